Context: an optimization exercise on an open-source flow, tuned for a short achievable clock period and few clock cycles. The choices shown serve that exercise and are no tape-out recipe. Only simulation tests tie the RTL to the original design; equivalence was not proved. Runs are listed by start time; runs that overlapped did not see each other's results, and the first one shown may already differ from the original design. Some runs may be left out. An edit can pass the tests and still lose a function that they never use. Power figures rest on the tool's default switching activity, not on a simulated workload.

$ cat design.v
module nr_mcu(clk, enable, code_addr, code_din, emif_addr, emif_wr_n, emif_rd_n, emif_din, emif_dout);
   parameter        INTER_NUM = 32;
   parameter        INTER_NUM_2 = 5;
   input            clk;
   input            enable;
   output [15:0]    code_addr;
   input [39:0]     code_din;
   output [31:0]    emif_addr;
   reg [31:0]       emif_addr;
   output           emif_wr_n;
   reg              emif_wr_n;
   output           emif_rd_n;
   reg              emif_rd_n;
   output [31:0]    emif_din;
   reg [31:0]       emif_din;
   input [31:0]     emif_dout;
   localparam [7:0]  EMIF_RD_CODE = 8'h01;
   localparam [7:0]  EMIF_WR_CODE = 8'h02;
   localparam [7:0]  JUMP_GO_CODE = 8'h11;
   localparam [7:0]  JUMP_EQ_CODE = 8'h12;
   localparam [7:0]  JUMP_NQ_CODE = 8'h13;
   localparam [7:0]  INTER_RD_CODE = 8'h21;
   localparam [7:0]  INTER_WR_CODE = 8'h22;
   localparam [7:0]  SET_R0_CODE = 8'h23;
   localparam [7:0]  ADD_R0_CODE = 8'h31;
   localparam [7:0]  AND_R0_CODE = 8'h32;
   localparam [7:0]  OR_R0_CODE = 8'h33;
   localparam [7:0]  XOR_R0_CODE = 8'h34;
   localparam [7:0]  SHL_R0_CODE = 8'h35;
   localparam [7:0]  SHR_R0_CODE = 8'h36;
   localparam [7:0]  SHL4_R0_CODE = 8'h37;
   localparam [7:0]  SHR4_R0_CODE = 8'h38;
   localparam [7:0]  DELAY_CODE = 8'h41;
   localparam [7:0]  CALLON_CODE = 8'h51;
   localparam [7:0]  CALLBK_CODE = 8'h52;
   localparam [4:0]  c_idle = 0,
                    c_code = 1,
                    c_read = 2,
                    c_write = 3,
                    c_jump = 4,
                    c_jumpe = 5,
                    c_jumpn = 6,
                    c_callon = 7,
                    c_callbk = 8,
                    c_iread = 9,
                    c_iwrite = 10,
                    c_setR0 = 11,
                    c_addR0 = 12,
                    c_andR0 = 13,
                    c_orR0 = 14,
                    c_xorR0 = 15,
                    c_shl = 16,
                    c_shr = 17,
                    c_shl4 = 18,
                    c_shr4 = 19,
                    c_delay = 20,
                    c_opt1 = 21,
                    c_err = 22;
   reg [4:0]        c_state;
   reg [1:0]        code_cnt;
   reg [7:0]        code_opt;
   reg [31:0]       code_data;
   reg [31:0]       inter_reg[INTER_NUM-1:0];
   reg [31:0]       inter_R0;
   reg [3:0]        emif_read_cnt;
   reg [3:0]        emif_wr_cnt;
   reg [15:0]       code_addr_i;
   reg [15:0]       code_addr_bk1;
   reg [15:0]       code_addr_bk2;
   reg [15:0]       code_addr_bk3;
   reg [15:0]       code_addr_bk4;
   reg [31:0]       delay_cnt;
   always @(posedge clk)
      begin
         if (enable == 1'b0)
            c_state <= c_idle;
         else
            case (c_state)
               (c_idle) :
                  c_state <= c_code;
               (c_code) :
                  if (code_cnt == 2'b11)
                  begin
                     if (code_opt == EMIF_RD_CODE)
                        c_state <= c_read;
                     else if (code_opt == EMIF_WR_CODE)
                        c_state <= c_write;
                     else if (code_opt == JUMP_GO_CODE)
                        c_state <= c_jump;
                     else if (code_opt == JUMP_EQ_CODE)
                        c_state <= c_jumpe;
                     else if (code_opt == JUMP_NQ_CODE)
                        c_state <= c_jumpn;
                     else if (code_opt == CALLON_CODE)
                        c_state <= c_callon;
                     else if (code_opt == CALLBK_CODE)
                        c_state <= c_callbk;
                     else if (code_opt == INTER_RD_CODE)
                        c_state <= c_iread;
                     else if (code_opt == INTER_WR_CODE)
                        c_state <= c_iwrite;
                     else if (code_opt == SET_R0_CODE)
                        c_state <= c_setR0;
                     else if (code_opt == ADD_R0_CODE)
                        c_state <= c_addR0;
                     else if (code_opt == AND_R0_CODE)
                        c_state <= c_andR0;
                     else if (code_opt == OR_R0_CODE)
                        c_state <= c_orR0;
                     else if (code_opt == XOR_R0_CODE)
                        c_state <= c_xorR0;
                     else if (code_opt == SHL_R0_CODE)
                        c_state <= c_shl;
                     else if (code_opt == SHR_R0_CODE)
                        c_state <= c_shr;
                     else if (code_opt == SHL4_R0_CODE)
                        c_state <= c_shl4;
                     else if (code_opt == SHR4_R0_CODE)
                        c_state <= c_shr4;
                     else if (code_opt == DELAY_CODE)
                        c_state <= c_delay;
                     else
                        c_state <= c_err;
                  end
               (c_read) :
                  if (emif_read_cnt == 4'h9)
                     c_state <= c_opt1;
               (c_write) :
                  if (emif_wr_cnt == 4'h5)
                     c_state <= c_opt1;
               (c_jump) :
                  c_state <= c_idle;
               (c_jumpe) :
                  c_state <= c_idle;
               (c_jumpn) :
                  c_state <= c_idle;
               (c_callon) :
                  c_state <= c_idle;
               (c_callbk) :
                  c_state <= c_idle;
               (c_iread) :
                  c_state <= c_opt1;
               (c_iwrite) :
                  c_state <= c_opt1;
               (c_setR0) :
                  c_state <= c_opt1;
               (c_addR0) :
                  c_state <= c_opt1;
               (c_andR0) :
                  c_state <= c_opt1;
               (c_orR0) :
                  c_state <= c_opt1;
               (c_xorR0) :
                  c_state <= c_opt1;
               (c_shl) :
                  c_state <= c_opt1;
               (c_shr) :
                  c_state <= c_opt1;
               (c_shl4) :
                  c_state <= c_opt1;
               (c_shr4) :
                  c_state <= c_opt1;
               (c_delay) :
                  if (delay_cnt == code_data)
                     c_state <= c_opt1;
               (c_opt1) :
                  c_state <= c_idle;
               (c_err) :
                  c_state <= c_err;
               default :
                  c_state <= c_idle;
            endcase
      end
   always @(posedge clk)
      begin
         if (c_state == c_code)
            code_cnt <= code_cnt + 1'b1;
         else
            code_cnt <= {2{1'b0}};
         if (c_state == c_read)
            emif_read_cnt <= emif_read_cnt + 1'b1;
         else
            emif_read_cnt <= {4{1'b0}};
         if (c_state == c_write)
            emif_wr_cnt <= emif_wr_cnt + 1'b1;
         else
            emif_wr_cnt <= {4{1'b0}};
         if (c_state == c_delay)
            delay_cnt <= delay_cnt + 1'b1;
         else
            delay_cnt <= {32{1'b0}};
      end
   always @(posedge clk)
      begin
         if ((c_state == c_code) & (code_cnt == 2'b10))
         begin
            code_opt <= code_din[39:32];
            code_data <= code_din[31:0];
         end
      end
   always @(posedge clk)
      begin
         if (c_state == c_read)
         begin
            if (emif_read_cnt == 4'h0)
            begin
               emif_addr <= code_data;
               emif_wr_n <= 1'b1;
               emif_rd_n <= 1'b1;
               emif_din <= {32{1'b0}};
            end
            else if (emif_read_cnt == 4'h1)
               emif_rd_n <= 1'b0;
            else if (emif_read_cnt == 4'h9)
               emif_rd_n <= 1'b1;
         end
         else if (c_state == c_write)
         begin
            if (emif_wr_cnt == 4'h0)
            begin
               emif_addr <= code_data;
               emif_wr_n <= 1'b1;
               emif_rd_n <= 1'b1;
               emif_din <= inter_R0;
            end
            else if (emif_wr_cnt == 4'h4)
               emif_wr_n <= 1'b0;
            else if (emif_wr_cnt == 4'h5)
               emif_wr_n <= 1'b1;
         end
         else
         begin
            emif_addr <= {32{1'b0}};
            emif_wr_n <= 1'b1;
            emif_rd_n <= 1'b1;
            emif_din <= {32{1'b0}};
         end
      end
   always @(posedge clk)
      begin
         if ((c_state == c_read) & (emif_read_cnt == 4'h9))
            inter_R0 <= emif_dout;
         else if (c_state == c_iread)
            inter_R0 <= inter_reg[(code_data[INTER_NUM_2 - 1:0])];
         else if (c_state == c_setR0)
            inter_R0 <= code_data;
         else if (c_state == c_addR0)
            inter_R0 <= inter_reg[(code_data[INTER_NUM_2 - 1:0])] + inter_R0;
         else if (c_state == c_andR0)
            inter_R0 <= {32{inter_reg[(code_data[INTER_NUM_2 - 1:0])]}} & inter_R0;
         else if (c_state == c_orR0)
            inter_R0 <= {32{inter_reg[(code_data[INTER_NUM_2 - 1:0])]}} | inter_R0;
         else if (c_state == c_xorR0)
            inter_R0 <= {32{inter_reg[(code_data[INTER_NUM_2 - 1:0])]}} ^ inter_R0;
         else if (c_state == c_shl)
            inter_R0 <= {inter_R0[30:0], 1'b0};
         else if (c_state == c_shr)
            inter_R0 <= {1'b0, inter_R0[31:1]};
         else if (c_state == c_shl4)
            inter_R0 <= {inter_R0[27:0], 4'b0000};
         else if (c_state == c_shr4)
            inter_R0 <= {4'b0000, inter_R0[31:4]};
      end
   always @(posedge clk)
      begin
         if (c_state == c_iwrite)
            inter_reg[(code_data[INTER_NUM_2 - 1:0])] <= inter_R0;
      end
   always @(posedge clk)
      begin
         if (enable == 1'b0)
            code_addr_i <= {16{1'b0}};
         else if (c_state == c_opt1)
            code_addr_i <= code_addr_i + 1'b1;
         else if (c_state == c_jump)
            code_addr_i <= code_data[15:0];
         else if (c_state == c_jumpe)
         begin
            if (inter_R0 == 32'h00000000)
               code_addr_i <= code_data[15:0];
            else
               code_addr_i <= code_addr_i + 1'b1;
         end
         else if (c_state == c_jumpn)
         begin
            if (inter_R0 != 32'h00000000)
               code_addr_i <= code_data[15:0];
            else
               code_addr_i <= code_addr_i + 1'b1;
         end
         else if (c_state == c_callon)
         begin
            code_addr_i <= code_data[15:0];
            code_addr_bk1 <= code_addr_i + 1'b1;
            code_addr_bk2 <= code_addr_bk1;
            code_addr_bk3 <= code_addr_bk2;
            code_addr_bk4 <= code_addr_bk3;
         end
         else if (c_state == c_callbk)
         begin
            code_addr_i <= code_addr_bk1;
            code_addr_bk1 <= code_addr_bk2;
            code_addr_bk2 <= code_addr_bk3;
            code_addr_bk3 <= code_addr_bk4;
         end
      end
   assign code_addr = code_addr_i;
endmodule
$ cat run.sh
#!/bin/bash
# synth_recipe.tcl (not shown) runs the flow's synth.tcl, then flattens the netlist and writes it again
# the make line also repeats each setting of config.mk as NAME=value (left out here)
make -C /OpenROAD-flow-scripts/flow DESIGN_CONFIG=/design/flow/config.mk WORK_HOME=/design/flow/orfs CLKGATE_MAP_FILE= SYNTH_SCRIPT=/design/flow/synth_recipe.tcl finish
$ cat config.mk
export PLATFORM = sky130hd
export DESIGN_NAME = nr_mcu
export DESIGN_NICKNAME = nr_mcu
export VERILOG_FILES = /design/flow/design.v
export SDC_FILE = /design/flow/constraint.sdc
export NUM_CORES = 4
export LEC_CHECK = 0
export CAP_MARGIN = 20
export CORE_MARGIN = 2
export CORE_UTILIZATION = 40
export SLEW_MARGIN = 20
$ cat constraint.sdc
create_clock -name core_clock -period 7.0 [get_ports {clk}]
set_input_delay 1.4000 -clock core_clock [delete_from_list [all_inputs] [get_ports {clk}]]
set_output_delay 1.4000 -clock core_clock [all_outputs]
set_load 0.01 [all_outputs]
==> results of run 1 <==
[metal layers]
layer	global-route usage, %	vias up
met5	0.206	-
met4	8.43	0
met3	4.80	273
met2	35.1	1609
met1	32.9	16900
li1	-	13500
[cell families after synthesis]
family / Yosys count / share of synthesized area (%)
flip-flops: 1294 / 69.2
AND/OR/NAND/NOR: 646 / 5.38
AO/OA/AOI/OAI: 489 / 5.64
multiplexers: 391 / 14.4
buffers and inverters: 278 / 2.10
XOR/XNOR: 98 / 1.56
adder cells (fa/ha/maj): 75 / 1.71
[critical path: stages (launching register included)]
cell                       delay [ns]
sky130_fd_sc_hd__dfxtp_4         0.63
sky130_fd_sc_hd__buf_4           0.57
sky130_fd_sc_hd__mux4_2          0.58
sky130_fd_sc_hd__mux4_2          0.48
sky130_fd_sc_hd__mux2_2          0.32
sky130_fd_sc_hd__inv_1           0.11
sky130_fd_sc_hd__ha_1            0.26
sky130_fd_sc_hd__a211oi_1        0.33
sky130_fd_sc_hd__o21bai_1        0.21
sky130_fd_sc_hd__o21ai_0         0.38
sky130_fd_sc_hd__a21boi_1        0.12
sky130_fd_sc_hd__buf_4           0.18
sky130_fd_sc_hd__a211o_1         0.28
sky130_fd_sc_hd__and2_1          0.21
sky130_fd_sc_hd__or3b_1          0.35
sky130_fd_sc_hd__a31oi_1         0.18
sky130_fd_sc_hd__a211oi_1        0.07
[final timing paths]
path               startpoint                to  slack, ns  cells past startpoint
max reg2reg              flop      inter_R0[29]       1.46                     16
min          code_addr_bk3[4]  code_addr_bk4[4]       0.45                      0
max                      flop      inter_R0[29]       1.46                     16
min reg2reg  code_addr_bk3[4]  code_addr_bk4[4]       0.45                      0
[stage by stage]
step                setup slack [ns]  util, %  std cells
finish                          1.46     46.5       5401
global route                    1.10     46.5       5399
CTS                             1.47     46.5       5397
detailed placement              1.49     43.4       5154
global placement                1.51     43.3       5151
floorplan                       1.42        -       3271
[synth_stat cells (56+ instances only)]
library cell and count:
sky130_fd_sc_hd__dfxtp_1 68, sky130_fd_sc_hd__mux2i_1 56, sky130_fd_sc_hd__nand2_1 198, sky130_fd_sc_hd__inv_1 89, sky130_fd_sc_hd__nor2_1 223, sky130_fd_sc_hd__o21ai_0 138
sky130_fd_sc_hd__clkbuf_1 129, sky130_fd_sc_hd__a21oi_1 126, sky130_fd_sc_hd__edfxtp_1 1226, sky130_fd_sc_hd__xor2_1 71, sky130_fd_sc_hd__mux4_2 320, sky130_fd_sc_hd__ha_1 74
[power breakdown]
| group | switching, uW | internal (uW) | leakage (uW) |
|---|---|---|---|
| combinational | 1920 | 1070 | 0.00709 |
| clock | 3030 | 4000 | 0.00207 |
| sequential | 153 | 9040 | 0.0118 |
[cell type report]
class                      count  share of cell area [%]
sequential                  1294                    59.9
antenna                        3                  0.0118
inverter                      90                   0.529
clock buffer                 184                    5.68
multi-input combinational   1699                    25.3
clock inverter                59                    1.04
timing repair buffer         278                    4.07
tap                         1794                    3.52
==> run summary, run 1 <==
Worst setup path:
- The arrival time reported for the critical path endpoint is 6.05 ns.
- The data required time at the worst endpoint is 7.51 ns.
- The endpoint kind of the worst setup timing path is a flop.
- Of all nets on the critical path, the largest fanout is 29.
- The category of the critical setup timing path is flop to flop.
- STA classifies the critical path startpoint as a flop.

Yosys:
- Sorting the synthesized cells by area gives the leading types as sky130_fd_sc_hd__edfxtp_1 67%, sky130_fd_sc_hd__mux4_2 13%, sky130_fd_sc_hd__dfxtp_1 2.5%.
- The synthesized netlist net count is 3420.
- Counting flops with a built-in enable in the synthesized netlist gives 1226.
- The total of flip-flops plus latches after synthesis is 1294.
- In the synthesized netlist, the number of instances is ~3300.
- After synthesis, flip-flops and latches occupy just under 70% of the total area.
- The synthesized netlist occupies a cell area of ~55000 um2.
- The netlist uses between 70 and 80 different library cells.
- The count of yosys warnings during synthesis is 1.
- The average size of a mapped cell is 16.9 um2.
- The synthesized design devotes to its leading area cell type 66.7% of total area.
- The biggest area contributor in the post-synthesis netlist is sky130_fd_sc_hd__edfxtp_1.
- After synthesis, the share of flip-flops with an asynchronous set or reset is 0%.
- For this run, the leading register cell type out of synthesis is sky130_fd_sc_hd__edfxtp_1.

Timing:
- The number of setup violations in the final report is 0.
- The final total negative setup slack is 0 ns.
- The final number of hold-violating endpoints was 0.
- Across all hold checks on the routed design, the worst slack comes to 0.454 ns.
- Timing would allow up to 180 MHz.
- The worst-margin pin slew is 1.17 ns.
- The worst clock skew is 0.0275 ns.
- Setup repair after global routing left no endpoint under its margin.
- In this run the tightest slew margin relative to its limit is between 20 and 25%.
- The total count of max-transition violations in the final report is 0.
- The clock period minus final worst setup slack is 5.54 ns.
- Of the available clock period, the critical path in the final layout requires 79.2%.

Detailed routing:
- The number of routed nets with antenna violations is 0.
- The post-detailed-route via-to-cell ratio is 5.98.
- The total detailed-routing wirelength is 163000 um.
- The vias after detailed routing is 32300.
- In the routed design, unresolved DRC markers number 0.
- The number of design-rule violations left by the first detailed-router iteration is 4274.
- After detailed routing, the wire length on met1 is 67900 um.
- The routed design uses 15000 um of met3 wire.
- The highest metal layer used by the detailed router is met4.
- The first detailed-routing pass ran for 6 iterations.
- Dividing the detail-routed wire length by the instance count gives 30.3 um.
- The detailed-routed wire length on met2 is 74800 um.

Clock tree:
- The quantity of hold-fixing buffers added after cts is 0.
- CTS placed an instance of sky130_fd_sc_hd__clkbuf_16 at the clock tree root.
- The number of buffers created by CTS is 134.
- The H-tree was split into 4 levels.
- For the worst-skew pair, the clock arrives at the later sink with an insertion delay of 0.78 ns.
- The buffer count from post-CTS setup fixing is 0.
- The clock-pin slew on the worst setup and hold paths is about 0.06 ns.
- The maximum count of clock buffers along a single path is 3.
- The TritonCTS clock tree is yes.
- The post-cts repair resize count is 0.
- The CTS sink count is ~1300.

Final layout:
- The multi-input combinational cells in the finished layout cover a total of 16100 um2.
- In the layout the commonest cells are 1226 x sky130_fd_sc_hd__edfxtp_1, 320 x sky130_fd_sc_hd__mux4_2, 196 x sky130_fd_sc_hd__nand2_1, 187 x sky130_fd_sc_hd__nor2_1, 155 x sky130_fd_sc_hd__clkdlybuf4s50_1.
- The fill cell instance count of the final layout is 11700.
- Across the whole layout, storage elements account for 38200 um2.
- After routing the design area is 63800 um2.
- The library cell used most frequently in the layout, excluding fill and tap cells, is sky130_fd_sc_hd__edfxtp_1.
- For this run, the post-layout net count is 3646.
- The area growth from synthesis to layout is 15.7%.
- The fraction of layout cells with a size suffix above 1 is 19.6%.
- The number of flip-flops under the largest register name is roughly 1000.

Place:
- Once detailed placement completed, the half-perimeter wirelength came to 98800 um.
- Input and output buffers added on the ports amount to 155.
- Once placement finished, the instance area stood at 59500 um2.
- The routability congestion estimate from global placement is 0.947.

GRT:
- Entering global routing, the biggest net connects 72 pins.
- The first global-routing pass estimated between 200000 and 250000 um of wire.
- The number of global-route vias before repair came to 31300.
- The total overflow reported by the global router is 0.
- The combined global-route utilization of all metal layers is 23.1%.
- The number of antenna violations at the first check in global routing is 7.

Die:
- Once the floorplan was initialized, standard cells occupied about two fifths of the core.
- In this run the vertical extent of the chip is ~380 um.
- Pin placement for this block handled 156 I/O pins.
- The floorplan has 136 rows.
- The floorplan step defined a die boundary enclosing 141000 um2.
- The floorplan step set the die width to approximately 380 um.
- The core region is 137000 um2.

Worst hold path:
- In this run the worst hold path is classified as flop to flop.

Run status:
- The run finished with no timing, DRC or antenna violations.

Pwr:
- The power consumption is 19200 uW.
- The static leakage is 0.0209 uW.
- Dividing total power by cell area gives a power density of 301 nW/um2.
- The maximum resistive drop on vdd is 0.265 mV.

Flow run:
- Max-cap violations in this run came to 0.
Testbench counts, summed over its fixed seeds: cycles 302,893.
==> inputs of run 2 (changes only) <==
==> design.v (replaced) <==
module nr_mcu(clk, enable, code_addr, code_din, emif_addr, emif_wr_n, emif_rd_n, emif_din, emif_dout);
   input            clk;
   input            enable;
   output [15:0]    code_addr;
   input [39:0]     code_din;
   output [31:0]    emif_addr;
   reg [31:0]       emif_addr;
   output           emif_wr_n;
   reg              emif_wr_n;
   output           emif_rd_n;
   reg              emif_rd_n;
   output [31:0]    emif_din;
   reg [31:0]       emif_din;
   input [31:0]     emif_dout;
   localparam K_READ = 0, K_WRITE = 1, K_IREAD = 2, K_IWRITE = 3, K_SET = 4,
              K_ADD = 5, K_AND = 6, K_OR = 7, K_XOR = 8, K_SHL = 9, K_SHR = 10,
              K_SHL4 = 11, K_SHR4 = 12, K_DELAY = 13;
   localparam NK = 14;
   reg [15:0]       pc_f;
   reg              d_v;
   reg [15:0]       d_pc;
   reg              hold;
   reg              hold_jcc;
   reg              halted;
   reg [15:0]       bk1, bk2, bk3, bk4;
   reg              r_v;
   reg [NK-1:0]     r_k;
   reg [31:0]       r_dat;
   reg              e_v;
   reg [NK-1:0]     e_k;
   reg [31:0]       e_dat;
   reg [31:0]       e_opnd;
   reg              e_started;
   reg [31:0]       R0;
   reg [31:0]       regs [0:31];
   reg              b_rd, b_wr;
   reg [3:0]        bc;
   reg [31:0]       dly;
   assign code_addr = pc_f;
   wire [7:0]  op_d = code_din[39:32];
   wire d_jmp  = (op_d == 8'h11);
   wire d_jeq  = (op_d == 8'h12);
   wire d_jne  = (op_d == 8'h13);
   wire d_call = (op_d == 8'h51);
   wire d_ret  = (op_d == 8'h52);
   wire d_jcc  = d_jeq | d_jne;
   wire [NK-1:0] d_k;
   assign d_k[K_READ]   = (op_d == 8'h01);
   assign d_k[K_WRITE]  = (op_d == 8'h02);
   assign d_k[K_IREAD]  = (op_d == 8'h21);
   assign d_k[K_IWRITE] = (op_d == 8'h22);
   assign d_k[K_SET]    = (op_d == 8'h23);
   assign d_k[K_ADD]    = (op_d == 8'h31);
   assign d_k[K_AND]    = (op_d == 8'h32);
   assign d_k[K_OR]     = (op_d == 8'h33);
   assign d_k[K_XOR]    = (op_d == 8'h34);
   assign d_k[K_SHL]    = (op_d == 8'h35);
   assign d_k[K_SHR]    = (op_d == 8'h36);
   assign d_k[K_SHL4]   = (op_d == 8'h37);
   assign d_k[K_SHR4]   = (op_d == 8'h38);
   assign d_k[K_DELAY]  = (op_d == 8'h41);
   wire d_data = |d_k;
   wire d_ctl  = d_jmp | d_jcc | d_call | d_ret;
   wire bus_idle = ~b_rd & ~b_wr;
   wire bus_free = bus_idle | (b_rd & (bc == 4'd9)) | (b_wr & (bc == 4'd5));
   wire dly_ok   = (dly[31:1] == 31'd0);           
   wire dly_zero = dly_ok & ~dly[0];
   wire dly_ok2  = (dly[31:2] == 30'd0) & ~(dly[1] & dly[0]);   
   wire e_acc      = e_k[K_READ] | e_k[K_WRITE];
   wire e_start    = e_v & e_acc & ~e_started & bus_free & dly_ok;
   wire e_rd_done  = e_v & e_k[K_READ] & e_started & b_rd & (bc == 4'd8);
   wire e_dly_go   = e_v & e_k[K_DELAY] & bus_idle & dly_zero;
   wire e_go       = e_v & ((~e_acc & ~e_k[K_DELAY]) |
                            (e_k[K_WRITE] & e_start) |
                            e_rd_done | e_dly_go);
   wire e_free     = ~e_v | e_go;
   wire r_adv      = r_v & e_free;
   wire r_free     = ~r_v | e_free;
   wire gn_e = e_v & ((e_k[K_READ] & e_started & b_rd & (bc == 4'd7)) |
                      (e_acc & ~e_started & dly_ok2 &
                       (bus_free | (b_rd & (bc == 4'd8)) | (b_wr & (bc == 4'd4)))) |
                      (e_k[K_DELAY] & dly_ok &
                       (bus_idle | (b_rd & (bc == 4'd9)) | (b_wr & (bc == 4'd5)))));
   wire r_wr0  = r_k[K_READ] | r_k[K_IREAD] | r_k[K_SET] | r_k[K_ADD] | r_k[K_AND] |
                 r_k[K_OR] | r_k[K_XOR] | r_k[K_SHL] | r_k[K_SHR] | r_k[K_SHL4] | r_k[K_SHR4];
   wire e_wr0  = e_k[K_READ] | e_k[K_IREAD] | e_k[K_SET] | e_k[K_ADD] | e_k[K_AND] |
                 e_k[K_OR] | e_k[K_XOR] | e_k[K_SHL] | e_k[K_SHR] | e_k[K_SHL4] | e_k[K_SHR4];
   wire R0z    = (R0 == 32'd0);
   wire opz    = (e_opnd == 32'd0);
   wire [31:0] a_x = R0 ^ e_opnd;
   wire [31:0] a_o = R0 | e_opnd;
   wire addz   = ~a_x[0] & (a_x[31:1] == a_o[30:0]);
   wire e_z    = (e_k[K_SET]  & (e_dat == 32'd0)) |
                 (e_k[K_IREAD] & opz) |
                 (e_k[K_ADD]  & addz) |
                 (e_k[K_AND]  & ((R0 & e_opnd) == 32'd0)) |
                 (e_k[K_OR]   & R0z & opz) |
                 (e_k[K_XOR]  & (a_x == 32'd0)) |
                 (e_k[K_SHL]  & (R0[30:0] == 31'd0)) |
                 (e_k[K_SHR]  & (R0[31:1] == 31'd0)) |
                 (e_k[K_SHL4] & (R0[27:0] == 28'd0)) |
                 (e_k[K_SHR4] & (R0[31:4] == 28'd0));
   reg zres, zval;
   always @(*) begin
      if (r_v & r_wr0) begin
         zres = r_k[K_SET];
         zval = (r_dat == 32'd0);
      end else if (e_v & e_wr0) begin
         zres = ~e_k[K_READ];
         zval = e_z;
      end else begin
         zres = 1'b1;
         zval = R0z;
      end
   end
   wire d_take  = d_v & (d_jmp | d_call | d_ret | (d_jeq & zres & zval) | (d_jne & zres & ~zval));
   wire d_stall = d_v & ((d_data & ~r_free) | (d_jcc & ~zres));
   wire d_halt  = d_v & ~d_data & ~d_ctl;
   wire d_tor   = d_v & d_data & r_free;       
   wire r_unres = r_k[K_READ] | (r_wr0 & ~r_k[K_SET]);
   wire go_j = r_adv ? ~r_k[K_READ] :
               (~(r_v & r_unres) & ~(e_v & e_k[K_READ] & ~e_go));
   wire go_e = ~r_v | r_adv | gn_e;
   wire go_n = hold_jcc ? go_j : go_e;
   wire [15:0] d_pc1  = d_pc + 16'd1;
   wire [15:0] pc_f1  = pc_f + 16'd1;
   always @(posedge clk) begin
      if (~enable) begin
         pc_f <= 16'd0;
         d_v <= 1'b0;
         hold <= 1'b0;
         hold_jcc <= 1'b0;
         halted <= 1'b0;
      end else if (halted | d_halt) begin
         halted <= 1'b1;
         d_v <= 1'b0;
      end else if (d_take) begin
         pc_f <= d_ret ? bk1 : code_din[15:0];
         d_v <= 1'b0;
         hold <= 1'b0;
      end else if (d_stall) begin
         if (hold) begin
            d_v <= 1'b1;
            d_pc <= pc_f;
            pc_f <= go_n ? pc_f1 : pc_f;
            hold <= ~go_n;
         end else begin
            pc_f <= d_pc;
            d_v <= 1'b0;
            hold <= 1'b1;
            hold_jcc <= d_jcc;
         end
      end else if (d_v) begin
         if (hold) begin
            d_v <= 1'b0;
            pc_f <= d_pc1;
            hold <= 1'b0;
         end else begin
            d_v <= 1'b1;
            d_pc <= pc_f;
            pc_f <= pc_f1;
         end
      end else begin
         d_v <= 1'b1;
         d_pc <= pc_f;
         if (hold) begin
            pc_f <= go_n ? pc_f1 : pc_f;
            hold <= ~go_n;
         end else
            pc_f <= pc_f1;
      end
   end
   always @(posedge clk) begin
      if (enable & ~halted & d_take & d_call) begin
         bk1 <= d_pc1;
         bk2 <= bk1;
         bk3 <= bk2;
         bk4 <= bk3;
      end else if (enable & ~halted & d_take & d_ret) begin
         bk1 <= bk2;
         bk2 <= bk3;
         bk3 <= bk4;
      end
   end
   always @(posedge clk) begin
      if (~enable)
         r_v <= 1'b0;
      else if (r_free)
         r_v <= d_tor & ~halted;
      if (r_free) begin
         r_k <= d_k;
         r_dat <= code_din[31:0];
      end
   end
   wire [4:0]  r_idx = r_dat[4:0];
   wire [31:0] r_opnd = (e_v & e_k[K_IWRITE] & (e_dat[4:0] == r_idx)) ? R0 : regs[r_idx];
   always @(posedge clk) begin
      if (~enable) begin
         e_v <= 1'b0;
         e_started <= 1'b0;
      end else if (e_free) begin
         e_v <= r_v;
         e_started <= 1'b0;
      end else if (e_start)
         e_started <= 1'b1;
      if (e_free) begin
         e_k <= r_k;
         e_dat <= r_dat;
         e_opnd <= r_opnd;
      end
   end
   always @(posedge clk) begin
      if (e_v) begin
         if (e_rd_done)        R0 <= emif_dout;
         else if (e_k[K_SET])  R0 <= e_dat;
         else if (e_k[K_IREAD]) R0 <= e_opnd;
         else if (e_k[K_ADD])  R0 <= R0 + e_opnd;
         else if (e_k[K_AND])  R0 <= R0 & e_opnd;
         else if (e_k[K_OR])   R0 <= R0 | e_opnd;
         else if (e_k[K_XOR])  R0 <= R0 ^ e_opnd;
         else if (e_k[K_SHL])  R0 <= {R0[30:0], 1'b0};
         else if (e_k[K_SHR])  R0 <= {1'b0, R0[31:1]};
         else if (e_k[K_SHL4]) R0 <= {R0[27:0], 4'b0000};
         else if (e_k[K_SHR4]) R0 <= {4'b0000, R0[31:4]};
      end
   end
   always @(posedge clk) begin
      if (e_v & e_k[K_IWRITE])
         regs[e_dat[4:0]] <= R0;
   end
   always @(posedge clk) begin
      if (~enable)
         dly <= 32'd0;
      else if (e_dly_go)
         dly <= e_dat;
      else if (~dly_zero)
         dly <= dly - 32'd1;
   end
   always @(posedge clk) begin
      if (~enable) begin
         b_rd <= 1'b0;
         b_wr <= 1'b0;
         emif_rd_n <= 1'b1;
         emif_wr_n <= 1'b1;
      end else if (e_start) begin
         emif_addr <= e_dat;
         if (e_k[K_WRITE])
            emif_din <= R0;
         b_rd <= e_k[K_READ];
         b_wr <= e_k[K_WRITE];
         bc <= 4'd0;
         emif_rd_n <= 1'b1;
         emif_wr_n <= 1'b1;
      end else if (b_rd) begin
         bc <= bc + 4'd1;
         emif_rd_n <= ~(bc <= 4'd7);
         if (bc == 4'd9)
            b_rd <= 1'b0;
      end else if (b_wr) begin
         bc <= bc + 4'd1;
         emif_wr_n <= ~(bc == 4'd3);
         if (bc == 4'd5)
            b_wr <= 1'b0;
      end
   end
endmodule
==> run 2 against run 1 <==
Count of clock-buffer cells in the layout is 6 lower. Highest routed layer is now met5. Clock skew is 0.0056 ns higher. Worst setup slack better by 0.99 ns. Sequential share of layout area is 0.10 points lower.
==> run summary, run 2 <==
Run status:
- The run finished with no timing, DRC or antenna violations.

Worst setup path:
- STA classifies the critical path endpoint as a flop.
- At the worst endpoint, the arrival time is between 5 and 6 ns.
- STA classifies the critical path startpoint as a flop.
- STA puts the critical path data required time at 7.46 ns.
- Along the worst path, the maximum fanout reaches 41.
- By startpoint and endpoint, the worst setup path is classified as flop to flop.

Yosys:
- For this run, the number of Yosys warnings is 1.
- Summed over its instances, the top area cell type makes up 66.5% of the synthesized netlist area.
- Yosys instantiated no cell more often than sky130_fd_sc_hd__edfxtp_1.
- Dividing the synthesized area by the synthesized cell count gives around 17 um2.
- The count of mapped cells out of synthesis is roughly 3600.
- In this run, synthesis inferred 1328 flip-flops with an integrated enable.
- Summing every instance area after synthesis gives 60000 um2.
- Synthesis inferred 1387 register bits.
- Yosys mapped the design onto 85 distinct sky130hd cell types.
- The synthesized netlist net count is 3765.
- The synthesized design spends more area on one cell type than any other, namely sky130_fd_sc_hd__edfxtp_1.
- By area the synthesized netlist is led by sky130_fd_sc_hd__edfxtp_1 66%, sky130_fd_sc_hd__mux4_2 12%, sky130_fd_sc_hd__mux2i_1 2.1%.
- Sequential cells were found to cover 68.4% of the synthesized design area.
- After synthesis, the most frequently instantiated cells are 1328 x sky130_fd_sc_hd__edfxtp_1, 320 x sky130_fd_sc_hd__mux4_2, 225 x sky130_fd_sc_hd__nor2_1.
- In the synthesized netlist the dominant register cell turns out to be sky130_fd_sc_hd__edfxtp_1.
- For this run, asynchronously set or reset flops after synthesis account for 0%.

Detailed routing:
- The number of design-rule violations left by the first detailed-router iteration is 4543.
- The detail-routed net length per standard cell is between 20 and 30 um.
- The number of routed nets with antenna violations is 0.
- For this run, the detailed router's first-pass iteration total came to 5.
- The total detailed-routing wirelength is 173000 um.
- After detailed routing, the number of vias per cell comes to approximately 5.9.
- The residual DRC count is 0.
- Across all layers, the routed design uses 34900 vias.

Timing:
- The number of setup violations in the final report is 0.
- The worst path uses 65.0% of the clock period.
- The clock period minus final worst setup slack is 4.55 ns.
- The worst clock skew is 0.0330 ns.
- The tightest hold path in the finished design has a slack of 0.422 ns.
- The worst-margin pin slew is about 1.2 ns.
- The relative slew slack is 20.4%.
- The final number of hold-violating endpoints was 0.
- Setup total negative slack on the finished layout was measured at 0 ns.
- The highest clock frequency the design can meet is between 200 and 250 MHz.
- The total count of max-transition violations in the final report is 0.
- Setup repair after global routing left no endpoint under its margin.

Final layout:
- Fill cells in the final layout number 12800.
- Cells fill 46.0% of the core in the end.
- The top cell types in the final layout, fill and taps aside, are 1328 x sky130_fd_sc_hd__edfxtp_1, 320 x sky130_fd_sc_hd__mux4_2, 190 x sky130_fd_sc_hd__nor2_1, 182 x sky130_fd_sc_hd__nand2_1, 164 x sky130_fd_sc_hd__a21oi_1.
- The area growth from synthesis to layout is 14.5%.
- The multi-input combinational cells in the finished layout cover a total of 18100 um2.
- Across the whole layout, storage elements account for ~41000 um2.
- The fraction of layout cells with a size suffix above 1 is 18.7%.
- The register with the most flip-flops in the layout has a little over 1000 of them.
- The finished cells cover 68700 um2.
- The net total in the final layout is 3955.
- The most common cell after layout, fill and taps aside is sky130_fd_sc_hd__edfxtp_1.
- The final non-filler cell total is approximately 5900.

Clock tree:
- The maximum count of clock buffers along a single path is 3.
- The clock net in this run drives a total of 1387 sinks.
- The cell at the root of the clock tree is sky130_fd_sc_hd__clkbuf_16.
- The clock tree synthesis step divided the H-tree into 4 levels.
- For the worst-skew pair, the clock arrives at the later sink with an insertion delay of 0.79 ns.
- The number of setup buffers added after CTS is 0.
- The quantity of hold-fixing buffers added after cts is 0.
- The TritonCTS clock tree is yes.
- Gates resized during post-CTS repair numbered 0.
- Clock-pin slew was measured on the worst setup and hold paths at approximately 0.060 ns.
- Clock tree synthesis inserted a total of 142 buffers.

Pwr:
- The power dissipated by switching net loads is approximately 4300 uW.
- The share of power burned in combinational logic is approximately a tenth.
- The internal cell power is 13900 uW.
- The analysis attributes to cell leakage a power of roughly 0.022 uW.
- In this run switching power makes up a little under a quarter of total power.
- Power spread over the standard cell area amounts to 265 nW/um2.
- The clock network fraction of design power is 39.4%.
- The sequential fraction of design power is 51.3%.
- Across the VDD grid, the largest voltage drop is 0.176 mV.

GRT:
- The wire length of the first global-routing pass is ~250000 um.
- The total overflow reported by the global router is 0.
- The number of global-route vias before repair is 33800.
- The met2 track utilization from global routing is 35.2%.
- The routing usage on met1 is a little under a third.
- Entering global routing, the biggest net connects ~120 pins.
- The combined global-route utilization of all metal layers is 22.4%.
- Global routing consumed, on the met3 layer, 4.02% of the routing resources.
- The most used routing layer in global routing is met2.
- The number of antenna violations at the first check in global routing is 10.

Die:
- The die is 391 um wide.
- The area of the die is 153000 um2.
- For this configuration, the core starts out at a cell density of 40.2%.
- Row generation in the floorplan step produced approximately 140 rows.
- For this design the top-level I/O count stands at 156.
- The total area inside the core boundary comes to around 150000 um2.
- The height of the die is 391 um.

Place:
- Counting tap cells, the placed design contains a total of between 5000 and 6000 instances.
- After detailed placement, the total cell area comes to approximately 64000 um2.
- The sum of net half-perimeters after detailed placement is 103000 um.
- At the end of routability-driven placement, the weighted congestion stood at 0.967.
- The port buffer count is roughly 160.

Flow run:
- The max-capacitance violation count is 0.

Worst hold path:
- The min-delay analysis places its worst path in the category flop to flop.
## run 2: logic make-up after synthesis
kind of cell    after synthesis  synth area share [%]
compound gates              492                  5.20
xor+xnor                    110                  1.61
fa+ha+maj                    72                  1.51
buf+inv                     313                  2.02
flops                      1387                  68.4
mux                         500                  15.1
simple gates                745                  6.12
## run 2: cell type report
class	instances	share of cell area, %
repair buffers	263	3.56
clock buffers	178	5.43
diodes	2	0.00728
clock inverters	67	0.776
multi-input cells	1919	26.3
well taps	2016	3.67
flip-flops and latches	1387	59.8
inverters	96	0.524
## run 2: worst paths after layout
kind	start	endpoint	slack (ns)	cells after the start
hold / removal	r_k[13]	e_k[13]	0.42	0
setup reg to reg	R0[22]	d_pc[10]	2.45	13
setup / recovery	R0[22]	d_pc[10]	2.45	13
hold reg to reg	r_k[13]	e_k[13]	0.42	0
## run 2: per-layer routing
metal	vias to the layer above	share of wire, %
met5	-	0.037
met4	8	3.5
met3	311	7.4
met2	1578	47
met1	18200	42
li1	14800	-
## run 2: worst max-delay path: stages, from the launching register on
cell,delay (ns)
sky130_fd_sc_hd__edfxtp_1,0.32
sky130_fd_sc_hd__buf_4,0.38
sky130_fd_sc_hd__inv_1,0.09
sky130_fd_sc_hd__ha_1,0.53
sky130_fd_sc_hd__nor4_1,0.15
sky130_fd_sc_hd__nand4_1,0.14
sky130_fd_sc_hd__nor4_1,0.10
sky130_fd_sc_hd__or4b_1,0.55
sky130_fd_sc_hd__a2111oi_1,0.60
sky130_fd_sc_hd__buf_4,0.25
sky130_fd_sc_hd__mux2i_1,0.34
sky130_fd_sc_hd__a21oi_4,0.26
sky130_fd_sc_hd__nor3_2,0.22
sky130_fd_sc_hd__buf_4,0.28
## run 2: power groups by stage
stage,sequential (uW),combinational [uW],clock (uW)
floorplan,9410,1240,0
global placement,9490,1670,0
detailed placement,9490,1680,0
CTS,9320,1680,7290
global route,9340,1830,7580
finish,9330,1700,7170
## run 2: stage by stage
step | setup WS [ns] | power (uW)
after global routing | 2.26 | 18700
final | 2.45 | 18200
after detailed placement | 1.75 | 11200
after CTS | 2.55 | 18300
after global placement | 1.79 | 11200
after floorplan | 1.05 | 10600
Testbench counts for the RTL of run 2, summed over its fixed seeds: cycles 65,538.
==> inputs of run 3 (changes only) <==
--- a/design.v
+++ b/design.v
@@ -32,4 +32,6 @@
    reg [31:0]       e_opnd;
    reg              e_started;
+   reg              r_started;
+   reg              r0p;              
    reg [31:0]       R0;
    reg [31:0]       regs [0:31];
@@ -68,14 +70,20 @@
    wire dly_ok2  = (dly[31:2] == 30'd0) & ~(dly[1] & dly[0]);   
    wire e_acc      = e_k[K_READ] | e_k[K_WRITE];
-   wire e_start    = e_v & e_acc & ~e_started & bus_free & dly_ok;
-   wire e_rd_done  = e_v & e_k[K_READ] & e_started & b_rd & (bc == 4'd8);
+   wire e_needr0   = e_k[K_WRITE] | e_k[K_IWRITE] | e_k[K_ADD] | e_k[K_AND] | e_k[K_OR] |
+                     e_k[K_XOR] | e_k[K_SHL] | e_k[K_SHR] | e_k[K_SHL4] | e_k[K_SHR4];
+   wire e_start    = e_v & e_acc & ~e_started & bus_free & dly_ok & ~(e_k[K_WRITE] & r0p);
+   wire rd_data    = b_rd & (bc == 4'd8);         
    wire e_dly_go   = e_v & e_k[K_DELAY] & bus_idle & dly_zero;
-   wire e_go       = e_v & ((~e_acc & ~e_k[K_DELAY]) |
+   wire e_go       = e_v & ((e_k[K_READ] & (e_started | e_start)) |
                             (e_k[K_WRITE] & e_start) |
-                            e_rd_done | e_dly_go);
+                            e_dly_go |
+                            (~e_acc & ~e_k[K_DELAY] & ~(e_needr0 & r0p)));
    wire e_free     = ~e_v | e_go;
    wire r_adv      = r_v & e_free;
    wire r_free     = ~r_v | e_free;
-   wire gn_e = e_v & ((e_k[K_READ] & e_started & b_rd & (bc == 4'd7)) |
+   wire r_start    = r_v & r_k[K_READ] & ~r_started & bus_free & dly_ok &
+                     ~(e_v & ((e_acc & ~e_started) | e_k[K_DELAY]));
+   wire e_kill     = e_v & (e_k[K_SET] | e_k[K_IREAD]);
+   wire gn_e = e_v & ((e_needr0 & r0p & rd_data) |
                       (e_acc & ~e_started & dly_ok2 &
                        (bus_free | (b_rd & (bc == 4'd8)) | (b_wr & (bc == 4'd4)))) |
@@ -107,8 +115,8 @@
          zval = (r_dat == 32'd0);
       end else if (e_v & e_wr0) begin
-         zres = ~e_k[K_READ];
+         zres = e_k[K_SET] | e_k[K_IREAD] | (~e_k[K_READ] & ~r0p);
          zval = e_z;
       end else begin
-         zres = 1'b1;
+         zres = ~r0p;
          zval = R0z;
       end
@@ -119,6 +127,7 @@
    wire d_tor   = d_v & d_data & r_free;       
    wire r_unres = r_k[K_READ] | (r_wr0 & ~r_k[K_SET]);
-   wire go_j = r_adv ? ~r_k[K_READ] :
-               (~(r_v & r_unres) & ~(e_v & e_k[K_READ] & ~e_go));
+   wire r0p_n = (r0p & ~rd_data) | r_start | (e_start & e_k[K_READ]);
+   wire go_j = r_adv ? (r_k[K_SET] | r_k[K_IREAD] | (~r_k[K_READ] & ~r0p_n)) :
+               (~(r_v & r_unres) & ~(e_v & e_k[K_READ] & ~e_go) & ~r0p_n);
    wire go_e = ~r_v | r_adv | gn_e;
    wire go_n = hold_jcc ? go_j : go_e;
@@ -188,4 +197,8 @@
       else if (r_free)
          r_v <= d_tor & ~halted;
+      if (~enable | r_free)
+         r_started <= 1'b0;
+      else if (r_start)
+         r_started <= 1'b1;
       if (r_free) begin
          r_k <= d_k;
@@ -201,5 +214,5 @@
       end else if (e_free) begin
          e_v <= r_v;
-         e_started <= 1'b0;
+         e_started <= r_started | r_start;
       end else if (e_start)
          e_started <= 1'b1;
@@ -211,7 +224,12 @@
    end
    always @(posedge clk) begin
-      if (e_v) begin
-         if (e_rd_done)        R0 <= emif_dout;
-         else if (e_k[K_SET])  R0 <= e_dat;
+      if (~enable)
+         r0p <= 1'b0;
+      else if (r_start | (e_start & e_k[K_READ]))
+         r0p <= 1'b1;
+      else if (rd_data | e_kill)
+         r0p <= 1'b0;
+      if (e_kill | (e_v & e_wr0 & ~e_k[K_READ] & ~r0p)) begin
+         if (e_k[K_SET])  R0 <= e_dat;
          else if (e_k[K_IREAD]) R0 <= e_opnd;
          else if (e_k[K_ADD])  R0 <= R0 + e_opnd;
@@ -223,8 +241,9 @@
          else if (e_k[K_SHL4]) R0 <= {R0[27:0], 4'b0000};
          else if (e_k[K_SHR4]) R0 <= {4'b0000, R0[31:4]};
-      end
-   end
-   always @(posedge clk) begin
-      if (e_v & e_k[K_IWRITE])
+      end else if (r0p & rd_data)
+         R0 <= emif_dout;
+   end
+   always @(posedge clk) begin
+      if (e_v & e_k[K_IWRITE] & ~r0p)
          regs[e_dat[4:0]] <= R0;
    end
@@ -243,10 +262,10 @@
          emif_rd_n <= 1'b1;
          emif_wr_n <= 1'b1;
-      end else if (e_start) begin
-         emif_addr <= e_dat;
-         if (e_k[K_WRITE])
+      end else if (e_start | r_start) begin
+         emif_addr <= e_start ? e_dat : r_dat;
+         if (e_start & e_k[K_WRITE])
             emif_din <= R0;
-         b_rd <= e_k[K_READ];
-         b_wr <= e_k[K_WRITE];
+         b_rd <= ~(e_start & e_k[K_WRITE]);
+         b_wr <= e_start & e_k[K_WRITE];
          bc <= 4'd0;
          emif_rd_n <= 1'b1;
--- a/config.mk
+++ b/config.mk
@@ -6,6 +6,8 @@
 export NUM_CORES = 4
 export LEC_CHECK = 0
+export ABC_CLOCK_PERIOD_IN_PS = 2400
 export CAP_MARGIN = 20
 export CORE_MARGIN = 2
 export CORE_UTILIZATION = 40
+export SETUP_SLACK_MARGIN = 4.6
 export SLEW_MARGIN = 20
==> run 3 against run 2 <==
Sequential share of layout area fell by 8.8 points. Final cell count rose by 12%. Fmax rose by 16%. Die area rose by 1.5%. First-iteration DRC count rose by 23%. Synthesized area rose by 1.6%. Critical endpoint is now bk3[7]. Clock power rose by 11%. Hold slack got worse by 0.0044 ns. Clock skew rose by 0.046 ns. Count of clock-buffer cells in the layout did not move.
==> run summary, run 3 <==
Run status:
- The flow ran to the end and the layout has no timing, DRC or antenna violations.

Die:
- Once the floorplan was initialized, standard cells occupied 40.2% of the core.
- The site row count is approximately 140.
- The number of primary I/O pins is around 160.
- The area of the die is 155000 um2.
- The placeable core area is approximately 150000 um2.
- The floorplan step set the die height to 394 um.
- The floorplan step set the die width to just under 400 um.

Worst hold path:
- The path category of the worst min-delay check is flop to flop.
- The startpoint of the worst hold path is r_k[3].

Pwr:
- Of the total power, the clock network draws 40.2%.
- The share of power burned in combinational logic is 12.3%.
- The power per standard cell area is between 200 and 250 nW/um2.
- The static leakage is approximately 0.028 uW.
- The internal cell power is 14800 uW.
- The maximum resistive drop on vdd is 0.243 mV.
- The analysis attributes to net switching a power of 4950 uW.
- Net switching is 25.1% of the power.
- The sequential fraction of design power is between 40% and 50%.

Place:
- The pre-CTS setup slack is 1.50 ns.
- The sum of net half-perimeters after detailed placement is ~120000 um.
- Once placement completed, the tool counted placed cells totaling 5822.
- The port buffer count is 155.
- Routability-driven placement finished with a final weighted congestion of 0.994.

Detailed routing:
- Dividing the detail-routed via count by the number of cells gives around 6.
- In the routed design, unresolved DRC markers number 0.
- The number of design-rule violations left by the first detailed-router iteration is 5586.
- The routed layout has 41000 vias.
- After detailed routing, the average wire length per cell comes to 33.7 um.
- The total detailed-routing wirelength is 224000 um.
- The number of search-and-repair iterations in the first detailed-routing pass is 5.
- The number of routed nets with antenna violations is 0.

Worst setup path:
- The category of the critical setup timing path is flop to flop.
- Counting cells, the worst reg-to-reg path comes to 11.
- The end of the worst register-to-register path is bk3[7].
- STA puts the critical path data arrival time at 4.49 ns.
- The startpoint type of the worst setup path is a flop.
- The critical path starts at R0[26].
- Along the worst path, the maximum fanout reaches 5.
- The endpoint kind of the worst setup timing path is a flop.
- The last element of the critical path is bk3[7].
- The data required time at the worst endpoint is 7.58 ns.
- The setup check on the worst reg-to-reg path leaves a slack of around 3.1 ns.
- The startpoint identified for the worst register-to-register timing path is R0[26].

Yosys:
- The cell area that synthesis handed to floorplanning was 60900 um2.
- The number of enable-type register cells in the synthesized netlist is roughly 1300.
- The total of flip-flops plus latches after synthesis is 1394.
- Averaged over all synthesized cells, the footprint is ~16 um2.
- Of the post-synthesis cell area, the dominant cell type holds roughly 65%.
- When the netlist entered floorplanning its net count stood at 3892.
- By instance count, the leading cell after synthesis is sky130_fd_sc_hd__edfxtp_1.
- The most used flip-flop cell after synthesis is sky130_fd_sc_hd__edfxtp_1.
- The count of mapped cells out of synthesis is 3746.
- Ranked by total cell area, the synthesized netlist is headed by sky130_fd_sc_hd__edfxtp_1 65%, sky130_fd_sc_hd__mux4_2 12%, sky130_fd_sc_hd__dfxtp_1 2.2%.
- Counting distinct cell types in the post-synthesis netlist gives 92.
- The commonest cells after synthesis are 1328 x sky130_fd_sc_hd__edfxtp_1, 320 x sky130_fd_sc_hd__mux4_2, 249 x sky130_fd_sc_hd__nand2_1.
- For this run, the number of Yosys warnings is 1.
- For this run, asynchronously set or reset flops after synthesis account for 0%.
- Sequential cells were found to cover 67.6% of the synthesized design area.
- The library cell with the largest summed area after synthesis is sky130_fd_sc_hd__edfxtp_1.

Flow run:
- Max-cap violations in this run came to 0.

GRT:
- The number of global-route vias before repair was 38900.
- In the global route stage, overall resource usage came out at 27.9%.
- The number of antenna violations at the first check in global routing is 6.
- Entering global routing, the biggest net connects 72 pins.
- The total overflow reported by the global router is 0.
- The first global-routing pass estimated 305000 um of wire.

Clock tree:
- The clock-pin slew on the worst setup and hold paths is 0.07 ns.
- Clock latency on the worst-skew pair, taken at its later pin, is about 0.84 ns.
- The cell at the root of the clock tree is sky130_fd_sc_hd__clkbuf_16.
- In this run the deepest clock path goes through 3 buffers.
- The quantity of hold-fixing buffers added after cts is 0.
- The TritonCTS clock tree is yes.
- The number of clock buffers added by TritonCTS is 148.
- The CTS sink count is 1394.
- The maximum level of the CTS H-tree is 4.

Timing:
- The final total negative setup slack is 0 ns.
- The final worst-path cycle share is 56.0%.
- After layout, the worst setup slack is 3.08 ns.
- For the final database, setup skew stands at 0.0793 ns.
- The number of setup violations in the final report is 0.
- The total count of max-transition violations in the final report came to 0.
- The clock period minus final worst setup slack is 3.92 ns.
- The relative slew slack is 27.0%.
- The worst hold slack across all endpoints is ~0.42 ns.
- The highest clock frequency the design can meet is 255 MHz.
- The worst-margin pin slew is 1.10 ns.
- The final number of hold-violating endpoints came to 0.
- Setup repair after global routing could not meet its margin everywhere.

Final layout:
- The library cell used most frequently in the layout, excluding fill and tap cells, is sky130_fd_sc_hd__edfxtp_1.
- For this run, the post-layout net count is 4635.
- Compared with the post-synthesis result, the final layout area differs by 32.9%.
- The fraction of layout cells with a size suffix above 1 is 38.9%.
- Excluding fillers, the count of instances in the completed layout stands at 6639.
- The library cells used most frequently in the layout, excluding fill and tap cells, are 1328 x sky130_fd_sc_hd__edfxtp_1, 321 x sky130_fd_sc_hd__buf_4, 320 x sky130_fd_sc_hd__mux4_2, 228 x sky130_fd_sc_hd__nand2_1, 168 x sky130_fd_sc_hd__nor2_1.
- The register with the most flip-flops in the layout has 1024 of them.
==> run 3: cell types whose count changed after synthesis, moves of 18 or more <==
cell	before	now
sky130_fd_sc_hd__nand2_1	184	249
sky130_fd_sc_hd__mux2_2	52	18
sky130_fd_sc_hd__a211oi_1	45	63
sky130_fd_sc_hd__mux2_4	0	47
sky130_fd_sc_hd__xnor2_1	76	42
sky130_fd_sc_hd__mux2i_1	128	108
==> run 3: how the worst min path moves through the flow <==
stage / cells after the start / endpoint / slack, ns
global placement: 0 / e_k[3] / 0.40
finish: 0 / e_k[3] / 0.42
global route: 0 / e_k[3] / 0.43
floorplan: 0 / e_k[13] / 0.40
detailed placement: 0 / e_k[3] / 0.41
CTS: 0 / e_k[3] / 0.42
==> run 3: per-layer routing <==
metal | GRT usage [%] | vias to the layer above | share of wire, %
met1 | 37.9 | 21400 | 39
met2 | 43.6 | 2492 | 46
li1 | - | 16600 | -
met4 | 13.2 | 8 | 5.7
met5 | 0 | - | 0.027
met3 | 5.12 | 541 | 9.4
==> run 3: cells by family after synthesis <==
group | share of synthesized area, %
adders and majority gates | 1.49
DFF | 67.6
AOI/OAI and AO/OA | 5.83
buffers and inverters | 2.04
and+or+nand+nor | 6.61
xor gates and xnor gates | 1.34
muxes | 15.1
==> run 3: final cells by class <==
| type | count | area (um2) |
|---|---|---|
| fill | 11900 | 70600 |
| sequential | 1394 | 41300 |
| multi-input combinational | 2043 | 21700 |
| timing repair buffer | 805 | 10100 |
| clock buffer | 178 | 3830 |
| tap | 2030 | 2540 |
| clock inverter | 91 | 1080 |
| inverter | 97 | 420 |
| antenna | 1 | 2.50 |
==> run 3: what timing repair did <==
item,CTS,global route
pin swaps,142,108
endpoints found under the hold margin,0,0
setup endpoints to repair,1591,1108
setup buffers,331,115
gates resized for setup,1003,251
cloned,81,20
==> run 3: per-stage QoR <==
stage / util (%) / instance area, um2 / total power, uW
floorplan: - / 61900 / 10500
global placement: 43.4 / 65800 / 11000
detailed placement: 43.5 / 65900 / 11000
CTS: 51.7 / 78400 / 19400
global route: 53.4 / 81000 / 20300
finish: 53.4 / 81000 / 19800
==> run 3: power by group through the flow <==
stage | clock network (uW) | registers (uW) | logic (uW)
after floorplan | 0 | 9420 | 1110
after global placement | 0 | 9520 | 1500
after detailed placement | 0 | 9520 | 1500
after CTS | 8020 | 9340 | 2020
after global routing | 8330 | 9390 | 2540
final | 7940 | 9380 | 2430
==> run 3: worst max-delay path, cell delays in order (launching register included) <==
cell and delay (ns):
sky130_fd_sc_hd__edfxtp_1 0.44, sky130_fd_sc_hd__buf_12 0.17, sky130_fd_sc_hd__nor4_4 0.36, sky130_fd_sc_hd__nand4_1 0.28
sky130_fd_sc_hd__o21ai_2 0.30, sky130_fd_sc_hd__a21oi_4 0.14, sky130_fd_sc_hd__or4_4 0.54, sky130_fd_sc_hd__mux2i_4 0.19
sky130_fd_sc_hd__o21ai_4 0.09, sky130_fd_sc_hd__or4_4 0.62, sky130_fd_sc_hd__clkbuf_16 0.22, sky130_fd_sc_hd__mux2_4 0.29
Testbench counts for the RTL of run 3, summed over its fixed seeds: cycles 60,871.
==> inputs of run 4 (changes only) <==
==> design.v (replaced) <==
module nr_mcu(clk, enable, code_addr, code_din, emif_addr, emif_wr_n, emif_rd_n, emif_din, emif_dout);
   input            clk;
   input            enable;
   output [15:0]    code_addr;
   input [39:0]     code_din;
   output [31:0]    emif_addr;
   reg [31:0]       emif_addr;
   output           emif_wr_n;
   reg              emif_wr_n;
   output           emif_rd_n;
   reg              emif_rd_n;
   output [31:0]    emif_din;
   reg [31:0]       emif_din;
   input [31:0]     emif_dout;
   localparam K_READ = 0, K_WRITE = 1, K_IREAD = 2, K_IWRITE = 3, K_SET = 4,
              K_ADD = 5, K_AND = 6, K_OR = 7, K_XOR = 8, K_SHL = 9, K_SHR = 10,
              K_SHL4 = 11, K_SHR4 = 12, K_DELAY = 13;
   localparam NK = 14;
   reg [15:0]       pc_f;
   reg              d_v;
   reg [15:0]       d_pc;
   reg [15:0]       d_pc1;
   reg              hold;
   reg              hold_jcc;
   reg              halted;
   reg [15:0]       bk1, bk2, bk3, bk4;
   reg              push_p, pop_p;
   reg [15:0]       push_v;
   reg              r_v;
   reg [NK-1:0]     r_k;
   reg [31:0]       r_dat;
   reg              r_datz;
   reg [31:0]       r_sel;           
   reg              r_started;
   reg              e_v;
   reg [NK-1:0]     e_k;
   reg [31:0]       e_dat;
   reg              e_datz;
   reg [31:0]       e_sel;
   reg [31:0]       e_opnd;
   reg              e_opz;
   reg              e_started;
   reg [31:0]       R0;
   reg              R0z;              
   reg              r0p;              
   reg [31:0]       regs [0:31];
   reg              b_rd, b_wr;
   reg [3:0]        bc;
   reg              f_idle;           
   reg              f_free;           
   reg              f_rdd;            
   reg              f_free1;          
   reg              f_idle1;          
   reg [31:0]       dly;
   reg              dly0, dly1, dly2, dly3;    
   assign code_addr = pc_f;
   wire [7:0]  op_d = code_din[39:32];
   wire d_jmp  = (op_d == 8'h11);
   wire d_jeq  = (op_d == 8'h12);
   wire d_jne  = (op_d == 8'h13);
   wire d_call = (op_d == 8'h51);
   wire d_ret  = (op_d == 8'h52);
   wire d_jcc  = d_jeq | d_jne;
   wire [NK-1:0] d_k;
   assign d_k[K_READ]   = (op_d == 8'h01);
   assign d_k[K_WRITE]  = (op_d == 8'h02);
   assign d_k[K_IREAD]  = (op_d == 8'h21);
   assign d_k[K_IWRITE] = (op_d == 8'h22);
   assign d_k[K_SET]    = (op_d == 8'h23);
   assign d_k[K_ADD]    = (op_d == 8'h31);
   assign d_k[K_AND]    = (op_d == 8'h32);
   assign d_k[K_OR]     = (op_d == 8'h33);
   assign d_k[K_XOR]    = (op_d == 8'h34);
   assign d_k[K_SHL]    = (op_d == 8'h35);
   assign d_k[K_SHR]    = (op_d == 8'h36);
   assign d_k[K_SHL4]   = (op_d == 8'h37);
   assign d_k[K_SHR4]   = (op_d == 8'h38);
   assign d_k[K_DELAY]  = (op_d == 8'h41);
   wire d_data = |d_k;
   wire d_ctl  = d_jmp | d_jcc | d_call | d_ret;
   wire e_acc      = e_k[K_READ] | e_k[K_WRITE];
   wire e_alu      = e_k[K_ADD] | e_k[K_AND] | e_k[K_OR] | e_k[K_XOR] |
                     e_k[K_SHL] | e_k[K_SHR] | e_k[K_SHL4] | e_k[K_SHR4];
   wire e_needr0   = e_k[K_WRITE] | e_k[K_IWRITE] | e_alu;
   wire e_start    = e_v & e_acc & ~e_started & f_free & dly1 & ~(e_k[K_WRITE] & r0p);
   wire e_dly_go   = e_v & e_k[K_DELAY] & f_idle & dly0;
   wire e_go       = e_v & ((e_k[K_READ] & (e_started | e_start)) |
                            (e_k[K_WRITE] & e_start) |
                            e_dly_go |
                            (~e_acc & ~e_k[K_DELAY] & ~(e_needr0 & r0p)));
   wire e_free     = ~e_v | e_go;
   wire r_adv      = r_v & e_free;
   wire r_free     = ~r_v | e_free;
   wire e_kill     = e_v & (e_k[K_SET] | e_k[K_IREAD]);
   wire e_rdfin    = e_v & e_k[K_READ] & (e_started | e_start);
   wire r_acc      = r_k[K_READ] | r_k[K_WRITE];
   wire e_wait     = e_v & ((e_acc & ~e_started) | e_k[K_DELAY]);
   wire r_start    = r_v & r_k[K_READ] & ~r_started & f_free & dly1 & ~e_wait;
   wire older_wait = (r_v & ((r_acc & ~r_started) | r_k[K_DELAY])) | e_wait;
   wire d_start_ok = f_free & dly1 & ~older_wait & ~halted;
   wire gn_e = e_v & ((e_needr0 & r0p & f_rdd) |
                      (e_acc & ~e_started & dly2 & f_free1) |
                      (e_k[K_DELAY] & dly1 & f_idle1));
   wire r_wr0  = r_k[K_READ] | r_k[K_IREAD] | r_k[K_SET] | r_k[K_ADD] | r_k[K_AND] |
                 r_k[K_OR] | r_k[K_XOR] | r_k[K_SHL] | r_k[K_SHR] | r_k[K_SHL4] | r_k[K_SHR4];
   wire [31:0] a_x = R0 ^ e_opnd;
   wire [31:0] a_o = R0 | e_opnd;
   wire addz   = ~a_x[0] & (a_x[31:1] == a_o[30:0]);
   wire e_z    = (e_k[K_SET]  & e_datz) |
                 (e_k[K_IREAD] & e_opz) |
                 (e_k[K_ADD]  & addz) |
                 (e_k[K_AND]  & ((R0 & e_opnd) == 32'd0)) |
                 (e_k[K_OR]   & R0z & e_opz) |
                 (e_k[K_XOR]  & (a_x == 32'd0)) |
                 (e_k[K_SHL]  & (R0[30:0] == 31'd0)) |
                 (e_k[K_SHR]  & (R0[31:1] == 31'd0)) |
                 (e_k[K_SHL4] & (R0[27:0] == 28'd0)) |
                 (e_k[K_SHR4] & (R0[31:4] == 28'd0));
   wire sel_r  = r_v & r_wr0;
   wire sel_e  = ~sel_r & e_v & (e_k[K_SET] | e_k[K_IREAD] | e_alu | e_k[K_READ]);
   wire sel_n  = ~sel_r & ~sel_e;
   wire zres   = (sel_r & r_k[K_SET]) |
                 (sel_e & (e_k[K_SET] | e_k[K_IREAD] | (e_alu & ~r0p))) |
                 (sel_n & ~r0p);
   wire zval   = (sel_r & r_datz) | (sel_e & e_z) | (sel_n & R0z);
   wire d_take  = d_v & (d_jmp | d_call | d_ret | (d_jeq & zres & zval) | (d_jne & zres & ~zval));
   wire d_stall = d_v & ((d_data & ~r_free) | (d_jcc & ~zres));
   wire d_halt  = d_v & ~d_data & ~d_ctl;
   wire d_tor   = d_v & d_data & r_free;       
   wire d_start = d_tor & d_k[K_READ] & d_start_ok;
   wire r_unres = r_k[K_READ] | (r_wr0 & ~r_k[K_SET]);
   wire r0p_n = (r0p & ~f_rdd) | e_rdfin;
   wire go_j = r_adv ? (r_k[K_SET] | r_k[K_IREAD] | (~r_k[K_READ] & ~r0p_n)) :
               (~(r_v & r_unres) & ~(e_v & e_k[K_READ] & ~e_go) & ~r0p_n);
   wire go_e = ~r_v | r_adv | gn_e;
   wire go_n = hold_jcc ? go_j : go_e;
   wire [15:0] pc_f1  = pc_f + 16'd1;
   always @(posedge clk) begin
      d_pc <= pc_f;
      d_pc1 <= pc_f1;
   end
   always @(posedge clk) begin
      if (~enable) begin
         pc_f <= 16'd0;
         d_v <= 1'b0;
         hold <= 1'b0;
         hold_jcc <= 1'b0;
         halted <= 1'b0;
      end else if (halted | d_halt) begin
         halted <= 1'b1;
         d_v <= 1'b0;
      end else if (d_take) begin
         pc_f <= d_ret ? bk1 : code_din[15:0];
         d_v <= 1'b0;
         hold <= 1'b0;
      end else if (d_stall) begin
         if (hold) begin
            d_v <= 1'b1;
            pc_f <= go_n ? pc_f1 : pc_f;
            hold <= ~go_n;
         end else begin
            pc_f <= d_pc;
            d_v <= 1'b0;
            hold <= 1'b1;
            hold_jcc <= d_jcc;
         end
      end else if (d_v) begin
         if (hold) begin
            d_v <= 1'b0;
            pc_f <= d_pc1;
            hold <= 1'b0;
         end else begin
            d_v <= 1'b1;
            pc_f <= pc_f1;
         end
      end else begin
         d_v <= 1'b1;
         if (hold) begin
            pc_f <= go_n ? pc_f1 : pc_f;
            hold <= ~go_n;
         end else
            pc_f <= pc_f1;
      end
   end
   always @(posedge clk) begin
      push_p <= enable & ~halted & d_take & d_call;
      pop_p  <= enable & ~halted & d_take & d_ret;
      push_v <= d_pc1;
      if (push_p) begin
         bk1 <= push_v;
         bk2 <= bk1;
         bk3 <= bk2;
         bk4 <= bk3;
      end else if (pop_p) begin
         bk1 <= bk2;
         bk2 <= bk3;
         bk3 <= bk4;
      end
   end
   integer i;
   always @(posedge clk) begin
      if (~enable)
         r_v <= 1'b0;
      else if (r_free)
         r_v <= d_tor & ~halted;
      if (~enable)
         r_started <= 1'b0;
      else if (r_free)
         r_started <= d_start;
      else if (r_start)
         r_started <= 1'b1;
      if (r_free) begin
         r_k <= d_k;
         r_dat <= code_din[31:0];
         r_datz <= (code_din[31:0] == 32'd0);
         for (i = 0; i < 32; i = i + 1)
            r_sel[i] <= (code_din[4:0] == i);
      end
   end
   reg [31:0] r_rd;
   always @(*) begin
      r_rd = 32'd0;
      for (i = 0; i < 32; i = i + 1)
         r_rd = r_rd | ({32{r_sel[i]}} & regs[i]);
   end
   wire r_fwd = e_v & e_k[K_IWRITE] & (e_dat[4:0] == r_dat[4:0]);
   wire [31:0] r_opnd = r_fwd ? R0 : r_rd;
   always @(posedge clk) begin
      if (~enable) begin
         e_v <= 1'b0;
         e_started <= 1'b0;
      end else if (e_free) begin
         e_v <= r_v;
         e_started <= r_started | r_start;
      end else if (e_start)
         e_started <= 1'b1;
      if (e_free) begin
         e_k <= r_k;
         e_dat <= r_dat;
         e_datz <= r_datz;
         e_sel <= r_sel;
         e_opnd <= r_opnd;
         e_opz <= (r_opnd == 32'd0);
      end
   end
   wire e_w = e_kill | (e_v & e_alu & ~r0p);
   always @(posedge clk) begin
      if (~enable)
         r0p <= 1'b0;
      else if (e_rdfin)
         r0p <= 1'b1;
      else if (f_rdd | e_kill)
         r0p <= 1'b0;
      if (e_w) begin
         R0z <= e_z;
         if (e_k[K_SET])  R0 <= e_dat;
         else if (e_k[K_IREAD]) R0 <= e_opnd;
         else if (e_k[K_ADD])  R0 <= R0 + e_opnd;
         else if (e_k[K_AND])  R0 <= R0 & e_opnd;
         else if (e_k[K_OR])   R0 <= R0 | e_opnd;
         else if (e_k[K_XOR])  R0 <= R0 ^ e_opnd;
         else if (e_k[K_SHL])  R0 <= {R0[30:0], 1'b0};
         else if (e_k[K_SHR])  R0 <= {1'b0, R0[31:1]};
         else if (e_k[K_SHL4]) R0 <= {R0[27:0], 4'b0000};
         else                  R0 <= {4'b0000, R0[31:4]};
      end else if (r0p & f_rdd) begin
         R0 <= emif_dout;
         R0z <= (emif_dout == 32'd0);
      end
   end
   always @(posedge clk) begin
      for (i = 0; i < 32; i = i + 1)
         if (e_v & e_k[K_IWRITE] & ~r0p & e_sel[i])
            regs[i] <= R0;
   end
   always @(posedge clk) begin
      if (~enable) begin
         dly <= 32'd0;
         dly0 <= 1'b1;
         dly1 <= 1'b1;
         dly2 <= 1'b1;
         dly3 <= 1'b1;
      end else if (e_dly_go) begin
         dly <= e_dat;
         dly0 <= e_datz;
         dly1 <= (e_dat[31:1] == 31'd0);
         dly2 <= (e_dat[31:2] == 30'd0) & ~(e_dat[1] & e_dat[0]);
         dly3 <= (e_dat[31:2] == 30'd0);
      end else if (~dly0) begin
         dly <= dly - 32'd1;
         dly0 <= dly1;
         dly1 <= dly2;
         dly2 <= dly3;
         dly3 <= (dly[31:3] == 29'd0) & ~(dly[2] & (dly[1] | dly[0]));    
      end
   end
   wire b_start = e_start | r_start | d_start;
   always @(posedge clk) begin
      if (~enable) begin
         b_rd <= 1'b0;
         b_wr <= 1'b0;
         emif_rd_n <= 1'b1;
         emif_wr_n <= 1'b1;
         f_idle <= 1'b1;
         f_free <= 1'b1;
         f_rdd <= 1'b0;
         f_free1 <= 1'b1;
         f_idle1 <= 1'b1;
      end else if (b_start) begin
         emif_addr <= e_start ? e_dat : r_start ? r_dat : code_din[31:0];
         if (e_start & e_k[K_WRITE])
            emif_din <= R0;
         b_rd <= ~(e_start & e_k[K_WRITE]);
         b_wr <= e_start & e_k[K_WRITE];
         bc <= 4'd0;
         emif_rd_n <= 1'b1;
         emif_wr_n <= 1'b1;
         f_idle <= 1'b0;
         f_free <= 1'b0;
         f_rdd <= 1'b0;
         f_free1 <= 1'b0;
         f_idle1 <= 1'b0;
      end else if (b_rd) begin
         bc <= bc + 4'd1;
         emif_rd_n <= ~(bc <= 4'd7);
         if (bc == 4'd9)
            b_rd <= 1'b0;
         f_idle <= (bc == 4'd9);
         f_free <= (bc >= 4'd8);
         f_rdd <= (bc == 4'd7);
         f_free1 <= (bc >= 4'd7);
         f_idle1 <= (bc >= 4'd8);
      end else if (b_wr) begin
         bc <= bc + 4'd1;
         emif_wr_n <= ~(bc == 4'd3);
         if (bc == 4'd5)
            b_wr <= 1'b0;
         f_idle <= (bc == 4'd5);
         f_free <= (bc >= 4'd4);
         f_rdd <= 1'b0;
         f_free1 <= (bc >= 4'd3);
         f_idle1 <= (bc >= 4'd4);
      end else begin
         f_idle <= 1'b1;
         f_free <= 1'b1;
         f_rdd <= 1'b0;
         f_free1 <= 1'b1;
         f_idle1 <= 1'b1;
      end
   end
endmodule
==> run 4 against run 3 <==
Utilization decreased by 1.3 points. Sequential cell count increased by 105. Total power decreased by 3.7%. Sequential share of layout area up 4.4 points. Global-route usage increased by 3.3 points. Sequential power grew 4.8%. Design area fell by 2.2%. Combinational power is 44% lower. Fmax increased by 14%. Register-to-register slack better by 0.47 ns. Clock power down 1%. Synthesized cell count increased by 13%. Largest power group unchanged.
==> run summary, run 4 <==
Die:
- The site row count is 143.
- 156 I/O pins were placed.
- The initial core utilization is 40.3%.
- The die covers 156000 um2.
- The placeable core area is 152000 um2.
- The width of the die is 395 um.
- Measured along the y axis, the die boundary spans roughly 400 um.

Clock tree:
- The TritonCTS clock tree is yes.
- For the worst-skew pair, the clock arrives at the later sink with an insertion delay of 0.80 ns.
- The clock-pin slew on the worst setup and hold paths is 0.07 ns.
- The clock net in this run drives a total of 1499 sinks.
- In this run, CTS created clock tree buffers numbering 146.
- The cell sitting at the root of the clock tree is a sky130_fd_sc_hd__clkbuf_16.
- The clock passes through at most 3 buffers.
- The H-tree generated during clock tree synthesis spans 4 levels.

Worst setup path:
- The reg-to-reg critical path startpoint is R0[5].
- The startpoint of the most critical setup path is R0[5].
- The worst register-to-register path has a depth of 12.
- The worst-case register-to-register setup slack is approximately 3.5 ns.
- The worst register-to-register path ends at pc_f[7].
- STA classifies the critical path startpoint as a flop.
- The worst setup path is captured at a flop.
- The category of the critical setup timing path is flop to flop.
- The arrival time reported for the critical path endpoint is roughly 4.2 ns.
- At the worst endpoint, the required time is 7.72 ns.
- The maximum fanout encountered on the critical timing path is 5.
- The last element of the critical path is pc_f[7].

Detailed routing:
- The number of routed nets with antenna violations is 0.
- Before antenna repair, the detailed router went through 8 iterations.
- The post-detailed-route via-to-cell ratio is 6.60.
- Wires add up to 255000 um.
- After the first detailed-routing iteration, the DRC count stood at 8213.
- For this run, design rule violations remaining after detail routing come to 0.
- In the final routed layout, each cell accounts on average for 36.5 um.
- Detailed routing inserted a total of 46200 vias.

Yosys:
- Summing the sequential cell areas from Yosys gives 71.5% of the chip area.
- The average size of a mapped cell is 14.5 um2.
- After synthesis, the largest area contributor takes up 67.6% of total cell area.
- Yosys mapped a number of flops with a built-in enable equal to 1380.
- Summing the areas of all xor and xnor instances in the mapped netlist gives less than 1% of the synthesized area.
- The count of mapped cells out of synthesis is ~4200.
- Of all flip-flops after synthesis, the portion carrying an async set or reset was 0%.
- The count of cell types in the netlist is 89.
- The area share of fa/ha/maj cells after synthesis is between 1 and 1.5%.
- Summing the areas of all and, or, nand and nor instances in the mapped netlist gives ~7.6% of the synthesized area.
- The library cell with the largest summed area after synthesis is sky130_fd_sc_hd__edfxtp_1.
- The post-synthesis compound-gate area fraction is approximately an eighth.
- After synthesis, the cell types taking the most area are sky130_fd_sc_hd__edfxtp_1 68%, sky130_fd_sc_hd__a22oi_1 4.7%, sky130_fd_sc_hd__dfxtp_1 3.9%.
- The count of yosys warnings during synthesis is 2.
- In the synthesized netlist, mux cells make up 3.57% of the area.
- The combinational family with the most area after synthesis is compound AO/OA/AOI/OAI gates.
- The synthesized netlist net count is 4366.
- Among all flip-flop cells after synthesis, the most frequent one is sky130_fd_sc_hd__edfxtp_1.
- By count the netlist is led by 1380 x sky130_fd_sc_hd__edfxtp_1, 384 x sky130_fd_sc_hd__a22oi_1, 213 x sky130_fd_sc_hd__clkbuf_1.
- The synthesized design contains around 1500 register bits.
- The most frequently used cell type in the post-synthesis netlist is sky130_fd_sc_hd__edfxtp_1.
- The synthesized netlist occupies a cell area of 61300 um2.

Run status:
- The run finished with no timing, DRC or antenna violations.

Place:
- Detailed placement finished with a half-perimeter wire length of 120000 um.
- The routability congestion estimate from global placement is 0.953.
- Input and output buffers added on the ports amount to 155.

Final layout:
- The number of flip-flops under the largest register name is 1024.
- In the final design database the tool counted 4989 nets.
- From synthesis to final layout, the design area changed by 29.3%.
- In the layout the commonest cells are 1380 x sky130_fd_sc_hd__edfxtp_1, 381 x sky130_fd_sc_hd__a22oi_1, 286 x sky130_fd_sc_hd__buf_4, 187 x sky130_fd_sc_hd__nand2_1, 185 x sky130_fd_sc_hd__nor2_1.
- The fraction of layout cells with a size suffix above 1 is between 20% and 30%.
- The most common cell after layout, fill and taps aside is sky130_fd_sc_hd__edfxtp_1.

GRT:
- The number of antenna violations at the first check in global routing is 11.
- The combined global-route utilization of all metal layers is approximately 31%.
- The number of global-route vias before repair came to 42600.
- The total overflow reported by the global router is 0.
- Entering global routing, the biggest net connects 66 pins.
- The first global-routing pass estimated 342000 um of wire.

Pwr:
- For this design the static power due to leakage is 0.0271 uW.
- Power spread over the standard cell area amounts to 240 nW/um2.
- IR analysis of the VDD net gives a maximum drop of around 0.26 mV.

Timing:
- The number of setup violations in the final report is 0.
- Hold is met by 0.349 ns.
- In the finished design, the share of the clock period the worst path needs comes to 49.3%.
- The highest clock frequency the design can meet is 290 MHz.
- The total count of max-transition violations in the final report is 0.
- The final number of hold-violating endpoints is 0.
- The worst-margin pin slew is between 1 and 1.5 ns.
- Across the routed clock network, the largest skew measured is 0.0324 ns.
- Adding up every negative setup slack in the final design gives 0 ns.
- The clock period minus final worst setup slack is 3.45 ns.
- Setup repair after global routing could not meet its margin everywhere.
- The relative slew slack is 25.2%.

Worst hold path:
- The worst hold path passes through 0 cells.
- The path category of the worst min-delay check is flop to flop.

Flow run:
- The max-capacitance violation count is 0.
run 4: area by class of cell:
class                      count  area (um2)
timing repair buffer         674        8080
multi-input combinational   2403       19300
clock inverter                78         732
fill                       12400       72900
antenna                        5        12.5
timing repair inverter        15         297
sequential                  1499       43900
tap                         2030        2540
inverter                     105         452
clock buffer                 185        3880
run 4: critical path, cell delays in order, from the launching register on:
cell and delay, ns:
sky130_fd_sc_hd__edfxtp_1 0.43, sky130_fd_sc_hd__buf_12 0.16, sky130_fd_sc_hd__buf_4 0.13, sky130_fd_sc_hd__nor4_1 0.31
sky130_fd_sc_hd__nand4_1 0.29, sky130_fd_sc_hd__a211oi_2 0.41, sky130_fd_sc_hd__a41oi_2 0.12, sky130_fd_sc_hd__nand3_4 0.21
sky130_fd_sc_hd__nor3_2 0.05, sky130_fd_sc_hd__a21o_1 0.19, sky130_fd_sc_hd__o31a_4 0.39, sky130_fd_sc_hd__or4_4 0.56
sky130_fd_sc_hd__o22ai_2 0.12
run 4: metrics by stage:
stage	utilization, %	cells	instance area (um2)	worst slack, ns	power (uW)
after floorplan	-	4221	61700	3.04	10500
after global placement	43.2	6272	65800	1.80	10900
after detailed placement	43.3	6273	65800	1.76	10900
after CTS	50.7	6889	77200	3.72	18800
after global routing	52.1	6989	79200	3.56	19400
final	52.1	6994	79200	3.55	19000
run 4: repair_timing:
item / CTS / global route
cloned: 95 / 18
buffers inserted: 258 / 82
gates resized for setup: 1059 / 244
setup endpoints to repair: 1531 / 601
pin swaps: 196 / 119
hold buffers: 0 / 0
run 4: worst min path at each step:
stage,end,start
3_5_place_dp,push_v[8],d_pc1[8]
2_1_floorplan,push_v[0],d_pc1[0]
6_report,push_v[8],d_pc1[8]
3_3_place_gp,push_v[8],d_pc1[8]
5_1_grt,push_v[5],d_pc1[5]
4_1_cts,push_v[8],d_pc1[8]
run 4: routing by layer:
metal	wire [um]	GRT usage, %	up-vias
met5	59	0	-
met4	17500	16.6	10
met3	36600	8.79	851
met2	110000	46.2	3951
met1	91600	41.5	23200
li1	-	-	18100
run 4: cell families after synthesis:
logic type,count (synthesis)
AO/OA/AOI/OAI,1102
XOR/XNOR,68
adder cells (fa/ha/maj),71
buffers and inverters,362
flip-flops,1499
multiplexers,208
AND/OR/NAND/NOR,911
run 4: report_power, final:
part | switching, uW | internal [uW]
Combinational | 777 | 581
Clock | 3520 | 4320
Sequential | 102 | 9730
Testbench counts for the RTL of run 4, summed over its fixed seeds: cycles 60,100.
==> inputs of run 5 (changes only) <==
--- a/config.mk
+++ b/config.mk
@@ -6,8 +6,8 @@
 export NUM_CORES = 4
 export LEC_CHECK = 0
-export ABC_CLOCK_PERIOD_IN_PS = 2400
+export ABC_CLOCK_PERIOD_IN_PS = 1500
 export CAP_MARGIN = 20
 export CORE_MARGIN = 2
-export CORE_UTILIZATION = 40
-export SETUP_SLACK_MARGIN = 4.6
+export CORE_UTILIZATION = 35
+export SETUP_SLACK_MARGIN = 4.4
 export SLEW_MARGIN = 20
==> run 5 against run 4 <==
Fmax increased by 2.0%. Sequential share of layout area increased by 0.22 points. Global-route usage decreased by 4.0 points. Register-to-register slack improved by 0.07 ns.
==> run summary, run 5 <==
Clock tree:
- Clock-pin slew was measured on the worst setup and hold paths at about 0.060 ns.
- The tree built by TritonCTS fans out to 1499 sinks.
- The maximum level of the CTS H-tree is 4.
- At the later pin of the worst-skew pair, clock insertion delay measures 0.83 ns.
- The TritonCTS clock tree is yes.
- The maximum count of clock buffers along a single path is 3.
- Clock tree synthesis inserted a total of between 100 and 150 buffers.
- The cell sitting at the root of the clock tree is a sky130_fd_sc_hd__clkbuf_16.

Yosys:
- Synthesis handed over a netlist of approximately 4200 instances.
- The average size of a mapped cell is 14.5 um2.
- By count the netlist is led by 1380 x sky130_fd_sc_hd__edfxtp_1, 384 x sky130_fd_sc_hd__a22oi_1, 213 x sky130_fd_sc_hd__clkbuf_1.
- The sequential cell area fraction in the yosys report is 71.5%.
- The post-synthesis instance area is roughly 61000 um2.
- The largest total area in the synthesized netlist belongs to sky130_fd_sc_hd__edfxtp_1.
- For this run, the leading register cell type out of synthesis is sky130_fd_sc_hd__edfxtp_1.
- After synthesis the netlist holds a flip-flop and latch count of about 1500.
- The share of synthesized area in the top cell type comes to 67.6%.
- The number of enable-type register cells in the synthesized netlist is 1380.
- Yosys attributes the largest share of cell area to sky130_fd_sc_hd__edfxtp_1 68%, sky130_fd_sc_hd__a22oi_1 4.7%, sky130_fd_sc_hd__dfxtp_1 3.9%.
- The async set or reset register ratio after synthesis is 0%.
- The count of cell types in the netlist is 89.
- Among all cell types in the netlist, the one instantiated most often is sky130_fd_sc_hd__edfxtp_1.
- The synthesized netlist net count is 4366.
- The count of yosys warnings during synthesis is 2.

Worst setup path:
- At the worst endpoint, the required time is 7.70 ns.
- Of all nets on the critical path, the largest fanout is 7.
- The arrival time reported for the critical path endpoint is 4.08 ns.
- The worst setup path is launched from a flop.
- The category of the critical setup timing path is flop to flop.
- The endpoint kind of the worst setup timing path is a flop.

Place:
- At the end of routability-driven placement, the weighted congestion stood at 0.911.
- Timing analysis after detailed placement gives a worst setup slack of ~1.7 ns.
- The port buffer count is 155.
- The sum of net half-perimeters after detailed placement is 117000 um.

Timing:
- The final number of hold-violating endpoints is 0.
- Once routing completed, OpenROAD measured the worst setup slack at 3.62 ns.
- The final worst-path cycle share is 48.3%.
- The final total negative setup slack is 0 ns.
- The relative slew slack is between 30 and 40%.
- The total count of max-transition violations in the final report is 0.
- The highest clock frequency the design can meet is 296 MHz.
- The worst clock skew is 0.0517 ns.
- Setup violations remaining at the end of the flow were counted as 0.
- Subtracting the final worst setup slack from the clock period gives roughly 3.4 ns.
- Setup repair after global routing could not meet its margin everywhere.
- For the pin with the worst max-slew slack, the measured transition is 0.930 ns.

Pwr:
- Summed over all nets, the switching power comes to between 4000 and 5000 uW.
- Registers are responsible for 51.3% of the overall power.
- Combinational logic is responsible for 7.2% of the overall power.
- In this run the static leakage power is 0.0269 uW.
- The clock network fraction of design power is 41.5%.
- Net switching is between 20% and 30% of the power.
- Cell internal power was estimated by the tool at around 15000 uW.
- The maximum resistive drop on vdd is roughly 0.29 mV.
- The power per standard cell area is ~240 nW/um2.

GRT:
- The number of global-route vias before repair was 41800.
- Entering global routing, the biggest net connects 66 pins.
- The number of antenna violations at the first check in global routing was 20.
- Global routing finished with a remaining overflow of 0.
- Across every metal layer, demand over resource in global routing totals 27.1%.
- The wire length of the first global-routing pass is 340000 um.

Detailed routing:
- The total detailed-routing wirelength is 256000 um.
- Dividing the detail-routed wire length by the instance count gives 35.4 um.
- In the routed design, unresolved DRC markers number 0.
- Summing over every cut layer, the via total after detailed routing is 46100.
- The post-detailed-route via-to-cell ratio is 6.36.
- The detailed router finished its first iteration with 8547 violations.
- The number of search-and-repair iterations in the first detailed-routing pass is 10.
- The number of routed nets with antenna violations is 0.

Die:
- The floorplan step defined a die boundary enclosing 178000 um2.
- The die is 422 um wide.
- The site row count is 153.
- The number of primary I/O pins is 156.
- From bottom edge to top edge, the die measures 422 um.
- The floorplan step defined a core boundary enclosing 174000 um2.
- The initial core utilization is 35.3%.

Worst hold path:
- The path class of the tightest hold or removal check is flop to flop.

Final layout:
- The post-route netlist has between 20% and 30% of its cells at a drive strength greater than 1.
- In the layout the commonest cells are 1380 x sky130_fd_sc_hd__edfxtp_1, 382 x sky130_fd_sc_hd__a22oi_1, 275 x sky130_fd_sc_hd__buf_4, 190 x sky130_fd_sc_hd__nand2_1, 190 x sky130_fd_sc_hd__nor2_1.
- The library cell used most frequently in the layout, excluding fill and tap cells, is sky130_fd_sc_hd__edfxtp_1.
- The final layout contains 4941 nets.
- The utilization after layout is 45.4%.
- The area growth from synthesis to layout is 28.7%.
- The number of flip-flops under the largest register name is 1024.

Run status:
- The run finished with no timing, DRC or antenna violations.

Flow run:
- The max-capacitance violation count is 0.
run 5: critical path, cell delays in order (launching register included):
cell,delay [ns]
sky130_fd_sc_hd__edfxtp_1,0.44
sky130_fd_sc_hd__buf_12,0.17
sky130_fd_sc_hd__inv_4,0.06
sky130_fd_sc_hd__ha_4,0.23
sky130_fd_sc_hd__xnor2_4,0.15
sky130_fd_sc_hd__nor4_4,0.31
sky130_fd_sc_hd__o2111a_1,0.26
sky130_fd_sc_hd__a41oi_2,0.19
sky130_fd_sc_hd__nand3_4,0.18
sky130_fd_sc_hd__nor3_2,0.06
sky130_fd_sc_hd__a21o_1,0.19
sky130_fd_sc_hd__o31a_4,0.38
sky130_fd_sc_hd__or4_1,0.54
sky130_fd_sc_hd__o22ai_1,0.11
run 5: layout make-up:
| class | count | area, um2 |
|---|---|---|
| flip-flops and latches | 1499 | 43900 |
| fillers | 15100 | 94900 |
| diodes | 5 | 12.5 |
| multi-input cells | 2393 | 19000 |
| clock buffers | 182 | 3830 |
| well taps | 2325 | 2910 |
| inverters | 105 | 445 |
| repair inverters | 10 | 238 |
| repair buffers | 642 | 7690 |
| clock inverters | 85 | 867 |
run 5: logic make-up after synthesis:
group                    share of synthesized area [%]
AO/OA/AOI/OAI                                     12.6
buffers and inverters                             2.26
multiplexers                                      3.57
adder cells (fa/ha/maj)                           1.46
flip-flops                                        71.5
XOR/XNOR                                         0.972
AND/OR/NAND/NOR                                   7.60
run 5: worst paths after layout:
kind	start	to	slack, ns	depth (start not counted)
worst max-delay path	R0[4]	pc_f[7]	3.62	13
worst min-delay path	d_pc1[6]	push_v[6]	0.35	0
worst max register to register	R0[4]	pc_f[7]	3.62	13
worst min register to register	d_pc1[6]	push_v[6]	0.35	0
run 5: power groups by stage:
| stage | Clock [uW] | Sequential [uW] | Combinational, uW |
|---|---|---|---|
| 3_3_place_gp | 0 | 10000 | 902 |
| 4_1_cts | 7930 | 9810 | 1210 |
| 6_report | 7940 | 9820 | 1370 |
| 3_5_place_dp | 0 | 10000 | 901 |
| 2_1_floorplan | 0 | 9960 | 543 |
| 5_1_grt | 8270 | 9820 | 1400 |
run 5: repair_timing:
item / CTS / global route
cloned: 81 / 25
pin swaps: 175 / 127
hold buffers: 0 / 0
setup endpoints to repair: 1488 / 1078
buffers inserted: 244 / 65
resized for setup: 989 / 248
hold endpoints to repair: 0 / 0
run 5: per-layer routing:
layer	share of wire (%)	global-route usage, %	vias to the layer above
li1	-	-	18000
met1	36	36.4	23200
met2	43	39.8	4003
met3	15	8.63	852
met4	6.1	13.2	14
met5	0.045	0	-
run 5: through the flow:
step	cells	hold slack (ns)	cell area [um2]	power [uW]
3_3_place_gp	6559	0.341	66000	10900
2_1_floorplan	4221	0.331	61600	10500
6_report	7246	0.349	78900	19100
3_5_place_dp	6559	0.337	66000	10900
4_1_cts	7151	0.346	76900	19000
5_1_grt	7241	0.358	78900	19500
==> inputs of run 6 (changes only) <==
==> design.v (replaced) <==
module nr_mcu(clk, enable, code_addr, code_din, emif_addr, emif_wr_n, emif_rd_n, emif_din, emif_dout);
   input            clk;
   input            enable;
   output [15:0]    code_addr;
   input [39:0]     code_din;
   output [31:0]    emif_addr;
   reg [31:0]       emif_addr;
   output           emif_wr_n;
   reg              emif_wr_n;
   output           emif_rd_n;
   reg              emif_rd_n;
   output [31:0]    emif_din;
   reg [31:0]       emif_din;
   input [31:0]     emif_dout;
   localparam K_READ = 0, K_WRITE = 1, K_IREAD = 2, K_IWRITE = 3, K_SET = 4,
              K_ADD = 5, K_AND = 6, K_OR = 7, K_XOR = 8, K_SHL = 9, K_SHR = 10,
              K_SHL4 = 11, K_SHR4 = 12, K_DELAY = 13;
   localparam NK = 14;
   integer i;
   reg [15:0]       pc_f;
   reg              d_v;
   reg [15:0]       d_pc1;
   reg              sk_v;
   reg [39:0]       sk_w;
   reg [15:0]       sk_pc1;
   reg              halted;
   reg [15:0]       bk1, bk2, bk3, bk4;
   reg              push_p, pop_p;
   reg [15:0]       push_v;
   reg              r_v;
   reg [NK-1:0]     r_k;
   reg [31:0]       r_dat;
   reg              r_datz;
   reg [31:0]       r_sel;           
   reg              r_started;       
   reg              e_v;
   reg [NK-1:0]     e_k;
   reg              e_alu;           
   reg              e_nr0;           
   reg              e_simp;          
   reg              e_acw;           
   reg              e_rds;           
   reg [31:0]       e_dat;
   reg              e_datz;
   reg [31:0]       e_sel;
   reg [31:0]       e_opnd;
   reg [31:0]       R0;
   reg              r0p;              
   reg [31:0]       regs [0:31];
   reg              b_rd, b_wr;
   reg [3:0]        bc;
   reg              f_idle;           
   reg              f_free;           
   reg              f_rdd;            
   reg [31:0]       dly;
   reg              dly0, dly1;       
   assign code_addr = pc_f;
   wire        dv   = d_v | sk_v;
   wire [39:0] dw   = sk_v ? sk_w : code_din;
   wire [15:0] dpc1 = sk_v ? sk_pc1 : d_pc1;
   wire [7:0]  op_d = dw[39:32];
   wire d_jmp  = (op_d == 8'h11);
   wire d_jeq  = (op_d == 8'h12);
   wire d_jne  = (op_d == 8'h13);
   wire d_call = (op_d == 8'h51);
   wire d_ret  = (op_d == 8'h52);
   wire d_jcc  = d_jeq | d_jne;
   wire [NK-1:0] d_k;
   assign d_k[K_READ]   = (op_d == 8'h01);
   assign d_k[K_WRITE]  = (op_d == 8'h02);
   assign d_k[K_IREAD]  = (op_d == 8'h21);
   assign d_k[K_IWRITE] = (op_d == 8'h22);
   assign d_k[K_SET]    = (op_d == 8'h23);
   assign d_k[K_ADD]    = (op_d == 8'h31);
   assign d_k[K_AND]    = (op_d == 8'h32);
   assign d_k[K_OR]     = (op_d == 8'h33);
   assign d_k[K_XOR]    = (op_d == 8'h34);
   assign d_k[K_SHL]    = (op_d == 8'h35);
   assign d_k[K_SHR]    = (op_d == 8'h36);
   assign d_k[K_SHL4]   = (op_d == 8'h37);
   assign d_k[K_SHR4]   = (op_d == 8'h38);
   assign d_k[K_DELAY]  = (op_d == 8'h41);
   wire d_data = |d_k;
   wire d_ctl  = d_jmp | d_jcc | d_call | d_ret;
   wire r_alu   = r_k[K_ADD] | r_k[K_AND] | r_k[K_OR] | r_k[K_XOR] |
                  r_k[K_SHL] | r_k[K_SHR] | r_k[K_SHL4] | r_k[K_SHR4];
   wire r_acc   = r_k[K_READ] | r_k[K_WRITE];
   wire r_wr0   = r_k[K_READ] | r_k[K_IREAD] | r_k[K_SET] | r_alu;
   wire e_start = e_acw & f_free & dly1 & ~(e_k[K_WRITE] & r0p);
   wire e_dlygo = e_k[K_DELAY] & f_idle & dly0;
   wire e_go    = e_start | e_rds | e_dlygo | (e_simp & ~(e_nr0 & r0p));
   wire e_free  = ~e_v | e_go;
   wire r_free  = ~r_v | e_free;
   wire e_kill  = e_k[K_SET] | e_k[K_IREAD];
   wire e_rdfin = e_rds | (e_start & e_k[K_READ]);
   wire e_wait  = e_acw | e_k[K_DELAY];
   wire r_start = r_k[K_READ] & ~r_started & f_free & dly1 & ~e_wait;
   wire r_wait  = (r_acc & ~r_started) | r_k[K_DELAY];
   wire d_start_ok = f_free & dly1 & ~r_wait & ~e_wait & ~halted;
   wire [31:0] a_x = R0 ^ e_opnd;
   wire [31:0] a_o = R0 | e_opnd;
   wire addz    = ~a_x[0] & (a_x[31:1] == a_o[30:0]);    
   wire opz     = (e_opnd == 32'd0);
   wire R0z     = (R0 == 32'd0);
   wire e_any0  = e_k[K_SET] | e_k[K_IREAD] | e_alu | e_k[K_READ];
   wire zres    = r_wr0 ? r_k[K_SET] :
                  e_any0 ? (e_k[K_SET] | e_k[K_IREAD] | (e_k[K_ADD] & ~r0p)) :
                  ~r0p;
   wire use_add = ~r_wr0 & e_k[K_ADD];
   wire z_fast  = r_wr0 ? r_datz :
                  e_k[K_SET] ? e_datz :
                  e_k[K_IREAD] ? opz : R0z;
   wire zval    = use_add ? addz : z_fast;
   wire d_halt  = dv & ~d_data & ~d_ctl;
   wire halt_c  = halted | d_halt;
   wire d_stall = dv & ((d_data & ~r_free) | (d_jcc & ~zres));
   wire d_tor   = dv & d_data & r_free;       
   wire d_start = d_tor & d_k[K_READ] & d_start_ok;
   wire t_unc   = dv & (d_jmp | d_call | d_ret);
   wire t_ok    = dv & zres;
   wire take1   = ~halt_c & (t_unc | (t_ok & d_jeq));   
   wire take0   = ~halt_c & (t_unc | (t_ok & d_jne));   
   wire [15:0] pc_f1  = pc_f + 16'd1;
   wire [15:0] tgt    = d_ret ? bk1 : dw[15:0];
   wire [15:0] pc_o   = (halt_c | d_stall) ? pc_f : pc_f1;
   wire [15:0] pc_n1  = take1 ? tgt : pc_o;
   wire [15:0] pc_n0  = take0 ? tgt : pc_o;
   wire        dv_o   = ~halt_c & ~d_stall;
   wire        dv_n1  = dv_o & ~take1;
   wire        dv_n0  = dv_o & ~take0;
   always @(posedge clk) begin
      d_pc1 <= pc_f1;
      if (~enable) begin
         pc_f <= 16'd0;
         d_v <= 1'b0;
         sk_v <= 1'b0;
         halted <= 1'b0;
      end else begin
         pc_f <= zval ? pc_n1 : pc_n0;
         d_v <= zval ? dv_n1 : dv_n0;
         sk_v <= ~halt_c & d_stall;
         halted <= halt_c;
      end
      if (~sk_v) begin
         sk_w <= code_din;
         sk_pc1 <= d_pc1;
      end
   end
   always @(posedge clk) begin
      push_p <= enable & ~halted & dv & d_call;
      pop_p  <= enable & ~halted & dv & d_ret;
      push_v <= dpc1;
      if (push_p) begin
         bk1 <= push_v;
         bk2 <= bk1;
         bk3 <= bk2;
         bk4 <= bk3;
      end else if (pop_p) begin
         bk1 <= bk2;
         bk2 <= bk3;
         bk3 <= bk4;
      end
   end
   wire d_go_r = d_tor & ~halted;
   always @(posedge clk) begin
      if (~enable) begin
         r_v <= 1'b0;
         r_k <= {NK{1'b0}};
         r_started <= 1'b0;
      end else if (r_free) begin
         r_v <= d_go_r;
         r_k <= d_go_r ? d_k : {NK{1'b0}};
         r_started <= d_start;
      end else if (r_start)
         r_started <= 1'b1;
      if (r_free) begin
         r_dat <= dw[31:0];
         r_datz <= (dw[31:0] == 32'd0);
         for (i = 0; i < 32; i = i + 1)
            r_sel[i] <= (dw[4:0] == i);
      end
   end
   reg [31:0] r_rd;
   always @(*) begin
      r_rd = 32'd0;
      for (i = 0; i < 32; i = i + 1)
         r_rd = r_rd | ({32{r_sel[i]}} & regs[i]);
   end
   wire r_fwd = e_k[K_IWRITE] & (e_dat[4:0] == r_dat[4:0]);
   wire [31:0] r_opnd = r_fwd ? R0 : r_rd;
   wire r_st = r_started | r_start;
   always @(posedge clk) begin
      if (~enable) begin
         e_v <= 1'b0;
         e_k <= {NK{1'b0}};
         e_alu <= 1'b0;
         e_nr0 <= 1'b0;
         e_simp <= 1'b0;
         e_acw <= 1'b0;
         e_rds <= 1'b0;
      end else if (e_free) begin
         e_v <= r_v;
         e_k <= r_k;
         e_alu <= r_alu;
         e_nr0 <= r_alu | r_k[K_WRITE] | r_k[K_IWRITE];
         e_simp <= r_v & ~r_acc & ~r_k[K_DELAY];
         e_acw <= r_acc & ~(r_k[K_READ] & r_st);
         e_rds <= r_k[K_READ] & r_st;
      end
      if (e_free) begin
         e_dat <= r_dat;
         e_datz <= r_datz;
         e_sel <= r_sel;
         e_opnd <= r_opnd;
      end
   end
   wire e_w = e_kill | (e_alu & ~r0p);
   reg [31:0] e_res;
   always @(*) begin
      e_res = ({32{e_k[K_SET]}}   & e_dat) |
              ({32{e_k[K_IREAD]}} & e_opnd) |
              ({32{e_k[K_ADD]}}   & (R0 + e_opnd)) |
              ({32{e_k[K_AND]}}   & (R0 & e_opnd)) |
              ({32{e_k[K_OR]}}    & (R0 | e_opnd)) |
              ({32{e_k[K_XOR]}}   & (R0 ^ e_opnd)) |
              ({32{e_k[K_SHL]}}   & {R0[30:0], 1'b0}) |
              ({32{e_k[K_SHR]}}   & {1'b0, R0[31:1]}) |
              ({32{e_k[K_SHL4]}}  & {R0[27:0], 4'b0000}) |
              ({32{e_k[K_SHR4]}}  & {4'b0000, R0[31:4]});
   end
   always @(posedge clk) begin
      if (~enable)
         r0p <= 1'b0;
      else if (e_rdfin)
         r0p <= 1'b1;
      else if (f_rdd | e_kill)
         r0p <= 1'b0;
      if (e_w)
         R0 <= e_res;
      else if (r0p & f_rdd)
         R0 <= emif_dout;
   end
   always @(posedge clk) begin
      for (i = 0; i < 32; i = i + 1)
         if (e_k[K_IWRITE] & ~r0p & e_sel[i])
            regs[i] <= R0;
   end
   always @(posedge clk) begin
      if (~enable) begin
         dly <= 32'd0;
         dly0 <= 1'b1;
         dly1 <= 1'b1;
      end else if (e_dlygo) begin
         dly <= e_dat;
         dly0 <= e_datz;
         dly1 <= (e_dat[31:1] == 31'd0);
      end else if (~dly0) begin
         dly <= dly - 32'd1;
         dly0 <= dly1;
         dly1 <= (dly[31:2] == 30'd0) & ~(dly[1] & dly[0]);    
      end
   end
   wire b_start = e_start | r_start | d_start;
   always @(posedge clk) begin
      if (~enable) begin
         b_rd <= 1'b0;
         b_wr <= 1'b0;
         emif_rd_n <= 1'b1;
         emif_wr_n <= 1'b1;
         f_idle <= 1'b1;
         f_free <= 1'b1;
         f_rdd <= 1'b0;
      end else if (b_start) begin
         emif_addr <= e_start ? e_dat : r_start ? r_dat : dw[31:0];
         if (e_start & e_k[K_WRITE])
            emif_din <= R0;
         b_rd <= ~(e_start & e_k[K_WRITE]);
         b_wr <= e_start & e_k[K_WRITE];
         bc <= 4'd0;
         emif_rd_n <= 1'b1;
         emif_wr_n <= 1'b1;
         f_idle <= 1'b0;
         f_free <= 1'b0;
         f_rdd <= 1'b0;
      end else if (b_rd) begin
         bc <= bc + 4'd1;
         emif_rd_n <= ~(bc <= 4'd7);
         if (bc == 4'd9)
            b_rd <= 1'b0;
         f_idle <= (bc == 4'd9);
         f_free <= (bc >= 4'd8);
         f_rdd <= (bc == 4'd7);
      end else if (b_wr) begin
         bc <= bc + 4'd1;
         emif_wr_n <= ~(bc == 4'd3);
         if (bc == 4'd5)
            b_wr <= 1'b0;
         f_idle <= (bc == 4'd5);
         f_free <= (bc >= 4'd4);
         f_rdd <= 1'b0;
      end else begin
         f_idle <= 1'b1;
         f_free <= 1'b1;
         f_rdd <= 1'b0;
      end
   end
endmodule
==> run 6 against run 5 <==
Critical path type unchanged. Wire length fell by 11%. Critical endpoint is now pc_f[9]. Largest power group unchanged. Clock skew rose by 0.033 ns. Register-to-register slack improved by 0.18 ns. Count of clock-buffer cells in the layout rose by 2. Sequential share of layout area rose by 4.0 points. Utilization fell by 2.1 points. First-iteration DRC count fell by 16%. Synthesized area fell by 1.9%.
==> run summary, run 6 <==
Die:
- From bottom edge to top edge, the die measures 418 um.
- The initial core utilization is 35.1%.
- The die covers roughly 180000 um2.
- In this run the standard cell core region covers 171000 um2.
- Pin placement for this block handled 156 I/O pins.
- The width of the die is 418 um.
- In this run the core area contains 152 standard-cell rows.

Pwr:
- The share of power burned in combinational logic is about 6%.
- For this design the total switching power over the nets is approximately 4500 uW.
- The sequential fraction of design power is 51.4%.
- For this design the static power due to leakage is 0.0252 uW.
- The worst-case IR drop observed on VDD is 0.285 mV.
- Cell internal power was estimated by the tool at 14900 uW.
- Net switching is 23.1% of the power.
- For this design the ratio of total power to cell area is 262 nW/um2.
- Of the total power, the clock network draws around 43%.
- Summing internal, switching and leakage power gives 19400 uW.

Clock tree:
- The maximum count of clock buffers along a single path is 3.
- The clock reaches the later pin of the worst-skew pair after 0.83 ns.
- The maximum level of the CTS H-tree is 4.
- In this run the clock root is driven by a sky130_fd_sc_hd__clkbuf_16.
- The clock-pin slew on the worst setup and hold paths is 0.06 ns.
- Buffers inserted during clock tree synthesis total 150.
- Hold repair after CTS inserted 0 buffers.
- The TritonCTS clock tree is yes.
- The CTS sink count is between 1500 and 2000.

Run status:
- The run finished with no timing, DRC or antenna violations.

Timing:
- The number of setup violations in the final report is 0.
- Headroom to the max-slew limit came out at 28.6%.
- The final number of hold-violating endpoints is 0.
- The worst-margin pin slew is between 1 and 1.5 ns.
- Setup repair after global routing could not meet its margin everywhere.
- After layout, the worst path uses between 40% and 50% of the clock period.
- The worst clock skew is 0.0842 ns.
- The clock period minus final worst setup slack is 3.20 ns.
- For this run, the top clock speed supported by timing is between 300 and 400 MHz.
- Adding up every negative setup slack in the final design gives 0 ns.
- The total count of max-transition violations in the final report is 0.

Yosys:
- Counting every instance in the synthesized netlist gives 4023.
- After Yosys synthesis, and, or, nand and nor cells account for 6.90% of the synthesized area.
- A synthesized cell averages roughly 15 um2.
- The area share of fa/ha/maj cells after synthesis is 1.49%.
- The synthesized design contains 1366 enable-type register cells.
- The library cell with the largest summed area after synthesis is sky130_fd_sc_hd__edfxtp_1.
- The sequential cell area fraction in the yosys report is between 70% and 80%.
- For this run, the number of Yosys warnings is 2.
- The count of cell types in the netlist is 88.
- The total of flip-flops plus latches after synthesis is 1521.
- Ranked by total cell area, the synthesized netlist is headed by sky130_fd_sc_hd__edfxtp_1 68%, sky130_fd_sc_hd__a22oi_1 5.2%, sky130_fd_sc_hd__dfxtp_1 5.2%.
- The async set or reset register ratio after synthesis is 0%.
- The most frequently used cell type in the post-synthesis netlist is sky130_fd_sc_hd__edfxtp_1.
- The post-synthesis instance area is 60100 um2.
- The synthesized netlist net count is 4168.
- The post-synthesis compound-gate area fraction is between 10 and 15%.
- In the synthesized netlist, the cells that appear most often are 1366 x sky130_fd_sc_hd__edfxtp_1, 418 x sky130_fd_sc_hd__a22oi_1, 238 x sky130_fd_sc_hd__nor2_1.
- By area, the combinational part of the netlist is dominated by compound AO/OA/AOI/OAI gates.
- Of the post-synthesis cell area, the dominant cell type holds about two thirds.
- The share of cell area taken by muxes after synthesis is 1.97%.
- The most used flip-flop cell after synthesis is sky130_fd_sc_hd__edfxtp_1.
- The synthesized netlist devotes under 10% of its cell area to XOR and XNOR gates.

Detailed routing:
- Using the TritonRoute via totals, the vias-per-cell ratio works out to slightly above 6.
- For this block, wires on met1 add up to around 80000 um.
- The count of nets left with antenna violations once routing finished came out at 0.
- The highest metal layer used by the detailed router is met5.
- Detailed routing inserted a total of 41900 vias.
- The number of design-rule violations left by the first detailed-router iteration is a little over 7000.
- After detailed routing, the met3 layer carries ~28000 um of wire.
- For this run, design rule violations remaining after detail routing come to 0.
- The total detailed-routing wirelength is 227000 um.
- The number of search-and-repair iterations in the first detailed-routing pass is 7.
- The detailed-routed wire length on met2 is 104000 um.
- Dividing the detail-routed wire length by the instance count gives between 30 and 40 um.

Worst setup path:
- For the worst flop-to-flop path, the logic depth is 13.
- The endpoint kind of the worst setup timing path is a flop.
- The category of the critical setup timing path is flop to flop.
- The worst setup path is launched from a flop.
- STA puts the critical path data arrival time at 3.92 ns.
- Data on the critical path is required at its endpoint by roughly 7.7 ns.
- In this run the worst path has a maximum fanout of 8.

GRT:
- The number of global-route vias before repair is between 30000 and 40000.
- The total overflow reported by the global router is 0.
- The number of antenna violations at the first check in global routing is 14.
- Entering global routing, the biggest net connects 95 pins.
- The wire length of the first global-routing pass is 311000 um.
- The combined global-route utilization of all metal layers is 25.2%.

Place:
- The port buffer count is 155.
- The number of placed instances, taps included, is 6311.
- The routability congestion estimate from global placement is between 0.9 and 1.
- The sum of net half-perimeters after detailed placement is 118000 um.

Final layout:
- The library cells used most frequently in the layout, excluding fill and tap cells, are 1366 x sky130_fd_sc_hd__edfxtp_1, 418 x sky130_fd_sc_hd__a22oi_1, 225 x sky130_fd_sc_hd__nor2_1, 210 x sky130_fd_sc_hd__buf_4, 160 x sky130_fd_sc_hd__nand2_1.
- The largest registers in the layout are regs x1024, sk_w x40.
- The area growth from synthesis to layout is 23.3%.
- Measured on the finished design, the core utilization comes to 43.3%.
- The final non-filler cell total is between 6000 and 7000.
- The fraction of layout cells with a size suffix above 1 is 22.2%.
- The most common cell after layout, fill and taps aside is sky130_fd_sc_hd__edfxtp_1.
- The register with the most flip-flops in the layout has 1024 of them.
- In the final design database the tool counted between 4000 and 5000 nets.

Worst hold path:
- The tightest min-delay check is of the flop to flop type.
- The number of cells on the worst hold path is 0.

Flow run:
- Max-cap violations in this run came to 0.
-- run 6: cell types whose count changed after synthesis, moves of 25 or more --
cell / delta
sky130_fd_sc_hd__mux2i_1: -85
sky130_fd_sc_hd__o21ai_0: -53
sky130_fd_sc_hd__dfxtp_1: +36
sky130_fd_sc_hd__a22oi_1: +34
sky130_fd_sc_hd__nand2_1: -33
sky130_fd_sc_hd__nor2_1: +31
sky130_fd_sc_hd__clkbuf_1: -30
sky130_fd_sc_hd__a221oi_1: +27
sky130_fd_sc_hd__o22ai_1: -25
-- run 6: routing by layer --
metal | up-vias | track usage, %
met5 | - | 0
met4 | 12 | 12.6
met3 | 640 | 5.79
met2 | 3051 | 39.7
met1 | 21300 | 32.8
li1 | 16900 | -
-- run 6: cell families (layout without fill, tap and decap cells) --
kind of cell / after synthesis / count (layout)
fa+ha+maj: 71 / 71
flops: 1521 / 1521
xor+xnor: 79 / 79
mux: 109 / 109
simple gates: 839 / 843
compound gates: 1068 / 1068
other cells: 0 / 3
buf+inv: 336 / 860
-- run 6: worst max-delay path, cell delays in order, from the launching register on --
cell	delay, ns
sky130_fd_sc_hd__edfxtp_1	0.42
sky130_fd_sc_hd__buf_12	0.16
sky130_fd_sc_hd__clkinv_4	0.04
sky130_fd_sc_hd__ha_4	0.19
sky130_fd_sc_hd__a22o_1	0.21
sky130_fd_sc_hd__or4_1	0.40
sky130_fd_sc_hd__or4_4	0.44
sky130_fd_sc_hd__nor4_4	0.16
sky130_fd_sc_hd__buf_4	0.20
sky130_fd_sc_hd__o31ai_2	0.07
sky130_fd_sc_hd__o21ai_2	0.22
sky130_fd_sc_hd__or2_4	0.30
sky130_fd_sc_hd__nand2_4	0.12
sky130_fd_sc_hd__o22ai_2	0.15
-- run 6: power groups by stage --
stage,logic (uW),registers (uW),clock network [uW]
global placement,866,10200,0
detailed placement,867,10200,0
floorplan,531,10100,0
CTS,1070,9960,8280
global route,1220,9970,8610
finish,1170,9970,8260
-- run 6: through the flow --
stage	setup WS, ns	hold WS, ns	cell area [um2]
finish	3.80	0.392	74100
global route	3.74	0.400	74100
CTS	3.85	0.392	73200
detailed placement	2.61	0.389	64900
global placement	2.64	0.387	64900
floorplan	3.46	0.386	60500
-- run 6: worst paths after layout --
check                 from   endpoint  slack [ns]
setup / recovery    R0[19]    pc_f[9]        3.80
setup reg to reg    R0[19]    pc_f[9]        3.80
hold / removal    d_pc1[5]  sk_pc1[5]        0.39
hold reg to reg   d_pc1[5]  sk_pc1[5]        0.39
-- run 6: layout make-up --
| type | instances | area [um2] |
|---|---|---|
| antenna | 3 | 7.51 |
| clock buffer | 184 | 3910 |
| clock inverter | 90 | 1090 |
| fill | 15100 | 97000 |
| inverter | 111 | 458 |
| multi-input combinational | 2170 | 16500 |
| sequential | 1521 | 44200 |
| tap | 2233 | 2790 |
| timing repair buffer | 474 | 5090 |
| timing repair inverter | 1 | 16.3 |
-- run 6: what timing repair did --
| item | in CTS | in global routing |
|---|---|---|
| setup buffers | 126 | 32 |
| endpoints found under the setup margin | 457 | 263 |
| resized for setup | 691 | 128 |
| pin swaps | 87 | 75 |
| cloned | 38 | 3 |
Testbench counts for the RTL of run 6, summed over its fixed seeds: cycles 59,949.
==> inputs of run 7 (changes only) <==
--- a/config.mk
+++ b/config.mk
@@ -10,4 +10,4 @@
 export CORE_MARGIN = 2
 export CORE_UTILIZATION = 35
-export SETUP_SLACK_MARGIN = 4.4
+export SETUP_SLACK_MARGIN = 3.9
 export SLEW_MARGIN = 20
==> run 7 against run 6 <==
Still clean on timing, DRC and antenna. Clock power shrank 3.6%. Sequential power is essentially flat. Synthesized area is the same. Wire length shrank 3.0%. Design area shrank 3.4%. Clock skew shrank 0.034 ns. Utilization shrank 1.5 points. Final cell count shrank 1.5%. Sequential share of layout area grew 2.0 points. Count of clock-buffer cells in the layout grew 14. Critical path depth shrank 3. First-iteration DRC count shrank 13%. Largest power group unchanged. Highest routed layer unchanged.
==> run summary, run 7 <==
Die:
- The height of the die is 418 um.
- The area of the die is 175000 um2.
- In this run the count of I/O pins placed on the die edge is 156.
- After floorplanning, the core was divided into approximately 150 placement rows.
- The initial core utilization is 35.1%.
- From left edge to right edge, the die measures 418 um.
- The placeable core area is 171000 um2.

Pwr:
- VDD sags by at most 0.162 mV.
- The share of total power dissipated in the clock network is 42.0%.
- Power spread over the standard cell area amounts to 265 nW/um2.
- Cell internal power was estimated by the tool at approximately 15000 uW.
- The share of power burned in combinational logic is 5.5%.
- The static leakage is 0.0241 uW.
- Sequential cells account for 52.6% of the total power.
- The fraction of power spent switching nets is around 22%.
- In this run the power spent charging and discharging nets is 4260 uW.

Detailed routing:
- After detailed routing, the number of remaining DRC violations is 0.
- The detailed router finished its first iteration with roughly 6200 violations.
- After detailed routing, the number of vias per cell comes to 6.06.
- In this run the remaining antenna-violating nets after routing total 0.
- The detail-routed net length per standard cell is between 30 and 40 um.
- The number of search-and-repair iterations in the first detailed-routing pass is 8.
- The routed design has 221000 um of wire.
- The vias after detailed routing is 40500.

Worst hold path:
- The number of cells on the worst hold path is 0.
- The path class of the tightest hold or removal check is flop to flop.

Worst setup path:
- The critical path buffer and inverter count is 1.
- In this run the number of cells on the critical path is 10.
- The arrival time reported for the critical path endpoint is about 3.8 ns.
- The number of cells on the worst reg-to-reg path is 10.
- STA classifies the critical path startpoint as a flop.
- STA classifies the critical path endpoint as a flop.
- Along the worst path, the maximum fanout reaches 8.
- Grouping stages by cell kind, the critical path spends the most delay in simple AND/OR/NAND/NOR gates.
- The category of the critical setup timing path is flop to flop.
- Traced cell by cell, the critical path runs through buf_4 > nor4_1 > nand3_1 > nor3_1 > a311o_1 > o21a_1 > o21ai_4 > or2_4 > a211oi_2 > a211oi_2.
- The worst stage delay on the critical path is 0.60 ns.
- The most common cell type on the critical path is sky130_fd_sc_hd__a211oi_2.
- The data required time at the worst endpoint is 7.64 ns.
- The slowest library cell on the worst path is sky130_fd_sc_hd__nor4_1.

Yosys:
- The commonest cells after synthesis are 1366 x sky130_fd_sc_hd__edfxtp_1, 418 x sky130_fd_sc_hd__a22oi_1, 238 x sky130_fd_sc_hd__nor2_1.
- In this run the cell area of the synthesized design comes to 60100 um2.
- Yosys mapped a number of flops with a built-in enable equal to between 1000 and 1500.
- The count of mapped cells out of synthesis is 4023.
- The total of flip-flops plus latches after synthesis is 1521.
- The library cell with the largest summed area after synthesis is sky130_fd_sc_hd__edfxtp_1.
- The count of cell types in the netlist is 88.
- By area the synthesized netlist is led by sky130_fd_sc_hd__edfxtp_1 68%, sky130_fd_sc_hd__a22oi_1 5.2%, sky130_fd_sc_hd__dfxtp_1 5.2%.
- The synthesized netlist net count is around 4200.
- Of the synthesized area, sequential elements account for 73.4%.
- The count of yosys warnings during synthesis is 2.
- The share of synthesized area in the top cell type comes to about two thirds.
- The most used flip-flop cell after synthesis is sky130_fd_sc_hd__edfxtp_1.
- By instance count, the leading cell after synthesis is sky130_fd_sc_hd__edfxtp_1.
- After synthesis, the share of flip-flops with an asynchronous set or reset is 0%.
- The average size of a mapped cell is about 15 um2.

Timing:
- The relative slew slack is 29.7%.
- The highest clock frequency the design can meet is 314 MHz.
- The total count of max-transition violations in the final report was 0.
- The final number of hold-violating endpoints is 0.
- The worst clock skew is 0.0506 ns.
- Dividing the final minimum period by the clock period gives 45.6%.
- The smallest clock period supported by the final layout is computed as 3.19 ns.
- In the final timing run, aggregate negative setup slack is 0 ns.
- Setup repair after global routing could not meet its margin everywhere.
- Setup violations remaining at the end of the flow were counted as 0.
- The worst-margin pin slew is 1.05 ns.

Clock tree:
- The clock passes through at most 3 buffers.
- The cell sitting at the root of the clock tree is a sky130_fd_sc_hd__clkbuf_16.
- The clock-pin slew on the worst setup and hold paths is 0.06 ns.
- TritonCTS built the clock tree.
- The worst-skew pair later-pin latency is 0.81 ns.
- In this run, CTS created clock tree buffers numbering 152.
- The maximum level of the CTS H-tree is 4.
- The CTS sink count is about 1500.
- In this run, post-CTS hold repair placed 0 buffers.

Final layout:
- Counting the fill cells in the layout gives 15400.
- The most common cell after layout, fill and taps aside is sky130_fd_sc_hd__edfxtp_1.
- Across the whole layout, storage elements account for 44200 um2.
- The multi-input gate area in the final layout is 15600 um2.
- The fraction of layout cells with a size suffix above 1 is 15.8%.
- The final non-filler cell total is about 6700.
- The final instance area is 71600 um2.
- In the layout the commonest cells are 1366 x sky130_fd_sc_hd__edfxtp_1, 418 x sky130_fd_sc_hd__a22oi_1, 231 x sky130_fd_sc_hd__nor2_1, 177 x sky130_fd_sc_hd__buf_4, 166 x sky130_fd_sc_hd__nand2_1.
- The largest registers in the layout are regs x1024, sk_w x40.
- From synthesis to final layout, the design area changed by 19.2%.
- The utilization after layout is 41.8%.
- The net total in the final layout is about 4500.
- The number of flip-flops under the largest register name is 1024.

GRT:
- The number of global-route vias before repair came to 38700.
- Entering global routing, the biggest net connects 74 pins.
- For this run the aggregate overflow at the end of global routing stands at 0.
- The combined global-route utilization of all metal layers is roughly 24%.
- The number of antenna violations at the first check in global routing is 10.
- The first global-routing pass estimated 301000 um of wire.

Place:
- Summing all placed instances gives a cell area of 64600 um2.
- Detailed placement ended at an HPWL of roughly 120000 um.
- Routability-driven placement finished with a final weighted congestion of about 0.87.
- Input and output buffers added on the ports amount to approximately 160.
- Once placement completed, the tool counted placed cells totaling ~6300.

Run status:
- The flow ran to the end and the layout has no timing, DRC or antenna violations.

Flow run:
- The max-capacitance violation count is 0.
==> run 7: power by group through the flow <==
stage	sequential, uW	combinational (uW)	clock [uW]
6_report	9960	1030	7960
5_1_grt	9970	1080	8340
4_1_cts	9970	905	8000
3_5_place_dp	10200	834	0
3_3_place_gp	10200	837	0
2_1_floorplan	10100	498	0
==> run 7: logic make-up after synthesis <==
logic type / synth area share [%]
compound gates: 12.8
flops: 73.4
buf+inv: 2.21
fa+ha+maj: 1.49
simple gates: 6.90
mux: 1.97
xor+xnor: 1.15
==> run 7: worst register-to-register path, stage by stage, from the launching register on <==
cell and delay (ns):
sky130_fd_sc_hd__edfxtp_1 0.51, sky130_fd_sc_hd__buf_4 0.19, sky130_fd_sc_hd__nor4_1 0.60, sky130_fd_sc_hd__nand3_1 0.17, sky130_fd_sc_hd__nor3_1 0.28, sky130_fd_sc_hd__a311o_1 0.38
sky130_fd_sc_hd__o21a_1 0.20, sky130_fd_sc_hd__o21ai_4 0.08, sky130_fd_sc_hd__or2_4 0.35, sky130_fd_sc_hd__a211oi_2 0.21, sky130_fd_sc_hd__a211oi_2 0.06
==> run 7: layout make-up <==
cell class	count	area share (%)
repair inverters	1	0.0157
inverters	111	0.632
repair buffers	379	5.35
flip-flops and latches	1521	61.7
diodes	1	0.00349
multi-input cells	2168	21.8
well taps	2233	3.90
clock inverters	76	0.912
clock buffers	198	5.73
==> run 7: timing repair <==
item	4_1_cts	5_1_grt
setup buffers	38	57
pin swaps	19	26
endpoints found under the setup margin	242	165
resized for setup	215	107
gates cloned	14	7
==> run 7: final timing paths <==
kind | start | endpoint | slack, ns
worst max register to register | e_opnd[0] | pc_f[1] | 3.81
worst max-delay path | e_opnd[0] | pc_f[1] | 3.81
worst min register to register | d_pc1[10] | sk_pc1[10] | 0.40
worst min-delay path | d_pc1[10] | sk_pc1[10] | 0.40
==> run 7: routing by layer <==
layer  GRT usage [%]  routed length, um
met1            32.0              82300
met2            39.0             103000
met3            4.55              23900
met4            11.3              11400
met5               0                 20
==> run 7: metrics by stage <==
| step | hold WS [ns] | worst slack [ns] | power, uW |
|---|---|---|---|
| floorplan | 0.386 | 3.46 | 10600 |
| global placement | 0.388 | 2.45 | 11000 |
| detailed placement | 0.389 | 2.51 | 11000 |
| CTS | 0.402 | 3.88 | 18900 |
| global route | 0.409 | 3.76 | 19400 |
| finish | 0.402 | 3.81 | 19000 |
==> inputs of run 8 (changes only) <==
--- a/design.v
+++ b/design.v
@@ -19,4 +19,14 @@
    integer i;
    reg [15:0]       pc_f;
+   reg [15:0]       pc_o_r;          
+   reg              d_pred;          
+   reg              sk_pred;
+   reg [15:0]       d_pc, sk_pc;
+   localparam NB = 8;
+   reg [NB-1:0]     bt_v;
+   reg [NB-1:0]     bt_ret;
+   reg [15:0]       bt_tag [0:NB-1];
+   reg [15:0]       bt_tgt [0:NB-1];
+   reg [2:0]        bt_ptr;
    reg              d_v;
    reg [15:0]       d_pc1;
@@ -26,6 +36,4 @@
    reg              halted;
    reg [15:0]       bk1, bk2, bk3, bk4;
-   reg              push_p, pop_p;
-   reg [15:0]       push_v;
    reg              r_v;
    reg [NK-1:0]     r_k;
@@ -55,8 +63,10 @@
    reg [31:0]       dly;
    reg              dly0, dly1;       
-   assign code_addr = pc_f;
+   assign code_addr = pc_o_r;
    wire        dv   = d_v | sk_v;
    wire [39:0] dw   = sk_v ? sk_w : code_din;
    wire [15:0] dpc1 = sk_v ? sk_pc1 : d_pc1;
+   wire [15:0] dpc  = sk_v ? sk_pc : d_pc;
+   wire        dpred = sk_v ? sk_pred : (d_v & d_pred);
    wire [7:0]  op_d = dw[39:32];
    wire d_jmp  = (op_d == 8'h11);
@@ -123,19 +133,39 @@
    wire [15:0] pc_f1  = pc_f + 16'd1;
    wire [15:0] tgt    = d_ret ? bk1 : dw[15:0];
-   wire [15:0] pc_o   = (halt_c | d_stall) ? pc_f : pc_f1;
-   wire [15:0] pc_n1  = take1 ? tgt : pc_o;
-   wire [15:0] pc_n0  = take0 ? tgt : pc_o;
-   wire        dv_o   = ~halt_c & ~d_stall;
-   wire        dv_n1  = dv_o & ~take1;
-   wire        dv_n0  = dv_o & ~take0;
+   wire [15:0] bk1_n  = (dv & d_call) ? dpc1 : (dv & d_ret) ? bk2 : bk1;
+   reg         bt_hit;
+   reg [15:0]  bt_t;
+   always @(*) begin
+      bt_hit = 1'b0;
+      bt_t = 16'd0;
+      for (i = 0; i < NB; i = i + 1)
+         if (bt_v[i] & (bt_tag[i] == pc_f)) begin
+            bt_hit = 1'b1;
+            bt_t = bt_t | (bt_ret[i] ? bk1_n : bt_tgt[i]);
+         end
+   end
+   wire [15:0] seqn   = bt_hit ? bt_t : pc_f1;
+   wire        hs     = halt_c | d_stall;
+   wire [15:0] pc_t   = dpred ? seqn : tgt;     
+   wire [15:0] pc_nt  = dpred ? dpc1 : seqn;    
+   wire [15:0] pc_n1  = hs ? pc_f : take1 ? pc_t : pc_nt;
+   wire [15:0] pc_n0  = hs ? pc_f : take0 ? pc_t : pc_nt;
+   wire        dv_n1  = ~hs & (take1 ? dpred : ~dpred);
+   wire        dv_n0  = ~hs & (take0 ? dpred : ~dpred);
+   wire [15:0] pc_n   = zval ? pc_n1 : pc_n0;
+   wire        take   = zval ? take1 : take0;
    always @(posedge clk) begin
       d_pc1 <= pc_f1;
+      d_pc <= pc_f;
+      d_pred <= bt_hit;
       if (~enable) begin
          pc_f <= 16'd0;
+         pc_o_r <= 16'd0;
          d_v <= 1'b0;
          sk_v <= 1'b0;
          halted <= 1'b0;
       end else begin
-         pc_f <= zval ? pc_n1 : pc_n0;
+         pc_f <= pc_n;
+         pc_o_r <= pc_n;
          d_v <= zval ? dv_n1 : dv_n0;
          sk_v <= ~halt_c & d_stall;
@@ -145,16 +175,33 @@
          sk_w <= code_din;
          sk_pc1 <= d_pc1;
+         sk_pc <= d_pc;
+         sk_pred <= d_pred;
+      end
+   end
+   reg         ba_v, ba_ret;
+   reg [15:0]  ba_tag, ba_tgt;
+   always @(posedge clk) begin
+      ba_v <= enable & take & ~dpred;
+      ba_ret <= d_ret;
+      ba_tag <= dpc;
+      ba_tgt <= dw[15:0];
+      if (~enable) begin
+         bt_v <= {NB{1'b0}};
+         bt_ptr <= 3'd0;
+      end else if (ba_v) begin
+         bt_v[bt_ptr] <= 1'b1;
+         bt_ret[bt_ptr] <= ba_ret;
+         bt_tag[bt_ptr] <= ba_tag;
+         bt_tgt[bt_ptr] <= ba_tgt;
+         bt_ptr <= bt_ptr + 3'd1;
       end
    end
    always @(posedge clk) begin
-      push_p <= enable & ~halted & dv & d_call;
-      pop_p  <= enable & ~halted & dv & d_ret;
-      push_v <= dpc1;
-      if (push_p) begin
-         bk1 <= push_v;
+      if (enable & dv & d_call) begin
+         bk1 <= dpc1;
          bk2 <= bk1;
          bk3 <= bk2;
          bk4 <= bk3;
-      end else if (pop_p) begin
+      end else if (enable & dv & d_ret) begin
          bk1 <= bk2;
          bk2 <= bk3;
--- a/config.mk
+++ b/config.mk
@@ -10,4 +10,4 @@
 export CORE_MARGIN = 2
 export CORE_UTILIZATION = 35
-export SETUP_SLACK_MARGIN = 3.9
+export SETUP_SLACK_MARGIN = 4.4
 export SLEW_MARGIN = 20
==> run 8 against run 7 <==
First-iteration DRC count rose by 39%. Largest cell class unchanged. Register-to-register slack lost 0.21 ns. Worst setup slack worse by 0.21 ns.
==> run summary, run 8 <==
Final layout:
- Summing all flip-flop and latch instances after layout gives 53000 um2.
- In the final layout, the multi-input gates occupy ~21000 um2.
- The net total in the final layout is approximately 5700.
- Leaving out fill and tap cells, the most frequent cell in the layout is sky130_fd_sc_hd__edfxtp_1.
- The fraction of layout cells with a size suffix above 1 is 24.0%.
- The largest registers in the layout are regs x1024, bt_tag x128, bt_tgt x128.
- The area growth from synthesis to layout is 24.6%.
- The number of flip-flops under the largest register name is between 1000 and 1500.
- Cells fill 43.9% of the core in the end.
- The fill cell instance count of the final layout is 18300.
- In the layout the commonest cells are 1631 x sky130_fd_sc_hd__edfxtp_1, 433 x sky130_fd_sc_hd__a22oi_1, 332 x sky130_fd_sc_hd__buf_4, 273 x sky130_fd_sc_hd__nor2_1, 210 x sky130_fd_sc_hd__nand2_1.

Detailed routing:
- The number of design-rule violations left by the first detailed-router iteration is 8659.
- The vias after detailed routing is 50700.
- The first TritonRoute pass finished after 8 iterations.
- The total detailed-routing wirelength is approximately 270000 um.
- The number of routed nets with antenna violations is 0.
- The residual DRC count is 0.
- Dividing the detail-routed wire length by the instance count gives about 32 um.
- The post-detailed-route via-to-cell ratio is ~6.0.

Clock tree:
- The TritonCTS clock tree is yes.
- The clock-pin slew on the worst setup and hold paths is 0.06 ns.
- The cell at the root of the clock tree is sky130_fd_sc_hd__clkbuf_16.
- The CTS sink count is 1830.
- The maximum level of the CTS H-tree is 4.
- For this design, the CTS-stage hold fixing added 0 buffers.
- The maximum count of clock buffers along a single path is 3.
- At the later pin of the worst-skew pair, clock insertion delay measures 0.89 ns.
- Counting the buffers created by CTS gives roughly 180.

Yosys:
- Among all cell types in the netlist, the one instantiated most often is sky130_fd_sc_hd__edfxtp_1.
- The number of nets in the synthesized netlist is 5071.
- For this run, the leading register cell type out of synthesis is sky130_fd_sc_hd__edfxtp_1.
- The library cell with the largest summed area after synthesis is sky130_fd_sc_hd__edfxtp_1.
- The total of flip-flops plus latches after synthesis is roughly 1800.
- The average size of a mapped cell is 14.8 um2.
- The count of cell types in the netlist is 96.
- After synthesis, the largest area contributor takes up 67.0% of total cell area.
- After synthesis, the most frequently instantiated cells are 1631 x sky130_fd_sc_hd__edfxtp_1, 437 x sky130_fd_sc_hd__a22oi_1, 297 x sky130_fd_sc_hd__nor2_1.
- Counting every instance in the synthesized netlist gives 4922.
- The count of yosys warnings during synthesis is 2.
- The sequential cell area fraction in the yosys report is 72.5%.
- By area the synthesized netlist is led by sky130_fd_sc_hd__edfxtp_1 67%, sky130_fd_sc_hd__dfxtp_1 5.5%, sky130_fd_sc_hd__a22oi_1 4.5%.
- In this run, synthesis inferred 1631 flip-flops with an integrated enable.
- Counting flops with an async set or reset pin after synthesis yields a share of 0%.
- The post-synthesis instance area is 73100 um2.

Pwr:
- The static leakage is between 0.03 and 0.04 uW.
- The power consumption is 23000 uW.
- The power per standard cell area is 253 nW/um2.
- The maximum resistive drop on vdd is 0.290 mV.

Timing:
- On the final layout, the worst hold slack is 0.400 ns.
- The relative slew slack is 29.7%.
- The clock period minus final worst setup slack is 3.40 ns.
- The final worst-path cycle share is 48.6%.
- The total count of max-transition violations in the final report is 0.
- The highest clock frequency the design can meet is 294 MHz.
- The final total negative setup slack is 0 ns.
- The worst clock skew is 0.113 ns.
- For the pin with the worst max-slew slack, the measured transition is 1.05 ns.
- Setup repair after global routing could not meet its margin everywhere.
- Once routing completed, OpenROAD measured the worst setup slack at 3.60 ns.
- The final number of hold-violating endpoints is 0.
- The number of setup violations in the final report is 0.

Worst setup path:
- The critical path buffer and inverter count is 4.
- The data required time at the worst endpoint is 7.76 ns.
- The critical path is of the input pin to flop type.
- The number of cells on the worst reg-to-reg path is 12.
- Traced cell by cell, the critical path runs through buf_6 > mux2_4 > o21ai_4 > a311oi_2 > buf_4 > buf_6 > a2111oi_4 > nand2b_4 > nor3_4 > a211oi_4 > buf_12 > mux2_4 > a211o_1 > a22o_1.
- STA classifies the critical path endpoint as a flop.
- The startpoint of the most critical setup path is code_din[36].
- The worst register-to-register path begins at e_opnd[0].
- The largest individual stage delay along the critical path comes from the cell sky130_fd_sc_hd__mux2_4.
- The number of cells on the critical path is 14.
- The worst stage delay on the critical path is about 0.37 ns.
- The worst setup path is launched from an input pin.
- Across all register-to-register paths, the minimum setup slack is 3.60 ns.
- The kind of cell with the highest combined delay along the critical path is compound AO/OA/AOI/OAI gates.
- In this run the worst path has a maximum fanout of 6.
- At the worst endpoint, the arrival time is 4.16 ns.

GRT:
- Entering global routing, the biggest net connects between 60 and 70 pins.
- The combined global-route utilization of all metal layers is 24.6%.
- The wire length of the first global-routing pass is 370000 um.
- After global routing the overflow that remains totals 0.
- The number of antenna violations at the first check in global routing came to 20.
- The number of global-route vias before repair is approximately 47000.

Worst hold path:
- The worst hold path begins at d_pc[6].
- The number of cells on the worst hold path is 0.
- The tightest min-delay check is of the flop to flop type.

Die:
- The width of the die is 461 um.
- The placeable core area is 207000 um2.
- The area of the die is between 200000 and 250000 um2.
- Row generation in the floorplan step produced about 170 rows.
- The height of the die is 461 um.
- The initial core utilization is 35.3%.
- The number of primary I/O pins is roughly 160.

Place:
- The routability congestion estimate from global placement is 0.896.
- The port buffer count is 155.
- The pre-CTS setup slack is around 1.6 ns.
- The sum of net half-perimeters after detailed placement is 142000 um.

Flow run:
- The max-capacitance violation count is 0.

Run status:
- The flow ran to the end and the layout has no timing, DRC or antenna violations.
-- run 8: cell count changes after synthesis, moves of 22 or more --
cell,delta
sky130_fd_sc_hd__xnor2_1,+76
sky130_fd_sc_hd__nor2_1,+59
sky130_fd_sc_hd__a22o_1,+23
sky130_fd_sc_hd__nand3_1,+40
sky130_fd_sc_hd__buf_2,+29
sky130_fd_sc_hd__nor4_1,+22
sky130_fd_sc_hd__a21oi_1,+34
sky130_fd_sc_hd__a221oi_1,+31
sky130_fd_sc_hd__edfxtp_1,+265
sky130_fd_sc_hd__mux2i_1,+36
sky130_fd_sc_hd__nand2_1,+53
sky130_fd_sc_hd__dfxtp_1,+44
sky130_fd_sc_hd__xor2_1,+54
-- run 8: final cells by class --
class / instances / area share, %
multi-input cells: 2702 / 23.1
clock buffers: 223 / 5.18
flip-flops and latches: 1830 / 58.2
diodes: 20 / 0.0550
inverters: 120 / 0.550
well taps: 2788 / 3.83
clock inverters: 106 / 1.24
repair buffers: 675 / 7.84
-- run 8: path summary, 6_finish.rpt --
check,endpoint
worst min-delay path,ba_tag[6]
worst max register to register,pc_f[9]
worst min register to register,ba_tag[6]
worst max-delay path,pc_f[9]
-- run 8: worst register-to-register path, delay by kind of cell, from the launching register on --
kind | cells | cell delay (ns)
flops | 1 | 0.49
compound gates | 5 | 1.17
mux | 1 | 0.37
buf+inv | 3 | 0.53
simple gates | 3 | 0.72
-- run 8: kinds of logic (layout without fill, tap and decap cells) --
group | count (synthesis) | count (layout) | share of synthesized area, %
flops | 1830 | 1830 | 72.5
compound gates | 1183 | 1183 | 11.8
simple gates | 1072 | 1074 | 7.38
buf+inv | 392 | 1124 | 2.19
xor+xnor | 209 | 209 | 2.51
mux | 161 | 161 | 2.36
fa+ha+maj | 75 | 75 | 1.29
other cells | 0 | 20 | 0
-- run 8: timing repair --
item	in CTS	in global routing
pin swaps	110	125
gates cloned	36	4
buffers inserted	222	106
setup endpoints to repair	839	452
gates resized for setup	844	271
-- run 8: per-stage QoR --
stage | area (um2) | std cells
after CTS | 88900 | 8334
final | 91000 | 8464
after detailed placement | 78500 | 7747
after global routing | 91000 | 8461
after global placement | 78500 | 7746
after floorplan | 73300 | 4922
-- run 8: where the power goes --
group / switching (uW) / leakage (uW) / internal (uW)
Clock: 4380 / 0.00283 / 5250
Sequential: 117 / 0.0164 / 11900
Combinational: 809 / 0.0112 / 610
-- run 8: metal layers --
layer  track usage, %  vias up  wire length [um]
met3             5.06      696             32300
met1             33.3    25700            102000
li1                 -    20700                 -
met2             38.0     3612            123000
met5                0        -               102
met4             11.6       12             14000
Testbench counts for the RTL of run 8, summed over its fixed seeds: cycles 58,116.
==> inputs of run 9 (changes only) <==
==> design.v: back to that of run 6 <==
--- a/config.mk
+++ b/config.mk
@@ -10,4 +10,5 @@
 export CORE_MARGIN = 2
 export CORE_UTILIZATION = 35
+export PLACE_DENSITY = 0.75
 export SETUP_SLACK_MARGIN = 4.4
 export SLEW_MARGIN = 20
==> run 9 against run 8 <==
Non-clock buffer count decreased by 222. Utilization decreased by 0.94 points. Highest routed layer unchanged. Count of clock-buffer cells in the layout shrank 37. Largest cell class unchanged. Synthesized cell count is 18% lower.
==> run summary, run 9 <==
Clock tree:
- In this run the number of H-tree levels came out at 4.
- Clock-pin slew was measured on the worst setup and hold paths at 0.07 ns.
- TritonCTS built the clock tree.
- The maximum count of clock buffers along a single path is 3.
- The later pin in the worst-skew pair is clocked with a latency of between 0.8 and 0.9 ns.
- The CTS sink count is 1521.
- Hold repair after CTS inserted 0 buffers.
- The tree is rooted in a sky130_fd_sc_hd__clkbuf_16.
- TritonCTS created 147 clock buffers.

Timing:
- Dividing the final minimum period by the clock period gives 45.3%.
- The worst clock skew is 0.0409 ns.
- The total count of max-transition violations in the final report was 0.
- At the pin with the least slew margin, the transition time is 1.00 ns.
- The final total negative setup slack is 0 ns.
- Setup violations remaining at the end of the flow were counted as 0.
- The final number of hold-violating endpoints was 0.
- The relative slew slack is 33.2%.
- On the final layout, the worst hold slack is about 0.40 ns.
- The highest clock frequency the design can meet is 315 MHz.
- Setup repair after global routing could not meet its margin everywhere.
- The clock period could shrink to about 3.2 ns.

Final layout:
- Registers take 44200 um2.
- The most common cell after layout, fill and taps aside is sky130_fd_sc_hd__edfxtp_1.
- Leaving out fill and tap cells, the most frequent cells in the layout are 1366 x sky130_fd_sc_hd__edfxtp_1, 418 x sky130_fd_sc_hd__a22oi_1, 227 x sky130_fd_sc_hd__nor2_1, 206 x sky130_fd_sc_hd__buf_4.
- The final layout contains about 4500 nets.
- The multi-input gate area in the final layout is ~17000 um2.
- Of the cells placed in the final design, the portion with a size suffix greater than 1 is 21.4%.
- The fill cell instance count of the final layout is about 15000.
- The number of flip-flops under the largest register name is about 1000.
- The area growth from synthesis to layout is 22.4%.
- The largest registers in the layout are regs x1024, sk_w x40.

Place:
- The port buffer count is 155.
- The congestion estimate from routability-driven global placement came to between 0.9 and 1.
- The sum of net half-perimeters after detailed placement is 114000 um.

Detailed routing:
- The number of routed nets with antenna violations is 0.
- The number of search-and-repair iterations in the first detailed-routing pass is 9.
- The vias after detailed routing is 42500.
- In this run, the number of DRC markers left after iteration 0 of detailed routing was 8567.
- The post-detailed-route via-to-cell ratio is around 6.3.
- The total detailed-routing wirelength is 218000 um.
- Dividing the detail-routed wire length by the instance count gives 32.3 um.
- After detailed routing, the number of remaining DRC violations is 0.

Yosys:
- The count of yosys warnings during synthesis is 2.
- Synthesis produced a netlist with a net count of 4168.
- Ranked by total cell area, the synthesized netlist is headed by sky130_fd_sc_hd__edfxtp_1 68%, sky130_fd_sc_hd__a22oi_1 5.2%, sky130_fd_sc_hd__dfxtp_1 5.2%.
- Sorting the synthesized cells by how often they occur yields 1366 x sky130_fd_sc_hd__edfxtp_1, 418 x sky130_fd_sc_hd__a22oi_1, 238 x sky130_fd_sc_hd__nor2_1.
- Counting flops and latches in the post-synthesis netlist gives 1521.
- Summing every instance area after synthesis gives roughly 60000 um2.
- The most used flip-flop cell after synthesis is sky130_fd_sc_hd__edfxtp_1.
- The most frequently used cell type in the post-synthesis netlist is sky130_fd_sc_hd__edfxtp_1.
- The library cell with the largest summed area after synthesis is sky130_fd_sc_hd__edfxtp_1.
- The synthesized design contains 1366 enable-type register cells.
- In this run, distinct cell masters in the synthesized netlist total 88.
- Synthesis produced a netlist whose cell count is 4023.
- The sequential cell area fraction in the yosys report is 73.4%.
- Counting flops with an async set or reset pin after synthesis yields a share of 0%.
- The average size of a mapped cell is 14.9 um2.
- The top-area cell type share of the netlist area is approximately two thirds.

Flow run:
- Max-cap violations in this run came to 0.

Worst setup path:
- In this run the worst path has a maximum fanout of 40.
- The worst stage delay on the critical path is 0.44 ns.
- Among cell families on the critical path, the largest total delay comes from compound AO/OA/AOI/OAI gates.
- In this design, the critical path's most frequently occurring cell is sky130_fd_sc_hd__o21ai_2.
- At the worst endpoint, the required time is 7.65 ns.
- STA classifies the critical path startpoint as a flop.
- The signal on the critical path passes through buf_4 > ha_2 > a211oi_1 > o21ai_0 > nand3_1 > nand4_1 > a31oi_4 > o21ai_2 > o21ai_2 > o41ai_1 > a21o_1.
- The category of the critical setup timing path is flop to flop.
- The arrival time reported for the critical path endpoint is around 3.8 ns.
- The endpoint kind of the worst setup timing path is a flop.
- The number of buffers and inverters on the critical path is 1.
- The slowest library cell on the worst path is sky130_fd_sc_hd__buf_4.

Die:
- The initialized floorplan defines between 150 and 200 standard-cell rows.
- Once the floorplan was initialized, standard cells occupied a little over a third of the core.
- The height of the die is 418 um.
- From left edge to right edge, the die measures roughly 420 um.
- The core region is around 170000 um2.
- The area of the die is between 150000 and 200000 um2.
- The number of primary I/O pins is 156.

GRT:
- The combined global-route utilization of all metal layers is 23.8%.
- The number of global-route vias before repair is 39900.
- The number of antenna violations at the first check in global routing is 28.
- The total overflow reported by the global router is 0.
- The first global-routing pass estimated roughly 300000 um of wire.
- The maximum number of pins on one net before global-route repair is 68.

Run status:
- The flow ran to the end and the layout has no timing, DRC or antenna violations.

Pwr:
- The power consumption is ~19000 uW.
- The maximum resistive drop on vdd is between 0.15 and 0.2 mV.
- In this run the power density over the cells is 261 nW/um2.
- The static leakage is about 0.025 uW.

Worst hold path:
- In this run the worst hold path is classified as flop to flop.
## run 9: path summary, 6_finish.rpt
check	from	end	slack (ns)	cells after the start
worst max register to register	R0[8]	R0[30]	3.83	11
worst min register to register	d_pc1[11]	sk_pc1[11]	0.40	0
worst min-delay path	d_pc1[11]	sk_pc1[11]	0.40	0
worst max-delay path	R0[8]	R0[30]	3.83	11
## run 9: power breakdown
part           internal, uW  leakage (uW)  switching [uW]
clock network          4530       0.00237            3560
registers              9860        0.0140             106
logic                   470       0.00843             676
## run 9: logic make-up (layout without fill, tap and decap cells)
group	Yosys count	count (layout)	share of synthesized area (%)
adder cells (fa/ha/maj)	71	71	1.49
AND/OR/NAND/NOR	839	841	6.90
AO/OA/AOI/OAI	1068	1068	12.8
other	0	3	0
multiplexers	109	109	1.97
XOR/XNOR	79	79	1.15
buffers and inverters	336	833	2.21
flip-flops	1521	1521	73.4
## run 9: final cells by class
class                           count  area share, %
Clock buffer                      186           5.37
Inverter                          111          0.616
Tap cell                         2233           3.80
Sequential cell                  1521           60.1
Multi-Input combinational cell   2168           22.4
Antenna cell                        3         0.0102
Clock inverter                     82           1.24
Timing Repair inverter              1         0.0221
Timing Repair Buffer              453           6.43
## run 9: per-layer routing
layer	vias to the layer above	part of all wire [%]	global-route usage (%)	routed length, um
li1	16800	-	-	-
met1	20700	33	29.3	71500
met2	4097	44	36.7	96300
met3	863	16	7.74	35000
met4	16	7.0	13.8	15300
met5	-	0.042	0	92
## run 9: through the flow
stage | instances | cell area [um2] | setup WS (ns) | util (%)
detailed placement | 6304 | 64800 | 2.64 | 37.9
global placement | 6304 | 64800 | 2.59 | 37.9
global route | 6755 | 73600 | 3.67 | 43.0
floorplan | 4023 | 60500 | 3.46 | -
CTS | 6700 | 72200 | 3.83 | 42.2
finish | 6758 | 73600 | 3.83 | 43.0
## run 9: worst register-to-register path: stages (launching register included)
cell	delay [ns]
sky130_fd_sc_hd__edfxtp_1	0.36
sky130_fd_sc_hd__buf_4	0.44
sky130_fd_sc_hd__ha_2	0.40
sky130_fd_sc_hd__a211oi_1	0.10
sky130_fd_sc_hd__o21ai_0	0.28
sky130_fd_sc_hd__nand3_1	0.27
sky130_fd_sc_hd__nand4_1	0.31
sky130_fd_sc_hd__a31oi_4	0.14
sky130_fd_sc_hd__o21ai_2	0.19
sky130_fd_sc_hd__o21ai_2	0.09
sky130_fd_sc_hd__o41ai_1	0.30
sky130_fd_sc_hd__a21o_1	0.14
## run 9: repair_timing
item / 4_1_cts / 5_1_grt
pin swaps: 54 / 78
buffers inserted: 104 / 46
endpoints found under the setup margin: 373 / 294
gates cloned: 24 / 9
resized for setup: 648 / 164
Testbench counts for the RTL of run 9, summed over its fixed seeds: cycles 59,949.
==> inputs of run 10 (changes only) <==
--- a/design.v
+++ b/design.v
@@ -187,6 +187,11 @@
          r_rd = r_rd | ({32{r_sel[i]}} & regs[i]);
    end
-   wire r_fwd = e_k[K_IWRITE] & (e_dat[4:0] == r_dat[4:0]);
-   wire [31:0] r_opnd = r_fwd ? R0 : r_rd;
+   reg         wb_v;
+   reg [4:0]   wb_idx;
+   reg [31:0]  wb_sel;
+   reg [31:0]  wb_dat;
+   wire r_fwd  = e_k[K_IWRITE] & (e_dat[4:0] == r_dat[4:0]);
+   wire r_fwdw = wb_v & (wb_idx == r_dat[4:0]);
+   wire [31:0] r_opnd = r_fwd ? R0 : r_fwdw ? wb_dat : r_rd;
    wire r_st = r_started | r_start;
    always @(posedge clk) begin
@@ -242,7 +247,11 @@
    end
    always @(posedge clk) begin
+      wb_v <= e_k[K_IWRITE] & ~r0p;
+      wb_idx <= e_dat[4:0];
+      wb_sel <= e_sel;
+      wb_dat <= R0;
       for (i = 0; i < 32; i = i + 1)
-         if (e_k[K_IWRITE] & ~r0p & e_sel[i])
-            regs[i] <= R0;
+         if (wb_v & wb_sel[i])
+            regs[i] <= wb_dat;
    end
    always @(posedge clk) begin
--- a/config.mk
+++ b/config.mk
@@ -10,5 +10,4 @@
 export CORE_MARGIN = 2
 export CORE_UTILIZATION = 35
-export PLACE_DENSITY = 0.75
 export SETUP_SLACK_MARGIN = 4.4
 export SLEW_MARGIN = 20
==> run 10 against run 9 <==
Critical path depth fell by 10. Design area rose by 2.0%. Total power rose by 4.6%. Synthesized area rose by 3.1%. Global-route usage fell by 0.095 points. Synthesized cell count rose by 3.9%. Largest power group unchanged.
==> run summary, run 10 <==
GRT:
- The met2 track utilization from global routing is a little over a third.
- The total overflow reported by the global router is 0.
- The number of antenna violations at the first check in global routing came to 7.
- The first global-routing pass estimated 306000 um of wire.
- The most used routing layer in global routing is met2.
- Across every metal layer, demand over resource in global routing totals 23.7%.
- The number of global-route vias before repair is 40700.
- Global routing consumed, on the met1 layer, 32.1% of the routing resources.
- Entering global routing, the biggest net connects 90 pins.
- Global routing consumed, on the met3 layer, under 10% of the routing resources.

Final layout:
- The fraction of layout cells with a size suffix above 1 is 22.0%.
- The net total in the final layout is approximately 4700.
- The register with the most flip-flops in the layout has 1024 of them.
- Leaving out fill and tap cells, the most frequent cells in the layout are 1366 x sky130_fd_sc_hd__edfxtp_1, 475 x sky130_fd_sc_hd__a22oi_1, 258 x sky130_fd_sc_hd__buf_4, 228 x sky130_fd_sc_hd__nor2_1, 187 x sky130_fd_sc_hd__dfxtp_1.
- The largest registers in the layout are regs x1024, sk_w x40.
- The library cell used most frequently in the layout, excluding fill and tap cells, is sky130_fd_sc_hd__edfxtp_1.
- Cells fill 42.6% of the core in the end.
- The fill cell instance count of the final layout is 15800.
- The area growth from synthesis to layout is 21.1%.

Timing:
- Clock skew on the completed layout was measured at roughly 0.075 ns.
- The final number of hold-violating endpoints is 0.
- The clock period minus final worst setup slack is 3.17 ns.
- For this run, the top clock speed supported by timing is 316 MHz.
- At the pin with the least slew margin, the transition time is around 1.2 ns.
- The final worst-path cycle share is between 40% and 50%.
- The final total negative setup slack is 0 ns.
- Setup repair after global routing could not meet its margin everywhere.
- The worst hold slack across all endpoints is 0.268 ns.
- The total count of max-transition violations in the final report is 0.
- Setup violations remaining at the end of the flow were counted as 0.
- The relative slew slack is approximately 22%.

Clock tree:
- The clock passes through at most 3 buffers.
- The worst-skew pair later-pin latency is between 0.8 and 0.9 ns.
- Clock tree synthesis found a total of 1591 sinks.
- The TritonCTS clock tree is yes.
- The clock-pin slew on the worst setup and hold paths is 0.06 ns.
- The tree is rooted in a sky130_fd_sc_hd__clkbuf_16.
- The maximum level of the CTS H-tree is 4.
- The quantity of hold-fixing buffers added after cts is 0.
- The number of buffers created by CTS is between 150 and 200.

Worst setup path:
- The number of cells on the critical path is 1.
- The largest single stage delay on the critical path is 0.74 ns.
- The critical path is of the flop to primary output type.
- The slowest library cell on the worst path is sky130_fd_sc_hd__edfxtp_1.
- Walking the worst path, the cells encountered are buf_2.
- The endpoint kind of the worst setup timing path is a primary output.
- The number of cells on the worst reg-to-reg path is 12.
- For the worst setup path, the data required time is 5.60 ns.
- The arrival time reported for the critical path endpoint is 1.77 ns.
- The maximum fanout encountered on the critical timing path is 8.
- The reg-to-reg critical path startpoint is e_opnd[24].
- The worst setup path is launched from a flop.
- Together, buffers and inverters on the worst path number 1.
- The end of the worst register-to-register path is pc_f[5].
- Broken down by cell family, the worst path's largest delay share belongs to flip-flops.
- For flop-to-flop paths, the worst setup slack is 3.94 ns.

Place:
- During placement, the flow inserted port buffers numbering 155.
- Detailed placement finished with a half-perimeter wire length of 122000 um.
- The routability congestion estimate from global placement is 0.919.

Detailed routing:
- The count of nets left with antenna violations once routing finished came out at 0.
- In the final routed layout, each cell accounts on average for 31.2 um.
- The residual DRC count is 0.
- In the routed layout, each cell is associated on average with a via count of 5.91.
- The number of design-rule violations left by the first detailed-router iteration is 6190.
- The total detailed-routing wirelength is 220000 um.
- Before antenna repair, the detailed router went through 8 iterations.
- The routed layout has between 40000 and 50000 vias.

Pwr:
- The maximum resistive drop on vdd is 0.267 mV.
- The power per standard cell area is 268 nW/um2.
- The analysis attributes to cell leakage a power of 0.0249 uW.

Yosys:
- The total of flip-flops plus latches after synthesis is 1591.
- The most frequently used cell type in the post-synthesis netlist is sky130_fd_sc_hd__edfxtp_1.
- The top-area cell type share of the netlist area is between 60% and 70%.
- After synthesis, flip-flops and latches occupy 73.4% of the total area.
- Yosys mapped a number of flops with a built-in enable equal to 1366.
- The count of yosys warnings during synthesis is 2.
- The synthesized netlist net count is 4323.
- For this run, asynchronously set or reset flops after synthesis account for 0%.
- The mapped netlist covers 62000 um2.
- In the synthesized netlist, the number of instances is 4178.
- The average size of a mapped cell is roughly 15 um2.
- The most used flip-flop cell after synthesis is sky130_fd_sc_hd__edfxtp_1.
- The commonest cells after synthesis are 1366 x sky130_fd_sc_hd__edfxtp_1, 475 x sky130_fd_sc_hd__a22oi_1, 234 x sky130_fd_sc_hd__nor2_1.
- The count of cell types in the netlist is 88.
- By area the synthesized netlist is led by sky130_fd_sc_hd__edfxtp_1 66%, sky130_fd_sc_hd__dfxtp_1 7.3%, sky130_fd_sc_hd__a22oi_1 5.8%.
- The library cell with the largest summed area after synthesis is sky130_fd_sc_hd__edfxtp_1.

Worst hold path:
- The number of cells on the worst hold path is 0.
- The path category of the worst min-delay check is flop to flop.
- The startpoint identified for the worst hold timing path is e_sel[6].
- The worst hold path terminates at wb_sel[6].

Run status:
- The run finished with no timing, DRC or antenna violations.

Die:
- Once the floorplan was initialized, standard cells occupied 35.2% of the core.
- In this run the horizontal extent of the chip is 425 um.
- The region available for standard cell placement spans ~180000 um2.
- The floorplan has roughly 150 rows.
- The area of the die is between 150000 and 200000 um2.
- The height of the die is 425 um.
- The number of primary I/O pins is 156.

Flow run:
- Max-cap violations in this run came to 0.
-- run 10: kinds of logic (layout without fill, tap and decap cells) --
logic type,after synthesis,count (layout),share of synthesized area (%)
XOR/XNOR,93,93,1.33
flip-flops,1591,1591,73.4
other,0,12,0
adder cells (fa/ha/maj),71,71,1.45
AO/OA/AOI/OAI,1081,1083,12.3
multiplexers,130,130,2.32
buffers and inverters,331,863,2.11
AND/OR/NAND/NOR,881,885,7.03
-- run 10: timing repair --
item                       4_1_cts  5_1_grt
resized for setup              699      102
setup buffers                  152       39
setup endpoints to repair      437      255
cloned                          11        0
pin swaps                      109       57
-- run 10: metrics by stage --
step,setup slack (ns),std cells,total power [uW],area (um2)
floorplan,3.52,4178,11100,62200
global placement,2.61,6560,11500,66700
detailed placement,2.59,6560,11500,66700
CTS,3.76,7017,20000,74300
global route,3.79,7067,20600,75100
finish,3.83,7068,20100,75100
-- run 10: routing by layer --
layer  vias to the layer above  part of all wire (%)
met5                         -                 0.015
met4                         4                   5.1
met3                       476                    11
met2                      2639                    45
met1                     21300                    39
li1                      17300                     -
-- run 10: area by class of cell --
| type | instances | area, um2 | share of cell area [%] |
|---|---|---|---|
| tap | 2340 | 2930 | 3.90 |
| inverter | 104 | 423 | 0.563 |
| clock buffer | 230 | 4410 | 5.88 |
| antenna | 12 | 30.0 | 0.0400 |
| timing repair inverter | 1 | 8.76 | 0.0117 |
| timing repair buffer | 464 | 3960 | 5.27 |
| sequential | 1591 | 45600 | 60.8 |
| multi-input combinational | 2262 | 17000 | 22.6 |
| clock inverter | 64 | 721 | 0.960 |
-- run 10: how the worst max path moves through the flow --
stage / startpoint / endpoint
2_1_floorplan: code_din[34] / emif_addr[0]
3_3_place_gp: code_din[33] / pc_f[2]
3_5_place_dp: code_din[35] / pc_f[5]
4_1_cts: emif_din[14] / emif_din[14]
5_1_grt: emif_din[14] / emif_din[14]
6_report: emif_din[14] / emif_din[14]
-- run 10: power by group --
group | internal (uW) | switching (uW) | leakage (uW)
Combinational | 548 | 729 | 0.00805
Sequential | 10300 | 108 | 0.0143
Clock | 4690 | 3740 | 0.00249
Total | 15500 | 4580 | 0.0249
Testbench counts for the RTL of run 10, summed over its fixed seeds: cycles 59,949.
==> inputs of run 11 (changes only) <==
--- a/design.v
+++ b/design.v
@@ -221,9 +221,8 @@
    end
    wire e_w = e_kill | (e_alu & ~r0p);
-   reg [31:0] e_res;
+   reg [31:0] e_res, e_oth;
    always @(*) begin
-      e_res = ({32{e_k[K_SET]}}   & e_dat) |
+      e_oth = ({32{e_k[K_SET]}}   & e_dat) |
               ({32{e_k[K_IREAD]}} & e_opnd) |
-              ({32{e_k[K_ADD]}}   & (R0 + e_opnd)) |
               ({32{e_k[K_AND]}}   & (R0 & e_opnd)) |
               ({32{e_k[K_OR]}}    & (R0 | e_opnd)) |
@@ -233,4 +232,5 @@
               ({32{e_k[K_SHL4]}}  & {R0[27:0], 4'b0000}) |
               ({32{e_k[K_SHR4]}}  & {4'b0000, R0[31:4]});
+      e_res = e_k[K_ADD] ? (R0 + e_opnd) : e_oth;
    end
    always @(posedge clk) begin
==> run 11 against run 10 <==
Total power grew 1.2%. Synthesized area increased by 0.56%. Die area up 0.55%. Clock power rose by 2%. Final cell count grew 0.91%. Sequential power about the same. Clock skew is 0.0034 ns higher. Register-to-register slack better by 0.19 ns.
==> run summary, run 11 <==
Run status:
- The run finished with no timing, DRC or antenna violations.

Timing:
- Derived from the worst setup path, the maximum achievable clock frequency is approximately 330 MHz.
- The clock arrives with between 0.07 and 0.08 ns of skew.
- Setup violations remaining at the end of the flow were counted as 0.
- At the pin with the least slew margin, the transition time is about 1.2 ns.
- The clock period minus final worst setup slack is 2.99 ns.
- After layout, the worst path uses 42.7% of the clock period.
- The final worst slack is 4.01 ns.
- The total count of max-transition violations in the final report is 0.
- Hold is met by 0.296 ns.
- The final number of hold-violating endpoints is 0.
- Setup repair after global routing could not meet its margin everywhere.
- The worst pin sits at a relative slew slack of 21.6%.
- The final total negative setup slack is 0 ns.

Detailed routing:
- In the final routed layout, each cell accounts on average for 31.1 um.
- The number of search-and-repair iterations in the first detailed-routing pass is 8.
- The total detailed-routing wirelength is 222000 um.
- The vias after detailed routing is 42600.
- The number of design-rule violations left by the first detailed-router iteration is 6514.
- In the routed design, unresolved DRC markers number 0.
- The post-detailed-route via-to-cell ratio is 5.98.
- The number of routed nets with antenna violations is 0.

Place:
- Buffers placed on the I/O ports in this run total 155.
- Summed over all nets, the half-perimeter wirelength after detailed placement is 116000 um.
- At the placement stage, the worst setup path has a slack of between 2 and 2.5 ns.
- The routability congestion estimate from global placement is 0.907.
- The area after detailed placement is 66800 um2.

Die:
- The width of the die is 426 um.
- The placeable core area is 176000 um2.
- The die is around 430 um tall.
- The number of primary I/O pins is between 150 and 200.
- The area of the die is approximately 180000 um2.
- The initialized floorplan defines 154 standard-cell rows.
- Once the floorplan was initialized, standard cells occupied 35.3% of the core.

Clock tree:
- The number of buffers created by CTS is 160.
- Clock-pin slew was measured on the worst setup and hold paths at 0.06 ns.
- The TritonCTS clock tree is yes.
- The tree is rooted in a sky130_fd_sc_hd__clkbuf_16.
- The CTS sink count is 1591.
- The maximum count of clock buffers along a single path is 3.
- At the later pin of the worst-skew pair, clock insertion delay measures 0.82 ns.
- The maximum level of the CTS H-tree is 4.

Worst setup path:
- The endpoint kind of the worst setup timing path is a primary output.
- The worst stage delay on the critical path is 0.61 ns.
- At the worst endpoint, the required time is 5.60 ns.
- By startpoint and endpoint, the worst setup path is classified as flop to primary output.
- Walking the worst path, the cells encountered are buf_2.
- The arrival time reported for the critical path endpoint is roughly 1.6 ns.
- In this run the worst path has a maximum fanout of 1.
- The cell family contributing the most delay on the critical path is flip-flops.
- The worst setup path is launched from a flop.
- Counting both buffers and inverters, the worst setup path holds a total of 1.
- The slowest library cell on the worst path is sky130_fd_sc_hd__edfxtp_1.

Yosys:
- Ranked by instance count, the synthesized netlist is headed by 1366 x sky130_fd_sc_hd__edfxtp_1, 478 x sky130_fd_sc_hd__a22oi_1, 249 x sky130_fd_sc_hd__nor2_1.
- The average size of a mapped cell is 14.6 um2.
- Yosys attributes the largest share of cell area to sky130_fd_sc_hd__edfxtp_1 66%, sky130_fd_sc_hd__dfxtp_1 7.2%, sky130_fd_sc_hd__a22oi_1 5.8%.
- The most used flip-flop cell after synthesis is sky130_fd_sc_hd__edfxtp_1.
- For this run, the number of Yosys warnings is 2.
- The synthesized design spends more area on one cell type than any other, namely sky130_fd_sc_hd__edfxtp_1.
- The post-synthesis instance area is 62300 um2.
- The count of mapped cells out of synthesis is 4256.
- Counting distinct cell types in the post-synthesis netlist gives between 90 and 100.
- The number of nets in the synthesized netlist is 4401.
- The top-area cell type share of the netlist area is 65.8%.
- The most frequently used cell type in the post-synthesis netlist is sky130_fd_sc_hd__edfxtp_1.
- The total of flip-flops plus latches after synthesis is ~1600.
- The async set or reset register ratio after synthesis is 0%.
- The number of enable-type register cells in the synthesized netlist is 1366.
- Sequential cells were found to cover 73.0% of the synthesized design area.

GRT:
- The most used routing layer in global routing is met2.
- For met3 alone, demand over resource in global routing was 4.84%.
- The total overflow left after global routing is 0.
- The number of global-route vias before repair is 40600.
- The routing usage on met1 is a little under a third.
- Global routing used 23.5% of the available tracks.
- The number of antenna violations at the first check in global routing is 7.
- For met2 alone, demand over resource in global routing was around 37%.
- Entering global routing, the biggest net connects 85 pins.
- The wire length of the first global-routing pass is between 300000 and 400000 um.

Final layout:
- The area growth from synthesis to layout is 21.8%.
- In the final layout, the registers with the most flip-flops are regs x1024, sk_w x40.
- The register with the most flip-flops in the layout has 1024 of them.
- In the layout the commonest cells are 1366 x sky130_fd_sc_hd__edfxtp_1, 477 x sky130_fd_sc_hd__a22oi_1, 254 x sky130_fd_sc_hd__buf_4, 230 x sky130_fd_sc_hd__nor2_1, 188 x sky130_fd_sc_hd__dfxtp_1.
- At the end of the flow, the number of nets in the layout was about 4800.
- The final instance area is 75900 um2.
- Leaving out fill and tap cells, the most frequent cell in the layout is sky130_fd_sc_hd__edfxtp_1.
- The fraction of layout cells with a size suffix above 1 is between 20% and 30%.

Flow run:
- The tool flagged a number of max-cap violations equal to 0.

Pwr:
- Summed over all cells, the static leakage comes to about 0.025 uW.
- Across the VDD grid, the largest voltage drop is ~0.23 mV.
- The power per standard cell area is 268 nW/um2.

Worst hold path:
- The path category of the worst min-delay check is flop to flop.
-- run 11: changes by cell type in the layout (fill, tap and decap cells not counted), sizes merged, moves of 14 or more --
cell,before,now
a21oi,114,177
xor2,68,24
xnor2,25,61
a21boi,35,6
a22o,39,56
nor2b,24,9
o21ai,199,184
nor4,51,65
-- run 11: final timing paths --
| path | from | end | slack [ns] | cells past startpoint |
|---|---|---|---|---|
| setup reg to reg | R0[0] | pc_f[1] | 4.13 | 13 |
| setup / recovery | emif_din[0] | emif_din[0] | 4.01 | 1 |
| hold reg to reg | e_sel[31] | wb_sel[31] | 0.30 | 0 |
| hold / removal | e_sel[31] | wb_sel[31] | 0.30 | 0 |
-- run 11: where the power goes --
part	switching (uW)	internal, uW	total (uW)
Sequential	121	10300	10400
Combinational	749	575	1320
Clock	3830	4790	8610
-- run 11: layer usage --
layer  vias to the layer above  routed length (um)
li1                      17700                   -
met4                         4               11100
met3                       558               23000
met5                         -                  27
met1                     21700               86400
met2                      2725              101000
-- run 11: repair_timing --
item / CTS / global route
pin swaps: 73 / 108
hold buffers: 0 / 0
hold endpoints to repair: 0 / 0
gates cloned: 11 / 2
setup buffers: 168 / 54
gates resized for setup: 670 / 213
endpoints found under the setup margin: 339 / 274
-- run 11: kinds of logic (layout without fill, tap and decap cells) --
group,Yosys count,count (layout),share of synthesized area (%)
other,0,1,0
AOI/OAI and AO/OA,1140,1141,12.7
adders and majority gates,71,71,1.44
and+or+nand+nor,901,907,7.18
buffers and inverters,338,866,2.15
xor gates and xnor gates,85,85,1.19
muxes,130,130,2.27
DFF,1591,1591,73.0
-- run 11: final cells by class --
cell class / count / area [um2]
Clock inverter: 85 / 951
Antenna cell: 1 / 2.50
Fill cell: 15800 / 101000
Sequential cell: 1591 / 45600
Tap cell: 2340 / 2930
Multi-Input combinational cell: 2334 / 17600
Clock buffer: 215 / 4330
Timing Repair Buffer: 469 / 4090
Inverter: 97 / 377
-- run 11: through the flow --
stage	util, %	total power (uW)	cells
floorplan	-	11100	4256
global placement	37.9	11500	6596
detailed placement	37.9	11500	6596
CTS	42.2	20100	7075
global route	43.0	20800	7132
finish	43.0	20300	7132
Testbench counts for the RTL of run 11, summed over its fixed seeds: cycles 59,949.
==> inputs of run 12 (changes only) <==
--- a/design.v
+++ b/design.v
@@ -281,7 +281,4 @@
          f_rdd <= 1'b0;
       end else if (b_start) begin
-         emif_addr <= e_start ? e_dat : r_start ? r_dat : dw[31:0];
-         if (e_start & e_k[K_WRITE])
-            emif_din <= R0;
          b_rd <= ~(e_start & e_k[K_WRITE]);
          b_wr <= e_start & e_k[K_WRITE];
@@ -295,4 +292,5 @@
          bc <= bc + 4'd1;
          emif_rd_n <= ~(bc <= 4'd7);
+         emif_wr_n <= 1'b1;
          if (bc == 4'd9)
             b_rd <= 1'b0;
@@ -303,4 +301,5 @@
          bc <= bc + 4'd1;
          emif_wr_n <= ~(bc == 4'd3);
+         emif_rd_n <= 1'b1;
          if (bc == 4'd5)
             b_wr <= 1'b0;
@@ -309,4 +308,6 @@
          f_rdd <= 1'b0;
       end else begin
+         emif_rd_n <= 1'b1;
+         emif_wr_n <= 1'b1;
          f_idle <= 1'b1;
          f_free <= 1'b1;
@@ -314,3 +315,13 @@
       end
    end
+   reg [31:0]  a_h, w_h;
+   wire        w_start = e_start & e_k[K_WRITE];
+   wire [31:0] a_n = b_start ? (e_start ? e_dat : r_start ? r_dat : dw[31:0]) : a_h;
+   wire [31:0] w_n = w_start ? R0 : w_h;
+   always @(posedge clk) begin
+      a_h <= a_n;
+      w_h <= w_n;
+      emif_addr <= enable ? a_n : 32'd0;
+      emif_din <= enable ? w_n : 32'd0;
+   end
 endmodule
==> run 12 against run 11 <==
Non-clock buffer count is 3 higher. Final cell count is 4.7% higher. Fmax is 9.9% lower. First-iteration DRC count is 15% higher. Combinational power is 11% higher. Sequential cell count is 64 higher. Via count is 4.9% higher. Sequential share of layout area is 1.6 points lower. Wire length is 1.2% higher. Register-to-register slack worse by 0.44 ns. Highest routed layer unchanged.
==> run summary, run 12 <==
Worst setup path:
- Together, buffers and inverters on the worst path number 4.
- STA classifies the critical path endpoint as a flop.
- Setup slack on the worst reg-to-reg path comes out at 3.69 ns.
- The most common cell type on the critical path is sky130_fd_sc_hd__buf_6.
- The worst stage delay on the critical path is 0.55 ns.
- At the worst endpoint, the arrival time is between 3 and 4 ns.
- The startpoint type of the worst setup path is a flop.
- Walking the worst path, the cells encountered are buf_6 > inv_1 > ha_4 > nor2b_4 > buf_4 > o2111ai_1 > nor3_4 > a31oi_2 > a21oi_2 > a2111oi_4 > buf_6 > or2_4 > o311a_1.
- The reg-to-reg critical path startpoint is e_opnd[0].
- The data required time at the worst endpoint is around 7.7 ns.
- The startpoint of the most critical setup path is e_opnd[0].
- The slowest library cell on the worst path is sky130_fd_sc_hd__edfxtp_1.
- In this run the critical register-to-register path is captured at pc_f[4].
- The largest delay contributor family on the critical path is compound AO/OA/AOI/OAI gates.
- In this run the worst path has a maximum fanout of 8.
- The worst register-to-register path has a depth of 13.
- The worst setup path is of the flop to flop kind.

Final layout:
- The finished cells cover 79100 um2.
- The most common cell after layout, fill and taps aside is sky130_fd_sc_hd__edfxtp_1.
- The fraction of layout cells with a size suffix above 1 is 25.1%.
- For this run, the post-layout net count is 5015.
- The largest registers in the layout are regs x1024, sk_w x40.
- The number of flip-flops under the largest register name is 1024.
- The fill cell instance count of the final layout is 16400.
- Compared with the post-synthesis result, the final layout area differs by 22.7%.
- The top cell types in the final layout, fill and taps aside, are 1302 x sky130_fd_sc_hd__edfxtp_1, 419 x sky130_fd_sc_hd__a22oi_1, 263 x sky130_fd_sc_hd__dfxtp_1, 229 x sky130_fd_sc_hd__buf_4, 226 x sky130_fd_sc_hd__nand2_1.

Detailed routing:
- The vias after detailed routing is 44700.
- The number of design-rule violations left by the first detailed-router iteration is 7505.
- The number of routed nets with antenna violations is 0.
- Dividing the detail-routed wire length by the instance count gives 30.1 um.
- The total detailed-routing wirelength is ~220000 um.
- Dividing the detail-routed via count by the number of cells gives 5.99.
- After detailed routing, the number of remaining DRC violations is 0.
- The first TritonRoute pass finished after 10 iterations.

Die:
- In this run the horizontal extent of the chip is 433 um.
- The initial core utilization is 35.2%.
- After floorplanning, the core was divided into 157 placement rows.
- The floorplan step defined a core boundary enclosing 183000 um2.
- The number of primary I/O pins is 156.
- The die covers 188000 um2.
- Measured along the y axis, the die boundary spans 433 um.

Yosys:
- In this run, synthesis inferred 1302 flip-flops with an integrated enable.
- For this run, the number of Yosys warnings is 2.
- The async set or reset register ratio after synthesis is 0%.
- The synthesized netlist net count is 4650.
- Sorting the synthesized cells by how often they occur yields 1302 x sky130_fd_sc_hd__edfxtp_1, 427 x sky130_fd_sc_hd__a22oi_1, 353 x sky130_fd_sc_hd__dfxtp_1.
- The share of synthesized area in the top cell type comes to between 60% and 70%.
- In this run, synthesis produced a sequential element count of 1655.
- In the post-synthesis netlist, the biggest area contributors are sky130_fd_sc_hd__edfxtp_1 61%, sky130_fd_sc_hd__dfxtp_1 11%, sky130_fd_sc_hd__a22oi_1 5.0%.
- Sequential elements use slightly above 70% of the synthesized area.
- After technology mapping, the gate count stands at 4505.
- The library cell with the largest summed area after synthesis is sky130_fd_sc_hd__edfxtp_1.
- The post-synthesis instance area is roughly 64000 um2.
- The most frequently used cell type in the post-synthesis netlist is sky130_fd_sc_hd__edfxtp_1.
- A synthesized cell averages 14.3 um2.
- Synthesis instantiated 94 different standard cells from the library.
- The most used flip-flop cell after synthesis is sky130_fd_sc_hd__edfxtp_1.

GRT:
- Summed over all layers, the global routing overflow is 0.
- The first global-routing pass estimated 312000 um of wire.
- The maximum number of pins on one net before global-route repair is 101.
- The number of antenna violations at the first check in global routing is 7.
- The number of global-route vias before repair is 42300.
- In the global route stage, overall resource usage came out at 23.1%.

Timing:
- The total count of max-transition violations in the final report came to 0.
- Setup repair after global routing could not meet its margin everywhere.
- In the finished design, the share of the clock period the worst path needs comes to 47.3%.
- Setup violations remaining at the end of the flow were counted as 0.
- The final total negative setup slack is 0 ns.
- For the final database, setup skew stands at 0.0502 ns.
- The final number of hold-violating endpoints was 0.
- The highest clock frequency the design can meet is 302 MHz.
- The worst-margin pin slew is about 1.2 ns.
- The worst pin sits at a relative slew slack of 22.0%.
- The clock period minus final worst setup slack is 3.31 ns.

Place:
- The wire-length estimate of the detail-placed layout is 119000 um.
- After detailed placement, the total cell area comes to 69100 um2.
- At the end of routability-driven placement, the weighted congestion stood at between 0.9 and 1.
- The port buffer count is 155.

Clock tree:
- The maximum level of the CTS H-tree is 4.
- The TritonCTS clock tree is yes.
- CTS saw 1655 sinks.
- Counting the buffers created by CTS gives around 160.
- The number of hold buffers added after CTS was 0.
- The clock-pin slew on the worst setup and hold paths is 0.06 ns.
- The longest clock path from root to sink contains 3 buffers.
- The cell at the root of the clock tree is sky130_fd_sc_hd__clkbuf_16.
- Clock latency on the worst-skew pair, taken at its later pin, is 0.81 ns.

Worst hold path:
- In this run the most critical hold path is launched from e_sel[4].
- The path class of the tightest hold or removal check is flop to flop.
- The path with the worst hold slack has its endpoint at wb_sel[4].
- The number of cells on the worst hold path is 0.

Pwr:
- Summed over all cells, the static leakage comes to 0.0271 uW.
- Dividing total power by cell area gives a power density of 265 nW/um2.
- VDD sags by at most 0.283 mV.

Flow run:
- The tool flagged a number of max-cap violations equal to 0.

Run status:
- The run finished with no timing, DRC or antenna violations.
[run 12: changes by cell type in the layout (fill, tap and decap cells not counted), moves of 32 or more]
cell / change
sky130_fd_sc_hd__dfxtp_1: +75
sky130_fd_sc_hd__buf_6: +35
sky130_fd_sc_hd__a22oi_1: -58
sky130_fd_sc_hd__mux2_4: +33
sky130_fd_sc_hd__dfxtp_2: +55
sky130_fd_sc_hd__nor2_1: -32
sky130_fd_sc_hd__nand2_1: +43
sky130_fd_sc_hd__and2_1: +41
sky130_fd_sc_hd__edfxtp_1: -64
[run 12: layout make-up]
type,count,area (um2),share of cell area [%]
sequential,1655,46300,58.5
multi-input combinational,2459,19400,24.5
clock buffer,223,4610,5.83
inverter,120,483,0.610
antenna,3,7.51,0.00949
clock inverter,74,653,0.825
tap,2464,3080,3.90
timing repair buffer,472,4600,5.82
[run 12: stage by stage]
step / cells / setup slack [ns] / hold slack, ns / total power (uW) / utilization, %
after floorplan: 4505 / 3.48 / 0.323 / 11600 / -
after global placement: 6941 / 1.93 / 0.324 / 12000 / 37.7
after detailed placement: 6943 / 2.13 / 0.327 / 12000 / 37.8
after CTS: 7421 / 3.84 / 0.326 / 20900 / 42.5
after global routing: 7467 / 3.66 / 0.336 / 21500 / 43.2
final: 7470 / 3.69 / 0.308 / 21000 / 43.2
[run 12: worst max path at each step]
stage                          to  slack, ns  cells past startpoint
floorplan           emif_addr[10]       3.48                      9
global placement         pc_f[12]       1.93                      8
detailed placement        pc_f[1]       2.13                     10
CTS                       pc_f[4]       3.84                     11
global route              pc_f[4]       3.66                     13
finish                    pc_f[4]       3.69                     13
[run 12: logic make-up (layout without fill, tap and decap cells)]
logic type      count (synthesis)  in the layout  share of synthesized area, %
compound gates               1152           1155                          12.7
buf+inv                       400            889                          2.45
other cells                     0              3                             0
mux                           171            171                          3.10
flops                        1655           1655                          71.6
simple gates                  985            991                          7.76
fa+ha+maj                      71             71                          1.39
xor+xnor                       71             71                         0.965
[run 12: metal layers]
metal	share of wire (%)	routed length [um]	global-route usage (%)	vias to the layer above
met5	0.0085	19	0	-
met4	3.5	7830	7.57	4
met3	12	26000	4.88	446
met2	45	100000	34.9	2958
met1	40	90500	33.0	22900
li1	-	-	-	18400
[run 12: timing repair]
action                     in CTS  in global routing
pin swaps                     124                117
setup endpoints to repair     461                322
cloned                         11                  1
resized for setup             840                228
buffers inserted              170                 44
[run 12: power by group]
| part | switching [uW] | internal [uW] |
|---|---|---|
| logic | 816 | 658 |
| clock network | 3830 | 4920 |
| registers | 134 | 10600 |
| total | 4780 | 16200 |
Testbench counts for the RTL of run 12, summed over its fixed seeds: cycles 59,949.
==> inputs of run 13 (changes only) <==
--- a/config.mk
+++ b/config.mk
@@ -6,8 +6,8 @@
 export NUM_CORES = 4
 export LEC_CHECK = 0
-export ABC_CLOCK_PERIOD_IN_PS = 1500
+export ABC_CLOCK_PERIOD_IN_PS = 1200
 export CAP_MARGIN = 20
 export CORE_MARGIN = 2
 export CORE_UTILIZATION = 35
-export SETUP_SLACK_MARGIN = 4.4
+export SETUP_SLACK_MARGIN = 4.8
 export SLEW_MARGIN = 20
==> run 13 against run 12 <==
Hold slack improved by 0.00091 ns. Design area rose by 4.7%. Total power up 1.0%. Synthesized area unchanged. Critical path type unchanged. Still clean on timing, DRC and antenna. Combinational power grew 9%. Worst setup slack better by 0.12 ns. Via count rose by 2.5%. Largest power group unchanged. Clock power is 0.8% higher. Sequential share of layout area fell by 2.6 points. Die area is the same. First-iteration DRC count up 7.6%. Sequential power hardly changed.
==> run summary, run 13 <==
Run status:
- The flow ran to the end and the layout has no timing, DRC or antenna violations.

Clock tree:
- TritonCTS built the clock tree.
- The maximum count of clock buffers along a single path is 3.
- CTS built an H-tree with a depth of 4.
- The worst-skew pair later-pin latency is approximately 0.83 ns.
- Clock tree synthesis found a total of 1655 sinks.
- The number of buffers created by CTS is 165.
- The cell sitting at the root of the clock tree is a sky130_fd_sc_hd__clkbuf_16.
- After clock tree synthesis, the clock-pin slew on the worst setup and hold paths is 0.06 ns.

GRT:
- The first global-routing pass estimated approximately 320000 um of wire.
- The number of antenna violations at the first check in global routing is 1.
- For this run the aggregate overflow at the end of global routing stands at 0.
- The maximum number of pins on one net before global-route repair is around 70.
- The number of global-route vias before repair is 42900.
- Global routing consumed, over all layers together, 24.2% of the routing resources.

Timing:
- For the pin with the worst max-slew slack, the measured transition is 1.17 ns.
- The number of setup violations in the final report is 0.
- After layout, the worst path uses 45.6% of the clock period.
- Setup repair after global routing could not meet its margin everywhere.
- The final number of hold-violating endpoints came to 0.
- The worst clock skew is 0.0567 ns.
- Static timing analysis puts the maximum clock frequency at ~310 MHz.
- The total count of max-transition violations in the final report is 0.
- The worst pin sits at a relative slew slack of 21.8%.
- The clock period minus final worst setup slack is 3.19 ns.
- The final total negative setup slack is 0 ns.

Detailed routing:
- Dividing the detail-routed via count by the number of cells gives 5.98.
- The number of design-rule violations left by the first detailed-router iteration is 8079.
- In this run the remaining antenna-violating nets after routing total 0.
- The pre-antenna-repair detailed-routing pass consisted of 7 iterations.
- The total detailed-routing wirelength is 237000 um.
- The vias after detailed routing is roughly 46000.
- After detailed routing, the average wire length per cell comes to approximately 31 um.
- After detailed routing, the number of remaining DRC violations is 0.

Final layout:
- From synthesis to final layout, the design area changed by 28.6%.
- The register with the most flip-flops in the layout has slightly above 1000 of them.
- The fraction of layout cells with a size suffix above 1 is 30.9%.
- The net total in the final layout is 5208.
- The number of antenna diodes is 0.
- The multi-input gate area in the final layout is 20400 um2.
- The library cells used most frequently in the layout, excluding fill and tap cells, are 1302 x sky130_fd_sc_hd__edfxtp_1, 390 x sky130_fd_sc_hd__a22oi_1, 307 x sky130_fd_sc_hd__buf_4, 258 x sky130_fd_sc_hd__dfxtp_1, 218 x sky130_fd_sc_hd__nand2_1.
- The library cell used most frequently in the layout, excluding fill and tap cells, is sky130_fd_sc_hd__edfxtp_1.
- The fill cell instance count of the final layout is approximately 16000.
- The flip-flop and latch area is 46300 um2.
- The largest registers in the layout are regs x1024, sk_w x40.

Pwr:
- The maximum resistive drop on vdd is 0.248 mV.
- The power dissipated by switching net loads is 4950 uW.
- The sequential fraction of design power is 50.8%.
- The clock network fraction of design power is a little over two fifths.
- The internal cell power is around 16000 uW.
- The static leakage is roughly 0.029 uW.
- In this run the power density over the cells is roughly 260 nW/um2.
- The share of power burned in combinational logic is 7.5%.
- The design draws 21200 uW.
- The fraction of power spent switching nets is between 20% and 30%.

Yosys:
- During synthesis, Yosys emitted a total of 2 warnings.
- Synthesis produced 4505 cells.
- The synthesized netlist net count is 4650.
- The average size of a mapped cell is between 10 and 15 um2.
- The most common cell in the synthesized netlist is sky130_fd_sc_hd__edfxtp_1.
- Counting flops with a built-in enable in the synthesized netlist gives ~1300.
- The library cell with the largest summed area after synthesis is sky130_fd_sc_hd__edfxtp_1.
- The sequential cell area fraction in the yosys report is 71.6%.
- The commonest cells after synthesis are 1302 x sky130_fd_sc_hd__edfxtp_1, 427 x sky130_fd_sc_hd__a22oi_1, 353 x sky130_fd_sc_hd__dfxtp_1.
- The mapped netlist covers around 64000 um2.
- After synthesis, the cell types taking the most area are sky130_fd_sc_hd__edfxtp_1 61%, sky130_fd_sc_hd__dfxtp_1 11%, sky130_fd_sc_hd__a22oi_1 5.0%.
- For this run, asynchronously set or reset flops after synthesis account for 0%.
- After synthesis the netlist holds a flip-flop and latch count of between 1500 and 2000.
- The top-area cell type share of the netlist area is 60.6%.
- Yosys mapped the design onto 94 distinct sky130hd cell types.
- The most used flip-flop cell after synthesis is sky130_fd_sc_hd__edfxtp_1.

Die:
- The floorplan has 157 rows.
- The initial core utilization is 35.2%.
- Measured along the x axis, the die boundary spans 433 um.
- The placeable core area is 183000 um2.
- The number of primary I/O pins is roughly 160.
- The die covers 188000 um2.
- The height of the die is ~430 um.

Worst hold path:
- The worst hold path belongs to the class flop to flop.
- The worst hold path was traced through 0 stages.
- The startpoint of the worst hold path is e_sel[17].
- The worst hold endpoint is wb_sel[17].

Worst setup path:
- STA classifies the critical path endpoint as a flop.
- The worst register-to-register path begins at e_opnd[7].
- At the worst endpoint, the required time is 7.69 ns.
- For this design, the slowest cell found on the critical path is sky130_fd_sc_hd__edfxtp_1.
- In this run the critical register-to-register path is captured at pc_f[3].
- The worst stage delay on the critical path is 0.48 ns.
- The maximum fanout encountered on the critical timing path is 8.
- The startpoint type of the worst setup path is a flop.
- The arrival time reported for the critical path endpoint is slightly below 4 ns.
- The number of cells on the worst reg-to-reg path is 10.
- In this run the register-to-register setup slack is 3.81 ns.
- The category of the critical setup timing path is flop to flop.
- The signal on the critical path passes through buf_4 > nor4_4 > nand4_1 > o211ai_1 > o2111ai_4 > a21oi_2 > a2111oi_4 > buf_6 > or2_4 > o311a_1.

Place:
- The sum of net half-perimeters after detailed placement is about 120000 um.
- The routability congestion estimate from global placement is around 0.90.
- The port buffer count is approximately 160.

Flow run:
- Across the run, the number of max-cap violations was 0.
[run 13: area by class of cell]
type	count	area share, %
Timing Repair inverter	1	0.0106
Multi-Input combinational cell	2461	24.6
Clock inverter	87	1.05
Timing Repair Buffer	659	8.71
Sequential cell	1655	55.9
Clock buffer	217	5.43
Tap cell	2464	3.72
Inverter	120	0.611
[run 13: worst max path at each step]
stage / start / end / depth (start not counted)
floorplan: code_din[32] / emif_addr[10] / 9
global placement: code_din[33] / pc_f[1] / 10
detailed placement: code_din[33] / pc_f[1] / 10
CTS: e_opnd[13] / pc_f[3] / 10
global route: e_opnd[7] / pc_f[2] / 13
finish: e_opnd[7] / pc_f[3] / 10
[run 13: repair_timing]
action | in CTS | in global routing
cloned | 30 | 6
pin swaps | 209 | 194
resized for setup | 1118 | 327
hold buffers | 0 | 0
setup endpoints to repair | 594 | 398
buffers inserted | 266 | 116
[run 13: logic make-up after synthesis]
group / count (synthesis) / share of synthesized area, %
AO/OA/AOI/OAI: 1152 / 12.7
XOR/XNOR: 71 / 0.965
adder cells (fa/ha/maj): 71 / 1.39
buffers and inverters: 400 / 2.45
flip-flops: 1655 / 71.6
multiplexers: 171 / 3.10
AND/OR/NAND/NOR: 985 / 7.76
[run 13: metrics by stage]
stage	worst slack (ns)	instance area (um2)	std cells	utilization, %	hold WS (ns)
global placement	2.21	69300	6942	37.8	0.323
finish	3.81	82900	7664	45.3	0.309
floorplan	3.52	65100	4505	-	0.323
detailed placement	2.14	69300	6942	37.9	0.327
CTS	3.92	80500	7542	43.9	0.316
global route	3.75	82900	7664	45.3	0.326
[run 13: worst max-delay path: cells and delay by family (launching register included)]
kind / cells / cell delay, ns
AOI/OAI and AO/OA: 5 / 1.37
buffers and inverters: 2 / 0.37
DFF: 1 / 0.48
and+or+nand+nor: 3 / 0.85
[run 13: power by group through the flow]
stage	logic, uW	registers (uW)	clock network (uW)
after floorplan	650	10900	0
after global placement	1040	11000	0
after detailed placement	1050	11000	0
after CTS	1400	10800	8870
after global routing	1670	10800	9250
final	1600	10800	8830
[run 13: routing by layer]
layer  vias up  wire [um]  GRT usage (%)
met4         0       8780           7.94
met5         -          0              0
met1     23300      92000           34.2
met2      3189     105000           36.5
li1      18800          -              -
met3       493      30800           5.85
==> inputs of run 14 (changes only) <==
--- a/design.v
+++ b/design.v
@@ -44,6 +44,8 @@
    reg              e_datz;
    reg [31:0]       e_sel;
-   reg [31:0]       e_opnd;
+   reg [31:0]       e_opnd;          
+   reg [31:0]       e_opc;           
    reg [31:0]       R0;
+   reg [31:0]       R0c;              
    reg              r0p;              
    reg [31:0]       regs [0:31];
@@ -101,6 +103,6 @@
    wire [31:0] a_o = R0 | e_opnd;
    wire addz    = ~a_x[0] & (a_x[31:1] == a_o[30:0]);    
-   wire opz     = (e_opnd == 32'd0);
-   wire R0z     = (R0 == 32'd0);
+   wire opz     = (e_opc == 32'd0);
+   wire R0z     = (R0c == 32'd0);
    wire e_any0  = e_k[K_SET] | e_k[K_IREAD] | e_alu | e_k[K_READ];
    wire zres    = r_wr0 ? r_k[K_SET] :
@@ -193,5 +195,5 @@
    wire r_fwd  = e_k[K_IWRITE] & (e_dat[4:0] == r_dat[4:0]);
    wire r_fwdw = wb_v & (wb_idx == r_dat[4:0]);
-   wire [31:0] r_opnd = r_fwd ? R0 : r_fwdw ? wb_dat : r_rd;
+   wire [31:0] r_opnd = r_fwd ? R0c : r_fwdw ? wb_dat : r_rd;
    wire r_st = r_started | r_start;
    always @(posedge clk) begin
@@ -217,19 +219,22 @@
          e_datz <= r_datz;
          e_sel <= r_sel;
-         e_opnd <= r_opnd;
       end
+      if (enable & e_free)
+         e_opc <= r_opnd;
    end
+   always @(posedge clk)
+      e_opnd <= e_free ? r_opnd : e_opc;
    wire e_w = e_kill | (e_alu & ~r0p);
    reg [31:0] e_res, e_oth;
    always @(*) begin
       e_oth = ({32{e_k[K_SET]}}   & e_dat) |
-              ({32{e_k[K_IREAD]}} & e_opnd) |
-              ({32{e_k[K_AND]}}   & (R0 & e_opnd)) |
-              ({32{e_k[K_OR]}}    & (R0 | e_opnd)) |
-              ({32{e_k[K_XOR]}}   & (R0 ^ e_opnd)) |
-              ({32{e_k[K_SHL]}}   & {R0[30:0], 1'b0}) |
-              ({32{e_k[K_SHR]}}   & {1'b0, R0[31:1]}) |
-              ({32{e_k[K_SHL4]}}  & {R0[27:0], 4'b0000}) |
-              ({32{e_k[K_SHR4]}}  & {4'b0000, R0[31:4]});
+              ({32{e_k[K_IREAD]}} & e_opc) |
+              ({32{e_k[K_AND]}}   & (R0c & e_opc)) |
+              ({32{e_k[K_OR]}}    & (R0c | e_opc)) |
+              ({32{e_k[K_XOR]}}   & (R0c ^ e_opc)) |
+              ({32{e_k[K_SHL]}}   & {R0c[30:0], 1'b0}) |
+              ({32{e_k[K_SHR]}}   & {1'b0, R0c[31:1]}) |
+              ({32{e_k[K_SHL4]}}  & {R0c[27:0], 4'b0000}) |
+              ({32{e_k[K_SHR4]}}  & {4'b0000, R0c[31:4]});
       e_res = e_k[K_ADD] ? (R0 + e_opnd) : e_oth;
    end
@@ -245,4 +250,10 @@
       else if (r0p & f_rdd)
          R0 <= emif_dout;
+      else
+         R0 <= R0c;
+      if (enable & e_w)
+         R0c <= e_res;
+      else if (enable & r0p & f_rdd)
+         R0c <= emif_dout;
    end
    always @(posedge clk) begin
@@ -250,5 +261,5 @@
       wb_idx <= e_dat[4:0];
       wb_sel <= e_sel;
-      wb_dat <= R0;
+      wb_dat <= R0c;
       for (i = 0; i < 32; i = i + 1)
          if (wb_v & wb_sel[i])
@@ -318,5 +329,5 @@
    wire        w_start = e_start & e_k[K_WRITE];
    wire [31:0] a_n = b_start ? (e_start ? e_dat : r_start ? r_dat : dw[31:0]) : a_h;
-   wire [31:0] w_n = w_start ? R0 : w_h;
+   wire [31:0] w_n = w_start ? R0c : w_h;
    always @(posedge clk) begin
       a_h <= a_n;
--- a/config.mk
+++ b/config.mk
@@ -6,8 +6,8 @@
 export NUM_CORES = 4
 export LEC_CHECK = 0
-export ABC_CLOCK_PERIOD_IN_PS = 1200
+export ABC_CLOCK_PERIOD_IN_PS = 1500
 export CAP_MARGIN = 20
 export CORE_MARGIN = 2
 export CORE_UTILIZATION = 35
-export SETUP_SLACK_MARGIN = 4.8
+export SETUP_SLACK_MARGIN = 4.4
 export SLEW_MARGIN = 20
==> run 14 against run 13 <==
Combinational power down 9%. Via count up 2.4%. Sequential cell count up 64. First-iteration DRC count down 8.0%. Critical path depth down 1. Sequential share of layout area up 1.9 points. Clock power up 6.2%. Wire length up 1.9%. Final cell count up 2.4%. Worst setup slack better by 0.23 ns. Synthesized area up 5.5%. Global-route usage down 0.70 points.
==> run summary, run 14 <==
Run status:
- The flow ran to the end and the layout has no timing, DRC or antenna violations.

GRT:
- In the global route stage, overall resource usage came out at 23.5%.
- The most used routing layer in global routing is met2.
- Entering global routing, the biggest net connects between 80 and 90 pins.
- The number of antenna violations at the first check in global routing is 7.
- After global routing the overflow that remains totals 0.
- The first global-routing pass estimated 334000 um of wire.
- The number of global-route vias before repair came to 44200.
- For met3 alone, demand over resource in global routing was 4.80%.
- For met1 alone, demand over resource in global routing was 33.5%.
- The met2 track utilization from global routing is 35.6%.

Final layout:
- Summing all multi-input logic gate instances after layout gives 21200 um2.
- Fill cells in the final layout number 17100.
- At the end of the flow, the number of nets in the layout was 5375.
- Leaving out fill and tap cells, the most frequent cell in the layout is sky130_fd_sc_hd__edfxtp_1.
- The largest registers in the layout are regs x1024, sk_w x40.
- The area growth from synthesis to layout is 21.1%.
- In the layout the commonest cells are 1302 x sky130_fd_sc_hd__edfxtp_1, 445 x sky130_fd_sc_hd__a22oi_1, 324 x sky130_fd_sc_hd__dfxtp_1, 244 x sky130_fd_sc_hd__nor2_1, 208 x sky130_fd_sc_hd__nand2_1.
- In the final layout, the share of cells above drive strength 1 is 22.7%.
- The flip-flop and latch area is 47600 um2.
- The register with the most flip-flops in the layout has approximately 1000 of them.

Timing:
- Setup repair after global routing could not meet its margin everywhere.
- In the post-route analysis, the smallest setup slack over all paths is 4.03 ns.
- The clock period minus final worst setup slack is between 2 and 3 ns.
- After layout, the worst path uses 42.4% of the clock period.
- Setup violations remaining at the end of the flow were counted as 0.
- The worst clock skew is 0.0860 ns.
- The total count of max-transition violations in the final report is 0.
- Measured against its own limit, the worst slew margin works out to 25.2%.
- The worst-margin pin slew is approximately 1.1 ns.
- The highest clock frequency the design can meet is 337 MHz.
- The final total negative setup slack is 0 ns.
- The final number of hold-violating endpoints was 0.

Yosys:
- After Yosys synthesis, XOR and XNOR cells account for 1.07% of the synthesized area.
- The most frequently used cell type in the post-synthesis netlist is sky130_fd_sc_hd__edfxtp_1.
- The number of enable-type register cells in the synthesized netlist is 1302.
- The total of flip-flops plus latches after synthesis is between 1500 and 2000.
- The post-synthesis instance area is slightly below 70000 um2.
- Summing the areas of all compound-gate instances in the mapped netlist gives about an eighth of the synthesized area.
- Of all flip-flops after synthesis, the portion carrying an async set or reset was 0%.
- After technology mapping, the gate count stands at 4869.
- The average size of a mapped cell is about 14 um2.
- By count the netlist is led by 1302 x sky130_fd_sc_hd__edfxtp_1, 449 x sky130_fd_sc_hd__a22oi_1, 417 x sky130_fd_sc_hd__dfxtp_1.
- The synthesized netlist net count is between 5000 and 6000.
- After synthesis, the cell types taking the most area are sky130_fd_sc_hd__edfxtp_1 57%, sky130_fd_sc_hd__dfxtp_1 12%, sky130_fd_sc_hd__a22oi_1 5.0%.
- Yosys printed 2 warnings.
- The count of cell types in the netlist is 94.
- The share of synthesized area in the top cell type comes to 57.5%.
- After synthesis, the share of cell area in mux cells is under 10%.
- Of the total synthesized cell area, the portion taken by AND, OR, NAND and NOR gates is 7.78%.
- The library cell with the largest summed area after synthesis is sky130_fd_sc_hd__edfxtp_1.
- The combinational family with the most area after synthesis is compound AO/OA/AOI/OAI gates.
- The most used flip-flop cell after synthesis is sky130_fd_sc_hd__edfxtp_1.
- The sequential cell area fraction in the yosys report is 69.7%.
- Summing the areas of all fa, ha and maj instances in the mapped netlist gives about 2.5% of the synthesized area.

Worst setup path:
- The startpoint type of the worst setup path is a flop.
- On the worst path, the slowest cell contributes a delay of 0.40 ns.
- Across all register-to-register paths, the minimum setup slack is just over 4 ns.
- Grouping stages by cell kind, the critical path spends the most delay in compound AO/OA/AOI/OAI gates.
- Along the worst path, the maximum fanout reaches 11.
- At the worst endpoint, the arrival time is 3.68 ns.
- The reg-to-reg critical path startpoint is R0c[15].
- On the critical path, the stage with the largest delay is an instance of sky130_fd_sc_hd__a211o_4.
- Measured in cells, the most critical reg-to-reg path has a length of 9.
- The critical path buffer and inverter count is 1.
- In this run the critical register-to-register path is captured at pc_f[1].
- STA puts the critical path data required time at 7.71 ns.
- STA classifies the critical path endpoint as a flop.
- The critical path is of the flop to flop type.
- Walking the worst path, the cells encountered are buf_4 > nor4_4 > nand4_1 > o21ai_2 > nand3_4 > o211a_4 > a211o_4 > a211o_1 > o31ai_2.

Clock tree:
- The clock-pin slew on the worst setup and hold paths is 0.06 ns.
- The maximum count of clock buffers along a single path is 3.
- The number of buffers created by CTS is 174.
- The maximum level of the CTS H-tree is 4.
- For this design, the sink count on the clock tree is between 1500 and 2000.
- The TritonCTS clock tree is yes.
- The cell at the root of the clock tree is sky130_fd_sc_hd__clkbuf_16.
- Clock latency on the worst-skew pair, taken at its later pin, is 0.85 ns.

Detailed routing:
- The vias after detailed routing is 47000.
- The number of search-and-repair iterations in the first detailed-routing pass is 7.
- For this block, the routed nets add up to about 240000 um of wire.
- The residual DRC count is 0.
- In the final routed layout, each cell accounts on average for 30.7 um.
- After the first detailed-routing iteration, the DRC count stood at 7436.
- Once detail routing completed, the nets flagged for antenna violations numbered 0.
- Dividing the detail-routed via count by the number of cells gives 5.98.

Worst hold path:
- The worst hold path was traced through 0 stages.
- The startpoint of the worst hold path is e_sel[20].
- The worst hold path terminates at wb_sel[20].
- The worst hold path belongs to the class flop to flop.

Die:
- In this run the core area contains 161 standard-cell rows.
- The width of the die is 445 um.
- The initial utilization of the core area, before any placement, comes to 35.3%.
- The die covers 198000 um2.
- The height of the die is about 440 um.
- The number of primary I/O pins is 156.
- The region available for standard cell placement spans 193000 um2.

Pwr:
- The maximum resistive drop on vdd is roughly 0.24 mV.
- After layout, the design draws a total of approximately 22000 uW.
- Summed over all cells, the static leakage comes to between 0.02 and 0.03 uW.
- The power per standard cell area is 267 nW/um2.

Place:
- The pre-CTS setup slack is between 2 and 2.5 ns.
- The sum of net half-perimeters after detailed placement is 131000 um.
- The routability congestion estimate from global placement is 0.938.
- The port buffer count is 155.

Flow run:
- The tool flagged a number of max-cap violations equal to 0.
## run 14: cell type report
cell class,count,share of cell area [%]
clock inverter,73,1.07
multi-input combinational,2690,25.7
sequential,1719,57.8
tap,2526,3.84
clock buffer,249,5.90
timing repair buffer,424,4.93
antenna,8,0.0243
inverter,159,0.755
## run 14: how the worst max path moves through the flow
| stage | from | endpoint | cells past startpoint |
|---|---|---|---|
| global route | R0c[24] | pc_f[1] | 9 |
| global placement | code_din[32] | pc_f[6] | 9 |
| CTS | e_opnd[26] | pc_f[14] | 11 |
| detailed placement | code_din[32] | pc_f[12] | 9 |
| finish | R0c[15] | pc_f[1] | 9 |
| floorplan | code_din[39] | bc[0] | 10 |
## run 14: kinds of logic (layout without fill, tap and decap cells)
logic type | after synthesis | in the layout
simple gates | 1045 | 1056
fa+ha+maj | 133 | 133
mux | 206 | 206
buf+inv | 472 | 905
compound gates | 1211 | 1212
flops | 1719 | 1719
other cells | 0 | 8
xor+xnor | 83 | 83
## run 14: routing by layer
metal  part of all wire [%]  wire (um)  up-vias
met5                 0.0054         13        -
met4                    3.5       8380        2
met3                     12      28300      443
met2                     45     107000     3083
met1                     40      97200    23900
li1                       -          -    19500
## run 14: what timing repair did
action | in CTS | in global routing
endpoints found under the hold margin | 0 | 0
cloned | 11 | 1
resized for setup | 835 | 223
pin swaps | 84 | 81
hold buffers | 0 | 0
setup buffers | 106 | 42
endpoints found under the setup margin | 542 | 337
## run 14: per-stage QoR
step                hold WS [ns]  instance area (um2)  utilization [%]  cells
finish                     0.271                82400             42.7   7848
global route               0.279                82400             42.7   7841
CTS                        0.274                81200             42.1   7797
detailed placement         0.327                72700             37.7   7358
global placement           0.324                72700             37.7   7358
floorplan                  0.323                68300                -   4869
## run 14: report_power, final
part	switching, uW	internal, uW	total (uW)
Combinational	813	648	1460
Sequential	158	11000	11200
Clock	4090	5290	9380
Testbench counts for the RTL of run 14, summed over its fixed seeds: cycles 59,949.
==> inputs of run 15 (changes only) <==
--- a/design.v
+++ b/design.v
@@ -292,4 +292,7 @@
          f_rdd <= 1'b0;
       end else if (b_start) begin
+         emif_addr <= e_start ? e_dat : r_start ? r_dat : dw[31:0];
+         if (e_start & e_k[K_WRITE])
+            emif_din <= R0c;
          b_rd <= ~(e_start & e_k[K_WRITE]);
          b_wr <= e_start & e_k[K_WRITE];
@@ -303,5 +306,4 @@
          bc <= bc + 4'd1;
          emif_rd_n <= ~(bc <= 4'd7);
-         emif_wr_n <= 1'b1;
          if (bc == 4'd9)
             b_rd <= 1'b0;
@@ -312,5 +314,4 @@
          bc <= bc + 4'd1;
          emif_wr_n <= ~(bc == 4'd3);
-         emif_rd_n <= 1'b1;
          if (bc == 4'd5)
             b_wr <= 1'b0;
@@ -319,6 +320,4 @@
          f_rdd <= 1'b0;
       end else begin
-         emif_rd_n <= 1'b1;
-         emif_wr_n <= 1'b1;
          f_idle <= 1'b1;
          f_free <= 1'b1;
@@ -326,13 +325,3 @@
       end
    end
-   reg [31:0]  a_h, w_h;
-   wire        w_start = e_start & e_k[K_WRITE];
-   wire [31:0] a_n = b_start ? (e_start ? e_dat : r_start ? r_dat : dw[31:0]) : a_h;
-   wire [31:0] w_n = w_start ? R0c : w_h;
-   always @(posedge clk) begin
-      a_h <= a_n;
-      w_h <= w_n;
-      emif_addr <= enable ? a_n : 32'd0;
-      emif_din <= enable ? w_n : 32'd0;
-   end
 endmodule
==> run 15 against run 14 <==
Still clean. Die area down 3.6%. Utilization is 0.26 points higher. Register-to-register slack got worse by 0.15 ns. Wire length is 3.6% lower. Total power shrank 4.5%. Clock skew down 0.012 ns. Sequential power is 4% lower. Global-route usage decreased by 0.11 points. Synthesized cell count fell by 5.7%. Combinational power shrank 7%. First-iteration DRC count fell by 5.1%. Sequential share of layout area grew 0.92 points. Critical path type unchanged.
==> run summary, run 15 <==
Yosys:
- The top-area cell type share of the netlist area is 62.6%.
- The number of enable-type register cells in the synthesized netlist is 1366.
- The library cell with the largest summed area after synthesis is sky130_fd_sc_hd__edfxtp_1.
- The async set or reset register ratio after synthesis is 0%.
- The total of flip-flops plus latches after synthesis is 1655.
- The number of nets handed over by synthesis was 4800.
- The average size of a mapped cell is 14.3 um2.
- The post-synthesis instance area is ~66000 um2.
- Synthesis instantiated 89 different standard cells from the library.
- For this run, the leading register cell type out of synthesis is sky130_fd_sc_hd__edfxtp_1.
- Yosys printed 2 warnings.
- Synthesis produced between 4000 and 5000 cells.
- After synthesis, the most frequently instantiated cells are 1366 x sky130_fd_sc_hd__edfxtp_1, 439 x sky130_fd_sc_hd__a22oi_1, 289 x sky130_fd_sc_hd__dfxtp_1.
- Yosys attributes the largest share of cell area to sky130_fd_sc_hd__edfxtp_1 63%, sky130_fd_sc_hd__dfxtp_1 8.8%, sky130_fd_sc_hd__a22oi_1 5.0%.
- The sequential cell area fraction in the yosys report is 71.4%.
- Yosys instantiated no cell more often than sky130_fd_sc_hd__edfxtp_1.

Die:
- The placeable core area is roughly 190000 um2.
- The site row count is 158.
- The initial core utilization is 35.3%.
- The floorplan step defined a die boundary enclosing 191000 um2.
- roughly 160 I/O pins were placed.
- The height of the die is 437 um.
- In this run the horizontal extent of the chip is 437 um.

Clock tree:
- The worst-skew pair later-pin latency is 0.83 ns.
- In this run the deepest clock path goes through 3 buffers.
- The number of buffers created by CTS is 166.
- The H-tree was split into 4 levels.
- The TritonCTS clock tree is yes.
- The CTS sink count is 1655.
- After clock tree synthesis, the clock-pin slew on the worst setup and hold paths is 0.06 ns.
- The cell at the root of the clock tree is sky130_fd_sc_hd__clkbuf_16.

Place:
- At the placement stage, the worst setup path has a slack of 2.30 ns.
- The port buffer count is 155.
- At the end of routability-driven placement, the weighted congestion stood at 0.910.
- The HPWL after detailed placement is between 100000 and 150000 um.

Final layout:
- In the final layout, the registers with the most flip-flops are regs x1024, sk_w x40.
- The fraction of layout cells with a size suffix above 1 is 21.4%.
- The net total in the final layout is 5126.
- The library cell used most frequently in the layout, excluding fill and tap cells, is sky130_fd_sc_hd__edfxtp_1.
- Leaving out fill and tap cells, the most frequent cells in the layout are 1366 x sky130_fd_sc_hd__edfxtp_1, 438 x sky130_fd_sc_hd__a22oi_1, 239 x sky130_fd_sc_hd__dfxtp_1, 239 x sky130_fd_sc_hd__nor2_1.
- The number of flip-flops under the largest register name is between 1000 and 1500.
- Compared with the post-synthesis result, the final layout area differs by 21.9%.
- Cells fill between 40 and 50% of the core in the end.

Timing:
- In the finished design, the share of the clock period the worst path needs comes to around 44%.
- The clock period minus final worst setup slack is 3.11 ns.
- The number of setup violations in the final report is 0.
- At the pin with the least slew margin, the transition time is 1.12 ns.
- Measured against its own limit, the worst slew margin works out to 25.1%.
- The highest clock frequency the design can meet is roughly 320 MHz.
- The worst clock skew is 0.0742 ns.
- The final number of hold-violating endpoints came to 0.
- The total count of max-transition violations in the final report is 0.
- The final total negative setup slack is 0 ns.
- Setup repair after global routing could not meet its margin everywhere.
- Setup slack on the critical path of the routed design comes to 3.89 ns.

Worst setup path:
- The endpoint kind of the worst setup timing path is a flop.
- Traced cell by cell, the critical path runs through inv_1 > ha_4 > xor2_2 > nand4_1 > nor4_2 > nand4_1 > a31oi_4 > nand3b_1 > a21oi_4 > buf_12 > buf_16 > o311a_1.
- The largest individual stage delay along the critical path comes from the cell sky130_fd_sc_hd__a31oi_4.
- The startpoint type of the worst setup path is a flop.
- The category of the critical setup timing path is flop to flop.
- The most common cell type on the critical path is sky130_fd_sc_hd__nand4_1.
- For the worst setup path, the data arrival time is 3.80 ns.
- The worst stage delay on the critical path is slightly below 0.4 ns.
- Of all nets on the critical path, the largest fanout is 6.
- For the worst setup path, the data required time is 7.69 ns.

Detailed routing:
- Once detail routing completed, the nets flagged for antenna violations numbered 0.
- The number of search-and-repair iterations in the first detailed-routing pass is 8.
- For this run, design rule violations remaining after detail routing come to 0.
- Summing over every cut layer, the via total after detailed routing is approximately 45000.
- After the first detailed-routing iteration, the DRC count stood at a little over 7000.
- The detail-routed net length per standard cell is 30.8 um.
- The total detailed-routing wirelength is between 200000 and 250000 um.
- Using the TritonRoute via totals, the vias-per-cell ratio works out to 5.99.

Worst hold path:
- The tightest min-delay check is of the flop to flop type.

GRT:
- The number of antenna violations at the first check in global routing is 5.
- Entering global routing, the biggest net connects 82 pins.
- The combined global-route utilization of all metal layers is 23.4%.
- The first global-routing pass estimated approximately 320000 um of wire.
- The number of global-route vias before repair is 43000.
- The total overflow reported by the global router is 0.

Pwr:
- The static leakage is 0.0275 uW.
- The power per standard cell area is 263 nW/um2.
- The maximum resistive drop on vdd is 0.218 mV.

Flow run:
- The tool flagged a number of max-cap violations equal to 0.

Run status:
- The run finished with no timing, DRC or antenna violations.
run 15: cell types whose count changed in the layout (fill, tap and decap cells not counted), moves of 30 or more:
| cell | before | now |
|---|---|---|
| sky130_fd_sc_hd__mux2_2 | 119 | 73 |
| sky130_fd_sc_hd__a21oi_1 | 141 | 180 |
| sky130_fd_sc_hd__dfxtp_2 | 70 | 32 |
| sky130_fd_sc_hd__and2_1 | 47 | 5 |
| sky130_fd_sc_hd__and2_4 | 52 | 19 |
| sky130_fd_sc_hd__buf_2 | 20 | 50 |
| sky130_fd_sc_hd__buf_6 | 125 | 75 |
| sky130_fd_sc_hd__dfxtp_1 | 324 | 239 |
| sky130_fd_sc_hd__edfxtp_1 | 1302 | 1366 |
run 15: report_power, final:
| part | switching, uW | total [uW] | internal (uW) |
|---|---|---|---|
| Sequential | 134 | 10800 | 10700 |
| Clock | 3910 | 8880 | 4970 |
| Combinational | 777 | 1360 | 583 |
run 15: per-layer routing:
layer,vias up,wire [um],GRT usage [%]
li1,18600,-,-
met1,23000,90500,32.2
met2,3094,104000,36.0
met3,488,28500,5.34
met4,4,9500,8.85
met5,-,23,0
run 15: cell type report:
| cell class | count | area [um2] |
|---|---|---|
| fill | 16600 | 106000 |
| sequential | 1655 | 46900 |
| multi-input combinational | 2488 | 19400 |
| clock buffer | 251 | 4800 |
| timing repair buffer | 429 | 4330 |
| tap | 2480 | 3100 |
| inverter | 178 | 716 |
| clock inverter | 60 | 634 |
| timing repair inverter | 1 | 11.3 |
| antenna | 4 | 10.0 |
run 15: final timing paths:
check              endpoint  cells past startpoint  startpoint  slack, ns
setup / recovery   pc_f[15]                     12  e_opnd[19]       3.89
hold / removal    wb_sel[2]                      0    e_sel[2]       0.32
setup reg to reg   pc_f[15]                     12  e_opnd[19]       3.89
hold reg to reg   wb_sel[2]                      0    e_sel[2]       0.32
run 15: what timing repair did:
action,4_1_cts,5_1_grt
pin swaps,103,127
buffers inserted,108,49
endpoints found under the setup margin,557,363
gates cloned,11,5
resized for setup,741,244
hold buffers,0,0
run 15: logic make-up after synthesis:
| family | after synthesis | share of synthesized area, % |
|---|---|---|
| xor+xnor | 87 | 1.16 |
| compound gates | 1214 | 13.2 |
| buf+inv | 456 | 2.67 |
| flops | 1655 | 71.4 |
| simple gates | 933 | 7.11 |
| mux | 115 | 1.90 |
| fa+ha+maj | 133 | 2.55 |
run 15: worst max-delay path: cells and delay by family (launching register included):
| kind | cells | cell delay [ns] |
|---|---|---|
| compound gates | 3 | 0.84 |
| xor+xnor | 1 | 0.18 |
| fa+ha+maj | 1 | 0.32 |
| buf+inv | 3 | 0.38 |
| flops | 1 | 0.35 |
| simple gates | 4 | 0.93 |
run 15: through the flow:
stage | instance area (um2) | hold WS [ns] | instances | power, uW
after CTS | 78400 | 0.328 | 7488 | 20900
final | 79900 | 0.323 | 7546 | 21000
after global placement | 70200 | 0.324 | 7058 | 11900
after floorplan | 65800 | 0.323 | 4593 | 11500
after detailed placement | 70200 | 0.327 | 7058 | 11900
after global routing | 79900 | 0.339 | 7543 | 21500
Testbench counts for the RTL of run 15, summed over its fixed seeds: cycles 59,949.
==> inputs of run 16 (changes only) <==
--- a/design.v
+++ b/design.v
@@ -19,4 +19,12 @@
    integer i;
    reg [15:0]       pc_f;
+   reg              d_pred;          
+   reg              sk_pred;
+   reg [15:0]       d_pc, sk_pc;
+   localparam NB = 8;
+   reg [NB-1:0]     bt_v;
+   reg [15:0]       bt_tag [0:NB-1];
+   reg [15:0]       bt_tgt [0:NB-1];
+   reg [2:0]        bt_ptr;
    reg              d_v;
    reg [15:0]       d_pc1;
@@ -26,6 +34,4 @@
    reg              halted;
    reg [15:0]       bk1, bk2, bk3, bk4;
-   reg              push_p, pop_p;
-   reg [15:0]       push_v;
    reg              r_v;
    reg [NK-1:0]     r_k;
@@ -61,4 +67,6 @@
    wire [39:0] dw   = sk_v ? sk_w : code_din;
    wire [15:0] dpc1 = sk_v ? sk_pc1 : d_pc1;
+   wire [15:0] dpc  = sk_v ? sk_pc : d_pc;
+   wire        dpred = sk_v ? sk_pred : (d_v & d_pred);
    wire [7:0]  op_d = dw[39:32];
    wire d_jmp  = (op_d == 8'h11);
@@ -125,12 +133,27 @@
    wire [15:0] pc_f1  = pc_f + 16'd1;
    wire [15:0] tgt    = d_ret ? bk1 : dw[15:0];
-   wire [15:0] pc_o   = (halt_c | d_stall) ? pc_f : pc_f1;
-   wire [15:0] pc_n1  = take1 ? tgt : pc_o;
-   wire [15:0] pc_n0  = take0 ? tgt : pc_o;
-   wire        dv_o   = ~halt_c & ~d_stall;
-   wire        dv_n1  = dv_o & ~take1;
-   wire        dv_n0  = dv_o & ~take0;
+   reg         bt_hit;
+   reg [15:0]  bt_t;
+   always @(*) begin
+      bt_hit = 1'b0;
+      bt_t = 16'd0;
+      for (i = 0; i < NB; i = i + 1)
+         if (bt_v[i] & (bt_tag[i] == pc_f)) begin
+            bt_hit = 1'b1;
+            bt_t = bt_t | bt_tgt[i];
+         end
+   end
+   wire [15:0] seqn   = bt_hit ? bt_t : pc_f1;
+   wire        hs     = halt_c | d_stall;
+   wire [15:0] pc_t   = dpred ? seqn : tgt;     
+   wire [15:0] pc_nt  = dpred ? dpc1 : seqn;    
+   wire [15:0] pc_n1  = hs ? pc_f : take1 ? pc_t : pc_nt;
+   wire [15:0] pc_n0  = hs ? pc_f : take0 ? pc_t : pc_nt;
+   wire        dv_n1  = ~hs & (take1 ? dpred : ~dpred);
+   wire        dv_n0  = ~hs & (take0 ? dpred : ~dpred);
    always @(posedge clk) begin
       d_pc1 <= pc_f1;
+      d_pc <= pc_f;
+      d_pred <= bt_hit;
       if (~enable) begin
          pc_f <= 16'd0;
@@ -147,16 +170,33 @@
          sk_w <= code_din;
          sk_pc1 <= d_pc1;
+         sk_pc <= d_pc;
+         sk_pred <= d_pred;
+      end
+   end
+   reg         ba_v1, ba_v0, ba_z;
+   reg [15:0]  ba_tag, ba_tgt;
+   always @(posedge clk) begin
+      ba_v1 <= enable & take1 & ~dpred & ~d_ret;
+      ba_v0 <= enable & take0 & ~dpred & ~d_ret;
+      ba_z <= zval;
+      ba_tag <= dpc;
+      ba_tgt <= dw[15:0];
+      if (~enable) begin
+         bt_v <= {NB{1'b0}};
+         bt_ptr <= 3'd0;
+      end else if (ba_z ? ba_v1 : ba_v0) begin
+         bt_v[bt_ptr] <= 1'b1;
+         bt_tag[bt_ptr] <= ba_tag;
+         bt_tgt[bt_ptr] <= ba_tgt;
+         bt_ptr <= bt_ptr + 3'd1;
       end
    end
    always @(posedge clk) begin
-      push_p <= enable & ~halted & dv & d_call;
-      pop_p  <= enable & ~halted & dv & d_ret;
-      push_v <= dpc1;
-      if (push_p) begin
-         bk1 <= push_v;
+      if (enable & dv & d_call) begin
+         bk1 <= dpc1;
          bk2 <= bk1;
          bk3 <= bk2;
          bk4 <= bk3;
-      end else if (pop_p) begin
+      end else if (enable & dv & d_ret) begin
          bk1 <= bk2;
          bk2 <= bk3;
==> run 16 against run 15 <==
Sequential share of layout area decreased by 0.52 points. Sequential power increased by 19%. Still clean on timing, DRC and antenna. Utilization increased by 0.42 points. Combinational power increased by 32%. Critical path depth increased by 1. Clock power increased by about 20%. Register-to-register slack got worse by 0.21 ns. Worst setup slack got worse by 0.28 ns. Design area increased by 19%. Largest power group unchanged. Non-clock buffer count increased by 162.
==> run summary, run 16 <==
GRT:
- The number of antenna violations at the first check in global routing is 2.
- For met1 alone, demand over resource in global routing was a little under a third.
- For this run, global-route usage on met2 was measured as 36.1%.
- The global routing met3 resource utilization is between 5 and 6%.
- The most used routing layer in global routing is met2.
- Global routing used 23.2% of the available tracks.
- The first global-routing pass estimated 375000 um of wire.
- Summed over all layers, the global routing overflow is 0.
- Entering global routing, the biggest net connects 77 pins.
- The number of global-route vias before repair is 49800.

Timing:
- Setup repair after global routing could not meet its margin everywhere.
- Derived from the worst setup path, the maximum achievable clock frequency is 295 MHz.
- The number of setup violations in the final report is 0.
- The total count of max-transition violations in the final report came to 0.
- In this run the tightest slew margin relative to its limit is 23.3%.
- Across the routed clock network, the largest skew measured is around 0.09 ns.
- Setup total negative slack on the finished layout was measured at 0 ns.
- The worst-margin pin slew is 1.15 ns.
- The final number of hold-violating endpoints is 0.
- The final worst-path cycle share is 48.4%.
- The clock period minus final worst setup slack is 3.39 ns.

Yosys:
- The most frequently used cell type in the post-synthesis netlist is sky130_fd_sc_hd__edfxtp_1.
- Yosys mapped a number of flops with a built-in enable equal to 1623.
- The library cell with the largest summed area after synthesis is sky130_fd_sc_hd__edfxtp_1.
- The synthesized netlist net count is 5619.
- The top-area cell type share of the netlist area is between 60% and 70%.
- The async set or reset register ratio after synthesis is 0%.
- In this run the cell area of the synthesized design comes to ~77000 um2.
- The Yosys step of the flow raised 2 warnings.
- The count of mapped cells out of synthesis is around 5400.
- For this run, the leading register cell type out of synthesis is sky130_fd_sc_hd__edfxtp_1.
- Yosys mapped the design onto 87 distinct sky130hd cell types.
- The sequential cell area fraction in the yosys report is between 70% and 80%.
- Yosys attributes the largest share of cell area to sky130_fd_sc_hd__edfxtp_1 63%, sky130_fd_sc_hd__dfxtp_1 8.6%, sky130_fd_sc_hd__a22oi_1 4.4%.
- The commonest cells after synthesis are 1623 x sky130_fd_sc_hd__edfxtp_1, 452 x sky130_fd_sc_hd__a22oi_1, 334 x sky130_fd_sc_hd__dfxtp_1.
- Synthesis inferred 1957 register bits.
- Dividing the synthesized area by the synthesized cell count gives 14.3 um2.

Worst setup path:
- The endpoint kind of the worst setup timing path is a flop.
- In this run the worst path has a maximum fanout of 6.
- The startpoint type of the worst setup path is an input pin.
- The most common cell type on the critical path is sky130_fd_sc_hd__buf_12.
- For the worst setup path, the data arrival time is a little over 4 ns.
- The largest single stage delay on the critical path is 0.40 ns.
- The reg-to-reg critical path startpoint is sk_v.
- By startpoint and endpoint, the worst setup path is classified as input pin to flop.
- The number of cells on the worst reg-to-reg path is 11.
- The worst-case register-to-register setup slack is approximately 3.7 ns.
- The slowest library cell on the worst path is sky130_fd_sc_hd__or3_4.
- The data required time at the worst endpoint is between 7 and 8 ns.
- The critical path contains buffers and inverters numbering 4 combined.
- Broken down by cell family, the worst path's largest delay share belongs to compound AO/OA/AOI/OAI gates.
- The end of the worst register-to-register path is emif_addr[2].
- Walking the worst path, the cells encountered are buf_4 > mux2i_4 > o211ai_1 > or2_4 > buf_12 > a221o_1 > o21ai_4 > nor3_4 > buf_6 > buf_12 > or3_4 > a211o_1 > a41o_1.

Place:
- Routability-driven placement finished with a final weighted congestion of 0.877.
- The number of placed instances, taps included, is 8344.
- The wire-length estimate of the detail-placed layout is 146000 um.
- Once placement finished, the instance area stood at 82900 um2.
- The port buffer count is 155.

Die:
- The floorplan step set the die width to between 400 and 500 um.
- The height of the die is around 470 um.
- The region available for standard cell placement spans 220000 um2.
- The site row count is between 150 and 200.
- The area of the die is 225000 um2.
- The number of primary I/O pins is 156.
- The initial utilization of the core area, before any placement, comes to 35.2%.

Final layout:
- Once layout is done, the placed cells without fillers occupy 95400 um2.
- The largest registers in the layout are regs x1024, bt_tag x128, bt_tgt x128.
- In the layout the commonest cells are 1623 x sky130_fd_sc_hd__edfxtp_1, 450 x sky130_fd_sc_hd__a22oi_1, 295 x sky130_fd_sc_hd__nand2_1, 287 x sky130_fd_sc_hd__dfxtp_1, 276 x sky130_fd_sc_hd__buf_4.
- The fraction of layout cells with a size suffix above 1 is between 20% and 30%.
- The number of flip-flops under the largest register name is 1024.
- The layout has a little under 20000 filler cells.
- Compared with the post-synthesis result, the final layout area differs by 23.4%.
- The library cell used most frequently in the layout, excluding fill and tap cells, is sky130_fd_sc_hd__edfxtp_1.
- At the end of the flow, the number of nets in the layout was 6083.
- The final non-filler cell total is 9000.

Clock tree:
- Counting the buffers created by CTS gives 190.
- After clock tree synthesis, the clock-pin slew on the worst setup and hold paths is 0.06 ns.
- The clock net in this run drives a total of 1957 sinks.
- The maximum level of the CTS H-tree is 4.
- The worst-skew pair later-pin latency is 0.88 ns.
- TritonCTS built the clock tree.
- The cell at the root of the clock tree is sky130_fd_sc_hd__clkbuf_16.
- The maximum count of clock buffers along a single path is 3.

Flow run:
- Across the run, the number of max-cap violations was 0.

Pwr:
- IR analysis of the VDD net gives a maximum drop of 0.281 mV.
- Dividing total power by cell area gives a power density of 266 nW/um2.
- The power consumption is 25400 uW.
- The static leakage is 0.0330 uW.

Worst hold path:
- The startpoint identified for the worst hold timing path is e_sel[16].
- The worst hold path terminates at wb_sel[16].
- The worst hold path belongs to the class flop to flop.
- Along the worst hold path, the cell count comes to 0.

Detailed routing:
- The number of design-rule violations left by the first detailed-router iteration is 8258.
- The vias after detailed routing is 52900.
- The number of search-and-repair iterations in the first detailed-routing pass is 8.
- After detailed routing, the number of remaining DRC violations is 0.
- The total detailed-routing wirelength is 271000 um.
- The post-detailed-route via-to-cell ratio is ~5.9.
- Dividing the detail-routed wire length by the instance count gives 30.1 um.
- The detail route stage leaves a number of antenna-violating nets equal to 0.

Run status:
- The run finished with no timing, DRC or antenna violations.
## run 16: cell types whose count changed in the layout (fill, tap and decap cells not counted), moves of 24 or more
cell                       change
sky130_fd_sc_hd__nand2_1     +115
sky130_fd_sc_hd__buf_4       +107
sky130_fd_sc_hd__xnor2_1     +114
sky130_fd_sc_hd__nand4_1      +24
sky130_fd_sc_hd__buf_2        +24
sky130_fd_sc_hd__edfxtp_1    +257
sky130_fd_sc_hd__nor2_1       -27
sky130_fd_sc_hd__dfxtp_1      +48
sky130_fd_sc_hd__a21oi_1      -27
## run 16: metrics by stage
step	hold WS [ns]	utilization (%)	worst slack, ns
finish	0.299	43.4	3.61
global route	0.310	43.4	3.56
CTS	0.325	42.6	3.68
detailed placement	0.327	37.7	1.77
global placement	0.324	37.7	1.84
floorplan	0.323	-	2.69
## run 16: cell families (layout without fill, tap and decap cells)
| logic type | count (synthesis) | in the layout | synth area share, % |
|---|---|---|---|
| multiplexers | 115 | 115 | 1.59 |
| XOR/XNOR | 209 | 209 | 2.37 |
| adder cells (fa/ha/maj) | 137 | 137 | 2.23 |
| flip-flops | 1957 | 1957 | 71.7 |
| other | 0 | 3 | 0 |
| AND/OR/NAND/NOR | 1148 | 1155 | 7.30 |
| AO/OA/AOI/OAI | 1330 | 1330 | 12.3 |
| buffers and inverters | 512 | 1136 | 2.57 |
## run 16: where the power goes
part	switching [uW]	internal, uW	total, uW
clock network	4690	6050	10700
logic	1000	786	1790
registers	197	12700	12900
## run 16: layer usage
layer	up-vias	part of all wire [%]
met4	0	4.0
met2	3350	45
met1	27100	39
li1	21900	-
met3	521	11
met5	-	0
## run 16: layout make-up
cell class | count | area, um2 | area share, %
flip-flops and latches | 1957 | 55500 | 58.2
clock buffers | 238 | 5030 | 5.27
well taps | 2958 | 3700 | 3.88
multi-input cells | 2946 | 23000 | 24.1
diodes | 3 | 7.51 | 0.00787
repair inverters | 2 | 16.3 | 0.0170
repair buffers | 591 | 5950 | 6.23
inverters | 184 | 729 | 0.764
clock inverters | 121 | 1500 | 1.57
## run 16: what timing repair did
action	CTS	global route
gates cloned	19	3
hold buffers	0	0
setup buffers	201	71
pin swaps	147	141
setup endpoints to repair	879	389
endpoints found under the hold margin	0	0
resized for setup	904	283
## run 16: how the worst max path moves through the flow
stage,slack (ns),to,from,cells after the start
finish,3.61,pc_f[15],code_din[32],13
global route,3.56,pc_f[15],e_k[5],12
floorplan,2.69,emif_addr[0],code_din[33],10
global placement,1.84,pc_f[0],code_din[32],13
CTS,3.68,emif_addr[29],code_din[34],11
detailed placement,1.77,pc_f[1],code_din[32],13
Testbench counts for the RTL of run 16, summed over its fixed seeds: cycles 58,373.
==> inputs of run 17 (changes only) <==
==> design.v: back to that of run 14 <==
--- a/config.mk
+++ b/config.mk
@@ -9,5 +9,5 @@
 export CAP_MARGIN = 20
 export CORE_MARGIN = 2
-export CORE_UTILIZATION = 35
+export CORE_UTILIZATION = 45
 export SETUP_SLACK_MARGIN = 4.4
 export SLEW_MARGIN = 20
==> run 17 against run 16 <==
Final cell count is 19% lower. Clock skew is 0.030 ns lower. Still clean on timing, DRC and antenna. Utilization is 11 points higher. Global-route usage is 6.8 points higher. Non-clock buffer count is 169 lower. Register-to-register slack better by 0.36 ns. Clock power is 12% lower. Sequential power is 13% lower. Fmax is 15% higher. Die area is 31% lower.
==> run summary, run 17 <==
Pwr:
- In this run the power density over the cells is 270 nW/um2.
- In this run, the clock network consumes 42.7% of the power.
- In this run, the combinational gates consume under 10% of the power.
- VDD sags by at most approximately 0.24 mV.
- For this design the total switching power over the nets is 5060 uW.
- The sequential fraction of design power is 50.5%.
- The internal cell power is 17100 uW.
- The power consumption is 22100 uW.
- For this design the static power due to leakage is 0.0286 uW.
- Of the total power, the share spent switching nets is a little under a quarter.

Yosys:
- The synthesized netlist net count is 5076.
- Yosys attributes the largest share of cell area to sky130_fd_sc_hd__edfxtp_1 57%, sky130_fd_sc_hd__dfxtp_1 12%, sky130_fd_sc_hd__a22oi_1 5.0%.
- By count the netlist is led by 1302 x sky130_fd_sc_hd__edfxtp_1, 449 x sky130_fd_sc_hd__a22oi_1, 417 x sky130_fd_sc_hd__dfxtp_1.
- The count of mapped cells out of synthesis is 4869.
- Synthesis inferred ~1700 register bits.
- The number of enable-type register cells in the synthesized netlist is 1302.
- The synthesized netlist occupies a cell area of 68000 um2.
- For this run, the register share of the synthesized area comes to 69.7%.
- Of the post-synthesis cell area, the dominant cell type holds 57.5%.
- The async set or reset register ratio after synthesis is 0%.
- For this run, the number of Yosys warnings is 2.
- Dividing the synthesized area by the synthesized cell count gives between 10 and 15 um2.
- The most used flip-flop cell after synthesis is sky130_fd_sc_hd__edfxtp_1.
- After synthesis, the netlist uses 94 different library cells.
- The library cell with the largest summed area after synthesis is sky130_fd_sc_hd__edfxtp_1.
- The most frequently used cell type in the post-synthesis netlist is sky130_fd_sc_hd__edfxtp_1.

Timing:
- The final number of hold-violating endpoints is 0.
- Setup total negative slack on the finished layout was measured at 0 ns.
- Setup repair after global routing could not meet its margin everywhere.
- On the final layout, the worst clock skew is 0.0606 ns.
- The highest clock frequency the design can meet is 338 MHz.
- Of the available clock period, the critical path in the final layout requires ~42%.
- The clock period minus final worst setup slack is 2.96 ns.
- For the pin with the worst max-slew slack, the measured transition is 1.17 ns.
- The total count of max-transition violations in the final report is 0.
- Headroom to the max-slew limit came out at ~22%.
- The final worst slack is around 4.0 ns.
- Setup violations remaining at the end of the flow were counted as 0.

Worst setup path:
- The worst setup path is launched from a flop.
- STA puts the critical path data arrival time at 3.66 ns.
- The critical path is of the flop to flop type.
- The data required time at the worst endpoint is 7.69 ns.
- In this run the worst path has a maximum fanout of 6.
- The worst setup path is captured at a flop.

Clock tree:
- The quantity of hold-fixing buffers added after cts is 0.
- The worst-skew pair later-pin latency is slightly above 0.8 ns.
- The clock-pin slew on the worst setup and hold paths is 0.06 ns.
- The number of buffers created by CTS is roughly 170.
- TritonCTS built the clock tree.
- CTS saw roughly 1700 sinks.
- The tree is rooted in a sky130_fd_sc_hd__clkbuf_16.
- The maximum count of clock buffers along a single path is 3.
- The maximum level of the CTS H-tree is 4.

GRT:
- For met3 alone, demand over resource in global routing was under 10%.
- For this run the aggregate overflow at the end of global routing stands at 0.
- The number of antenna violations at the first check in global routing is 6.
- Across every metal layer, demand over resource in global routing totals 30.1%.
- The wire length of the first global-routing pass is 329000 um.
- Entering global routing, the biggest net connects 88 pins.
- After global routing, the most crowded layer is met2.
- The number of global-route vias before repair is 44100.
- The routing usage on met1 is a little over two fifths.
- In the global route stage, met2 resource usage came out at 45.4%.

Flow run:
- The max-capacitance violation count is 0.

Place:
- The routability congestion estimate from global placement is 0.897.
- The sum of net half-perimeters after detailed placement is 128000 um.
- The port buffer count is around 160.
- The area after detailed placement is a little over 70000 um2.
- OpenSTA, run right after detailed placement, puts the worst setup slack at 2.34 ns.

Final layout:
- Summing all multi-input logic gate instances after layout gives 21100 um2.
- The largest registers in the layout are regs x1024, sk_w x40.
- The fill cell instance count of the final layout is 12300.
- In the final layout, flip-flops and latches occupy 47600 um2.
- The net count of the finished layout is approximately 5400.
- Of the cells placed in the final design, the portion with a size suffix greater than 1 is approximately 22%.
- The finished cells cover 81800 um2.
- The register with the most flip-flops in the layout has about 1000 of them.
- The utilization after layout is 54.5%.
- The top cell types in the final layout, fill and taps aside, are 1302 x sky130_fd_sc_hd__edfxtp_1, 446 x sky130_fd_sc_hd__a22oi_1, 334 x sky130_fd_sc_hd__dfxtp_1, 244 x sky130_fd_sc_hd__nor2_1, 207 x sky130_fd_sc_hd__nand2_1.
- Leaving out fill and tap cells, the most frequent cell in the layout is sky130_fd_sc_hd__edfxtp_1.
- The area growth from synthesis to layout is 20.2%.

Worst hold path:
- In this run the worst hold path is classified as flop to flop.

Die:
- The area of the die is ~150000 um2.
- The site row count is 142.
- The width of the die is 393 um.
- The initial core utilization is 45.4%.
- The number of primary I/O pins is 156.
- The die is 393 um tall.
- The placeable core area is 150000 um2.

Detailed routing:
- The number of routed nets with antenna violations is 0.
- The detail-routed net length per standard cell is between 30 and 40 um.
- In this run, the number of DRC markers left after iteration 0 of detailed routing was approximately 7000.
- The final layout contains routed wiring with a total length of 238000 um.
- The number of search-and-repair iterations in the first detailed-routing pass is 9.
- The final route contains 46900 vias.
- The post-detailed-route via-to-cell ratio is 6.39.
- In the routed design, unresolved DRC markers number 0.

Run status:
- The flow ran to the end and the layout has no timing, DRC or antenna violations.
[run 17: power by group through the flow]
stage	registers [uW]	logic [uW]	clock network (uW)
finish	11200	1490	9440
global route	11200	1570	9900
CTS	11200	1340	9490
detailed placement	11400	1120	0
global placement	11400	1110	0
floorplan	11300	683	0
[run 17: cell families after synthesis]
family / synth area share (%)
flops: 69.7
compound gates: 12.8
simple gates: 7.78
buf+inv: 2.71
mux: 3.46
fa+ha+maj: 2.46
xor+xnor: 1.07
[run 17: layer usage]
layer	vias to the layer above	part of all wire, %
li1	19500	-
met1	23900	40
met2	3005	45
met3	495	11
met4	0	4.0
met5	-	0
[run 17: worst paths after layout]
check / depth (start not counted) / from / slack, ns / end
min reg2reg: 0 / e_sel[23] / 0.33 / wb_sel[23]
max reg2reg: 11 / R0[1] / 4.04 / pc_f[6]
max: 11 / R0[1] / 4.04 / pc_f[6]
min: 0 / e_sel[23] / 0.33 / wb_sel[23]
[run 17: what timing repair did]
action,CTS,global route
cloned,9,2
resized for setup,777,255
setup buffers,80,62
pin swaps,70,101
endpoints found under the setup margin,415,334
[run 17: worst max-delay path: stages, from the launching register on]
cell                      delay, ns
sky130_fd_sc_hd__dfxtp_1       0.33
sky130_fd_sc_hd__inv_1         0.10
sky130_fd_sc_hd__ha_4          0.32
sky130_fd_sc_hd__xor2_2        0.21
sky130_fd_sc_hd__nand4_1       0.23
sky130_fd_sc_hd__nor4_2        0.32
sky130_fd_sc_hd__buf_4         0.24
sky130_fd_sc_hd__nand4_1       0.14
sky130_fd_sc_hd__o211a_4       0.19
sky130_fd_sc_hd__a211o_4       0.41
sky130_fd_sc_hd__a211o_1       0.29
sky130_fd_sc_hd__o31ai_1       0.09
[run 17: final cells by class]
cell class / count / area share [%]
well taps: 2016 / 3.08
diodes: 2 / 0.00612
clock inverters: 85 / 1.15
flip-flops and latches: 1719 / 58.2
repair buffers: 422 / 4.91
clock buffers: 244 / 6.02
inverters: 159 / 0.756
multi-input cells: 2688 / 25.9
[run 17: per-stage QoR]
| stage | instances | hold slack (ns) |
|---|---|---|
| 2_1_floorplan | 4869 | 0.323 |
| 3_3_place_gp | 6850 | 0.324 |
| 3_5_place_dp | 6850 | 0.327 |
| 4_1_cts | 7268 | 0.332 |
| 5_1_grt | 7333 | 0.346 |
| 6_report | 7335 | 0.332 |
Testbench counts for the RTL of run 17, summed over its fixed seeds: cycles 59,949.
==> inputs of run 18 (changes only) <==
==> design.v: back to that of run 11 <==
--- a/config.mk
+++ b/config.mk
@@ -9,5 +9,6 @@
 export CAP_MARGIN = 20
 export CORE_MARGIN = 2
-export CORE_UTILIZATION = 45
+export CORE_UTILIZATION = 35
 export SETUP_SLACK_MARGIN = 4.4
 export SLEW_MARGIN = 20
+export TNS_END_PERCENT = 20
==> run 18 against run 17 <==
Synthesized cell count decreased by 13%. First-iteration DRC count decreased by 5.8%. Critical path depth decreased by 10. Synthesized area decreased by 8.4%. Wire length decreased by 7.4%. Clock power decreased by 11%. Sequential cell count decreased by 128. Sequential power decreased by 7%. Critical path type is now flop to primary output.
==> run summary, run 18 <==
Worst hold path:
- The path category of the worst min-delay check is flop to flop.
- The worst hold path was traced through 0 stages.

Timing:
- Setup violations remaining at the end of the flow were counted as 0.
- Once routing completed, OpenROAD measured the worst setup slack at around 4 ns.
- The total count of max-transition violations in the final report is 0.
- The final number of hold-violating endpoints is 0.
- Setup repair after global routing could not meet its margin everywhere.
- On the final layout, the worst clock skew is 0.0966 ns.
- Of the available clock period, the critical path in the final layout requires 42.7%.
- For the pin with the worst max-slew slack, the measured transition is 1.12 ns.
- The clock period minus final worst setup slack is 2.99 ns.
- The highest clock frequency the design can meet is 335 MHz.
- The final total negative setup slack is 0 ns.
- Measured against its own limit, the worst slew margin works out to 25.5%.

Place:
- Before CTS, the worst setup slack after placement is 2.26 ns.
- The area after detailed placement is 66700 um2.
- The number of cells after detailed placement is 6613.
- The port buffer count is 155.
- The sum of net half-perimeters after detailed placement is 118000 um.
- The routability congestion estimate from global placement is 0.908.

Yosys:
- Counting every net in the synthesized netlist gives approximately 4400.
- The biggest area contributor in the post-synthesis netlist is sky130_fd_sc_hd__edfxtp_1.
- Counting flops with a built-in enable in the synthesized netlist gives 1366.
- The top-area cell type share of the netlist area is 65.8%.
- Yosys attributes the largest share of cell area to sky130_fd_sc_hd__edfxtp_1 66%, sky130_fd_sc_hd__dfxtp_1 7.2%, sky130_fd_sc_hd__a22oi_1 5.8%.
- The synthesized design contains 1591 register bits.
- The commonest cells after synthesis are 1366 x sky130_fd_sc_hd__edfxtp_1, 478 x sky130_fd_sc_hd__a22oi_1, 249 x sky130_fd_sc_hd__nor2_1.
- Sequential elements use 73.0% of the synthesized area.
- Counting every instance in the synthesized netlist gives 4256.
- Among all cell types in the netlist, the one instantiated most often is sky130_fd_sc_hd__edfxtp_1.
- The post-synthesis instance area is 62300 um2.
- The average size of a mapped cell is 14.6 um2.
- The count of yosys warnings during synthesis is 2.
- In the synthesized netlist the async set-or-reset flop fraction comes to 0%.
- The most used flip-flop cell after synthesis is sky130_fd_sc_hd__edfxtp_1.
- Synthesis instantiated between 90 and 100 different standard cells from the library.

GRT:
- The first global-routing pass estimated 304000 um of wire.
- The total overflow reported by the global router is 0.
- Entering global routing, the biggest net connects 80 pins.
- The combined global-route utilization of all metal layers is 23.4%.
- The number of global-route vias before repair came to roughly 40000.
- The number of antenna violations at the first check in global routing is 2.

Clock tree:
- TritonCTS built the clock tree.
- Clock latency on the worst-skew pair, taken at its later pin, is about 0.83 ns.
- The clock net in this run drives a total of about 1600 sinks.
- TritonCTS created 161 clock buffers.
- Hold repair after CTS inserted 0 buffers.
- The cell at the root of the clock tree is sky130_fd_sc_hd__clkbuf_16.
- CTS built an H-tree with a depth of 4.
- The maximum count of clock buffers along a single path is 3.
- After clock tree synthesis, the clock-pin slew on the worst setup and hold paths is 0.06 ns.

Die:
- The initial core utilization is 35.3%.
- The die covers around 180000 um2.
- Pin placement for this block handled 156 I/O pins.
- The die is 426 um wide.
- The die is 426 um tall.
- The floorplan has 154 rows.
- The placeable core area is 176000 um2.

Worst setup path:
- The endpoint kind of the worst setup timing path is a primary output.
- The worst stage delay on the critical path is 0.60 ns.
- The number of cells on the worst reg-to-reg path is 12.
- On the critical path the largest part of the delay comes from flip-flops.
- The number of cells on the critical path is 1.
- The critical path buffer and inverter count is 1.
- STA puts the critical path data required time at 5.60 ns.
- The critical path goes through buf_2.
- The critical path in this run is classified as flop to primary output.
- The slowest library cell on the worst path is sky130_fd_sc_hd__edfxtp_1.
- STA classifies the critical path startpoint as a flop.
- At the worst endpoint, the arrival time is 1.59 ns.
- The maximum fanout encountered on the critical timing path is 1.
- Setup slack on the worst reg-to-reg path comes out at 4.12 ns.

Final layout:
- After routing the design area is ~75000 um2.
- The fill cell instance count of the final layout is 16000.
- The area growth from synthesis to layout is 20.2%.
- The net total in the final layout is about 4800.
- The top cell types in the final layout, fill and taps aside, are 1366 x sky130_fd_sc_hd__edfxtp_1, 477 x sky130_fd_sc_hd__a22oi_1, 258 x sky130_fd_sc_hd__buf_4, 242 x sky130_fd_sc_hd__nor2_1, 187 x sky130_fd_sc_hd__dfxtp_1.
- Summing all flip-flop and latch instances after layout gives ~46000 um2.
- In the final layout, the multi-input gates occupy 17000 um2.
- The fraction of layout cells with a size suffix above 1 is 20.3%.
- In the final layout, the registers with the most flip-flops are regs x1024, sk_w x40.
- For this run, the share of the core covered by cells in the final layout is 42.4%.
- The number of flip-flops under the largest register name is 1024.
- Leaving out fill and tap cells, the most frequent cell in the layout is sky130_fd_sc_hd__edfxtp_1.
- The final non-filler cell total is 7109.

Detailed routing:
- The number of search-and-repair iterations in the first detailed-routing pass is 6.
- The detailed router placed 42700 vias in this run.
- The number of routed nets with antenna violations is 0.
- In the routed design, unresolved DRC markers number 0.
- The total detailed-routing wirelength is 220000 um.
- Dividing the detail-routed wire length by the instance count gives 31.0 um.
- Dividing the detail-routed via count by the number of cells gives 6.00.
- In this run, the number of DRC markers left after iteration 0 of detailed routing was 6618.

Run status:
- The flow ran to the end and the layout has no timing, DRC or antenna violations.

Flow run:
- Across the run, the number of max-cap violations was 0.

Pwr:
- The power per standard cell area is between 200 and 300 nW/um2.
- VDD sags by at most between 0.15 and 0.2 mV.
- The static leakage is 0.0246 uW.
## run 18: cell count changes after synthesis, sizes merged, moves of 60 or more
cell / delta
edfxtp: +64
inv: -61
clkbuf: -62
ha: -62
dfxtp: -192
and2: -69
mux2: -60
## run 18: area by class of cell
type,count,share of cell area (%)
clock buffer,212,5.77
timing repair buffer,451,5.08
antenna,1,0.00334
tap,2340,3.91
clock inverter,84,1.10
sequential,1591,60.9
inverter,97,0.496
multi-input combinational,2333,22.8
## run 18: where the power goes
| part | switching (uW) | leakage [uW] | internal, uW | total (uW) |
|---|---|---|---|---|
| Clock | 3780 | 0.00248 | 4590 | 8370 |
| Sequential | 116 | 0.0143 | 10300 | 10400 |
| Combinational | 699 | 0.00777 | 502 | 1200 |
## run 18: final timing paths
check,from,to
worst max-delay path,emif_din[9],emif_din[9]
worst max register to register,e_opnd[28],pc_f[11]
worst min register to register,e_sel[20],wb_sel[20]
worst min-delay path,e_sel[20],wb_sel[20]
## run 18: kinds of logic (layout without fill, tap and decap cells)
group           Yosys count  in the layout  share of synthesized area [%]
xor+xnor                 85             85                           1.19
mux                     130            130                           2.27
flops                  1591           1591                           73.0
buf+inv                 338            844                           2.15
other cells               0              1                              0
fa+ha+maj                71             71                           1.44
compound gates         1140           1141                           12.7
simple gates            901            906                           7.18
## run 18: timing repair
action,in CTS,in global routing
gates resized for setup,388,234
setup buffers,132,56
pin swaps,72,45
setup endpoints to repair,430,347
gates cloned,9,2
## run 18: routing by layer
| metal | global-route usage, % | up-vias | part of all wire [%] |
|---|---|---|---|
| met5 | 0 | - | 0.0055 |
| met4 | 10.2 | 2 | 4.9 |
| met3 | 4.14 | 528 | 10 |
| met2 | 36.2 | 2782 | 45 |
| met1 | 32.2 | 21700 | 40 |
| li1 | - | 17600 | - |
## run 18: through the flow
stage          total power, uW  hold WS [ns]
2_1_floorplan            11100         0.323
3_3_place_gp             11500         0.323
3_5_place_dp             11500         0.327
4_1_cts                  19900         0.308
5_1_grt                  20400         0.310
6_report                 20000         0.304
Testbench counts for the RTL of run 18, summed over its fixed seeds: cycles 59,949.
==> inputs of run 19 (changes only) <==
--- a/config.mk
+++ b/config.mk
@@ -10,5 +10,6 @@
 export CORE_MARGIN = 2
 export CORE_UTILIZATION = 35
+export CTS_CLUSTER_DIAMETER = 60
+export CTS_CLUSTER_SIZE = 20
 export SETUP_SLACK_MARGIN = 4.4
 export SLEW_MARGIN = 20
-export TNS_END_PERCENT = 20
==> run 19 against run 18 <==
Sequential power hardly changed. Global-route usage is 0.099 points lower. Critical endpoint is now emif_din[0]. Combinational power is 6% higher. Still clean on timing, DRC and antenna. Via count fell by 1.2%. Worst setup slack improved by 0.017 ns. Register-to-register slack improved by 0.05 ns. Synthesized cell count stayed put. First-iteration DRC count fell by 2.4%. Wire length rose by 0.19%. Fmax rose by 0.58%. Critical path depth stayed put. Critical path type unchanged. Clock skew is 0.0039 ns higher. Largest cell class unchanged.
==> run summary, run 19 <==
Run status:
- The flow ran to the end and the layout has no timing, DRC or antenna violations.

Detailed routing:
- For this run, design rule violations remaining after detail routing come to 0.
- The detail-routed net length per standard cell is between 30 and 40 um.
- In the routed layout, each cell is associated on average with a via count of approximately 6.
- Summed over all layers, the routed wires come to 221000 um.
- The number of routed nets with antenna violations is 0.
- The vias after detailed routing is 42200.
- The number of search-and-repair iterations in the first detailed-routing pass is 6.
- The number of design-rule violations left by the first detailed-router iteration is 6458.

Timing:
- Setup repair after global routing could not meet its margin everywhere.
- The final number of hold-violating endpoints is 0.
- The worst clock skew is 0.100 ns.
- For the pin with the worst max-slew slack, the measured transition is 1.19 ns.
- The tightest hold path in the finished design has a slack of roughly 0.32 ns.
- The relative slew slack is between 20% and 30%.
- The highest clock frequency the design can meet is 337 MHz.
- The final total negative setup slack is 0 ns.
- The total count of max-transition violations in the final report was 0.
- The final critical path takes up 42.5% of the cycle.
- Setup violations remaining at the end of the flow were counted as 0.
- The clock period minus final worst setup slack is 2.97 ns.

Yosys:
- In this run, synthesis produced a sequential element count of roughly 1600.
- After synthesis, the most frequently instantiated cells are 1366 x sky130_fd_sc_hd__edfxtp_1, 478 x sky130_fd_sc_hd__a22oi_1, 249 x sky130_fd_sc_hd__nor2_1.
- A synthesized cell averages 14.6 um2.
- The count of yosys warnings during synthesis is 2.
- The post-synthesis instance area is 62300 um2.
- After synthesis, the netlist uses 92 different library cells.
- Among all flip-flop cells after synthesis, the most frequent one is sky130_fd_sc_hd__edfxtp_1.
- Ranked by total cell area, the synthesized netlist is headed by sky130_fd_sc_hd__edfxtp_1 66%, sky130_fd_sc_hd__dfxtp_1 7.2%, sky130_fd_sc_hd__a22oi_1 5.8%.
- The number of enable-type register cells in the synthesized netlist is 1366.
- The synthesized netlist net count is 4401.
- Summed over all instances, the cell type with the most area after synthesis is sky130_fd_sc_hd__edfxtp_1.
- The most frequently used cell type in the post-synthesis netlist is sky130_fd_sc_hd__edfxtp_1.
- Summing the sequential cell areas from Yosys gives 73.0% of the chip area.
- The async set or reset register ratio after synthesis is 0%.
- Synthesis produced around 4300 cells.
- Of the post-synthesis cell area, the dominant cell type holds 65.8%.

GRT:
- The first global-routing pass estimated between 300000 and 400000 um of wire.
- Entering global routing, the biggest net connects 85 pins.
- The number of antenna violations at the first check in global routing is 11.
- The number of global-route vias before repair is between 30000 and 40000.
- Global routing consumed, over all layers together, 23.3% of the routing resources.
- The total overflow reported by the global router is 0.

Worst setup path:
- The critical path goes through buf_2.
- STA classifies the critical path endpoint as a primary output.
- The startpoint type of the worst setup path is a flop.
- Among all stages on the critical path, the largest delay is contributed by sky130_fd_sc_hd__edfxtp_1.
- The largest delay contributor family on the critical path is flip-flops.
- The critical path buffer and inverter count is 1.
- The critical path is of the flop to primary output type.
- The maximum fanout encountered on the critical timing path is 1.
- The data required time at the worst endpoint is between 5 and 6 ns.
- The arrival time reported for the critical path endpoint is about 1.6 ns.
- For this run, the slowest stage of the critical path takes slightly above 0.6 ns.

Final layout:
- The final instance area is about 74000 um2.
- The fill cell instance count of the final layout is 16000.
- The fraction of layout cells with a size suffix above 1 is 21.5%.
- The register with the most flip-flops in the layout has around 1000 of them.
- The most common cell after layout, fill and taps aside is sky130_fd_sc_hd__edfxtp_1.
- The library cells used most frequently in the layout, excluding fill and tap cells, are 1366 x sky130_fd_sc_hd__edfxtp_1, 477 x sky130_fd_sc_hd__a22oi_1, 231 x sky130_fd_sc_hd__buf_4, 230 x sky130_fd_sc_hd__nor2_1, 189 x sky130_fd_sc_hd__dfxtp_1.
- The net total in the final layout is between 4000 and 5000.
- The largest registers in the layout are regs x1024, sk_w x40.
- The area growth from synthesis to layout is 18.7%.

Place:
- In this run the cell area measured after placement is 66800 um2.
- The sum of net half-perimeters after detailed placement is 116000 um.
- The port buffer count is roughly 160.
- The congestion estimate from routability-driven global placement came to 0.907.

Clock tree:
- After clock tree synthesis, the flow added hold-fix buffers numbering 0.
- The tree is rooted in a sky130_fd_sc_hd__clkbuf_16.
- The clock drives 1591 sinks.
- After clock tree synthesis, the clock-pin slew on the worst setup and hold paths is 0.08 ns.
- The TritonCTS clock tree is yes.
- The maximum level of the CTS H-tree is 3.
- The number of buffers created by CTS is 109.
- The worst-skew pair later-pin latency is ~0.80 ns.
- In this run the deepest clock path goes through 3 buffers.

Pwr:
- The design draws 18500 uW.
- VDD sags by at most approximately 0.24 mV.
- The power dissipated by switching net loads is 4350 uW.
- Of the total power, the share spent switching nets is 23.5%.
- The sequential fraction of design power is 56.0%.
- Power spread over the standard cell area amounts to 250 nW/um2.
- The clock network fraction of design power is between 30% and 40%.
- The share of total power dissipated in combinational logic is 6.8%.
- The analysis attributes to cell leakage a power of 0.0240 uW.
- The internal cell power is 14200 uW.

Die:
- In this run the horizontal extent of the chip is approximately 430 um.
- The placeable core area is 176000 um2.
- The number of primary I/O pins is 156.
- Once the floorplan was initialized, standard cells occupied 35.3% of the core.
- The area of the die is 181000 um2.
- In this run the vertical extent of the chip is 426 um.
- After floorplanning, the core was divided into ~150 placement rows.

Flow run:
- The max-capacitance violation count is 0.

Worst hold path:
- The min-delay analysis places its worst path in the category flop to flop.
[run 19: changes by cell type in the layout (fill, tap and decap cells not counted), sizes merged]
cell           delta
and2              -1
and3              +3
buf              +60
bufinv            +4
clkbuf          -115
clkdlybuf4s15     -1
clkinv           -44
clkinvlp          +2
dlygate4sd2      -35
inv              +16
[run 19: final timing paths]
check	from	cells past startpoint	to	slack, ns
worst max register to register	R0[0]	13	pc_f[1]	4.17
worst min register to register	e_sel[24]	0	wb_sel[24]	0.32
worst max-delay path	emif_din[0]	1	emif_din[0]	4.03
worst min-delay path	e_sel[24]	0	wb_sel[24]	0.32
[run 19: stage by stage]
step	cells	worst slack, ns	util, %
2_1_floorplan	4256	3.45	-
3_3_place_gp	6596	2.24	37.9
3_5_place_dp	6596	2.26	37.9
4_1_cts	6961	3.97	41.4
5_1_grt	6998	4.01	41.9
6_report	6998	4.03	41.9
[run 19: kinds of logic (layout without fill, tap and decap cells)]
family	count (synthesis)	after routing	share of synthesized area, %
other	0	1	0
AO/OA/AOI/OAI	1140	1141	12.7
multiplexers	130	130	2.27
AND/OR/NAND/NOR	901	908	7.18
flip-flops	1591	1591	73.0
XOR/XNOR	85	85	1.19
adder cells (fa/ha/maj)	71	71	1.44
buffers and inverters	338	731	2.15
[run 19: layer usage]
layer / up-vias / wire (um) / global-route usage (%)
met1: 21400 / 85400 / 31.5
met4: 6 / 11000 / 9.90
met2: 2735 / 100000 / 36.6
met5: - / 34 / 0
li1: 17500 / - / -
met3: 513 / 23600 / 4.56
[run 19: final cells by class]
cell class                      instances  area (um2)  area share, %
Clock buffer                          125        2850           3.85
Clock inverter                         62         878           1.19
Antenna cell                            1        2.50        0.00338
Sequential cell                      1591       45600           61.7
Timing Repair Buffer                  447        3950           5.34
Inverter                               97         379          0.512
Tap cell                             2340        2930           3.96
Multi-Input combinational cell       2335       17400           23.5
[run 19: what timing repair did]
item,in CTS,in global routing
cloned,11,3
pin swaps,82,86
endpoints found under the setup margin,341,286
endpoints found under the hold margin,0,0
gates resized for setup,687,160
setup buffers,167,32
[run 19: power by group through the flow]
| stage | combinational, uW | sequential [uW] | clock (uW) |
|---|---|---|---|
| after floorplan | 566 | 10500 | 0 |
| after global placement | 878 | 10600 | 0 |
| after detailed placement | 880 | 10600 | 0 |
| after CTS | 1120 | 10400 | 6920 |
| after global routing | 1330 | 10400 | 7230 |
| final | 1270 | 10400 | 6870 |
==> inputs of run 20 (changes only) <==
--- a/design.v
+++ b/design.v
@@ -282,6 +282,4 @@
       end else if (b_start) begin
          emif_addr <= e_start ? e_dat : r_start ? r_dat : dw[31:0];
-         if (e_start & e_k[K_WRITE])
-            emif_din <= R0;
          b_rd <= ~(e_start & e_k[K_WRITE]);
          b_wr <= e_start & e_k[K_WRITE];
@@ -314,3 +312,11 @@
       end
    end
+   reg [31:0]  w_h;
+   wire        w_start = e_start & e_k[K_WRITE];
+   wire [31:0] w_n = w_start ? R0 : w_h;
+   wire        wwin_n = enable & (w_start | (b_wr & (bc != 4'd5) & ~b_start));
+   always @(posedge clk) begin
+      w_h <= w_n;
+      emif_din <= wwin_n ? w_n : 32'd0;
+   end
 endmodule
--- a/config.mk
+++ b/config.mk
@@ -10,6 +10,4 @@
 export CORE_MARGIN = 2
 export CORE_UTILIZATION = 35
-export CTS_CLUSTER_DIAMETER = 60
-export CTS_CLUSTER_SIZE = 20
 export SETUP_SLACK_MARGIN = 4.4
 export SLEW_MARGIN = 20
==> run 20 against run 19 <==
Final cell count up 3.7%. Sequential power is essentially flat. Global-route usage decreased by 0.43 points. Die area grew 1.5%. Critical path depth is 8 higher. Worst setup slack worse by 0.22 ns. Clock skew fell by 0.052 ns. Non-clock buffer count is 46 higher. Synthesized cell count increased by 2.3%. Critical path type is now flop to flop.
==> run summary, run 20 <==
Worst setup path:
- The critical path buffer and inverter count is 1.
- The worst setup path is launched from a flop.
- The largest delay contributor family on the critical path is compound AO/OA/AOI/OAI gates.
- The worst setup path is of the flop to flop kind.
- The worst stage delay on the critical path is 0.54 ns.
- At the worst endpoint, the arrival time is 3.84 ns.
- Walking the worst path, the cells encountered are nor4_2 > nand4_1 > nor2_1 > a21oi_2 > o311ai_4 > mux2i_4 > buf_6 > o211a_4 > a221oi_2.
- The largest individual stage delay along the critical path comes from the cell sky130_fd_sc_hd__o311ai_4.
- The maximum fanout encountered on the critical timing path is 8.
- The endpoint kind of the worst setup timing path is a flop.
- STA puts the critical path data required time at 7.65 ns.

Clock tree:
- The CTS sink count is 1623.
- Clock tree synthesis inserted a total of roughly 160 buffers.
- The TritonCTS clock tree is yes.
- Clock-pin slew was measured on the worst setup and hold paths at 0.06 ns.
- The clock passes through at most 3 buffers.
- The quantity of hold-fixing buffers added after cts is 0.
- The tree is rooted in a sky130_fd_sc_hd__clkbuf_16.
- The worst-skew pair later-pin latency is 0.81 ns.
- The maximum level of the CTS H-tree is 4.

Final layout:
- The number of flip-flops under the largest register name is 1024.
- The largest registers in the layout are regs x1024, sk_w x40.
- The multi-input gate area in the final layout is 17800 um2.
- The net total in the final layout is 4891.
- The area growth from synthesis to layout is 21.8%.
- In the layout the commonest cells are 1334 x sky130_fd_sc_hd__edfxtp_1, 420 x sky130_fd_sc_hd__a22oi_1, 244 x sky130_fd_sc_hd__buf_4, 242 x sky130_fd_sc_hd__nand2_1, 231 x sky130_fd_sc_hd__dfxtp_1.
- Fill cells in the final layout number 16100.
- Across the whole layout, storage elements account for 46000 um2.
- The post-route netlist has 23.0% of its cells at a drive strength greater than 1.
- The final non-filler cell total is 7254.
- The most common cell after layout, fill and taps aside is sky130_fd_sc_hd__edfxtp_1.

Yosys:
- Counting instances in the post-synthesis netlist gives the leading cell types as 1334 x sky130_fd_sc_hd__edfxtp_1, 422 x sky130_fd_sc_hd__a22oi_1, 289 x sky130_fd_sc_hd__dfxtp_1.
- The total of flip-flops plus latches after synthesis is 1623.
- In this run the mean area of a mapped cell was 14.5 um2.
- After synthesis, the cell types taking the most area are sky130_fd_sc_hd__edfxtp_1 63%, sky130_fd_sc_hd__dfxtp_1 9.1%, sky130_fd_sc_hd__a22oi_1 5.0%.
- The most used flip-flop cell after synthesis is sky130_fd_sc_hd__edfxtp_1.
- Counting flops with a built-in enable in the synthesized netlist gives 1334.
- The top-area cell type share of the netlist area is 63.3%.
- The post-synthesis instance area is 63200 um2.
- The synthesized netlist net count is 4499.
- The count of yosys warnings during synthesis is 2.
- In the synthesized netlist the async set-or-reset flop fraction comes to 0%.
- The library cell with the largest summed area after synthesis is sky130_fd_sc_hd__edfxtp_1.
- In the post-synthesis netlist, the cell with the most instances is sky130_fd_sc_hd__edfxtp_1.
- The sequential cell area fraction in the yosys report is 72.5%.
- The count of cell types in the netlist is 94.
- After technology mapping, the gate count stands at about 4400.

Die:
- The width of the die is 429 um.
- The floorplan step set the die height to 429 um.
- The placeable core area is 180000 um2.
- The site row count is ~160.
- 156 I/O pins were placed.
- The initial core utilization is 35.1%.
- The die covers 184000 um2.

GRT:
- The total overflow reported by the global router is 0.
- The wire length of the first global-routing pass is 305000 um.
- The number of antenna violations at the first check in global routing is 2.
- The maximum number of pins on one net before global-route repair is 82.
- The number of global-route vias before repair is 41400.
- Global routing consumed, over all layers together, between 20 and 25% of the routing resources.

Pwr:
- The share of power burned in combinational logic is 6.0%.
- The analysis attributes to net switching a power of 4630 uW.
- The static leakage is 0.0259 uW.
- The sequential fraction of design power is 51.9%.
- The fraction of power spent switching nets is 22.7%.
- The power per standard cell area is 264 nW/um2.
- The worst-case IR drop observed on VDD is 0.273 mV.
- Of the total power, the clock network draws between 40 and 50%.
- Cell internal power was estimated by the tool at ~16000 uW.

Detailed routing:
- The residual DRC count is 0.
- The detailed router finished its first iteration with 6415 violations.
- The vias after detailed routing is 43300.
- The routed design has 219000 um of wire.
- The pre-antenna-repair detailed-routing pass consisted of 9 iterations.
- The number of routed nets with antenna violations is 0.
- Using the TritonRoute via totals, the vias-per-cell ratio works out to 5.97.
- Dividing the detail-routed wire length by the instance count gives 30.2 um.

Place:
- Once placement completed, the tool counted placed cells totaling between 6000 and 7000.
- The pre-CTS setup slack is 2.17 ns.
- The sum of net half-perimeters after detailed placement is 114000 um.
- The routability congestion estimate from global placement is between 0.9 and 1.
- The port buffer count is ~160.

Timing:
- Measured against its own limit, the worst slew margin works out to 19.9%.
- Setup total negative slack on the finished layout was measured at 0 ns.
- The clock period minus final worst setup slack is approximately 3.2 ns.
- The worst-margin pin slew is 1.20 ns.
- The final worst slack is 3.80 ns.
- The final number of hold-violating endpoints is 0.
- Timing would allow up to 313 MHz.
- Across the routed clock network, the largest skew measured is ~0.049 ns.
- Final hold analysis gives a worst-case slack of 0.327 ns.
- The final worst-path cycle share is 45.6%.
- Setup violations remaining at the end of the flow were counted as 0.
- The total count of max-transition violations in the final report is 0.
- Setup repair after global routing could not meet its margin everywhere.

Worst hold path:
- The path category of the worst min-delay check is flop to flop.

Run status:
- The flow ran to the end and the layout has no timing, DRC or antenna violations.

Flow run:
- The max-capacitance violation count is 0.
-- run 20: cell types whose count changed after synthesis, moves of 21 or more --
cell / previous run / this run
sky130_fd_sc_hd__nor2b_1: 9 / 47
sky130_fd_sc_hd__nand4_1: 121 / 92
sky130_fd_sc_hd__nor2_1: 249 / 195
sky130_fd_sc_hd__xnor2_1: 61 / 40
sky130_fd_sc_hd__xor2_1: 24 / 49
sky130_fd_sc_hd__a22o_1: 56 / 83
sky130_fd_sc_hd__edfxtp_1: 1366 / 1334
sky130_fd_sc_hd__nand2_1: 187 / 248
sky130_fd_sc_hd__a221oi_1: 79 / 106
sky130_fd_sc_hd__clkbuf_1: 201 / 231
sky130_fd_sc_hd__dfxtp_1: 225 / 289
sky130_fd_sc_hd__a22oi_1: 478 / 422
-- run 20: area by class of cell --
type / count / share of cell area (%)
antenna: 1 / 0.00325
clock buffer: 235 / 5.98
clock inverter: 66 / 0.855
inverter: 107 / 0.551
multi-input combinational: 2359 / 23.1
sequential: 1623 / 59.7
tap: 2370 / 3.85
timing repair buffer: 493 / 5.99
-- run 20: cells by family (layout without fill, tap and decap cells) --
family | count (synthesis) | after routing | share of synthesized area (%)
flops | 1623 | 1623 | 72.5
compound gates | 1128 | 1132 | 12.7
simple gates | 905 | 910 | 7.09
buf+inv | 381 | 901 | 2.35
mux | 157 | 157 | 2.70
xor+xnor | 89 | 89 | 1.23
fa+ha+maj | 71 | 71 | 1.42
other cells | 0 | 1 | 0
-- run 20: through the flow --
step	util [%]	cell area [um2]	power (uW)
floorplan	-	63700	11300
global placement	37.6	67800	11700
detailed placement	37.6	67800	11700
CTS	41.9	75500	20300
global route	42.7	77000	20800
finish	42.7	77000	20400
-- run 20: worst reg2reg max path: stages (launching register included) --
cell                       delay, ns
sky130_fd_sc_hd__edfxtp_1       0.50
sky130_fd_sc_hd__nor4_2         0.43
sky130_fd_sc_hd__nand4_1        0.27
sky130_fd_sc_hd__nor2_1         0.22
sky130_fd_sc_hd__a21oi_2        0.10
sky130_fd_sc_hd__o311ai_4       0.54
sky130_fd_sc_hd__mux2i_4        0.44
sky130_fd_sc_hd__buf_6          0.17
sky130_fd_sc_hd__o211a_4        0.28
sky130_fd_sc_hd__a221oi_2       0.10
-- run 20: power groups by stage --
stage	logic (uW)	clock network (uW)	registers, uW
floorplan	575	0	10700
global placement	891	0	10800
detailed placement	893	0	10800
CTS	1070	8640	10600
global route	1280	9010	10600
finish	1220	8580	10600
-- run 20: per-layer routing --
metal  track usage, %  vias to the layer above  share of wire, %
met4             7.83                        4               3.7
met3             5.21                      477                11
met2             35.2                     2808                45
met5                0                        -             0.016
met1             31.8                    22100                40
li1                 -                    17900                 -
-- run 20: repair_timing --
action                                 in CTS  in global routing
pin swaps                                  90                 72
setup buffers                             183                 56
cloned                                     13                  1
endpoints found under the hold margin       0                  0
gates resized for setup                   665                221
setup endpoints to repair                 486                294
-- run 20: final timing paths --
path | startpoint | end | slack (ns) | cells after the start
setup / recovery | e_opnd[1] | pc_f[11] | 3.80 | 9
hold / removal | e_sel[13] | wb_sel[13] | 0.33 | 0
setup reg to reg | e_opnd[1] | pc_f[11] | 3.80 | 9
hold reg to reg | e_sel[13] | wb_sel[13] | 0.33 | 0
Testbench counts for the RTL of run 20, summed over its fixed seeds: cycles 59,949.
==> inputs of run 21 (changes only) <==
--- a/design.v
+++ b/design.v
@@ -281,5 +281,4 @@
          f_rdd <= 1'b0;
       end else if (b_start) begin
-         emif_addr <= e_start ? e_dat : r_start ? r_dat : dw[31:0];
          b_rd <= ~(e_start & e_k[K_WRITE]);
          b_wr <= e_start & e_k[K_WRITE];
@@ -320,3 +319,10 @@
       emif_din <= wwin_n ? w_n : 32'd0;
    end
+   reg [31:0]  a_h;
+   wire [31:0] a_n = ~b_start ? a_h : e_start ? e_dat : r_start ? r_dat : dw[31:0];
+   wire        awin_n = enable & (b_start | (b_rd & (bc != 4'd9)) | (b_wr & (bc != 4'd5)));
+   always @(posedge clk) begin
+      a_h <= a_n;
+      emif_addr <= awin_n ? a_n : 32'd0;
+   end
 endmodule
==> run 21 against run 20 <==
Non-clock buffer count down 14. Hold slack worse by 0.023 ns. Synthesized cell count up 3.5%. Global-route usage up 0.68 points. Synthesized area up 1.0%. Total power up 2.6%. Wire length up 4.2%. Combinational power up 15%. First-iteration DRC count up 6.1%. Die area up 1.0%. Fmax up 3.6%. Utilization up 0.87 points.
==> run summary, run 21 <==
Run status:
- The flow ran to the end and the layout has no timing, DRC or antenna violations.

GRT:
- Summed over all layers, the global routing overflow is 0.
- The number of antenna violations at the first check in global routing is 8.
- The wire length of the first global-routing pass is 315000 um.
- The number of global-route vias before repair is about 42000.
- The combined global-route utilization of all metal layers is 23.5%.
- The maximum number of pins on one net before global-route repair is 71.

Yosys:
- The synthesized netlist net count is 4653.
- Synthesis instantiated 86 different standard cells from the library.
- The Yosys step of the flow raised 2 warnings.
- Synthesis inferred around 1700 register bits.
- Of the synthesized area, sequential elements account for between 70% and 80%.
- A synthesized cell averages between 10 and 15 um2.
- The cell area that synthesis handed to floorplanning was 63900 um2.
- The most frequently used cell type in the post-synthesis netlist is sky130_fd_sc_hd__edfxtp_1.
- In this run the biggest area consumer among cell types represents 61.2% of the synthesized area.
- Summed over all instances, the cell type with the most area after synthesis is sky130_fd_sc_hd__edfxtp_1.
- Among all flip-flop cells after synthesis, the most frequent one is sky130_fd_sc_hd__edfxtp_1.
- The async set or reset register ratio after synthesis is 0%.
- The number of enable-type register cells in the synthesized netlist is 1302.
- After technology mapping, the gate count stands at ~4500.
- Yosys attributes the largest share of cell area to sky130_fd_sc_hd__edfxtp_1 61%, sky130_fd_sc_hd__dfxtp_1 11%, sky130_fd_sc_hd__a22oi_1 4.9%.
- By count the netlist is led by 1302 x sky130_fd_sc_hd__edfxtp_1, 420 x sky130_fd_sc_hd__a22oi_1, 353 x sky130_fd_sc_hd__dfxtp_1.

Die:
- The height of the die is about 430 um.
- The floorplan has ~160 rows.
- The core region is 181000 um2.
- During I/O placement, the number of pins put on the boundary was between 150 and 200.
- The area of the die is ~190000 um2.
- The initial core utilization is 35.3%.
- From left edge to right edge, the die measures ~430 um.

Worst setup path:
- The data required time at the worst endpoint is approximately 7.7 ns.
- The startpoint type of the worst setup path is an input pin.
- The end of the worst register-to-register path is pc_f[4].
- The worst-case register-to-register setup slack is ~4.0 ns.
- The number of cells on the worst reg-to-reg path is 11.
- The arrival time reported for the critical path endpoint is 3.78 ns.
- The worst setup path is captured at a flop.
- In this run the critical register-to-register path is launched from sk_v.
- In this run the worst path has a maximum fanout of 5.
- The worst setup path is of the input pin to flop kind.

Clock tree:
- The number of buffers created by CTS is 165.
- The clock-pin slew on the worst setup and hold paths is 0.06 ns.
- The worst-skew pair later-pin latency is between 0.8 and 0.9 ns.
- The maximum count of clock buffers along a single path is 3.
- The maximum level of the CTS H-tree is 4.
- Counting every sink on the clock net gives 1655.
- The root buffer cell chosen for the clock tree is sky130_fd_sc_hd__clkbuf_16.
- TritonCTS built the clock tree.

Final layout:
- The most common cell after layout, fill and taps aside is sky130_fd_sc_hd__edfxtp_1.
- The number of flip-flops under the largest register name is 1024.
- The final instance area is between 70000 and 80000 um2.
- In the layout the commonest cells are 1302 x sky130_fd_sc_hd__edfxtp_1, 419 x sky130_fd_sc_hd__a22oi_1, 281 x sky130_fd_sc_hd__nand2_1, 253 x sky130_fd_sc_hd__dfxtp_1, 231 x sky130_fd_sc_hd__buf_4.
- Of the cells placed in the final design, the portion with a size suffix greater than 1 is 24.7%.
- The net total in the final layout is 5039.
- The area growth from synthesis to layout is 23.6%.
- The largest registers in the layout are regs x1024, sk_w x40.

Timing:
- The final number of hold-violating endpoints is 0.
- For the final routed database, the setup TNS stands at 0 ns.
- The relative slew slack is 15.0%.
- Setup repair after global routing could not meet its margin everywhere.
- The highest clock frequency the design can meet is 324 MHz.
- The total count of max-transition violations in the final report is 0.
- The worst clock skew is 0.0953 ns.
- At the pin with the least slew margin, the transition time is between 1 and 1.5 ns.
- For the finished layout, the period the worst path requires is 3.08 ns.
- The final worst-path cycle share is about 44%.
- The number of setup violations in the final report is 0.

Pwr:
- In this run the static leakage power is 0.0264 uW.
- The fraction of power spent switching nets is 23.1%.
- The internal cell power is 16100 uW.
- The clock network is responsible for 41.8% of the overall power.
- The power dissipated by switching net loads is 4820 uW.
- In this run the power density over the cells is 264 nW/um2.
- The sequential fraction of design power is 51.5%.
- The worst-case IR drop observed on VDD is 0.217 mV.
- The share of power burned in combinational logic is 6.7%.

Detailed routing:
- The detail-routed net length per standard cell is between 30 and 40 um.
- After detailed routing, the number of remaining DRC violations is 0.
- For this block, the via count after detailed routing is 44300.
- The total detailed-routing wirelength is between 200000 and 250000 um.
- Using the TritonRoute via totals, the vias-per-cell ratio works out to 5.99.
- The number of design-rule violations left by the first detailed-router iteration is 6808.
- The first detailed-routing pass ran for 6 iterations.
- The number of routed nets with antenna violations is 0.

Flow run:
- The max-capacitance violation count is 0.

Place:
- The area after detailed placement is about 68000 um2.
- The port buffer count is 155.
- The routability congestion estimate from global placement is slightly above 0.9.
- Detailed placement finished with a half-perimeter wire length of 122000 um.

Worst hold path:
- Counting instances, the worst hold path has a depth of 0.
- The path category of the worst min-delay check is flop to flop.
- The worst hold endpoint is wb_sel[22].
- The startpoint identified for the worst hold timing path is e_sel[22].
[run 21: what timing repair did]
action | CTS | global route
gates cloned | 8 | 11
resized for setup | 868 | 329
setup buffers | 152 | 52
hold buffers | 0 | 0
endpoints found under the setup margin | 515 | 306
pin swaps | 82 | 113
[run 21: layout make-up]
cell class                      count  area [um2]
Multi-Input combinational cell   2483       19100
Sequential cell                  1655       46400
Timing Repair Buffer              479        4800
Fill cell                       16100      102000
Inverter                          110         455
Tap cell                         2370        2970
Clock inverter                     71         707
Clock buffer                      233        4620
Antenna cell                        5        12.5
[run 21: worst max path at each step]
stage	startpoint	endpoint	slack [ns]	depth (start not counted)
2_1_floorplan	code_din[39]	bc[0]	3.53	9
3_3_place_gp	code_din[33]	pc_f[11]	2.34	9
3_5_place_dp	code_din[33]	pc_f[11]	2.23	9
4_1_cts	code_din[32]	pc_f[3]	4.13	11
5_1_grt	code_din[32]	pc_f[4]	3.93	11
6_report	code_din[32]	pc_f[4]	3.92	11
[run 21: power groups by stage]
| stage | combinational, uW | clock (uW) | sequential, uW |
|---|---|---|---|
| floorplan | 575 | 0 | 10900 |
| global placement | 929 | 0 | 11000 |
| detailed placement | 933 | 0 | 11000 |
| CTS | 1200 | 8790 | 10700 |
| global route | 1470 | 9190 | 10800 |
| finish | 1400 | 8730 | 10800 |
[run 21: logic make-up after synthesis]
kind of cell               after synthesis  synth area share [%]
buffers and inverters                  374                  2.27
xor gates and xnor gates                86                  1.18
muxes                                   97                  1.66
DFF                                   1655                  72.2
and+or+nand+nor                       1033                  8.10
AOI/OAI and AO/OA                     1192                  13.1
adders and majority gates               71                  1.40
[run 21: per-stage QoR]
step | total power (uW) | setup slack (ns) | std cells | utilization (%) | hold slack (ns)
5_1_grt | 21400 | 3.93 | 7402 | 43.6 | 0.315
3_3_place_gp | 11900 | 2.34 | 6873 | 37.8 | 0.324
4_1_cts | 20700 | 4.13 | 7337 | 42.4 | 0.305
2_1_floorplan | 11500 | 3.53 | 4508 | - | 0.323
3_5_place_dp | 11900 | 2.23 | 6873 | 37.8 | 0.327
6_report | 20900 | 3.92 | 7406 | 43.6 | 0.305
[run 21: critical path, cell delays in order]
cell                       delay (ns)
sky130_fd_sc_hd__buf_6           0.10
sky130_fd_sc_hd__nor3b_4         0.14
sky130_fd_sc_hd__or2_1           0.26
sky130_fd_sc_hd__o2111a_1        0.29
sky130_fd_sc_hd__nor4_4          0.47
sky130_fd_sc_hd__buf_4           0.23
sky130_fd_sc_hd__buf_6           0.12
sky130_fd_sc_hd__o22ai_4         0.10
sky130_fd_sc_hd__nor3_2          0.20
sky130_fd_sc_hd__xnor2_1         0.14
sky130_fd_sc_hd__a221oi_1        0.34
[run 21: layer usage]
metal / share of wire [%] / global-route usage [%]
met1: 40 / 32.8
met2: 45 / 36.1
met3: 11 / 5.16
met4: 3.9 / 8.57
met5: 0.020 / 0
Testbench counts for the RTL of run 21, summed over its fixed seeds: cycles 59,949.
==> inputs of run 22 (changes only) <==
--- a/design.v
+++ b/design.v
@@ -281,4 +281,7 @@
          f_rdd <= 1'b0;
       end else if (b_start) begin
+         emif_addr <= e_start ? e_dat : r_start ? r_dat : dw[31:0];
+         if (e_start & e_k[K_WRITE])
+            emif_din <= R0;
          b_rd <= ~(e_start & e_k[K_WRITE]);
          b_wr <= e_start & e_k[K_WRITE];
@@ -311,18 +314,3 @@
       end
    end
-   reg [31:0]  w_h;
-   wire        w_start = e_start & e_k[K_WRITE];
-   wire [31:0] w_n = w_start ? R0 : w_h;
-   wire        wwin_n = enable & (w_start | (b_wr & (bc != 4'd5) & ~b_start));
-   always @(posedge clk) begin
-      w_h <= w_n;
-      emif_din <= wwin_n ? w_n : 32'd0;
-   end
-   reg [31:0]  a_h;
-   wire [31:0] a_n = ~b_start ? a_h : e_start ? e_dat : r_start ? r_dat : dw[31:0];
-   wire        awin_n = enable & (b_start | (b_rd & (bc != 4'd9)) | (b_wr & (bc != 4'd5)));
-   always @(posedge clk) begin
-      a_h <= a_n;
-      emif_addr <= awin_n ? a_n : 32'd0;
-   end
 endmodule
--- a/config.mk
+++ b/config.mk
@@ -10,4 +10,6 @@
 export CORE_MARGIN = 2
 export CORE_UTILIZATION = 35
-export SETUP_SLACK_MARGIN = 4.4
+export CTS_CLUSTER_DIAMETER = 60
+export CTS_CLUSTER_SIZE = 20
+export SETUP_SLACK_MARGIN = 4.6
 export SLEW_MARGIN = 20
==> run 22 against run 21 <==
Still clean. Clock power decreased by 24%. Utilization is 1.2 points lower. Count of clock-buffer cells in the layout fell by 91. Critical path depth down 10. Via count shrank 3.9%. Sequential share of layout area increased by 2.2 points. Design area is 5.2% lower. Largest cell class unchanged. Largest power group unchanged.
==> run summary, run 22 <==
Yosys:
- The most used flip-flop cell after synthesis is sky130_fd_sc_hd__edfxtp_1.
- The number of enable-type register cells in the synthesized netlist is 1366.
- The simple-gate share of the synthesized area is 7.18%.
- In this run the cell area of the synthesized design comes to 62300 um2.
- The average size of a mapped cell is roughly 15 um2.
- The top cell type by area accounts for 65.8% of the synthesized area.
- After synthesis, the most frequently instantiated cells are 1366 x sky130_fd_sc_hd__edfxtp_1, 478 x sky130_fd_sc_hd__a22oi_1, 249 x sky130_fd_sc_hd__nor2_1.
- The fraction of synthesized cell area in xor and xnor cells is between 1 and 1.5%.
- The share of cell area taken by muxes after synthesis is 2.27%.
- The async set or reset register ratio after synthesis is 0%.
- The Yosys step of the flow raised 2 warnings.
- The count of cell types in the netlist is 92.
- Yosys attributes the largest share of cell area to sky130_fd_sc_hd__edfxtp_1 66%, sky130_fd_sc_hd__dfxtp_1 7.2%, sky130_fd_sc_hd__a22oi_1 5.8%.
- The combinational family with the most area after synthesis is compound AO/OA/AOI/OAI gates.
- The total of flip-flops plus latches after synthesis is 1591.
- The count of mapped cells out of synthesis is approximately 4300.
- Summing the areas of all fa, ha and maj instances in the mapped netlist gives 1.44% of the synthesized area.
- The post-synthesis compound-gate area fraction is 12.7%.
- The synthesized netlist net count is 4401.
- The sequential cell area fraction in the yosys report is 73.0%.
- The most frequently used cell type in the post-synthesis netlist is sky130_fd_sc_hd__edfxtp_1.
- The library cell with the largest summed area after synthesis is sky130_fd_sc_hd__edfxtp_1.

Worst setup path:
- The category of the critical setup timing path is flop to primary output.
- The worst setup path is launched from a flop.
- The largest single stage delay on the critical path is 0.66 ns.
- For this design, the slowest cell found on the critical path is sky130_fd_sc_hd__edfxtp_1.
- In this design, the largest share of critical-path delay is due to flip-flops.
- The arrival time reported for the critical path endpoint is 1.64 ns.
- The signal on the critical path passes through buf_2.
- Counting both buffers and inverters, the worst setup path holds a total of 1.
- The worst setup path is captured at a primary output.
- The maximum fanout encountered on the critical timing path is 1.
- The data required time at the worst endpoint is 5.60 ns.

Timing:
- The total count of max-transition violations in the final report is 0.
- Setup violations remaining at the end of the flow were counted as 0.
- The tightest hold path in the finished design has a slack of 0.323 ns.
- The final number of hold-violating endpoints was 0.
- The worst path needs about 3 ns of the cycle, external delays included.
- Setup repair after global routing could not meet its margin everywhere.
- The final worst-path cycle share is 43.4%.
- The worst-margin pin slew is approximately 1.2 ns.
- The relative slew slack is 21.8%.
- The worst clock skew is 0.118 ns.
- The highest clock frequency the design can meet is 329 MHz.
- The final total negative setup slack is 0 ns.

Die:
- The initial core utilization is a little over a third.
- The height of the die is about 430 um.
- In this run the count of I/O pins placed on the die edge is 156.
- The region available for standard cell placement spans 176000 um2.
- The width of the die is 426 um.
- The area of the die is 181000 um2.
- The site row count is 154.

GRT:
- The combined global-route utilization of all metal layers is 23.6%.
- The number of global-route vias before repair is approximately 40000.
- The number of antenna violations at the first check in global routing is 4.
- The total overflow reported by the global router is 0.
- Entering global routing, the biggest net connects 81 pins.
- The first global-routing pass estimated 306000 um of wire.

Place:
- The port buffer count is ~160.
- The routability congestion estimate from global placement is around 0.88.
- The HPWL after detailed placement is roughly 120000 um.
- The area after detailed placement is 67100 um2.

Clock tree:
- The TritonCTS clock tree is yes.
- The maximum level of the CTS H-tree is 3.
- The clock-pin slew on the worst setup and hold paths is 0.08 ns.
- CTS placed an instance of sky130_fd_sc_hd__clkbuf_16 at the clock tree root.
- The CTS sink count is 1591.
- At the later pin of the worst-skew pair, clock insertion delay measures roughly 0.81 ns.
- The number of buffers created by CTS is 106.
- Counting along the longest clock path gives a buffer depth of 3.

Detailed routing:
- Dividing the detail-routed via count by the number of cells gives 6.04.
- For this run, design rule violations remaining after detail routing come to 0.
- After the first detailed-routing iteration, the DRC count stood at 6583.
- For this block, the routed nets add up to 222000 um of wire.
- After detailed routing, the average wire length per cell comes to 31.5 um.
- The vias after detailed routing is 42600.
- The number of search-and-repair iterations in the first detailed-routing pass is 10.
- Once detail routing completed, the nets flagged for antenna violations numbered 0.

Pwr:
- Across the VDD grid, the largest voltage drop is 0.216 mV.
- Power spread over the standard cell area amounts to roughly 240 nW/um2.
- Overall power consumption after layout is estimated at 18300 uW.
- The static leakage is 0.0244 uW.

Final layout:
- Leaving out fill and tap cells, the most frequent cell in the layout is sky130_fd_sc_hd__edfxtp_1.
- The top cell types in the final layout, fill and taps aside, are 1366 x sky130_fd_sc_hd__edfxtp_1, 477 x sky130_fd_sc_hd__a22oi_1, 232 x sky130_fd_sc_hd__buf_4, 231 x sky130_fd_sc_hd__nor2_1, 188 x sky130_fd_sc_hd__dfxtp_1.
- The flip-flop and latch area is 45600 um2.
- After routing the design area is ~75000 um2.
- The final layout contains 4768 nets.
- The multi-input gate area in the final layout is between 15000 and 20000 um2.
- The area growth from synthesis to layout is 20.2%.
- The largest registers in the layout are regs x1024, sk_w x40.
- The fill cell instance count of the final layout is 16000.
- The register with the most flip-flops in the layout has 1024 of them.
- In the final layout, the share of cells above drive strength 1 is 22.9%.
- At the end of the flow the core is filled with cells to 42.5%.

Worst hold path:
- The tightest min-delay check is of the flop to flop type.

Flow run:
- The max-capacitance violation count is 0.

Run status:
- The run finished with no timing, DRC or antenna violations.
[run 22: cell types whose count changed after synthesis, moves of 39 or more]
cell / before / now
sky130_fd_sc_hd__edfxtp_1: 1302 / 1366
sky130_fd_sc_hd__nand2_1: 290 / 187
sky130_fd_sc_hd__dfxtp_1: 353 / 225
sky130_fd_sc_hd__a21oi_1: 136 / 177
sky130_fd_sc_hd__a22oi_1: 420 / 478
sky130_fd_sc_hd__a221oi_1: 119 / 79
sky130_fd_sc_hd__nor2_1: 201 / 249
sky130_fd_sc_hd__nand4_1: 82 / 121
[run 22: worst paths after layout]
| path | start | to | slack, ns | depth (start not counted) |
|---|---|---|---|---|
| worst max register to register | R0[2] | R0[23] | 4.07 | 12 |
| worst max-delay path | emif_din[11] | emif_din[11] | 3.96 | 1 |
| worst min-delay path | e_sel[22] | wb_sel[22] | 0.32 | 0 |
| worst min register to register | e_sel[22] | wb_sel[22] | 0.32 | 0 |
[run 22: layer usage]
| layer | part of all wire (%) | global-route usage, % | vias to the layer above | wire [um] |
|---|---|---|---|---|
| met5 | 0.015 | 0 | - | 34 |
| met4 | 5.1 | 9.62 | 6 | 11400 |
| met3 | 10 | 3.99 | 512 | 23100 |
| met2 | 45 | 36.4 | 2792 | 99800 |
| met1 | 40 | 33.0 | 21700 | 88100 |
| li1 | - | - | 17600 | - |
[run 22: power by group]
group / total (uW) / internal, uW / switching, uW
clock network: 6620 / 3120 / 3500
registers: 10400 / 10300 / 121
logic: 1330 / 581 / 745
[run 22: final cells by class]
cell class              instances  share of cell area [%]
repair buffers                493                    6.17
clock buffers                 142                    3.82
clock inverters                50                   0.918
multi-input cells            2334                    23.8
inverters                      97                   0.523
diodes                          3                  0.0100
flip-flops and latches       1591                    60.9
well taps                    2340                    3.91
[run 22: cell families (layout without fill, tap and decap cells)]
group	count (synthesis)	after routing
AO/OA/AOI/OAI	1140	1142
XOR/XNOR	85	85
adder cells (fa/ha/maj)	71	71
buffers and inverters	338	782
flip-flops	1591	1591
multiplexers	130	130
other	0	3
AND/OR/NAND/NOR	901	906
[run 22: repair_timing]
item / 4_1_cts / 5_1_grt
gates resized for setup: 802 / 167
gates cloned: 9 / 4
hold buffers: 0 / 0
pin swaps: 121 / 88
setup endpoints to repair: 509 / 338
setup buffers: 187 / 46
[run 22: per-stage QoR]
stage	setup slack (ns)	instances
final	3.96	7050
after global placement	2.45	6607
after global routing	3.97	7048
after detailed placement	2.39	6609
after CTS	3.96	6997
after floorplan	3.45	4256
Testbench counts for the RTL of run 22, summed over its fixed seeds: cycles 59,949.
==> inputs of run 23 (changes only) <==
==> config.mk (replaced) <==
export PLATFORM = sky130hd
export DESIGN_NAME = nr_mcu
export DESIGN_NICKNAME = nr_mcu
export VERILOG_FILES = /design/flow/design.v
export SDC_FILE = /design/flow/constraint.sdc
export NUM_CORES = 4
export LEC_CHECK = 0
export ABC_CLOCK_PERIOD_IN_PS = 1200
export CAP_MARGIN = 20
export CORE_MARGIN = 2
export CORE_UTILIZATION = 40
export SETUP_SLACK_MARGIN = 4.4
export SLEW_MARGIN = 20
==> run 23 against run 22 <==
Wire length up 0.26%. Critical endpoint is now emif_din[9]. Largest power group unchanged. Synthesized area did not move. Sequential power barely moved.
==> run summary, run 23 <==
Clock tree:
- Counting along the longest clock path gives a buffer depth of 3.
- After clock tree synthesis, the flow added hold-fix buffers numbering 0.
- The clock drives between 1500 and 2000 sinks.
- The cell at the root of the clock tree is sky130_fd_sc_hd__clkbuf_16.
- TritonCTS built the clock tree.
- The number of buffers created by CTS is roughly 160.
- The clock-pin slew on the worst setup and hold paths is roughly 0.060 ns.
- For the worst-skew pair, the clock arrives at the later sink with an insertion delay of 0.83 ns.
- The clock tree synthesis step divided the H-tree into 4 levels.

Yosys:
- Summed over all instances, the cell type with the most area after synthesis is sky130_fd_sc_hd__edfxtp_1.
- After synthesis, the most frequently instantiated cells are 1366 x sky130_fd_sc_hd__edfxtp_1, 478 x sky130_fd_sc_hd__a22oi_1, 249 x sky130_fd_sc_hd__nor2_1.
- The most used flip-flop cell after synthesis is sky130_fd_sc_hd__edfxtp_1.
- Yosys attributes the largest share of cell area to sky130_fd_sc_hd__edfxtp_1 66%, sky130_fd_sc_hd__dfxtp_1 7.2%, sky130_fd_sc_hd__a22oi_1 5.8%.
- The async set or reset register ratio after synthesis is 0%.
- The number of nets in the synthesized netlist is around 4400.
- The most frequently used cell type in the post-synthesis netlist is sky130_fd_sc_hd__edfxtp_1.
- The post-synthesis instance area is 62300 um2.
- The count of cell types in the netlist is 92.
- For this run, the number of Yosys warnings is 2.
- The count of mapped cells out of synthesis is ~4300.
- After synthesis the netlist holds a flip-flop and latch count of 1591.
- The average size of a mapped cell is 14.6 um2.
- The sequential cell area fraction in the yosys report is 73.0%.
- The top-area cell type share of the netlist area is 65.8%.
- Counting flops with a built-in enable in the synthesized netlist gives 1366.

Detailed routing:
- After detailed routing, the number of remaining DRC violations is 0.
- After detailed routing, the number of vias per cell comes to 6.26.
- The total detailed-routing wirelength is 223000 um.
- The number of design-rule violations left by the first detailed-router iteration is between 6000 and 7000.
- The number of routed nets with antenna violations is 0.
- The routed layout has 42900 vias.
- In the final routed layout, each cell accounts on average for 32.6 um.
- For this run, the detailed router's first-pass iteration total came to 6.

Place:
- At the placement stage, the worst setup path has a slack of 2.19 ns.
- The HPWL after detailed placement is 119000 um.
- Buffers placed on the I/O ports in this run total about 160.
- The routability congestion estimate from global placement is 0.891.
- The area after detailed placement is about 67000 um2.

Timing:
- The worst clock skew is between 0.05 and 0.06 ns.
- Setup repair after global routing could not meet its margin everywhere.
- For this run, the top clock speed supported by timing is 336 MHz.
- The final total negative setup slack is 0 ns.
- The worst-margin pin slew is approximately 1.2 ns.
- After layout, the worst path uses 42.5% of the clock period.
- The final worst slack is about 4.0 ns.
- The total count of max-transition violations in the final report came to 0.
- The worst pin sits at a relative slew slack of 21.8%.
- The final number of hold-violating endpoints was 0.
- The number of setup violations in the final report is 0.
- The clock period minus final worst setup slack is roughly 3 ns.

Final layout:
- The fill cell instance count of the final layout is 13100.
- The finished cells cover 75700 um2.
- The fraction of layout cells with a size suffix above 1 is 23.1%.
- Relative to the synthesized area, the layout overhead comes to 21.4%.
- The flip-flop and latch area is 45600 um2.
- The multi-input combinational cells in the finished layout cover a total of 17700 um2.
- The register with the most flip-flops in the layout has approximately 1000 of them.
- The largest registers in the layout are regs x1024, sk_w x40.
- The most common cell after layout, fill and taps aside is sky130_fd_sc_hd__edfxtp_1.
- The net count of the finished layout is 4810.
- In the layout the commonest cells are 1366 x sky130_fd_sc_hd__edfxtp_1, 477 x sky130_fd_sc_hd__a22oi_1, 244 x sky130_fd_sc_hd__buf_4, 233 x sky130_fd_sc_hd__nor2_1, 183 x sky130_fd_sc_hd__dfxtp_1.

Die:
- The placeable core area is approximately 150000 um2.
- The site row count is 144.
- In this run the count of I/O pins placed on the die edge is 156.
- The height of the die is 399 um.
- In this run the horizontal extent of the chip is ~400 um.
- The initial core utilization is approximately two fifths.
- The die covers 159000 um2.

Run status:
- The run finished with no timing, DRC or antenna violations.

Pwr:
- The power consumption is 20200 uW.
- For this design the ratio of total power to cell area is 266 nW/um2.
- The maximum resistive drop on vdd is around 0.20 mV.
- The static leakage is between 0.02 and 0.025 uW.

Worst setup path:
- The arrival time reported for the critical path endpoint is 1.58 ns.
- The largest delay contributor family on the critical path is flip-flops.
- Together, buffers and inverters on the worst path number 1.
- The critical path goes through buf_2.
- The worst setup path is captured at a primary output.
- The category of the critical setup timing path is flop to primary output.
- The maximum fanout encountered on the critical timing path is 1.
- The slowest library cell on the worst path is sky130_fd_sc_hd__edfxtp_1.
- The startpoint type of the worst setup path is a flop.
- For the worst setup path, the data required time is around 5.6 ns.
- The worst stage delay on the critical path is between 0.5 and 0.6 ns.

GRT:
- The number of global-route vias before repair is 40600.
- The number of antenna violations at the first check in global routing is 6.
- The wire length of the first global-routing pass is ~310000 um.
- Summed over all layers, the global routing overflow is 0.
- For this run, the total global-route usage over all layers was measured as between 20 and 30%.
- Entering global routing, the biggest net connects between 60 and 70 pins.

Flow run:
- Across the run, the number of max-cap violations was 0.

Worst hold path:
- The path category of the worst min-delay check is flop to flop.
==> run 23: cell counts after synthesis <==
No cell type changed its count.
==> run 23: report_power, final <==
| group | switching [uW] | internal, uW |
|---|---|---|
| combinational | 775 | 590 |
| clock | 3800 | 4600 |
| sequential | 112 | 10300 |
==> run 23: repair_timing <==
| action | CTS | global route |
|---|---|---|
| cloned | 10 | 3 |
| buffers inserted | 175 | 46 |
| gates resized for setup | 711 | 168 |
| pin swaps | 85 | 93 |
| setup endpoints to repair | 439 | 317 |
==> run 23: area by class of cell <==
| type | count | area share [%] |
|---|---|---|
| inverters | 97 | 0.494 |
| clock inverters | 90 | 1.06 |
| multi-input cells | 2333 | 23.4 |
| repair buffers | 480 | 5.63 |
| flip-flops and latches | 1591 | 60.3 |
| diodes | 1 | 0.00331 |
| clock buffers | 206 | 5.71 |
| well taps | 2044 | 3.38 |
==> run 23: through the flow <==
| step | utilization, % | std cells | hold slack, ns |
|---|---|---|---|
| 3_3_place_gp | 43.1 | 6309 | 0.324 |
| 3_5_place_dp | 43.1 | 6311 | 0.327 |
| 5_1_grt | 49.0 | 6841 | 0.312 |
| 2_1_floorplan | - | 4256 | 0.323 |
| 4_1_cts | 48.2 | 6792 | 0.306 |
| 6_report | 49.0 | 6842 | 0.308 |
==> run 23: path summary, 6_finish.rpt <==
check               from            end  slack, ns  cells after the start
max          emif_din[9]    emif_din[9]       4.02                      1
max reg2reg      e_k[13]  emif_addr[22]       4.15                     11
min reg2reg     e_sel[0]      wb_sel[0]       0.31                      0
min             e_sel[0]      wb_sel[0]       0.31                      0
==> run 23: metal layers <==
layer / share of wire [%] / routed length (um) / track usage (%)
met1: 39 / 87300 / 38.1
met2: 45 / 100000 / 41.7
met3: 11 / 24700 / 5.02
met4: 4.9 / 10900 / 11.8
met5: 0.0036 / 8 / 0
==> run 23: cells by family (layout without fill, tap and decap cells) <==
group	count (synthesis)	in the layout	synth area share, %
xor gates and xnor gates	85	85	1.19
and+or+nand+nor	901	906	7.18
adders and majority gates	71	71	1.44
buffers and inverters	338	873	2.15
muxes	130	130	2.27
AOI/OAI and AO/OA	1140	1141	12.7
DFF	1591	1591	73.0
other	0	1	0
==> inputs of run 24 (changes only) <==
--- a/design.v
+++ b/design.v
@@ -53,5 +53,5 @@
    reg              f_free;           
    reg              f_rdd;            
-   reg [31:0]       dly;
+   reg [32:0]       dly;
    reg              dly0, dly1;       
    assign code_addr = pc_f;
@@ -88,5 +88,5 @@
    wire r_wr0   = r_k[K_READ] | r_k[K_IREAD] | r_k[K_SET] | r_alu;
    wire e_start = e_acw & f_free & dly1 & ~(e_k[K_WRITE] & r0p);
-   wire e_dlygo = e_k[K_DELAY] & f_idle & dly0;
+   wire e_dlygo = e_k[K_DELAY] & dly0;
    wire e_go    = e_start | e_rds | e_dlygo | (e_simp & ~(e_nr0 & r0p));
    wire e_free  = ~e_v | e_go;
@@ -255,17 +255,19 @@
             regs[i] <= wb_dat;
    end
+   wire [3:0]  dly_rem = b_rd ? (4'd10 - bc) : b_wr ? (4'd6 - bc) : 4'd0;
+   wire [32:0] dly_ld  = {1'b0, e_dat} + {29'd0, dly_rem};
    always @(posedge clk) begin
       if (~enable) begin
-         dly <= 32'd0;
+         dly <= 33'd0;
          dly0 <= 1'b1;
          dly1 <= 1'b1;
       end else if (e_dlygo) begin
-         dly <= e_dat;
-         dly0 <= e_datz;
-         dly1 <= (e_dat[31:1] == 31'd0);
+         dly <= dly_ld;
+         dly0 <= e_datz & (dly_rem == 4'd0);
+         dly1 <= (dly_rem == 4'd0) ? (e_dat[31:1] == 31'd0) : ((dly_rem == 4'd1) & e_datz);
       end else if (~dly0) begin
-         dly <= dly - 32'd1;
+         dly <= dly - 33'd1;
          dly0 <= dly1;
-         dly1 <= (dly[31:2] == 30'd0) & ~(dly[1] & dly[0]);    
+         dly1 <= (dly[32:2] == 31'd0) & ~(dly[1] & dly[0]);    
       end
    end
--- a/config.mk
+++ b/config.mk
@@ -6,8 +6,8 @@
 export NUM_CORES = 4
 export LEC_CHECK = 0
-export ABC_CLOCK_PERIOD_IN_PS = 1200
+export ABC_CLOCK_PERIOD_IN_PS = 1500
 export CAP_MARGIN = 20
 export CORE_MARGIN = 2
-export CORE_UTILIZATION = 40
+export CORE_UTILIZATION = 35
 export SETUP_SLACK_MARGIN = 4.4
 export SLEW_MARGIN = 20
==> run 24 against run 23 <==
Still clean on timing, DRC and antenna. Sequential cell count stayed put. Wire length is 4.1% higher. Count of clock-buffer cells in the layout rose by 5. First-iteration DRC count up 2.8%. Sequential power about the same. Critical endpoint is now pc_f[13]. Largest cell class unchanged.
==> run summary, run 24 <==
Yosys:
- For this run, the leading register cell type out of synthesis is sky130_fd_sc_hd__edfxtp_1.
- The average size of a mapped cell is 14.4 um2.
- Synthesis handed over a netlist of about 4400 instances.
- The total of flip-flops plus latches after synthesis is 1591.
- After synthesis the cells add up to 63000 um2.
- The count of cell types in the netlist is 79.
- The most frequently used cell type in the post-synthesis netlist is sky130_fd_sc_hd__edfxtp_1.
- Sorting the synthesized cells by area gives the leading types as sky130_fd_sc_hd__edfxtp_1 65%, sky130_fd_sc_hd__dfxtp_1 7.1%, sky130_fd_sc_hd__a22oi_1 5.1%.
- By count the netlist is led by 1366 x sky130_fd_sc_hd__edfxtp_1, 430 x sky130_fd_sc_hd__a22oi_1, 269 x sky130_fd_sc_hd__nand2_1.
- Of the post-synthesis cell area, the dominant cell type holds 65.1%.
- Counting flops with an async set or reset pin after synthesis yields a share of 0%.
- Counting every net in the synthesized netlist gives 4529.
- Summed over all instances, the cell type with the most area after synthesis is sky130_fd_sc_hd__edfxtp_1.
- For this run, the register share of the synthesized area comes to 72.2%.
- The synthesized design contains 1366 enable-type register cells.
- During synthesis, Yosys emitted a total of 2 warnings.

Flow run:
- The max-capacitance violation count is 0.

Timing:
- The relative slew slack is 17.9%.
- The tightest hold path in the finished design has a slack of 0.327 ns.
- Dividing the final minimum period by the clock period gives 43.8%.
- The final number of hold-violating endpoints came to 0.
- The clock period could shrink to 3.06 ns.
- Across the routed clock network, the largest skew measured is between 0.04 and 0.05 ns.
- At the pin with the least slew margin, the transition time is 1.23 ns.
- Setup violations remaining at the end of the flow were counted as 0.
- The highest clock frequency the design can meet is 327 MHz.
- Setup repair after global routing could not meet its margin everywhere.
- The total count of max-transition violations in the final report was 0.
- Setup total negative slack on the finished layout was measured at 0 ns.

Final layout:
- The register with the most flip-flops in the layout has 1024 of them.
- The top cell types in the final layout, fill and taps aside, are 1366 x sky130_fd_sc_hd__edfxtp_1, 428 x sky130_fd_sc_hd__a22oi_1, 266 x sky130_fd_sc_hd__buf_4, 262 x sky130_fd_sc_hd__nand2_1.
- The most common cell after layout, fill and taps aside is sky130_fd_sc_hd__edfxtp_1.
- The fraction of layout cells with a size suffix above 1 is 23.4%.
- In the final layout, the registers with the most flip-flops are regs x1024, sk_w x40, dly x33.
- The final non-filler cell total is 7317.
- For this run, the post-layout net count is 4977.
- Relative to the synthesized area, the layout overhead comes to 23.5%.

Clock tree:
- The worst-skew pair later-pin latency is 0.82 ns.
- TritonCTS built the clock tree.
- The cell at the root of the clock tree is sky130_fd_sc_hd__clkbuf_16.
- Counting the buffers created by CTS gives 160.
- CTS built an H-tree with a depth of 4.
- The clock passes through at most 3 buffers.
- The clock-pin slew on the worst setup and hold paths is 0.06 ns.
- The CTS sink count is 1591.

Die:
- The area of the die is 183000 um2.
- For this configuration, the core starts out at a cell density of 35.3%.
- Measured along the y axis, the die boundary spans 428 um.
- After floorplanning, the core was divided into around 160 placement rows.
- The placeable core area is about 180000 um2.
- The width of the die is 428 um.
- The number of primary I/O pins is 156.

Detailed routing:
- The routed layout has 44300 vias.
- After detailed routing, the number of remaining DRC violations is 0.
- The total detailed-routing wirelength is 232000 um.
- After the first detailed-routing iteration, the DRC count stood at 6711.
- After detailed routing, the average wire length per cell comes to roughly 32 um.
- After detailed routing, the met2 layer carries around 110000 um of wire.
- The number of search-and-repair iterations in the first detailed-routing pass is 8.
- The detailed router put a total of around 87000 um of wire on met1.
- The amount of wire on met3 after detailed routing is 24800 um.
- Routed signal wires occupy layers up through met5.
- The post-detailed-route via-to-cell ratio is 6.06.
- Once detail routing completed, the nets flagged for antenna violations numbered 0.

Pwr:
- The maximum resistive drop on vdd is around 0.20 mV.
- The power consumption is 20300 uW.
- The static leakage is about 0.026 uW.
- Dividing total power by cell area gives a power density of between 200 and 300 nW/um2.

Worst setup path:
- The critical path goes through inv_1 > ha_2 > xor2_2 > nand4_1 > nor4_4 > buf_4 > a31oi_1 > a21o_1 > buf_6 > o21ai_4 > and3_4 > a22o_1.
- On the critical path the largest part of the delay comes from simple AND/OR/NAND/NOR gates.
- The critical path contains buffers and inverters numbering 3 combined.
- The arrival time reported for the critical path endpoint is 3.82 ns.
- The endpoint kind of the worst setup timing path is a flop.
- The critical path is of the flop to flop type.
- In this design, the stage delay of the slowest critical-path cell is 0.41 ns.
- The maximum fanout encountered on the critical timing path is 8.
- The startpoint type of the worst setup path is a flop.
- The slowest stage of the critical path is the sky130_fd_sc_hd__edfxtp_1 cell.
- The data required time at the worst endpoint is between 7 and 8 ns.

GRT:
- The combined global-route utilization of all metal layers is approximately a quarter.
- For this run the aggregate overflow at the end of global routing stands at 0.
- The maximum number of pins on one net before global-route repair is 77.
- The number of antenna violations at the first check in global routing is 11.
- The number of global-route vias before repair is 41600.
- The first global-routing pass estimated ~320000 um of wire.

Place:
- The routability congestion estimate from global placement is between 0.9 and 1.
- The number of cells after detailed placement is 6739.
- During placement, the flow inserted port buffers numbering 155.
- Once detailed placement completed, the half-perimeter wirelength came to 122000 um.

Worst hold path:
- The path category of the worst min-delay check is flop to flop.

Run status:
- The run finished with no timing, DRC or antenna violations.
run 24: cell count changes after synthesis, moves of 20 or more:
cell | previous run | this run
sky130_fd_sc_hd__a22o_1 | 56 | 91
sky130_fd_sc_hd__a221oi_1 | 79 | 108
sky130_fd_sc_hd__nand2_1 | 187 | 269
sky130_fd_sc_hd__a22oi_1 | 478 | 430
sky130_fd_sc_hd__a21oi_1 | 177 | 153
sky130_fd_sc_hd__xnor2_1 | 61 | 41
sky130_fd_sc_hd__xor2_1 | 24 | 75
sky130_fd_sc_hd__nand4_1 | 121 | 98
sky130_fd_sc_hd__nor2_1 | 249 | 194
run 24: logic make-up after synthesis:
| logic type | Yosys count | share of synthesized area [%] |
|---|---|---|
| flip-flops | 1591 | 72.2 |
| adder cells (fa/ha/maj) | 76 | 1.53 |
| AO/OA/AOI/OAI | 1154 | 12.9 |
| AND/OR/NAND/NOR | 965 | 7.61 |
| XOR/XNOR | 116 | 1.61 |
| buffers and inverters | 365 | 2.21 |
| multiplexers | 112 | 1.92 |
run 24: worst register-to-register path, delay by kind of cell, from the launching register on:
| kind | cells | cell delay, ns |
|---|---|---|
| flops | 1 | 0.41 |
| simple gates | 3 | 0.85 |
| buf+inv | 3 | 0.43 |
| compound gates | 4 | 0.76 |
| fa+ha+maj | 1 | 0.34 |
| xor+xnor | 1 | 0.22 |
run 24: through the flow:
stage	util, %	setup slack, ns	instance area, um2
after floorplan	-	3.21	63400
after global placement	37.9	2.10	67700
final	43.6	3.94	77900
after detailed placement	37.9	1.98	67800
after global routing	43.6	3.90	77800
after CTS	42.7	3.95	76200
run 24: layout make-up:
cell class	instances	area, um2
multi-input combinational	2430	18500
clock inverter	83	843
fill	15700	101000
antenna	3	7.51
clock buffer	211	4370
timing repair inverter	2	13.8
sequential	1591	45600
tap	2355	2950
timing repair buffer	528	5040
inverter	114	467
run 24: report_power, final:
group | total [uW] | switching [uW] | leakage (uW) | internal, uW
registers | 10400 | 114 | 0.0143 | 10300
logic | 1300 | 740 | 0.00931 | 562
clock network | 8590 | 3760 | 0.00253 | 4830
run 24: final timing paths:
kind	start	end	slack [ns]	depth (start not counted)
worst min-delay path	e_sel[6]	wb_sel[6]	0.33	0
worst max-delay path	e_opnd[30]	pc_f[13]	3.94	12
worst min register to register	e_sel[6]	wb_sel[6]	0.33	0
worst max register to register	e_opnd[30]	pc_f[13]	3.94	12
run 24: timing repair:
item,4_1_cts,5_1_grt
setup endpoints to repair,526,291
pin swaps,121,126
resized for setup,797,191
setup buffers,184,73
hold buffers,0,0
cloned,15,8
endpoints found under the hold margin,0,0
run 24: routing by layer:
layer	vias up	global-route usage [%]
met3	606	5.03
met5	-	0
met1	22500	31.3
met4	4	11.1
li1	18200	-
met2	3012	38.4
Testbench counts for the RTL of run 24, summed over its fixed seeds: cycles 59,440.
==> inputs of run 25 (changes only) <==
--- a/config.mk
+++ b/config.mk
@@ -6,8 +6,8 @@
 export NUM_CORES = 4
 export LEC_CHECK = 0
-export ABC_CLOCK_PERIOD_IN_PS = 1500
+export ABC_CLOCK_PERIOD_IN_PS = 1200
 export CAP_MARGIN = 20
 export CORE_MARGIN = 2
-export CORE_UTILIZATION = 35
+export CORE_UTILIZATION = 40
 export SETUP_SLACK_MARGIN = 4.4
 export SLEW_MARGIN = 20
==> run 25 against run 24 <==
First-iteration DRC count grew 1.2%. Hold slack improved by 0.0036 ns. Count of clock-buffer cells in the layout grew 13. Sequential share of layout area up 0.62 points. Critical path depth unchanged. Synthesized cell count stayed put. Global-route usage grew 3.0 points. Critical path type unchanged. Clock power shrank 2.8%. Critical endpoint is now pc_f[3]. Still clean. Total power is 1.3% lower. Worst setup slack got worse by 0.0069 ns.
==> run summary, run 25 <==
Die:
- In this run the vertical extent of the chip is 401 um.
- The initial core utilization is between 40% and 50%.
- The number of primary I/O pins is 156.
- The floorplan step defined a die boundary enclosing 161000 um2.
- The placeable core area is around 160000 um2.
- Row generation in the floorplan step produced 145 rows.
- In this run the horizontal extent of the chip is around 400 um.

Clock tree:
- Buffers inserted during clock tree synthesis total 158.
- The clock net in this run drives a total of 1591 sinks.
- The cell sitting at the root of the clock tree is a sky130_fd_sc_hd__clkbuf_16.
- The maximum level of the CTS H-tree is 4.
- The TritonCTS clock tree is yes.
- The quantity of hold-fixing buffers added after cts is 0.
- The clock passes through at most 3 buffers.
- The worst-skew pair later-pin latency is about 0.84 ns.
- Clock-pin slew was measured on the worst setup and hold paths at 0.06 ns.

Yosys:
- The count of mapped cells out of synthesis is about 4400.
- The average size of a mapped cell is 14.4 um2.
- In the post-synthesis netlist, the biggest area contributors are sky130_fd_sc_hd__edfxtp_1 65%, sky130_fd_sc_hd__dfxtp_1 7.1%, sky130_fd_sc_hd__a22oi_1 5.1%.
- The post-synthesis instance area is approximately 63000 um2.
- After synthesis, the most frequently instantiated cells are 1366 x sky130_fd_sc_hd__edfxtp_1, 430 x sky130_fd_sc_hd__a22oi_1, 269 x sky130_fd_sc_hd__nand2_1.
- By instance count, the leading cell after synthesis is sky130_fd_sc_hd__edfxtp_1.
- The synthesized netlist net count is around 4500.
- For this run, the number of Yosys warnings is 2.
- After synthesis the netlist holds a flip-flop and latch count of 1591.
- For this run, the leading register cell type out of synthesis is sky130_fd_sc_hd__edfxtp_1.
- The synthesized design contains 1366 enable-type register cells.
- The async set or reset register ratio after synthesis is 0%.
- The count of cell types in the netlist is 79.
- The sequential cell area fraction in the yosys report is between 70% and 80%.
- The library cell with the largest summed area after synthesis is sky130_fd_sc_hd__edfxtp_1.
- After synthesis, the largest area contributor takes up roughly two thirds of total cell area.

Detailed routing:
- The number of search-and-repair iterations in the first detailed-routing pass is 9.
- In the final routed layout, each cell accounts on average for 32.1 um.
- The detailed router finished its first iteration with 6793 violations.
- Summed over all layers, the routed wires come to 225000 um.
- The detail route stage leaves a number of antenna-violating nets equal to 0.
- For this run, design rule violations remaining after detail routing come to 0.
- The post-detailed-route via-to-cell ratio is 6.27.
- Across all layers, the routed design uses between 40000 and 50000 vias.

Worst hold path:
- The worst hold path belongs to the class flop to flop.
- The startpoint identified for the worst hold timing path is e_sel[10].

Final layout:
- The register with the most flip-flops in the layout has a little over 1000 of them.
- Relative to the synthesized area, the layout overhead comes to 22.2%.
- The largest registers in the layout are regs x1024, sk_w x40, dly x33.
- Of the cells placed in the final design, the portion with a size suffix greater than 1 is between 20 and 25%.
- In the final design database the tool counted a little under 5000 nets.
- The final non-filler cell total is 6991.
- In the layout the commonest cells are 1366 x sky130_fd_sc_hd__edfxtp_1, 423 x sky130_fd_sc_hd__a22oi_1, 263 x sky130_fd_sc_hd__nand2_1, 251 x sky130_fd_sc_hd__buf_4, 183 x sky130_fd_sc_hd__dfxtp_1.
- Leaving out fill and tap cells, the most frequent cell in the layout is sky130_fd_sc_hd__edfxtp_1.

Worst setup path:
- The category of the critical setup timing path is flop to flop.
- STA classifies the critical path startpoint as a flop.
- The arrival time reported for the critical path endpoint is 3.76 ns.
- The reg-to-reg critical path startpoint is e_opnd[14].
- The maximum fanout encountered on the critical timing path is 7.
- The slowest library cell on the worst path is sky130_fd_sc_hd__edfxtp_1.
- Tracing the worst setup path back leads to its startpoint at e_opnd[14].
- The critical path buffer and inverter count is 3.
- The largest delay contributor family on the critical path is simple AND/OR/NAND/NOR gates.
- STA classifies the critical path endpoint as a flop.
- The worst stage delay on the critical path is 0.44 ns.
- At the worst endpoint, the required time is a little under 8 ns.
- Walking the worst path, the cells encountered are inv_2 > ha_4 > xor2_2 > nand4_1 > nor4_4 > buf_4 > a31oi_1 > a21o_1 > or2_4 > o2bb2ai_4 > buf_6 > a22o_1.

Timing:
- The total count of max-transition violations in the final report is 0.
- The clock period minus final worst setup slack is 3.07 ns.
- After layout, the worst path uses a little over two fifths of the clock period.
- At the pin with the least slew margin, the transition time is 1.18 ns.
- The worst clock skew is 0.0604 ns.
- In the final timing run, aggregate negative setup slack is 0 ns.
- In this run the tightest slew margin relative to its limit is between 20% and 30%.
- Setup repair after global routing could not meet its margin everywhere.
- Derived from the worst setup path, the maximum achievable clock frequency is 326 MHz.
- Setup violations remaining at the end of the flow were counted as 0.
- The final number of hold-violating endpoints was 0.

Place:
- The port buffer count is roughly 160.
- The congestion estimate from routability-driven global placement came to ~0.9.
- The sum of net half-perimeters after detailed placement is 120000 um.
- The number of cells after detailed placement is 6452.

Pwr:
- The static leakage is 0.0259 uW.
- The power per standard cell area is 260 nW/um2.
- The maximum resistive drop on vdd is 0.191 mV.

GRT:
- The number of global-route vias before repair is 41600.
- The combined global-route utilization of all metal layers is 27.0%.
- The first global-routing pass estimated 313000 um of wire.
- The maximum number of pins on one net before global-route repair is between 70 and 80.
- The total overflow left after global routing is 0.
- The number of antenna violations at the first check in global routing is 9.

Flow run:
- Across the run, the number of max-cap violations was 0.

Run status:
- The run finished with no timing, DRC or antenna violations.
## run 25: cell counts after synthesis
Identical to the previous run, type by type.
## run 25: repair_timing
item / CTS / global route
setup endpoints to repair: 479 / 414
gates cloned: 12 / 4
pin swaps: 95 / 117
resized for setup: 766 / 218
setup buffers: 182 / 42
## run 25: power breakdown
| group | total, uW | switching [uW] | internal, uW |
|---|---|---|---|
| clock | 8350 | 3750 | 4610 |
| combinational | 1270 | 737 | 538 |
| sequential | 10400 | 109 | 10300 |
## run 25: layer usage
layer  GRT usage, %  share of wire [%]  vias to the layer above
li1               -                  -                    18100
met1           35.8                 38                    22300
met2           43.1                 47                     2870
met3           6.14                 11                      552
met4           10.6                4.3                        0
met5              0                  0                        -
## run 25: logic make-up (layout without fill, tap and decap cells)
kind of cell	count (synthesis)	count (layout)	synth area share (%)
xor gates and xnor gates	116	116	1.61
buffers and inverters	365	908	2.21
DFF	1591	1591	72.2
adders and majority gates	76	76	1.53
other	0	6	0
muxes	112	112	1.92
and+or+nand+nor	965	970	7.61
AOI/OAI and AO/OA	1154	1154	12.9
## run 25: path summary, 6_finish.rpt
check | slack [ns] | cells past startpoint | to
setup / recovery | 3.93 | 12 | pc_f[3]
hold / removal | 0.33 | 0 | wb_sel[10]
setup reg to reg | 3.93 | 12 | pc_f[3]
hold reg to reg | 0.33 | 0 | wb_sel[10]
## run 25: per-stage QoR
stage	hold WS [ns]	util, %	setup WS [ns]	area [um2]	total power, uW
floorplan	0.323	-	3.21	63400	11100
CTS	0.340	48.4	3.98	75600	19900
detailed placement	0.327	43.1	2.05	67500	11500
global route	0.343	49.3	3.90	77000	20500
finish	0.330	49.3	3.93	77000	20000
global placement	0.323	43.1	2.16	67400	11500
## run 25: area by class of cell
| cell class | count | area (um2) |
|---|---|---|
| antenna | 6 | 15.0 |
| clock buffer | 224 | 4390 |
| clock inverter | 69 | 669 |
| fill | 13300 | 79400 |
| inverter | 114 | 443 |
| multi-input combinational | 2428 | 18600 |
| sequential | 1591 | 45600 |
| tap | 2058 | 2570 |
| timing repair buffer | 500 | 4750 |
| timing repair inverter | 1 | 5.00 |
==> inputs of run 26 (changes only) <==
--- a/design.v
+++ b/design.v
@@ -53,5 +53,5 @@
    reg              f_free;           
    reg              f_rdd;            
-   reg [32:0]       dly;
+   reg [31:0]       dly;
    reg              dly0, dly1;       
    assign code_addr = pc_f;
@@ -88,5 +88,5 @@
    wire r_wr0   = r_k[K_READ] | r_k[K_IREAD] | r_k[K_SET] | r_alu;
    wire e_start = e_acw & f_free & dly1 & ~(e_k[K_WRITE] & r0p);
-   wire e_dlygo = e_k[K_DELAY] & dly0;
+   wire e_dlygo = e_k[K_DELAY] & f_idle & dly0;
    wire e_go    = e_start | e_rds | e_dlygo | (e_simp & ~(e_nr0 & r0p));
    wire e_free  = ~e_v | e_go;
@@ -255,19 +255,17 @@
             regs[i] <= wb_dat;
    end
-   wire [3:0]  dly_rem = b_rd ? (4'd10 - bc) : b_wr ? (4'd6 - bc) : 4'd0;
-   wire [32:0] dly_ld  = {1'b0, e_dat} + {29'd0, dly_rem};
    always @(posedge clk) begin
       if (~enable) begin
-         dly <= 33'd0;
+         dly <= 32'd0;
          dly0 <= 1'b1;
          dly1 <= 1'b1;
       end else if (e_dlygo) begin
-         dly <= dly_ld;
-         dly0 <= e_datz & (dly_rem == 4'd0);
-         dly1 <= (dly_rem == 4'd0) ? (e_dat[31:1] == 31'd0) : ((dly_rem == 4'd1) & e_datz);
+         dly <= e_dat;
+         dly0 <= e_datz;
+         dly1 <= (e_dat[31:1] == 31'd0);
       end else if (~dly0) begin
-         dly <= dly - 33'd1;
+         dly <= dly - 32'd1;
          dly0 <= dly1;
-         dly1 <= (dly[32:2] == 31'd0) & ~(dly[1] & dly[0]);    
+         dly1 <= (dly[31:2] == 30'd0) & ~(dly[1] & dly[0]);    
       end
    end
--- a/config.mk
+++ b/config.mk
@@ -6,8 +6,10 @@
 export NUM_CORES = 4
 export LEC_CHECK = 0
-export ABC_CLOCK_PERIOD_IN_PS = 1200
+export ABC_CLOCK_PERIOD_IN_PS = 1500
 export CAP_MARGIN = 20
 export CORE_MARGIN = 2
 export CORE_UTILIZATION = 40
+export CTS_CLUSTER_DIAMETER = 60
+export CTS_CLUSTER_SIZE = 20
 export SETUP_SLACK_MARGIN = 4.4
 export SLEW_MARGIN = 20
==> run 26 against run 25 <==
Synthesized area is 1.1% lower. Global-route usage fell by 0.20 points. Design area fell by 4.7%. Critical endpoint is now emif_din[6]. Largest power group unchanged.
==> run summary, run 26 <==
Yosys:
- In the synthesized netlist the async set-or-reset flop fraction comes to 0%.
- Yosys printed 2 warnings.
- Synthesis produced a netlist with a net count of 4401.
- In this run, synthesis produced a sequential element count of 1591.
- The cell count after synthesis came out at about 4300.
- By instance count, the leading cell after synthesis is sky130_fd_sc_hd__edfxtp_1.
- Sequential cells were found to cover roughly three quarters of the synthesized design area.
- After synthesis, the most frequently instantiated cells are 1366 x sky130_fd_sc_hd__edfxtp_1, 478 x sky130_fd_sc_hd__a22oi_1, 249 x sky130_fd_sc_hd__nor2_1.
- The number of enable-type register cells in the synthesized netlist is 1366.
- The post-synthesis instance area is between 60000 and 70000 um2.
- The count of cell types in the netlist is a little over 90.
- The library cell with the largest summed area after synthesis is sky130_fd_sc_hd__edfxtp_1.
- The average size of a mapped cell is 14.6 um2.
- The top-area cell type share of the netlist area is 65.8%.
- The most used flip-flop cell after synthesis is sky130_fd_sc_hd__edfxtp_1.
- Ranked by total cell area, the synthesized netlist is headed by sky130_fd_sc_hd__edfxtp_1 66%, sky130_fd_sc_hd__dfxtp_1 7.2%, sky130_fd_sc_hd__a22oi_1 5.8%.

Final layout:
- The flip-flop and latch area is 45600 um2.
- The most common cell after layout, fill and taps aside is sky130_fd_sc_hd__edfxtp_1.
- The multi-input gate area in the final layout is between 15000 and 20000 um2.
- The register with the most flip-flops in the layout has roughly 1000 of them.
- Cells with a size suffix above 1 make up between 20% and 30% of the layout.
- The fill cell instance count of the final layout is around 13000.
- The utilization after layout is 47.6%.
- After routing the design area is 73400 um2.
- The net count of the finished layout is 4722.
- The area growth from synthesis to layout is 17.8%.
- The largest registers in the layout are regs x1024, sk_w x40.
- In the layout the commonest cells are 1366 x sky130_fd_sc_hd__edfxtp_1, 477 x sky130_fd_sc_hd__a22oi_1, 231 x sky130_fd_sc_hd__nor2_1, 215 x sky130_fd_sc_hd__buf_4, 184 x sky130_fd_sc_hd__dfxtp_1.

Timing:
- Timing would allow up to about 340 MHz.
- After routing, the total negative slack on setup checks comes to 0 ns.
- Dividing the final minimum period by the clock period gives 41.6%.
- The relative slew slack is 24.1%.
- The worst clock skew is approximately 0.065 ns.
- The total count of max-transition violations in the final report is 0.
- Setup repair after global routing could not meet its margin everywhere.
- The clock period could shrink to ~2.9 ns.
- The final number of hold-violating endpoints is 0.
- The worst-margin pin slew is 1.14 ns.
- Setup violations remaining at the end of the flow were counted as 0.

Flow run:
- The max-capacitance violation count is 0.

Detailed routing:
- For this block, the initial DRC count from the detailed router was 6554.
- In the routed layout, each cell is associated on average with a via count of 6.27.
- The total detailed-routing wirelength is 219000 um.
- The number of routed nets with antenna violations is 0.
- For this run, the detailed router's first-pass iteration total came to 6.
- After detailed routing, the number of remaining DRC violations is 0.
- In the final routed layout, each cell accounts on average for 32.6 um.
- For this block, the via count after detailed routing is approximately 42000.

GRT:
- The total overflow reported by the global router is 0.
- Entering global routing, the biggest net connects 68 pins.
- The number of global-route vias before repair is 39900.
- Global routing consumed, over all layers together, 26.8% of the routing resources.
- The first global-routing pass estimated 303000 um of wire.
- The number of antenna violations at the first check in global routing is 7.

Pwr:
- Of the total power, the share spent switching nets is 23.9%.
- The power per standard cell area is 249 nW/um2.
- The static leakage is 0.0239 uW.
- The share of power burned in combinational logic is 7.1%.
- IR analysis of the VDD net gives a maximum drop of roughly 0.22 mV.
- Cell internal power was estimated by the tool at 13900 uW.
- The clock network fraction of design power is between 30% and 40%.
- For this design the total switching power over the nets is about 4400 uW.
- The sequential fraction of design power is 56.6%.

Worst setup path:
- The largest delay contributor family on the critical path is flip-flops.
- The critical path buffer and inverter count is 1.
- For the worst setup path, the data arrival time is 1.51 ns.
- STA classifies the critical path startpoint as a flop.
- The data required time at the worst endpoint is 5.60 ns.
- The worst stage delay on the critical path is 0.55 ns.
- The critical path is of the flop to primary output type.
- The critical path goes through buf_2.
- The worst-case register-to-register setup slack is 4.16 ns.
- The maximum fanout encountered on the critical timing path is 1.
- The slowest library cell on the worst path is sky130_fd_sc_hd__edfxtp_1.
- The endpoint kind of the worst setup timing path is a primary output.

Place:
- Once placement finished, the instance area stood at 66600 um2.
- At the end of routability-driven placement, the weighted congestion stood at a little under 0.9.
- The port buffer count is 155.
- The HPWL after detailed placement is 119000 um.

Run status:
- The run finished with no timing, DRC or antenna violations.

Die:
- During I/O placement, the number of pins put on the boundary was 156.
- The die covers roughly 160000 um2.
- The floorplan has approximately 140 rows.
- The width of the die is 399 um.
- The height of the die is roughly 400 um.
- The total area inside the core boundary comes to around 150000 um2.
- The initial core utilization is around two fifths.

Clock tree:
- For this design, the sink count on the clock tree is 1591.
- No sink is reached through more buffers than the 3 on the longest clock path.
- The maximum level of the CTS H-tree is 3.
- Clock latency on the worst-skew pair, taken at its later pin, is 0.78 ns.
- CTS placed an instance of sky130_fd_sc_hd__clkbuf_16 at the clock tree root.
- TritonCTS created 110 clock buffers.
- TritonCTS built the clock tree.
- After clock tree synthesis, the clock-pin slew on the worst setup and hold paths is ~0.080 ns.

Worst hold path:
- The min-delay analysis places its worst path in the category flop to flop.
## run 26: cell types whose count changed after synthesis, moves of 23 or more
cell / previous run / this run
sky130_fd_sc_hd__a22oi_1: 430 / 478
sky130_fd_sc_hd__nand2_1: 269 / 187
sky130_fd_sc_hd__a22o_1: 91 / 56
sky130_fd_sc_hd__xor2_1: 75 / 24
sky130_fd_sc_hd__a21oi_1: 153 / 177
sky130_fd_sc_hd__nor2_1: 194 / 249
sky130_fd_sc_hd__nand4_1: 98 / 121
sky130_fd_sc_hd__a221oi_1: 108 / 79
## run 26: final timing paths
path,start,cells past startpoint,end
max,emif_din[6],1,emif_din[6]
min,e_sel[27],0,wb_sel[27]
max reg2reg,e_opnd[15],11,R0[26]
min reg2reg,e_sel[27],0,wb_sel[27]
## run 26: final cells by class
type	count	share of cell area, %
antenna	3	0.0102
timing repair buffer	444	5.20
multi-input combinational	2333	23.8
clock inverter	59	0.980
inverter	97	0.513
sequential	1591	62.1
tap	2044	3.48
clock buffer	128	3.90
## run 26: per-layer routing
| layer | GRT usage (%) | share of wire, % | wire [um] |
|---|---|---|---|
| met3 | 4.67 | 11 | 23200 |
| met2 | 41.0 | 45 | 97900 |
| met1 | 37.6 | 40 | 86800 |
| met4 | 11.8 | 4.9 | 10700 |
| met5 | 0 | 0.0037 | 8 |
## run 26: what timing repair did
item | 4_1_cts | 5_1_grt
pin swaps | 79 | 76
cloned | 8 | 0
hold buffers | 0 | 0
gates resized for setup | 692 | 155
setup endpoints to repair | 439 | 310
setup buffers | 150 | 40
## run 26: logic make-up (layout without fill, tap and decap cells)
| logic type | after synthesis | after routing | synth area share, % |
|---|---|---|---|
| fa+ha+maj | 71 | 71 | 1.44 |
| mux | 130 | 130 | 2.27 |
| other cells | 0 | 3 | 0 |
| xor+xnor | 85 | 85 | 1.19 |
| flops | 1591 | 1591 | 73.0 |
| buf+inv | 338 | 728 | 2.15 |
| simple gates | 901 | 906 | 7.18 |
| compound gates | 1140 | 1141 | 12.7 |
## run 26: through the flow
stage               worst slack (ns)  power (uW)  hold WS [ns]  cells
floorplan                       3.45       11100         0.323   4256
global placement                2.26       11500         0.324   6309
detailed placement              2.19       11500         0.327   6311
CTS                             4.04       18200         0.325   6656
global route                    4.03       18800         0.325   6696
finish                          4.09       18300         0.321   6699
## run 26: power by group through the flow
| stage | logic, uW | registers, uW | clock network, uW |
|---|---|---|---|
| after global placement | 891 | 10600 | 0 |
| after floorplan | 566 | 10500 | 0 |
| final | 1290 | 10400 | 6650 |
| after CTS | 1140 | 10400 | 6690 |
| after global routing | 1360 | 10400 | 7020 |
| after detailed placement | 892 | 10600 | 0 |
Testbench counts for the RTL of run 26, summed over its fixed seeds: cycles 59,949.
==> inputs of run 27 (changes only) <==
--- a/config.mk
+++ b/config.mk
@@ -9,7 +9,6 @@
 export CAP_MARGIN = 20
 export CORE_MARGIN = 2
-export CORE_UTILIZATION = 40
-export CTS_CLUSTER_DIAMETER = 60
-export CTS_CLUSTER_SIZE = 20
-export SETUP_SLACK_MARGIN = 4.4
+export CORE_UTILIZATION = 35
+export PLACE_DENSITY_LB_ADDON = 0.1
+export SETUP_SLACK_MARGIN = 4.2
 export SLEW_MARGIN = 20
==> run 27 against run 26 <==
Utilization is 4.8 points lower. Via count is 0.57% higher. Sequential share of layout area is 1.7 points lower. Synthesized area stayed put. Highest routed layer unchanged. Die area is 14% higher. Critical endpoint is now emif_din[0]. Total power is 11% higher. Clock power is 29% higher. Sequential power hardly changed. First-iteration DRC count is 15% lower. Worst setup slack worse by 0.032 ns.
==> run summary, run 27 <==
Run status:
- The run finished with no timing, DRC or antenna violations.

Worst setup path:
- The worst setup path is captured at a primary output.
- The worst-case register-to-register setup slack is between 4 and 5 ns.
- The number of cells on the critical path is 1.
- The critical path goes through buf_2.
- The critical path buffer and inverter count is 1.
- The worst register-to-register path begins at e_opnd[25].
- STA classifies the critical path startpoint as a flop.
- The end of the worst register-to-register path is pc_f[9].
- For this run, the slowest stage of the critical path takes 0.53 ns.
- Of all nets on the critical path, the largest fanout is 1.
- The data required time at the worst endpoint is 5.60 ns.
- Data on the critical path arrives at its endpoint at 1.55 ns.
- Measured in cells, the most critical reg-to-reg path has a length of 10.
- The slowest stage of the critical path is the sky130_fd_sc_hd__edfxtp_1 cell.
- The category of the critical setup timing path is flop to primary output.
- In this design, the largest share of critical-path delay is due to flip-flops.

Yosys:
- The mapped netlist covers 62300 um2.
- The Yosys step of the flow raised 2 warnings.
- The most frequently used cell type in the post-synthesis netlist is sky130_fd_sc_hd__edfxtp_1.
- Counting flops with a built-in enable in the synthesized netlist gives 1366.
- sky130_fd_sc_hd__edfxtp_1 takes more of the synthesized area than any other cell.
- The count of cell types in the netlist is 92.
- The sequential cell area fraction in the yosys report is 73.0%.
- The synthesized netlist net count is 4401.
- The most used flip-flop cell after synthesis is sky130_fd_sc_hd__edfxtp_1.
- After technology mapping, the gate count stands at 4256.
- Sorting the synthesized cells by area gives the leading types as sky130_fd_sc_hd__edfxtp_1 66%, sky130_fd_sc_hd__dfxtp_1 7.2%, sky130_fd_sc_hd__a22oi_1 5.8%.
- In this run the mean area of a mapped cell was roughly 15 um2.
- The total of flip-flops plus latches after synthesis is 1591.
- After synthesis, the largest area contributor takes up between 60 and 70% of total cell area.
- After synthesis, the most frequently instantiated cells are 1366 x sky130_fd_sc_hd__edfxtp_1, 478 x sky130_fd_sc_hd__a22oi_1, 249 x sky130_fd_sc_hd__nor2_1.
- The async set or reset register ratio after synthesis is 0%.

Final layout:
- The largest registers in the layout are regs x1024, sk_w x40.
- In the layout the commonest cells are 1366 x sky130_fd_sc_hd__edfxtp_1, 477 x sky130_fd_sc_hd__a22oi_1, 288 x sky130_fd_sc_hd__buf_4, 235 x sky130_fd_sc_hd__nor2_1, 191 x sky130_fd_sc_hd__dfxtp_1.
- The final layout contains 4824 nets.
- The area growth from synthesis to layout is 21.2%.
- The register with the most flip-flops in the layout has approximately 1000 of them.
- The fraction of layout cells with a size suffix above 1 is 21.9%.
- The utilization after layout is 42.8%.
- The most common cell after layout, fill and taps aside is sky130_fd_sc_hd__edfxtp_1.
- Leaving out filler cells and counting taps, the final layout contains 7161.

Timing:
- The worst hold slack across all endpoints is 0.337 ns.
- For the pin with the worst max-slew slack, the measured transition is 1.11 ns.
- The clock period minus final worst setup slack is between 2 and 3 ns.
- Headroom to the max-slew limit came out at 26.2%.
- Adding up every negative setup slack in the final design gives 0 ns.
- Setup repair after global routing could not meet its margin everywhere.
- The worst clock skew is about 0.034 ns.
- Timing would allow up to around 340 MHz.
- The number of setup violations in the final report is 0.
- The final number of hold-violating endpoints is 0.
- After layout, the worst path uses 42.1% of the clock period.
- The total count of max-transition violations in the final report was 0.

Detailed routing:
- The number of routed nets with antenna violations is 0.
- The vias after detailed routing is ~42000.
- The number of design-rule violations left by the first detailed-router iteration is 5599.
- The number of search-and-repair iterations in the first detailed-routing pass is 6.
- The total detailed-routing wirelength is between 200000 and 250000 um.
- The post-detailed-route via-to-cell ratio is 5.89.
- Dividing the detail-routed wire length by the instance count gives 33.9 um.
- For this run, design rule violations remaining after detail routing come to 0.

Place:
- Summed over all nets, the half-perimeter wirelength after detailed placement is 134000 um.
- The routability congestion estimate from global placement is 0.895.
- Counting tap cells, the placed design contains a total of 6647 instances.
- Port buffering added roughly 160 buffers.

Clock tree:
- CTS built an H-tree with a depth of 4.
- TritonCTS built the clock tree.
- TritonCTS created between 150 and 200 clock buffers.
- The cell at the root of the clock tree is sky130_fd_sc_hd__clkbuf_16.
- Clock latency on the worst-skew pair, taken at its later pin, is 0.83 ns.
- The clock-pin slew on the worst setup and hold paths is 0.06 ns.
- After clock tree synthesis, the flow added hold-fix buffers numbering 0.
- Counting every sink on the clock net gives approximately 1600.
- The maximum count of clock buffers along a single path is 3.

Pwr:
- The clock network fraction of design power is 42.4%.
- Of the total power, registers draw 51.2%.
- The internal cell power is 15600 uW.
- Net switching is about 23% of the power.
- The share of power burned in combinational logic is 6.4%.
- The power consumption is 20300 uW.
- For this design the static power due to leakage is 0.0249 uW.
- The power dissipated by switching net loads is 4670 uW.
- IR analysis of the VDD net gives a maximum drop of 0.242 mV.
- In this run the power density over the cells is 269 nW/um2.

Flow run:
- The tool flagged a number of max-cap violations equal to 0.

GRT:
- The total overflow reported by the global router is 0.
- Global routing consumed, over all layers together, 26.2% of the routing resources.
- The number of global-route vias before repair is about 40000.
- The wire length of the first global-routing pass is 332000 um.
- The maximum number of pins on one net before global-route repair is 80.
- The number of antenna violations at the first check in global routing was 4.

Die:
- The initial core utilization is 35.3%.
- The placeable core area is about 180000 um2.
- The number of primary I/O pins is 156.
- The height of the die is ~430 um.
- The site row count is 154.
- The floorplan step defined a die boundary enclosing 181000 um2.
- From left edge to right edge, the die measures 426 um.

Worst hold path:
- Along the worst hold path, the cell count comes to 0.
- The tightest min-delay check is of the flop to flop type.
- The startpoint of the worst hold path is e_sel[2].
- The worst hold path terminates at wb_sel[2].
-- run 27: cell counts after synthesis --
Identical to the previous run, type by type.
-- run 27: kinds of logic (layout without fill, tap and decap cells) --
| kind of cell | count (synthesis) | in the layout | share of synthesized area, % |
|---|---|---|---|
| buffers and inverters | 338 | 896 | 2.15 |
| flip-flops | 1591 | 1591 | 73.0 |
| AO/OA/AOI/OAI | 1140 | 1141 | 12.7 |
| XOR/XNOR | 85 | 85 | 1.19 |
| multiplexers | 130 | 130 | 2.27 |
| other | 0 | 1 | 0 |
| AND/OR/NAND/NOR | 901 | 906 | 7.18 |
| adder cells (fa/ha/maj) | 71 | 71 | 1.44 |
-- run 27: what timing repair did --
item | in CTS | in global routing
resized for setup | 576 | 186
hold endpoints to repair | 0 | 0
pin swaps | 44 | 76
setup buffers | 152 | 39
setup endpoints to repair | 368 | 113
gates cloned | 9 | 1
-- run 27: per-stage QoR --
stage / setup slack (ns) / instance area (um2)
after floorplan: 3.45 / 62500
after global placement: 2.39 / 67200
after detailed placement: 2.32 / 67200
after CTS: 3.97 / 74300
after global routing: 4.03 / 75500
final: 4.05 / 75500
-- run 27: worst max-delay path by stage --
stage | from | end
2_1_floorplan | code_din[33] | emif_addr[0]
3_3_place_gp | code_din[32] | emif_addr[16]
3_5_place_dp | code_din[38] | emif_addr[16]
4_1_cts | emif_din[0] | emif_din[0]
5_1_grt | emif_din[0] | emif_din[0]
6_report | emif_din[0] | emif_din[0]
-- run 27: worst reg2reg max path, cell delays in order (launching register included) --
cell and delay, ns:
sky130_fd_sc_hd__edfxtp_1 0.46, sky130_fd_sc_hd__buf_4 0.18, sky130_fd_sc_hd__nor4_1 0.40, sky130_fd_sc_hd__nand4_1 0.31, sky130_fd_sc_hd__nor3_2 0.34, sky130_fd_sc_hd__o21a_2 0.28
sky130_fd_sc_hd__nand4bb_4 0.22, sky130_fd_sc_hd__and3_4 0.31, sky130_fd_sc_hd__buf_6 0.15, sky130_fd_sc_hd__o21ai_1 0.05, sky130_fd_sc_hd__a21oi_1 0.16
-- run 27: cell type report --
type / count / area [um2]
multi-input combinational: 2333 / 17300
timing repair buffer: 487 / 4060
sequential: 1591 / 45600
antenna: 1 / 2.50
clock buffer: 245 / 4710
tap: 2340 / 2930
clock inverter: 67 / 524
fill: 16200 / 101000
inverter: 97 / 372
-- run 27: routing by layer --
metal	global-route usage (%)	share of wire, %	routed length [um]
met5	0	0.0033	8
met4	6.85	2.7	6540
met3	3.87	6.5	15900
met2	41.9	47	114000
met1	37.1	44	106000
-- run 27: power by group through the flow --
stage | Clock (uW) | Combinational (uW) | Sequential, uW
after CTS | 8730 | 1100 | 10400
after global routing | 9100 | 1370 | 10400
after floorplan | 0 | 548 | 10500
after detailed placement | 0 | 912 | 10600
final | 8600 | 1300 | 10400
after global placement | 0 | 915 | 10600
==> inputs of run 28 (changes only) <==
--- a/config.mk
+++ b/config.mk
@@ -6,9 +6,8 @@
 export NUM_CORES = 4
 export LEC_CHECK = 0
-export ABC_CLOCK_PERIOD_IN_PS = 1500
+export ABC_CLOCK_PERIOD_IN_PS = 1000
 export CAP_MARGIN = 20
 export CORE_MARGIN = 2
 export CORE_UTILIZATION = 35
-export PLACE_DENSITY_LB_ADDON = 0.1
-export SETUP_SLACK_MARGIN = 4.2
+export SETUP_SLACK_MARGIN = 4.5
 export SLEW_MARGIN = 20
==> run 28 against run 27 <==
Non-clock buffer count shrank 33. Total power increased by 0.38%. Die area stayed put. Synthesized area stayed put. Sequential power about the same. Hold slack worse by 0.0057 ns. Wire length shrank 8.1%. Critical endpoint is now emif_din[9].
==> run summary, run 28 <==
Run status:
- The flow ran to the end and the layout has no timing, DRC or antenna violations.

Clock tree:
- The CTS sink count is 1591.
- CTS placed an instance of sky130_fd_sc_hd__clkbuf_16 at the clock tree root.
- The worst-skew pair later-pin latency is 0.84 ns.
- Clock-pin slew was measured on the worst setup and hold paths at 0.06 ns.
- The maximum count of clock buffers along a single path is 3.
- TritonCTS built the clock tree.
- In this run, post-CTS hold repair placed 0 buffers.
- Buffers inserted during clock tree synthesis total 165.
- The maximum level of the CTS H-tree is 4.

Yosys:
- The sequential cell area fraction in the yosys report is about three quarters.
- After synthesis the netlist holds a flip-flop and latch count of 1591.
- The number of enable-type register cells in the synthesized netlist is 1366.
- By count the netlist is led by 1366 x sky130_fd_sc_hd__edfxtp_1, 478 x sky130_fd_sc_hd__a22oi_1, 249 x sky130_fd_sc_hd__nor2_1.
- The most frequently used cell type in the post-synthesis netlist is sky130_fd_sc_hd__edfxtp_1.
- The synthesized design devotes to its leading area cell type between 60% and 70% of total area.
- The library cell with the largest summed area after synthesis is sky130_fd_sc_hd__edfxtp_1.
- The most used flip-flop cell after synthesis is sky130_fd_sc_hd__edfxtp_1.
- Synthesis produced a netlist with a net count of 4401.
- After synthesis, the cell types taking the most area are sky130_fd_sc_hd__edfxtp_1 66%, sky130_fd_sc_hd__dfxtp_1 7.2%, sky130_fd_sc_hd__a22oi_1 5.8%.
- The average size of a mapped cell is between 10 and 15 um2.
- The async set or reset register ratio after synthesis is 0%.
- The cell area that synthesis handed to floorplanning was 62300 um2.
- The netlist uses between 90 and 100 different library cells.
- Synthesis produced a netlist whose cell count is 4256.
- For this run, the number of Yosys warnings is 2.

Pwr:
- The share of power burned in combinational logic is 6.6%.
- The share of total power dissipated in sequential elements is 51.0%.
- The power per standard cell area is around 270 nW/um2.
- The clock network burns 42.4% of the power.
- Of the total power, the share spent switching nets is 23.2%.
- The internal portion of the total power is around 16000 uW.
- For this design the total switching power over the nets is 4710 uW.
- In this run the static leakage power is 0.0249 uW.
- VDD sags by at most between 0.2 and 0.25 mV.

Place:
- The sum of net half-perimeters after detailed placement is 119000 um.
- Routability-driven placement finished with a final weighted congestion of 0.925.
- The port buffer count is approximately 160.
- Summing all placed instances gives a cell area of 67000 um2.
- The pre-CTS setup slack is 2.37 ns.

Die:
- In this run the core area contains about 150 standard-cell rows.
- Measured along the y axis, the die boundary spans 426 um.
- The number of primary I/O pins is 156.
- The initial core utilization is a little over a third.
- The width of the die is 426 um.
- The core region is about 180000 um2.
- The area of the die is 181000 um2.

Timing:
- The total count of max-transition violations in the final report is 0.
- The highest clock frequency the design can meet is 331 MHz.
- The final critical path takes up 43.2% of the cycle.
- Setup repair after global routing could not meet its margin everywhere.
- The final number of hold-violating endpoints is 0.
- At the pin with the least slew margin, the transition time is 1.14 ns.
- The relative slew slack is 23.6%.
- Setup violations remaining at the end of the flow were counted as 0.
- Adding up every negative setup slack in the final design gives 0 ns.
- The clock period minus final worst setup slack is 3.02 ns.
- The worst clock skew is ~0.08 ns.
- Across all setup checks in the final design, the least slack found is slightly below 4 ns.

Worst hold path:
- The path class of the tightest hold or removal check is flop to flop.
- The startpoint of the worst hold path is e_sel[12].

Worst setup path:
- The slowest library cell on the worst path is sky130_fd_sc_hd__edfxtp_1.
- Setup slack on the worst reg-to-reg path comes out at about 4.1 ns.
- In this run the worst setup path terminates at emif_din[9].
- On the worst path, the slowest cell contributes a delay of roughly 0.63 ns.
- The startpoint type of the worst setup path is a flop.
- The category of the critical setup timing path is flop to primary output.
- The worst register-to-register path begins at e_opnd[19].
- The arrival time reported for the critical path endpoint is 1.62 ns.
- The maximum fanout encountered on the critical timing path is 1.
- The end of the worst register-to-register path is pc_f[4].
- Measured in cells, the most critical reg-to-reg path has a length of 11.
- For the worst setup path, the data required time is 5.60 ns.
- The endpoint kind of the worst setup timing path is a primary output.
- The critical path buffer and inverter count is 1.
- In this design, the largest share of critical-path delay is due to flip-flops.
- The number of cells on the critical path is 1.
- The startpoint of the most critical setup path is emif_din[9].
- The critical path goes through buf_2.

GRT:
- The first global-routing pass estimated 307000 um of wire.
- The number of antenna violations at the first check in global routing is 4.
- For this run, the total global-route usage over all layers was measured as 23.8%.
- The total overflow reported by the global router is 0.
- The maximum number of pins on one net before global-route repair is 87.
- The number of global-route vias before repair is around 41000.

Detailed routing:
- Using the TritonRoute via totals, the vias-per-cell ratio works out to 5.98.
- The detailed router finished its first iteration with between 6000 and 7000 violations.
- In the final routed layout, each cell accounts on average for 31.3 um.
- The first detailed-routing pass took 8 iterations.
- The routed layout has 42600 vias.
- The number of routed nets with antenna violations is 0.
- The total detailed-routing wirelength is 223000 um.
- The residual DRC count is 0.

Final layout:
- The area growth from synthesis to layout is 21.9%.
- The fraction of layout cells with a size suffix above 1 is 23.0%.
- After routing the design area is 76000 um2.
- Measured on the finished design, the core utilization comes to 43.1%.
- In the final design database the tool counted 4789 nets.
- The number of flip-flops under the largest register name is ~1000.
- The largest registers in the layout are regs x1024, sk_w x40.
- The most common cell after layout, fill and taps aside is sky130_fd_sc_hd__edfxtp_1.
- The library cells used most frequently in the layout, excluding fill and tap cells, are 1366 x sky130_fd_sc_hd__edfxtp_1, 477 x sky130_fd_sc_hd__a22oi_1, 230 x sky130_fd_sc_hd__nor2_1, 225 x sky130_fd_sc_hd__buf_4, 185 x sky130_fd_sc_hd__dfxtp_1.

Flow run:
- The max-capacitance violation count is 0.
run 28: cell counts after synthesis:
Identical to the previous run, type by type.
run 28: power groups by stage:
stage	clock network, uW	logic, uW	registers [uW]
after floorplan	0	580	10500
after global placement	0	901	10600
after detailed placement	0	907	10600
after CTS	8680	1230	10400
after global routing	9030	1400	10400
final	8630	1340	10400
run 28: layout make-up:
| type | instances | area [um2] |
|---|---|---|
| tap | 2340 | 2930 |
| fill | 15800 | 100000 |
| antenna | 4 | 10.0 |
| sequential | 1591 | 45600 |
| multi-input combinational | 2335 | 17700 |
| clock inverter | 80 | 708 |
| inverter | 97 | 398 |
| clock buffer | 223 | 4590 |
| timing repair buffer | 454 | 4050 |
run 28: stage by stage:
step	total power [uW]	hold slack (ns)	instances
CTS	20300	0.334	7092
detailed placement	11500	0.327	6602
floorplan	11100	0.323	4256
global placement	11500	0.323	6601
global route	20800	0.338	7122
finish	20400	0.332	7124
run 28: worst min-delay path by stage:
stage | slack [ns] | cells past startpoint | endpoint
4_1_cts | 0.33 | 0 | wb_sel[12]
6_report | 0.33 | 0 | wb_sel[12]
5_1_grt | 0.34 | 0 | wb_sel[12]
3_3_place_gp | 0.32 | 0 | wb_sel[14]
2_1_floorplan | 0.32 | 0 | wb_sel[0]
3_5_place_dp | 0.33 | 0 | wb_sel[12]
run 28: cell families (layout without fill, tap and decap cells):
| family | Yosys count | in the layout | synth area share [%] |
|---|---|---|---|
| AOI/OAI and AO/OA | 1140 | 1141 | 12.7 |
| xor gates and xnor gates | 85 | 85 | 1.19 |
| adders and majority gates | 71 | 71 | 1.44 |
| buffers and inverters | 338 | 854 | 2.15 |
| DFF | 1591 | 1591 | 73.0 |
| muxes | 130 | 130 | 2.27 |
| other | 0 | 4 | 0 |
| and+or+nand+nor | 901 | 908 | 7.18 |
run 28: what timing repair did:
action,4_1_cts,5_1_grt
setup buffers,178,27
setup endpoints to repair,510,390
pin swaps,109,69
gates resized for setup,776,132
gates cloned,9,0
run 28: routing by layer:
layer  global-route usage (%)  part of all wire (%)  vias to the layer above
met5                        0                 0.010                        -
met3                     5.31                    11                      558
li1                         -                     -                    17700
met2                     36.5                    45                     2749
met1                     32.0                    39                    21700
met4                     11.2                   5.2                        4
==> inputs of run 29 (changes only) <==
--- a/config.mk
+++ b/config.mk
@@ -6,8 +6,8 @@
 export NUM_CORES = 4
 export LEC_CHECK = 0
-export ABC_CLOCK_PERIOD_IN_PS = 1000
+export ABC_CLOCK_PERIOD_IN_PS = 1500
 export CAP_MARGIN = 20
 export CORE_MARGIN = 2
-export CORE_UTILIZATION = 35
-export SETUP_SLACK_MARGIN = 4.5
+export CORE_UTILIZATION = 30
+export SETUP_SLACK_MARGIN = 4.4
 export SLEW_MARGIN = 20
==> run 29 against run 28 <==
Still clean on timing, DRC and antenna. Utilization down 5.8 points. Hold slack improved by 0.0031 ns. Die area rose by 17%. Combinational power up 4%. Critical path type unchanged.
==> run summary, run 29 <==
Place:
- The area after detailed placement is 67400 um2.
- At the placement stage, the worst setup path has a slack of 2.42 ns.
- The port buffer count is 155.
- Once detailed placement completed, the half-perimeter wirelength came to roughly 120000 um.
- The routability congestion estimate from global placement is 0.891.

Worst setup path:
- The number of cells on the worst reg-to-reg path is 10.
- In this run the number of cells on the critical path is 1.
- The worst setup path is captured at a primary output.
- The data required time at the worst endpoint is 5.60 ns.
- In this design, the stage delay of the slowest critical-path cell is around 0.63 ns.
- In this run the worst path has a maximum fanout of 1.
- The worst register-to-register path begins at e_opnd[25].
- Tracing the worst setup path back leads to its startpoint at emif_din[11].
- The worst setup path is launched from a flop.
- The slowest library cell on the worst path is sky130_fd_sc_hd__edfxtp_1.
- The last element of the critical path is emif_din[11].
- Data on the critical path arrives at its endpoint at 1.63 ns.
- The signal on the critical path passes through buf_2.
- The number of buffers and inverters on the critical path is 1.
- The cell family contributing the most delay on the critical path is flip-flops.
- The setup check on the worst reg-to-reg path leaves a slack of 4.20 ns.
- The end of the worst register-to-register path is pc_f[10].
- The category of the critical setup timing path is flop to primary output.

Detailed routing:
- The vias after detailed routing is 43500.
- In the final routed layout, each cell accounts on average for between 30 and 40 um.
- Using the TritonRoute via totals, the vias-per-cell ratio works out to 5.77.
- The total detailed-routing wirelength is roughly 230000 um.
- In the routed design, unresolved DRC markers number 0.
- The first routing iteration left ~7300 violations.
- The number of search-and-repair iterations in the first detailed-routing pass is 7.
- The number of routed nets with antenna violations is 0.

Yosys:
- The most used flip-flop cell after synthesis is sky130_fd_sc_hd__edfxtp_1.
- Counting every net in the synthesized netlist gives around 4400.
- The simple-gate share of the synthesized area is 7.18%.
- In the post-synthesis netlist, the biggest area contributors are sky130_fd_sc_hd__edfxtp_1 66%, sky130_fd_sc_hd__dfxtp_1 7.2%, sky130_fd_sc_hd__a22oi_1 5.8%.
- The share of cell area taken by muxes after synthesis is 2.27%.
- The area share of fa/ha/maj cells after synthesis is ~1.4%.
- The number of enable-type register cells in the synthesized netlist is 1366.
- Counting instances in the post-synthesis netlist gives the leading cell types as 1366 x sky130_fd_sc_hd__edfxtp_1, 478 x sky130_fd_sc_hd__a22oi_1, 249 x sky130_fd_sc_hd__nor2_1.
- After synthesis the netlist holds a flip-flop and latch count of roughly 1600.
- For this run, the register share of the synthesized area comes to 73.0%.
- Of the total synthesized cell area, the portion taken by XOR and XNOR cells is 1.19%.
- The top-area cell type share of the netlist area is 65.8%.
- After synthesis, the share of flip-flops with an asynchronous set or reset is 0%.
- The combinational family with the most area after synthesis is compound AO/OA/AOI/OAI gates.
- The count of mapped cells out of synthesis is 4256.
- The post-synthesis instance area is between 60000 and 70000 um2.
- The post-synthesis compound-gate area fraction is between 10% and 20%.
- The most frequently used cell type in the post-synthesis netlist is sky130_fd_sc_hd__edfxtp_1.
- The library cell with the largest summed area after synthesis is sky130_fd_sc_hd__edfxtp_1.
- The count of yosys warnings during synthesis is 2.
- Counting distinct cell types in the post-synthesis netlist gives between 90 and 100.
- The average size of a mapped cell is 14.6 um2.

Clock tree:
- The clock passes through at most 3 buffers.
- Clock tree synthesis found a total of ~1600 sinks.
- At the later pin of the worst-skew pair, clock insertion delay measures 0.81 ns.
- The number of buffers created by CTS is 162.
- The maximum level of the CTS H-tree is 4.
- The tree is rooted in a sky130_fd_sc_hd__clkbuf_16.
- The TritonCTS clock tree is yes.
- After clock tree synthesis, the clock-pin slew on the worst setup and hold paths is 0.06 ns.
- Hold repair after CTS inserted 0 buffers.

Worst hold path:
- The path category of the worst min-delay check is flop to flop.

Timing:
- The number of setup violations in the final report is 0.
- The total count of max-transition violations in the final report is 0.
- Based on the critical path, the design can be clocked at up to 330 MHz.
- At the pin with the least slew margin, the transition time is 1.19 ns.
- The clock period minus final worst setup slack is 3.03 ns.
- The final number of hold-violating endpoints is 0.
- The final worst slack is between 3 and 4 ns.
- In this run the tightest slew margin relative to its limit is 20.3%.
- After layout, the worst path uses a little over two fifths of the clock period.
- Setup repair after global routing could not meet its margin everywhere.
- The final total negative setup slack is 0 ns.
- On the final layout, the worst clock skew is 0.0701 ns.

Die:
- Measured along the y axis, the die boundary spans 460 um.
- The die covers roughly 210000 um2.
- For this configuration, the core starts out at a cell density of 30.1%.
- The number of primary I/O pins is approximately 160.
- The placeable core area is 207000 um2.
- Measured along the x axis, the die boundary spans approximately 460 um.
- The floorplan has 167 rows.

Final layout:
- The largest registers in the layout are regs x1024, sk_w x40.
- At the end of the flow, the number of nets in the layout was 4841.
- The flip-flop and latch area is 45600 um2.
- The multi-input gate area in the final layout is roughly 18000 um2.
- The fraction of layout cells with a size suffix above 1 is 23.8%.
- The finished cells cover 77000 um2.
- The filler cells instantiated in the layout total 19400.
- The number of flip-flops under the largest register name is 1024.
- From synthesis to final layout, the design area changed by 23.6%.
- Leaving out fill and tap cells, the most frequent cell in the layout is sky130_fd_sc_hd__edfxtp_1.
- The library cells used most frequently in the layout, excluding fill and tap cells, are 1366 x sky130_fd_sc_hd__edfxtp_1, 477 x sky130_fd_sc_hd__a22oi_1, 277 x sky130_fd_sc_hd__buf_4, 231 x sky130_fd_sc_hd__nor2_1, 191 x sky130_fd_sc_hd__dfxtp_1.

GRT:
- The first global-routing pass estimated 314000 um of wire.
- Entering global routing, the biggest net connects 89 pins.
- The number of antenna violations at the first check in global routing is 14.
- The total overflow reported by the global router is 0.
- The combined global-route utilization of all metal layers is 20.7%.
- The number of global-route vias before repair is 41000.

Pwr:
- IR analysis of the VDD net gives a maximum drop of between 0.2 and 0.3 mV.
- The power per standard cell area is about 260 nW/um2.
- The power consumption is 20200 uW.
- In this run the static leakage power is around 0.025 uW.

Run status:
- The flow ran to the end and the layout has no timing, DRC or antenna violations.

Flow run:
- The max-capacitance violation count is 0.
==> run 29: power by group <==
part           switching, uW  internal [uW]  leakage [uW]
clock                   3800           4630       0.00249
sequential               117          10300        0.0143
combinational            785            604       0.00836
total                   4700          15500        0.0252
==> run 29: per-stage QoR <==
| stage | hold slack, ns | utilization (%) | instances |
|---|---|---|---|
| 2_1_floorplan | 0.323 | - | 4256 |
| 3_3_place_gp | 0.324 | 32.6 | 6969 |
| 3_5_place_dp | 0.327 | 32.6 | 6969 |
| 4_1_cts | 0.332 | 36.4 | 7458 |
| 5_1_grt | 0.343 | 37.2 | 7540 |
| 6_report | 0.335 | 37.2 | 7541 |
==> run 29: cells by family (layout without fill, tap and decap cells) <==
group / count (synthesis) / after routing
AND/OR/NAND/NOR: 901 / 912
multiplexers: 130 / 130
adder cells (fa/ha/maj): 71 / 71
flip-flops: 1591 / 1591
buffers and inverters: 338 / 904
AO/OA/AOI/OAI: 1140 / 1141
other: 0 / 3
XOR/XNOR: 85 / 85
==> run 29: worst min-delay path by stage <==
stage | from | end | depth (start not counted)
after floorplan | e_sel[0] | wb_sel[0] | 0
after global placement | e_sel[9] | wb_sel[9] | 0
after detailed placement | e_sel[19] | wb_sel[19] | 0
after CTS | e_sel[9] | wb_sel[9] | 0
after global routing | e_sel[9] | wb_sel[9] | 0
final | e_sel[9] | wb_sel[9] | 0
==> run 29: per-layer routing <==
layer	routed length [um]	share of wire (%)	vias up	global-route usage, %
li1	-	-	17800	-
met1	89900	39	22300	28.3
met2	102000	45	2939	31.6
met3	27800	12	517	5.06
met4	9870	4.3	18	8.22
met5	109	0.047	-	0
==> run 29: area by class of cell <==
type                    instances  share of cell area [%]
repair buffers                505                    5.94
inverters                      97                   0.509
diodes                          3                 0.00975
clock buffers                 227                    5.77
clock inverters                75                   0.892
multi-input cells            2339                    23.3
well taps                    2704                    4.39
flip-flops and latches       1591                    59.2
==> run 29: timing repair <==
action | CTS | global route
endpoints found under the setup margin | 467 | 332
gates resized for setup | 736 | 216
setup buffers | 175 | 75
pin swaps | 80 | 117
cloned | 12 | 5
==> inputs of run 30 (changes only) <==
--- a/config.mk
+++ b/config.mk
@@ -6,8 +6,8 @@
 export NUM_CORES = 4
 export LEC_CHECK = 0
-export ABC_CLOCK_PERIOD_IN_PS = 1500
+export ABC_CLOCK_PERIOD_IN_PS = 1200
 export CAP_MARGIN = 20
 export CORE_MARGIN = 2
-export CORE_UTILIZATION = 30
-export SETUP_SLACK_MARGIN = 4.4
+export CORE_UTILIZATION = 40
+export SETUP_SLACK_MARGIN = 4.6
 export SLEW_MARGIN = 20
==> run 30 against run 29 <==
Sequential cell count stayed put. Clock skew down 0.021 ns. Synthesized cell count is the same. Synthesized area unchanged. Total power shrank 1.1%. Combinational power down 6%. Critical path type is now flop to flop. Largest cell class unchanged. Highest routed layer unchanged.
==> run summary, run 30 <==
Run status:
- The flow ran to the end and the layout has no timing, DRC or antenna violations.

Yosys:
- The synthesized netlist net count is 4401.
- Sorting the synthesized cells by area gives the leading types as sky130_fd_sc_hd__edfxtp_1 66%, sky130_fd_sc_hd__dfxtp_1 7.2%, sky130_fd_sc_hd__a22oi_1 5.8%.
- The total of flip-flops plus latches after synthesis is 1591.
- Sequential cells were found to cover 73.0% of the synthesized design area.
- The average size of a mapped cell is 14.6 um2.
- The number of enable-type register cells in the synthesized netlist is 1366.
- For this run, the leading register cell type out of synthesis is sky130_fd_sc_hd__edfxtp_1.
- For this run, asynchronously set or reset flops after synthesis account for 0%.
- The biggest area contributor in the post-synthesis netlist is sky130_fd_sc_hd__edfxtp_1.
- The top-area cell type share of the netlist area is 65.8%.
- The cell area that synthesis handed to floorplanning was 62300 um2.
- The count of mapped cells out of synthesis is 4256.
- The count of yosys warnings during synthesis is 2.
- The most frequently used cell type in the post-synthesis netlist is sky130_fd_sc_hd__edfxtp_1.
- In the synthesized netlist, the cells that appear most often are 1366 x sky130_fd_sc_hd__edfxtp_1, 478 x sky130_fd_sc_hd__a22oi_1, 249 x sky130_fd_sc_hd__nor2_1.
- The synthesized netlist contains 92 unique library cells.

Worst hold path:
- The path category of the worst min-delay check is flop to flop.

Clock tree:
- After clock tree synthesis, the clock-pin slew on the worst setup and hold paths is 0.07 ns.
- CTS placed an instance of sky130_fd_sc_hd__clkbuf_16 at the clock tree root.
- The quantity of hold-fixing buffers added after cts is 0.
- TritonCTS built the clock tree.
- The maximum level of the CTS H-tree is 4.
- The maximum count of clock buffers along a single path is 3.
- The clock reaches the later pin of the worst-skew pair after 0.83 ns.
- The CTS sink count is 1591.
- Counting the buffers created by CTS gives 159.

GRT:
- Global routing used about 27% of the available tracks across all layers.
- The maximum number of pins on one net before global-route repair is 81.
- The first global-routing pass estimated roughly 310000 um of wire.
- The total overflow reported by the global router is 0.
- The number of antenna violations at the first check in global routing is 6.
- The number of global-route vias before repair came to 40900.

Worst setup path:
- The critical path goes through buf_6 > buf_6 > buf_4 > buf_4 > nor4_1 > nand4_1 > nor3_1 > o21a_2 > nand4bb_4 > buf_6 > nand3_4 > nand2_8 > mux2i_1.
- STA classifies the critical path startpoint as a flop.
- Among all stages on the critical path, the largest delay is contributed by sky130_fd_sc_hd__edfxtp_1.
- The data required time at the worst endpoint is 7.75 ns.
- Along the worst path, the maximum fanout reaches 6.
- The most common cell type on the critical path is sky130_fd_sc_hd__buf_6.
- The category of the critical setup timing path is flop to flop.
- At the worst endpoint, the arrival time is 3.73 ns.
- On the worst path, the slowest cell contributes a delay of approximately 0.43 ns.
- The endpoint kind of the worst setup timing path is a flop.
- The critical path buffer and inverter count is 5.
- In this design, the largest share of critical-path delay is due to simple AND/OR/NAND/NOR gates.

Die:
- The initialized floorplan defines about 140 standard-cell rows.
- The floorplan step set the die height to 399 um.
- The initial core utilization is about two fifths.
- The number of primary I/O pins is 156.
- The placeable core area is around 150000 um2.
- The area of the die is 159000 um2.
- In this run the horizontal extent of the chip is approximately 400 um.

Final layout:
- In the layout the commonest cells are 1366 x sky130_fd_sc_hd__edfxtp_1, 476 x sky130_fd_sc_hd__a22oi_1, 230 x sky130_fd_sc_hd__nor2_1, 230 x sky130_fd_sc_hd__buf_4.
- The library cell used most frequently in the layout, excluding fill and tap cells, is sky130_fd_sc_hd__edfxtp_1.
- The final instance area is 76000 um2.
- In the final design database the tool counted ~4800 nets.
- The fraction of layout cells with a size suffix above 1 is about a quarter.
- From synthesis to final layout, the design area changed by 21.9%.
- For this run, the share of the core covered by cells in the final layout is 49.2%.
- The register with the most flip-flops in the layout has 1024 of them.
- In the final layout, the registers with the most flip-flops are regs x1024, sk_w x40.

Timing:
- On the final layout, the worst clock skew is 0.0490 ns.
- The relative slew slack is 21.5%.
- After layout, the worst path uses between 40% and 50% of the clock period.
- The final number of hold-violating endpoints came to 0.
- At the pin with the least slew margin, the transition time is about 1.2 ns.
- The highest clock frequency the design can meet is 335 MHz.
- The number of setup violations in the final report is 0.
- The total count of max-transition violations in the final report came to 0.
- The worst hold slack across all endpoints is roughly 0.34 ns.
- Setup repair after global routing could not meet its margin everywhere.
- In the final timing run, aggregate negative setup slack is 0 ns.
- Counting I/O delays and the setup requirement, the final critical path takes 2.98 ns.

Flow run:
- The tool flagged a number of max-cap violations equal to 0.

Detailed routing:
- The number of search-and-repair iterations in the first detailed-routing pass is 6.
- The vias after detailed routing is around 43000.
- For this run, design rule violations remaining after detail routing come to 0.
- For this block, the routed nets add up to 225000 um of wire.
- The post-detailed-route via-to-cell ratio is between 6 and 7.
- After detailed routing, the average wire length per cell comes to 32.9 um.
- The number of routed nets with antenna violations is 0.
- The number of design-rule violations left by the first detailed-router iteration is 6574.

Place:
- The area after detailed placement is around 67000 um2.
- The routability congestion estimate from global placement is 0.896.
- The port buffer count is approximately 160.
- The HPWL after detailed placement is 116000 um.

Pwr:
- Summed over all cells, the static leakage comes to ~0.025 uW.
- The power per standard cell area is 263 nW/um2.
- The power consumption is 20000 uW.
- The maximum resistive drop on vdd is ~0.24 mV.
-- run 30: cell counts after synthesis --
No cell type changed its count.
-- run 30: cells by family (layout without fill, tap and decap cells) --
logic type      count (synthesis)  after routing  synth area share [%]
flops                        1591           1591                  73.0
compound gates               1140           1141                  12.7
simple gates                  901            909                  7.18
buf+inv                       338            870                  2.15
mux                           130            130                  2.27
xor+xnor                       85             85                  1.19
fa+ha+maj                      71             71                  1.44
other cells                     0              4                     0
-- run 30: worst paths after layout --
check	depth (start not counted)	from	to	slack [ns]
max	13	R0[0]	pc_f[1]	4.02
min	0	e_sel[1]	wb_sel[1]	0.34
max reg2reg	13	R0[0]	pc_f[1]	4.02
min reg2reg	0	e_sel[1]	wb_sel[1]	0.34
-- run 30: layout make-up --
class	count	area (um2)
Tap cell	2044	2560
Multi-Input combinational cell	2336	17800
Fill cell	13200	78400
Antenna cell	4	10.0
Timing Repair Buffer	484	4590
Clock inverter	68	646
Sequential cell	1591	45600
Clock buffer	221	4390
Inverter	97	374
-- run 30: what timing repair did --
action                                  in CTS  in global routing
pin swaps                                   93                105
resized for setup                          738                199
endpoints found under the setup margin     503                335
gates cloned                                12                  8
buffers inserted                           166                 67
-- run 30: worst register-to-register path, stage by stage, from the launching register on --
cell and delay, ns:
sky130_fd_sc_hd__edfxtp_1 0.43, sky130_fd_sc_hd__buf_6 0.16, sky130_fd_sc_hd__buf_6 0.12, sky130_fd_sc_hd__buf_4 0.13, sky130_fd_sc_hd__buf_4 0.16, sky130_fd_sc_hd__nor4_1 0.22, sky130_fd_sc_hd__nand4_1 0.11, sky130_fd_sc_hd__nor3_1 0.41
sky130_fd_sc_hd__o21a_2 0.32, sky130_fd_sc_hd__nand4bb_4 0.23, sky130_fd_sc_hd__buf_6 0.12, sky130_fd_sc_hd__nand3_4 0.18, sky130_fd_sc_hd__nand2_8 0.18, sky130_fd_sc_hd__mux2i_1 0.18
-- run 30: power by group --
part / switching [uW] / internal [uW] / total (uW)
Combinational: 758 / 553 / 1310
Sequential: 118 / 10300 / 10400
Clock: 3750 / 4540 / 8290
Total: 4620 / 15400 / 20000
-- run 30: metrics by stage --
| stage | setup slack [ns] | std cells |
|---|---|---|
| finish | 4.02 | 6845 |
| global route | 3.98 | 6841 |
| CTS | 4.00 | 6766 |
| detailed placement | 2.31 | 6299 |
| global placement | 2.34 | 6298 |
| floorplan | 3.45 | 4256 |
-- run 30: routing by layer --
metal | up-vias | share of wire, % | global-route usage [%]
met5 | - | 0.0058 | 0
met4 | 2 | 4.5 | 11.7
met3 | 502 | 11 | 5.15
met2 | 2821 | 45 | 41.6
met1 | 22000 | 40 | 38.3
li1 | 17700 | - | -
==> inputs of run 31 (changes only) <==
--- a/config.mk
+++ b/config.mk
@@ -6,8 +6,9 @@
 export NUM_CORES = 4
 export LEC_CHECK = 0
-export ABC_CLOCK_PERIOD_IN_PS = 1200
+export ABC_CLOCK_PERIOD_IN_PS = 1500
 export CAP_MARGIN = 20
 export CORE_MARGIN = 2
-export CORE_UTILIZATION = 40
-export SETUP_SLACK_MARGIN = 4.6
+export CORE_UTILIZATION = 35
+export GPL_ROUTABILITY_DRIVEN = 0
+export SETUP_SLACK_MARGIN = 4.4
 export SLEW_MARGIN = 20
==> run 31 against run 30 <==
Still clean on timing, DRC and antenna. Register-to-register slack gained 0.07 ns. First-iteration DRC count grew 5.0%. Sequential power is essentially flat. Via count grew 0.10%. Worst setup slack lost 0.014 ns. Fmax shrank 0.47%. Global-route usage shrank 4.0 points. Wire length shrank 2.6%. Sequential cell count is the same. Total power shrank 0.48%. Synthesized cell count is the same. Clock skew shrank 0.0039 ns. Critical path type is now flop to primary output. Critical endpoint is now emif_din[11]. Highest routed layer unchanged.
==> run summary, run 31 <==
Pwr:
- For this design the total switching power over the nets is ~4600 uW.
- The internal cell power is 15300 uW.
- IR analysis of the VDD net gives a maximum drop of 0.285 mV.
- The power per standard cell area is 263 nW/um2.
- The sequential fraction of design power is 52.2%.
- The share of power burned in combinational logic is 6.8%.
- In this run the static leakage power is 0.0248 uW.
- Per report_power, the clock group accounts for 41.0% of the total.
- The fraction of power spent switching nets is 23.1%.

Die:
- The site row count is ~150.
- The floorplan step set the die width to 426 um.
- After floorplanning, the core was sized to cover 176000 um2.
- The floorplan step set the die height to roughly 430 um.
- The initial core utilization is between 30% and 40%.
- The area of the die is 181000 um2.
- The number of primary I/O pins is around 160.

Worst setup path:
- Data on the critical path arrives at its endpoint at approximately 1.6 ns.
- The number of cells on the critical path is 1.
- The startpoint of the most critical setup path is emif_din[11].
- The largest single stage delay on the critical path is 0.60 ns.
- Data on the critical path is required at its endpoint by approximately 5.6 ns.
- In this run the worst setup path terminates at emif_din[11].
- The slowest library cell on the worst path is sky130_fd_sc_hd__edfxtp_1.
- The reg-to-reg critical path startpoint is e_opnd[11].
- Setup slack on the worst reg-to-reg path comes out at approximately 4.1 ns.
- The worst setup path is captured at a primary output.
- The end of the worst register-to-register path is pc_f[5].
- The critical path buffer and inverter count is 1.
- On the critical path the largest part of the delay comes from flip-flops.
- In this run the worst path has a maximum fanout of 1.
- The worst setup path is launched from a flop.
- The signal on the critical path passes through buf_2.
- The worst setup path is of the flop to primary output kind.
- The number of cells on the worst reg-to-reg path is 12.

Detailed routing:
- The vias after detailed routing is 43100.
- The detail-routed net length per standard cell is between 30 and 40 um.
- The number of search-and-repair iterations in the first detailed-routing pass is 6.
- The routed design has 220000 um of wire.
- For this block, the initial DRC count from the detailed router was ~6900.
- The residual DRC count is 0.
- The number of routed nets with antenna violations is 0.
- Using the TritonRoute via totals, the vias-per-cell ratio works out to 6.04.

Worst hold path:
- The worst hold path belongs to the class flop to flop.

Timing:
- The relative slew slack is 23.2%.
- The final number of hold-violating endpoints came to 0.
- The clock period minus final worst setup slack is between 2 and 3 ns.
- The worst clock skew is ~0.045 ns.
- The worst-margin pin slew is 1.15 ns.
- Setup violations remaining at the end of the flow were counted as 0.
- Setup repair after global routing could not meet its margin everywhere.
- The highest clock frequency the design can meet is 334 MHz.
- The total count of max-transition violations in the final report came to 0.
- The final worst-path cycle share is a little over two fifths.
- The final total negative setup slack is 0 ns.

GRT:
- For this run, the total global-route usage over all layers was measured as between 20% and 30%.
- The number of antenna violations at the first check in global routing was 10.
- The number of global-route vias before repair is 40700.
- The first global-routing pass estimated a little over 300000 um of wire.
- Entering global routing, the biggest net connects 81 pins.
- After global routing the overflow that remains totals 0.

Yosys:
- The netlist uses 92 different library cells.
- The most frequently used cell type in the post-synthesis netlist is sky130_fd_sc_hd__edfxtp_1.
- The most used flip-flop cell after synthesis is sky130_fd_sc_hd__edfxtp_1.
- The top-area cell type share of the netlist area is 65.8%.
- Yosys mapped a number of flops with a built-in enable equal to 1366.
- Counting every net in the synthesized netlist gives 4401.
- The cell area that synthesis handed to floorplanning was ~62000 um2.
- Of all flip-flops after synthesis, the portion carrying an async set or reset was 0%.
- The total of flip-flops plus latches after synthesis is 1591.
- In the post-synthesis netlist, the biggest area contributors are sky130_fd_sc_hd__edfxtp_1 66%, sky130_fd_sc_hd__dfxtp_1 7.2%, sky130_fd_sc_hd__a22oi_1 5.8%.
- Synthesis handed over a netlist of 4256 instances.
- Averaged over all synthesized cells, the footprint is between 10 and 15 um2.
- The sequential cell area fraction in the yosys report is 73.0%.
- The count of yosys warnings during synthesis is 2.
- Summed over all instances, the cell type with the most area after synthesis is sky130_fd_sc_hd__edfxtp_1.
- In the synthesized netlist, the cells that appear most often are 1366 x sky130_fd_sc_hd__edfxtp_1, 478 x sky130_fd_sc_hd__a22oi_1, 249 x sky130_fd_sc_hd__nor2_1.

Place:
- The count of buffers added on input and output ports is roughly 160.
- The sum of net half-perimeters after detailed placement is 115000 um.

Final layout:
- The library cells used most frequently in the layout, excluding fill and tap cells, are 1366 x sky130_fd_sc_hd__edfxtp_1, 477 x sky130_fd_sc_hd__a22oi_1, 251 x sky130_fd_sc_hd__buf_4, 232 x sky130_fd_sc_hd__nor2_1.
- The most common cell after layout, fill and taps aside is sky130_fd_sc_hd__edfxtp_1.
- Of the cells placed in the final design, the portion with a size suffix greater than 1 is a little under a quarter.
- From synthesis to final layout, the design area changed by 21.5%.
- The fill cell instance count of the final layout is 15800.
- The net total in the final layout is just under 5000.
- The utilization after layout is 42.9%.
- The multi-input gate area in the final layout is 17700 um2.
- In the final layout, the registers with the most flip-flops are regs x1024, sk_w x40.
- The register with the most flip-flops in the layout has just over 1000 of them.
- The flip-flop and latch area is 45600 um2.

Clock tree:
- No sink is reached through more buffers than the 3 on the longest clock path.
- Counting the buffers created by CTS gives 160.
- The worst-skew pair later-pin latency is 0.81 ns.
- In this run the clock root is driven by a sky130_fd_sc_hd__clkbuf_16.
- TritonCTS built the clock tree.
- The clock-pin slew on the worst setup and hold paths is approximately 0.060 ns.
- The clock drives 1591 sinks.
- In this run the number of H-tree levels came out at 4.
- The quantity of hold-fixing buffers added after cts is 0.

Flow run:
- The max-capacitance violation count is 0.

Run status:
- The run finished with no timing, DRC or antenna violations.
-- run 31: cell counts after synthesis --
Identical to the previous run, type by type.
-- run 31: final cells by class --
cell class	instances	share of cell area, %
diodes	2	0.00661
clock buffers	210	5.60
clock inverters	82	0.870
inverters	97	0.509
multi-input cells	2334	23.3
flip-flops and latches	1591	60.2
well taps	2340	3.87
repair buffers	481	5.61
-- run 31: per-layer routing --
| metal | wire, um | track usage (%) |
|---|---|---|
| met5 | 33 | 0 |
| met4 | 12000 | 11.2 |
| met3 | 23400 | 4.14 |
| met2 | 99100 | 35.8 |
| met1 | 85000 | 32.0 |
-- run 31: power groups by stage --
| stage | clock (uW) | sequential (uW) | combinational (uW) |
|---|---|---|---|
| floorplan | 0 | 10500 | 566 |
| global placement | 0 | 10600 | 866 |
| detailed placement | 0 | 10600 | 871 |
| CTS | 8190 | 10400 | 1120 |
| global route | 8560 | 10400 | 1410 |
| finish | 8150 | 10400 | 1350 |
-- run 31: how the worst min path moves through the flow --
stage                      end  slack, ns  cells past startpoint       from
floorplan            wb_sel[0]       0.32                      0   e_sel[0]
global placement    wb_sel[10]       0.32                      0  e_sel[10]
detailed placement  wb_sel[26]       0.33                      0  e_sel[26]
CTS                 wb_sel[12]       0.33                      0  e_sel[12]
global route        wb_sel[12]       0.34                      0  e_sel[12]
finish              wb_sel[12]       0.33                      0  e_sel[12]
-- run 31: repair_timing --
action,4_1_cts,5_1_grt
cloned,8,3
buffers inserted,173,60
setup endpoints to repair,468,319
resized for setup,692,204
pin swaps,72,86
-- run 31: kinds of logic after synthesis --
| group | synth area share [%] |
|---|---|
| xor gates and xnor gates | 1.19 |
| muxes | 2.27 |
| DFF | 73.0 |
| and+or+nand+nor | 7.18 |
| adders and majority gates | 1.44 |
| AOI/OAI and AO/OA | 12.7 |
| buffers and inverters | 2.15 |
-- run 31: stage by stage --
step	std cells	setup slack, ns	area (um2)	total power [uW]	hold slack (ns)
floorplan	4256	3.45	62700	11100	0.323
global placement	6598	2.40	66900	11500	0.324
detailed placement	6599	2.33	66900	11500	0.327
CTS	7072	3.94	74300	19700	0.326
global route	7137	3.99	75700	20400	0.338
finish	7137	4.00	75700	19900	0.325

==> port drivers added, routing unchanged <==
The results above use ideal ports. As a check the final layouts listed here were re-extracted and re-timed, cells and wires unchanged.
Step 1 (the two cells are an assumption about what drives the block):
set clk [get_ports {clk}]
set_driving_cell -lib_cell sky130_fd_sc_hd__clkbuf_16 $clk
set_driving_cell -lib_cell sky130_fd_sc_hd__buf_2 [delete_from_list [all_inputs] $clk]
Step 2 adds t to the input delays and takes it off the output delays; t is the mean of the earliest and latest rising clock arrival at the registers after step 1. Input paths then give back, and output paths get back, about the clock's delay inside the block.
Three values: ideal, step 1, step 2; two values: the first two.
run | t (ns) | setup slack, ns | clock arrival spread, ns
run 1 | 0.843 | 1.455 / 1.455 / 1.455 | 0.028 / 0.029
run 2 | 0.853 | 2.448 / 2.448 / 1.758 | 0.034 / 0.034
run 3 | 0.887 | 3.081 / 3.081 / 2.309 | 0.082 / 0.081
run 4 | 0.867 | 3.549 / 3.549 / 2.773 | 0.035 / 0.035
run 5 | 0.879 | 3.616 / 3.616 / 2.804 | 0.054 / 0.054
run 6 | 0.866 | 3.797 / 3.797 / 3.156 | 0.084 / 0.084
run 7 | 0.860 | 3.811 / 3.811 / 3.139 | 0.051 / 0.052
run 8 | 0.910 | 3.601 / 3.602 / 2.734 | 0.118 / 0.118
run 9 | 0.867 | 3.829 / 3.761 / 3.260 | 0.045 / 0.045
run 10 | 0.867 | 3.833 / 3.756 / 3.099 | 0.076 / 0.077
run 11 | 0.869 | 4.013 / 3.930 / 3.346 | 0.083 / 0.083
run 12 | 0.871 | 3.686 / 3.686 / 3.100 | 0.051 / 0.051
run 13 | 0.891 | 3.807 / 3.807 / 3.052 | 0.058 / 0.057
run 14 | 0.896 | 4.034 / 4.034 / 3.260 | 0.086 / 0.087
run 15 | 0.875 | 3.888 / 3.888 / 3.048 | 0.076 / 0.076
run 16 | 0.929 | 3.609 / 3.660 / 2.731 | 0.114 / 0.114
run 17 | 0.888 | 4.039 / 4.039 / 3.243 | 0.070 / 0.070
run 18 | 0.859 | 4.011 / 3.931 / 3.351 | 0.098 / 0.099
run 19 | 0.826 | 4.028 / 3.948 / 3.334 | 0.111 / 0.111
run 20 | 0.873 | 3.805 / 3.805 / 3.291 | 0.057 / 0.056
run 21 | 0.877 | 3.917 / 3.964 / 3.087 | 0.097 / 0.097
run 22 | 0.832 | 3.961 / 3.880 / 3.214 | 0.124 / 0.123
run 23 | 0.875 | 4.024 / 3.946 / 3.283 | 0.061 / 0.060
run 24 | 0.885 | 3.937 / 3.894 / 3.220 | 0.047 / 0.048
run 25 | 0.887 | 3.930 / 3.930 / 3.176 | 0.061 / 0.061
run 26 | 0.828 | 4.087 / 4.010 / 3.304 | 0.072 / 0.071
run 27 | 0.889 | 4.055 / 3.975 / 3.232 | 0.034 / 0.034
run 28 | 0.878 | 3.979 / 3.901 / 3.293 | 0.084 / 0.084
run 29 | 0.859 | 3.970 / 3.891 / 3.338 | 0.072 / 0.072
run 30 | 0.885 | 4.016 / 3.977 / 3.274 | 0.050 / 0.050
run 31 | 0.873 | 4.002 / 3.918 / 3.275 | 0.062 / 0.063
After both steps every run listed still meets setup and hold. For run 16, which loses most, drivers alone change the setup slack by +0.051 ns; drivers and shift together by -0.878 ns.
